Source: an optimization exercise on an open RTL-to-GDS flow (aim: small area, a short achievable clock period and few clock cycles per item). Production flows keep margins and buffers that such runs may drop.
Where RTL was checked, it was by simulation tests only, not by an equivalence proof against the original.
Runs are listed by start time; runs that overlapped did not see each other's results, and the first one shown may already differ from the original design.
Not every run is shown, and edits may drop behaviour that the tests do not exercise.
No functional check of the RTL was part of runs 1, 7, 12 to 15 and 26.

[config.mk]
export PLATFORM = sky130hd
export DESIGN_NAME = Exponential
export DESIGN_NICKNAME = Exponential
export VERILOG_FILES = /design/flow/design.v
export SDC_FILE = /design/flow/constraint.sdc
export NUM_CORES = 4
export LEC_CHECK = 0
export CAP_MARGIN = 20
export CORE_MARGIN = 2
export CORE_UTILIZATION = 40
export SLEW_MARGIN = 20
[constraint.sdc]
create_clock -name core_clock -period 9.0 [get_ports {clk}]
set_input_delay 1.8000 -clock core_clock [delete_from_list [all_inputs] [get_ports {clk}]]
set_output_delay 1.8000 -clock core_clock [all_outputs]
set_load 0.01 [all_outputs]
[design.v]
module controller(input clk,rst,start,co,
		    output reg done, zx,initx,ldx, zt,initt,ldt, zr,initr,ldr, zc,ldc,enc, s);
	reg [2:0] ps, ns;
	parameter [2:0]
	Idle = 0, Initialization = 1, Begin = 2, Mult1 = 3, Mult2 = 4, Add=5;
	always@(ps,co,start)begin
		ns = Idle;
		case(ps)
			Idle:
				ns = (start)? Initialization : Idle;
			Initialization:
				ns = (start)? Initialization : Begin;
			Begin:
				ns = Mult1;
			Mult1:
				ns = Mult2;
			Mult2:
				ns = Add;
			Add:
				ns = (co)? Idle : Mult1;
		endcase
	end
	always@(ps,co,start)begin
	done = 1'b0; zx = 1'b0; initx = 1'b0; ldx = 1'b0; zt = 1'b0; initt = 1'b0; ldt = 1'b0; 
	zr = 1'b0; initr = 1'b0; ldr = 1'b0;  zc = 1'b0; ldc = 1'b0; enc = 1'b0; s = 1'b0;
		case(ps)
			Idle:begin
				zx = 1'b1;
				zt = 1'b1;
				zc = 1'b1;
				done = 1'b1;
			end
			Initialization: begin
				ldx = 1'b1;
			end
			Begin:begin
				initr = 1'b1;
				initt = 1'b1;
			end
			Mult1:begin
				s = 1'b0;
				ldt = 1'b1;
			end
			Mult2:begin
				s = 1'b1;
				ldt = 1'b1;
			end
			Add:begin
				enc =1'b1;
				ldr = 1'b1;
			end
		endcase
	end
	always@(posedge clk,posedge rst)begin
		if(rst == 1'b1)
			ps <= Idle;
		else
			ps <= ns;
	end
endmodule
`timescale 1 ns/ 100 ps
module register (input clk,rst,zero,init,ld, input [15:0] r_in, output reg [15:0] r_out);
	always@(posedge clk, posedge rst)begin
		if(rst == 1'b1)
			r_out <= 0;
		else
			if(zero == 1'b1)
				r_out <= 0;
			else if (init == 1'b1)
				r_out <= 16'hFFFF;
			else if(ld == 1'b1)
				r_out <= r_in;
	end
 endmodule
`timescale 1 ns/ 100 ps
module register18 (input clk,rst,zero,init,ld, input [17:0] r_in, output reg [17:0] r_out);
	always@(posedge clk, posedge rst)begin
		if(rst == 1'b1)
			r_out <= 0;
		else
			if(zero == 1'b1)
				r_out <= 0;
			else if (init == 1'b1)
				r_out <= 16'hFFFF;
			else if(ld == 1'b1)
				r_out <= r_in;
	end
 endmodule
`timescale 1 ns/ 100 ps
module counter (input clk,rst,zero,ld,enb, input [2:0] in ,output reg [3:0] out, output  co);
	always@(posedge clk, posedge rst)begin
		if(rst == 1'b1)
			out <= 0;
		else
			if(zero == 1'b1)
				out <= 0;
			else if(ld == 1'b1)
				out <= in;
			else if(enb == 1'b1)
				out <= out + 1'b1;
	end
	assign co = (out >= 4'b1000)? 1'b1: 1'b0;
endmodule 
module LUT (input [3:0] adr, output [15:0] data);
reg [15:0] datat;
	always @(adr) begin
		case(adr)
			0: datat = 16'hFFFF;
			1: datat = 16'h8000; 
			2: datat = 16'h5555; 
			3: datat = 16'h4000; 
			4: datat = 16'h3333; 
			5: datat = 16'h2AAA; 
			6: datat = 16'h2492; 
			7: datat = 16'h2000; 
			default: datat = 16'h2000;  
		endcase
	end
assign data = datat;
endmodule
`timescale 1 ns/ 100 ps
module mux2to1(input [15:0] a,b, input s, output [15:0] y);
	assign y = (~s)? a:b;
endmodule 
`timescale 1 ns/ 100 ps
module multiplier(input [15:0] a,b, output [15:0] c);
wire [31:0]temp;
	assign temp = a*b;
	assign c = temp[31:16];
endmodule
module adder(input [17:0] a,b, output [17:0] s);
assign s = a+b;
endmodule
module datapath(input clk,rst, zx,initx,ldx, zt,initt,ldt, zr,initr,ldr, zc,ldc,enc, s,
		 input [15:0] x, output co,output [17:0]result);
	wire [15:0] xptwo;
	wire [2:0] c_in = 0;
	wire [15:0] data,m_out,temp_in,ymux;
	wire [15:0] xptwor,temp_out, xr;
	wire [17:0] res_in;
	wire [3:0] adr;
	register regx(clk,rst,zx,initx,ldx,x,xr);
	counter count(clk,rst,zc,ldc,enc,c_in,adr,co);
	LUT lut(adr,data);
	mux2to1 mux(xr,data,s,m_out);
	multiplier mult(m_out,temp_out,temp_in);
	register rtemp(clk,rst,zt,initt,ldt,temp_in,temp_out);
	adder add(result,{2'b00,temp_out},res_in);
	register18 rres(clk,rst,zr,initr,ldr,res_in,result);
endmodule
module Exponential(input clk,rst,start, input [15:0] x, 
		   output done, output[1:0] intpart, output [15:0]fracpart);
	wire co,zx,initx,ldx,zt,initt,ldt,zr,initr,ldr,zc,ldc,enc,s;
	controller control(clk,rst,start,co,done, zx,initx,ldx, 
			  zt,initt,ldt, zr,initr,ldr, zc,ldc,enc, s);
	datapath dP(clk,rst, zx,initx,ldx, zt,initt,ldt,
		    zr,initr,ldr, zc,ldc,enc, s,x,co,{intpart,fracpart});
endmodule
[run.sh]
#!/bin/bash
# synth_recipe.tcl (not shown) runs the flow's synth.tcl, then flattens the netlist and writes it again
# the make line also repeats each setting of config.mk as NAME=value (left out here)
make -C /OpenROAD-flow-scripts/flow DESIGN_CONFIG=/design/flow/config.mk WORK_HOME=/design/flow/orfs CLKGATE_MAP_FILE= SYNTH_SCRIPT=/design/flow/synth_recipe.tcl finish
==> results.sh, run 1 <==
export IMPL_status="finished clean"
export IMPL_grt_remaining_overflow=0
export IMPL_synth_area_um2=11500
export IMPL_cts_sinks=57
export IMPL_fin_crit_ns=8.35
export IMPL_synthFlopType="dfrtp_1"
export IMPL_ant_nets=0
export IMPL_h_tree_depth=3
export IMPL_required_ns=9.18
export IMPL_rsz0062_at_grt="no"
export IMPL_avgViaCountPerCell=5.23
export IMPL_die_area_um2=30200
export IMPL_seq_area_frac_synth_pct=12.4
export IMPL_r2r_start="control.ps[1]$_DFF_PP0_"
export IMPL_drc=0
export IMPL_initial_utilization_pct=40.4
export IMPL_synth_edf_count=0
export IMPL_cts_reportedPaths_clkPinSlew_ns=0.06
export IMPL_core_area_um2=28500
export IMPL_die_y_um=174
export IMPL_dr_total_vias=8936
export IMPL_slew_violations=0
export IMPL_fin_setup_tns_ns=0
export IMPL_cts_hold_buffers_added=0
export IMPL_endpoint_kind="register"
export IMPL_place_hpwl_um=22300
export IMPL_relSlewSlack_pct=38.4
export IMPL_final_cell_mix="inv_1, nand2_1, fa_1, ha_1, and2_1"
export IMPL_cp_top_family="adder cells"
export IMPL_final_layout_size_suffix_gt1_share_pct=4.23
export IMPL_root_buffer="clkbuf_16"
export IMPL_cp_start_kind="register"
export IMPL_finalCritPeriodShare_pct=92.8
export IMPL_crit_path_frequent_cell="fa_1"
export IMPL_post_cts_resized=0
export IMPL_max_freq_ghz=0.120
export IMPL_hold_viol_final=0
export IMPL_fin_skew_ns=0.00686
export IMPL_crit_start="control.ps[1]$_DFF_PP0_"
export IMPL_gp_congestion=0.837
export IMPL_firstDrtPassIters=5
export IMPL_synth_cells=1312
export IMPL_hold_class="reg2reg"
export IMPL_wirelength_um=29500
export IMPL_die_w_um=174
export IMPL_first_global_vias=9340
export IMPL_grt_pass1_wl_um=49200
export IMPL_worstMarginPinSlew_ns=0.914
export IMPL_postSynthAreaPerCell_um2=8.80
export IMPL_final_common_cell="inv_1"
export IMPL_ys_warn_count=5
export IMPL_cts_buffer_depth=2
export IMPL_crit_path_max_incr_delay_ns=0.78
export IMPL_track_usage_pct=20.5
export IMPL_crit_buf_inv=3
export IMPL_critPathArrivalTime_ns=8.53
export IMPL_wl_per_cell_um=17.2
export IMPL_synth_nets=1647
export IMPL_io_pins=38
export IMPL_ys_types=59
export IMPL_rows=62
export IMPL_finalSetupViolCount=0
export IMPL_tritoncts="done"
export IMPL_ys_ff_latch=57
export IMPL_cts_buffers=9
export IMPL_drt_iter0_drc=504
export IMPL_syn2layout_area_growth_pct=9.52
export IMPL_drv_cap=0
export IMPL_final_net_count=1654
export IMPL_grt_max_degree=58
export IMPL_io_buffers=37
export IMPL_cp_max_fo=23
export IMPL_postCtsSetupBuffers=0
export IMPL_crit_type="reg2reg"
export IMPL_crit_path_top_delay_cell="or3b_1"
export IMPL_worst_hold_startpoint="dP.rres.r_out[17]$_DFFE_PP0P_"
export IMPL_antenna_found_initial=0
export IMPL_clock_latency_ns=0.33
export IMPL_crit_chain="or3b_1 > nor3_1 > a21o_1 > nand2_1 > fa_1 > fa_1 > inv_1 > fa_1 > fa_1 > fa_1 > inv_1 > fa_1 > inv_1 > ha_1 > a2111oi_0 > o21a_1 > o211ai_1 > o22ai_1 > or3_4 > a21boi_2 > or3_1 > a21oi_1 > a211oi_2"
export IMPL_synth_async_reset_ratio_pct=100
layout make-up:
cell class,count,area [um^2]
diodes,1,2.50
clock buffers,9,225
clock inverters,7,101
inverters,242,908
multi-input cells,958,9030
fillers,2914,15900
flip-flops and latches,57,1430
well taps,384,480
repair buffers,51,475
routing by layer:
layer	part of all wire (%)	global-route usage [%]	vias to the layer above	wire length, um
met3	5.1	2.56	25	1520
met4	1.1	3.89	0	326
li1	-	-	4158	-
met5	0	0	-	0
met2	50	35.6	247	14600
met1	44	27.8	4506	13000
per-stage QoR:
step	hold WS (ns)	worst slack [ns]	instances	area [um^2]	util (%)
after CTS	0.480	0.788	1707	12600	44.3
after global placement	0.465	1.08	1691	12300	43.1
after global routing	0.494	0.145	1708	12600	44.3
after floorplan	0.466	1.76	1312	11500	-
after detailed placement	0.463	0.803	1691	12300	43.1
final	0.483	0.650	1709	12600	44.3
state kept, by name, summed over array words and instances, names as in the netlist:
name,count
dP.rres.r_out,18
dP.regx.r_out,16
dP.rtemp.r_out,16
dP.count.out,4
control.ps,3
worst register-to-register path: stages (launching register included):
cell	delay, ns
dfrtp_1	0.55
or3b_1	0.78
nor3_1	0.36
a21o_1	0.58
nand2_1	0.18
fa_1	0.55
fa_1	0.52
inv_1	0.06
fa_1	0.56
fa_1	0.43
fa_1	0.49
inv_1	0.05
fa_1	0.48
inv_1	0.05
ha_1	0.33
a2111oi_0	0.55
o21a_1	0.22
o211ai_1	0.16
o22ai_1	0.42
or3_4	0.25
a21boi_2	0.06
or3_1	0.34
a21oi_1	0.19
a211oi_2	0.06
path summary, 6_finish.rpt:
kind	to	slack, ns	cells after the start
max reg2reg	dP.rtemp.r_out[13]$_DFFE_PP0P_	0.65	23
min in group asynchronous	dP.rres.r_out[2]$_DFFE_PP0P_	2.01	3
min	dP.rres.r_out[17]$_DFFE_PP0P_	0.48	1
max	dP.rtemp.r_out[13]$_DFFE_PP0P_	0.65	23
max in group asynchronous	dP.rtemp.r_out[11]$_DFFE_PP0P_	6.49	3
min reg2reg	dP.rres.r_out[17]$_DFFE_PP0P_	0.48	1
cell families after synthesis:
logic type	share of synthesized area, %
buf+inv	9.73
compound gates	11.2
xor+xnor	1.82
simple gates	17.7
flops	12.4
fa+ha+maj	46.9
mux	0.358
cell usage after synthesis, drive strengths merged (7+ instances only):
cell type,instances,area (um^2)
a211oi,11,103
o21ai,37,189
xnor2,14,123
nor2,36,135
nand2,201,757
xor2,10,87.6
clkbuf,50,188
and2,115,719
inv,242,908
nand3,12,60.1
nand4,7,43.8
dfrtp,57,1430
nor3,15,75.1
a22o,16,140
ha,122,1530
or3,9,66.3
o211ai,11,82.6
fa,194,3880
o21a,11,82.6
a21o,13,97.6
a21oi,58,302
Power of run 1 is left out: the tool's default activity adds up to more than one toggle a clock period on the data nets, which glitch-free logic cannot reach.
==> inputs of run 2 (changes only) <==
==> design.v (replaced) <==
module Exponential(input clk, rst, start, input [15:0] x,
                   output done, output [1:0] intpart, output [15:0] fracpart);
  reg        busy;
  reg [3:0]  step;
  reg [15:0] a;       
  reg [15:0] t;       
  reg [17:0] r;       
  reg        acc;     
  wire [31:0] p = a * t;
  reg [15:0] q;
  always @(*) begin
    case (step)
      4'd0:    q = p[31:17];
      4'd3:    q = p[31:18];
      4'd10:   q = p[31:19];
      default: q = p[31:16];
    endcase
  end
  wire q_term = (step == 4'd0) | (step == 4'd2) | (step == 4'd3) | (step == 4'd5) |
                (step == 4'd7) | (step == 4'd9) | (step == 4'd10);
  wire last   = (step == 4'd10) | (q == 16'd0);
  reg [15:0] a_next;
  always @(*) begin
    case (step)
      4'd1:    a_next = 16'h5555;
      4'd4:    a_next = 16'h3333;
      4'd6:    a_next = 16'h2AAA;
      4'd8:    a_next = 16'h2492;
      default: a_next = x;
    endcase
  end
  wire [17:0] sum = r + (acc ? {2'b00, t} : 18'd0);
  assign {intpart, fracpart} = sum;
  assign done = ~busy;
  wire [15:0] t0 = (x > 16'd2) ? x - 16'd2 : 16'd0;
  always @(posedge clk or posedge rst) begin
    if (rst)
      busy <= 1'b0;
    else if (start & ~busy)
      busy <= 1'b1;
    else if (last)
      busy <= 1'b0;
  end
  always @(posedge clk) begin
    if (start & ~busy) begin
      step <= 4'd0;
      a    <= x;
      t    <= t0;
      r    <= 18'h0FFFF;
      acc  <= 1'b1;
    end else begin
      step <= step + 4'd1;
      a    <= a_next;
      if (busy) begin
        t   <= q;
        r   <= sum;
        acc <= q_term;
      end
    end
  end
endmodule
==> run 2 against run 1 <==
  * Largest cell class unchanged
  * Highest routed layer unchanged
  * Die area increased by 3.7%
  * Critical path type unchanged
  * Non-clock buffer count decreased by 2
  * Final area increased by 1.7%
  * Core utilization decreased by 0.78 points
  * Final cell count increased by 4.9%
  * Clock skew increased by 0.0095 ns
==> results.sh, run 2 <==
export IMPL_status="finished clean"
export IMPL_cp_start_kind="register"
export IMPL_ys_warn_count=1
export IMPL_use_met3_pct=2.66
export IMPL_postCtsSetupBuffers=0
export IMPL_grt_busiest_layer="met2"
export IMPL_synth_edf_count=16
export IMPL_gr_usage_met2_pct=37.6
export IMPL_regMostFlops="r"
export IMPL_hold_class="reg2reg"
export IMPL_cp_max_fo=16
export IMPL_yosysTopAreaCell="fa_1"
export IMPL_cts_reportedPaths_clkPinSlew_ns=0.08
export IMPL_grt_remaining_overflow=0
export IMPL_tritoncts="done"
export IMPL_io_buffers=37
export IMPL_post_dp_cell_area_um2=12700
export IMPL_holdWs_ns=0.478
export IMPL_ys_types=70
export IMPL_cts_buffers=5
export IMPL_dp_slack_ns=1.17
export IMPL_die_w_um=177
export IMPL_clock_latency_ns=0.31
export IMPL_first_global_vias=10100
export IMPL_ant_nets=0
export IMPL_die_y_um=177
export IMPL_avgViaCountPerCell=5.44
export IMPL_crit_start="a[11]$_DFF_P_"
export IMPL_io_pins=38
export IMPL_cts_buffer_depth=2
export IMPL_cts_sinks=56
export IMPL_final_layout_size_suffix_gt1_share_pct=2.57
export IMPL_max_freq_ghz=0.127
export IMPL_reg_top3="r x18, a x16, t x16"
export IMPL_critPathArrivalTime_ns=8.09
export IMPL_synth_area_um2=12000
export IMPL_crit_path_frequent_cell="fa_1"
export IMPL_synth_async_reset_ratio_pct=1.79
export IMPL_hold_viol_final=0
export IMPL_h_tree_depth=2
export IMPL_worstMarginPinSlew_ns=0.851
export IMPL_rsz0062_at_grt="no"
export IMPL_place_hpwl_um=25800
export IMPL_grt_pass1_wl_um=53300
export IMPL_post_cts_resized=0
export IMPL_synth_common_cells="inv_1, nand2_1, fa_1"
export IMPL_wl_per_cell_um=18.2
export IMPL_relSlewSlack_pct=43.2
export IMPL_synth_cells=1402
export IMPL_track_usage_pct=21.8
export IMPL_antenna_cells=0
export IMPL_antenna_found_initial=0
export IMPL_gp_congestion=0.895
export IMPL_finalCritPeriodShare_pct=87.7
export IMPL_yosysMostFrequentCell="inv_1"
export IMPL_fin_crit_ns=7.90
export IMPL_wirelength_um=32600
export IMPL_synthFlopType="dfxtp_1"
export IMPL_fin_skew_ns=0.0164
export IMPL_postSynthAreaPerCell_um2=8.55
export IMPL_drc=0
export IMPL_synth_area_top_cells="fa_1, ha_1, inv_1, and2_1, dfxtp_1"
export IMPL_nFillCells=2936
export IMPL_grtUsageMet1_pct=28.4
export IMPL_design_area_um2=12900
export IMPL_drv_cap=0
export IMPL_fin_setup_tns_ns=0
export IMPL_core_area_um2=29600
export IMPL_synth_nets=1737
export IMPL_syn2layout_area_growth_pct=7.38
export IMPL_die_area_um2=31400
export IMPL_endpoint_kind="register"
export IMPL_final_common_cell="inv_1"
export IMPL_rows=63
export IMPL_slew_violations=0
export IMPL_crit_path_top_delay_cell="dfxtp_1"
export IMPL_firstDrtPassIters=5
export IMPL_crit_path_max_incr_delay_ns=0.85
export IMPL_initial_utilization_pct=40.5
export IMPL_largest_reg_flops=18
export IMPL_dr_total_vias=9754
export IMPL_final_cell_mix="inv_1, nand2_1, fa_1, and2_1, ha_1"
export IMPL_finalSetupViolCount=0
export IMPL_crit_chain="nand2_1 > fa_1 > fa_1 > fa_1 > inv_1 > fa_1 > fa_1 > inv_1 > fa_1 > inv_1 > ha_1 > a211oi_2 > o21bai_2 > o31a_1 > o31ai_1 > a211o_1 > a311oi_1 > o31a_1 > a221o_1 > or4_1 > nor4_1 > a21oi_1"
export IMPL_required_ns=9.19
export IMPL_crit_type="reg2reg"
export IMPL_r2r_start="a[11]$_DFF_P_"
export IMPL_cts_hold_buffers_added=0
export IMPL_worst_hold_startpoint="r[10]$_SDFFE_PP1P_"
export IMPL_setup_ws_ns=1.10
export IMPL_seq_area_frac_synth_pct=10.7
export IMPL_root_buffer="clkbuf_16"
export IMPL_grt_max_degree=31
export IMPL_yosysTopAreaCellShare_pct=32.4
export IMPL_ys_ff_latch=56
export IMPL_drt_iter0_drc=610
export IMPL_final_net_count=1736
-- run 2: cell count changes after synthesis, sizes merged, moves of 10 or more --
cell	delta
dfrtp	-56
dfxtp	+39
and2	+21
inv	+20
edfxtp	+16
a22o	-13
o22a	+13
xnor2	+13
a21oi	-10
-- run 2: final timing paths --
kind	cells after the start	endpoint	slack, ns
max in group asynchronous	2	busy$_DFFE_PP0P_	7.25
min reg2reg	1	r[10]$_SDFFE_PP1P_	0.48
max reg2reg	22	busy$_DFFE_PP0P_	1.10
max	22	busy$_DFFE_PP0P_	1.10
min	1	r[10]$_SDFFE_PP1P_	0.48
min in group asynchronous	2	busy$_DFFE_PP0P_	1.64
-- run 2: critical path, delay by kind of cell, from the launching register on --
family | cells | cell delay (ns)
fa+ha+maj | 7 | 3.49
buf+inv | 3 | 0.15
simple gates | 3 | 0.94
compound gates | 9 | 2.31
flops | 1 | 0.85
-- run 2: cells by family after synthesis --
logic type | count (synthesis) | share of synthesized area [%]
AOI/OAI and AO/OA | 198 | 11.5
xor gates and xnor gates | 41 | 3.00
adders and majority gates | 316 | 45.2
muxes | 6 | 0.512
and+or+nand+nor | 465 | 19.0
buffers and inverters | 320 | 10.0
DFF | 56 | 10.7
-- run 2: layout make-up --
class,count,area [um^2],share of cell area [%]
Multi-Input combinational cell,1026,9490,73.8
Tap cell,390,488,3.79
Inverter,263,987,7.67
Clock inverter,1,8.76,0.0681
Timing Repair Buffer,49,460,3.58
Clock buffer,7,143,1.11
Sequential cell,56,1290,10.0
-- run 2: layer usage --
metal | share of wire, % | wire length [um]
met5 | 0 | 0
met4 | 2.8 | 920
met3 | 4.7 | 1530
met2 | 49 | 16100
met1 | 43 | 14000
-- run 2: metrics by stage --
step | utilization (%) | std cells
global route | 43.5 | 1792
global placement | 43.0 | 1784
detailed placement | 43.0 | 1784
CTS | 43.5 | 1792
floorplan | - | 1402
finish | 43.5 | 1792
Testbench counts for the RTL of run 2, summed over its fixed seeds: cycles 3,466, items 384.
Power of run 2 is left out for the same reason.
==> inputs of run 3 (changes only) <==
--- a/design.v
+++ b/design.v
@@ -2,23 +2,29 @@
                    output done, output [1:0] intpart, output [15:0] fracpart);
   reg        busy;
   reg [3:0]  step;
+  reg        half;    
   reg [15:0] a;       
   reg [15:0] t;       
+  reg [15:0] pp;      
   reg [17:0] r;       
   reg        acc;     
-  wire [31:0] p = a * t;
+  wire [7:0]  dig = half ? t[15:8] : t[7:0];
+  wire [23:0] s   = (half ? {8'd0, pp} : 24'd0) + a * dig;
+  wire        hi  = |t[15:8];
+  wire        fin = half | ~hi;           
+  wire [15:0] prod = half ? s[23:8] : {8'd0, s[23:16]};
   reg [15:0] q;
   always @(*) begin
     case (step)
-      4'd0:    q = p[31:17];
-      4'd3:    q = p[31:18];
-      4'd10:   q = p[31:19];
-      default: q = p[31:16];
+      4'd0:    q = {1'b0, prod[15:1]};
+      4'd3:    q = {2'b0, prod[15:2]};
+      4'd10:   q = {3'b0, prod[15:3]};
+      default: q = prod;
     endcase
   end
   wire q_term = (step == 4'd0) | (step == 4'd2) | (step == 4'd3) | (step == 4'd5) |
                 (step == 4'd7) | (step == 4'd9) | (step == 4'd10);
-  wire last   = (step == 4'd10) | (q == 16'd0);
+  wire last   = fin & ((step == 4'd10) | (q == 16'd0));
   reg [15:0] a_next;
   always @(*) begin
     case (step)
@@ -44,17 +50,20 @@
   always @(posedge clk) begin
     if (start & ~busy) begin
       step <= 4'd0;
+      half <= 1'b0;
       a    <= x;
       t    <= t0;
       r    <= 18'h0FFFF;
       acc  <= 1'b1;
-    end else begin
-      step <= step + 4'd1;
-      a    <= a_next;
-      if (busy) begin
-        t   <= q;
-        r   <= sum;
-        acc <= q_term;
+    end else if (busy) begin
+      r    <= sum;
+      pp   <= s[23:8];
+      half <= ~fin;
+      acc  <= fin & q_term;
+      if (fin) begin
+        step <= step + 4'd1;
+        a    <= a_next;
+        t    <= q;
       end
     end
   end
==> run 3 against run 2 <==
  * Register-to-register slack improved by 0.67 ns
  * Critical path depth shrank 2
  * Non-clock buffer count down 1
  * Synthesized cell count shrank 21%
  * Wire length decreased by 21%
  * Area after synthesis fell by 21%
==> results.sh, run 3 <==
export IMPL_worstMarginPinSlew_ns=1.03
export IMPL_cts_buffers=9
export IMPL_r2r_start="half$_SDFFE_PP0P_"
export IMPL_cts_reportedPaths_clkPinSlew_ns=0.06
export IMPL_tritoncts="done"
export IMPL_io_buffers=37
export IMPL_clock_latency_ns=0.34
export IMPL_rr_worst_depth=20
export IMPL_place_hpwl_um=20300
export IMPL_yosysTopAreaCell="fa_1"
export IMPL_rows=56
export IMPL_required_ns=9.22
export IMPL_dr_total_vias=7957
export IMPL_endpoint="busy$_DFFE_PP0P_"
export IMPL_r2r_end="busy$_DFFE_PP0P_"
export IMPL_wirelength_um=25700
export IMPL_max_freq_ghz=0.138
export IMPL_ys_types=71
export IMPL_drv_cap=0
export IMPL_cp_start_kind="register"
export IMPL_yosysMostFrequentCell="inv_1"
export IMPL_fin_skew_ns=0.0106
export IMPL_die_w_um=158
export IMPL_final_layout_size_suffix_gt1_share_pct=4.05
export IMPL_final_net_count=1312
export IMPL_cts_buffer_depth=2
export IMPL_crit_path_frequent_cell="fa_1"
export IMPL_hold_viol_final=0
export IMPL_die_area_um2=24900
export IMPL_avgViaCountPerCell=5.46
export IMPL_drc=0
export IMPL_wl_per_cell_um=17.6
export IMPL_crit_path_max_incr_delay_ns=0.96
export IMPL_core_area_um2=23300
export IMPL_track_usage_pct=21.4
export IMPL_synth_cells=1111
export IMPL_synth_common_cells="inv_1, nand2_1, fa_1"
export IMPL_relSlewSlack_pct=30.9
export IMPL_postCtsSetupBuffers=0
export IMPL_antenna_cells=0
export IMPL_slew_violations=0
export IMPL_h_tree_depth=3
export IMPL_first_global_vias=7701
export IMPL_grt_pass1_wl_um=41600
export IMPL_fin_setup_tns_ns=0
export IMPL_crit_path_top_delay_cell="dfxtp_2"
export IMPL_synth_nets=1291
export IMPL_drt_iter0_drc=783
export IMPL_cp_max_fo=48
export IMPL_rsz0062_at_grt="no"
export IMPL_ys_warn_count=1
export IMPL_seq_area_frac_synth_pct=20.6
export IMPL_synthMuxAreaShare_pct=1.31
export IMPL_nFillCells=2307
export IMPL_final_cell_mix="inv_1, nand2_1, fa_1, nor2b_1, nor2_1"
export IMPL_status="finished clean"
export IMPL_die_y_um=158
export IMPL_ys_ff_latch=73
export IMPL_grt_remaining_overflow=0
export IMPL_cts_hold_buffers_added=0
export IMPL_reg2reg_slack_ns=1.78
export IMPL_synth_area_top_cells="fa_1, edfxtp_1, ha_1, nor2b_1, inv_1"
export IMPL_post_cts_resized=0
export IMPL_worst_hold_startpoint="r[2]$_SDFFE_PP1P_"
export IMPL_initial_utilization_pct=40.5
export IMPL_crit_type="reg2reg"
export IMPL_antenna_found_initial=0
export IMPL_final_common_cell="inv_1"
export IMPL_largest_reg_flops=18
export IMPL_synth_top_family_by_area="adder cells"
export IMPL_firstDrtPassIters=8
export IMPL_finalCritPeriodShare_pct=80.3
export IMPL_crit_start="half$_SDFFE_PP0P_"
export IMPL_ant_nets=0
export IMPL_synth_simple_gate_area_share_pct=23.5
export IMPL_postSynthAreaPerCell_um2=8.51
export IMPL_endpoint_kind="register"
export IMPL_fin_crit_ns=7.22
export IMPL_synth_area_um2=9460
export IMPL_cts_sinks=73
export IMPL_synthFlopType="edfxtp_1"
export IMPL_synth_edf_count=48
export IMPL_synth_compound_area_share_pct=14.8
export IMPL_critPathArrivalTime_ns=7.44
export IMPL_regMostFlops="r"
export IMPL_crit_chain="mux2i_1 > buf_4 > nand2b_1 > fa_1 > fa_1 > inv_1 > fa_1 > fa_1 > ha_1 > nand4_1 > o31ai_1 > o21ai_0 > o211ai_1 > xnor2_1 > o2bb2ai_1 > a221o_1 > nor4_1 > nand4_1 > nor4_1 > nor2_1"
export IMPL_hold_class="reg2reg"
export IMPL_yosysTopAreaCellShare_pct=21.2
export IMPL_synthXorXnorAreaFrac_pct=3.15
export IMPL_synthAdderAreaFrac_pct=29.2
export IMPL_gp_congestion=0.931
export IMPL_root_buffer="clkbuf_16"
export IMPL_syn2layout_area_growth_pct=10.3
export IMPL_finalSetupViolCount=0
export IMPL_io_pins=38
export IMPL_grt_max_degree=50
export IMPL_synth_async_reset_ratio_pct=1.37
[run 3: cell types whose count changed after synthesis, moves of 16 or more]
cell      delta
nor2b_1     +81
o21ai_0     +16
nor2_1      +44
inv_1      -118
ha_1        -61
clkbuf_1    -23
fa_1        -94
edfxtp_1    +32
nand2b_1    +17
and2_1     -115
nand2_1     -80
[run 3: worst min-delay path by stage]
stage / end / cells past startpoint / slack [ns]
after floorplan: r[12]$_SDFFE_PP1P_ / 2 / 0.45
after global placement: r[6]$_SDFFE_PP1P_ / 2 / 0.47
after detailed placement: r[2]$_SDFFE_PP1P_ / 2 / 0.47
after CTS: r[2]$_SDFFE_PP1P_ / 2 / 0.49
after global routing: r[3]$_SDFFE_PP1P_ / 2 / 0.51
final: r[2]$_SDFFE_PP1P_ / 2 / 0.48
[run 3: final cells by class]
cell class / count / area (um^2) / share of cell area [%]
Tap cell: 319 / 399 / 3.83
Clock inverter: 3 / 17.5 / 0.168
Multi-Input combinational cell: 854 / 6810 / 65.3
Timing Repair Buffer: 48 / 453 / 4.34
Clock buffer: 13 / 250 / 2.40
Sequential cell: 73 / 1950 / 18.7
Inverter: 146 / 548 / 5.25
[run 3: cell families (layout without fill, tap and decap cells)]
group | after synthesis | count (layout)
muxes | 12 | 12
AOI/OAI and AO/OA | 206 | 206
xor gates and xnor gates | 34 | 34
DFF | 73 | 73
buffers and inverters | 184 | 210
and+or+nand+nor | 441 | 441
adders and majority gates | 161 | 161
[run 3: through the flow]
| stage | worst slack, ns | cell area (um^2) | hold WS, ns | util [%] | std cells |
|---|---|---|---|---|---|
| after floorplan | 2.04 | 9460 | 0.452 | - | 1111 |
| after global placement | 1.86 | 10200 | 0.466 | 43.5 | 1440 |
| after detailed placement | 1.88 | 10200 | 0.474 | 43.5 | 1440 |
| after CTS | 1.85 | 10400 | 0.489 | 44.7 | 1456 |
| after global routing | 1.31 | 10400 | 0.508 | 44.7 | 1456 |
| final | 1.78 | 10400 | 0.484 | 44.7 | 1456 |
[run 3: metal layers]
layer / global-route usage, % / share of wire [%] / vias to the layer above
li1: - / - / 3787
met1: 31.0 / 47 / 3821
met2: 33.8 / 45 / 271
met3: 2.16 / 5.5 / 78
met4: 6.19 / 3.0 / 0
met5: 0 / 0 / -
[run 3: critical path, delay by kind of cell (launching register included)]
family	cells	cell delay [ns]
adder cells (fa/ha/maj)	5	2.36
flip-flops	1	0.96
XOR/XNOR	1	0.35
buffers and inverters	2	0.34
AND/OR/NAND/NOR	6	1.13
AO/OA/AOI/OAI	5	1.67
multiplexers	1	0.27
Testbench counts for the RTL of run 3, summed over its fixed seeds: cycles 5,178, items 384.
Power of run 3 is left out for the same reason.
==> inputs of run 4 (changes only) <==
--- a/design.v
+++ b/design.v
@@ -1,3 +1,474 @@
+module mac16x8(input [15:0] a, input [7:0] b, input [15:0] c,
+  output [23:0] s0, output [23:0] s1);
+  wire w1;
+  wire w2;
+  wire w3;
+  wire w4;
+  wire w5;
+  wire w6;
+  wire w7;
+  wire w8;
+  wire w9;
+  wire w10;
+  wire w11;
+  wire w12;
+  wire w13;
+  wire w14;
+  wire w15;
+  wire w16;
+  wire w17;
+  wire w18;
+  wire w19;
+  wire w20;
+  wire w21;
+  wire w22;
+  wire w23;
+  wire w24;
+  wire w25;
+  wire w26;
+  wire w27;
+  wire w28;
+  wire w29;
+  wire w30;
+  wire w31;
+  wire w32;
+  wire w33;
+  wire w34;
+  wire w35;
+  wire w36;
+  wire w37;
+  wire w38;
+  wire w39;
+  wire w40;
+  wire w41;
+  wire w42;
+  wire w43;
+  wire w44;
+  wire w45;
+  wire w46;
+  wire w47;
+  wire w48;
+  wire w49;
+  wire w50;
+  wire w51;
+  wire w52;
+  wire w53;
+  wire w54;
+  wire w55;
+  wire w56;
+  wire w57;
+  wire w58;
+  wire w59;
+  wire w60;
+  wire w61;
+  wire w62;
+  wire w63;
+  wire w64;
+  wire w65;
+  wire w66;
+  wire w67;
+  wire w68;
+  wire w69;
+  wire w70;
+  wire w71;
+  wire w72;
+  wire w73;
+  wire w74;
+  wire w75;
+  wire w76;
+  wire w77;
+  wire w78;
+  wire w79;
+  wire w80;
+  wire w81;
+  wire w82;
+  wire w83;
+  wire w84;
+  wire w85;
+  wire w86;
+  wire w87;
+  wire w88;
+  wire w89;
+  wire w90;
+  wire w91;
+  wire w92;
+  wire w93;
+  wire w94;
+  wire w95;
+  wire w96;
+  wire w97;
+  wire w98;
+  wire w99;
+  wire w100;
+  wire w101;
+  wire w102;
+  wire w103;
+  wire w104;
+  wire w105;
+  wire w106;
+  wire w107;
+  wire w108;
+  wire w109;
+  wire w110;
+  wire w111;
+  wire w112;
+  wire w113;
+  wire w114;
+  wire w115;
+  wire w116;
+  wire w117;
+  wire w118;
+  wire w119;
+  wire w120;
+  wire w121;
+  wire w122;
+  wire w123;
+  wire w124;
+  wire w125;
+  wire w126;
+  wire w127;
+  wire w128;
+  wire w129;
+  wire w130;
+  wire w131;
+  wire w132;
+  wire w133;
+  wire w134;
+  wire w135;
+  wire w136;
+  wire w137;
+  wire w138;
+  wire w139;
+  wire w140;
+  wire w141;
+  wire w142;
+  wire w143;
+  wire w144;
+  wire w145;
+  wire w146;
+  wire w147;
+  wire w148;
+  wire w149;
+  wire w150;
+  wire w151;
+  wire w152;
+  wire w153;
+  wire w154;
+  wire w155;
+  wire w156;
+  wire w157;
+  wire w158;
+  wire w159;
+  wire w160;
+  wire w161;
+  wire w162;
+  wire w163;
+  wire w164;
+  wire w165;
+  wire w166;
+  wire w167;
+  wire w168;
+  wire w169;
+  wire w170;
+  wire w171;
+  wire w172;
+  wire w173;
+  wire w174;
+  wire w175;
+  wire w176;
+  wire w177;
+  wire w178;
+  wire w179;
+  wire w180;
+  wire w181;
+  wire w182;
+  wire w183;
+  wire w184;
+  wire w185;
+  wire w186;
+  wire w187;
+  wire w188;
+  wire w189;
+  wire w190;
+  wire w191;
+  wire w192;
+  wire w193;
+  wire w194;
+  wire w195;
+  wire w196;
+  wire w197;
+  wire w198;
+  wire w199;
+  wire w200;
+  wire w201;
+  wire w202;
+  wire w203;
+  wire w204;
+  wire w205;
+  wire w206;
+  wire w207;
+  wire w208;
+  wire w209;
+  wire w210;
+  assign w1 = (a[0] & b[5]) ^ (a[1] & b[4]);
+  assign w2 = (a[0] & b[5]) & (a[1] & b[4]);
+  assign w3 = (a[0] & b[6]) ^ (a[1] & b[5]) ^ (a[2] & b[4]);
+  assign w4 = ((a[0] & b[6]) & (a[1] & b[5])) | ((a[0] & b[6]) & (a[2] & b[4])) | ((a[1] & b[5]) & (a[2] & b[4]));
+  assign w5 = (a[3] & b[3]) ^ (a[4] & b[2]);
+  assign w6 = (a[3] & b[3]) & (a[4] & b[2]);
+  assign w7 = (a[0] & b[7]) ^ (a[1] & b[6]) ^ (a[2] & b[5]);
+  assign w8 = ((a[0] & b[7]) & (a[1] & b[6])) | ((a[0] & b[7]) & (a[2] & b[5])) | ((a[1] & b[6]) & (a[2] & b[5]));
+  assign w9 = (a[3] & b[4]) ^ (a[4] & b[3]) ^ (a[5] & b[2]);
+  assign w10 = ((a[3] & b[4]) & (a[4] & b[3])) | ((a[3] & b[4]) & (a[5] & b[2])) | ((a[4] & b[3]) & (a[5] & b[2]));
+  assign w11 = (a[6] & b[1]) ^ (a[7] & b[0]);
+  assign w12 = (a[6] & b[1]) & (a[7] & b[0]);
+  assign w13 = (a[1] & b[7]) ^ (a[2] & b[6]) ^ (a[3] & b[5]);
+  assign w14 = ((a[1] & b[7]) & (a[2] & b[6])) | ((a[1] & b[7]) & (a[3] & b[5])) | ((a[2] & b[6]) & (a[3] & b[5]));
+  assign w15 = (a[4] & b[4]) ^ (a[5] & b[3]) ^ (a[6] & b[2]);
+  assign w16 = ((a[4] & b[4]) & (a[5] & b[3])) | ((a[4] & b[4]) & (a[6] & b[2])) | ((a[5] & b[3]) & (a[6] & b[2]));
+  assign w17 = (a[7] & b[1]) ^ (a[8] & b[0]) ^ c[8];
+  assign w18 = ((a[7] & b[1]) & (a[8] & b[0])) | ((a[7] & b[1]) & c[8]) | ((a[8] & b[0]) & c[8]);
+  assign w19 = (a[2] & b[7]) ^ (a[3] & b[6]) ^ (a[4] & b[5]);
+  assign w20 = ((a[2] & b[7]) & (a[3] & b[6])) | ((a[2] & b[7]) & (a[4] & b[5])) | ((a[3] & b[6]) & (a[4] & b[5]));
+  assign w21 = (a[5] & b[4]) ^ (a[6] & b[3]) ^ (a[7] & b[2]);
+  assign w22 = ((a[5] & b[4]) & (a[6] & b[3])) | ((a[5] & b[4]) & (a[7] & b[2])) | ((a[6] & b[3]) & (a[7] & b[2]));
+  assign w23 = (a[8] & b[1]) ^ (a[9] & b[0]) ^ c[9];
+  assign w24 = ((a[8] & b[1]) & (a[9] & b[0])) | ((a[8] & b[1]) & c[9]) | ((a[9] & b[0]) & c[9]);
+  assign w25 = (a[3] & b[7]) ^ (a[4] & b[6]) ^ (a[5] & b[5]);
+  assign w26 = ((a[3] & b[7]) & (a[4] & b[6])) | ((a[3] & b[7]) & (a[5] & b[5])) | ((a[4] & b[6]) & (a[5] & b[5]));
+  assign w27 = (a[6] & b[4]) ^ (a[7] & b[3]) ^ (a[8] & b[2]);
+  assign w28 = ((a[6] & b[4]) & (a[7] & b[3])) | ((a[6] & b[4]) & (a[8] & b[2])) | ((a[7] & b[3]) & (a[8] & b[2]));
+  assign w29 = (a[9] & b[1]) ^ (a[10] & b[0]) ^ c[10];
+  assign w30 = ((a[9] & b[1]) & (a[10] & b[0])) | ((a[9] & b[1]) & c[10]) | ((a[10] & b[0]) & c[10]);
+  assign w31 = (a[4] & b[7]) ^ (a[5] & b[6]) ^ (a[6] & b[5]);
+  assign w32 = ((a[4] & b[7]) & (a[5] & b[6])) | ((a[4] & b[7]) & (a[6] & b[5])) | ((a[5] & b[6]) & (a[6] & b[5]));
+  assign w33 = (a[7] & b[4]) ^ (a[8] & b[3]) ^ (a[9] & b[2]);
+  assign w34 = ((a[7] & b[4]) & (a[8] & b[3])) | ((a[7] & b[4]) & (a[9] & b[2])) | ((a[8] & b[3]) & (a[9] & b[2]));
+  assign w35 = (a[10] & b[1]) ^ (a[11] & b[0]) ^ c[11];
+  assign w36 = ((a[10] & b[1]) & (a[11] & b[0])) | ((a[10] & b[1]) & c[11]) | ((a[11] & b[0]) & c[11]);
+  assign w37 = (a[5] & b[7]) ^ (a[6] & b[6]) ^ (a[7] & b[5]);
+  assign w38 = ((a[5] & b[7]) & (a[6] & b[6])) | ((a[5] & b[7]) & (a[7] & b[5])) | ((a[6] & b[6]) & (a[7] & b[5]));
+  assign w39 = (a[8] & b[4]) ^ (a[9] & b[3]) ^ (a[10] & b[2]);
+  assign w40 = ((a[8] & b[4]) & (a[9] & b[3])) | ((a[8] & b[4]) & (a[10] & b[2])) | ((a[9] & b[3]) & (a[10] & b[2]));
+  assign w41 = (a[11] & b[1]) ^ (a[12] & b[0]) ^ c[12];
+  assign w42 = ((a[11] & b[1]) & (a[12] & b[0])) | ((a[11] & b[1]) & c[12]) | ((a[12] & b[0]) & c[12]);
+  assign w43 = (a[6] & b[7]) ^ (a[7] & b[6]) ^ (a[8] & b[5]);
+  assign w44 = ((a[6] & b[7]) & (a[7] & b[6])) | ((a[6] & b[7]) & (a[8] & b[5])) | ((a[7] & b[6]) & (a[8] & b[5]));
+  assign w45 = (a[9] & b[4]) ^ (a[10] & b[3]) ^ (a[11] & b[2]);
+  assign w46 = ((a[9] & b[4]) & (a[10] & b[3])) | ((a[9] & b[4]) & (a[11] & b[2])) | ((a[10] & b[3]) & (a[11] & b[2]));
+  assign w47 = (a[12] & b[1]) ^ (a[13] & b[0]) ^ c[13];
+  assign w48 = ((a[12] & b[1]) & (a[13] & b[0])) | ((a[12] & b[1]) & c[13]) | ((a[13] & b[0]) & c[13]);
+  assign w49 = (a[7] & b[7]) ^ (a[8] & b[6]) ^ (a[9] & b[5]);
+  assign w50 = ((a[7] & b[7]) & (a[8] & b[6])) | ((a[7] & b[7]) & (a[9] & b[5])) | ((a[8] & b[6]) & (a[9] & b[5]));
+  assign w51 = (a[10] & b[4]) ^ (a[11] & b[3]) ^ (a[12] & b[2]);
+  assign w52 = ((a[10] & b[4]) & (a[11] & b[3])) | ((a[10] & b[4]) & (a[12] & b[2])) | ((a[11] & b[3]) & (a[12] & b[2]));
+  assign w53 = (a[13] & b[1]) ^ (a[14] & b[0]) ^ c[14];
+  assign w54 = ((a[13] & b[1]) & (a[14] & b[0])) | ((a[13] & b[1]) & c[14]) | ((a[14] & b[0]) & c[14]);
+  assign w55 = (a[8] & b[7]) ^ (a[9] & b[6]) ^ (a[10] & b[5]);
+  assign w56 = ((a[8] & b[7]) & (a[9] & b[6])) | ((a[8] & b[7]) & (a[10] & b[5])) | ((a[9] & b[6]) & (a[10] & b[5]));
+  assign w57 = (a[11] & b[4]) ^ (a[12] & b[3]) ^ (a[13] & b[2]);
+  assign w58 = ((a[11] & b[4]) & (a[12] & b[3])) | ((a[11] & b[4]) & (a[13] & b[2])) | ((a[12] & b[3]) & (a[13] & b[2]));
+  assign w59 = (a[14] & b[1]) ^ (a[15] & b[0]) ^ c[15];
+  assign w60 = ((a[14] & b[1]) & (a[15] & b[0])) | ((a[14] & b[1]) & c[15]) | ((a[15] & b[0]) & c[15]);
+  assign w61 = (a[9] & b[7]) ^ (a[10] & b[6]) ^ (a[11] & b[5]);
+  assign w62 = ((a[9] & b[7]) & (a[10] & b[6])) | ((a[9] & b[7]) & (a[11] & b[5])) | ((a[10] & b[6]) & (a[11] & b[5]));
+  assign w63 = (a[12] & b[4]) ^ (a[13] & b[3]) ^ (a[14] & b[2]);
+  assign w64 = ((a[12] & b[4]) & (a[13] & b[3])) | ((a[12] & b[4]) & (a[14] & b[2])) | ((a[13] & b[3]) & (a[14] & b[2]));
+  assign w65 = (a[10] & b[7]) ^ (a[11] & b[6]) ^ (a[12] & b[5]);
+  assign w66 = ((a[10] & b[7]) & (a[11] & b[6])) | ((a[10] & b[7]) & (a[12] & b[5])) | ((a[11] & b[6]) & (a[12] & b[5]));
+  assign w67 = (a[0] & b[3]) ^ (a[1] & b[2]);
+  assign w68 = (a[0] & b[3]) & (a[1] & b[2]);
+  assign w69 = (a[0] & b[4]) ^ (a[1] & b[3]) ^ (a[2] & b[2]);
+  assign w70 = ((a[0] & b[4]) & (a[1] & b[3])) | ((a[0] & b[4]) & (a[2] & b[2])) | ((a[1] & b[3]) & (a[2] & b[2]));
+  assign w71 = (a[3] & b[1]) ^ (a[4] & b[0]);
+  assign w72 = (a[3] & b[1]) & (a[4] & b[0]);
+  assign w73 = w1 ^ (a[2] & b[3]) ^ (a[3] & b[2]);
+  assign w74 = (w1 & (a[2] & b[3])) | (w1 & (a[3] & b[2])) | ((a[2] & b[3]) & (a[3] & b[2]));
+  assign w75 = (a[4] & b[1]) ^ (a[5] & b[0]) ^ c[5];
+  assign w76 = ((a[4] & b[1]) & (a[5] & b[0])) | ((a[4] & b[1]) & c[5]) | ((a[5] & b[0]) & c[5]);
+  assign w77 = w2 ^ w3 ^ w5;
+  assign w78 = (w2 & w3) | (w2 & w5) | (w3 & w5);
+  assign w79 = (a[5] & b[1]) ^ (a[6] & b[0]) ^ c[6];
+  assign w80 = ((a[5] & b[1]) & (a[6] & b[0])) | ((a[5] & b[1]) & c[6]) | ((a[6] & b[0]) & c[6]);
+  assign w81 = w4 ^ w6 ^ w7;
+  assign w82 = (w4 & w6) | (w4 & w7) | (w6 & w7);
+  assign w83 = w9 ^ w11 ^ c[7];
+  assign w84 = (w9 & w11) | (w9 & c[7]) | (w11 & c[7]);
+  assign w85 = w8 ^ w10 ^ w12;
+  assign w86 = (w8 & w10) | (w8 & w12) | (w10 & w12);
+  assign w87 = w13 ^ w15 ^ w17;
+  assign w88 = (w13 & w15) | (w13 & w17) | (w15 & w17);
+  assign w89 = w14 ^ w16 ^ w18;
+  assign w90 = (w14 & w16) | (w14 & w18) | (w16 & w18);
+  assign w91 = w19 ^ w21 ^ w23;
+  assign w92 = (w19 & w21) | (w19 & w23) | (w21 & w23);
+  assign w93 = w20 ^ w22 ^ w24;
+  assign w94 = (w20 & w22) | (w20 & w24) | (w22 & w24);
+  assign w95 = w25 ^ w27 ^ w29;
+  assign w96 = (w25 & w27) | (w25 & w29) | (w27 & w29);
+  assign w97 = w26 ^ w28 ^ w30;
+  assign w98 = (w26 & w28) | (w26 & w30) | (w28 & w30);
+  assign w99 = w31 ^ w33 ^ w35;
+  assign w100 = (w31 & w33) | (w31 & w35) | (w33 & w35);
+  assign w101 = w32 ^ w34 ^ w36;
+  assign w102 = (w32 & w34) | (w32 & w36) | (w34 & w36);
+  assign w103 = w37 ^ w39 ^ w41;
+  assign w104 = (w37 & w39) | (w37 & w41) | (w39 & w41);
+  assign w105 = w38 ^ w40 ^ w42;
+  assign w106 = (w38 & w40) | (w38 & w42) | (w40 & w42);
+  assign w107 = w43 ^ w45 ^ w47;
+  assign w108 = (w43 & w45) | (w43 & w47) | (w45 & w47);
+  assign w109 = w44 ^ w46 ^ w48;
+  assign w110 = (w44 & w46) | (w44 & w48) | (w46 & w48);
+  assign w111 = w49 ^ w51 ^ w53;
+  assign w112 = (w49 & w51) | (w49 & w53) | (w51 & w53);
+  assign w113 = w50 ^ w52 ^ w54;
+  assign w114 = (w50 & w52) | (w50 & w54) | (w52 & w54);
+  assign w115 = w55 ^ w57 ^ w59;
+  assign w116 = (w55 & w57) | (w55 & w59) | (w57 & w59);
+  assign w117 = w56 ^ w58 ^ w60;
+  assign w118 = (w56 & w58) | (w56 & w60) | (w58 & w60);
+  assign w119 = w61 ^ w63 ^ (a[15] & b[1]);
+  assign w120 = (w61 & w63) | (w61 & (a[15] & b[1])) | (w63 & (a[15] & b[1]));
+  assign w121 = w62 ^ w64 ^ w65;
+  assign w122 = (w62 & w64) | (w62 & w65) | (w64 & w65);
+  assign w123 = (a[13] & b[4]) ^ (a[14] & b[3]) ^ (a[15] & b[2]);
+  assign w124 = ((a[13] & b[4]) & (a[14] & b[3])) | ((a[13] & b[4]) & (a[15] & b[2])) | ((a[14] & b[3]) & (a[15] & b[2]));
+  assign w125 = w66 ^ (a[11] & b[7]) ^ (a[12] & b[6]);
+  assign w126 = (w66 & (a[11] & b[7])) | (w66 & (a[12] & b[6])) | ((a[11] & b[7]) & (a[12] & b[6]));
+  assign w127 = (a[13] & b[5]) ^ (a[14] & b[4]) ^ (a[15] & b[3]);
+  assign w128 = ((a[13] & b[5]) & (a[14] & b[4])) | ((a[13] & b[5]) & (a[15] & b[3])) | ((a[14] & b[4]) & (a[15] & b[3]));
+  assign w129 = (a[12] & b[7]) ^ (a[13] & b[6]) ^ (a[14] & b[5]);
+  assign w130 = ((a[12] & b[7]) & (a[13] & b[6])) | ((a[12] & b[7]) & (a[14] & b[5])) | ((a[13] & b[6]) & (a[14] & b[5]));
+  assign w131 = (a[0] & b[2]) ^ (a[1] & b[1]);
+  assign w132 = (a[0] & b[2]) & (a[1] & b[1]);
+  assign w133 = w67 ^ (a[2] & b[1]) ^ (a[3] & b[0]);
+  assign w134 = (w67 & (a[2] & b[1])) | (w67 & (a[3] & b[0])) | ((a[2] & b[1]) & (a[3] & b[0]));
+  assign w135 = w68 ^ w69 ^ w71;
+  assign w136 = (w68 & w69) | (w68 & w71) | (w69 & w71);
+  assign w137 = w70 ^ w72 ^ w73;
+  assign w138 = (w70 & w72) | (w70 & w73) | (w72 & w73);
+  assign w139 = w74 ^ w76 ^ w77;
+  assign w140 = (w74 & w76) | (w74 & w77) | (w76 & w77);
+  assign w141 = w78 ^ w80 ^ w81;
+  assign w142 = (w78 & w80) | (w78 & w81) | (w80 & w81);
+  assign w143 = w82 ^ w84 ^ w85;
+  assign w144 = (w82 & w84) | (w82 & w85) | (w84 & w85);
+  assign w145 = w86 ^ w88 ^ w89;
+  assign w146 = (w86 & w88) | (w86 & w89) | (w88 & w89);
+  assign w147 = w90 ^ w92 ^ w93;
+  assign w148 = (w90 & w92) | (w90 & w93) | (w92 & w93);
+  assign w149 = w94 ^ w96 ^ w97;
+  assign w150 = (w94 & w96) | (w94 & w97) | (w96 & w97);
+  assign w151 = w98 ^ w100 ^ w101;
+  assign w152 = (w98 & w100) | (w98 & w101) | (w100 & w101);
+  assign w153 = w102 ^ w104 ^ w105;
+  assign w154 = (w102 & w104) | (w102 & w105) | (w104 & w105);
+  assign w155 = w106 ^ w108 ^ w109;
+  assign w156 = (w106 & w108) | (w106 & w109) | (w108 & w109);
+  assign w157 = w110 ^ w112 ^ w113;
+  assign w158 = (w110 & w112) | (w110 & w113) | (w112 & w113);
+  assign w159 = w114 ^ w116 ^ w117;
+  assign w160 = (w114 & w116) | (w114 & w117) | (w116 & w117);
+  assign w161 = w118 ^ w120 ^ w121;
+  assign w162 = (w118 & w120) | (w118 & w121) | (w120 & w121);
+  assign w163 = w122 ^ w124 ^ w125;
+  assign w164 = (w122 & w124) | (w122 & w125) | (w124 & w125);
+  assign w165 = w126 ^ w128 ^ w129;
+  assign w166 = (w126 & w128) | (w126 & w129) | (w128 & w129);
+  assign w167 = w130 ^ (a[13] & b[7]) ^ (a[14] & b[6]);
+  assign w168 = (w130 & (a[13] & b[7])) | (w130 & (a[14] & b[6])) | ((a[13] & b[7]) & (a[14] & b[6]));
+  assign w169 = (a[0] & b[1]) ^ (a[1] & b[0]);
+  assign w170 = (a[0] & b[1]) & (a[1] & b[0]);
+  assign w171 = w131 ^ (a[2] & b[0]) ^ c[2];
+  assign w172 = (w131 & (a[2] & b[0])) | (w131 & c[2]) | ((a[2] & b[0]) & c[2]);
+  assign w173 = w132 ^ w133 ^ c[3];
+  assign w174 = (w132 & w133) | (w132 & c[3]) | (w133 & c[3]);
+  assign w175 = w134 ^ w135 ^ c[4];
+  assign w176 = (w134 & w135) | (w134 & c[4]) | (w135 & c[4]);
+  assign w177 = w136 ^ w137 ^ w75;
+  assign w178 = (w136 & w137) | (w136 & w75) | (w137 & w75);
+  assign w179 = w138 ^ w139 ^ w79;
+  assign w180 = (w138 & w139) | (w138 & w79) | (w139 & w79);
+  assign w181 = w140 ^ w141 ^ w83;
+  assign w182 = (w140 & w141) | (w140 & w83) | (w141 & w83);
+  assign w183 = w142 ^ w143 ^ w87;
+  assign w184 = (w142 & w143) | (w142 & w87) | (w143 & w87);
+  assign w185 = w144 ^ w145 ^ w91;
+  assign w186 = (w144 & w145) | (w144 & w91) | (w145 & w91);
+  assign w187 = w146 ^ w147 ^ w95;
+  assign w188 = (w146 & w147) | (w146 & w95) | (w147 & w95);
+  assign w189 = w148 ^ w149 ^ w99;
+  assign w190 = (w148 & w149) | (w148 & w99) | (w149 & w99);
+  assign w191 = w150 ^ w151 ^ w103;
+  assign w192 = (w150 & w151) | (w150 & w103) | (w151 & w103);
+  assign w193 = w152 ^ w153 ^ w107;
+  assign w194 = (w152 & w153) | (w152 & w107) | (w153 & w107);
+  assign w195 = w154 ^ w155 ^ w111;
+  assign w196 = (w154 & w155) | (w154 & w111) | (w155 & w111);
+  assign w197 = w156 ^ w157 ^ w115;
+  assign w198 = (w156 & w157) | (w156 & w115) | (w157 & w115);
+  assign w199 = w158 ^ w159 ^ w119;
+  assign w200 = (w158 & w159) | (w158 & w119) | (w159 & w119);
+  assign w201 = w160 ^ w161 ^ w123;
+  assign w202 = (w160 & w161) | (w160 & w123) | (w161 & w123);
+  assign w203 = w162 ^ w163 ^ w127;
+  assign w204 = (w162 & w163) | (w162 & w127) | (w163 & w127);
+  assign w205 = w164 ^ w165 ^ (a[15] & b[4]);
+  assign w206 = (w164 & w165) | (w164 & (a[15] & b[4])) | (w165 & (a[15] & b[4]));
+  assign w207 = w166 ^ w167 ^ (a[15] & b[5]);
+  assign w208 = (w166 & w167) | (w166 & (a[15] & b[5])) | (w167 & (a[15] & b[5]));
+  assign w209 = w168 ^ (a[14] & b[7]) ^ (a[15] & b[6]);
+  assign w210 = (w168 & (a[14] & b[7])) | (w168 & (a[15] & b[6])) | ((a[14] & b[7]) & (a[15] & b[6]));
+  assign s0[0] = (a[0] & b[0]);
+  assign s1[0] = c[0];
+  assign s0[1] = w169;
+  assign s1[1] = c[1];
+  assign s0[2] = w170;
+  assign s1[2] = w171;
+  assign s0[3] = w172;
+  assign s1[3] = w173;
+  assign s0[4] = w174;
+  assign s1[4] = w175;
+  assign s0[5] = w176;
+  assign s1[5] = w177;
+  assign s0[6] = w178;
+  assign s1[6] = w179;
+  assign s0[7] = w180;
+  assign s1[7] = w181;
+  assign s0[8] = w182;
+  assign s1[8] = w183;
+  assign s0[9] = w184;
+  assign s1[9] = w185;
+  assign s0[10] = w186;
+  assign s1[10] = w187;
+  assign s0[11] = w188;
+  assign s1[11] = w189;
+  assign s0[12] = w190;
+  assign s1[12] = w191;
+  assign s0[13] = w192;
+  assign s1[13] = w193;
+  assign s0[14] = w194;
+  assign s1[14] = w195;
+  assign s0[15] = w196;
+  assign s1[15] = w197;
+  assign s0[16] = w198;
+  assign s1[16] = w199;
+  assign s0[17] = w200;
+  assign s1[17] = w201;
+  assign s0[18] = w202;
+  assign s1[18] = w203;
+  assign s0[19] = w204;
+  assign s1[19] = w205;
+  assign s0[20] = w206;
+  assign s1[20] = w207;
+  assign s0[21] = w208;
+  assign s1[21] = w209;
+  assign s0[22] = w210;
+  assign s1[22] = (a[15] & b[7]);
+  assign s0[23] = 1'b0;
+  assign s1[23] = 1'b0;
+endmodule
 module Exponential(input clk, rst, start, input [15:0] x,
                    output done, output [1:0] intpart, output [15:0] fracpart);
   reg        busy;
@@ -9,7 +480,9 @@
   reg [17:0] r;       
   reg        acc;     
   wire [7:0]  dig = half ? t[15:8] : t[7:0];
-  wire [23:0] s   = (half ? {8'd0, pp} : 24'd0) + a * dig;
+  wire [23:0] s0, s1;
+  mac16x8 mac(.a(a), .b(dig), .c(half ? pp : 16'd0), .s0(s0), .s1(s1));
+  wire [23:0] s   = s0 + s1;
   wire        hi  = |t[15:8];
   wire        fin = half | ~hi;           
   wire [15:0] prod = half ? s[23:8] : {8'd0, s[23:16]};
==> run 4 against run 3 <==
  * Setup slack better by 0.31 ns
  * Via count is 11% lower
  * Final area shrank 7.1%
==> results.sh, run 4 <==
export IMPL_hold_path_cell_count=1
export IMPL_crit_chain="buf_4 > mux2_2 > and2_1 > fa_1 > inv_1 > fa_1 > inv_1 > fa_1 > fa_1 > ha_1 > a21o_1 > a21oi_1 > o21ai_2 > o311ai_2 > nand3_1 > xnor2_2 > o21ai_0 > a221o_1 > or4_1 > nor4b_2 > a21oi_1"
export IMPL_rows=54
export IMPL_antenna_cells=0
export IMPL_syn2layout_area_growth_pct=10.9
export IMPL_dr_total_vias=7082
export IMPL_yosysTopAreaCell="fa_1"
export IMPL_synth_common_cells="inv_1, nand2_1, fa_1"
export IMPL_cts_sinks=73
export IMPL_clock_latency_ns=0.34
export IMPL_rsz0062_at_grt="no"
export IMPL_regMostFlops="r"
export IMPL_fin_setup_tns_ns=0
export IMPL_drc=0
export IMPL_r2r_start="half$_SDFFE_PP0P_"
export IMPL_gp_congestion=0.949
export IMPL_postSynthAreaPerCell_um2=8.83
export IMPL_finalSetupViolCount=0
export IMPL_firstDrtPassIters=8
export IMPL_synth_area_um2=8740
export IMPL_slew_violations=0
export IMPL_synth_area_top_cells="fa_1, edfxtp_1, ha_1, and2_1, dfxtp_1"
export IMPL_r2r_end="busy$_DFFE_PP0P_"
export IMPL_ys_ff_latch=73
export IMPL_cts_buffers=9
export IMPL_postCtsSetupBuffers=0
export IMPL_h_tree_depth=3
export IMPL_final_cells=1286
export IMPL_synth_edf_count=48
export IMPL_worst_hold_startpoint="r[17]$_SDFFE_PP0P_"
export IMPL_reg2reg_slack_ns=2.08
export IMPL_dp_cells=1269
export IMPL_place_hpwl_um=18300
export IMPL_wirelength_um=23400
export IMPL_synth_cells=989
export IMPL_holdWs_ns=0.488
export IMPL_die_y_um=152
export IMPL_seq_area_frac_synth_pct=22.3
export IMPL_tritoncts="done"
export IMPL_required_ns=9.21
export IMPL_finalCritPeriodShare_pct=76.9
export IMPL_core_area_um2=21600
export IMPL_hold_path_end="r[17]$_SDFFE_PP0P_"
export IMPL_cp_top_family="adder cells"
export IMPL_fin_crit_ns=6.92
export IMPL_io_pins=38
export IMPL_die_w_um=152
export IMPL_fin_skew_ns=0.00902
export IMPL_grt_max_degree=42
export IMPL_yosysTopAreaCellShare_pct=22.7
export IMPL_endpoint_kind="register"
export IMPL_crit_type="reg2reg"
export IMPL_initial_utilization_pct=40.4
export IMPL_final_layout_size_suffix_gt1_share_pct=4.27
export IMPL_io_buffers=37
export IMPL_rr_worst_depth=21
export IMPL_synth_nets=1157
export IMPL_relSlewSlack_pct=43.7
export IMPL_track_usage_pct=21.6
export IMPL_antenna_found_initial=2
export IMPL_max_freq_ghz=0.145
export IMPL_ys_warn_count=1
export IMPL_grt_remaining_overflow=0
export IMPL_synth_async_reset_ratio_pct=1.37
export IMPL_crit_path_top_delay_cell="mux2_2"
export IMPL_crit_buf_inv=3
export IMPL_wl_per_cell_um=18.2
export IMPL_largest_reg_flops=18
export IMPL_cp_start_kind="register"
export IMPL_grt_pass1_wl_um=38500
export IMPL_root_buffer="clkbuf_16"
export IMPL_hold_class="reg2reg"
export IMPL_first_global_vias=6953
export IMPL_cp_max_fo=35
export IMPL_cts_buffer_depth=2
export IMPL_ys_types=69
export IMPL_crit_path_max_incr_delay_ns=0.53
export IMPL_synthFlopType="edfxtp_1"
export IMPL_post_cts_resized=0
export IMPL_hold_viol_final=0
export IMPL_drt_iter0_drc=528
export IMPL_drv_cap=0
export IMPL_final_net_count=1169
export IMPL_status="finished clean"
export IMPL_critPathArrivalTime_ns=7.13
export IMPL_crit_path_frequent_cell="fa_1"
export IMPL_die_area_um2=23000
export IMPL_avgViaCountPerCell=5.51
export IMPL_cts_hold_buffers_added=0
export IMPL_worstMarginPinSlew_ns=0.842
export IMPL_cts_reportedPaths_clkPinSlew_ns=0.06
export IMPL_ant_nets=0
export IMPL_final_cell_mix="inv_1, nand2_1, fa_1, and2_1, nor2_1"
run 4: cell types whose count changed in the layout (fill, tap and decap cells not counted), sizes merged, moves of 7 or more:
cell / delta
nor2b: -80
buf: -7
inv: -19
and2: +74
o211ai: -7
nand3: -17
o21ai: -13
nor2: -9
ha: -11
nand2b: -18
and3: +7
run 4: cell type report:
cell class,count,area (um^2)
Clock buffer,10,229
Fill cell,2151,11900
Multi-Input combinational cell,747,6170
Timing Repair Buffer,41,420
Sequential cell,73,1950
Inverter,129,484
Clock inverter,6,92.6
Tap cell,280,350
run 4: worst register-to-register path, cell delays in order, from the launching register on:
cell      delay (ns)
dfxtp_1         0.44
buf_4           0.38
mux2_2          0.54
and2_1          0.24
fa_1            0.50
inv_1           0.05
fa_1            0.39
inv_1           0.08
fa_1            0.43
fa_1            0.47
ha_1            0.34
a21o_1          0.19
a21oi_1         0.20
o21ai_2         0.15
o311ai_2        0.37
nand3_1         0.21
xnor2_2         0.31
o21ai_0         0.24
a221o_1         0.43
or4_1           0.50
nor4b_2         0.22
a21oi_1         0.10
run 4: routing by layer:
metal	vias to the layer above	GRT usage (%)	wire length, um
met2	200	34.2	10900
met4	0	6.02	547
li1	3328	-	-
met5	-	0	0
met3	36	1.65	1040
met1	3518	32.0	11000
run 4: worst max path at each step:
stage / from / end / slack [ns] / cells after the start
final: half$_SDFFE_PP0P_ / busy$_DFFE_PP0P_ / 2.08 / 21
after global routing: half$_SDFFE_PP0P_ / busy$_DFFE_PP0P_ / 1.75 / 20
after detailed placement: half$_SDFFE_PP0P_ / busy$_DFFE_PP0P_ / 2.16 / 21
after floorplan: half$_SDFFE_PP0P_ / busy$_DFFE_PP0P_ / 2.25 / 23
after global placement: half$_SDFFE_PP0P_ / busy$_DFFE_PP0P_ / 2.13 / 21
after CTS: half$_SDFFE_PP0P_ / busy$_DFFE_PP0P_ / 2.09 / 21
run 4: logic make-up after synthesis:
logic type | count (synthesis) | share of synthesized area (%)
compound gates | 168 | 13.6
xor+xnor | 38 | 3.98
fa+ha+maj | 149 | 29.8
buf+inv | 169 | 7.27
flops | 73 | 22.3
mux | 13 | 1.75
simple gates | 379 | 21.2
run 4: metrics by stage:
stage / cell area, um^2 / util [%] / worst slack, ns
floorplan: 8740 / - / 2.25
global placement: 9340 / 43.2 / 2.13
detailed placement: 9340 / 43.2 / 2.16
CTS: 9660 / 44.7 / 2.09
global route: 9690 / 44.8 / 1.75
finish: 9690 / 44.8 / 2.08
Testbench counts for the RTL of run 4, summed over its fixed seeds: cycles 5,178, items 384.
Power of run 4 is left out for the same reason.
==> inputs of run 5 (changes only) <==
==> design.v (replaced) <==
module mul16x16(input [15:0] a, input [15:0] b, input [0:0] c,
  output [31:0] s0, output [31:0] s1);
  wire w1;
  wire w2;
  wire w3;
  wire w4;
  wire w5;
  wire w6;
  wire w7;
  wire w8;
  wire w9;
  wire w10;
  wire w11;
  wire w12;
  wire w13;
  wire w14;
  wire w15;
  wire w16;
  wire w17;
  wire w18;
  wire w19;
  wire w20;
  wire w21;
  wire w22;
  wire w23;
  wire w24;
  wire w25;
  wire w26;
  wire w27;
  wire w28;
  wire w29;
  wire w30;
  wire w31;
  wire w32;
  wire w33;
  wire w34;
  wire w35;
  wire w36;
  wire w37;
  wire w38;
  wire w39;
  wire w40;
  wire w41;
  wire w42;
  wire w43;
  wire w44;
  wire w45;
  wire w46;
  wire w47;
  wire w48;
  wire w49;
  wire w50;
  wire w51;
  wire w52;
  wire w53;
  wire w54;
  wire w55;
  wire w56;
  wire w57;
  wire w58;
  wire w59;
  wire w60;
  wire w61;
  wire w62;
  wire w63;
  wire w64;
  wire w65;
  wire w66;
  wire w67;
  wire w68;
  wire w69;
  wire w70;
  wire w71;
  wire w72;
  wire w73;
  wire w74;
  wire w75;
  wire w76;
  wire w77;
  wire w78;
  wire w79;
  wire w80;
  wire w81;
  wire w82;
  wire w83;
  wire w84;
  wire w85;
  wire w86;
  wire w87;
  wire w88;
  wire w89;
  wire w90;
  wire w91;
  wire w92;
  wire w93;
  wire w94;
  wire w95;
  wire w96;
  wire w97;
  wire w98;
  wire w99;
  wire w100;
  wire w101;
  wire w102;
  wire w103;
  wire w104;
  wire w105;
  wire w106;
  wire w107;
  wire w108;
  wire w109;
  wire w110;
  wire w111;
  wire w112;
  wire w113;
  wire w114;
  wire w115;
  wire w116;
  wire w117;
  wire w118;
  wire w119;
  wire w120;
  wire w121;
  wire w122;
  wire w123;
  wire w124;
  wire w125;
  wire w126;
  wire w127;
  wire w128;
  wire w129;
  wire w130;
  wire w131;
  wire w132;
  wire w133;
  wire w134;
  wire w135;
  wire w136;
  wire w137;
  wire w138;
  wire w139;
  wire w140;
  wire w141;
  wire w142;
  wire w143;
  wire w144;
  wire w145;
  wire w146;
  wire w147;
  wire w148;
  wire w149;
  wire w150;
  wire w151;
  wire w152;
  wire w153;
  wire w154;
  wire w155;
  wire w156;
  wire w157;
  wire w158;
  wire w159;
  wire w160;
  wire w161;
  wire w162;
  wire w163;
  wire w164;
  wire w165;
  wire w166;
  wire w167;
  wire w168;
  wire w169;
  wire w170;
  wire w171;
  wire w172;
  wire w173;
  wire w174;
  wire w175;
  wire w176;
  wire w177;
  wire w178;
  wire w179;
  wire w180;
  wire w181;
  wire w182;
  wire w183;
  wire w184;
  wire w185;
  wire w186;
  wire w187;
  wire w188;
  wire w189;
  wire w190;
  wire w191;
  wire w192;
  wire w193;
  wire w194;
  wire w195;
  wire w196;
  wire w197;
  wire w198;
  wire w199;
  wire w200;
  wire w201;
  wire w202;
  wire w203;
  wire w204;
  wire w205;
  wire w206;
  wire w207;
  wire w208;
  wire w209;
  wire w210;
  wire w211;
  wire w212;
  wire w213;
  wire w214;
  wire w215;
  wire w216;
  wire w217;
  wire w218;
  wire w219;
  wire w220;
  wire w221;
  wire w222;
  wire w223;
  wire w224;
  wire w225;
  wire w226;
  wire w227;
  wire w228;
  wire w229;
  wire w230;
  wire w231;
  wire w232;
  wire w233;
  wire w234;
  wire w235;
  wire w236;
  wire w237;
  wire w238;
  wire w239;
  wire w240;
  wire w241;
  wire w242;
  wire w243;
  wire w244;
  wire w245;
  wire w246;
  wire w247;
  wire w248;
  wire w249;
  wire w250;
  wire w251;
  wire w252;
  wire w253;
  wire w254;
  wire w255;
  wire w256;
  wire w257;
  wire w258;
  wire w259;
  wire w260;
  wire w261;
  wire w262;
  wire w263;
  wire w264;
  wire w265;
  wire w266;
  wire w267;
  wire w268;
  wire w269;
  wire w270;
  wire w271;
  wire w272;
  wire w273;
  wire w274;
  wire w275;
  wire w276;
  wire w277;
  wire w278;
  wire w279;
  wire w280;
  wire w281;
  wire w282;
  wire w283;
  wire w284;
  wire w285;
  wire w286;
  wire w287;
  wire w288;
  wire w289;
  wire w290;
  wire w291;
  wire w292;
  wire w293;
  wire w294;
  wire w295;
  wire w296;
  wire w297;
  wire w298;
  wire w299;
  wire w300;
  wire w301;
  wire w302;
  wire w303;
  wire w304;
  wire w305;
  wire w306;
  wire w307;
  wire w308;
  wire w309;
  wire w310;
  wire w311;
  wire w312;
  wire w313;
  wire w314;
  wire w315;
  wire w316;
  wire w317;
  wire w318;
  wire w319;
  wire w320;
  wire w321;
  wire w322;
  wire w323;
  wire w324;
  wire w325;
  wire w326;
  wire w327;
  wire w328;
  wire w329;
  wire w330;
  wire w331;
  wire w332;
  wire w333;
  wire w334;
  wire w335;
  wire w336;
  wire w337;
  wire w338;
  wire w339;
  wire w340;
  wire w341;
  wire w342;
  wire w343;
  wire w344;
  wire w345;
  wire w346;
  wire w347;
  wire w348;
  wire w349;
  wire w350;
  wire w351;
  wire w352;
  wire w353;
  wire w354;
  wire w355;
  wire w356;
  wire w357;
  wire w358;
  wire w359;
  wire w360;
  wire w361;
  wire w362;
  wire w363;
  wire w364;
  wire w365;
  wire w366;
  wire w367;
  wire w368;
  wire w369;
  wire w370;
  wire w371;
  wire w372;
  wire w373;
  wire w374;
  wire w375;
  wire w376;
  wire w377;
  wire w378;
  wire w379;
  wire w380;
  wire w381;
  wire w382;
  wire w383;
  wire w384;
  wire w385;
  wire w386;
  wire w387;
  wire w388;
  wire w389;
  wire w390;
  wire w391;
  wire w392;
  wire w393;
  wire w394;
  wire w395;
  wire w396;
  wire w397;
  wire w398;
  wire w399;
  wire w400;
  wire w401;
  wire w402;
  wire w403;
  wire w404;
  wire w405;
  wire w406;
  wire w407;
  wire w408;
  wire w409;
  wire w410;
  wire w411;
  wire w412;
  wire w413;
  wire w414;
  wire w415;
  wire w416;
  wire w417;
  wire w418;
  wire w419;
  wire w420;
  assign w1 = (a[0] & b[13]) ^ (a[1] & b[12]);
  assign w2 = (a[0] & b[13]) & (a[1] & b[12]);
  assign w3 = (a[0] & b[14]) ^ (a[1] & b[13]) ^ (a[2] & b[12]);
  assign w4 = ((a[0] & b[14]) & (a[1] & b[13])) | ((a[0] & b[14]) & (a[2] & b[12])) | ((a[1] & b[13]) & (a[2] & b[12]));
  assign w5 = (a[3] & b[11]) ^ (a[4] & b[10]);
  assign w6 = (a[3] & b[11]) & (a[4] & b[10]);
  assign w7 = (a[0] & b[15]) ^ (a[1] & b[14]) ^ (a[2] & b[13]);
  assign w8 = ((a[0] & b[15]) & (a[1] & b[14])) | ((a[0] & b[15]) & (a[2] & b[13])) | ((a[1] & b[14]) & (a[2] & b[13]));
  assign w9 = (a[3] & b[12]) ^ (a[4] & b[11]) ^ (a[5] & b[10]);
  assign w10 = ((a[3] & b[12]) & (a[4] & b[11])) | ((a[3] & b[12]) & (a[5] & b[10])) | ((a[4] & b[11]) & (a[5] & b[10]));
  assign w11 = (a[6] & b[9]) ^ (a[7] & b[8]);
  assign w12 = (a[6] & b[9]) & (a[7] & b[8]);
  assign w13 = (a[1] & b[15]) ^ (a[2] & b[14]) ^ (a[3] & b[13]);
  assign w14 = ((a[1] & b[15]) & (a[2] & b[14])) | ((a[1] & b[15]) & (a[3] & b[13])) | ((a[2] & b[14]) & (a[3] & b[13]));
  assign w15 = (a[4] & b[12]) ^ (a[5] & b[11]) ^ (a[6] & b[10]);
  assign w16 = ((a[4] & b[12]) & (a[5] & b[11])) | ((a[4] & b[12]) & (a[6] & b[10])) | ((a[5] & b[11]) & (a[6] & b[10]));
  assign w17 = (a[7] & b[9]) ^ (a[8] & b[8]);
  assign w18 = (a[7] & b[9]) & (a[8] & b[8]);
  assign w19 = (a[2] & b[15]) ^ (a[3] & b[14]) ^ (a[4] & b[13]);
  assign w20 = ((a[2] & b[15]) & (a[3] & b[14])) | ((a[2] & b[15]) & (a[4] & b[13])) | ((a[3] & b[14]) & (a[4] & b[13]));
  assign w21 = (a[5] & b[12]) ^ (a[6] & b[11]) ^ (a[7] & b[10]);
  assign w22 = ((a[5] & b[12]) & (a[6] & b[11])) | ((a[5] & b[12]) & (a[7] & b[10])) | ((a[6] & b[11]) & (a[7] & b[10]));
  assign w23 = (a[3] & b[15]) ^ (a[4] & b[14]) ^ (a[5] & b[13]);
  assign w24 = ((a[3] & b[15]) & (a[4] & b[14])) | ((a[3] & b[15]) & (a[5] & b[13])) | ((a[4] & b[14]) & (a[5] & b[13]));
  assign w25 = (a[0] & b[9]) ^ (a[1] & b[8]);
  assign w26 = (a[0] & b[9]) & (a[1] & b[8]);
  assign w27 = (a[0] & b[10]) ^ (a[1] & b[9]) ^ (a[2] & b[8]);
  assign w28 = ((a[0] & b[10]) & (a[1] & b[9])) | ((a[0] & b[10]) & (a[2] & b[8])) | ((a[1] & b[9]) & (a[2] & b[8]));
  assign w29 = (a[3] & b[7]) ^ (a[4] & b[6]);
  assign w30 = (a[3] & b[7]) & (a[4] & b[6]);
  assign w31 = (a[0] & b[11]) ^ (a[1] & b[10]) ^ (a[2] & b[9]);
  assign w32 = ((a[0] & b[11]) & (a[1] & b[10])) | ((a[0] & b[11]) & (a[2] & b[9])) | ((a[1] & b[10]) & (a[2] & b[9]));
  assign w33 = (a[3] & b[8]) ^ (a[4] & b[7]) ^ (a[5] & b[6]);
  assign w34 = ((a[3] & b[8]) & (a[4] & b[7])) | ((a[3] & b[8]) & (a[5] & b[6])) | ((a[4] & b[7]) & (a[5] & b[6]));
  assign w35 = (a[6] & b[5]) ^ (a[7] & b[4]);
  assign w36 = (a[6] & b[5]) & (a[7] & b[4]);
  assign w37 = (a[0] & b[12]) ^ (a[1] & b[11]) ^ (a[2] & b[10]);
  assign w38 = ((a[0] & b[12]) & (a[1] & b[11])) | ((a[0] & b[12]) & (a[2] & b[10])) | ((a[1] & b[11]) & (a[2] & b[10]));
  assign w39 = (a[3] & b[9]) ^ (a[4] & b[8]) ^ (a[5] & b[7]);
  assign w40 = ((a[3] & b[9]) & (a[4] & b[8])) | ((a[3] & b[9]) & (a[5] & b[7])) | ((a[4] & b[8]) & (a[5] & b[7]));
  assign w41 = (a[6] & b[6]) ^ (a[7] & b[5]) ^ (a[8] & b[4]);
  assign w42 = ((a[6] & b[6]) & (a[7] & b[5])) | ((a[6] & b[6]) & (a[8] & b[4])) | ((a[7] & b[5]) & (a[8] & b[4]));
  assign w43 = (a[9] & b[3]) ^ (a[10] & b[2]);
  assign w44 = (a[9] & b[3]) & (a[10] & b[2]);
  assign w45 = w1 ^ (a[2] & b[11]) ^ (a[3] & b[10]);
  assign w46 = (w1 & (a[2] & b[11])) | (w1 & (a[3] & b[10])) | ((a[2] & b[11]) & (a[3] & b[10]));
  assign w47 = (a[4] & b[9]) ^ (a[5] & b[8]) ^ (a[6] & b[7]);
  assign w48 = ((a[4] & b[9]) & (a[5] & b[8])) | ((a[4] & b[9]) & (a[6] & b[7])) | ((a[5] & b[8]) & (a[6] & b[7]));
  assign w49 = (a[7] & b[6]) ^ (a[8] & b[5]) ^ (a[9] & b[4]);
  assign w50 = ((a[7] & b[6]) & (a[8] & b[5])) | ((a[7] & b[6]) & (a[9] & b[4])) | ((a[8] & b[5]) & (a[9] & b[4]));
  assign w51 = (a[10] & b[3]) ^ (a[11] & b[2]) ^ (a[12] & b[1]);
  assign w52 = ((a[10] & b[3]) & (a[11] & b[2])) | ((a[10] & b[3]) & (a[12] & b[1])) | ((a[11] & b[2]) & (a[12] & b[1]));
  assign w53 = w2 ^ w3 ^ w5;
  assign w54 = (w2 & w3) | (w2 & w5) | (w3 & w5);
  assign w55 = (a[5] & b[9]) ^ (a[6] & b[8]) ^ (a[7] & b[7]);
  assign w56 = ((a[5] & b[9]) & (a[6] & b[8])) | ((a[5] & b[9]) & (a[7] & b[7])) | ((a[6] & b[8]) & (a[7] & b[7]));
  assign w57 = (a[8] & b[6]) ^ (a[9] & b[5]) ^ (a[10] & b[4]);
  assign w58 = ((a[8] & b[6]) & (a[9] & b[5])) | ((a[8] & b[6]) & (a[10] & b[4])) | ((a[9] & b[5]) & (a[10] & b[4]));
  assign w59 = (a[11] & b[3]) ^ (a[12] & b[2]) ^ (a[13] & b[1]);
  assign w60 = ((a[11] & b[3]) & (a[12] & b[2])) | ((a[11] & b[3]) & (a[13] & b[1])) | ((a[12] & b[2]) & (a[13] & b[1]));
  assign w61 = w4 ^ w6 ^ w7;
  assign w62 = (w4 & w6) | (w4 & w7) | (w6 & w7);
  assign w63 = w9 ^ w11 ^ (a[8] & b[7]);
  assign w64 = (w9 & w11) | (w9 & (a[8] & b[7])) | (w11 & (a[8] & b[7]));
  assign w65 = (a[9] & b[6]) ^ (a[10] & b[5]) ^ (a[11] & b[4]);
  assign w66 = ((a[9] & b[6]) & (a[10] & b[5])) | ((a[9] & b[6]) & (a[11] & b[4])) | ((a[10] & b[5]) & (a[11] & b[4]));
  assign w67 = (a[12] & b[3]) ^ (a[13] & b[2]) ^ (a[14] & b[1]);
  assign w68 = ((a[12] & b[3]) & (a[13] & b[2])) | ((a[12] & b[3]) & (a[14] & b[1])) | ((a[13] & b[2]) & (a[14] & b[1]));
  assign w69 = w8 ^ w10 ^ w12;
  assign w70 = (w8 & w10) | (w8 & w12) | (w10 & w12);
  assign w71 = w13 ^ w15 ^ w17;
  assign w72 = (w13 & w15) | (w13 & w17) | (w15 & w17);
  assign w73 = (a[9] & b[7]) ^ (a[10] & b[6]) ^ (a[11] & b[5]);
  assign w74 = ((a[9] & b[7]) & (a[10] & b[6])) | ((a[9] & b[7]) & (a[11] & b[5])) | ((a[10] & b[6]) & (a[11] & b[5]));
  assign w75 = (a[12] & b[4]) ^ (a[13] & b[3]) ^ (a[14] & b[2]);
  assign w76 = ((a[12] & b[4]) & (a[13] & b[3])) | ((a[12] & b[4]) & (a[14] & b[2])) | ((a[13] & b[3]) & (a[14] & b[2]));
  assign w77 = w14 ^ w16 ^ w18;
  assign w78 = (w14 & w16) | (w14 & w18) | (w16 & w18);
  assign w79 = w19 ^ w21 ^ (a[8] & b[9]);
  assign w80 = (w19 & w21) | (w19 & (a[8] & b[9])) | (w21 & (a[8] & b[9]));
  assign w81 = (a[9] & b[8]) ^ (a[10] & b[7]) ^ (a[11] & b[6]);
  assign w82 = ((a[9] & b[8]) & (a[10] & b[7])) | ((a[9] & b[8]) & (a[11] & b[6])) | ((a[10] & b[7]) & (a[11] & b[6]));
  assign w83 = (a[12] & b[5]) ^ (a[13] & b[4]) ^ (a[14] & b[3]);
  assign w84 = ((a[12] & b[5]) & (a[13] & b[4])) | ((a[12] & b[5]) & (a[14] & b[3])) | ((a[13] & b[4]) & (a[14] & b[3]));
  assign w85 = w20 ^ w22 ^ w23;
  assign w86 = (w20 & w22) | (w20 & w23) | (w22 & w23);
  assign w87 = (a[6] & b[12]) ^ (a[7] & b[11]) ^ (a[8] & b[10]);
  assign w88 = ((a[6] & b[12]) & (a[7] & b[11])) | ((a[6] & b[12]) & (a[8] & b[10])) | ((a[7] & b[11]) & (a[8] & b[10]));
  assign w89 = (a[9] & b[9]) ^ (a[10] & b[8]) ^ (a[11] & b[7]);
  assign w90 = ((a[9] & b[9]) & (a[10] & b[8])) | ((a[9] & b[9]) & (a[11] & b[7])) | ((a[10] & b[8]) & (a[11] & b[7]));
  assign w91 = (a[12] & b[6]) ^ (a[13] & b[5]) ^ (a[14] & b[4]);
  assign w92 = ((a[12] & b[6]) & (a[13] & b[5])) | ((a[12] & b[6]) & (a[14] & b[4])) | ((a[13] & b[5]) & (a[14] & b[4]));
  assign w93 = w24 ^ (a[4] & b[15]) ^ (a[5] & b[14]);
  assign w94 = (w24 & (a[4] & b[15])) | (w24 & (a[5] & b[14])) | ((a[4] & b[15]) & (a[5] & b[14]));
  assign w95 = (a[6] & b[13]) ^ (a[7] & b[12]) ^ (a[8] & b[11]);
  assign w96 = ((a[6] & b[13]) & (a[7] & b[12])) | ((a[6] & b[13]) & (a[8] & b[11])) | ((a[7] & b[12]) & (a[8] & b[11]));
  assign w97 = (a[9] & b[10]) ^ (a[10] & b[9]) ^ (a[11] & b[8]);
  assign w98 = ((a[9] & b[10]) & (a[10] & b[9])) | ((a[9] & b[10]) & (a[11] & b[8])) | ((a[10] & b[9]) & (a[11] & b[8]));
  assign w99 = (a[12] & b[7]) ^ (a[13] & b[6]) ^ (a[14] & b[5]);
  assign w100 = ((a[12] & b[7]) & (a[13] & b[6])) | ((a[12] & b[7]) & (a[14] & b[5])) | ((a[13] & b[6]) & (a[14] & b[5]));
  assign w101 = (a[5] & b[15]) ^ (a[6] & b[14]) ^ (a[7] & b[13]);
  assign w102 = ((a[5] & b[15]) & (a[6] & b[14])) | ((a[5] & b[15]) & (a[7] & b[13])) | ((a[6] & b[14]) & (a[7] & b[13]));
  assign w103 = (a[8] & b[12]) ^ (a[9] & b[11]) ^ (a[10] & b[10]);
  assign w104 = ((a[8] & b[12]) & (a[9] & b[11])) | ((a[8] & b[12]) & (a[10] & b[10])) | ((a[9] & b[11]) & (a[10] & b[10]));
  assign w105 = (a[11] & b[9]) ^ (a[12] & b[8]) ^ (a[13] & b[7]);
  assign w106 = ((a[11] & b[9]) & (a[12] & b[8])) | ((a[11] & b[9]) & (a[13] & b[7])) | ((a[12] & b[8]) & (a[13] & b[7]));
  assign w107 = (a[6] & b[15]) ^ (a[7] & b[14]) ^ (a[8] & b[13]);
  assign w108 = ((a[6] & b[15]) & (a[7] & b[14])) | ((a[6] & b[15]) & (a[8] & b[13])) | ((a[7] & b[14]) & (a[8] & b[13]));
  assign w109 = (a[9] & b[12]) ^ (a[10] & b[11]) ^ (a[11] & b[10]);
  assign w110 = ((a[9] & b[12]) & (a[10] & b[11])) | ((a[9] & b[12]) & (a[11] & b[10])) | ((a[10] & b[11]) & (a[11] & b[10]));
  assign w111 = (a[7] & b[15]) ^ (a[8] & b[14]) ^ (a[9] & b[13]);
  assign w112 = ((a[7] & b[15]) & (a[8] & b[14])) | ((a[7] & b[15]) & (a[9] & b[13])) | ((a[8] & b[14]) & (a[9] & b[13]));
  assign w113 = (a[0] & b[6]) ^ (a[1] & b[5]);
  assign w114 = (a[0] & b[6]) & (a[1] & b[5]);
  assign w115 = (a[0] & b[7]) ^ (a[1] & b[6]) ^ (a[2] & b[5]);
  assign w116 = ((a[0] & b[7]) & (a[1] & b[6])) | ((a[0] & b[7]) & (a[2] & b[5])) | ((a[1] & b[6]) & (a[2] & b[5]));
  assign w117 = (a[3] & b[4]) ^ (a[4] & b[3]);
  assign w118 = (a[3] & b[4]) & (a[4] & b[3]);
  assign w119 = (a[0] & b[8]) ^ (a[1] & b[7]) ^ (a[2] & b[6]);
  assign w120 = ((a[0] & b[8]) & (a[1] & b[7])) | ((a[0] & b[8]) & (a[2] & b[6])) | ((a[1] & b[7]) & (a[2] & b[6]));
  assign w121 = (a[3] & b[5]) ^ (a[4] & b[4]) ^ (a[5] & b[3]);
  assign w122 = ((a[3] & b[5]) & (a[4] & b[4])) | ((a[3] & b[5]) & (a[5] & b[3])) | ((a[4] & b[4]) & (a[5] & b[3]));
  assign w123 = (a[6] & b[2]) ^ (a[7] & b[1]);
  assign w124 = (a[6] & b[2]) & (a[7] & b[1]);
  assign w125 = w25 ^ (a[2] & b[7]) ^ (a[3] & b[6]);
  assign w126 = (w25 & (a[2] & b[7])) | (w25 & (a[3] & b[6])) | ((a[2] & b[7]) & (a[3] & b[6]));
  assign w127 = (a[4] & b[5]) ^ (a[5] & b[4]) ^ (a[6] & b[3]);
  assign w128 = ((a[4] & b[5]) & (a[5] & b[4])) | ((a[4] & b[5]) & (a[6] & b[3])) | ((a[5] & b[4]) & (a[6] & b[3]));
  assign w129 = (a[7] & b[2]) ^ (a[8] & b[1]) ^ (a[9] & b[0]);
  assign w130 = ((a[7] & b[2]) & (a[8] & b[1])) | ((a[7] & b[2]) & (a[9] & b[0])) | ((a[8] & b[1]) & (a[9] & b[0]));
  assign w131 = w26 ^ w27 ^ w29;
  assign w132 = (w26 & w27) | (w26 & w29) | (w27 & w29);
  assign w133 = (a[5] & b[5]) ^ (a[6] & b[4]) ^ (a[7] & b[3]);
  assign w134 = ((a[5] & b[5]) & (a[6] & b[4])) | ((a[5] & b[5]) & (a[7] & b[3])) | ((a[6] & b[4]) & (a[7] & b[3]));
  assign w135 = (a[8] & b[2]) ^ (a[9] & b[1]) ^ (a[10] & b[0]);
  assign w136 = ((a[8] & b[2]) & (a[9] & b[1])) | ((a[8] & b[2]) & (a[10] & b[0])) | ((a[9] & b[1]) & (a[10] & b[0]));
  assign w137 = w28 ^ w30 ^ w31;
  assign w138 = (w28 & w30) | (w28 & w31) | (w30 & w31);
  assign w139 = w33 ^ w35 ^ (a[8] & b[3]);
  assign w140 = (w33 & w35) | (w33 & (a[8] & b[3])) | (w35 & (a[8] & b[3]));
  assign w141 = (a[9] & b[2]) ^ (a[10] & b[1]) ^ (a[11] & b[0]);
  assign w142 = ((a[9] & b[2]) & (a[10] & b[1])) | ((a[9] & b[2]) & (a[11] & b[0])) | ((a[10] & b[1]) & (a[11] & b[0]));
  assign w143 = w32 ^ w34 ^ w36;
  assign w144 = (w32 & w34) | (w32 & w36) | (w34 & w36);
  assign w145 = w37 ^ w39 ^ w41;
  assign w146 = (w37 & w39) | (w37 & w41) | (w39 & w41);
  assign w147 = w43 ^ (a[11] & b[1]) ^ (a[12] & b[0]);
  assign w148 = (w43 & (a[11] & b[1])) | (w43 & (a[12] & b[0])) | ((a[11] & b[1]) & (a[12] & b[0]));
  assign w149 = w38 ^ w40 ^ w42;
  assign w150 = (w38 & w40) | (w38 & w42) | (w40 & w42);
  assign w151 = w44 ^ w45 ^ w47;
  assign w152 = (w44 & w45) | (w44 & w47) | (w45 & w47);
  assign w153 = w49 ^ w51 ^ (a[13] & b[0]);
  assign w154 = (w49 & w51) | (w49 & (a[13] & b[0])) | (w51 & (a[13] & b[0]));
  assign w155 = w46 ^ w48 ^ w50;
  assign w156 = (w46 & w48) | (w46 & w50) | (w48 & w50);
  assign w157 = w52 ^ w53 ^ w55;
  assign w158 = (w52 & w53) | (w52 & w55) | (w53 & w55);
  assign w159 = w57 ^ w59 ^ (a[14] & b[0]);
  assign w160 = (w57 & w59) | (w57 & (a[14] & b[0])) | (w59 & (a[14] & b[0]));
  assign w161 = w54 ^ w56 ^ w58;
  assign w162 = (w54 & w56) | (w54 & w58) | (w56 & w58);
  assign w163 = w60 ^ w61 ^ w63;
  assign w164 = (w60 & w61) | (w60 & w63) | (w61 & w63);
  assign w165 = w65 ^ w67 ^ (a[15] & b[0]);
  assign w166 = (w65 & w67) | (w65 & (a[15] & b[0])) | (w67 & (a[15] & b[0]));
  assign w167 = w62 ^ w64 ^ w66;
  assign w168 = (w62 & w64) | (w62 & w66) | (w64 & w66);
  assign w169 = w68 ^ w69 ^ w71;
  assign w170 = (w68 & w69) | (w68 & w71) | (w69 & w71);
  assign w171 = w73 ^ w75 ^ (a[15] & b[1]);
  assign w172 = (w73 & w75) | (w73 & (a[15] & b[1])) | (w75 & (a[15] & b[1]));
  assign w173 = w70 ^ w72 ^ w74;
  assign w174 = (w70 & w72) | (w70 & w74) | (w72 & w74);
  assign w175 = w76 ^ w77 ^ w79;
  assign w176 = (w76 & w77) | (w76 & w79) | (w77 & w79);
  assign w177 = w81 ^ w83 ^ (a[15] & b[2]);
  assign w178 = (w81 & w83) | (w81 & (a[15] & b[2])) | (w83 & (a[15] & b[2]));
  assign w179 = w78 ^ w80 ^ w82;
  assign w180 = (w78 & w80) | (w78 & w82) | (w80 & w82);
  assign w181 = w84 ^ w85 ^ w87;
  assign w182 = (w84 & w85) | (w84 & w87) | (w85 & w87);
  assign w183 = w89 ^ w91 ^ (a[15] & b[3]);
  assign w184 = (w89 & w91) | (w89 & (a[15] & b[3])) | (w91 & (a[15] & b[3]));
  assign w185 = w86 ^ w88 ^ w90;
  assign w186 = (w86 & w88) | (w86 & w90) | (w88 & w90);
  assign w187 = w92 ^ w93 ^ w95;
  assign w188 = (w92 & w93) | (w92 & w95) | (w93 & w95);
  assign w189 = w97 ^ w99 ^ (a[15] & b[4]);
  assign w190 = (w97 & w99) | (w97 & (a[15] & b[4])) | (w99 & (a[15] & b[4]));
  assign w191 = w94 ^ w96 ^ w98;
  assign w192 = (w94 & w96) | (w94 & w98) | (w96 & w98);
  assign w193 = w100 ^ w101 ^ w103;
  assign w194 = (w100 & w101) | (w100 & w103) | (w101 & w103);
  assign w195 = w105 ^ (a[14] & b[6]) ^ (a[15] & b[5]);
  assign w196 = (w105 & (a[14] & b[6])) | (w105 & (a[15] & b[5])) | ((a[14] & b[6]) & (a[15] & b[5]));
  assign w197 = w102 ^ w104 ^ w106;
  assign w198 = (w102 & w104) | (w102 & w106) | (w104 & w106);
  assign w199 = w107 ^ w109 ^ (a[12] & b[9]);
  assign w200 = (w107 & w109) | (w107 & (a[12] & b[9])) | (w109 & (a[12] & b[9]));
  assign w201 = (a[13] & b[8]) ^ (a[14] & b[7]) ^ (a[15] & b[6]);
  assign w202 = ((a[13] & b[8]) & (a[14] & b[7])) | ((a[13] & b[8]) & (a[15] & b[6])) | ((a[14] & b[7]) & (a[15] & b[6]));
  assign w203 = w108 ^ w110 ^ w111;
  assign w204 = (w108 & w110) | (w108 & w111) | (w110 & w111);
  assign w205 = (a[10] & b[12]) ^ (a[11] & b[11]) ^ (a[12] & b[10]);
  assign w206 = ((a[10] & b[12]) & (a[11] & b[11])) | ((a[10] & b[12]) & (a[12] & b[10])) | ((a[11] & b[11]) & (a[12] & b[10]));
  assign w207 = (a[13] & b[9]) ^ (a[14] & b[8]) ^ (a[15] & b[7]);
  assign w208 = ((a[13] & b[9]) & (a[14] & b[8])) | ((a[13] & b[9]) & (a[15] & b[7])) | ((a[14] & b[8]) & (a[15] & b[7]));
  assign w209 = w112 ^ (a[8] & b[15]) ^ (a[9] & b[14]);
  assign w210 = (w112 & (a[8] & b[15])) | (w112 & (a[9] & b[14])) | ((a[8] & b[15]) & (a[9] & b[14]));
  assign w211 = (a[10] & b[13]) ^ (a[11] & b[12]) ^ (a[12] & b[11]);
  assign w212 = ((a[10] & b[13]) & (a[11] & b[12])) | ((a[10] & b[13]) & (a[12] & b[11])) | ((a[11] & b[12]) & (a[12] & b[11]));
  assign w213 = (a[13] & b[10]) ^ (a[14] & b[9]) ^ (a[15] & b[8]);
  assign w214 = ((a[13] & b[10]) & (a[14] & b[9])) | ((a[13] & b[10]) & (a[15] & b[8])) | ((a[14] & b[9]) & (a[15] & b[8]));
  assign w215 = (a[9] & b[15]) ^ (a[10] & b[14]) ^ (a[11] & b[13]);
  assign w216 = ((a[9] & b[15]) & (a[10] & b[14])) | ((a[9] & b[15]) & (a[11] & b[13])) | ((a[10] & b[14]) & (a[11] & b[13]));
  assign w217 = (a[12] & b[12]) ^ (a[13] & b[11]) ^ (a[14] & b[10]);
  assign w218 = ((a[12] & b[12]) & (a[13] & b[11])) | ((a[12] & b[12]) & (a[14] & b[10])) | ((a[13] & b[11]) & (a[14] & b[10]));
  assign w219 = (a[10] & b[15]) ^ (a[11] & b[14]) ^ (a[12] & b[13]);
  assign w220 = ((a[10] & b[15]) & (a[11] & b[14])) | ((a[10] & b[15]) & (a[12] & b[13])) | ((a[11] & b[14]) & (a[12] & b[13]));
  assign w221 = (a[0] & b[4]) ^ (a[1] & b[3]);
  assign w222 = (a[0] & b[4]) & (a[1] & b[3]);
  assign w223 = (a[0] & b[5]) ^ (a[1] & b[4]) ^ (a[2] & b[3]);
  assign w224 = ((a[0] & b[5]) & (a[1] & b[4])) | ((a[0] & b[5]) & (a[2] & b[3])) | ((a[1] & b[4]) & (a[2] & b[3]));
  assign w225 = (a[3] & b[2]) ^ (a[4] & b[1]);
  assign w226 = (a[3] & b[2]) & (a[4] & b[1]);
  assign w227 = w113 ^ (a[2] & b[4]) ^ (a[3] & b[3]);
  assign w228 = (w113 & (a[2] & b[4])) | (w113 & (a[3] & b[3])) | ((a[2] & b[4]) & (a[3] & b[3]));
  assign w229 = (a[4] & b[2]) ^ (a[5] & b[1]) ^ (a[6] & b[0]);
  assign w230 = ((a[4] & b[2]) & (a[5] & b[1])) | ((a[4] & b[2]) & (a[6] & b[0])) | ((a[5] & b[1]) & (a[6] & b[0]));
  assign w231 = w114 ^ w115 ^ w117;
  assign w232 = (w114 & w115) | (w114 & w117) | (w115 & w117);
  assign w233 = (a[5] & b[2]) ^ (a[6] & b[1]) ^ (a[7] & b[0]);
  assign w234 = ((a[5] & b[2]) & (a[6] & b[1])) | ((a[5] & b[2]) & (a[7] & b[0])) | ((a[6] & b[1]) & (a[7] & b[0]));
  assign w235 = w116 ^ w118 ^ w119;
  assign w236 = (w116 & w118) | (w116 & w119) | (w118 & w119);
  assign w237 = w121 ^ w123 ^ (a[8] & b[0]);
  assign w238 = (w121 & w123) | (w121 & (a[8] & b[0])) | (w123 & (a[8] & b[0]));
  assign w239 = w120 ^ w122 ^ w124;
  assign w240 = (w120 & w122) | (w120 & w124) | (w122 & w124);
  assign w241 = w125 ^ w127 ^ w129;
  assign w242 = (w125 & w127) | (w125 & w129) | (w127 & w129);
  assign w243 = w126 ^ w128 ^ w130;
  assign w244 = (w126 & w128) | (w126 & w130) | (w128 & w130);
  assign w245 = w131 ^ w133 ^ w135;
  assign w246 = (w131 & w133) | (w131 & w135) | (w133 & w135);
  assign w247 = w132 ^ w134 ^ w136;
  assign w248 = (w132 & w134) | (w132 & w136) | (w134 & w136);
  assign w249 = w137 ^ w139 ^ w141;
  assign w250 = (w137 & w139) | (w137 & w141) | (w139 & w141);
  assign w251 = w138 ^ w140 ^ w142;
  assign w252 = (w138 & w140) | (w138 & w142) | (w140 & w142);
  assign w253 = w143 ^ w145 ^ w147;
  assign w254 = (w143 & w145) | (w143 & w147) | (w145 & w147);
  assign w255 = w144 ^ w146 ^ w148;
  assign w256 = (w144 & w146) | (w144 & w148) | (w146 & w148);
  assign w257 = w149 ^ w151 ^ w153;
  assign w258 = (w149 & w151) | (w149 & w153) | (w151 & w153);
  assign w259 = w150 ^ w152 ^ w154;
  assign w260 = (w150 & w152) | (w150 & w154) | (w152 & w154);
  assign w261 = w155 ^ w157 ^ w159;
  assign w262 = (w155 & w157) | (w155 & w159) | (w157 & w159);
  assign w263 = w156 ^ w158 ^ w160;
  assign w264 = (w156 & w158) | (w156 & w160) | (w158 & w160);
  assign w265 = w161 ^ w163 ^ w165;
  assign w266 = (w161 & w163) | (w161 & w165) | (w163 & w165);
  assign w267 = w162 ^ w164 ^ w166;
  assign w268 = (w162 & w164) | (w162 & w166) | (w164 & w166);
  assign w269 = w167 ^ w169 ^ w171;
  assign w270 = (w167 & w169) | (w167 & w171) | (w169 & w171);
  assign w271 = w168 ^ w170 ^ w172;
  assign w272 = (w168 & w170) | (w168 & w172) | (w170 & w172);
  assign w273 = w173 ^ w175 ^ w177;
  assign w274 = (w173 & w175) | (w173 & w177) | (w175 & w177);
  assign w275 = w174 ^ w176 ^ w178;
  assign w276 = (w174 & w176) | (w174 & w178) | (w176 & w178);
  assign w277 = w179 ^ w181 ^ w183;
  assign w278 = (w179 & w181) | (w179 & w183) | (w181 & w183);
  assign w279 = w180 ^ w182 ^ w184;
  assign w280 = (w180 & w182) | (w180 & w184) | (w182 & w184);
  assign w281 = w185 ^ w187 ^ w189;
  assign w282 = (w185 & w187) | (w185 & w189) | (w187 & w189);
  assign w283 = w186 ^ w188 ^ w190;
  assign w284 = (w186 & w188) | (w186 & w190) | (w188 & w190);
  assign w285 = w191 ^ w193 ^ w195;
  assign w286 = (w191 & w193) | (w191 & w195) | (w193 & w195);
  assign w287 = w192 ^ w194 ^ w196;
  assign w288 = (w192 & w194) | (w192 & w196) | (w194 & w196);
  assign w289 = w197 ^ w199 ^ w201;
  assign w290 = (w197 & w199) | (w197 & w201) | (w199 & w201);
  assign w291 = w198 ^ w200 ^ w202;
  assign w292 = (w198 & w200) | (w198 & w202) | (w200 & w202);
  assign w293 = w203 ^ w205 ^ w207;
  assign w294 = (w203 & w205) | (w203 & w207) | (w205 & w207);
  assign w295 = w204 ^ w206 ^ w208;
  assign w296 = (w204 & w206) | (w204 & w208) | (w206 & w208);
  assign w297 = w209 ^ w211 ^ w213;
  assign w298 = (w209 & w211) | (w209 & w213) | (w211 & w213);
  assign w299 = w210 ^ w212 ^ w214;
  assign w300 = (w210 & w212) | (w210 & w214) | (w212 & w214);
  assign w301 = w215 ^ w217 ^ (a[15] & b[9]);
  assign w302 = (w215 & w217) | (w215 & (a[15] & b[9])) | (w217 & (a[15] & b[9]));
  assign w303 = w216 ^ w218 ^ w219;
  assign w304 = (w216 & w218) | (w216 & w219) | (w218 & w219);
  assign w305 = (a[13] & b[12]) ^ (a[14] & b[11]) ^ (a[15] & b[10]);
  assign w306 = ((a[13] & b[12]) & (a[14] & b[11])) | ((a[13] & b[12]) & (a[15] & b[10])) | ((a[14] & b[11]) & (a[15] & b[10]));
  assign w307 = w220 ^ (a[11] & b[15]) ^ (a[12] & b[14]);
  assign w308 = (w220 & (a[11] & b[15])) | (w220 & (a[12] & b[14])) | ((a[11] & b[15]) & (a[12] & b[14]));
  assign w309 = (a[13] & b[13]) ^ (a[14] & b[12]) ^ (a[15] & b[11]);
  assign w310 = ((a[13] & b[13]) & (a[14] & b[12])) | ((a[13] & b[13]) & (a[15] & b[11])) | ((a[14] & b[12]) & (a[15] & b[11]));
  assign w311 = (a[12] & b[15]) ^ (a[13] & b[14]) ^ (a[14] & b[13]);
  assign w312 = ((a[12] & b[15]) & (a[13] & b[14])) | ((a[12] & b[15]) & (a[14] & b[13])) | ((a[13] & b[14]) & (a[14] & b[13]));
  assign w313 = (a[0] & b[3]) ^ (a[1] & b[2]);
  assign w314 = (a[0] & b[3]) & (a[1] & b[2]);
  assign w315 = w221 ^ (a[2] & b[2]) ^ (a[3] & b[1]);
  assign w316 = (w221 & (a[2] & b[2])) | (w221 & (a[3] & b[1])) | ((a[2] & b[2]) & (a[3] & b[1]));
  assign w317 = w222 ^ w223 ^ w225;
  assign w318 = (w222 & w223) | (w222 & w225) | (w223 & w225);
  assign w319 = w224 ^ w226 ^ w227;
  assign w320 = (w224 & w226) | (w224 & w227) | (w226 & w227);
  assign w321 = w228 ^ w230 ^ w231;
  assign w322 = (w228 & w230) | (w228 & w231) | (w230 & w231);
  assign w323 = w232 ^ w234 ^ w235;
  assign w324 = (w232 & w234) | (w232 & w235) | (w234 & w235);
  assign w325 = w236 ^ w238 ^ w239;
  assign w326 = (w236 & w238) | (w236 & w239) | (w238 & w239);
  assign w327 = w240 ^ w242 ^ w243;
  assign w328 = (w240 & w242) | (w240 & w243) | (w242 & w243);
  assign w329 = w244 ^ w246 ^ w247;
  assign w330 = (w244 & w246) | (w244 & w247) | (w246 & w247);
  assign w331 = w248 ^ w250 ^ w251;
  assign w332 = (w248 & w250) | (w248 & w251) | (w250 & w251);
  assign w333 = w252 ^ w254 ^ w255;
  assign w334 = (w252 & w254) | (w252 & w255) | (w254 & w255);
  assign w335 = w256 ^ w258 ^ w259;
  assign w336 = (w256 & w258) | (w256 & w259) | (w258 & w259);
  assign w337 = w260 ^ w262 ^ w263;
  assign w338 = (w260 & w262) | (w260 & w263) | (w262 & w263);
  assign w339 = w264 ^ w266 ^ w267;
  assign w340 = (w264 & w266) | (w264 & w267) | (w266 & w267);
  assign w341 = w268 ^ w270 ^ w271;
  assign w342 = (w268 & w270) | (w268 & w271) | (w270 & w271);
  assign w343 = w272 ^ w274 ^ w275;
  assign w344 = (w272 & w274) | (w272 & w275) | (w274 & w275);
  assign w345 = w276 ^ w278 ^ w279;
  assign w346 = (w276 & w278) | (w276 & w279) | (w278 & w279);
  assign w347 = w280 ^ w282 ^ w283;
  assign w348 = (w280 & w282) | (w280 & w283) | (w282 & w283);
  assign w349 = w284 ^ w286 ^ w287;
  assign w350 = (w284 & w286) | (w284 & w287) | (w286 & w287);
  assign w351 = w288 ^ w290 ^ w291;
  assign w352 = (w288 & w290) | (w288 & w291) | (w290 & w291);
  assign w353 = w292 ^ w294 ^ w295;
  assign w354 = (w292 & w294) | (w292 & w295) | (w294 & w295);
  assign w355 = w296 ^ w298 ^ w299;
  assign w356 = (w296 & w298) | (w296 & w299) | (w298 & w299);
  assign w357 = w300 ^ w302 ^ w303;
  assign w358 = (w300 & w302) | (w300 & w303) | (w302 & w303);
  assign w359 = w304 ^ w306 ^ w307;
  assign w360 = (w304 & w306) | (w304 & w307) | (w306 & w307);
  assign w361 = w308 ^ w310 ^ w311;
  assign w362 = (w308 & w310) | (w308 & w311) | (w310 & w311);
  assign w363 = w312 ^ (a[13] & b[15]) ^ (a[14] & b[14]);
  assign w364 = (w312 & (a[13] & b[15])) | (w312 & (a[14] & b[14])) | ((a[13] & b[15]) & (a[14] & b[14]));
  assign w365 = (a[0] & b[2]) ^ (a[1] & b[1]);
  assign w366 = (a[0] & b[2]) & (a[1] & b[1]);
  assign w367 = w313 ^ (a[2] & b[1]) ^ (a[3] & b[0]);
  assign w368 = (w313 & (a[2] & b[1])) | (w313 & (a[3] & b[0])) | ((a[2] & b[1]) & (a[3] & b[0]));
  assign w369 = w314 ^ w315 ^ (a[4] & b[0]);
  assign w370 = (w314 & w315) | (w314 & (a[4] & b[0])) | (w315 & (a[4] & b[0]));
  assign w371 = w316 ^ w317 ^ (a[5] & b[0]);
  assign w372 = (w316 & w317) | (w316 & (a[5] & b[0])) | (w317 & (a[5] & b[0]));
  assign w373 = w318 ^ w319 ^ w229;
  assign w374 = (w318 & w319) | (w318 & w229) | (w319 & w229);
  assign w375 = w320 ^ w321 ^ w233;
  assign w376 = (w320 & w321) | (w320 & w233) | (w321 & w233);
  assign w377 = w322 ^ w323 ^ w237;
  assign w378 = (w322 & w323) | (w322 & w237) | (w323 & w237);
  assign w379 = w324 ^ w325 ^ w241;
  assign w380 = (w324 & w325) | (w324 & w241) | (w325 & w241);
  assign w381 = w326 ^ w327 ^ w245;
  assign w382 = (w326 & w327) | (w326 & w245) | (w327 & w245);
  assign w383 = w328 ^ w329 ^ w249;
  assign w384 = (w328 & w329) | (w328 & w249) | (w329 & w249);
  assign w385 = w330 ^ w331 ^ w253;
  assign w386 = (w330 & w331) | (w330 & w253) | (w331 & w253);
  assign w387 = w332 ^ w333 ^ w257;
  assign w388 = (w332 & w333) | (w332 & w257) | (w333 & w257);
  assign w389 = w334 ^ w335 ^ w261;
  assign w390 = (w334 & w335) | (w334 & w261) | (w335 & w261);
  assign w391 = w336 ^ w337 ^ w265;
  assign w392 = (w336 & w337) | (w336 & w265) | (w337 & w265);
  assign w393 = w338 ^ w339 ^ w269;
  assign w394 = (w338 & w339) | (w338 & w269) | (w339 & w269);
  assign w395 = w340 ^ w341 ^ w273;
  assign w396 = (w340 & w341) | (w340 & w273) | (w341 & w273);
  assign w397 = w342 ^ w343 ^ w277;
  assign w398 = (w342 & w343) | (w342 & w277) | (w343 & w277);
  assign w399 = w344 ^ w345 ^ w281;
  assign w400 = (w344 & w345) | (w344 & w281) | (w345 & w281);
  assign w401 = w346 ^ w347 ^ w285;
  assign w402 = (w346 & w347) | (w346 & w285) | (w347 & w285);
  assign w403 = w348 ^ w349 ^ w289;
  assign w404 = (w348 & w349) | (w348 & w289) | (w349 & w289);
  assign w405 = w350 ^ w351 ^ w293;
  assign w406 = (w350 & w351) | (w350 & w293) | (w351 & w293);
  assign w407 = w352 ^ w353 ^ w297;
  assign w408 = (w352 & w353) | (w352 & w297) | (w353 & w297);
  assign w409 = w354 ^ w355 ^ w301;
  assign w410 = (w354 & w355) | (w354 & w301) | (w355 & w301);
  assign w411 = w356 ^ w357 ^ w305;
  assign w412 = (w356 & w357) | (w356 & w305) | (w357 & w305);
  assign w413 = w358 ^ w359 ^ w309;
  assign w414 = (w358 & w359) | (w358 & w309) | (w359 & w309);
  assign w415 = w360 ^ w361 ^ (a[15] & b[12]);
  assign w416 = (w360 & w361) | (w360 & (a[15] & b[12])) | (w361 & (a[15] & b[12]));
  assign w417 = w362 ^ w363 ^ (a[15] & b[13]);
  assign w418 = (w362 & w363) | (w362 & (a[15] & b[13])) | (w363 & (a[15] & b[13]));
  assign w419 = w364 ^ (a[14] & b[15]) ^ (a[15] & b[14]);
  assign w420 = (w364 & (a[14] & b[15])) | (w364 & (a[15] & b[14])) | ((a[14] & b[15]) & (a[15] & b[14]));
  assign s0[0] = (a[0] & b[0]);
  assign s1[0] = c[0];
  assign s0[1] = (a[0] & b[1]);
  assign s1[1] = (a[1] & b[0]);
  assign s0[2] = w365;
  assign s1[2] = (a[2] & b[0]);
  assign s0[3] = w366;
  assign s1[3] = w367;
  assign s0[4] = w368;
  assign s1[4] = w369;
  assign s0[5] = w370;
  assign s1[5] = w371;
  assign s0[6] = w372;
  assign s1[6] = w373;
  assign s0[7] = w374;
  assign s1[7] = w375;
  assign s0[8] = w376;
  assign s1[8] = w377;
  assign s0[9] = w378;
  assign s1[9] = w379;
  assign s0[10] = w380;
  assign s1[10] = w381;
  assign s0[11] = w382;
  assign s1[11] = w383;
  assign s0[12] = w384;
  assign s1[12] = w385;
  assign s0[13] = w386;
  assign s1[13] = w387;
  assign s0[14] = w388;
  assign s1[14] = w389;
  assign s0[15] = w390;
  assign s1[15] = w391;
  assign s0[16] = w392;
  assign s1[16] = w393;
  assign s0[17] = w394;
  assign s1[17] = w395;
  assign s0[18] = w396;
  assign s1[18] = w397;
  assign s0[19] = w398;
  assign s1[19] = w399;
  assign s0[20] = w400;
  assign s1[20] = w401;
  assign s0[21] = w402;
  assign s1[21] = w403;
  assign s0[22] = w404;
  assign s1[22] = w405;
  assign s0[23] = w406;
  assign s1[23] = w407;
  assign s0[24] = w408;
  assign s1[24] = w409;
  assign s0[25] = w410;
  assign s1[25] = w411;
  assign s0[26] = w412;
  assign s1[26] = w413;
  assign s0[27] = w414;
  assign s1[27] = w415;
  assign s0[28] = w416;
  assign s1[28] = w417;
  assign s0[29] = w418;
  assign s1[29] = w419;
  assign s0[30] = w420;
  assign s1[30] = (a[15] & b[15]);
  assign s0[31] = 1'b0;
  assign s1[31] = 1'b0;
endmodule
module Exponential(input clk, rst, start, input [15:0] x,
                   output done, output [1:0] intpart, output [15:0] fracpart);
  reg        busy;
  reg [3:0]  step;
  reg [15:0] a;       
  reg [15:0] t;       
  reg [17:0] r;       
  reg        acc;     
  wire [31:0] p0, p1;
  mul16x16 mul(.a(a), .b(t), .c(1'b0), .s0(p0), .s1(p1));
  wire [31:0] p = p0 + p1;
  reg [15:0] q;
  always @(*) begin
    case (step)
      4'd0:    q = p[31:17];
      4'd3:    q = p[31:18];
      4'd10:   q = p[31:19];
      default: q = p[31:16];
    endcase
  end
  wire q_term = (step == 4'd0) | (step == 4'd2) | (step == 4'd3) | (step == 4'd5) |
                (step == 4'd7) | (step == 4'd9) | (step == 4'd10);
  wire last   = (step == 4'd10) | (q == 16'd0);
  reg [15:0] a_next;
  always @(*) begin
    case (step)
      4'd1:    a_next = 16'h5555;
      4'd4:    a_next = 16'h3333;
      4'd6:    a_next = 16'h2AAA;
      4'd8:    a_next = 16'h2492;
      default: a_next = x;
    endcase
  end
  wire [17:0] sum = r + (acc ? {2'b00, t} : 18'd0);
  assign {intpart, fracpart} = sum;
  assign done = ~busy;
  wire [15:0] t0 = (x > 16'd2) ? x - 16'd2 : 16'd0;
  always @(posedge clk or posedge rst) begin
    if (rst)
      busy <= 1'b0;
    else if (start & ~busy)
      busy <= 1'b1;
    else if (last)
      busy <= 1'b0;
  end
  always @(posedge clk) begin
    if (start & ~busy) begin
      step <= 4'd0;
      a    <= x;
      t    <= t0;
      r    <= 18'h0FFFF;
      acc  <= 1'b1;
    end else begin
      step <= step + 4'd1;
      a    <= a_next;
      if (busy) begin
        t   <= q;
        r   <= sum;
        acc <= q_term;
      end
    end
  end
endmodule
==> run 5 against run 4 <==
  * Flip-flop and latch count fell by 17
  * Critical path depth rose by 1
  * Die area rose by 30%
  * Wire length rose by 34%
  * Register-to-register slack got worse by 0.36 ns
  * First-iteration DRC count fell by 1.3%
  * Worst hold slack got worse by 0.011 ns
  * Maximum frequency fell by 4.9%
  * Via count rose by 31%
  * Clock skew rose by 0.0028 ns
  * Setup slack got worse by 0.36 ns
  * Critical endpoint unchanged
==> results.sh, run 5 <==
export IMPL_status="finished clean"
export IMPL_drc=0
export IMPL_seq_area_frac_synth_pct=11.3
export IMPL_slew_violations=0
export IMPL_finalCritPeriodShare_pct=80.8
export IMPL_crit_type="reg2reg"
export IMPL_cp_max_fo=17
export IMPL_synth_nets=1613
export IMPL_yosysMostFrequentCell="inv_1"
export IMPL_ant_nets=0
export IMPL_syn2layout_area_growth_pct=6.88
export IMPL_critPathArrivalTime_ns=7.43
export IMPL_synth_async_reset_ratio_pct=1.79
export IMPL_postCtsSetupBuffers=0
export IMPL_root_buffer="clkbuf_16"
export IMPL_track_usage_pct=21.6
export IMPL_final_layout_size_suffix_gt1_share_pct=2.56
export IMPL_io_buffers=37
export IMPL_synth_common_cells="inv_1, fa_1, nand2_1"
export IMPL_cts_buffer_depth=2
export IMPL_grt_remaining_overflow=0
export IMPL_endpoint_kind="register"
export IMPL_final_net_count=1607
export IMPL_final_common_cell="inv_1"
export IMPL_synth_area_top_cells="fa_1, and2_1, ha_1, inv_1, dfxtp_1"
export IMPL_synth_area_um2=11400
export IMPL_drv_cap=0
export IMPL_regMostFlops="r"
export IMPL_wl_per_cell_um=18.4
export IMPL_reg_top3="r x18, a x16, t x16"
export IMPL_ys_warn_count=1
export IMPL_fin_crit_ns=7.27
export IMPL_core_area_um2=27900
export IMPL_firstDrtPassIters=5
export IMPL_h_tree_depth=2
export IMPL_grt_pass1_wl_um=51600
export IMPL_die_y_um=173
export IMPL_clock_latency_ns=0.30
export IMPL_place_hpwl_um=24400
export IMPL_cts_reportedPaths_clkPinSlew_ns=0.08
export IMPL_required_ns=9.15
export IMPL_drt_iter0_drc=521
export IMPL_die_area_um2=29900
export IMPL_antenna_found_initial=1
export IMPL_synthMuxAreaShare_pct=0.263
export IMPL_synthFlopType="dfxtp_1"
export IMPL_cts_sinks=56
export IMPL_tritoncts="done"
export IMPL_final_cell_mix="inv_1, fa_1, nand2_1, and2_1, ha_1"
export IMPL_relSlewSlack_pct=34.5
export IMPL_yosysTopAreaCellShare_pct=34.2
export IMPL_synth_edf_count=16
export IMPL_post_cts_resized=0
export IMPL_first_global_vias=9646
export IMPL_cp_start_kind="register"
export IMPL_yosysTopAreaCell="fa_1"
export IMPL_cts_buffers=5
export IMPL_fin_setup_tns_ns=0
export IMPL_initial_utilization_pct=40.9
export IMPL_wirelength_um=31400
export IMPL_synthXorXnorAreaFrac_pct=2.84
export IMPL_ys_ff_latch=56
export IMPL_synth_simple_gate_area_share_pct=22.2
export IMPL_synth_compound_area_share_pct=12.5
export IMPL_dr_total_vias=9286
export IMPL_io_pins=38
export IMPL_largest_reg_flops=18
export IMPL_synth_cells=1333
export IMPL_grt_max_degree=32
export IMPL_gp_congestion=0.923
export IMPL_avgViaCountPerCell=5.44
export IMPL_rows=61
export IMPL_postSynthAreaPerCell_um2=8.57
export IMPL_hold_viol_final=0
export IMPL_ys_types=79
export IMPL_synth_top_family_by_area="adder cells"
export IMPL_synthAdderAreaFrac_pct=41.4
export IMPL_cts_hold_buffers_added=0
export IMPL_die_w_um=173
export IMPL_worstMarginPinSlew_ns=0.983
export IMPL_max_freq_ghz=0.137
export IMPL_rsz0062_at_grt="no"
export IMPL_fin_skew_ns=0.0119
export IMPL_finalSetupViolCount=0
export IMPL_hold_class="reg2reg"
export IMPL_antenna_cells=0
run 5: cell types whose count changed in the layout (fill, tap and decap cells not counted), moves of 16 or more:
cell	previous run	this run
nand2_1	128	177
nor2_1	67	36
ha_1	50	66
fa_1	99	195
inv_1	128	220
edfxtp_1	48	16
and2_1	95	174
run 5: path summary, 6_finish.rpt:
check / cells after the start / from / slack (ns) / end
min in group asynchronous: 2 / rst / 1.65 / busy$_DFFE_PP0P_
setup reg to reg: 22 / t[15]$_DFFE_PP_ / 1.73 / busy$_DFFE_PP0P_
setup / recovery: 22 / t[15]$_DFFE_PP_ / 1.73 / busy$_DFFE_PP0P_
hold reg to reg: 1 / r[2]$_SDFFE_PP1P_ / 0.48 / r[2]$_SDFFE_PP1P_
hold / removal: 1 / r[2]$_SDFFE_PP1P_ / 0.48 / r[2]$_SDFFE_PP1P_
max in group asynchronous: 2 / rst / 7.24 / busy$_DFFE_PP0P_
run 5: cell families (layout without fill, tap and decap cells):
logic type / after synthesis / count (layout)
compound gates: 209 / 209
xor+xnor: 37 / 37
fa+ha+maj: 261 / 261
buf+inv: 277 / 272
flops: 56 / 56
mux: 3 / 3
simple gates: 490 / 490
run 5: layout make-up:
cell class / count / area [um^2]
flip-flops and latches: 56 / 1290
repair buffers: 44 / 423
inverters: 220 / 826
fillers: 2880 / 15700
multi-input cells: 1000 / 9050
well taps: 378 / 473
clock buffers: 8 / 156
run 5: metrics by stage:
step / setup slack [ns] / util (%) / hold WS, ns / instance area (um^2) / cells
after CTS: 1.78 / 43.7 / 0.483 / 12200 / 1706
after global placement: 1.86 / 43.2 / 0.452 / 12100 / 1698
after detailed placement: 1.80 / 43.2 / 0.466 / 12100 / 1698
after global routing: 1.30 / 43.7 / 0.497 / 12200 / 1706
after floorplan: 2.56 / - / 0.443 / 11400 / 1333
final: 1.73 / 43.7 / 0.477 / 12200 / 1706
run 5: metal layers:
layer	share of wire (%)	routed length (um)	global-route usage (%)
met5	0	0	0
met2	48	15200	36.7
met4	2.6	803	6.04
met1	43	13600	28.8
met3	5.6	1740	2.95
run 5: worst max-delay path: stages (launching register included):
cell and delay (ns):
edfxtp_1 0.69, and2_1 0.29, fa_1 0.53, inv_1 0.05, fa_1 0.53, inv_1 0.05, fa_1 0.47, inv_1 0.05
fa_1 0.41, fa_1 0.52, inv_1 0.05, fa_1 0.47, ha_1 0.43, a21oi_1 0.37, o211ai_1 0.15, a211oi_1 0.38
nand2_1 0.11, a211o_1 0.33, a22o_2 0.25, o31ai_1 0.30, o2111ai_1 0.18, nor4_1 0.34, a41oi_1 0.16
Testbench counts for the RTL of run 5, summed over its fixed seeds: cycles 3,466, items 384.
Power of run 5 is left out for the same reason.
==> inputs of run 6 (changes only) <==
--- a/design.v
+++ b/design.v
@@ -916,6 +916,19 @@
   wire [31:0] p0, p1;
   mul16x16 mul(.a(a), .b(t), .c(1'b0), .s0(p0), .s1(p1));
   wire [31:0] p = p0 + p1;
+  wire [16:0] c16 = {1'b0, p0[15:0]} + {1'b0, p1[15:0]};
+  wire [17:0] c17 = {1'b0, p0[16:0]} + {1'b0, p1[16:0]};
+  wire [18:0] c18 = {1'b0, p0[17:0]} + {1'b0, p1[17:0]};
+  wire [19:0] c19 = {1'b0, p0[18:0]} + {1'b0, p1[18:0]};
+  reg zero;
+  always @(*) begin
+    case (step)
+      4'd0:    zero = ~(|p0[31:17]) & ~(|p1[31:17]) & ~c17[17];
+      4'd3:    zero = ~(|p0[31:18]) & ~(|p1[31:18]) & ~c18[18];
+      4'd10:   zero = ~(|p0[31:19]) & ~(|p1[31:19]) & ~c19[19];
+      default: zero = ~(|p0[31:16]) & ~(|p1[31:16]) & ~c16[16];
+    endcase
+  end
   reg [15:0] q;
   always @(*) begin
     case (step)
@@ -927,7 +940,7 @@
   end
   wire q_term = (step == 4'd0) | (step == 4'd2) | (step == 4'd3) | (step == 4'd5) |
                 (step == 4'd7) | (step == 4'd9) | (step == 4'd10);
-  wire last   = (step == 4'd10) | (q == 16'd0);
+  wire last   = (step == 4'd11) | zero;
   reg [15:0] a_next;
   always @(*) begin
     case (step)
@@ -938,33 +951,26 @@
       default: a_next = x;
     endcase
   end
-  wire [17:0] sum = r + (acc ? {2'b00, t} : 18'd0);
-  assign {intpart, fracpart} = sum;
+  assign {intpart, fracpart} = r;
   assign done = ~busy;
+  wire        go = start & ~busy;
   wire [15:0] t0 = (x > 16'd2) ? x - 16'd2 : 16'd0;
   always @(posedge clk or posedge rst) begin
     if (rst)
       busy <= 1'b0;
-    else if (start & ~busy)
+    else if (go)
       busy <= 1'b1;
     else if (last)
       busy <= 1'b0;
   end
   always @(posedge clk) begin
-    if (start & ~busy) begin
-      step <= 4'd0;
-      a    <= x;
-      t    <= t0;
-      r    <= 18'h0FFFF;
-      acc  <= 1'b1;
-    end else begin
-      step <= step + 4'd1;
-      a    <= a_next;
-      if (busy) begin
-        t   <= q;
-        r   <= sum;
-        acc <= q_term;
-      end
-    end
+    step <= go ? 4'd0 : step + 4'd1;
+    a    <= go ? x : a_next;
+    t    <= go ? t0 : q;
+    acc  <= go | q_term;
+    if (go)
+      r <= 18'h0FFFF;
+    else if (busy)
+      r <= r + (acc ? {2'b00, t} : 18'd0);
   end
 endmodule
==> run 6 against run 5 <==
  * Flip-flop and latch count unchanged
  * Core utilization decreased by 0.051 points
  * Register-to-register slack gained 0.68 ns
  * Die area is 4.7% lower
  * Via count fell by 7.6%
  * Maximum frequency up 10%
  * Critical endpoint is now t[13]$_DFF_P_
==> results.sh, run 6 <==
export IMPL_status="finished clean"
export IMPL_cts_hold_buffers_added=0
export IMPL_design_area_um2=11700
export IMPL_regMostFlops="r"
export IMPL_dp_slack_ns=2.39
export IMPL_final_cell_mix="inv_1, fa_1, and2_1, nand2_1, ha_1"
export IMPL_h_tree_depth=2
export IMPL_final_core_util_pct=43.7
export IMPL_clock_latency_ns=0.30
export IMPL_largest_reg_flops=18
export IMPL_post_cts_resized=0
export IMPL_ys_ff_latch=56
export IMPL_ys_types=64
export IMPL_seq_area_frac_synth_pct=10.4
export IMPL_slew_violations=0
export IMPL_yosysMostFrequentCell="inv_1"
export IMPL_crit_path_frequent_cell="fa_1"
export IMPL_hold_viol_final=0
export IMPL_root_buffer="clkbuf_16"
export IMPL_grt_remaining_overflow=0
export IMPL_crit_buf_inv=3
export IMPL_rsz0062_at_grt="no"
export IMPL_syn2layout_area_growth_pct=7.60
export IMPL_crit_type="reg2reg"
export IMPL_wl_per_cell_um=18.3
export IMPL_synth_edf_count=0
export IMPL_finalSetupViolCount=0
export IMPL_yosysTopAreaCellShare_pct=35.9
export IMPL_synth_area_top_cells="fa_1, dfxtp_1, and2_1, ha_1, inv_1"
export IMPL_cts_reportedPaths_clkPinSlew_ns=0.08
export IMPL_place_hpwl_um=23300
export IMPL_fin_crit_ns=6.60
export IMPL_firstDrtPassIters=5
export IMPL_cp_max_fo=17
export IMPL_antenna_found_initial=0
export IMPL_required_ns=9.17
export IMPL_wirelength_um=29700
export IMPL_relSlewSlack_pct=35.6
export IMPL_final_net_count=1563
export IMPL_synth_nets=1560
export IMPL_fin_skew_ns=0.0104
export IMPL_nFillCells=2649
export IMPL_crit_path_top_delay_cell="dfxtp_1"
export IMPL_postCtsSetupBuffers=0
export IMPL_endpoint_kind="register"
export IMPL_rows=60
export IMPL_fin_setup_tns_ns=0
export IMPL_avgViaCountPerCell=5.28
export IMPL_critPathArrivalTime_ns=6.76
export IMPL_cts_sinks=56
export IMPL_die_y_um=169
export IMPL_initial_utilization_pct=40.6
export IMPL_crit_chain="nand2_1 > fa_1 > fa_1 > inv_1 > fa_1 > inv_1 > fa_1 > fa_1 > fa_1 > inv_1 > ha_1 > a21oi_1 > nand2_1 > a221oi_2 > o22ai_2 > o21a_1 > or3_1 > xor2_1 > a222oi_1 > o221ai_1"
export IMPL_drc=0
export IMPL_synth_area_um2=10900
export IMPL_final_common_cell="inv_1"
export IMPL_track_usage_pct=21.8
export IMPL_ant_nets=0
export IMPL_ys_warn_count=1
export IMPL_worstMarginPinSlew_ns=0.965
export IMPL_post_dp_cell_area_um2=11600
export IMPL_cts_buffers=5
export IMPL_core_area_um2=26800
export IMPL_grt_max_degree=37
export IMPL_synth_cells=1280
export IMPL_cp_start_kind="register"
export IMPL_postSynthAreaPerCell_um2=8.50
export IMPL_crit_path_max_incr_delay_ns=0.81
export IMPL_drv_cap=0
export IMPL_synth_async_reset_ratio_pct=1.79
export IMPL_reg_top3="r x18, a x16, t x16"
export IMPL_die_area_um2=28500
export IMPL_yosysTopAreaCell="fa_1"
export IMPL_cp_top_family="adder cells"
export IMPL_hold_class="reg2reg"
export IMPL_synthFlopType="dfxtp_1"
export IMPL_drt_iter0_drc=560
export IMPL_tritoncts="done"
export IMPL_dr_total_vias=8584
export IMPL_gp_congestion=0.873
export IMPL_setup_ws_ns=2.40
export IMPL_synth_common_cells="inv_1, fa_1, and2_1"
export IMPL_max_freq_ghz=0.152
export IMPL_io_buffers=37
export IMPL_die_w_um=169
export IMPL_first_global_vias=8877
export IMPL_final_layout_size_suffix_gt1_share_pct=2.49
export IMPL_finalCritPeriodShare_pct=73.3
export IMPL_io_pins=38
export IMPL_cts_buffer_depth=2
export IMPL_grt_pass1_wl_um=48900
-- run 6: cell count changes after synthesis, sizes merged, moves of 10 or more --
| cell | change |
|---|---|
| nand2 | -20 |
| o22a | -16 |
| edfxtp | -16 |
| o22ai | -11 |
| nor3 | +10 |
| dfxtp | +16 |
| nor2 | +14 |
-- run 6: final timing paths --
| path | start | to | slack [ns] | cells after the start |
|---|---|---|---|---|
| min reg2reg | r[17]$_SDFFE_PP0P_ | r[17]$_SDFFE_PP0P_ | 0.47 | 1 |
| max in group asynchronous | rst | busy$_DFFE_PP0P_ | 7.26 | 2 |
| min | r[17]$_SDFFE_PP0P_ | r[17]$_SDFFE_PP0P_ | 0.47 | 1 |
| max | t[10]$_DFF_P_ | t[13]$_DFF_P_ | 2.40 | 20 |
| min in group asynchronous | rst | busy$_DFFE_PP0P_ | 1.64 | 2 |
| max reg2reg | t[10]$_DFF_P_ | t[13]$_DFF_P_ | 2.40 | 20 |
-- run 6: final cells by class --
class | instances | area [um^2] | share of cell area, %
inverter | 212 | 796 | 6.80
clock buffer | 6 | 129 | 1.10
tap | 341 | 427 | 3.65
clock inverter | 2 | 16.3 | 0.139
multi-input combinational | 960 | 8750 | 74.8
antenna | 1 | 2.50 | 0.0214
timing repair buffer | 48 | 453 | 3.87
sequential | 56 | 1130 | 9.62
-- run 6: kinds of logic after synthesis --
logic type               after synthesis  share of synthesized area (%)
AND/OR/NAND/NOR                      478                           22.3
buffers and inverters                264                           9.16
adder cells (fa/ha/maj)              261                           43.5
AO/OA/AOI/OAI                        175                           10.9
flip-flops                            56                           10.4
XOR/XNOR                              40                           3.22
multiplexers                           6                          0.552
-- run 6: stage by stage --
stage | hold slack [ns] | std cells
2_1_floorplan | 0.445 | 1280
3_3_place_gp | 0.447 | 1617
3_5_place_dp | 0.468 | 1617
4_1_cts | 0.479 | 1625
5_1_grt | 0.516 | 1625
6_report | 0.467 | 1626
-- run 6: metal layers --
metal / GRT usage (%) / share of wire, % / vias up
met4: 6.03 / 2.6 / 0
met2: 37.1 / 48 / 189
li1: - / - / 4039
met1: 30.4 / 45 / 4324
met5: 0 / 0 / -
met3: 1.33 / 3.5 / 32
Testbench counts for the RTL of run 6, summed over its fixed seeds: cycles 3,484, items 384.
Power of run 6 is left out for the same reason.
==> inputs of run 7 (changes only) <==
==> design.v (replaced) <==
module mul16r4(input [15:0] a, input [17:0] a3, input [15:0] b,
  output [31:0] s0, output [31:0] s1);
  wire d0_1 = b[0] & ~b[1];
  wire d0_2 = ~b[0] & b[1];
  wire d0_3 = b[0] & b[1];
  wire [17:0] pp0 = ({18{d0_1}} & {2'b00, a}) | ({18{d0_2}} & {1'b0, a, 1'b0}) | ({18{d0_3}} & a3);
  wire d1_1 = b[2] & ~b[3];
  wire d1_2 = ~b[2] & b[3];
  wire d1_3 = b[2] & b[3];
  wire [17:0] pp1 = ({18{d1_1}} & {2'b00, a}) | ({18{d1_2}} & {1'b0, a, 1'b0}) | ({18{d1_3}} & a3);
  wire d2_1 = b[4] & ~b[5];
  wire d2_2 = ~b[4] & b[5];
  wire d2_3 = b[4] & b[5];
  wire [17:0] pp2 = ({18{d2_1}} & {2'b00, a}) | ({18{d2_2}} & {1'b0, a, 1'b0}) | ({18{d2_3}} & a3);
  wire d3_1 = b[6] & ~b[7];
  wire d3_2 = ~b[6] & b[7];
  wire d3_3 = b[6] & b[7];
  wire [17:0] pp3 = ({18{d3_1}} & {2'b00, a}) | ({18{d3_2}} & {1'b0, a, 1'b0}) | ({18{d3_3}} & a3);
  wire d4_1 = b[8] & ~b[9];
  wire d4_2 = ~b[8] & b[9];
  wire d4_3 = b[8] & b[9];
  wire [17:0] pp4 = ({18{d4_1}} & {2'b00, a}) | ({18{d4_2}} & {1'b0, a, 1'b0}) | ({18{d4_3}} & a3);
  wire d5_1 = b[10] & ~b[11];
  wire d5_2 = ~b[10] & b[11];
  wire d5_3 = b[10] & b[11];
  wire [17:0] pp5 = ({18{d5_1}} & {2'b00, a}) | ({18{d5_2}} & {1'b0, a, 1'b0}) | ({18{d5_3}} & a3);
  wire d6_1 = b[12] & ~b[13];
  wire d6_2 = ~b[12] & b[13];
  wire d6_3 = b[12] & b[13];
  wire [17:0] pp6 = ({18{d6_1}} & {2'b00, a}) | ({18{d6_2}} & {1'b0, a, 1'b0}) | ({18{d6_3}} & a3);
  wire d7_1 = b[14] & ~b[15];
  wire d7_2 = ~b[14] & b[15];
  wire d7_3 = b[14] & b[15];
  wire [17:0] pp7 = ({18{d7_1}} & {2'b00, a}) | ({18{d7_2}} & {1'b0, a, 1'b0}) | ({18{d7_3}} & a3);
  wire w1;
  wire w2;
  wire w3;
  wire w4;
  wire w5;
  wire w6;
  wire w7;
  wire w8;
  wire w9;
  wire w10;
  wire w11;
  wire w12;
  wire w13;
  wire w14;
  wire w15;
  wire w16;
  wire w17;
  wire w18;
  wire w19;
  wire w20;
  wire w21;
  wire w22;
  wire w23;
  wire w24;
  wire w25;
  wire w26;
  wire w27;
  wire w28;
  wire w29;
  wire w30;
  wire w31;
  wire w32;
  wire w33;
  wire w34;
  wire w35;
  wire w36;
  wire w37;
  wire w38;
  wire w39;
  wire w40;
  wire w41;
  wire w42;
  wire w43;
  wire w44;
  wire w45;
  wire w46;
  wire w47;
  wire w48;
  wire w49;
  wire w50;
  wire w51;
  wire w52;
  wire w53;
  wire w54;
  wire w55;
  wire w56;
  wire w57;
  wire w58;
  wire w59;
  wire w60;
  wire w61;
  wire w62;
  wire w63;
  wire w64;
  wire w65;
  wire w66;
  wire w67;
  wire w68;
  wire w69;
  wire w70;
  wire w71;
  wire w72;
  wire w73;
  wire w74;
  wire w75;
  wire w76;
  wire w77;
  wire w78;
  wire w79;
  wire w80;
  wire w81;
  wire w82;
  wire w83;
  wire w84;
  wire w85;
  wire w86;
  wire w87;
  wire w88;
  wire w89;
  wire w90;
  wire w91;
  wire w92;
  wire w93;
  wire w94;
  wire w95;
  wire w96;
  wire w97;
  wire w98;
  wire w99;
  wire w100;
  wire w101;
  wire w102;
  wire w103;
  wire w104;
  wire w105;
  wire w106;
  wire w107;
  wire w108;
  wire w109;
  wire w110;
  wire w111;
  wire w112;
  wire w113;
  wire w114;
  wire w115;
  wire w116;
  wire w117;
  wire w118;
  wire w119;
  wire w120;
  wire w121;
  wire w122;
  wire w123;
  wire w124;
  wire w125;
  wire w126;
  wire w127;
  wire w128;
  wire w129;
  wire w130;
  wire w131;
  wire w132;
  wire w133;
  wire w134;
  wire w135;
  wire w136;
  wire w137;
  wire w138;
  wire w139;
  wire w140;
  wire w141;
  wire w142;
  wire w143;
  wire w144;
  wire w145;
  wire w146;
  wire w147;
  wire w148;
  wire w149;
  wire w150;
  wire w151;
  wire w152;
  wire w153;
  wire w154;
  wire w155;
  wire w156;
  wire w157;
  wire w158;
  wire w159;
  wire w160;
  wire w161;
  wire w162;
  wire w163;
  wire w164;
  wire w165;
  wire w166;
  wire w167;
  wire w168;
  wire w169;
  wire w170;
  wire w171;
  wire w172;
  wire w173;
  wire w174;
  wire w175;
  wire w176;
  wire w177;
  wire w178;
  wire w179;
  wire w180;
  wire w181;
  wire w182;
  wire w183;
  wire w184;
  wire w185;
  wire w186;
  wire w187;
  wire w188;
  wire w189;
  wire w190;
  wire w191;
  wire w192;
  assign w1 = pp0[12] ^ pp1[10];
  assign w2 = pp0[12] & pp1[10];
  assign w3 = pp0[13] ^ pp1[11] ^ pp2[9];
  assign w4 = (pp0[13] & pp1[11]) | (pp0[13] & pp2[9]) | (pp1[11] & pp2[9]);
  assign w5 = pp0[14] ^ pp1[12] ^ pp2[10];
  assign w6 = (pp0[14] & pp1[12]) | (pp0[14] & pp2[10]) | (pp1[12] & pp2[10]);
  assign w7 = pp3[8] ^ pp4[6];
  assign w8 = pp3[8] & pp4[6];
  assign w9 = pp0[15] ^ pp1[13] ^ pp2[11];
  assign w10 = (pp0[15] & pp1[13]) | (pp0[15] & pp2[11]) | (pp1[13] & pp2[11]);
  assign w11 = pp3[9] ^ pp4[7] ^ pp5[5];
  assign w12 = (pp3[9] & pp4[7]) | (pp3[9] & pp5[5]) | (pp4[7] & pp5[5]);
  assign w13 = pp0[16] ^ pp1[14] ^ pp2[12];
  assign w14 = (pp0[16] & pp1[14]) | (pp0[16] & pp2[12]) | (pp1[14] & pp2[12]);
  assign w15 = pp3[10] ^ pp4[8] ^ pp5[6];
  assign w16 = (pp3[10] & pp4[8]) | (pp3[10] & pp5[6]) | (pp4[8] & pp5[6]);
  assign w17 = pp0[17] ^ pp1[15] ^ pp2[13];
  assign w18 = (pp0[17] & pp1[15]) | (pp0[17] & pp2[13]) | (pp1[15] & pp2[13]);
  assign w19 = pp3[11] ^ pp4[9] ^ pp5[7];
  assign w20 = (pp3[11] & pp4[9]) | (pp3[11] & pp5[7]) | (pp4[9] & pp5[7]);
  assign w21 = pp1[16] ^ pp2[14] ^ pp3[12];
  assign w22 = (pp1[16] & pp2[14]) | (pp1[16] & pp3[12]) | (pp2[14] & pp3[12]);
  assign w23 = pp4[10] ^ pp5[8];
  assign w24 = pp4[10] & pp5[8];
  assign w25 = pp1[17] ^ pp2[15] ^ pp3[13];
  assign w26 = (pp1[17] & pp2[15]) | (pp1[17] & pp3[13]) | (pp2[15] & pp3[13]);
  assign w27 = pp4[11] ^ pp5[9];
  assign w28 = pp4[11] & pp5[9];
  assign w29 = pp2[16] ^ pp3[14] ^ pp4[12];
  assign w30 = (pp2[16] & pp3[14]) | (pp2[16] & pp4[12]) | (pp3[14] & pp4[12]);
  assign w31 = pp2[17] ^ pp3[15];
  assign w32 = pp2[17] & pp3[15];
  assign w33 = pp0[8] ^ pp1[6];
  assign w34 = pp0[8] & pp1[6];
  assign w35 = pp0[9] ^ pp1[7] ^ pp2[5];
  assign w36 = (pp0[9] & pp1[7]) | (pp0[9] & pp2[5]) | (pp1[7] & pp2[5]);
  assign w37 = pp0[10] ^ pp1[8] ^ pp2[6];
  assign w38 = (pp0[10] & pp1[8]) | (pp0[10] & pp2[6]) | (pp1[8] & pp2[6]);
  assign w39 = pp3[4] ^ pp4[2];
  assign w40 = pp3[4] & pp4[2];
  assign w41 = pp0[11] ^ pp1[9] ^ pp2[7];
  assign w42 = (pp0[11] & pp1[9]) | (pp0[11] & pp2[7]) | (pp1[9] & pp2[7]);
  assign w43 = pp3[5] ^ pp4[3] ^ pp5[1];
  assign w44 = (pp3[5] & pp4[3]) | (pp3[5] & pp5[1]) | (pp4[3] & pp5[1]);
  assign w45 = w1 ^ pp2[8] ^ pp3[6];
  assign w46 = (w1 & pp2[8]) | (w1 & pp3[6]) | (pp2[8] & pp3[6]);
  assign w47 = pp4[4] ^ pp5[2] ^ pp6[0];
  assign w48 = (pp4[4] & pp5[2]) | (pp4[4] & pp6[0]) | (pp5[2] & pp6[0]);
  assign w49 = w2 ^ w3 ^ pp3[7];
  assign w50 = (w2 & w3) | (w2 & pp3[7]) | (w3 & pp3[7]);
  assign w51 = pp4[5] ^ pp5[3] ^ pp6[1];
  assign w52 = (pp4[5] & pp5[3]) | (pp4[5] & pp6[1]) | (pp5[3] & pp6[1]);
  assign w53 = w4 ^ w5 ^ w7;
  assign w54 = (w4 & w5) | (w4 & w7) | (w5 & w7);
  assign w55 = pp5[4] ^ pp6[2] ^ pp7[0];
  assign w56 = (pp5[4] & pp6[2]) | (pp5[4] & pp7[0]) | (pp6[2] & pp7[0]);
  assign w57 = w6 ^ w8 ^ w9;
  assign w58 = (w6 & w8) | (w6 & w9) | (w8 & w9);
  assign w59 = w11 ^ pp6[3] ^ pp7[1];
  assign w60 = (w11 & pp6[3]) | (w11 & pp7[1]) | (pp6[3] & pp7[1]);
  assign w61 = w10 ^ w12 ^ w13;
  assign w62 = (w10 & w12) | (w10 & w13) | (w12 & w13);
  assign w63 = w15 ^ pp6[4] ^ pp7[2];
  assign w64 = (w15 & pp6[4]) | (w15 & pp7[2]) | (pp6[4] & pp7[2]);
  assign w65 = w14 ^ w16 ^ w17;
  assign w66 = (w14 & w16) | (w14 & w17) | (w16 & w17);
  assign w67 = w19 ^ pp6[5] ^ pp7[3];
  assign w68 = (w19 & pp6[5]) | (w19 & pp7[3]) | (pp6[5] & pp7[3]);
  assign w69 = w18 ^ w20 ^ w21;
  assign w70 = (w18 & w20) | (w18 & w21) | (w20 & w21);
  assign w71 = w23 ^ pp6[6] ^ pp7[4];
  assign w72 = (w23 & pp6[6]) | (w23 & pp7[4]) | (pp6[6] & pp7[4]);
  assign w73 = w22 ^ w24 ^ w25;
  assign w74 = (w22 & w24) | (w22 & w25) | (w24 & w25);
  assign w75 = w27 ^ pp6[7] ^ pp7[5];
  assign w76 = (w27 & pp6[7]) | (w27 & pp7[5]) | (pp6[7] & pp7[5]);
  assign w77 = w26 ^ w28 ^ w29;
  assign w78 = (w26 & w28) | (w26 & w29) | (w28 & w29);
  assign w79 = pp5[10] ^ pp6[8] ^ pp7[6];
  assign w80 = (pp5[10] & pp6[8]) | (pp5[10] & pp7[6]) | (pp6[8] & pp7[6]);
  assign w81 = w30 ^ w31 ^ pp4[13];
  assign w82 = (w30 & w31) | (w30 & pp4[13]) | (w31 & pp4[13]);
  assign w83 = pp5[11] ^ pp6[9] ^ pp7[7];
  assign w84 = (pp5[11] & pp6[9]) | (pp5[11] & pp7[7]) | (pp6[9] & pp7[7]);
  assign w85 = w32 ^ pp3[16] ^ pp4[14];
  assign w86 = (w32 & pp3[16]) | (w32 & pp4[14]) | (pp3[16] & pp4[14]);
  assign w87 = pp5[12] ^ pp6[10] ^ pp7[8];
  assign w88 = (pp5[12] & pp6[10]) | (pp5[12] & pp7[8]) | (pp6[10] & pp7[8]);
  assign w89 = pp3[17] ^ pp4[15] ^ pp5[13];
  assign w90 = (pp3[17] & pp4[15]) | (pp3[17] & pp5[13]) | (pp4[15] & pp5[13]);
  assign w91 = pp6[11] ^ pp7[9];
  assign w92 = pp6[11] & pp7[9];
  assign w93 = pp4[16] ^ pp5[14] ^ pp6[12];
  assign w94 = (pp4[16] & pp5[14]) | (pp4[16] & pp6[12]) | (pp5[14] & pp6[12]);
  assign w95 = pp4[17] ^ pp5[15];
  assign w96 = pp4[17] & pp5[15];
  assign w97 = pp0[6] ^ pp1[4];
  assign w98 = pp0[6] & pp1[4];
  assign w99 = pp0[7] ^ pp1[5] ^ pp2[3];
  assign w100 = (pp0[7] & pp1[5]) | (pp0[7] & pp2[3]) | (pp1[5] & pp2[3]);
  assign w101 = w33 ^ pp2[4] ^ pp3[2];
  assign w102 = (w33 & pp2[4]) | (w33 & pp3[2]) | (pp2[4] & pp3[2]);
  assign w103 = w34 ^ w35 ^ pp3[3];
  assign w104 = (w34 & w35) | (w34 & pp3[3]) | (w35 & pp3[3]);
  assign w105 = w36 ^ w37 ^ w39;
  assign w106 = (w36 & w37) | (w36 & w39) | (w37 & w39);
  assign w107 = w38 ^ w40 ^ w41;
  assign w108 = (w38 & w40) | (w38 & w41) | (w40 & w41);
  assign w109 = w42 ^ w44 ^ w45;
  assign w110 = (w42 & w44) | (w42 & w45) | (w44 & w45);
  assign w111 = w46 ^ w48 ^ w49;
  assign w112 = (w46 & w48) | (w46 & w49) | (w48 & w49);
  assign w113 = w50 ^ w52 ^ w53;
  assign w114 = (w50 & w52) | (w50 & w53) | (w52 & w53);
  assign w115 = w54 ^ w56 ^ w57;
  assign w116 = (w54 & w56) | (w54 & w57) | (w56 & w57);
  assign w117 = w58 ^ w60 ^ w61;
  assign w118 = (w58 & w60) | (w58 & w61) | (w60 & w61);
  assign w119 = w62 ^ w64 ^ w65;
  assign w120 = (w62 & w64) | (w62 & w65) | (w64 & w65);
  assign w121 = w66 ^ w68 ^ w69;
  assign w122 = (w66 & w68) | (w66 & w69) | (w68 & w69);
  assign w123 = w70 ^ w72 ^ w73;
  assign w124 = (w70 & w72) | (w70 & w73) | (w72 & w73);
  assign w125 = w74 ^ w76 ^ w77;
  assign w126 = (w74 & w76) | (w74 & w77) | (w76 & w77);
  assign w127 = w78 ^ w80 ^ w81;
  assign w128 = (w78 & w80) | (w78 & w81) | (w80 & w81);
  assign w129 = w82 ^ w84 ^ w85;
  assign w130 = (w82 & w84) | (w82 & w85) | (w84 & w85);
  assign w131 = w86 ^ w88 ^ w89;
  assign w132 = (w86 & w88) | (w86 & w89) | (w88 & w89);
  assign w133 = w90 ^ w92 ^ w93;
  assign w134 = (w90 & w92) | (w90 & w93) | (w92 & w93);
  assign w135 = w94 ^ w95 ^ pp6[13];
  assign w136 = (w94 & w95) | (w94 & pp6[13]) | (w95 & pp6[13]);
  assign w137 = w96 ^ pp5[16] ^ pp6[14];
  assign w138 = (w96 & pp5[16]) | (w96 & pp6[14]) | (pp5[16] & pp6[14]);
  assign w139 = pp5[17] ^ pp6[15];
  assign w140 = pp5[17] & pp6[15];
  assign w141 = pp0[4] ^ pp1[2];
  assign w142 = pp0[4] & pp1[2];
  assign w143 = pp0[5] ^ pp1[3] ^ pp2[1];
  assign w144 = (pp0[5] & pp1[3]) | (pp0[5] & pp2[1]) | (pp1[3] & pp2[1]);
  assign w145 = w97 ^ pp2[2] ^ pp3[0];
  assign w146 = (w97 & pp2[2]) | (w97 & pp3[0]) | (pp2[2] & pp3[0]);
  assign w147 = w98 ^ w99 ^ pp3[1];
  assign w148 = (w98 & w99) | (w98 & pp3[1]) | (w99 & pp3[1]);
  assign w149 = w100 ^ w101 ^ pp4[0];
  assign w150 = (w100 & w101) | (w100 & pp4[0]) | (w101 & pp4[0]);
  assign w151 = w102 ^ w103 ^ pp4[1];
  assign w152 = (w102 & w103) | (w102 & pp4[1]) | (w103 & pp4[1]);
  assign w153 = w104 ^ w105 ^ pp5[0];
  assign w154 = (w104 & w105) | (w104 & pp5[0]) | (w105 & pp5[0]);
  assign w155 = w106 ^ w107 ^ w43;
  assign w156 = (w106 & w107) | (w106 & w43) | (w107 & w43);
  assign w157 = w108 ^ w109 ^ w47;
  assign w158 = (w108 & w109) | (w108 & w47) | (w109 & w47);
  assign w159 = w110 ^ w111 ^ w51;
  assign w160 = (w110 & w111) | (w110 & w51) | (w111 & w51);
  assign w161 = w112 ^ w113 ^ w55;
  assign w162 = (w112 & w113) | (w112 & w55) | (w113 & w55);
  assign w163 = w114 ^ w115 ^ w59;
  assign w164 = (w114 & w115) | (w114 & w59) | (w115 & w59);
  assign w165 = w116 ^ w117 ^ w63;
  assign w166 = (w116 & w117) | (w116 & w63) | (w117 & w63);
  assign w167 = w118 ^ w119 ^ w67;
  assign w168 = (w118 & w119) | (w118 & w67) | (w119 & w67);
  assign w169 = w120 ^ w121 ^ w71;
  assign w170 = (w120 & w121) | (w120 & w71) | (w121 & w71);
  assign w171 = w122 ^ w123 ^ w75;
  assign w172 = (w122 & w123) | (w122 & w75) | (w123 & w75);
  assign w173 = w124 ^ w125 ^ w79;
  assign w174 = (w124 & w125) | (w124 & w79) | (w125 & w79);
  assign w175 = w126 ^ w127 ^ w83;
  assign w176 = (w126 & w127) | (w126 & w83) | (w127 & w83);
  assign w177 = w128 ^ w129 ^ w87;
  assign w178 = (w128 & w129) | (w128 & w87) | (w129 & w87);
  assign w179 = w130 ^ w131 ^ w91;
  assign w180 = (w130 & w131) | (w130 & w91) | (w131 & w91);
  assign w181 = w132 ^ w133 ^ pp7[10];
  assign w182 = (w132 & w133) | (w132 & pp7[10]) | (w133 & pp7[10]);
  assign w183 = w134 ^ w135 ^ pp7[11];
  assign w184 = (w134 & w135) | (w134 & pp7[11]) | (w135 & pp7[11]);
  assign w185 = w136 ^ w137 ^ pp7[12];
  assign w186 = (w136 & w137) | (w136 & pp7[12]) | (w137 & pp7[12]);
  assign w187 = w138 ^ w139 ^ pp7[13];
  assign w188 = (w138 & w139) | (w138 & pp7[13]) | (w139 & pp7[13]);
  assign w189 = w140 ^ pp6[16] ^ pp7[14];
  assign w190 = (w140 & pp6[16]) | (w140 & pp7[14]) | (pp6[16] & pp7[14]);
  assign w191 = pp6[17] ^ pp7[15];
  assign w192 = pp6[17] & pp7[15];
  assign s0[0] = pp0[0];
  assign s1[0] = 1'b0;
  assign s0[1] = pp0[1];
  assign s1[1] = 1'b0;
  assign s0[2] = pp0[2];
  assign s1[2] = pp1[0];
  assign s0[3] = pp0[3];
  assign s1[3] = pp1[1];
  assign s0[4] = w141;
  assign s1[4] = pp2[0];
  assign s0[5] = w142;
  assign s1[5] = w143;
  assign s0[6] = w144;
  assign s1[6] = w145;
  assign s0[7] = w146;
  assign s1[7] = w147;
  assign s0[8] = w148;
  assign s1[8] = w149;
  assign s0[9] = w150;
  assign s1[9] = w151;
  assign s0[10] = w152;
  assign s1[10] = w153;
  assign s0[11] = w154;
  assign s1[11] = w155;
  assign s0[12] = w156;
  assign s1[12] = w157;
  assign s0[13] = w158;
  assign s1[13] = w159;
  assign s0[14] = w160;
  assign s1[14] = w161;
  assign s0[15] = w162;
  assign s1[15] = w163;
  assign s0[16] = w164;
  assign s1[16] = w165;
  assign s0[17] = w166;
  assign s1[17] = w167;
  assign s0[18] = w168;
  assign s1[18] = w169;
  assign s0[19] = w170;
  assign s1[19] = w171;
  assign s0[20] = w172;
  assign s1[20] = w173;
  assign s0[21] = w174;
  assign s1[21] = w175;
  assign s0[22] = w176;
  assign s1[22] = w177;
  assign s0[23] = w178;
  assign s1[23] = w179;
  assign s0[24] = w180;
  assign s1[24] = w181;
  assign s0[25] = w182;
  assign s1[25] = w183;
  assign s0[26] = w184;
  assign s1[26] = w185;
  assign s0[27] = w186;
  assign s1[27] = w187;
  assign s0[28] = w188;
  assign s1[28] = w189;
  assign s0[29] = w190;
  assign s1[29] = w191;
  assign s0[30] = w192;
  assign s1[30] = pp7[16];
  assign s0[31] = pp7[17];
  assign s1[31] = 1'b0;
endmodule
module Exponential(input clk, rst, start, input [15:0] x,
                   output done, output [1:0] intpart, output [15:0] fracpart);
  reg        busy;
  reg [3:0]  step;
  reg [15:0] a;       
  reg [17:0] a3;      
  reg [15:0] t;       
  reg [17:0] r;       
  reg        acc;     
  wire [31:0] p0, p1;
  mul16r4 mul(.a(a), .a3(a3), .b(t), .s0(p0), .s1(p1));
  wire [31:0] p = p0 + p1;
  wire [16:0] c16 = {1'b0, p0[15:0]} + {1'b0, p1[15:0]};
  wire [17:0] c17 = {1'b0, p0[16:0]} + {1'b0, p1[16:0]};
  wire [18:0] c18 = {1'b0, p0[17:0]} + {1'b0, p1[17:0]};
  wire [19:0] c19 = {1'b0, p0[18:0]} + {1'b0, p1[18:0]};
  reg zero;
  always @(*) begin
    case (step)
      4'd0:    zero = ~(|p0[31:17]) & ~(|p1[31:17]) & ~c17[17];
      4'd3:    zero = ~(|p0[31:18]) & ~(|p1[31:18]) & ~c18[18];
      4'd10:   zero = ~(|p0[31:19]) & ~(|p1[31:19]) & ~c19[19];
      default: zero = ~(|p0[31:16]) & ~(|p1[31:16]) & ~c16[16];
    endcase
  end
  reg [15:0] q;
  always @(*) begin
    case (step)
      4'd0:    q = p[31:17];
      4'd3:    q = p[31:18];
      4'd10:   q = p[31:19];
      default: q = p[31:16];
    endcase
  end
  wire q_term = (step == 4'd0) | (step == 4'd2) | (step == 4'd3) | (step == 4'd5) |
                (step == 4'd7) | (step == 4'd9) | (step == 4'd10);
  wire last   = (step == 4'd11) | zero;
  wire [17:0] x3 = {2'b00, x} + {1'b0, x, 1'b0};
  reg [15:0] a_next;
  reg [17:0] a3_next;
  always @(*) begin
    case (step)
      4'd1:    begin a_next = 16'h5555; a3_next = 18'h0FFFF; end
      4'd4:    begin a_next = 16'h3333; a3_next = 18'h09999; end
      4'd6:    begin a_next = 16'h2AAA; a3_next = 18'h07FFE; end
      4'd8:    begin a_next = 16'h2492; a3_next = 18'h06DB6; end
      default: begin a_next = x;        a3_next = x3;        end
    endcase
  end
  assign {intpart, fracpart} = r;
  assign done = ~busy;
  wire        go = start & ~busy;
  wire [15:0] t0 = (x > 16'd2) ? x - 16'd2 : 16'd0;
  always @(posedge clk or posedge rst) begin
    if (rst)
      busy <= 1'b0;
    else if (go)
      busy <= 1'b1;
    else if (last)
      busy <= 1'b0;
  end
  always @(posedge clk) begin
    step <= go ? 4'd0 : step + 4'd1;
    a    <= go ? x : a_next;
    a3   <= go ? x3 : a3_next;
    t    <= go ? t0 : q;
    acc  <= go | q_term;
    if (go)
      r <= 18'h0FFFF;
    else if (busy)
      r <= r + (acc ? {2'b00, t} : 18'd0);
  end
endmodule
==> run 7 against run 6 <==
  * Core utilization rose by 0.47 points
  * Critical path depth did not move
  * Final area rose by 3.9%
  * Wire length rose by 19%
  * Global-route usage rose by 2.8 points
  * Register-to-register slack got worse by 0.14 ns
  * Clock skew fell by 0.0015 ns
  * Sequential share of layout area rose by 2.4 points
  * Worst hold slack got worse by 0.0069 ns
  * Non-clock buffer count rose by 15
  * Synthesized cell count rose by 0.55%
  * Maximum frequency fell by 2.1%
==> results.sh, run 7 <==
export IMPL_status="finished clean"
export IMPL_cts_buffers=9
export IMPL_synth_compound_area_share_pct=22.8
export IMPL_synth_simple_gate_area_share_pct=13.0
export IMPL_io_buffers=37
export IMPL_endpoint="t[10]$_DFF_P_"
export IMPL_antenna_found_initial=1
export IMPL_cts_sinks=73
export IMPL_nFillCells=2714
export IMPL_core_area_um2=27600
export IMPL_yosysTopAreaCell="fa_1"
export IMPL_r2r_start="t[3]$_DFF_P_"
export IMPL_hold_class="reg2reg"
export IMPL_final_net_count=1479
export IMPL_critPathArrivalTime_ns=6.95
export IMPL_place_hpwl_um=26800
export IMPL_relSlewSlack_pct=37.8
export IMPL_syn2layout_area_growth_pct=9.44
export IMPL_root_buffer="clkbuf_16"
export IMPL_synth_async_reset_ratio_pct=1.37
export IMPL_dr_total_vias=9858
export IMPL_fin_setup_tns_ns=0
export IMPL_synthMuxAreaShare_pct=13.2
export IMPL_synth_cells=1287
export IMPL_final_layout_size_suffix_gt1_share_pct=14.3
export IMPL_max_freq_ghz=0.148
export IMPL_finalSetupViolCount=0
export IMPL_io_pins=38
export IMPL_firstDrtPassIters=7
export IMPL_postCtsSetupBuffers=0
export IMPL_synthAdderAreaFrac_pct=26.0
export IMPL_ys_types=75
export IMPL_tritoncts="done"
export IMPL_grt_pass1_wl_um=55500
export IMPL_track_usage_pct=24.7
export IMPL_ys_warn_count=1
export IMPL_clock_latency_ns=0.35
export IMPL_synthXorXnorAreaFrac_pct=4.10
export IMPL_drv_cap=0
export IMPL_die_w_um=171
export IMPL_rr_worst_depth=20
export IMPL_final_common_cell="inv_1"
export IMPL_die_area_um2=29100
export IMPL_post_cts_resized=0
export IMPL_drt_iter0_drc=812
export IMPL_postSynthAreaPerCell_um2=8.63
export IMPL_h_tree_depth=3
export IMPL_cp_start_kind="register"
export IMPL_grt_remaining_overflow=0
export IMPL_cts_buffer_depth=2
export IMPL_first_global_vias=9830
export IMPL_required_ns=9.21
export IMPL_grt_max_degree=37
export IMPL_wl_per_cell_um=21.3
export IMPL_fin_skew_ns=0.00890
export IMPL_cts_hold_buffers_added=0
export IMPL_reg2reg_slack_ns=2.26
export IMPL_rsz0062_at_grt="no"
export IMPL_final_cell_mix="inv_1, mux2_2, ha_1, fa_1, a22o_1"
export IMPL_synth_nets=1486
export IMPL_die_y_um=171
export IMPL_yosysMostFrequentCell="inv_1"
export IMPL_fin_crit_ns=6.74
export IMPL_r2r_end="t[10]$_DFF_P_"
export IMPL_worstMarginPinSlew_ns=0.931
export IMPL_ys_ff_latch=73
export IMPL_gp_congestion=0.941
export IMPL_synth_common_cells="inv_1, mux2_2, ha_1"
export IMPL_finalCritPeriodShare_pct=74.9
export IMPL_initial_utilization_pct=40.3
export IMPL_synthFlopType="dfxtp_1"
export IMPL_cp_max_fo=19
export IMPL_crit_type="reg2reg"
export IMPL_cts_reportedPaths_clkPinSlew_ns=0.07
export IMPL_synth_top_family_by_area="adder cells"
export IMPL_slew_violations=0
export IMPL_seq_area_frac_synth_pct=13.2
export IMPL_avgViaCountPerCell=5.93
export IMPL_reg_top3="a3 x18, r x18, t x16"
export IMPL_drc=0
export IMPL_antenna_cells=0
export IMPL_wirelength_um=35400
export IMPL_synth_edf_count=0
export IMPL_synth_area_um2=11100
export IMPL_crit_start="t[3]$_DFF_P_"
export IMPL_hold_viol_final=0
export IMPL_synth_area_top_cells="fa_1, dfxtp_1, mux2_2, ha_1, a22o_1"
export IMPL_endpoint_kind="register"
export IMPL_yosysTopAreaCellShare_pct=15.3
export IMPL_ant_nets=0
export IMPL_rows=61
run 7: changes by cell type in the layout (fill, tap and decap cells not counted), sizes merged, moves of 17 or more:
cell,before,now
a22o,1,82
a22oi,2,38
and2,173,24
dfxtp,55,72
fa,195,85
ha,66,95
inv,211,146
mux2,0,123
nand2,159,66
run 7: kinds of logic (layout without fill, tap and decap cells):
family | Yosys count | after routing
AND/OR/NAND/NOR | 281 | 281
AO/OA/AOI/OAI | 346 | 346
adder cells (fa/ha/maj) | 180 | 180
buffers and inverters | 224 | 222
flip-flops | 73 | 73
XOR/XNOR | 52 | 52
multiplexers | 131 | 131
run 7: cell type report:
cell class / count / area, um^2 / share of cell area (%)
Sequential cell: 73 / 1470 / 12.1
Clock inverter: 7 / 87.6 / 0.720
Timing Repair Buffer: 63 / 573 / 4.71
Inverter: 143 / 537 / 4.41
Multi-Input combinational cell: 990 / 8800 / 72.4
Clock buffer: 9 / 225 / 1.85
Tap cell: 378 / 473 / 3.89
run 7: per-stage QoR:
| step | hold slack, ns | worst slack [ns] | cell area, um^2 | utilization [%] | instances |
|---|---|---|---|---|---|
| 3_3_place_gp | 0.450 | 2.33 | 11800 | 42.9 | 1646 |
| 2_1_floorplan | 0.445 | 2.68 | 11100 | - | 1287 |
| 4_1_cts | 0.466 | 2.28 | 12100 | 44.1 | 1662 |
| 5_1_grt | 0.502 | 1.99 | 12200 | 44.1 | 1663 |
| 3_5_place_dp | 0.455 | 2.34 | 11800 | 42.9 | 1646 |
| 6_report | 0.460 | 2.26 | 12200 | 44.1 | 1663 |
run 7: worst min-delay path by stage:
stage | startpoint | endpoint | slack (ns) | depth (start not counted)
after floorplan | step[0]$_SDFF_PP0_ | step[0]$_SDFF_PP0_ | 0.44 | 1
after global placement | r[17]$_SDFFE_PP0P_ | r[17]$_SDFFE_PP0P_ | 0.45 | 1
after detailed placement | r[17]$_SDFFE_PP0P_ | r[17]$_SDFFE_PP0P_ | 0.46 | 1
after CTS | r[17]$_SDFFE_PP0P_ | r[17]$_SDFFE_PP0P_ | 0.47 | 1
after global routing | r[17]$_SDFFE_PP0P_ | r[17]$_SDFFE_PP0P_ | 0.50 | 2
final | r[17]$_SDFFE_PP0P_ | r[17]$_SDFFE_PP0P_ | 0.46 | 1
run 7: per-layer routing:
layer  vias to the layer above  global-route usage (%)  part of all wire [%]
li1                       4596                       -                     -
met1                      4723                    33.7                    44
met2                       465                    38.7                    44
met3                        74                    4.88                   8.6
met4                         0                    8.84                   3.1
met5                         -                       0                     0
run 7: critical path, cell delays in order, from the launching register on:
cell and delay [ns]:
dfxtp_1 0.93, mux2_2 0.41, a22o_1 0.19, fa_1 0.51, inv_1 0.06, fa_1 0.52, inv_1 0.05, fa_1 0.47
inv_1 0.05, fa_1 0.50, inv_1 0.04, ha_1 0.37, nand3_2 0.15, or4_4 0.57, nor4_4 0.30, nor4_4 0.13
o31ai_4 0.42, a31oi_2 0.17, xnor2_1 0.21, a222oi_1 0.37, o221ai_1 0.17
Power of run 7 is left out for the same reason.
==> inputs of run 8 (changes only) <==
==> design.v: back to that of run 6 <==
--- a/config.mk
+++ b/config.mk
@@ -8,4 +8,5 @@
 export CAP_MARGIN = 20
 export CORE_MARGIN = 2
 export CORE_UTILIZATION = 40
+export SETUP_SLACK_MARGIN = 4
 export SLEW_MARGIN = 20
==> run 8 against run 7 <==
  * Final area is 4.8% higher
  * Setup slack better by 0.80 ns
  * Worst hold slack better by 0.018 ns
  * Critical path type unchanged
==> results.sh, run 8 <==
export IMPL_drv_cap=0
export IMPL_die_area_um2=28500
export IMPL_drt_iter0_drc=540
export IMPL_initial_utilization_pct=40.6
export IMPL_synth_common_cells="inv_1, fa_1, and2_1"
export IMPL_cp_start_kind="register"
export IMPL_synth_edf_count=0
export IMPL_crit_type="reg2reg"
export IMPL_endpoint_kind="register"
export IMPL_rsz0062_at_grt="yes"
export IMPL_multi_input_area_um2=9260
export IMPL_h_tree_depth=2
export IMPL_ys_warn_count=1
export IMPL_die_w_um=169
export IMPL_regMostFlops="r"
export IMPL_postSynthAreaPerCell_um2=8.50
export IMPL_synth_compound_area_share_pct=10.9
export IMPL_holdWs_ns=0.478
export IMPL_required_ns=9.22
export IMPL_synthFlopType="dfxtp_1"
export IMPL_fin_crit_ns=5.94
export IMPL_hold_viol_final=0
export IMPL_nFillCells=2576
export IMPL_status="finished clean"
export IMPL_final_common_cell="inv_1"
export IMPL_cts_hold_buffers_added=0
export IMPL_relSlewSlack_pct=38.1
export IMPL_dr_total_vias=9020
export IMPL_first_global_vias=9366
export IMPL_hold_class="reg2reg"
export IMPL_antenna_cells=0
export IMPL_rows=60
export IMPL_setup_ws_ns=3.06
export IMPL_cts_buffer_depth=2
export IMPL_reg_top3="r x18, a x16, t x16"
export IMPL_synth_top_family_by_area="adder cells"
export IMPL_track_usage_pct=22.7
export IMPL_die_y_um=169
export IMPL_largest_reg_flops=18
export IMPL_ys_ff_latch=56
export IMPL_final_net_count=1617
export IMPL_cts_buffers=5
export IMPL_wirelength_um=31500
export IMPL_yosysTopAreaCell="fa_1"
export IMPL_seq_area_frac_synth_pct=10.4
export IMPL_firstDrtPassIters=5
export IMPL_register_area_um2=1200
export IMPL_dp_slack_ns=2.55
export IMPL_avgViaCountPerCell=5.37
export IMPL_max_freq_ghz=0.168
export IMPL_synth_area_top_cells="fa_1, dfxtp_1, and2_1, ha_1, inv_1"
export IMPL_yosysMostFrequentCell="inv_1"
export IMPL_wl_per_cell_um=18.8
export IMPL_slew_violations=0
export IMPL_synth_simple_gate_area_share_pct=22.3
export IMPL_finalCritPeriodShare_pct=66.0
export IMPL_antenna_found_initial=2
export IMPL_fin_setup_tns_ns=0
export IMPL_tritoncts="done"
export IMPL_final_layout_size_suffix_gt1_share_pct=14.9
export IMPL_ant_nets=0
export IMPL_synth_area_um2=10900
export IMPL_cp_max_fo=6
export IMPL_clock_latency_ns=0.30
export IMPL_gp_congestion=0.838
export IMPL_io_buffers=37
export IMPL_io_pins=38
export IMPL_cts_sinks=56
export IMPL_grt_pass1_wl_um=50600
export IMPL_yosysTopAreaCellShare_pct=35.9
export IMPL_synthXorXnorAreaFrac_pct=3.22
export IMPL_critPathArrivalTime_ns=6.16
export IMPL_synthAdderAreaFrac_pct=43.5
export IMPL_worstMarginPinSlew_ns=0.927
export IMPL_drc=0
export IMPL_synth_async_reset_ratio_pct=1.79
export IMPL_ys_types=64
export IMPL_synthMuxAreaShare_pct=0.552
export IMPL_synth_cells=1280
export IMPL_cts_reportedPaths_clkPinSlew_ns=0.08
export IMPL_final_cell_mix="inv_1, fa_1, and2_1, nand2_1, buf_4"
export IMPL_grt_max_degree=37
export IMPL_place_hpwl_um=22600
export IMPL_synth_nets=1560
export IMPL_grt_remaining_overflow=0
export IMPL_fin_skew_ns=0.0104
export IMPL_syn2layout_area_growth_pct=17.2
export IMPL_root_buffer="clkbuf_16"
export IMPL_core_area_um2=26800
export IMPL_finalSetupViolCount=0
==> run 8: path summary, 6_finish.rpt <==
kind	from	slack (ns)	depth (start not counted)	end
max	t[15]$_DFF_P_	3.06	23	t[11]$_DFF_P_
min	r[17]$_SDFFE_PP0P_	0.48	1	r[17]$_SDFFE_PP0P_
max reg2reg	t[15]$_DFF_P_	3.06	23	t[11]$_DFF_P_
min reg2reg	r[17]$_SDFFE_PP0P_	0.48	1	r[17]$_SDFFE_PP0P_
max in group asynchronous	rst	7.26	2	busy$_DFFE_PP0P_
min in group asynchronous	rst	1.64	2	busy$_DFFE_PP0P_
==> run 8: cell type report <==
cell class | count | share of cell area (%)
clock buffer | 5 | 0.982
clock inverter | 3 | 0.334
inverter | 212 | 6.24
multi-input combinational | 960 | 72.7
sequential | 56 | 9.39
tap | 341 | 3.35
timing repair buffer | 102 | 7.04
==> run 8: per-stage QoR <==
stage,cell area [um^2],utilization [%],std cells
global route,12700,47.6,1679
global placement,11700,43.6,1614
floorplan,11100,-,1280
finish,12700,47.6,1679
CTS,12500,46.5,1671
detailed placement,11700,43.6,1614
==> run 8: critical path, stage by stage (launching register included) <==
cell,delay [ns]
dfxtp_4,0.39
and2_4,0.16
fa_2,0.56
inv_2,0.04
fa_1,0.52
inv_1,0.05
fa_2,0.53
inv_2,0.04
fa_2,0.36
fa_2,0.54
fa_1,0.42
inv_2,0.10
ha_4,0.21
nand4_1,0.11
inv_2,0.07
a221oi_4,0.38
o22ai_4,0.17
o21a_1,0.21
buf_4,0.13
buf_4,0.12
a211oi_2,0.28
a22o_1,0.21
a21oi_1,0.04
o221ai_1,0.19
==> run 8: timing repair <==
action	4_1_cts	5_1_grt
resized for setup	79	43
setup endpoints to repair	17	17
setup buffers	49	8
pin swaps	48	26
endpoints found under the hold margin	0	0
==> run 8: cell families after synthesis <==
kind of cell,Yosys count
AO/OA/AOI/OAI,175
buffers and inverters,264
multiplexers,6
XOR/XNOR,40
flip-flops,56
AND/OR/NAND/NOR,478
adder cells (fa/ha/maj),261
==> run 8: routing by layer <==
metal  share of wire, %  GRT usage [%]  vias up
met2                 48           37.4      277
met1                 43           31.6     4509
met5                  0              0        -
met4                3.1           7.12        0
met3                5.8           2.38       70
li1                   -              -     4164
Testbench counts for the RTL of run 8, summed over its fixed seeds: cycles 3,484, items 384.
Power of run 8 is left out for the same reason.
==> inputs of run 9 (changes only) <==
--- a/config.mk
+++ b/config.mk
@@ -8,5 +8,5 @@
 export CAP_MARGIN = 20
 export CORE_MARGIN = 2
 export CORE_UTILIZATION = 40
-export SETUP_SLACK_MARGIN = 4
+export SETUP_SLACK_MARGIN = 3
 export SLEW_MARGIN = 20
==> run 9 against run 8 <==
  * Still clean on timing, DRC and antenna
  * Largest cell class unchanged
  * Sequential share of layout area increased by 0.37 points
  * Critical path depth is 5 lower
  * Maximum frequency is essentially flat
==> results.sh, run 9 <==
export IMPL_antenna_cells=0
export IMPL_finalSetupViolCount=0
export IMPL_synth_area_top_cells="fa_1, dfxtp_1, and2_1, ha_1, inv_1"
export IMPL_die_y_um=169
export IMPL_ys_ff_latch=56
export IMPL_grt_pass1_wl_um=49600
export IMPL_final_net_count=1598
export IMPL_synthMuxAreaShare_pct=0.552
export IMPL_wl_per_cell_um=18.4
export IMPL_synthAdderAreaFrac_pct=43.5
export IMPL_r2r_start="t[14]$_DFF_P_"
export IMPL_place_hpwl_um=23300
export IMPL_synth_common_cells="inv_1, fa_1, and2_1"
export IMPL_cts_buffer_depth=2
export IMPL_firstDrtPassIters=5
export IMPL_relSlewSlack_pct=37.3
export IMPL_antenna_found_initial=0
export IMPL_avgViaCountPerCell=5.29
export IMPL_synth_async_reset_ratio_pct=1.79
export IMPL_grt_max_degree=37
export IMPL_cp_max_fo=6
export IMPL_drt_iter0_drc=573
export IMPL_largest_reg_flops=18
export IMPL_cts_hold_buffers_added=0
export IMPL_worstMarginPinSlew_ns=0.940
export IMPL_root_buffer="clkbuf_16"
export IMPL_die_area_um2=28500
export IMPL_reg2reg_slack_ns=3.06
export IMPL_regMostFlops="r"
export IMPL_r2r_end="t[1]$_DFF_P_"
export IMPL_fin_setup_tns_ns=0
export IMPL_rr_worst_depth=18
export IMPL_endpoint_kind="register"
export IMPL_yosysTopAreaCell="fa_1"
export IMPL_rsz0062_at_grt="yes"
export IMPL_seq_area_frac_synth_pct=10.4
export IMPL_tritoncts="done"
export IMPL_drc=0
export IMPL_first_global_vias=9055
export IMPL_ys_types=64
export IMPL_cts_reportedPaths_clkPinSlew_ns=0.08
export IMPL_clock_latency_ns=0.30
export IMPL_required_ns=9.15
export IMPL_hold_path_cell_count=1
export IMPL_rows=60
export IMPL_cts_buffers=5
export IMPL_wirelength_um=30600
export IMPL_crit_type="reg2reg"
export IMPL_ys_warn_count=1
export IMPL_grt_remaining_overflow=0
export IMPL_final_common_cell="inv_1"
export IMPL_synth_compound_area_share_pct=10.9
export IMPL_final_layout_size_suffix_gt1_share_pct=9.78
export IMPL_hold_viol_final=0
export IMPL_max_freq_ghz=0.168
export IMPL_yosysMostFrequentCell="inv_1"
export IMPL_hold_path_end="r[17]$_SDFFE_PP0P_"
export IMPL_hold_class="reg2reg"
export IMPL_gp_congestion=0.873
export IMPL_core_area_um2=26800
export IMPL_ant_nets=0
export IMPL_cts_sinks=56
export IMPL_synth_edf_count=0
export IMPL_slew_violations=0
export IMPL_synth_simple_gate_area_share_pct=22.3
export IMPL_synth_area_um2=10900
export IMPL_synthFlopType="dfxtp_1"
export IMPL_synth_cells=1280
export IMPL_critPathArrivalTime_ns=6.10
export IMPL_final_cell_mix="inv_1, fa_1, and2_1, nand2_1, ha_1"
export IMPL_h_tree_depth=2
export IMPL_cp_start_kind="register"
export IMPL_synth_nets=1560
export IMPL_reg_top3="r x18, a x16, t x16"
export IMPL_track_usage_pct=22.3
export IMPL_die_w_um=169
export IMPL_finalCritPeriodShare_pct=66.0
export IMPL_io_buffers=37
export IMPL_drv_cap=0
export IMPL_postSynthAreaPerCell_um2=8.50
export IMPL_status="finished clean"
export IMPL_synth_top_family_by_area="adder cells"
export IMPL_syn2layout_area_growth_pct=12.8
export IMPL_synthXorXnorAreaFrac_pct=3.22
export IMPL_fin_crit_ns=5.94
export IMPL_dr_total_vias=8783
export IMPL_io_pins=38
export IMPL_fin_skew_ns=0.0125
export IMPL_yosysTopAreaCellShare_pct=35.9
export IMPL_initial_utilization_pct=40.6
export IMPL_worst_hold_startpoint="r[17]$_SDFFE_PP0P_"
## run 9: changes by cell type in the layout (fill, tap and decap cells not counted), moves of 5 or more
cell     previous run  this run
buf_4              57        44
buf_6               7         1
fa_1              175       187
fa_2               20         8
inv_1             194       202
inv_2              17         9
nand2_1           153       158
o21ai_0            34        39
xnor2_1            18        23
## run 9: layer usage
layer | GRT usage [%] | vias to the layer above | share of wire (%)
li1 | - | 4115 | -
met1 | 30.7 | 4395 | 45
met2 | 37.5 | 224 | 48
met3 | 1.54 | 49 | 3.8
met4 | 7.01 | 0 | 3.2
met5 | 0 | - | 0
## run 9: worst max path at each step
| stage | startpoint | end | slack, ns | cells past startpoint |
|---|---|---|---|---|
| after global placement | t[12]$_DFF_P_ | t[13]$_DFF_P_ | 2.57 | 20 |
| after CTS | a[0]$_DFF_P_ | t[13]$_DFF_P_ | 3.00 | 19 |
| final | t[14]$_DFF_P_ | t[1]$_DFF_P_ | 3.06 | 18 |
| after global routing | t[12]$_DFF_P_ | t[13]$_DFF_P_ | 2.82 | 21 |
| after floorplan | t[12]$_DFF_P_ | t[13]$_DFF_P_ | 3.03 | 21 |
| after detailed placement | t[10]$_DFF_P_ | t[13]$_DFF_P_ | 2.39 | 20 |
## run 9: logic make-up after synthesis
| group | after synthesis |
|---|---|
| compound gates | 175 |
| fa+ha+maj | 261 |
| simple gates | 478 |
| buf+inv | 264 |
| mux | 6 |
| flops | 56 |
| xor+xnor | 40 |
## run 9: per-stage QoR
stage	cells	hold slack [ns]	util (%)	cell area [um^2]	worst slack (ns)
finish	1660	0.467	45.8	12300	3.06
global route	1660	0.516	45.8	12300	2.82
CTS	1644	0.479	44.8	12000	3.00
detailed placement	1617	0.468	43.1	11600	2.39
global placement	1617	0.447	43.1	11600	2.57
floorplan	1280	0.445	-	10900	3.03
## run 9: final cells by class
type,count,area (um^2)
fillers,2610,14500
multi-input cells,960,8970
flip-flops and latches,56,1200
inverters,212,796
repair buffers,83,727
well taps,341,427
clock buffers,6,129
clock inverters,2,16.3
## run 9: repair_timing
item / CTS / global route
gates resized for setup: 52 / 36
endpoints found under the setup margin: 17 / 17
pin swaps: 16 / 38
buffers inserted: 19 / 16
hold endpoints to repair: 0 / 0
## run 9: worst max-delay path, cell delays in order, from the launching register on
cell and delay (ns):
dfxtp_4 0.38, and2_1 0.16, fa_1 0.53, inv_1 0.05
fa_2 0.58, fa_1 0.46, fa_2 0.38, fa_2 0.54
inv_1 0.05, fa_1 0.50, ha_4 0.30, and4_1 0.20
nand3_1 0.14, o31ai_1 0.48, a21oi_1 0.20, xor2_1 0.36
o221ai_1 0.19, a21oi_1 0.18, o22ai_1 0.10
Power of run 9 is left out for the same reason.
==> inputs of run 10 (changes only) <==
--- a/config.mk
+++ b/config.mk
@@ -7,6 +7,6 @@
 export LEC_CHECK = 0
 export CAP_MARGIN = 20
 export CORE_MARGIN = 2
-export CORE_UTILIZATION = 40
+export CORE_UTILIZATION = 60
 export SETUP_SLACK_MARGIN = 3
 export SLEW_MARGIN = 20
==> run 10 against run 9 <==
  * Critical endpoint is now t[13]$_DFF_P_
  * Largest cell class unchanged
  * Register-to-register slack better by 0.07 ns
  * Critical path depth up 1
  * Clock skew down 0.0072 ns
  * Sequential share of layout area up 0.17 points
  * Worst hold slack better by 0.0061 ns
  * Global-route usage up 10 points
  * Final area down 1.8%
  * Wire length down 1.6%
  * Synthesized cell count unchanged
==> results.sh, run 10 <==
export IMPL_status="finished clean"
export IMPL_cts_reportedPaths_clkPinSlew_ns=0.08
export IMPL_relSlewSlack_pct=42.2
export IMPL_cp_max_fo=5
export IMPL_worstMarginPinSlew_ns=0.866
export IMPL_postSynthAreaPerCell_um2=8.50
export IMPL_antenna_cells=0
export IMPL_synthXorXnorAreaFrac_pct=3.22
export IMPL_grt_max_degree=37
export IMPL_yosysTopAreaCell="fa_1"
export IMPL_rsz0062_at_grt="yes"
export IMPL_finalSetupViolCount=0
export IMPL_clock_latency_ns=0.31
export IMPL_synth_nets=1560
export IMPL_cts_buffers=5
export IMPL_synth_simple_gate_area_share_pct=22.3
export IMPL_cts_sinks=56
export IMPL_drc=0
export IMPL_antenna_found_initial=1
export IMPL_hold_viol_final=0
export IMPL_ys_ff_latch=56
export IMPL_grt_pass1_wl_um=49500
export IMPL_fin_crit_ns=5.87
export IMPL_wl_per_cell_um=19.5
export IMPL_fin_skew_ns=0.00529
export IMPL_register_area_um2=1190
export IMPL_dr_total_vias=9022
export IMPL_slew_violations=0
export IMPL_synth_common_cells="inv_1, fa_1, and2_1"
export IMPL_multi_input_area_um2=8960
export IMPL_critPathArrivalTime_ns=6.04
export IMPL_holdWs_ns=0.473
export IMPL_synth_edf_count=0
export IMPL_h_tree_depth=2
export IMPL_max_freq_ghz=0.170
export IMPL_nFillCells=1545
export IMPL_die_w_um=139
export IMPL_drt_iter0_drc=786
export IMPL_ys_types=64
export IMPL_dp_slack_ns=2.40
export IMPL_gp_congestion=0.923
export IMPL_track_usage_pct=32.3
export IMPL_ys_warn_count=1
export IMPL_synthAdderAreaFrac_pct=43.5
export IMPL_hold_class="reg2reg"
export IMPL_first_global_vias=9331
export IMPL_synth_async_reset_ratio_pct=1.79
export IMPL_cts_buffer_depth=2
export IMPL_wirelength_um=30100
export IMPL_rows=49
export IMPL_firstDrtPassIters=6
export IMPL_setup_ws_ns=3.13
export IMPL_synth_top_family_by_area="adder cells"
export IMPL_ant_nets=0
export IMPL_initial_utilization_pct=60.7
export IMPL_place_hpwl_um=22100
export IMPL_tritoncts="done"
export IMPL_crit_type="reg2reg"
export IMPL_avgViaCountPerCell=5.86
export IMPL_io_pins=38
export IMPL_die_y_um=139
export IMPL_synth_area_top_cells="fa_1, dfxtp_1, and2_1, ha_1, inv_1"
export IMPL_yosysTopAreaCellShare_pct=35.9
export IMPL_grt_remaining_overflow=0
export IMPL_fin_setup_tns_ns=0
export IMPL_reg_top3="r x18, a x16, t x16"
export IMPL_root_buffer="clkbuf_16"
export IMPL_yosysMostFrequentCell="inv_1"
export IMPL_synth_area_um2=10900
export IMPL_largest_reg_flops=18
export IMPL_synthFlopType="dfxtp_1"
export IMPL_regMostFlops="r"
export IMPL_endpoint_kind="register"
export IMPL_synth_cells=1280
export IMPL_finalCritPeriodShare_pct=65.2
export IMPL_cp_start_kind="register"
export IMPL_final_layout_size_suffix_gt1_share_pct=8.70
export IMPL_syn2layout_area_growth_pct=10.7
export IMPL_required_ns=9.17
export IMPL_seq_area_frac_synth_pct=10.4
export IMPL_io_buffers=37
export IMPL_synth_compound_area_share_pct=10.9
export IMPL_final_net_count=1590
export IMPL_drv_cap=0
export IMPL_core_area_um2=17900
export IMPL_synthMuxAreaShare_pct=0.552
export IMPL_final_cell_mix="inv_1, fa_1, and2_1, nand2_1, ha_1"
export IMPL_final_common_cell="inv_1"
export IMPL_die_area_um2=19200
run 10: timing repair:
item                                    4_1_cts  5_1_grt
hold buffers                                  0        0
endpoints found under the hold margin         0        0
setup buffers                                19        9
endpoints found under the setup margin       17       15
resized for setup                            44       32
pin swaps                                     6       29
run 10: area by class of cell:
type	count	area share [%]
clock inverter	3	0.208
sequential	56	9.93
multi-input combinational	960	74.4
tap	229	2.38
timing repair buffer	75	5.45
inverter	212	6.61
clock buffer	5	1.04
run 10: final timing paths:
path,from,endpoint,slack (ns),depth (start not counted)
max,a[0]$_DFF_P_,t[13]$_DFF_P_,3.13,19
min,r[17]$_SDFFE_PP0P_,r[17]$_SDFFE_PP0P_,0.47,1
max reg2reg,a[0]$_DFF_P_,t[13]$_DFF_P_,3.13,19
min reg2reg,r[17]$_SDFFE_PP0P_,r[17]$_SDFFE_PP0P_,0.47,1
max in group asynchronous,rst,busy$_DFFE_PP0P_,7.28,2
min in group asynchronous,rst,busy$_DFFE_PP0P_,1.62,2
run 10: per-layer routing:
| metal | wire [um] | global-route usage [%] | vias up |
|---|---|---|---|
| met1 | 12700 | 45.1 | 4527 |
| met5 | 0 | 0 | - |
| met2 | 14600 | 54.9 | 330 |
| li1 | - | - | 4101 |
| met3 | 1950 | 3.52 | 64 |
| met4 | 931 | 7.87 | 0 |
run 10: stage by stage:
step	cell area (um^2)	instances	utilization [%]
after floorplan	10900	1280	-
after global placement	11400	1504	63.7
after detailed placement	11400	1504	63.7
after CTS	11900	1531	66.2
after global routing	12000	1540	67.2
final	12000	1540	67.2
run 10: logic make-up after synthesis:
| group | count (synthesis) |
|---|---|
| AND/OR/NAND/NOR | 478 |
| buffers and inverters | 264 |
| AO/OA/AOI/OAI | 175 |
| flip-flops | 56 |
| adder cells (fa/ha/maj) | 261 |
| multiplexers | 6 |
| XOR/XNOR | 40 |
run 10: critical path: stages (launching register included):
cell      delay (ns)
dfxtp_4         0.37
and2_1          0.18
fa_1            0.54
inv_1           0.05
fa_1            0.56
fa_2            0.48
fa_2            0.38
fa_2            0.53
inv_1           0.05
fa_1            0.55
ha_4            0.23
nand4_1         0.15
inv_2           0.07
a221oi_4        0.31
o22ai_4         0.15
o21a_1          0.23
or3_4           0.36
xor2_4          0.17
a222oi_1        0.22
o221ai_1        0.16
Power of run 10 is left out for the same reason.
==> inputs of run 11 (changes only) <==
--- a/config.mk
+++ b/config.mk
@@ -7,6 +7,6 @@
 export LEC_CHECK = 0
 export CAP_MARGIN = 20
 export CORE_MARGIN = 2
-export CORE_UTILIZATION = 60
+export CORE_UTILIZATION = 70
 export SETUP_SLACK_MARGIN = 3
 export SLEW_MARGIN = 20
==> run 11 against run 10 <==
  * Critical path type unchanged
  * Flip-flop and latch count unchanged
  * Final cell count down 2.5%
  * Clock skew rose by 0.0050 ns
  * Count of clock-buffer cells in the layout stayed put
  * First-iteration DRC count is 7.1% higher
  * Core utilization grew 12 points
  * Non-clock buffer count grew 1
  * Global-route usage up 4.4 points
  * Area after synthesis unchanged
==> results.sh, run 11 <==
export IMPL_status="finished clean"
export IMPL_tritoncts="done"
export IMPL_final_net_count=1591
export IMPL_fin_setup_tns_ns=0
export IMPL_postSynthAreaPerCell_um2=8.50
export IMPL_synth_nets=1560
export IMPL_rsz0062_at_grt="yes"
export IMPL_initial_utilization_pct=71.5
export IMPL_grtUsageMet1_pct=47.7
export IMPL_yosysMostFrequentCell="inv_1"
export IMPL_grt_busiest_layer="met2"
export IMPL_wl_per_cell_um=19.8
export IMPL_drv_cap=0
export IMPL_slew_violations=0
export IMPL_finalCritPeriodShare_pct=67.4
export IMPL_cts_reportedPaths_clkPinSlew_ns=0.08
export IMPL_yosysTopAreaCellShare_pct=35.9
export IMPL_grt_max_degree=36
export IMPL_reg_top3="r x18, a x16, t x16"
export IMPL_hold_viol_final=0
export IMPL_final_common_cell="inv_1"
export IMPL_synth_edf_count=0
export IMPL_ys_types=64
export IMPL_required_ns=9.15
export IMPL_wirelength_um=29700
export IMPL_drt_iter0_drc=842
export IMPL_root_buffer="clkbuf_16"
export IMPL_place_hpwl_um=21800
export IMPL_clock_latency_ns=0.30
export IMPL_grt_remaining_overflow=0
export IMPL_yosysTopAreaCell="fa_1"
export IMPL_ys_ff_latch=56
export IMPL_io_pins=38
export IMPL_io_buffers=37
export IMPL_synth_common_cells="inv_1, fa_1, and2_1"
export IMPL_fin_crit_ns=6.06
export IMPL_avgViaCountPerCell=6.15
export IMPL_final_cell_mix="inv_1, fa_1, and2_1, nand2_1, ha_1"
export IMPL_synth_async_reset_ratio_pct=1.79
export IMPL_use_met3_pct=6.86
export IMPL_track_usage_pct=36.7
export IMPL_rows=45
export IMPL_synthFlopType="dfxtp_1"
export IMPL_final_layout_size_suffix_gt1_share_pct=9.76
export IMPL_core_area_um2=15200
export IMPL_die_y_um=129
export IMPL_hold_class="reg2reg"
export IMPL_max_freq_ghz=0.165
export IMPL_ys_warn_count=1
export IMPL_cts_buffer_depth=2
export IMPL_seq_area_frac_synth_pct=10.4
export IMPL_first_global_vias=9465
export IMPL_critPathArrivalTime_ns=6.22
export IMPL_cts_hold_buffers_added=0
export IMPL_synth_cells=1280
export IMPL_die_w_um=129
export IMPL_crit_type="reg2reg"
export IMPL_grt_pass1_wl_um=47200
export IMPL_firstDrtPassIters=6
export IMPL_regMostFlops="r"
export IMPL_antenna_found_initial=1
export IMPL_endpoint_kind="register"
export IMPL_gr_usage_met2_pct=61.5
export IMPL_h_tree_depth=2
export IMPL_synth_area_um2=10900
export IMPL_gp_congestion=0.945
export IMPL_cts_buffers=5
export IMPL_drc=0
export IMPL_ant_nets=0
export IMPL_cp_max_fo=6
export IMPL_largest_reg_flops=18
export IMPL_finalSetupViolCount=0
export IMPL_synth_area_top_cells="fa_1, dfxtp_1, and2_1, ha_1, inv_1"
export IMPL_cts_sinks=56
export IMPL_cp_start_kind="register"
export IMPL_syn2layout_area_growth_pct=10.9
export IMPL_relSlewSlack_pct=43.1
export IMPL_dr_total_vias=9224
export IMPL_worstMarginPinSlew_ns=0.852
export IMPL_fin_skew_ns=0.0103
export IMPL_die_area_um2=16500
==> run 11: logic make-up (layout without fill, tap and decap cells) <==
group / after synthesis / in the layout / share of synthesized area [%]
AOI/OAI and AO/OA: 175 / 175 / 10.9
other: 0 / 1 / 0
and+or+nand+nor: 478 / 478 / 22.3
muxes: 6 / 6 / 0.552
DFF: 56 / 56 / 10.4
adders and majority gates: 261 / 261 / 43.5
xor gates and xnor gates: 40 / 40 / 3.22
buffers and inverters: 264 / 296 / 9.16
==> run 11: cell type report <==
class                   instances  area (um^2)
diodes                          1         2.50
clock buffers                   5          125
inverters                     212          796
fillers                      1098         3140
well taps                     188          235
multi-input cells             960         9030
flip-flops and latches         56         1190
clock inverters                 3         26.3
repair buffers                 76          663
==> run 11: layer usage <==
| layer | vias to the layer above | wire length [um] | part of all wire, % |
|---|---|---|---|
| met5 | - | 11 | 0.037 |
| met4 | 2 | 1410 | 4.7 |
| met2 | 443 | 14400 | 48 |
| met3 | 104 | 2350 | 7.9 |
| met1 | 4576 | 11500 | 39 |
| li1 | 4099 | - | - |
==> run 11: worst max-delay path, cell delays in order (launching register included) <==
cell and delay (ns):
dfxtp_4 0.38, buf_4 0.14, and2_1 0.16, ha_4 0.24, fa_1 0.53, inv_1 0.05, fa_2 0.53, inv_1 0.05
fa_2 0.33, fa_1 0.51, inv_1 0.05, fa_1 0.51, inv_1 0.08, ha_4 0.24, a21o_1 0.20, o21bai_4 0.19
a221oi_4 0.35, o22ai_4 0.17, o21a_1 0.25, or3_4 0.34, xor2_2 0.16, a222oi_1 0.24, o221ai_1 0.18
==> run 11: path summary, 6_finish.rpt <==
path | start | to | slack [ns] | cells past startpoint
worst max register to register | t[13]$_DFF_P_ | t[13]$_DFF_P_ | 2.94 | 22
worst min register to register | r[17]$_SDFFE_PP0P_ | r[17]$_SDFFE_PP0P_ | 0.48 | 1
worst min-delay path | r[17]$_SDFFE_PP0P_ | r[17]$_SDFFE_PP0P_ | 0.48 | 1
max in group asynchronous | rst | busy$_DFFE_PP0P_ | 7.25 | 2
worst max-delay path | t[13]$_DFF_P_ | t[13]$_DFF_P_ | 2.94 | 22
min in group asynchronous | rst | busy$_DFFE_PP0P_ | 1.65 | 2
==> run 11: through the flow <==
stage                     std cells  area [um^2]  util (%)  hold WS [ns]  setup WS (ns)
after floorplan                1280        10900         -         0.445           3.03
after global placement         1461        11300      74.6         0.454           2.53
after detailed placement       1461        11300      74.6         0.460           2.41
after CTS                      1493        11800      77.8         0.470           3.00
after global routing           1500        12100      79.3         0.485           2.83
final                          1501        12100      79.4         0.477           2.94
==> run 11: timing repair <==
item / 4_1_cts / 5_1_grt
setup buffers: 24 / 7
pin swaps: 11 / 37
gates resized for setup: 49 / 40
setup endpoints to repair: 17 / 15
Power of run 11 is left out for the same reason.
==> inputs of run 12 (changes only) <==
--- a/design.v
+++ b/design.v
@@ -905,6 +905,134 @@
   assign s0[31] = 1'b0;
   assign s1[31] = 1'b0;
 endmodule
+module cpa32h(input [31:0] a, input [31:0] b, output [15:0] s,
+  output c16, output c17, output c18, output c19);
+  wire [31:0] g = a & b;
+  wire [31:0] p = a ^ b;
+  wire G1 = g[1] | (p[1] & g[0]);
+  wire G2 = g[3] | (p[3] & g[2]);
+  wire P2 = p[3] & p[2];
+  wire G3 = g[5] | (p[5] & g[4]);
+  wire P3 = p[5] & p[4];
+  wire G4 = g[7] | (p[7] & g[6]);
+  wire P4 = p[7] & p[6];
+  wire G5 = g[9] | (p[9] & g[8]);
+  wire P5 = p[9] & p[8];
+  wire G6 = g[11] | (p[11] & g[10]);
+  wire P6 = p[11] & p[10];
+  wire G7 = g[13] | (p[13] & g[12]);
+  wire P7 = p[13] & p[12];
+  wire G8 = g[15] | (p[15] & g[14]);
+  wire P8 = p[15] & p[14];
+  wire G9 = G2 | (P2 & G1);
+  wire G10 = G4 | (P4 & G3);
+  wire P10 = P4 & P3;
+  wire G11 = G6 | (P6 & G5);
+  wire P11 = P6 & P5;
+  wire G12 = G8 | (P8 & G7);
+  wire P12 = P8 & P7;
+  wire G13 = G10 | (P10 & G9);
+  wire G14 = G12 | (P12 & G11);
+  wire P14 = P12 & P11;
+  wire G15 = G14 | (P14 & G13);
+  assign c16 = G15;
+  wire G16 = g[17] | (p[17] & g[16]);
+  wire P16 = p[17] & p[16];
+  wire G17 = g[19] | (p[19] & g[18]);
+  wire P17 = p[19] & p[18];
+  wire G18 = g[21] | (p[21] & g[20]);
+  wire P18 = p[21] & p[20];
+  wire G19 = g[23] | (p[23] & g[22]);
+  wire P19 = p[23] & p[22];
+  wire G20 = g[25] | (p[25] & g[24]);
+  wire P20 = p[25] & p[24];
+  wire G21 = g[27] | (p[27] & g[26]);
+  wire P21 = p[27] & p[26];
+  wire G22 = g[29] | (p[29] & g[28]);
+  wire P22 = p[29] & p[28];
+  wire G23 = g[31] | (p[31] & g[30]);
+  wire P23 = p[31] & p[30];
+  wire G24 = g[18] | (p[18] & G16);
+  wire P24 = p[18] & P16;
+  wire G25 = G17 | (P17 & G16);
+  wire P25 = P17 & P16;
+  wire G26 = g[22] | (p[22] & G18);
+  wire P26 = p[22] & P18;
+  wire G27 = G19 | (P19 & G18);
+  wire P27 = P19 & P18;
+  wire G28 = g[26] | (p[26] & G20);
+  wire P28 = p[26] & P20;
+  wire G29 = G21 | (P21 & G20);
+  wire P29 = P21 & P20;
+  wire G30 = g[30] | (p[30] & G22);
+  wire P30 = p[30] & P22;
+  wire G31 = G23 | (P23 & G22);
+  wire P31 = P23 & P22;
+  wire G32 = g[20] | (p[20] & G25);
+  wire P32 = p[20] & P25;
+  wire G33 = G18 | (P18 & G25);
+  wire P33 = P18 & P25;
+  wire G34 = G26 | (P26 & G25);
+  wire P34 = P26 & P25;
+  wire G35 = G27 | (P27 & G25);
+  wire P35 = P27 & P25;
+  wire G36 = g[28] | (p[28] & G29);
+  wire P36 = p[28] & P29;
+  wire G37 = G22 | (P22 & G29);
+  wire P37 = P22 & P29;
+  wire G38 = G30 | (P30 & G29);
+  wire P38 = P30 & P29;
+  wire G39 = G31 | (P31 & G29);
+  wire P39 = P31 & P29;
+  wire G40 = g[24] | (p[24] & G35);
+  wire P40 = p[24] & P35;
+  wire G41 = G20 | (P20 & G35);
+  wire P41 = P20 & P35;
+  wire G42 = G28 | (P28 & G35);
+  wire P42 = P28 & P35;
+  wire G43 = G29 | (P29 & G35);
+  wire P43 = P29 & P35;
+  wire G44 = G36 | (P36 & G35);
+  wire P44 = P36 & P35;
+  wire G45 = G37 | (P37 & G35);
+  wire P45 = P37 & P35;
+  wire G46 = G38 | (P38 & G35);
+  wire P46 = P38 & P35;
+  wire G47 = G39 | (P39 & G35);
+  wire P47 = P39 & P35;
+  assign c17 = g[16] | (p[16] & c16);
+  assign c18 = G16 | (P16 & c16);
+  assign c19 = G24 | (P24 & c16);
+  wire c20 = G25 | (P25 & c16);
+  wire c21 = G32 | (P32 & c16);
+  wire c22 = G33 | (P33 & c16);
+  wire c23 = G34 | (P34 & c16);
+  wire c24 = G35 | (P35 & c16);
+  wire c25 = G40 | (P40 & c16);
+  wire c26 = G41 | (P41 & c16);
+  wire c27 = G42 | (P42 & c16);
+  wire c28 = G43 | (P43 & c16);
+  wire c29 = G44 | (P44 & c16);
+  wire c30 = G45 | (P45 & c16);
+  wire c31 = G46 | (P46 & c16);
+  wire c32 = G47 | (P47 & c16);
+  assign s[0] = p[16] ^ c16;
+  assign s[1] = p[17] ^ c17;
+  assign s[2] = p[18] ^ c18;
+  assign s[3] = p[19] ^ c19;
+  assign s[4] = p[20] ^ c20;
+  assign s[5] = p[21] ^ c21;
+  assign s[6] = p[22] ^ c22;
+  assign s[7] = p[23] ^ c23;
+  assign s[8] = p[24] ^ c24;
+  assign s[9] = p[25] ^ c25;
+  assign s[10] = p[26] ^ c26;
+  assign s[11] = p[27] ^ c27;
+  assign s[12] = p[28] ^ c28;
+  assign s[13] = p[29] ^ c29;
+  assign s[14] = p[30] ^ c30;
+  assign s[15] = p[31] ^ c31;
+endmodule
 module Exponential(input clk, rst, start, input [15:0] x,
                    output done, output [1:0] intpart, output [15:0] fracpart);
   reg        busy;
@@ -915,27 +1043,25 @@
   reg        acc;     
   wire [31:0] p0, p1;
   mul16x16 mul(.a(a), .b(t), .c(1'b0), .s0(p0), .s1(p1));
-  wire [31:0] p = p0 + p1;
-  wire [16:0] c16 = {1'b0, p0[15:0]} + {1'b0, p1[15:0]};
-  wire [17:0] c17 = {1'b0, p0[16:0]} + {1'b0, p1[16:0]};
-  wire [18:0] c18 = {1'b0, p0[17:0]} + {1'b0, p1[17:0]};
-  wire [19:0] c19 = {1'b0, p0[18:0]} + {1'b0, p1[18:0]};
+  wire [15:0] p;
+  wire        c16, c17, c18, c19;
+  cpa32h cpa(.a(p0), .b(p1), .s(p), .c16(c16), .c17(c17), .c18(c18), .c19(c19));
   reg zero;
   always @(*) begin
     case (step)
-      4'd0:    zero = ~(|p0[31:17]) & ~(|p1[31:17]) & ~c17[17];
-      4'd3:    zero = ~(|p0[31:18]) & ~(|p1[31:18]) & ~c18[18];
-      4'd10:   zero = ~(|p0[31:19]) & ~(|p1[31:19]) & ~c19[19];
-      default: zero = ~(|p0[31:16]) & ~(|p1[31:16]) & ~c16[16];
+      4'd0:    zero = ~(|p0[31:17]) & ~(|p1[31:17]) & ~c17;
+      4'd3:    zero = ~(|p0[31:18]) & ~(|p1[31:18]) & ~c18;
+      4'd10:   zero = ~(|p0[31:19]) & ~(|p1[31:19]) & ~c19;
+      default: zero = ~(|p0[31:16]) & ~(|p1[31:16]) & ~c16;
     endcase
   end
   reg [15:0] q;
   always @(*) begin
     case (step)
-      4'd0:    q = p[31:17];
-      4'd3:    q = p[31:18];
-      4'd10:   q = p[31:19];
-      default: q = p[31:16];
+      4'd0:    q = {1'b0, p[15:1]};
+      4'd3:    q = {2'b0, p[15:2]};
+      4'd10:   q = {3'b0, p[15:3]};
+      default: q = p;
     endcase
   end
   wire q_term = (step == 4'd0) | (step == 4'd2) | (step == 4'd3) | (step == 4'd5) |
@@ -954,7 +1080,19 @@
   assign {intpart, fracpart} = r;
   assign done = ~busy;
   wire        go = start & ~busy;
-  wire [15:0] t0 = (x > 16'd2) ? x - 16'd2 : 16'd0;
+  reg [15:0] t0;
+  reg        bw;
+  integer    i;
+  always @(*) begin
+    bw = 1'b1;
+    t0[0] = x[0];
+    for (i = 1; i < 16; i = i + 1) begin
+      t0[i] = x[i] ^ bw;
+      bw = bw & ~x[i];
+    end
+    if (bw)
+      t0 = 16'd0;
+  end
   always @(posedge clk or posedge rst) begin
     if (rst)
       busy <= 1'b0;
--- a/config.mk
+++ b/config.mk
@@ -7,6 +7,6 @@
 export LEC_CHECK = 0
 export CAP_MARGIN = 20
 export CORE_MARGIN = 2
-export CORE_UTILIZATION = 70
+export CORE_UTILIZATION = 60
 export SETUP_SLACK_MARGIN = 3
 export SLEW_MARGIN = 20
==> run 12 against run 11 <==
  * Final cell count up 1.3%
  * Core utilization down 10 points
  * Register-to-register slack better by 0.11 ns
  * Global-route usage down 4.2 points
  * Wire length down 2.7%
  * Synthesized cell count down 2.7%
  * Sequential share of layout area up 0.067 points
  * Final area down 0.26%
  * Count of clock-buffer cells in the layout up 1
  * Die area up 14%
  * Setup slack better by 0.11 ns
  * First-iteration DRC count down 36%
  * Critical endpoint is now t[10]$_DFF_P_
==> results.sh, run 12 <==
export IMPL_status="finished clean"
export IMPL_track_usage_pct=32.5
export IMPL_endpoint_kind="register"
export IMPL_fin_skew_ns=0.00756
export IMPL_yosysTopAreaCellShare_pct=36.7
export IMPL_synth_cells=1245
export IMPL_seq_area_frac_synth_pct=10.5
export IMPL_crit_type="reg2reg"
export IMPL_cts_buffers=5
export IMPL_io_buffers=37
export IMPL_die_w_um=138
export IMPL_synth_edf_count=0
export IMPL_r2r_start="t[15]$_DFF_P_"
export IMPL_finalCritPeriodShare_pct=66.2
export IMPL_crit_chain="nand2_4 > fa_1 > inv_2 > fa_1 > fa_2 > inv_2 > fa_2 > fa_1 > fa_1 > inv_2 > ha_4 > a21o_1 > o21bai_4 > a211oi_2 > buf_4 > a211o_4 > a211o_1 > a21boi_2 > nor2b_2 > a222oi_1 > o221ai_1"
export IMPL_crit_path_max_incr_delay_ns=0.57
export IMPL_dr_total_vias=8688
export IMPL_worst_hold_startpoint="r[17]$_SDFFE_PP0P_"
export IMPL_relSlewSlack_pct=51.3
export IMPL_root_buffer="clkbuf_16"
export IMPL_grt_pass1_wl_um=46300
export IMPL_clock_latency_ns=0.30
export IMPL_core_area_um2=17400
export IMPL_cts_buffer_depth=2
export IMPL_wl_per_cell_um=19.0
export IMPL_die_area_um2=18900
export IMPL_drv_cap=0
export IMPL_grt_max_degree=38
export IMPL_drc=0
export IMPL_nFillCells=1445
export IMPL_yosysTopAreaCell="fa_1"
export IMPL_finalSetupViolCount=0
export IMPL_crit_start="t[15]$_DFF_P_"
export IMPL_rsz0062_at_grt="yes"
export IMPL_place_hpwl_um=20700
export IMPL_rows=48
export IMPL_fin_setup_tns_ns=0
export IMPL_syn2layout_area_growth_pct=12.5
export IMPL_crit_path_frequent_cell="fa_1"
export IMPL_postSynthAreaPerCell_um2=8.59
export IMPL_largest_reg_flops=18
export IMPL_hold_viol_final=0
export IMPL_register_area_um2=1190
export IMPL_fin_crit_ns=5.96
export IMPL_tritoncts="done"
export IMPL_antenna_found_initial=0
export IMPL_avgViaCountPerCell=5.72
export IMPL_ant_nets=0
export IMPL_required_ns=9.16
export IMPL_synth_nets=1537
export IMPL_final_net_count=1585
export IMPL_crit_path_top_delay_cell="fa_1"
export IMPL_firstDrtPassIters=6
export IMPL_slew_violations=0
export IMPL_grt_remaining_overflow=0
export IMPL_multi_input_area_um2=8720
export IMPL_reg_top3="r x18, a x16, t x16"
export IMPL_holdWs_ns=0.477
export IMPL_die_y_um=138
export IMPL_synth_area_um2=10700
export IMPL_yosysMostFrequentCell="inv_1"
export IMPL_gp_congestion=0.913
export IMPL_critPathArrivalTime_ns=6.12
export IMPL_max_freq_ghz=0.168
export IMPL_final_layout_size_suffix_gt1_share_pct=11.2
export IMPL_h_tree_depth=2
export IMPL_worstMarginPinSlew_ns=0.728
export IMPL_first_global_vias=8832
export IMPL_io_pins=38
export IMPL_final_common_cell="inv_1"
export IMPL_synth_common_cells="inv_1, fa_1, and2_1"
export IMPL_synth_area_top_cells="fa_1, dfxtp_1, and2_1, ha_1, inv_1"
export IMPL_cp_start_kind="register"
export IMPL_synthFlopType="dfxtp_1"
export IMPL_cts_reportedPaths_clkPinSlew_ns=0.07
export IMPL_regMostFlops="r"
export IMPL_initial_utilization_pct=61.6
export IMPL_wirelength_um=28900
export IMPL_synth_async_reset_ratio_pct=1.79
export IMPL_final_cell_mix="inv_1, fa_1, and2_1, nand2_1, ha_1"
export IMPL_cts_sinks=56
export IMPL_hold_class="reg2reg"
export IMPL_cp_max_fo=6
export IMPL_drt_iter0_drc=538
export IMPL_ys_types=67
export IMPL_ys_warn_count=1
export IMPL_ys_ff_latch=56
[run 12: cell types whose count changed after synthesis, moves of 7 or more]
cell / change
inv_1: +37
o211ai_1: -7
ha_1: +11
o21ai_0: -12
nor2_1: -27
nand4_1: -7
nand2_1: -10
xnor2_1: -13
[run 12: cell families after synthesis]
| group | Yosys count | share of synthesized area [%] |
|---|---|---|
| AND/OR/NAND/NOR | 421 | 20.3 |
| XOR/XNOR | 25 | 2.05 |
| flip-flops | 56 | 10.5 |
| adder cells (fa/ha/maj) | 273 | 45.7 |
| buffers and inverters | 297 | 10.4 |
| AO/OA/AOI/OAI | 170 | 10.7 |
| multiplexers | 3 | 0.281 |
[run 12: per-layer routing]
metal	routed length [um]	GRT usage, %
met5	0	0
met4	943	10.9
met3	1770	5.63
met2	14500	55.3
met1	11700	42.1
[run 12: repair_timing]
action	in CTS	in global routing
pin swaps	2	46
gates resized for setup	35	66
buffers inserted	27	17
hold buffers	0	0
setup endpoints to repair	17	17
[run 12: worst max-delay path, delay by kind of cell (launching register included)]
| family | cells | cell delay (ns) |
|---|---|---|
| fa+ha+maj | 7 | 3.23 |
| compound gates | 8 | 1.71 |
| flops | 1 | 0.43 |
| buf+inv | 4 | 0.31 |
| simple gates | 2 | 0.13 |
[run 12: final timing paths]
path	endpoint	cells after the start	slack [ns]
worst max-delay path	t[10]$_DFF_P_	21	3.04
worst min-delay path	r[17]$_SDFFE_PP0P_	1	0.48
worst min register to register	r[17]$_SDFFE_PP0P_	1	0.48
min in group asynchronous	busy$_DFFE_PP0P_	2	1.63
worst max register to register	t[10]$_DFF_P_	21	3.04
max in group asynchronous	busy$_DFFE_PP0P_	2	7.27
[run 12: layout make-up]
cell class | count | area share, %
clock buffers | 6 | 1.07
repair buffers | 91 | 6.39
multi-input cells | 892 | 72.4
diodes | 1 | 0.0208
clock inverters | 2 | 0.114
well taps | 225 | 2.34
inverters | 247 | 7.70
flip-flops and latches | 56 | 9.93
[run 12: through the flow]
stage                     instances  utilization, %  setup slack, ns  cell area (um^2)
after floorplan                1245               -             3.02             10700
after global placement         1467            64.7             2.37             11200
after detailed placement       1467            64.7             2.38             11200
after CTS                      1502            67.1             2.99             11600
after global routing           1519            69.3             2.88             12000
final                          1520            69.3             3.04             12000
Power of run 12 is left out for the same reason.
==> inputs of run 13 (changes only) <==
==> design.v (replaced) <==
module mulb(input [7:0] one, input [7:0] two, input [7:0] neg, input one8,
  input [15:0] b, output [31:0] s0, output [31:0] s1);
  wire [17:0] bx = {1'b0, b, 1'b0};    
  wire [16:0] m0;
  assign m0[0] = ((one[0] & bx[1]) | (two[0] & bx[0])) ^ neg[0];
  assign m0[1] = ((one[0] & bx[2]) | (two[0] & bx[1])) ^ neg[0];
  assign m0[2] = ((one[0] & bx[3]) | (two[0] & bx[2])) ^ neg[0];
  assign m0[3] = ((one[0] & bx[4]) | (two[0] & bx[3])) ^ neg[0];
  assign m0[4] = ((one[0] & bx[5]) | (two[0] & bx[4])) ^ neg[0];
  assign m0[5] = ((one[0] & bx[6]) | (two[0] & bx[5])) ^ neg[0];
  assign m0[6] = ((one[0] & bx[7]) | (two[0] & bx[6])) ^ neg[0];
  assign m0[7] = ((one[0] & bx[8]) | (two[0] & bx[7])) ^ neg[0];
  assign m0[8] = ((one[0] & bx[9]) | (two[0] & bx[8])) ^ neg[0];
  assign m0[9] = ((one[0] & bx[10]) | (two[0] & bx[9])) ^ neg[0];
  assign m0[10] = ((one[0] & bx[11]) | (two[0] & bx[10])) ^ neg[0];
  assign m0[11] = ((one[0] & bx[12]) | (two[0] & bx[11])) ^ neg[0];
  assign m0[12] = ((one[0] & bx[13]) | (two[0] & bx[12])) ^ neg[0];
  assign m0[13] = ((one[0] & bx[14]) | (two[0] & bx[13])) ^ neg[0];
  assign m0[14] = ((one[0] & bx[15]) | (two[0] & bx[14])) ^ neg[0];
  assign m0[15] = ((one[0] & bx[16]) | (two[0] & bx[15])) ^ neg[0];
  assign m0[16] = ((one[0] & bx[17]) | (two[0] & bx[16])) ^ neg[0];
  wire [16:0] m1;
  assign m1[0] = ((one[1] & bx[1]) | (two[1] & bx[0])) ^ neg[1];
  assign m1[1] = ((one[1] & bx[2]) | (two[1] & bx[1])) ^ neg[1];
  assign m1[2] = ((one[1] & bx[3]) | (two[1] & bx[2])) ^ neg[1];
  assign m1[3] = ((one[1] & bx[4]) | (two[1] & bx[3])) ^ neg[1];
  assign m1[4] = ((one[1] & bx[5]) | (two[1] & bx[4])) ^ neg[1];
  assign m1[5] = ((one[1] & bx[6]) | (two[1] & bx[5])) ^ neg[1];
  assign m1[6] = ((one[1] & bx[7]) | (two[1] & bx[6])) ^ neg[1];
  assign m1[7] = ((one[1] & bx[8]) | (two[1] & bx[7])) ^ neg[1];
  assign m1[8] = ((one[1] & bx[9]) | (two[1] & bx[8])) ^ neg[1];
  assign m1[9] = ((one[1] & bx[10]) | (two[1] & bx[9])) ^ neg[1];
  assign m1[10] = ((one[1] & bx[11]) | (two[1] & bx[10])) ^ neg[1];
  assign m1[11] = ((one[1] & bx[12]) | (two[1] & bx[11])) ^ neg[1];
  assign m1[12] = ((one[1] & bx[13]) | (two[1] & bx[12])) ^ neg[1];
  assign m1[13] = ((one[1] & bx[14]) | (two[1] & bx[13])) ^ neg[1];
  assign m1[14] = ((one[1] & bx[15]) | (two[1] & bx[14])) ^ neg[1];
  assign m1[15] = ((one[1] & bx[16]) | (two[1] & bx[15])) ^ neg[1];
  assign m1[16] = ((one[1] & bx[17]) | (two[1] & bx[16])) ^ neg[1];
  wire [16:0] m2;
  assign m2[0] = ((one[2] & bx[1]) | (two[2] & bx[0])) ^ neg[2];
  assign m2[1] = ((one[2] & bx[2]) | (two[2] & bx[1])) ^ neg[2];
  assign m2[2] = ((one[2] & bx[3]) | (two[2] & bx[2])) ^ neg[2];
  assign m2[3] = ((one[2] & bx[4]) | (two[2] & bx[3])) ^ neg[2];
  assign m2[4] = ((one[2] & bx[5]) | (two[2] & bx[4])) ^ neg[2];
  assign m2[5] = ((one[2] & bx[6]) | (two[2] & bx[5])) ^ neg[2];
  assign m2[6] = ((one[2] & bx[7]) | (two[2] & bx[6])) ^ neg[2];
  assign m2[7] = ((one[2] & bx[8]) | (two[2] & bx[7])) ^ neg[2];
  assign m2[8] = ((one[2] & bx[9]) | (two[2] & bx[8])) ^ neg[2];
  assign m2[9] = ((one[2] & bx[10]) | (two[2] & bx[9])) ^ neg[2];
  assign m2[10] = ((one[2] & bx[11]) | (two[2] & bx[10])) ^ neg[2];
  assign m2[11] = ((one[2] & bx[12]) | (two[2] & bx[11])) ^ neg[2];
  assign m2[12] = ((one[2] & bx[13]) | (two[2] & bx[12])) ^ neg[2];
  assign m2[13] = ((one[2] & bx[14]) | (two[2] & bx[13])) ^ neg[2];
  assign m2[14] = ((one[2] & bx[15]) | (two[2] & bx[14])) ^ neg[2];
  assign m2[15] = ((one[2] & bx[16]) | (two[2] & bx[15])) ^ neg[2];
  assign m2[16] = ((one[2] & bx[17]) | (two[2] & bx[16])) ^ neg[2];
  wire [16:0] m3;
  assign m3[0] = ((one[3] & bx[1]) | (two[3] & bx[0])) ^ neg[3];
  assign m3[1] = ((one[3] & bx[2]) | (two[3] & bx[1])) ^ neg[3];
  assign m3[2] = ((one[3] & bx[3]) | (two[3] & bx[2])) ^ neg[3];
  assign m3[3] = ((one[3] & bx[4]) | (two[3] & bx[3])) ^ neg[3];
  assign m3[4] = ((one[3] & bx[5]) | (two[3] & bx[4])) ^ neg[3];
  assign m3[5] = ((one[3] & bx[6]) | (two[3] & bx[5])) ^ neg[3];
  assign m3[6] = ((one[3] & bx[7]) | (two[3] & bx[6])) ^ neg[3];
  assign m3[7] = ((one[3] & bx[8]) | (two[3] & bx[7])) ^ neg[3];
  assign m3[8] = ((one[3] & bx[9]) | (two[3] & bx[8])) ^ neg[3];
  assign m3[9] = ((one[3] & bx[10]) | (two[3] & bx[9])) ^ neg[3];
  assign m3[10] = ((one[3] & bx[11]) | (two[3] & bx[10])) ^ neg[3];
  assign m3[11] = ((one[3] & bx[12]) | (two[3] & bx[11])) ^ neg[3];
  assign m3[12] = ((one[3] & bx[13]) | (two[3] & bx[12])) ^ neg[3];
  assign m3[13] = ((one[3] & bx[14]) | (two[3] & bx[13])) ^ neg[3];
  assign m3[14] = ((one[3] & bx[15]) | (two[3] & bx[14])) ^ neg[3];
  assign m3[15] = ((one[3] & bx[16]) | (two[3] & bx[15])) ^ neg[3];
  assign m3[16] = ((one[3] & bx[17]) | (two[3] & bx[16])) ^ neg[3];
  wire [16:0] m4;
  assign m4[0] = ((one[4] & bx[1]) | (two[4] & bx[0])) ^ neg[4];
  assign m4[1] = ((one[4] & bx[2]) | (two[4] & bx[1])) ^ neg[4];
  assign m4[2] = ((one[4] & bx[3]) | (two[4] & bx[2])) ^ neg[4];
  assign m4[3] = ((one[4] & bx[4]) | (two[4] & bx[3])) ^ neg[4];
  assign m4[4] = ((one[4] & bx[5]) | (two[4] & bx[4])) ^ neg[4];
  assign m4[5] = ((one[4] & bx[6]) | (two[4] & bx[5])) ^ neg[4];
  assign m4[6] = ((one[4] & bx[7]) | (two[4] & bx[6])) ^ neg[4];
  assign m4[7] = ((one[4] & bx[8]) | (two[4] & bx[7])) ^ neg[4];
  assign m4[8] = ((one[4] & bx[9]) | (two[4] & bx[8])) ^ neg[4];
  assign m4[9] = ((one[4] & bx[10]) | (two[4] & bx[9])) ^ neg[4];
  assign m4[10] = ((one[4] & bx[11]) | (two[4] & bx[10])) ^ neg[4];
  assign m4[11] = ((one[4] & bx[12]) | (two[4] & bx[11])) ^ neg[4];
  assign m4[12] = ((one[4] & bx[13]) | (two[4] & bx[12])) ^ neg[4];
  assign m4[13] = ((one[4] & bx[14]) | (two[4] & bx[13])) ^ neg[4];
  assign m4[14] = ((one[4] & bx[15]) | (two[4] & bx[14])) ^ neg[4];
  assign m4[15] = ((one[4] & bx[16]) | (two[4] & bx[15])) ^ neg[4];
  assign m4[16] = ((one[4] & bx[17]) | (two[4] & bx[16])) ^ neg[4];
  wire [16:0] m5;
  assign m5[0] = ((one[5] & bx[1]) | (two[5] & bx[0])) ^ neg[5];
  assign m5[1] = ((one[5] & bx[2]) | (two[5] & bx[1])) ^ neg[5];
  assign m5[2] = ((one[5] & bx[3]) | (two[5] & bx[2])) ^ neg[5];
  assign m5[3] = ((one[5] & bx[4]) | (two[5] & bx[3])) ^ neg[5];
  assign m5[4] = ((one[5] & bx[5]) | (two[5] & bx[4])) ^ neg[5];
  assign m5[5] = ((one[5] & bx[6]) | (two[5] & bx[5])) ^ neg[5];
  assign m5[6] = ((one[5] & bx[7]) | (two[5] & bx[6])) ^ neg[5];
  assign m5[7] = ((one[5] & bx[8]) | (two[5] & bx[7])) ^ neg[5];
  assign m5[8] = ((one[5] & bx[9]) | (two[5] & bx[8])) ^ neg[5];
  assign m5[9] = ((one[5] & bx[10]) | (two[5] & bx[9])) ^ neg[5];
  assign m5[10] = ((one[5] & bx[11]) | (two[5] & bx[10])) ^ neg[5];
  assign m5[11] = ((one[5] & bx[12]) | (two[5] & bx[11])) ^ neg[5];
  assign m5[12] = ((one[5] & bx[13]) | (two[5] & bx[12])) ^ neg[5];
  assign m5[13] = ((one[5] & bx[14]) | (two[5] & bx[13])) ^ neg[5];
  assign m5[14] = ((one[5] & bx[15]) | (two[5] & bx[14])) ^ neg[5];
  assign m5[15] = ((one[5] & bx[16]) | (two[5] & bx[15])) ^ neg[5];
  assign m5[16] = ((one[5] & bx[17]) | (two[5] & bx[16])) ^ neg[5];
  wire [16:0] m6;
  assign m6[0] = ((one[6] & bx[1]) | (two[6] & bx[0])) ^ neg[6];
  assign m6[1] = ((one[6] & bx[2]) | (two[6] & bx[1])) ^ neg[6];
  assign m6[2] = ((one[6] & bx[3]) | (two[6] & bx[2])) ^ neg[6];
  assign m6[3] = ((one[6] & bx[4]) | (two[6] & bx[3])) ^ neg[6];
  assign m6[4] = ((one[6] & bx[5]) | (two[6] & bx[4])) ^ neg[6];
  assign m6[5] = ((one[6] & bx[6]) | (two[6] & bx[5])) ^ neg[6];
  assign m6[6] = ((one[6] & bx[7]) | (two[6] & bx[6])) ^ neg[6];
  assign m6[7] = ((one[6] & bx[8]) | (two[6] & bx[7])) ^ neg[6];
  assign m6[8] = ((one[6] & bx[9]) | (two[6] & bx[8])) ^ neg[6];
  assign m6[9] = ((one[6] & bx[10]) | (two[6] & bx[9])) ^ neg[6];
  assign m6[10] = ((one[6] & bx[11]) | (two[6] & bx[10])) ^ neg[6];
  assign m6[11] = ((one[6] & bx[12]) | (two[6] & bx[11])) ^ neg[6];
  assign m6[12] = ((one[6] & bx[13]) | (two[6] & bx[12])) ^ neg[6];
  assign m6[13] = ((one[6] & bx[14]) | (two[6] & bx[13])) ^ neg[6];
  assign m6[14] = ((one[6] & bx[15]) | (two[6] & bx[14])) ^ neg[6];
  assign m6[15] = ((one[6] & bx[16]) | (two[6] & bx[15])) ^ neg[6];
  assign m6[16] = ((one[6] & bx[17]) | (two[6] & bx[16])) ^ neg[6];
  wire [16:0] m7;
  assign m7[0] = ((one[7] & bx[1]) | (two[7] & bx[0])) ^ neg[7];
  assign m7[1] = ((one[7] & bx[2]) | (two[7] & bx[1])) ^ neg[7];
  assign m7[2] = ((one[7] & bx[3]) | (two[7] & bx[2])) ^ neg[7];
  assign m7[3] = ((one[7] & bx[4]) | (two[7] & bx[3])) ^ neg[7];
  assign m7[4] = ((one[7] & bx[5]) | (two[7] & bx[4])) ^ neg[7];
  assign m7[5] = ((one[7] & bx[6]) | (two[7] & bx[5])) ^ neg[7];
  assign m7[6] = ((one[7] & bx[7]) | (two[7] & bx[6])) ^ neg[7];
  assign m7[7] = ((one[7] & bx[8]) | (two[7] & bx[7])) ^ neg[7];
  assign m7[8] = ((one[7] & bx[9]) | (two[7] & bx[8])) ^ neg[7];
  assign m7[9] = ((one[7] & bx[10]) | (two[7] & bx[9])) ^ neg[7];
  assign m7[10] = ((one[7] & bx[11]) | (two[7] & bx[10])) ^ neg[7];
  assign m7[11] = ((one[7] & bx[12]) | (two[7] & bx[11])) ^ neg[7];
  assign m7[12] = ((one[7] & bx[13]) | (two[7] & bx[12])) ^ neg[7];
  assign m7[13] = ((one[7] & bx[14]) | (two[7] & bx[13])) ^ neg[7];
  assign m7[14] = ((one[7] & bx[15]) | (two[7] & bx[14])) ^ neg[7];
  assign m7[15] = ((one[7] & bx[16]) | (two[7] & bx[15])) ^ neg[7];
  assign m7[16] = ((one[7] & bx[17]) | (two[7] & bx[16])) ^ neg[7];
  wire w1;
  wire w2;
  wire w3;
  wire w4;
  wire w5;
  wire w6;
  wire w7;
  wire w8;
  wire w9;
  wire w10;
  wire w11;
  wire w12;
  wire w13;
  wire w14;
  wire w15;
  wire w16;
  wire w17;
  wire w18;
  wire w19;
  wire w20;
  wire w21;
  wire w22;
  wire w23;
  wire w24;
  wire w25;
  wire w26;
  wire w27;
  wire w28;
  wire w29;
  wire w30;
  wire w31;
  wire w32;
  wire w33;
  wire w34;
  wire w35;
  wire w36;
  wire w37;
  wire w38;
  wire w39;
  wire w40;
  wire w41;
  wire w42;
  wire w43;
  wire w44;
  wire w45;
  wire w46;
  wire w47;
  wire w48;
  wire w49;
  wire w50;
  wire w51;
  wire w52;
  wire w53;
  wire w54;
  wire w55;
  wire w56;
  wire w57;
  wire w58;
  wire w59;
  wire w60;
  wire w61;
  wire w62;
  wire w63;
  wire w64;
  wire w65;
  wire w66;
  wire w67;
  wire w68;
  wire w69;
  wire w70;
  wire w71;
  wire w72;
  wire w73;
  wire w74;
  wire w75;
  wire w76;
  wire w77;
  wire w78;
  wire w79;
  wire w80;
  wire w81;
  wire w82;
  wire w83;
  wire w84;
  wire w85;
  wire w86;
  wire w87;
  wire w88;
  wire w89;
  wire w90;
  wire w91;
  wire w92;
  wire w93;
  wire w94;
  wire w95;
  wire w96;
  wire w97;
  wire w98;
  wire w99;
  wire w100;
  wire w101;
  wire w102;
  wire w103;
  wire w104;
  wire w105;
  wire w106;
  wire w107;
  wire w108;
  wire w109;
  wire w110;
  wire w111;
  wire w112;
  wire w113;
  wire w114;
  wire w115;
  wire w116;
  wire w117;
  wire w118;
  wire w119;
  wire w120;
  wire w121;
  wire w122;
  wire w123;
  wire w124;
  wire w125;
  wire w126;
  wire w127;
  wire w128;
  wire w129;
  wire w130;
  wire w131;
  wire w132;
  wire w133;
  wire w134;
  wire w135;
  wire w136;
  wire w137;
  wire w138;
  wire w139;
  wire w140;
  wire w141;
  wire w142;
  wire w143;
  wire w144;
  wire w145;
  wire w146;
  wire w147;
  wire w148;
  wire w149;
  wire w150;
  wire w151;
  wire w152;
  wire w153;
  wire w154;
  wire w155;
  wire w156;
  wire w157;
  wire w158;
  wire w159;
  wire w160;
  wire w161;
  wire w162;
  wire w163;
  wire w164;
  wire w165;
  wire w166;
  wire w167;
  wire w168;
  wire w169;
  wire w170;
  wire w171;
  wire w172;
  wire w173;
  wire w174;
  wire w175;
  wire w176;
  wire w177;
  wire w178;
  wire w179;
  wire w180;
  wire w181;
  wire w182;
  wire w183;
  wire w184;
  wire w185;
  wire w186;
  wire w187;
  wire w188;
  wire w189;
  wire w190;
  wire w191;
  wire w192;
  wire w193;
  wire w194;
  wire w195;
  wire w196;
  wire w197;
  wire w198;
  wire w199;
  wire w200;
  wire w201;
  wire w202;
  wire w203;
  wire w204;
  wire w205;
  wire w206;
  wire w207;
  wire w208;
  wire w209;
  wire w210;
  wire w211;
  wire w212;
  wire w213;
  wire w214;
  wire w215;
  wire w216;
  wire w217;
  wire w218;
  wire w219;
  wire w220;
  wire w221;
  wire w222;
  wire w223;
  wire w224;
  wire w225;
  wire w226;
  wire w227;
  wire w228;
  wire w229;
  wire w230;
  wire w231;
  wire w232;
  wire w233;
  wire w234;
  wire w235;
  wire w236;
  wire w237;
  wire w238;
  wire w239;
  wire w240;
  wire w241;
  wire w242;
  wire w243;
  wire w244;
  wire w245;
  wire w246;
  wire w247;
  wire w248;
  wire w249;
  wire w250;
  wire w251;
  wire w252;
  wire w253;
  wire w254;
  wire w255;
  wire w256;
  wire w257;
  wire w258;
  wire w259;
  wire w260;
  wire w261;
  wire w262;
  wire w263;
  wire w264;
  assign w1 = m0[10] ^ m1[8];
  assign w2 = m0[10] & m1[8];
  assign w3 = m0[11] ^ m1[9];
  assign w4 = m0[11] & m1[9];
  assign w5 = m0[12] ^ m1[10] ^ m2[8];
  assign w6 = (m0[12] & m1[10]) | (m0[12] & m2[8]) | (m1[10] & m2[8]);
  assign w7 = m3[6] ^ m4[4];
  assign w8 = m3[6] & m4[4];
  assign w9 = m0[13] ^ m1[11] ^ m2[9];
  assign w10 = (m0[13] & m1[11]) | (m0[13] & m2[9]) | (m1[11] & m2[9]);
  assign w11 = m3[7] ^ m4[5];
  assign w12 = m3[7] & m4[5];
  assign w13 = m0[14] ^ m1[12] ^ m2[10];
  assign w14 = (m0[14] & m1[12]) | (m0[14] & m2[10]) | (m1[12] & m2[10]);
  assign w15 = m3[8] ^ m4[6] ^ m5[4];
  assign w16 = (m3[8] & m4[6]) | (m3[8] & m5[4]) | (m4[6] & m5[4]);
  assign w17 = m6[2] ^ m7[0];
  assign w18 = m6[2] & m7[0];
  assign w19 = m0[15] ^ m1[13] ^ m2[11];
  assign w20 = (m0[15] & m1[13]) | (m0[15] & m2[11]) | (m1[13] & m2[11]);
  assign w21 = m3[9] ^ m4[7] ^ m5[5];
  assign w22 = (m3[9] & m4[7]) | (m3[9] & m5[5]) | (m4[7] & m5[5]);
  assign w23 = m6[3] ^ m7[1];
  assign w24 = m6[3] & m7[1];
  assign w25 = m0[16] ^ m1[14] ^ m2[12];
  assign w26 = (m0[16] & m1[14]) | (m0[16] & m2[12]) | (m1[14] & m2[12]);
  assign w27 = m3[10] ^ m4[8] ^ m5[6];
  assign w28 = (m3[10] & m4[8]) | (m3[10] & m5[6]) | (m4[8] & m5[6]);
  assign w29 = m6[4] ^ m7[2] ^ (one8 & b[0]);
  assign w30 = (m6[4] & m7[2]) | (m6[4] & (one8 & b[0])) | (m7[2] & (one8 & b[0]));
  assign w31 = m1[15] ^ m2[13] ^ m3[11];
  assign w32 = (m1[15] & m2[13]) | (m1[15] & m3[11]) | (m2[13] & m3[11]);
  assign w33 = m4[9] ^ m5[7] ^ m6[5];
  assign w34 = (m4[9] & m5[7]) | (m4[9] & m6[5]) | (m5[7] & m6[5]);
  assign w35 = m7[3] ^ (one8 & b[1]) ^ neg[0];
  assign w36 = (m7[3] & (one8 & b[1])) | (m7[3] & neg[0]) | ((one8 & b[1]) & neg[0]);
  assign w37 = m1[16] ^ m2[14] ^ m3[12];
  assign w38 = (m1[16] & m2[14]) | (m1[16] & m3[12]) | (m2[14] & m3[12]);
  assign w39 = m4[10] ^ m5[8] ^ m6[6];
  assign w40 = (m4[10] & m5[8]) | (m4[10] & m6[6]) | (m5[8] & m6[6]);
  assign w41 = m7[4] ^ (one8 & b[2]) ^ neg[0];
  assign w42 = (m7[4] & (one8 & b[2])) | (m7[4] & neg[0]) | ((one8 & b[2]) & neg[0]);
  assign w43 = ~neg[1] ^ m2[15] ^ m3[13];
  assign w44 = (~neg[1] & m2[15]) | (~neg[1] & m3[13]) | (m2[15] & m3[13]);
  assign w45 = m4[11] ^ m5[9] ^ m6[7];
  assign w46 = (m4[11] & m5[9]) | (m4[11] & m6[7]) | (m5[9] & m6[7]);
  assign w47 = m7[5] ^ (one8 & b[3]) ^ ~neg[0];
  assign w48 = (m7[5] & (one8 & b[3])) | (m7[5] & ~neg[0]) | ((one8 & b[3]) & ~neg[0]);
  assign w49 = m2[16] ^ m3[14] ^ m4[12];
  assign w50 = (m2[16] & m3[14]) | (m2[16] & m4[12]) | (m3[14] & m4[12]);
  assign w51 = m5[10] ^ m6[8] ^ m7[6];
  assign w52 = (m5[10] & m6[8]) | (m5[10] & m7[6]) | (m6[8] & m7[6]);
  assign w53 = (one8 & b[4]) ^ 1'b1;
  assign w54 = (one8 & b[4]) & 1'b1;
  assign w55 = ~neg[2] ^ m3[15] ^ m4[13];
  assign w56 = (~neg[2] & m3[15]) | (~neg[2] & m4[13]) | (m3[15] & m4[13]);
  assign w57 = m5[11] ^ m6[9] ^ m7[7];
  assign w58 = (m5[11] & m6[9]) | (m5[11] & m7[7]) | (m6[9] & m7[7]);
  assign w59 = m3[16] ^ m4[14] ^ m5[12];
  assign w60 = (m3[16] & m4[14]) | (m3[16] & m5[12]) | (m4[14] & m5[12]);
  assign w61 = m6[10] ^ m7[8];
  assign w62 = m6[10] & m7[8];
  assign w63 = ~neg[3] ^ m4[15] ^ m5[13];
  assign w64 = (~neg[3] & m4[15]) | (~neg[3] & m5[13]) | (m4[15] & m5[13]);
  assign w65 = m4[16] ^ m5[14];
  assign w66 = m4[16] & m5[14];
  assign w67 = m0[6] ^ m1[4];
  assign w68 = m0[6] & m1[4];
  assign w69 = m0[7] ^ m1[5];
  assign w70 = m0[7] & m1[5];
  assign w71 = m0[8] ^ m1[6] ^ m2[4];
  assign w72 = (m0[8] & m1[6]) | (m0[8] & m2[4]) | (m1[6] & m2[4]);
  assign w73 = m3[2] ^ m4[0];
  assign w74 = m3[2] & m4[0];
  assign w75 = m0[9] ^ m1[7] ^ m2[5];
  assign w76 = (m0[9] & m1[7]) | (m0[9] & m2[5]) | (m1[7] & m2[5]);
  assign w77 = m3[3] ^ m4[1];
  assign w78 = m3[3] & m4[1];
  assign w79 = w1 ^ m2[6] ^ m3[4];
  assign w80 = (w1 & m2[6]) | (w1 & m3[4]) | (m2[6] & m3[4]);
  assign w81 = m4[2] ^ m5[0] ^ neg[5];
  assign w82 = (m4[2] & m5[0]) | (m4[2] & neg[5]) | (m5[0] & neg[5]);
  assign w83 = w2 ^ w3 ^ m2[7];
  assign w84 = (w2 & w3) | (w2 & m2[7]) | (w3 & m2[7]);
  assign w85 = m3[5] ^ m4[3] ^ m5[1];
  assign w86 = (m3[5] & m4[3]) | (m3[5] & m5[1]) | (m4[3] & m5[1]);
  assign w87 = w4 ^ w5 ^ w7;
  assign w88 = (w4 & w5) | (w4 & w7) | (w5 & w7);
  assign w89 = m5[2] ^ m6[0] ^ neg[6];
  assign w90 = (m5[2] & m6[0]) | (m5[2] & neg[6]) | (m6[0] & neg[6]);
  assign w91 = w6 ^ w8 ^ w9;
  assign w92 = (w6 & w8) | (w6 & w9) | (w8 & w9);
  assign w93 = w11 ^ m5[3] ^ m6[1];
  assign w94 = (w11 & m5[3]) | (w11 & m6[1]) | (m5[3] & m6[1]);
  assign w95 = w10 ^ w12 ^ w13;
  assign w96 = (w10 & w12) | (w10 & w13) | (w12 & w13);
  assign w97 = w15 ^ w17 ^ neg[7];
  assign w98 = (w15 & w17) | (w15 & neg[7]) | (w17 & neg[7]);
  assign w99 = w14 ^ w16 ^ w18;
  assign w100 = (w14 & w16) | (w14 & w18) | (w16 & w18);
  assign w101 = w19 ^ w21 ^ w23;
  assign w102 = (w19 & w21) | (w19 & w23) | (w21 & w23);
  assign w103 = w20 ^ w22 ^ w24;
  assign w104 = (w20 & w22) | (w20 & w24) | (w22 & w24);
  assign w105 = w25 ^ w27 ^ w29;
  assign w106 = (w25 & w27) | (w25 & w29) | (w27 & w29);
  assign w107 = w26 ^ w28 ^ w30;
  assign w108 = (w26 & w28) | (w26 & w30) | (w28 & w30);
  assign w109 = w31 ^ w33 ^ w35;
  assign w110 = (w31 & w33) | (w31 & w35) | (w33 & w35);
  assign w111 = w32 ^ w34 ^ w36;
  assign w112 = (w32 & w34) | (w32 & w36) | (w34 & w36);
  assign w113 = w37 ^ w39 ^ w41;
  assign w114 = (w37 & w39) | (w37 & w41) | (w39 & w41);
  assign w115 = w38 ^ w40 ^ w42;
  assign w116 = (w38 & w40) | (w38 & w42) | (w40 & w42);
  assign w117 = w43 ^ w45 ^ w47;
  assign w118 = (w43 & w45) | (w43 & w47) | (w45 & w47);
  assign w119 = w44 ^ w46 ^ w48;
  assign w120 = (w44 & w46) | (w44 & w48) | (w46 & w48);
  assign w121 = w49 ^ w51 ^ w53;
  assign w122 = (w49 & w51) | (w49 & w53) | (w51 & w53);
  assign w123 = w50 ^ w52 ^ w54;
  assign w124 = (w50 & w52) | (w50 & w54) | (w52 & w54);
  assign w125 = w55 ^ w57 ^ (one8 & b[5]);
  assign w126 = (w55 & w57) | (w55 & (one8 & b[5])) | (w57 & (one8 & b[5]));
  assign w127 = w56 ^ w58 ^ w59;
  assign w128 = (w56 & w58) | (w56 & w59) | (w58 & w59);
  assign w129 = w61 ^ (one8 & b[6]) ^ 1'b1;
  assign w130 = (w61 & (one8 & b[6])) | (w61 & 1'b1) | ((one8 & b[6]) & 1'b1);
  assign w131 = w60 ^ w62 ^ w63;
  assign w132 = (w60 & w62) | (w60 & w63) | (w62 & w63);
  assign w133 = m6[11] ^ m7[9] ^ (one8 & b[7]);
  assign w134 = (m6[11] & m7[9]) | (m6[11] & (one8 & b[7])) | (m7[9] & (one8 & b[7]));
  assign w135 = w64 ^ w65 ^ m6[12];
  assign w136 = (w64 & w65) | (w64 & m6[12]) | (w65 & m6[12]);
  assign w137 = m7[10] ^ (one8 & b[8]) ^ 1'b1;
  assign w138 = (m7[10] & (one8 & b[8])) | (m7[10] & 1'b1) | ((one8 & b[8]) & 1'b1);
  assign w139 = w66 ^ ~neg[4] ^ m5[15];
  assign w140 = (w66 & ~neg[4]) | (w66 & m5[15]) | (~neg[4] & m5[15]);
  assign w141 = m6[13] ^ m7[11] ^ (one8 & b[9]);
  assign w142 = (m6[13] & m7[11]) | (m6[13] & (one8 & b[9])) | (m7[11] & (one8 & b[9]));
  assign w143 = m5[16] ^ m6[14] ^ m7[12];
  assign w144 = (m5[16] & m6[14]) | (m5[16] & m7[12]) | (m6[14] & m7[12]);
  assign w145 = (one8 & b[10]) ^ 1'b1;
  assign w146 = (one8 & b[10]) & 1'b1;
  assign w147 = ~neg[5] ^ m6[15] ^ m7[13];
  assign w148 = (~neg[5] & m6[15]) | (~neg[5] & m7[13]) | (m6[15] & m7[13]);
  assign w149 = m6[16] ^ m7[14];
  assign w150 = m6[16] & m7[14];
  assign w151 = m0[4] ^ m1[2];
  assign w152 = m0[4] & m1[2];
  assign w153 = m0[5] ^ m1[3];
  assign w154 = m0[5] & m1[3];
  assign w155 = w67 ^ m2[2] ^ m3[0];
  assign w156 = (w67 & m2[2]) | (w67 & m3[0]) | (m2[2] & m3[0]);
  assign w157 = w68 ^ w69 ^ m2[3];
  assign w158 = (w68 & w69) | (w68 & m2[3]) | (w69 & m2[3]);
  assign w159 = w70 ^ w71 ^ w73;
  assign w160 = (w70 & w71) | (w70 & w73) | (w71 & w73);
  assign w161 = w72 ^ w74 ^ w75;
  assign w162 = (w72 & w74) | (w72 & w75) | (w74 & w75);
  assign w163 = w76 ^ w78 ^ w79;
  assign w164 = (w76 & w78) | (w76 & w79) | (w78 & w79);
  assign w165 = w80 ^ w82 ^ w83;
  assign w166 = (w80 & w82) | (w80 & w83) | (w82 & w83);
  assign w167 = w84 ^ w86 ^ w87;
  assign w168 = (w84 & w86) | (w84 & w87) | (w86 & w87);
  assign w169 = w88 ^ w90 ^ w91;
  assign w170 = (w88 & w90) | (w88 & w91) | (w90 & w91);
  assign w171 = w92 ^ w94 ^ w95;
  assign w172 = (w92 & w94) | (w92 & w95) | (w94 & w95);
  assign w173 = w96 ^ w98 ^ w99;
  assign w174 = (w96 & w98) | (w96 & w99) | (w98 & w99);
  assign w175 = w100 ^ w102 ^ w103;
  assign w176 = (w100 & w102) | (w100 & w103) | (w102 & w103);
  assign w177 = w104 ^ w106 ^ w107;
  assign w178 = (w104 & w106) | (w104 & w107) | (w106 & w107);
  assign w179 = w108 ^ w110 ^ w111;
  assign w180 = (w108 & w110) | (w108 & w111) | (w110 & w111);
  assign w181 = w112 ^ w114 ^ w115;
  assign w182 = (w112 & w114) | (w112 & w115) | (w114 & w115);
  assign w183 = w116 ^ w118 ^ w119;
  assign w184 = (w116 & w118) | (w116 & w119) | (w118 & w119);
  assign w185 = w120 ^ w122 ^ w123;
  assign w186 = (w120 & w122) | (w120 & w123) | (w122 & w123);
  assign w187 = w124 ^ w126 ^ w127;
  assign w188 = (w124 & w126) | (w124 & w127) | (w126 & w127);
  assign w189 = w128 ^ w130 ^ w131;
  assign w190 = (w128 & w130) | (w128 & w131) | (w130 & w131);
  assign w191 = w132 ^ w134 ^ w135;
  assign w192 = (w132 & w134) | (w132 & w135) | (w134 & w135);
  assign w193 = w136 ^ w138 ^ w139;
  assign w194 = (w136 & w138) | (w136 & w139) | (w138 & w139);
  assign w195 = w140 ^ w142 ^ w143;
  assign w196 = (w140 & w142) | (w140 & w143) | (w142 & w143);
  assign w197 = w144 ^ w146 ^ w147;
  assign w198 = (w144 & w146) | (w144 & w147) | (w146 & w147);
  assign w199 = w148 ^ w149 ^ (one8 & b[12]);
  assign w200 = (w148 & w149) | (w148 & (one8 & b[12])) | (w149 & (one8 & b[12]));
  assign w201 = w150 ^ ~neg[6] ^ m7[15];
  assign w202 = (w150 & ~neg[6]) | (w150 & m7[15]) | (~neg[6] & m7[15]);
  assign w203 = m7[16] ^ (one8 & b[14]);
  assign w204 = m7[16] & (one8 & b[14]);
  assign w205 = m0[2] ^ m1[0];
  assign w206 = m0[2] & m1[0];
  assign w207 = m0[3] ^ m1[1];
  assign w208 = m0[3] & m1[1];
  assign w209 = w151 ^ m2[0] ^ neg[2];
  assign w210 = (w151 & m2[0]) | (w151 & neg[2]) | (m2[0] & neg[2]);
  assign w211 = w152 ^ w153 ^ m2[1];
  assign w212 = (w152 & w153) | (w152 & m2[1]) | (w153 & m2[1]);
  assign w213 = w154 ^ w155 ^ neg[3];
  assign w214 = (w154 & w155) | (w154 & neg[3]) | (w155 & neg[3]);
  assign w215 = w156 ^ w157 ^ m3[1];
  assign w216 = (w156 & w157) | (w156 & m3[1]) | (w157 & m3[1]);
  assign w217 = w158 ^ w159 ^ neg[4];
  assign w218 = (w158 & w159) | (w158 & neg[4]) | (w159 & neg[4]);
  assign w219 = w160 ^ w161 ^ w77;
  assign w220 = (w160 & w161) | (w160 & w77) | (w161 & w77);
  assign w221 = w162 ^ w163 ^ w81;
  assign w222 = (w162 & w163) | (w162 & w81) | (w163 & w81);
  assign w223 = w164 ^ w165 ^ w85;
  assign w224 = (w164 & w165) | (w164 & w85) | (w165 & w85);
  assign w225 = w166 ^ w167 ^ w89;
  assign w226 = (w166 & w167) | (w166 & w89) | (w167 & w89);
  assign w227 = w168 ^ w169 ^ w93;
  assign w228 = (w168 & w169) | (w168 & w93) | (w169 & w93);
  assign w229 = w170 ^ w171 ^ w97;
  assign w230 = (w170 & w171) | (w170 & w97) | (w171 & w97);
  assign w231 = w172 ^ w173 ^ w101;
  assign w232 = (w172 & w173) | (w172 & w101) | (w173 & w101);
  assign w233 = w174 ^ w175 ^ w105;
  assign w234 = (w174 & w175) | (w174 & w105) | (w175 & w105);
  assign w235 = w176 ^ w177 ^ w109;
  assign w236 = (w176 & w177) | (w176 & w109) | (w177 & w109);
  assign w237 = w178 ^ w179 ^ w113;
  assign w238 = (w178 & w179) | (w178 & w113) | (w179 & w113);
  assign w239 = w180 ^ w181 ^ w117;
  assign w240 = (w180 & w181) | (w180 & w117) | (w181 & w117);
  assign w241 = w182 ^ w183 ^ w121;
  assign w242 = (w182 & w183) | (w182 & w121) | (w183 & w121);
  assign w243 = w184 ^ w185 ^ w125;
  assign w244 = (w184 & w185) | (w184 & w125) | (w185 & w125);
  assign w245 = w186 ^ w187 ^ w129;
  assign w246 = (w186 & w187) | (w186 & w129) | (w187 & w129);
  assign w247 = w188 ^ w189 ^ w133;
  assign w248 = (w188 & w189) | (w188 & w133) | (w189 & w133);
  assign w249 = w190 ^ w191 ^ w137;
  assign w250 = (w190 & w191) | (w190 & w137) | (w191 & w137);
  assign w251 = w192 ^ w193 ^ w141;
  assign w252 = (w192 & w193) | (w192 & w141) | (w193 & w141);
  assign w253 = w194 ^ w195 ^ w145;
  assign w254 = (w194 & w195) | (w194 & w145) | (w195 & w145);
  assign w255 = w196 ^ w197 ^ (one8 & b[11]);
  assign w256 = (w196 & w197) | (w196 & (one8 & b[11])) | (w197 & (one8 & b[11]));
  assign w257 = w198 ^ w199 ^ 1'b1;
  assign w258 = (w198 & w199) | (w198 & 1'b1) | (w199 & 1'b1);
  assign w259 = w200 ^ w201 ^ (one8 & b[13]);
  assign w260 = (w200 & w201) | (w200 & (one8 & b[13])) | (w201 & (one8 & b[13]));
  assign w261 = w202 ^ w203 ^ 1'b1;
  assign w262 = (w202 & w203) | (w202 & 1'b1) | (w203 & 1'b1);
  assign w263 = w204 ^ ~neg[7] ^ (one8 & b[15]);
  assign w264 = (w204 & ~neg[7]) | (w204 & (one8 & b[15])) | (~neg[7] & (one8 & b[15]));
  assign s0[0] = m0[0];
  assign s1[0] = neg[0];
  assign s0[1] = m0[1];
  assign s1[1] = 1'b0;
  assign s0[2] = w205;
  assign s1[2] = neg[1];
  assign s0[3] = w206;
  assign s1[3] = w207;
  assign s0[4] = w208;
  assign s1[4] = w209;
  assign s0[5] = w210;
  assign s1[5] = w211;
  assign s0[6] = w212;
  assign s1[6] = w213;
  assign s0[7] = w214;
  assign s1[7] = w215;
  assign s0[8] = w216;
  assign s1[8] = w217;
  assign s0[9] = w218;
  assign s1[9] = w219;
  assign s0[10] = w220;
  assign s1[10] = w221;
  assign s0[11] = w222;
  assign s1[11] = w223;
  assign s0[12] = w224;
  assign s1[12] = w225;
  assign s0[13] = w226;
  assign s1[13] = w227;
  assign s0[14] = w228;
  assign s1[14] = w229;
  assign s0[15] = w230;
  assign s1[15] = w231;
  assign s0[16] = w232;
  assign s1[16] = w233;
  assign s0[17] = w234;
  assign s1[17] = w235;
  assign s0[18] = w236;
  assign s1[18] = w237;
  assign s0[19] = w238;
  assign s1[19] = w239;
  assign s0[20] = w240;
  assign s1[20] = w241;
  assign s0[21] = w242;
  assign s1[21] = w243;
  assign s0[22] = w244;
  assign s1[22] = w245;
  assign s0[23] = w246;
  assign s1[23] = w247;
  assign s0[24] = w248;
  assign s1[24] = w249;
  assign s0[25] = w250;
  assign s1[25] = w251;
  assign s0[26] = w252;
  assign s1[26] = w253;
  assign s0[27] = w254;
  assign s1[27] = w255;
  assign s0[28] = w256;
  assign s1[28] = w257;
  assign s0[29] = w258;
  assign s1[29] = w259;
  assign s0[30] = w260;
  assign s1[30] = w261;
  assign s0[31] = w262;
  assign s1[31] = w263;
endmodule
module cpa32h(input [31:0] a, input [31:0] b, output [15:0] s,
  output c16, output c17, output c18, output c19);
  wire [31:0] g = a & b;
  wire [31:0] p = a ^ b;
  wire G1 = g[1] | (p[1] & g[0]);
  wire G2 = g[3] | (p[3] & g[2]);
  wire P2 = p[3] & p[2];
  wire G3 = g[5] | (p[5] & g[4]);
  wire P3 = p[5] & p[4];
  wire G4 = g[7] | (p[7] & g[6]);
  wire P4 = p[7] & p[6];
  wire G5 = g[9] | (p[9] & g[8]);
  wire P5 = p[9] & p[8];
  wire G6 = g[11] | (p[11] & g[10]);
  wire P6 = p[11] & p[10];
  wire G7 = g[13] | (p[13] & g[12]);
  wire P7 = p[13] & p[12];
  wire G8 = g[15] | (p[15] & g[14]);
  wire P8 = p[15] & p[14];
  wire G9 = G2 | (P2 & G1);
  wire G10 = G4 | (P4 & G3);
  wire P10 = P4 & P3;
  wire G11 = G6 | (P6 & G5);
  wire P11 = P6 & P5;
  wire G12 = G8 | (P8 & G7);
  wire P12 = P8 & P7;
  wire G13 = G10 | (P10 & G9);
  wire G14 = G12 | (P12 & G11);
  wire P14 = P12 & P11;
  wire G15 = G14 | (P14 & G13);
  assign c16 = G15;
  wire G16 = g[17] | (p[17] & g[16]);
  wire P16 = p[17] & p[16];
  wire G17 = g[19] | (p[19] & g[18]);
  wire P17 = p[19] & p[18];
  wire G18 = g[21] | (p[21] & g[20]);
  wire P18 = p[21] & p[20];
  wire G19 = g[23] | (p[23] & g[22]);
  wire P19 = p[23] & p[22];
  wire G20 = g[25] | (p[25] & g[24]);
  wire P20 = p[25] & p[24];
  wire G21 = g[27] | (p[27] & g[26]);
  wire P21 = p[27] & p[26];
  wire G22 = g[29] | (p[29] & g[28]);
  wire P22 = p[29] & p[28];
  wire G23 = g[31] | (p[31] & g[30]);
  wire P23 = p[31] & p[30];
  wire G24 = g[18] | (p[18] & G16);
  wire P24 = p[18] & P16;
  wire G25 = G17 | (P17 & G16);
  wire P25 = P17 & P16;
  wire G26 = g[22] | (p[22] & G18);
  wire P26 = p[22] & P18;
  wire G27 = G19 | (P19 & G18);
  wire P27 = P19 & P18;
  wire G28 = g[26] | (p[26] & G20);
  wire P28 = p[26] & P20;
  wire G29 = G21 | (P21 & G20);
  wire P29 = P21 & P20;
  wire G30 = g[30] | (p[30] & G22);
  wire P30 = p[30] & P22;
  wire G31 = G23 | (P23 & G22);
  wire P31 = P23 & P22;
  wire G32 = g[20] | (p[20] & G25);
  wire P32 = p[20] & P25;
  wire G33 = G18 | (P18 & G25);
  wire P33 = P18 & P25;
  wire G34 = G26 | (P26 & G25);
  wire P34 = P26 & P25;
  wire G35 = G27 | (P27 & G25);
  wire P35 = P27 & P25;
  wire G36 = g[28] | (p[28] & G29);
  wire P36 = p[28] & P29;
  wire G37 = G22 | (P22 & G29);
  wire P37 = P22 & P29;
  wire G38 = G30 | (P30 & G29);
  wire P38 = P30 & P29;
  wire G39 = G31 | (P31 & G29);
  wire P39 = P31 & P29;
  wire G40 = g[24] | (p[24] & G35);
  wire P40 = p[24] & P35;
  wire G41 = G20 | (P20 & G35);
  wire P41 = P20 & P35;
  wire G42 = G28 | (P28 & G35);
  wire P42 = P28 & P35;
  wire G43 = G29 | (P29 & G35);
  wire P43 = P29 & P35;
  wire G44 = G36 | (P36 & G35);
  wire P44 = P36 & P35;
  wire G45 = G37 | (P37 & G35);
  wire P45 = P37 & P35;
  wire G46 = G38 | (P38 & G35);
  wire P46 = P38 & P35;
  wire G47 = G39 | (P39 & G35);
  wire P47 = P39 & P35;
  assign c17 = g[16] | (p[16] & c16);
  assign c18 = G16 | (P16 & c16);
  assign c19 = G24 | (P24 & c16);
  wire c20 = G25 | (P25 & c16);
  wire c21 = G32 | (P32 & c16);
  wire c22 = G33 | (P33 & c16);
  wire c23 = G34 | (P34 & c16);
  wire c24 = G35 | (P35 & c16);
  wire c25 = G40 | (P40 & c16);
  wire c26 = G41 | (P41 & c16);
  wire c27 = G42 | (P42 & c16);
  wire c28 = G43 | (P43 & c16);
  wire c29 = G44 | (P44 & c16);
  wire c30 = G45 | (P45 & c16);
  wire c31 = G46 | (P46 & c16);
  wire c32 = G47 | (P47 & c16);
  assign s[0] = p[16] ^ c16;
  assign s[1] = p[17] ^ c17;
  assign s[2] = p[18] ^ c18;
  assign s[3] = p[19] ^ c19;
  assign s[4] = p[20] ^ c20;
  assign s[5] = p[21] ^ c21;
  assign s[6] = p[22] ^ c22;
  assign s[7] = p[23] ^ c23;
  assign s[8] = p[24] ^ c24;
  assign s[9] = p[25] ^ c25;
  assign s[10] = p[26] ^ c26;
  assign s[11] = p[27] ^ c27;
  assign s[12] = p[28] ^ c28;
  assign s[13] = p[29] ^ c29;
  assign s[14] = p[30] ^ c30;
  assign s[15] = p[31] ^ c31;
endmodule
module Exponential(input clk, rst, start, input [15:0] x,
                   output done, output [1:0] intpart, output [15:0] fracpart);
  reg        busy;
  reg [3:0]  step;
  reg [7:0]  one, two, neg;    
  reg        one8;             
  reg [15:0] t;       
  reg [17:0] r;       
  reg        acc;     
  wire [31:0] p0, p1;
  mulb mul(.one(one), .two(two), .neg(neg), .one8(one8), .b(t), .s0(p0), .s1(p1));
  wire [15:0] p;
  wire        c16, c17, c18, c19;
  cpa32h cpa(.a(p0), .b(p1), .s(p), .c16(c16), .c17(c17), .c18(c18), .c19(c19));
  wire [31:0] hs = p0 ^ p1;
  wire [31:0] ho = p0 | p1;
  wire [31:17] ez = ~(hs[31:17] ^ ho[30:16]);
  wire        ez_hi = &ez[31:20];
  reg zero;
  always @(*) begin
    case (step)
      4'd0:    zero = ez_hi & (&ez[19:18]) & ~(hs[17] ^ c17);
      4'd3:    zero = ez_hi & ez[19] & ~(hs[18] ^ c18);
      4'd10:   zero = ez_hi & ~(hs[19] ^ c19);
      default: zero = ez_hi & (&ez[19:17]) & ~(hs[16] ^ c16);
    endcase
  end
  reg [15:0] q;
  always @(*) begin
    case (step)
      4'd0:    q = {1'b0, p[15:1]};
      4'd3:    q = {2'b0, p[15:2]};
      4'd10:   q = {3'b0, p[15:3]};
      default: q = p;
    endcase
  end
  wire q_term = (step == 4'd0) | (step == 4'd2) | (step == 4'd3) | (step == 4'd5) |
                (step == 4'd7) | (step == 4'd9) | (step == 4'd10);
  wire last   = (step == 4'd11) | zero;
  reg [15:0] y_next;
  always @(*) begin
    case (step)
      4'd1:    y_next = 16'h5555;
      4'd4:    y_next = 16'h3333;
      4'd6:    y_next = 16'h2AAA;
      4'd8:    y_next = 16'h2492;
      default: y_next = x;
    endcase
  end
  wire [15:0] y = (start & ~busy) ? x : y_next;
  wire [16:0] ym = {y, 1'b0};    
  reg  [7:0]  one_n, two_n, neg_n;
  integer j;
  always @(*) begin
    for (j = 0; j < 8; j = j + 1) begin
      one_n[j] = ym[2*j+1] ^ ym[2*j];
      two_n[j] = (ym[2*j+2] & ~ym[2*j+1] & ~ym[2*j]) | (~ym[2*j+2] & ym[2*j+1] & ym[2*j]);
      neg_n[j] = ym[2*j+2];
    end
  end
  assign {intpart, fracpart} = r;
  assign done = ~busy;
  wire go = start & ~busy;
  reg [15:0] t0;
  reg        bw;
  integer    i;
  always @(*) begin
    bw = 1'b1;
    t0[0] = x[0];
    for (i = 1; i < 16; i = i + 1) begin
      t0[i] = x[i] ^ bw;
      bw = bw & ~x[i];
    end
    if (bw)
      t0 = 16'd0;
  end
  always @(posedge clk or posedge rst) begin
    if (rst)
      busy <= 1'b0;
    else if (go)
      busy <= 1'b1;
    else if (last)
      busy <= 1'b0;
  end
  always @(posedge clk) begin
    step <= go ? 4'd0 : step + 4'd1;
    one  <= one_n;
    two  <= two_n;
    neg  <= neg_n;
    one8 <= y[15];
    t    <= go ? t0 : q;
    acc  <= go | q_term;
    if (go)
      r <= 18'h0FFFF;
    else if (busy)
      r <= r + (acc ? {2'b00, t} : 18'd0);
  end
endmodule
==> run 13 against run 12 <==
  * Maximum frequency rose by 2.8%
  * Sequential share of layout area grew 1.5 points
  * Global-route usage is 0.11 points higher
  * Critical endpoint unchanged
  * Critical path type unchanged
  * Still clean on timing, DRC and antenna
  * Area after synthesis is 1.4% lower
==> results.sh, run 13 <==
export IMPL_status="finished clean"
export IMPL_synthFlopType="dfxtp_1"
export IMPL_die_area_um2=18700
export IMPL_crit_path_frequent_cell="fa_1"
export IMPL_drc=0
export IMPL_wirelength_um=29100
export IMPL_relSlewSlack_pct=40.2
export IMPL_cp_start_kind="register"
export IMPL_synth_compound_area_share_pct=19.1
export IMPL_antenna_found_initial=1
export IMPL_fin_skew_ns=0.0101
export IMPL_dr_total_vias=8928
export IMPL_final_layout_size_suffix_gt1_share_pct=6.64
export IMPL_worstMarginPinSlew_ns=0.896
export IMPL_crit_type="reg2reg"
export IMPL_synthXorXnorAreaFrac_pct=15.5
export IMPL_final_cell_mix="inv_1, xnor2_1, a22oi_1, fa_1, ha_1"
export IMPL_ys_ff_latch=64
export IMPL_hold_class="reg2reg"
export IMPL_root_buffer="clkbuf_16"
export IMPL_yosysTopAreaCell="fa_1"
export IMPL_clock_latency_ns=0.34
export IMPL_gp_congestion=0.901
export IMPL_seq_area_frac_synth_pct=12.2
export IMPL_regMostFlops="r"
export IMPL_crit_chain="buf_4 > inv_2 > xnor2_1 > fa_1 > inv_1 > fa_1 > inv_1 > fa_1 > inv_1 > fa_1 > ha_1 > nand2_1 > o21ai_1 > nor4_4 > buf_4 > nor4b_2 > o31ai_4 > a21oi_2 > nor2_1 > xor2_1 > o221ai_1 > o22a_1"
export IMPL_synth_common_cells="inv_1, xnor2_1, a22oi_1"
export IMPL_die_w_um=137
export IMPL_finalSetupViolCount=0
export IMPL_rsz0062_at_grt="yes"
export IMPL_crit_path_top_delay_cell="fa_1"
export IMPL_drv_cap=0
export IMPL_syn2layout_area_growth_pct=8.28
export IMPL_ant_nets=0
export IMPL_cts_buffers=9
export IMPL_drt_iter0_drc=650
export IMPL_grt_max_degree=39
export IMPL_crit_path_max_incr_delay_ns=0.55
export IMPL_track_usage_pct=32.6
export IMPL_synth_async_reset_ratio_pct=1.56
export IMPL_firstDrtPassIters=5
export IMPL_cp_max_fo=11
export IMPL_yosysMostFrequentCell="inv_1"
export IMPL_endpoint_kind="register"
export IMPL_synth_area_um2=10600
export IMPL_max_freq_ghz=0.173
export IMPL_dr_max_layer_used="met4"
export IMPL_grt_remaining_overflow=0
export IMPL_yosysTopAreaCellShare_pct=19.7
export IMPL_cts_sinks=64
export IMPL_tritoncts="done"
export IMPL_ys_types=68
export IMPL_final_cells=1476
export IMPL_met1_length_um=12400
export IMPL_fin_setup_tns_ns=0
export IMPL_wl_per_cell_um=19.7
export IMPL_slew_violations=0
export IMPL_synthMuxAreaShare_pct=1.06
export IMPL_ys_warn_count=1
export IMPL_synth_simple_gate_area_share_pct=10.6
export IMPL_register_area_um2=1310
export IMPL_final_common_cell="inv_1"
export IMPL_final_net_count=1465
export IMPL_avgViaCountPerCell=6.05
export IMPL_synth_nets=1484
export IMPL_multi_input_area_um2=8200
export IMPL_wl_met3_um=2120
export IMPL_synthAdderAreaFrac_pct=31.2
export IMPL_synth_edf_count=0
export IMPL_die_y_um=137
export IMPL_postSynthAreaPerCell_um2=8.35
export IMPL_critPathArrivalTime_ns=6.03
export IMPL_cts_hold_buffers_added=0
export IMPL_cts_reportedPaths_clkPinSlew_ns=0.06
export IMPL_core_area_um2=17200
export IMPL_synth_cells=1264
export IMPL_finalCritPeriodShare_pct=64.4
export IMPL_crit_buf_inv=6
export IMPL_reg_top3="r x18, t x16"
export IMPL_first_global_vias=8839
export IMPL_io_buffers=37
export IMPL_synth_area_top_cells="fa_1, xnor2_1, dfxtp_1, ha_1, a22oi_1"
export IMPL_hold_viol_final=0
export IMPL_initial_utilization_pct=61.2
export IMPL_place_hpwl_um=21600
export IMPL_grt_pass1_wl_um=46600
export IMPL_required_ns=9.24
export IMPL_h_tree_depth=3
export IMPL_cts_buffer_depth=2
export IMPL_synth_top_family_by_area="adder cells"
export IMPL_io_pins=38
export IMPL_cp_top_family="adder cells"
export IMPL_largest_reg_flops=18
export IMPL_nFillCells=1537
export IMPL_rows=48
export IMPL_route_met2_wl_um=13600
export IMPL_fin_crit_ns=5.79
export IMPL_dp_cells=1458
run 13: changes by cell type in the layout (fill, tap and decap cells not counted), moves of 27 or more:
cell     change
a22oi_1    +119
and2_1     -143
fa_1        -80
ha_1        +27
inv_1       -52
nand2_1     -78
xnor2_1    +135
run 13: per-layer routing:
layer / vias up / track usage, %
met4: 0 / 12.8
met3: 88 / 7.07
met1: 4339 / 42.6
li1: 4167 / -
met2: 334 / 52.7
met5: - / 0
run 13: cell type report:
class | instances | area share (%)
Multi-Input combinational cell | 911 | 71.8
Sequential cell | 64 | 11.5
Inverter | 191 | 6.28
Timing Repair Buffer | 68 | 5.31
Tap cell | 225 | 2.46
Clock buffer | 9 | 1.97
Clock inverter | 7 | 0.690
Antenna cell | 1 | 0.0219
run 13: logic make-up after synthesis:
| logic type | Yosys count |
|---|---|
| buffers and inverters | 289 |
| AOI/OAI and AO/OA | 287 |
| xor gates and xnor gates | 186 |
| muxes | 11 |
| and+or+nand+nor | 226 |
| adders and majority gates | 201 |
| DFF | 64 |
run 13: timing repair:
action | 4_1_cts | 5_1_grt
gates resized for setup | 12 | 11
pin swaps | 0 | 1
endpoints found under the setup margin | 17 | 16
buffers inserted | 0 | 1
run 13: per-stage QoR:
| stage | area, um^2 | utilization [%] | setup WS (ns) | hold slack, ns |
|---|---|---|---|---|
| after global placement | 11100 | 64.2 | 2.78 | 0.467 |
| final | 11400 | 66.3 | 3.21 | 0.482 |
| after floorplan | 10600 | - | 3.28 | 0.445 |
| after detailed placement | 11100 | 64.2 | 2.62 | 0.471 |
| after CTS | 11400 | 66.1 | 3.00 | 0.485 |
| after global routing | 11400 | 66.3 | 2.97 | 0.500 |
run 13: worst paths after layout:
path / to / startpoint / slack (ns) / depth (start not counted)
max: t[10]$_DFF_P_ / neg[3]$_DFF_P_ / 3.21 / 22
min: step[0]$_SDFF_PP0_ / step[0]$_SDFF_PP0_ / 0.48 / 1
max reg2reg: t[10]$_DFF_P_ / neg[3]$_DFF_P_ / 3.21 / 22
min reg2reg: step[0]$_SDFF_PP0_ / step[0]$_SDFF_PP0_ / 0.48 / 1
max in group asynchronous: busy$_DFFE_PP0P_ / rst / 7.26 / 2
min in group asynchronous: busy$_DFFE_PP0P_ / rst / 1.63 / 2
Power of run 13 is left out for the same reason.
==> inputs of run 14 (changes only) <==
--- a/config.mk
+++ b/config.mk
@@ -8,5 +8,5 @@
 export CAP_MARGIN = 20
 export CORE_MARGIN = 2
 export CORE_UTILIZATION = 60
-export SETUP_SLACK_MARGIN = 3
+export SETUP_SLACK_MARGIN = 3.5
 export SLEW_MARGIN = 20
==> run 14 against run 13 <==
  * Core utilization up 5.2 points
  * Count of clock-buffer cells in the layout is the same
  * Synthesized cell count did not move
  * Global-route usage shrank 0.090 points
  * Critical path depth fell by 2
  * Sequential share of layout area down 0.44 points
  * Critical path type unchanged
  * Highest routed layer unchanged
==> results.sh, run 14 <==
export IMPL_clock_latency_ns=0.34
export IMPL_die_y_um=137
export IMPL_status="finished clean"
export IMPL_drc=0
export IMPL_place_hpwl_um=21500
export IMPL_crit_chain="a22oi_2 > xnor2_2 > fa_1 > fa_1 > inv_1 > fa_1 > inv_1 > fa_1 > ha_1 > nand2_2 > o21ai_4 > nor4_4 > buf_6 > nor4b_4 > o31ai_4 > a21oi_2 > mux2i_1 > and3_1 > o221ai_1 > o22a_1"
export IMPL_avgViaCountPerCell=6.05
export IMPL_firstDrtPassIters=6
export IMPL_synth_top_family_by_area="adder cells"
export IMPL_dp_cells=1458
export IMPL_synth_area_um2=10600
export IMPL_wirelength_um=30900
export IMPL_dr_total_vias=9239
export IMPL_reg2reg_slack_ns=3.63
export IMPL_crit_path_frequent_cell="fa_1"
export IMPL_crit_type="reg2reg"
export IMPL_synth_compound_area_share_pct=19.1
export IMPL_grt_max_degree=39
export IMPL_finalSetupViolCount=0
export IMPL_synth_cells=1264
export IMPL_synth_async_reset_ratio_pct=1.56
export IMPL_synthFlopType="dfxtp_1"
export IMPL_drv_cap=0
export IMPL_final_layout_size_suffix_gt1_share_pct=14.7
export IMPL_ant_nets=0
export IMPL_synth_common_cells="inv_1, xnor2_1, a22oi_1"
export IMPL_rows=48
export IMPL_postSynthAreaPerCell_um2=8.35
export IMPL_worst_hold_startpoint="step[0]$_SDFF_PP0_"
export IMPL_ys_warn_count=1
export IMPL_initial_utilization_pct=61.2
export IMPL_synthXorXnorAreaFrac_pct=15.5
export IMPL_fin_setup_tns_ns=0
export IMPL_grt_pass1_wl_um=46500
export IMPL_worstMarginPinSlew_ns=0.764
export IMPL_final_net_count=1515
export IMPL_h_tree_depth=3
export IMPL_io_buffers=37
export IMPL_required_ns=9.23
export IMPL_finalCritPeriodShare_pct=59.7
export IMPL_final_common_cell="inv_1"
export IMPL_root_buffer="clkbuf_16"
export IMPL_tritoncts="done"
export IMPL_gp_congestion=0.903
export IMPL_multi_input_area_um2=8550
export IMPL_critPathArrivalTime_ns=5.60
export IMPL_hold_viol_final=0
export IMPL_fin_skew_ns=0.0113
export IMPL_die_area_um2=18700
export IMPL_drt_iter0_drc=851
export IMPL_final_cell_mix="inv_1, xnor2_1, a22oi_1, fa_1, ha_1"
export IMPL_cp_max_fo=6
export IMPL_first_global_vias=8700
export IMPL_cts_reportedPaths_clkPinSlew_ns=0.06
export IMPL_regMostFlops="r"
export IMPL_synth_edf_count=0
export IMPL_core_area_um2=17200
export IMPL_r2r_end="t[9]$_DFF_P_"
export IMPL_rr_worst_depth=20
export IMPL_synthAdderAreaFrac_pct=31.2
export IMPL_fin_crit_ns=5.37
export IMPL_cp_start_kind="register"
export IMPL_synth_area_top_cells="fa_1, xnor2_1, dfxtp_1, ha_1, a22oi_1"
export IMPL_crit_buf_inv=3
export IMPL_cts_hold_buffers_added=0
export IMPL_cp_top_family="adder cells"
export IMPL_wl_per_cell_um=20.2
export IMPL_crit_path_top_delay_cell="fa_1"
export IMPL_cts_sinks=64
export IMPL_synthMuxAreaShare_pct=1.06
export IMPL_rsz0062_at_grt="yes"
export IMPL_ys_types=68
export IMPL_ys_ff_latch=64
export IMPL_r2r_start="t[13]$_DFF_P_"
export IMPL_yosysMostFrequentCell="inv_1"
export IMPL_yosysTopAreaCell="fa_1"
export IMPL_crit_start="t[13]$_DFF_P_"
export IMPL_cts_buffer_depth=2
export IMPL_io_pins=38
export IMPL_seq_area_frac_synth_pct=12.2
export IMPL_track_usage_pct=32.5
export IMPL_register_area_um2=1360
export IMPL_hold_path_end="step[0]$_SDFF_PP0_"
export IMPL_slew_violations=0
export IMPL_relSlewSlack_pct=47.7
export IMPL_cts_buffers=9
export IMPL_hold_path_cell_count=1
export IMPL_yosysTopAreaCellShare_pct=19.7
export IMPL_synth_nets=1484
export IMPL_max_freq_ghz=0.186
export IMPL_synth_simple_gate_area_share_pct=10.6
export IMPL_endpoint_kind="register"
export IMPL_final_cells=1526
export IMPL_antenna_found_initial=1
export IMPL_grt_remaining_overflow=0
export IMPL_crit_path_max_incr_delay_ns=0.51
export IMPL_reg_top3="r x18, t x16"
export IMPL_hold_class="reg2reg"
export IMPL_largest_reg_flops=18
export IMPL_syn2layout_area_growth_pct=16.8
export IMPL_die_w_um=137
export IMPL_nFillCells=1388
run 14: cell count changes in the layout (fill, tap and decap cells not counted), sizes merged:
cell / before / now
buf: 31 / 80
clkbuf: 9 / 10
clkdlybuf4s50: 37 / 36
dlymetal6s2s: 0 / 1
run 14: how the worst max path moves through the flow:
| stage | to | slack, ns | cells past startpoint |
|---|---|---|---|
| global placement | t[8]$_DFF_P_ | 2.76 | 18 |
| floorplan | t[8]$_DFF_P_ | 3.53 | 20 |
| detailed placement | t[8]$_DFF_P_ | 2.66 | 18 |
| global route | t[10]$_DFF_P_ | 3.40 | 19 |
| CTS | t[12]$_DFF_P_ | 3.49 | 22 |
| finish | t[9]$_DFF_P_ | 3.63 | 20 |
run 14: worst register-to-register path: stages (launching register included):
cell and delay, ns:
dfxtp_2 0.48, a22oi_2 0.14, xnor2_2 0.22, fa_1 0.48, fa_1 0.51, inv_1 0.06, fa_1 0.49, inv_1 0.06
fa_1 0.46, ha_1 0.33, nand2_2 0.08, o21ai_4 0.23, nor4_4 0.07, buf_6 0.15, nor4b_4 0.38, o31ai_4 0.13
a21oi_2 0.18, mux2i_1 0.24, and3_1 0.25, o221ai_1 0.14, o22a_1 0.18
run 14: repair_timing:
action                     CTS  global route
setup buffers                2            48
gates cloned                 0             1
pin swaps                    3            29
hold endpoints to repair     0             0
resized for setup           38            98
setup endpoints to repair   17            17
run 14: metrics by stage:
step	utilization [%]	hold WS (ns)	setup slack [ns]	area, um^2
after global routing	71.5	0.517	3.40	12300
after detailed placement	64.2	0.468	2.66	11100
after floorplan	-	0.445	3.53	10600
final	71.5	0.474	3.63	12300
after global placement	64.2	0.462	2.76	11100
after CTS	66.7	0.482	3.49	11500
run 14: cell families after synthesis:
family	after synthesis
AND/OR/NAND/NOR	226
XOR/XNOR	186
adder cells (fa/ha/maj)	201
buffers and inverters	289
flip-flops	64
multiplexers	11
AO/OA/AOI/OAI	287
run 14: final cells by class:
class                           count  share of cell area, %
Antenna cell                        1                 0.0203
Clock buffer                        9                   1.83
Clock inverter                      7                  0.640
Inverter                          191                   5.86
Multi-Input combinational cell    911                   69.4
Sequential cell                    64                   11.0
Tap cell                          225                   2.28
Timing Repair Buffer              118                   8.95
run 14: layer usage:
layer	routed length [um]	GRT usage, %	up-vias
li1	-	-	4255
met1	12800	41.9	4508
met2	14900	52.7	399
met3	2510	9.44	77
met4	738	10.3	0
met5	0	0	-
Power of run 14 is left out for the same reason.
==> inputs of run 15 (changes only) <==
--- a/config.mk
+++ b/config.mk
@@ -8,5 +8,5 @@
 export CAP_MARGIN = 20
 export CORE_MARGIN = 2
 export CORE_UTILIZATION = 60
-export SETUP_SLACK_MARGIN = 3.5
+export SETUP_SLACK_MARGIN = 4.5
 export SLEW_MARGIN = 20
==> run 15 against run 14 <==
  * Sequential share of layout area decreased by 0.22 points
  * Non-clock buffer count is 4 higher
  * Final area increased by 3.1%
  * Register-to-register slack improved by 0.02 ns
  * Die area did not move
  * Clock skew shrank 0.00090 ns
  * Critical endpoint unchanged
==> results.sh, run 15 <==
export IMPL_hold_path_end="step[0]$_SDFF_PP0_"
export IMPL_cp_max_fo=4
export IMPL_cts_hold_buffers_added=0
export IMPL_wl_per_cell_um=20.6
export IMPL_crit_path_top_delay_cell="fa_1"
export IMPL_multi_input_area_um2=8820
export IMPL_firstDrtPassIters=8
export IMPL_h_tree_depth=3
export IMPL_synth_simple_gate_area_share_pct=10.6
export IMPL_drv_cap=0
export IMPL_critPathArrivalTime_ns=5.56
export IMPL_yosysTopAreaCell="fa_1"
export IMPL_rsz0062_at_grt="yes"
export IMPL_final_net_count=1519
export IMPL_wirelength_um=31600
export IMPL_rr_worst_depth=22
export IMPL_initial_utilization_pct=61.2
export IMPL_synth_async_reset_ratio_pct=1.56
export IMPL_rows=48
export IMPL_synth_cells=1264
export IMPL_synth_top_family_by_area="adder cells"
export IMPL_ys_ff_latch=64
export IMPL_crit_chain="buf_12 > a22oi_2 > xnor2_2 > fa_2 > fa_1 > inv_1 > fa_1 > fa_1 > inv_2 > ha_4 > a21oi_4 > o21ai_4 > buf_6 > a21oi_4 > nor4b_4 > o31ai_4 > buf_4 > a21oi_4 > mux2i_2 > and3_4 > o221ai_1 > o22a_1"
export IMPL_r2r_start="t[12]$_DFF_P_"
export IMPL_synth_nets=1484
export IMPL_crit_type="reg2reg"
export IMPL_cts_reportedPaths_clkPinSlew_ns=0.06
export IMPL_final_cell_mix="inv_1, xnor2_1, a22oi_1, fa_1, ha_1"
export IMPL_drc=0
export IMPL_io_pins=38
export IMPL_synth_edf_count=0
export IMPL_avgViaCountPerCell=6.11
export IMPL_synthXorXnorAreaFrac_pct=15.5
export IMPL_synthAdderAreaFrac_pct=31.2
export IMPL_track_usage_pct=34.6
export IMPL_r2r_end="t[9]$_DFF_P_"
export IMPL_io_buffers=37
export IMPL_status="finished clean"
export IMPL_fin_skew_ns=0.0104
export IMPL_synth_compound_area_share_pct=19.1
export IMPL_hold_viol_final=0
export IMPL_place_hpwl_um=21300
export IMPL_seq_area_frac_synth_pct=12.2
export IMPL_hold_path_cell_count=1
export IMPL_fin_setup_tns_ns=0
export IMPL_cts_buffers=9
export IMPL_crit_path_max_incr_delay_ns=0.51
export IMPL_reg2reg_slack_ns=3.65
export IMPL_die_area_um2=18700
export IMPL_finalCritPeriodShare_pct=59.4
export IMPL_core_area_um2=17200
export IMPL_antenna_cells=0
export IMPL_clock_latency_ns=0.33
export IMPL_grt_remaining_overflow=0
export IMPL_dr_total_vias=9349
export IMPL_largest_reg_flops=18
export IMPL_synth_common_cells="inv_1, xnor2_1, a22oi_1"
export IMPL_worstMarginPinSlew_ns=0.764
export IMPL_max_freq_ghz=0.187
export IMPL_cts_sinks=64
export IMPL_slew_violations=0
export IMPL_synth_area_um2=10600
export IMPL_cts_buffer_depth=2
export IMPL_first_global_vias=9259
export IMPL_holdWs_ns=0.493
export IMPL_cp_top_family="adder cells"
export IMPL_antenna_found_initial=0
export IMPL_relSlewSlack_pct=47.8
export IMPL_regMostFlops="r"
export IMPL_ys_types=68
export IMPL_crit_buf_inv=5
export IMPL_grt_pass1_wl_um=49400
export IMPL_yosysMostFrequentCell="inv_1"
export IMPL_yosysTopAreaCellShare_pct=19.7
export IMPL_reg_top3="r x18, t x16"
export IMPL_finalSetupViolCount=0
export IMPL_fin_crit_ns=5.35
export IMPL_root_buffer="clkbuf_16"
export IMPL_syn2layout_area_growth_pct=20.4
export IMPL_hold_class="reg2reg"
export IMPL_synthFlopType="dfxtp_1"
export IMPL_die_y_um=137
export IMPL_gp_congestion=0.897
export IMPL_ant_nets=0
export IMPL_grt_max_degree=39
export IMPL_postSynthAreaPerCell_um2=8.35
export IMPL_tritoncts="done"
export IMPL_ys_warn_count=1
export IMPL_register_area_um2=1380
export IMPL_synth_area_top_cells="fa_1, xnor2_1, dfxtp_1, ha_1, a22oi_1"
export IMPL_synthMuxAreaShare_pct=1.06
export IMPL_endpoint_kind="register"
export IMPL_required_ns=9.22
export IMPL_worst_hold_startpoint="step[0]$_SDFF_PP0_"
export IMPL_cp_start_kind="register"
export IMPL_drt_iter0_drc=835
export IMPL_final_layout_size_suffix_gt1_share_pct=18.8
export IMPL_nFillCells=1326
export IMPL_final_common_cell="inv_1"
export IMPL_die_w_um=137
==> run 15: changes by cell type in the layout (fill, tap and decap cells not counted), moves of 5 or more <==
cell | previous run | this run
dfxtp_1 | 42 | 36
inv_1 | 188 | 182
inv_2 | 1 | 7
ha_4 | 2 | 7
ha_1 | 92 | 87
fa_1 | 100 | 92
xnor2_1 | 140 | 135
fa_2 | 4 | 12
buf_12 | 5 | 12
==> run 15: metal layers <==
metal	GRT usage, %	vias up	routed length, um
li1	-	4278	-
met1	44.5	4545	12500
met2	57.8	439	15400
met3	7.22	87	2630
met4	12.0	0	1070
met5	0	-	0
==> run 15: final cells by class <==
class	count	share of cell area, %
Tap cell	225	2.22
Sequential cell	64	10.8
Clock inverter	6	0.532
Timing Repair Buffer	122	9.44
Clock buffer	10	1.88
Inverter	191	5.68
Multi-Input combinational cell	911	69.4
==> run 15: logic make-up (layout without fill, tap and decap cells) <==
| group | Yosys count | count (layout) |
|---|---|---|
| AOI/OAI and AO/OA | 287 | 287 |
| buffers and inverters | 289 | 329 |
| and+or+nand+nor | 226 | 226 |
| DFF | 64 | 64 |
| xor gates and xnor gates | 186 | 186 |
| adders and majority gates | 201 | 201 |
| muxes | 11 | 11 |
==> run 15: metrics by stage <==
| step | utilization [%] | instances | setup WS, ns | instance area [um^2] |
|---|---|---|---|---|
| after floorplan | - | 1264 | 3.98 | 10800 |
| after global placement | 64.3 | 1453 | 3.02 | 11100 |
| after detailed placement | 64.3 | 1453 | 2.90 | 11100 |
| after CTS | 72.4 | 1521 | 3.72 | 12500 |
| after global routing | 73.7 | 1529 | 3.50 | 12700 |
| final | 73.7 | 1529 | 3.65 | 12700 |
==> run 15: worst max-delay path by stage <==
stage | startpoint | endpoint | cells after the start
2_1_floorplan | one[2]$_DFF_P_ | t[13]$_DFF_P_ | 21
3_3_place_gp | x[1] | t[11]$_DFF_P_ | 21
3_5_place_dp | x[1] | t[11]$_DFF_P_ | 21
4_1_cts | t[11]$_DFF_P_ | t[9]$_DFF_P_ | 21
5_1_grt | two[0]$_DFF_P_ | t[9]$_DFF_P_ | 20
6_report | t[12]$_DFF_P_ | t[9]$_DFF_P_ | 22
==> run 15: repair_timing <==
item / 4_1_cts / 5_1_grt
endpoints found under the setup margin: 19 / 18
setup buffers: 52 / 8
gates resized for setup: 165 / 38
pin swaps: 46 / 28
Power of run 15 is left out for the same reason.
==> inputs of run 16 (changes only) <==
--- a/design.v
+++ b/design.v
@@ -1,3 +1,26 @@
+module radd(input [17:0] r, input [15:0] t, output [17:0] s);
+  wire [8:0] cl;
+  wire [10:0] c0, c1;
+  wire [9:0] s0, s1;
+  wire [9:0] th = {2'b00, t[15:8]};
+  assign cl[0] = 1'b0;
+  genvar i;
+  generate
+    for (i = 0; i < 8; i = i + 1) begin : lo
+      assign s[i]    = r[i] ^ t[i] ^ cl[i];
+      assign cl[i+1] = (r[i] & t[i]) | (r[i] & cl[i]) | (t[i] & cl[i]);
+    end
+    assign c0[0] = 1'b0;
+    assign c1[0] = 1'b1;
+    for (i = 0; i < 10; i = i + 1) begin : hi
+      assign s0[i]   = r[8+i] ^ th[i] ^ c0[i];
+      assign c0[i+1] = (r[8+i] & th[i]) | (r[8+i] & c0[i]) | (th[i] & c0[i]);
+      assign s1[i]   = r[8+i] ^ th[i] ^ c1[i];
+      assign c1[i+1] = (r[8+i] & th[i]) | (r[8+i] & c1[i]) | (th[i] & c1[i]);
+    end
+  endgenerate
+  assign s[17:8] = cl[8] ? s1 : s0;
+endmodule
 module mulb(input [7:0] one, input [7:0] two, input [7:0] neg, input one8,
   input [15:0] b, output [31:0] s0, output [31:0] s1);
   wire [17:0] bx = {1'b0, b, 1'b0};    
@@ -927,6 +950,8 @@
     end
   end
   assign {intpart, fracpart} = r;
+  wire [17:0] rsum;
+  radd ra(.r(r), .t(acc ? t : 16'd0), .s(rsum));
   assign done = ~busy;
   wire go = start & ~busy;
   reg [15:0] t0;
@@ -961,6 +986,6 @@
     if (go)
       r <= 18'h0FFFF;
     else if (busy)
-      r <= r + (acc ? {2'b00, t} : 18'd0);
+      r <= rsum;
   end
 endmodule
--- a/config.mk
+++ b/config.mk
@@ -8,5 +8,5 @@
 export CAP_MARGIN = 20
 export CORE_MARGIN = 2
 export CORE_UTILIZATION = 60
-export SETUP_SLACK_MARGIN = 4.5
+export SETUP_SLACK_MARGIN = 3
 export SLEW_MARGIN = 20
==> run 16 against run 15 <==
  * Still clean on timing, DRC and antenna
  * Via count fell by 2.7%
  * Critical path depth fell by 6
  * Non-clock buffer count fell by 66
  * Worst hold slack worse by 0.0039 ns
  * Maximum frequency decreased by 6.9%
  * Final area fell by 9.6%
  * Global-route usage down 0.73 points
  * Core utilization decreased by 7.6 points
  * Register-to-register slack lost 0.40 ns
  * Count of clock-buffer cells in the layout fell by 1
  * First-iteration DRC count fell by 3.4%
  * Final cell count fell by 2.9%
  * Critical endpoint is now t[3]$_DFF_P_
  * Largest cell class unchanged
  * Highest routed layer unchanged
==> results.sh, run 16 <==
export IMPL_status="finished clean"
export IMPL_synth_nets=1514
export IMPL_die_y_um=138
export IMPL_final_net_count=1476
export IMPL_synth_edf_count=0
export IMPL_synth_area_um2=10700
export IMPL_firstDrtPassIters=6
export IMPL_nFillCells=1494
export IMPL_synth_async_reset_ratio_pct=1.56
export IMPL_seq_area_frac_synth_pct=12.0
export IMPL_initial_utilization_pct=61.6
export IMPL_cts_sinks=64
export IMPL_yosysTopAreaCellShare_pct=20.6
export IMPL_synthFlopType="dfxtp_1"
export IMPL_die_w_um=138
export IMPL_grt_remaining_overflow=0
export IMPL_design_area_um2=11500
export IMPL_max_freq_ghz=0.174
export IMPL_antenna_found_initial=0
export IMPL_clock_latency_ns=0.34
export IMPL_synth_cells=1293
export IMPL_first_global_vias=8971
export IMPL_relSlewSlack_pct=40.2
export IMPL_postSynthAreaPerCell_um2=8.27
export IMPL_slew_violations=0
export IMPL_fin_skew_ns=0.0117
export IMPL_register_area_um2=1320
export IMPL_syn2layout_area_growth_pct=7.33
export IMPL_cts_buffers=9
export IMPL_largest_reg_flops=18
export IMPL_ant_nets=0
export IMPL_drv_cap=0
export IMPL_ys_ff_latch=64
export IMPL_cp_max_fo=18
export IMPL_dr_total_vias=9095
export IMPL_cts_buffer_depth=2
export IMPL_rsz0062_at_grt="no"
export IMPL_rows=48
export IMPL_finalSetupViolCount=0
export IMPL_drc=0
export IMPL_post_dp_cell_area_um2=11100
export IMPL_place_hpwl_um=22400
export IMPL_io_pins=38
export IMPL_yosysTopAreaCell="fa_1"
export IMPL_avgViaCountPerCell=6.12
export IMPL_final_cell_mix="inv_1, xnor2_1, a22oi_1, fa_1, ha_1"
export IMPL_gp_congestion=0.945
export IMPL_fin_crit_ns=5.75
export IMPL_cp_start_kind="register"
export IMPL_fin_setup_tns_ns=0
export IMPL_regMostFlops="r"
export IMPL_final_layout_size_suffix_gt1_share_pct=7.46
export IMPL_multi_input_area_um2=8340
export IMPL_track_usage_pct=33.9
export IMPL_h_tree_depth=3
export IMPL_grt_max_degree=36
export IMPL_finalCritPeriodShare_pct=63.9
export IMPL_die_area_um2=18900
export IMPL_worstMarginPinSlew_ns=0.898
export IMPL_grt_pass1_wl_um=48400
export IMPL_yosysMostFrequentCell="inv_1"
export IMPL_synth_area_top_cells="fa_1, dfxtp_1, ha_1, xnor2_1, a22oi_1"
export IMPL_required_ns=9.21
export IMPL_synth_common_cells="inv_1, xnor2_1, a22oi_1"
export IMPL_endpoint_kind="register"
export IMPL_root_buffer="clkbuf_16"
export IMPL_hold_class="reg2reg"
export IMPL_critPathArrivalTime_ns=5.96
export IMPL_wirelength_um=30800
export IMPL_io_buffers=37
export IMPL_drt_iter0_drc=807
export IMPL_cts_hold_buffers_added=0
export IMPL_tritoncts="done"
export IMPL_ys_types=71
export IMPL_core_area_um2=17400
export IMPL_antenna_cells=0
export IMPL_ys_warn_count=1
export IMPL_wl_per_cell_um=20.7
export IMPL_reg_top3="r x18, t x16"
export IMPL_hold_viol_final=0
export IMPL_cts_reportedPaths_clkPinSlew_ns=0.06
export IMPL_final_common_cell="inv_1"
export IMPL_crit_type="reg2reg"
## run 16: cell types whose count changed after synthesis, moves of 6 or more
cell and change:
clkbuf_1 +8, fa_1 +6, nand2_1 +9, nor2_1 +18, o22ai_1 -7, xnor2_1 -24, xor2_1 +11
## run 16: layer usage
metal | global-route usage, % | wire [um]
met2 | 55.8 | 14800
met5 | 0 | 0
met1 | 44.9 | 12400
met4 | 11.7 | 1010
met3 | 5.89 | 2580
## run 16: layout make-up
type | instances | share of cell area [%]
Inverter | 185 | 6.05
Timing Repair Buffer | 56 | 4.47
Multi-Input combinational cell | 939 | 72.6
Clock buffer | 9 | 1.96
Sequential cell | 64 | 11.5
Clock inverter | 7 | 0.894
Tap cell | 225 | 2.45
## run 16: cell families (layout without fill, tap and decap cells)
group           Yosys count  count (layout)  synth area share (%)
compound gates          287             287                  19.0
xor+xnor                172             172                  14.1
fa+ha+maj               202             202                  31.3
buf+inv                 290             257                  10.2
flops                    64              64                  12.0
mux                      12              12                  1.13
simple gates            266             266                  12.2
## run 16: path summary, 6_finish.rpt
path / start / to / slack, ns / cells past startpoint
max: t[12]$_DFF_P_ / t[3]$_DFF_P_ / 3.25 / 16
min: step[0]$_SDFF_PP0_ / step[0]$_SDFF_PP0_ / 0.49 / 1
max reg2reg: t[12]$_DFF_P_ / t[3]$_DFF_P_ / 3.25 / 16
min reg2reg: step[0]$_SDFF_PP0_ / step[0]$_SDFF_PP0_ / 0.49 / 1
max in group asynchronous: rst / busy$_DFFE_PP0P_ / 7.21 / 2
min in group asynchronous: rst / busy$_DFFE_PP0P_ / 1.69 / 2
## run 16: critical path, cell delays in order, from the launching register on
cell	delay, ns
dfxtp_2	0.67
a22oi_1	0.19
xnor2_1	0.18
fa_1	0.57
inv_1	0.07
fa_1	0.46
fa_1	0.52
inv_1	0.05
fa_1	0.43
ha_1	0.45
a21o_1	0.27
or4_4	0.56
a311oi_2	0.24
xor2_1	0.40
a2bb2o_4	0.24
a211oi_1	0.20
o22ai_1	0.11
## run 16: through the flow
step | setup slack, ns | utilization, % | std cells | hold slack [ns]
after floorplan | 3.24 | - | 1293 | 0.445
after global placement | 2.84 | 63.9 | 1469 | 0.461
after detailed placement | 2.76 | 63.9 | 1469 | 0.472
after CTS | 3.00 | 65.9 | 1485 | 0.486
after global routing | 3.00 | 66.1 | 1485 | 0.498
final | 3.25 | 66.1 | 1485 | 0.489
## run 16: repair_timing
action | 4_1_cts | 5_1_grt
gates cloned | 0 | 0
buffers inserted | 0 | 0
gates resized for setup | 9 | 26
hold endpoints to repair | 0 | 0
endpoints found under the setup margin | 17 | 19
Testbench counts for the RTL of run 16, summed over its fixed seeds: cycles 3,484, items 384.
Power of run 16 is left out for the same reason.
==> inputs of run 17 (changes only) <==
==> design.v (replaced) <==
module radd(input [17:0] r, input [15:0] t, output reg [17:0] s);
  reg [9:0] th, s0, s1;
  reg       c, c0, c1;
  integer   i;
  always @(*) begin
    c = 1'b0;
    for (i = 0; i < 8; i = i + 1) begin
      s[i] = r[i] ^ t[i] ^ c;
      c    = (r[i] & t[i]) | (r[i] & c) | (t[i] & c);
    end
    th = {2'b00, t[15:8]};
    c0 = 1'b0;
    c1 = 1'b1;
    for (i = 0; i < 10; i = i + 1) begin
      s0[i] = r[8+i] ^ th[i] ^ c0;
      c0    = (r[8+i] & th[i]) | (r[8+i] & c0) | (th[i] & c0);
      s1[i] = r[8+i] ^ th[i] ^ c1;
      c1    = (r[8+i] & th[i]) | (r[8+i] & c1) | (th[i] & c1);
    end
    s[17:8] = c ? s1 : s0;
  end
endmodule
module mulb(input [7:0] one, input [7:0] two, input [7:0] neg, input one8,
  input [15:0] b, output reg [31:0] s0, output reg [31:0] s1);
  wire [17:0] bx = {1'b0, b, 1'b0};    
  reg m0_0, m0_1, m0_2, m0_3, m0_4, m0_5, m0_6, m0_7, m0_8, m0_9, m0_10, m0_11, m0_12, m0_13, m0_14, m0_15;
  reg m0_16, m1_0, m1_1, m1_2, m1_3, m1_4, m1_5, m1_6, m1_7, m1_8, m1_9, m1_10, m1_11, m1_12, m1_13, m1_14;
  reg m1_15, m1_16, m2_0, m2_1, m2_2, m2_3, m2_4, m2_5, m2_6, m2_7, m2_8, m2_9, m2_10, m2_11, m2_12, m2_13;
  reg m2_14, m2_15, m2_16, m3_0, m3_1, m3_2, m3_3, m3_4, m3_5, m3_6, m3_7, m3_8, m3_9, m3_10, m3_11, m3_12;
  reg m3_13, m3_14, m3_15, m3_16, m4_0, m4_1, m4_2, m4_3, m4_4, m4_5, m4_6, m4_7, m4_8, m4_9, m4_10, m4_11;
  reg m4_12, m4_13, m4_14, m4_15, m4_16, m5_0, m5_1, m5_2, m5_3, m5_4, m5_5, m5_6, m5_7, m5_8, m5_9, m5_10;
  reg m5_11, m5_12, m5_13, m5_14, m5_15, m5_16, m6_0, m6_1, m6_2, m6_3, m6_4, m6_5, m6_6, m6_7, m6_8, m6_9;
  reg m6_10, m6_11, m6_12, m6_13, m6_14, m6_15, m6_16, m7_0, m7_1, m7_2, m7_3, m7_4, m7_5, m7_6, m7_7, m7_8;
  reg m7_9, m7_10, m7_11, m7_12, m7_13, m7_14, m7_15, m7_16, w1, w2, w3, w4, w5, w6, w7, w8;
  reg w9, w10, w11, w12, w13, w14, w15, w16, w17, w18, w19, w20, w21, w22, w23, w24;
  reg w25, w26, w27, w28, w29, w30, w31, w32, w33, w34, w35, w36, w37, w38, w39, w40;
  reg w41, w42, w43, w44, w45, w46, w47, w48, w49, w50, w51, w52, w53, w54, w55, w56;
  reg w57, w58, w59, w60, w61, w62, w63, w64, w65, w66, w67, w68, w69, w70, w71, w72;
  reg w73, w74, w75, w76, w77, w78, w79, w80, w81, w82, w83, w84, w85, w86, w87, w88;
  reg w89, w90, w91, w92, w93, w94, w95, w96, w97, w98, w99, w100, w101, w102, w103, w104;
  reg w105, w106, w107, w108, w109, w110, w111, w112, w113, w114, w115, w116, w117, w118, w119, w120;
  reg w121, w122, w123, w124, w125, w126, w127, w128, w129, w130, w131, w132, w133, w134, w135, w136;
  reg w137, w138, w139, w140, w141, w142, w143, w144, w145, w146, w147, w148, w149, w150, w151, w152;
  reg w153, w154, w155, w156, w157, w158, w159, w160, w161, w162, w163, w164, w165, w166, w167, w168;
  reg w169, w170, w171, w172, w173, w174, w175, w176, w177, w178, w179, w180, w181, w182, w183, w184;
  reg w185, w186, w187, w188, w189, w190, w191, w192, w193, w194, w195, w196, w197, w198, w199, w200;
  reg w201, w202, w203, w204, w205, w206, w207, w208, w209, w210, w211, w212, w213, w214, w215, w216;
  reg w217, w218, w219, w220, w221, w222, w223, w224, w225, w226, w227, w228, w229, w230, w231, w232;
  reg w233, w234, w235, w236, w237, w238, w239, w240, w241, w242, w243, w244, w245, w246, w247, w248;
  reg w249, w250, w251, w252, w253, w254, w255, w256, w257, w258, w259, w260, w261, w262, w263, w264;
  always @(*) begin
    m0_0 = ((one[0] & bx[1]) | (two[0] & bx[0])) ^ neg[0];
    m0_1 = ((one[0] & bx[2]) | (two[0] & bx[1])) ^ neg[0];
    m0_2 = ((one[0] & bx[3]) | (two[0] & bx[2])) ^ neg[0];
    m0_3 = ((one[0] & bx[4]) | (two[0] & bx[3])) ^ neg[0];
    m0_4 = ((one[0] & bx[5]) | (two[0] & bx[4])) ^ neg[0];
    m0_5 = ((one[0] & bx[6]) | (two[0] & bx[5])) ^ neg[0];
    m0_6 = ((one[0] & bx[7]) | (two[0] & bx[6])) ^ neg[0];
    m0_7 = ((one[0] & bx[8]) | (two[0] & bx[7])) ^ neg[0];
    m0_8 = ((one[0] & bx[9]) | (two[0] & bx[8])) ^ neg[0];
    m0_9 = ((one[0] & bx[10]) | (two[0] & bx[9])) ^ neg[0];
    m0_10 = ((one[0] & bx[11]) | (two[0] & bx[10])) ^ neg[0];
    m0_11 = ((one[0] & bx[12]) | (two[0] & bx[11])) ^ neg[0];
    m0_12 = ((one[0] & bx[13]) | (two[0] & bx[12])) ^ neg[0];
    m0_13 = ((one[0] & bx[14]) | (two[0] & bx[13])) ^ neg[0];
    m0_14 = ((one[0] & bx[15]) | (two[0] & bx[14])) ^ neg[0];
    m0_15 = ((one[0] & bx[16]) | (two[0] & bx[15])) ^ neg[0];
    m0_16 = ((one[0] & bx[17]) | (two[0] & bx[16])) ^ neg[0];
    m1_0 = ((one[1] & bx[1]) | (two[1] & bx[0])) ^ neg[1];
    m1_1 = ((one[1] & bx[2]) | (two[1] & bx[1])) ^ neg[1];
    m1_2 = ((one[1] & bx[3]) | (two[1] & bx[2])) ^ neg[1];
    m1_3 = ((one[1] & bx[4]) | (two[1] & bx[3])) ^ neg[1];
    m1_4 = ((one[1] & bx[5]) | (two[1] & bx[4])) ^ neg[1];
    m1_5 = ((one[1] & bx[6]) | (two[1] & bx[5])) ^ neg[1];
    m1_6 = ((one[1] & bx[7]) | (two[1] & bx[6])) ^ neg[1];
    m1_7 = ((one[1] & bx[8]) | (two[1] & bx[7])) ^ neg[1];
    m1_8 = ((one[1] & bx[9]) | (two[1] & bx[8])) ^ neg[1];
    m1_9 = ((one[1] & bx[10]) | (two[1] & bx[9])) ^ neg[1];
    m1_10 = ((one[1] & bx[11]) | (two[1] & bx[10])) ^ neg[1];
    m1_11 = ((one[1] & bx[12]) | (two[1] & bx[11])) ^ neg[1];
    m1_12 = ((one[1] & bx[13]) | (two[1] & bx[12])) ^ neg[1];
    m1_13 = ((one[1] & bx[14]) | (two[1] & bx[13])) ^ neg[1];
    m1_14 = ((one[1] & bx[15]) | (two[1] & bx[14])) ^ neg[1];
    m1_15 = ((one[1] & bx[16]) | (two[1] & bx[15])) ^ neg[1];
    m1_16 = ((one[1] & bx[17]) | (two[1] & bx[16])) ^ neg[1];
    m2_0 = ((one[2] & bx[1]) | (two[2] & bx[0])) ^ neg[2];
    m2_1 = ((one[2] & bx[2]) | (two[2] & bx[1])) ^ neg[2];
    m2_2 = ((one[2] & bx[3]) | (two[2] & bx[2])) ^ neg[2];
    m2_3 = ((one[2] & bx[4]) | (two[2] & bx[3])) ^ neg[2];
    m2_4 = ((one[2] & bx[5]) | (two[2] & bx[4])) ^ neg[2];
    m2_5 = ((one[2] & bx[6]) | (two[2] & bx[5])) ^ neg[2];
    m2_6 = ((one[2] & bx[7]) | (two[2] & bx[6])) ^ neg[2];
    m2_7 = ((one[2] & bx[8]) | (two[2] & bx[7])) ^ neg[2];
    m2_8 = ((one[2] & bx[9]) | (two[2] & bx[8])) ^ neg[2];
    m2_9 = ((one[2] & bx[10]) | (two[2] & bx[9])) ^ neg[2];
    m2_10 = ((one[2] & bx[11]) | (two[2] & bx[10])) ^ neg[2];
    m2_11 = ((one[2] & bx[12]) | (two[2] & bx[11])) ^ neg[2];
    m2_12 = ((one[2] & bx[13]) | (two[2] & bx[12])) ^ neg[2];
    m2_13 = ((one[2] & bx[14]) | (two[2] & bx[13])) ^ neg[2];
    m2_14 = ((one[2] & bx[15]) | (two[2] & bx[14])) ^ neg[2];
    m2_15 = ((one[2] & bx[16]) | (two[2] & bx[15])) ^ neg[2];
    m2_16 = ((one[2] & bx[17]) | (two[2] & bx[16])) ^ neg[2];
    m3_0 = ((one[3] & bx[1]) | (two[3] & bx[0])) ^ neg[3];
    m3_1 = ((one[3] & bx[2]) | (two[3] & bx[1])) ^ neg[3];
    m3_2 = ((one[3] & bx[3]) | (two[3] & bx[2])) ^ neg[3];
    m3_3 = ((one[3] & bx[4]) | (two[3] & bx[3])) ^ neg[3];
    m3_4 = ((one[3] & bx[5]) | (two[3] & bx[4])) ^ neg[3];
    m3_5 = ((one[3] & bx[6]) | (two[3] & bx[5])) ^ neg[3];
    m3_6 = ((one[3] & bx[7]) | (two[3] & bx[6])) ^ neg[3];
    m3_7 = ((one[3] & bx[8]) | (two[3] & bx[7])) ^ neg[3];
    m3_8 = ((one[3] & bx[9]) | (two[3] & bx[8])) ^ neg[3];
    m3_9 = ((one[3] & bx[10]) | (two[3] & bx[9])) ^ neg[3];
    m3_10 = ((one[3] & bx[11]) | (two[3] & bx[10])) ^ neg[3];
    m3_11 = ((one[3] & bx[12]) | (two[3] & bx[11])) ^ neg[3];
    m3_12 = ((one[3] & bx[13]) | (two[3] & bx[12])) ^ neg[3];
    m3_13 = ((one[3] & bx[14]) | (two[3] & bx[13])) ^ neg[3];
    m3_14 = ((one[3] & bx[15]) | (two[3] & bx[14])) ^ neg[3];
    m3_15 = ((one[3] & bx[16]) | (two[3] & bx[15])) ^ neg[3];
    m3_16 = ((one[3] & bx[17]) | (two[3] & bx[16])) ^ neg[3];
    m4_0 = ((one[4] & bx[1]) | (two[4] & bx[0])) ^ neg[4];
    m4_1 = ((one[4] & bx[2]) | (two[4] & bx[1])) ^ neg[4];
    m4_2 = ((one[4] & bx[3]) | (two[4] & bx[2])) ^ neg[4];
    m4_3 = ((one[4] & bx[4]) | (two[4] & bx[3])) ^ neg[4];
    m4_4 = ((one[4] & bx[5]) | (two[4] & bx[4])) ^ neg[4];
    m4_5 = ((one[4] & bx[6]) | (two[4] & bx[5])) ^ neg[4];
    m4_6 = ((one[4] & bx[7]) | (two[4] & bx[6])) ^ neg[4];
    m4_7 = ((one[4] & bx[8]) | (two[4] & bx[7])) ^ neg[4];
    m4_8 = ((one[4] & bx[9]) | (two[4] & bx[8])) ^ neg[4];
    m4_9 = ((one[4] & bx[10]) | (two[4] & bx[9])) ^ neg[4];
    m4_10 = ((one[4] & bx[11]) | (two[4] & bx[10])) ^ neg[4];
    m4_11 = ((one[4] & bx[12]) | (two[4] & bx[11])) ^ neg[4];
    m4_12 = ((one[4] & bx[13]) | (two[4] & bx[12])) ^ neg[4];
    m4_13 = ((one[4] & bx[14]) | (two[4] & bx[13])) ^ neg[4];
    m4_14 = ((one[4] & bx[15]) | (two[4] & bx[14])) ^ neg[4];
    m4_15 = ((one[4] & bx[16]) | (two[4] & bx[15])) ^ neg[4];
    m4_16 = ((one[4] & bx[17]) | (two[4] & bx[16])) ^ neg[4];
    m5_0 = ((one[5] & bx[1]) | (two[5] & bx[0])) ^ neg[5];
    m5_1 = ((one[5] & bx[2]) | (two[5] & bx[1])) ^ neg[5];
    m5_2 = ((one[5] & bx[3]) | (two[5] & bx[2])) ^ neg[5];
    m5_3 = ((one[5] & bx[4]) | (two[5] & bx[3])) ^ neg[5];
    m5_4 = ((one[5] & bx[5]) | (two[5] & bx[4])) ^ neg[5];
    m5_5 = ((one[5] & bx[6]) | (two[5] & bx[5])) ^ neg[5];
    m5_6 = ((one[5] & bx[7]) | (two[5] & bx[6])) ^ neg[5];
    m5_7 = ((one[5] & bx[8]) | (two[5] & bx[7])) ^ neg[5];
    m5_8 = ((one[5] & bx[9]) | (two[5] & bx[8])) ^ neg[5];
    m5_9 = ((one[5] & bx[10]) | (two[5] & bx[9])) ^ neg[5];
    m5_10 = ((one[5] & bx[11]) | (two[5] & bx[10])) ^ neg[5];
    m5_11 = ((one[5] & bx[12]) | (two[5] & bx[11])) ^ neg[5];
    m5_12 = ((one[5] & bx[13]) | (two[5] & bx[12])) ^ neg[5];
    m5_13 = ((one[5] & bx[14]) | (two[5] & bx[13])) ^ neg[5];
    m5_14 = ((one[5] & bx[15]) | (two[5] & bx[14])) ^ neg[5];
    m5_15 = ((one[5] & bx[16]) | (two[5] & bx[15])) ^ neg[5];
    m5_16 = ((one[5] & bx[17]) | (two[5] & bx[16])) ^ neg[5];
    m6_0 = ((one[6] & bx[1]) | (two[6] & bx[0])) ^ neg[6];
    m6_1 = ((one[6] & bx[2]) | (two[6] & bx[1])) ^ neg[6];
    m6_2 = ((one[6] & bx[3]) | (two[6] & bx[2])) ^ neg[6];
    m6_3 = ((one[6] & bx[4]) | (two[6] & bx[3])) ^ neg[6];
    m6_4 = ((one[6] & bx[5]) | (two[6] & bx[4])) ^ neg[6];
    m6_5 = ((one[6] & bx[6]) | (two[6] & bx[5])) ^ neg[6];
    m6_6 = ((one[6] & bx[7]) | (two[6] & bx[6])) ^ neg[6];
    m6_7 = ((one[6] & bx[8]) | (two[6] & bx[7])) ^ neg[6];
    m6_8 = ((one[6] & bx[9]) | (two[6] & bx[8])) ^ neg[6];
    m6_9 = ((one[6] & bx[10]) | (two[6] & bx[9])) ^ neg[6];
    m6_10 = ((one[6] & bx[11]) | (two[6] & bx[10])) ^ neg[6];
    m6_11 = ((one[6] & bx[12]) | (two[6] & bx[11])) ^ neg[6];
    m6_12 = ((one[6] & bx[13]) | (two[6] & bx[12])) ^ neg[6];
    m6_13 = ((one[6] & bx[14]) | (two[6] & bx[13])) ^ neg[6];
    m6_14 = ((one[6] & bx[15]) | (two[6] & bx[14])) ^ neg[6];
    m6_15 = ((one[6] & bx[16]) | (two[6] & bx[15])) ^ neg[6];
    m6_16 = ((one[6] & bx[17]) | (two[6] & bx[16])) ^ neg[6];
    m7_0 = ((one[7] & bx[1]) | (two[7] & bx[0])) ^ neg[7];
    m7_1 = ((one[7] & bx[2]) | (two[7] & bx[1])) ^ neg[7];
    m7_2 = ((one[7] & bx[3]) | (two[7] & bx[2])) ^ neg[7];
    m7_3 = ((one[7] & bx[4]) | (two[7] & bx[3])) ^ neg[7];
    m7_4 = ((one[7] & bx[5]) | (two[7] & bx[4])) ^ neg[7];
    m7_5 = ((one[7] & bx[6]) | (two[7] & bx[5])) ^ neg[7];
    m7_6 = ((one[7] & bx[7]) | (two[7] & bx[6])) ^ neg[7];
    m7_7 = ((one[7] & bx[8]) | (two[7] & bx[7])) ^ neg[7];
    m7_8 = ((one[7] & bx[9]) | (two[7] & bx[8])) ^ neg[7];
    m7_9 = ((one[7] & bx[10]) | (two[7] & bx[9])) ^ neg[7];
    m7_10 = ((one[7] & bx[11]) | (two[7] & bx[10])) ^ neg[7];
    m7_11 = ((one[7] & bx[12]) | (two[7] & bx[11])) ^ neg[7];
    m7_12 = ((one[7] & bx[13]) | (two[7] & bx[12])) ^ neg[7];
    m7_13 = ((one[7] & bx[14]) | (two[7] & bx[13])) ^ neg[7];
    m7_14 = ((one[7] & bx[15]) | (two[7] & bx[14])) ^ neg[7];
    m7_15 = ((one[7] & bx[16]) | (two[7] & bx[15])) ^ neg[7];
    m7_16 = ((one[7] & bx[17]) | (two[7] & bx[16])) ^ neg[7];
    w1 = m0_10 ^ m1_8;
    w2 = m0_10 & m1_8;
    w3 = m0_11 ^ m1_9;
    w4 = m0_11 & m1_9;
    w5 = m0_12 ^ m1_10 ^ m2_8;
    w6 = (m0_12 & m1_10) | (m0_12 & m2_8) | (m1_10 & m2_8);
    w7 = m3_6 ^ m4_4;
    w8 = m3_6 & m4_4;
    w9 = m0_13 ^ m1_11 ^ m2_9;
    w10 = (m0_13 & m1_11) | (m0_13 & m2_9) | (m1_11 & m2_9);
    w11 = m3_7 ^ m4_5;
    w12 = m3_7 & m4_5;
    w13 = m0_14 ^ m1_12 ^ m2_10;
    w14 = (m0_14 & m1_12) | (m0_14 & m2_10) | (m1_12 & m2_10);
    w15 = m3_8 ^ m4_6 ^ m5_4;
    w16 = (m3_8 & m4_6) | (m3_8 & m5_4) | (m4_6 & m5_4);
    w17 = m6_2 ^ m7_0;
    w18 = m6_2 & m7_0;
    w19 = m0_15 ^ m1_13 ^ m2_11;
    w20 = (m0_15 & m1_13) | (m0_15 & m2_11) | (m1_13 & m2_11);
    w21 = m3_9 ^ m4_7 ^ m5_5;
    w22 = (m3_9 & m4_7) | (m3_9 & m5_5) | (m4_7 & m5_5);
    w23 = m6_3 ^ m7_1;
    w24 = m6_3 & m7_1;
    w25 = m0_16 ^ m1_14 ^ m2_12;
    w26 = (m0_16 & m1_14) | (m0_16 & m2_12) | (m1_14 & m2_12);
    w27 = m3_10 ^ m4_8 ^ m5_6;
    w28 = (m3_10 & m4_8) | (m3_10 & m5_6) | (m4_8 & m5_6);
    w29 = m6_4 ^ m7_2 ^ (one8 & b[0]);
    w30 = (m6_4 & m7_2) | (m6_4 & (one8 & b[0])) | (m7_2 & (one8 & b[0]));
    w31 = m1_15 ^ m2_13 ^ m3_11;
    w32 = (m1_15 & m2_13) | (m1_15 & m3_11) | (m2_13 & m3_11);
    w33 = m4_9 ^ m5_7 ^ m6_5;
    w34 = (m4_9 & m5_7) | (m4_9 & m6_5) | (m5_7 & m6_5);
    w35 = m7_3 ^ (one8 & b[1]) ^ neg[0];
    w36 = (m7_3 & (one8 & b[1])) | (m7_3 & neg[0]) | ((one8 & b[1]) & neg[0]);
    w37 = m1_16 ^ m2_14 ^ m3_12;
    w38 = (m1_16 & m2_14) | (m1_16 & m3_12) | (m2_14 & m3_12);
    w39 = m4_10 ^ m5_8 ^ m6_6;
    w40 = (m4_10 & m5_8) | (m4_10 & m6_6) | (m5_8 & m6_6);
    w41 = m7_4 ^ (one8 & b[2]) ^ neg[0];
    w42 = (m7_4 & (one8 & b[2])) | (m7_4 & neg[0]) | ((one8 & b[2]) & neg[0]);
    w43 = ~neg[1] ^ m2_15 ^ m3_13;
    w44 = (~neg[1] & m2_15) | (~neg[1] & m3_13) | (m2_15 & m3_13);
    w45 = m4_11 ^ m5_9 ^ m6_7;
    w46 = (m4_11 & m5_9) | (m4_11 & m6_7) | (m5_9 & m6_7);
    w47 = m7_5 ^ (one8 & b[3]) ^ ~neg[0];
    w48 = (m7_5 & (one8 & b[3])) | (m7_5 & ~neg[0]) | ((one8 & b[3]) & ~neg[0]);
    w49 = m2_16 ^ m3_14 ^ m4_12;
    w50 = (m2_16 & m3_14) | (m2_16 & m4_12) | (m3_14 & m4_12);
    w51 = m5_10 ^ m6_8 ^ m7_6;
    w52 = (m5_10 & m6_8) | (m5_10 & m7_6) | (m6_8 & m7_6);
    w53 = (one8 & b[4]) ^ 1'b1;
    w54 = (one8 & b[4]) & 1'b1;
    w55 = ~neg[2] ^ m3_15 ^ m4_13;
    w56 = (~neg[2] & m3_15) | (~neg[2] & m4_13) | (m3_15 & m4_13);
    w57 = m5_11 ^ m6_9 ^ m7_7;
    w58 = (m5_11 & m6_9) | (m5_11 & m7_7) | (m6_9 & m7_7);
    w59 = m3_16 ^ m4_14 ^ m5_12;
    w60 = (m3_16 & m4_14) | (m3_16 & m5_12) | (m4_14 & m5_12);
    w61 = m6_10 ^ m7_8;
    w62 = m6_10 & m7_8;
    w63 = ~neg[3] ^ m4_15 ^ m5_13;
    w64 = (~neg[3] & m4_15) | (~neg[3] & m5_13) | (m4_15 & m5_13);
    w65 = m4_16 ^ m5_14;
    w66 = m4_16 & m5_14;
    w67 = m0_6 ^ m1_4;
    w68 = m0_6 & m1_4;
    w69 = m0_7 ^ m1_5;
    w70 = m0_7 & m1_5;
    w71 = m0_8 ^ m1_6 ^ m2_4;
    w72 = (m0_8 & m1_6) | (m0_8 & m2_4) | (m1_6 & m2_4);
    w73 = m3_2 ^ m4_0;
    w74 = m3_2 & m4_0;
    w75 = m0_9 ^ m1_7 ^ m2_5;
    w76 = (m0_9 & m1_7) | (m0_9 & m2_5) | (m1_7 & m2_5);
    w77 = m3_3 ^ m4_1;
    w78 = m3_3 & m4_1;
    w79 = w1 ^ m2_6 ^ m3_4;
    w80 = (w1 & m2_6) | (w1 & m3_4) | (m2_6 & m3_4);
    w81 = m4_2 ^ m5_0 ^ neg[5];
    w82 = (m4_2 & m5_0) | (m4_2 & neg[5]) | (m5_0 & neg[5]);
    w83 = w2 ^ w3 ^ m2_7;
    w84 = (w2 & w3) | (w2 & m2_7) | (w3 & m2_7);
    w85 = m3_5 ^ m4_3 ^ m5_1;
    w86 = (m3_5 & m4_3) | (m3_5 & m5_1) | (m4_3 & m5_1);
    w87 = w4 ^ w5 ^ w7;
    w88 = (w4 & w5) | (w4 & w7) | (w5 & w7);
    w89 = m5_2 ^ m6_0 ^ neg[6];
    w90 = (m5_2 & m6_0) | (m5_2 & neg[6]) | (m6_0 & neg[6]);
    w91 = w6 ^ w8 ^ w9;
    w92 = (w6 & w8) | (w6 & w9) | (w8 & w9);
    w93 = w11 ^ m5_3 ^ m6_1;
    w94 = (w11 & m5_3) | (w11 & m6_1) | (m5_3 & m6_1);
    w95 = w10 ^ w12 ^ w13;
    w96 = (w10 & w12) | (w10 & w13) | (w12 & w13);
    w97 = w15 ^ w17 ^ neg[7];
    w98 = (w15 & w17) | (w15 & neg[7]) | (w17 & neg[7]);
    w99 = w14 ^ w16 ^ w18;
    w100 = (w14 & w16) | (w14 & w18) | (w16 & w18);
    w101 = w19 ^ w21 ^ w23;
    w102 = (w19 & w21) | (w19 & w23) | (w21 & w23);
    w103 = w20 ^ w22 ^ w24;
    w104 = (w20 & w22) | (w20 & w24) | (w22 & w24);
    w105 = w25 ^ w27 ^ w29;
    w106 = (w25 & w27) | (w25 & w29) | (w27 & w29);
    w107 = w26 ^ w28 ^ w30;
    w108 = (w26 & w28) | (w26 & w30) | (w28 & w30);
    w109 = w31 ^ w33 ^ w35;
    w110 = (w31 & w33) | (w31 & w35) | (w33 & w35);
    w111 = w32 ^ w34 ^ w36;
    w112 = (w32 & w34) | (w32 & w36) | (w34 & w36);
    w113 = w37 ^ w39 ^ w41;
    w114 = (w37 & w39) | (w37 & w41) | (w39 & w41);
    w115 = w38 ^ w40 ^ w42;
    w116 = (w38 & w40) | (w38 & w42) | (w40 & w42);
    w117 = w43 ^ w45 ^ w47;
    w118 = (w43 & w45) | (w43 & w47) | (w45 & w47);
    w119 = w44 ^ w46 ^ w48;
    w120 = (w44 & w46) | (w44 & w48) | (w46 & w48);
    w121 = w49 ^ w51 ^ w53;
    w122 = (w49 & w51) | (w49 & w53) | (w51 & w53);
    w123 = w50 ^ w52 ^ w54;
    w124 = (w50 & w52) | (w50 & w54) | (w52 & w54);
    w125 = w55 ^ w57 ^ (one8 & b[5]);
    w126 = (w55 & w57) | (w55 & (one8 & b[5])) | (w57 & (one8 & b[5]));
    w127 = w56 ^ w58 ^ w59;
    w128 = (w56 & w58) | (w56 & w59) | (w58 & w59);
    w129 = w61 ^ (one8 & b[6]) ^ 1'b1;
    w130 = (w61 & (one8 & b[6])) | (w61 & 1'b1) | ((one8 & b[6]) & 1'b1);
    w131 = w60 ^ w62 ^ w63;
    w132 = (w60 & w62) | (w60 & w63) | (w62 & w63);
    w133 = m6_11 ^ m7_9 ^ (one8 & b[7]);
    w134 = (m6_11 & m7_9) | (m6_11 & (one8 & b[7])) | (m7_9 & (one8 & b[7]));
    w135 = w64 ^ w65 ^ m6_12;
    w136 = (w64 & w65) | (w64 & m6_12) | (w65 & m6_12);
    w137 = m7_10 ^ (one8 & b[8]) ^ 1'b1;
    w138 = (m7_10 & (one8 & b[8])) | (m7_10 & 1'b1) | ((one8 & b[8]) & 1'b1);
    w139 = w66 ^ ~neg[4] ^ m5_15;
    w140 = (w66 & ~neg[4]) | (w66 & m5_15) | (~neg[4] & m5_15);
    w141 = m6_13 ^ m7_11 ^ (one8 & b[9]);
    w142 = (m6_13 & m7_11) | (m6_13 & (one8 & b[9])) | (m7_11 & (one8 & b[9]));
    w143 = m5_16 ^ m6_14 ^ m7_12;
    w144 = (m5_16 & m6_14) | (m5_16 & m7_12) | (m6_14 & m7_12);
    w145 = (one8 & b[10]) ^ 1'b1;
    w146 = (one8 & b[10]) & 1'b1;
    w147 = ~neg[5] ^ m6_15 ^ m7_13;
    w148 = (~neg[5] & m6_15) | (~neg[5] & m7_13) | (m6_15 & m7_13);
    w149 = m6_16 ^ m7_14;
    w150 = m6_16 & m7_14;
    w151 = m0_4 ^ m1_2;
    w152 = m0_4 & m1_2;
    w153 = m0_5 ^ m1_3;
    w154 = m0_5 & m1_3;
    w155 = w67 ^ m2_2 ^ m3_0;
    w156 = (w67 & m2_2) | (w67 & m3_0) | (m2_2 & m3_0);
    w157 = w68 ^ w69 ^ m2_3;
    w158 = (w68 & w69) | (w68 & m2_3) | (w69 & m2_3);
    w159 = w70 ^ w71 ^ w73;
    w160 = (w70 & w71) | (w70 & w73) | (w71 & w73);
    w161 = w72 ^ w74 ^ w75;
    w162 = (w72 & w74) | (w72 & w75) | (w74 & w75);
    w163 = w76 ^ w78 ^ w79;
    w164 = (w76 & w78) | (w76 & w79) | (w78 & w79);
    w165 = w80 ^ w82 ^ w83;
    w166 = (w80 & w82) | (w80 & w83) | (w82 & w83);
    w167 = w84 ^ w86 ^ w87;
    w168 = (w84 & w86) | (w84 & w87) | (w86 & w87);
    w169 = w88 ^ w90 ^ w91;
    w170 = (w88 & w90) | (w88 & w91) | (w90 & w91);
    w171 = w92 ^ w94 ^ w95;
    w172 = (w92 & w94) | (w92 & w95) | (w94 & w95);
    w173 = w96 ^ w98 ^ w99;
    w174 = (w96 & w98) | (w96 & w99) | (w98 & w99);
    w175 = w100 ^ w102 ^ w103;
    w176 = (w100 & w102) | (w100 & w103) | (w102 & w103);
    w177 = w104 ^ w106 ^ w107;
    w178 = (w104 & w106) | (w104 & w107) | (w106 & w107);
    w179 = w108 ^ w110 ^ w111;
    w180 = (w108 & w110) | (w108 & w111) | (w110 & w111);
    w181 = w112 ^ w114 ^ w115;
    w182 = (w112 & w114) | (w112 & w115) | (w114 & w115);
    w183 = w116 ^ w118 ^ w119;
    w184 = (w116 & w118) | (w116 & w119) | (w118 & w119);
    w185 = w120 ^ w122 ^ w123;
    w186 = (w120 & w122) | (w120 & w123) | (w122 & w123);
    w187 = w124 ^ w126 ^ w127;
    w188 = (w124 & w126) | (w124 & w127) | (w126 & w127);
    w189 = w128 ^ w130 ^ w131;
    w190 = (w128 & w130) | (w128 & w131) | (w130 & w131);
    w191 = w132 ^ w134 ^ w135;
    w192 = (w132 & w134) | (w132 & w135) | (w134 & w135);
    w193 = w136 ^ w138 ^ w139;
    w194 = (w136 & w138) | (w136 & w139) | (w138 & w139);
    w195 = w140 ^ w142 ^ w143;
    w196 = (w140 & w142) | (w140 & w143) | (w142 & w143);
    w197 = w144 ^ w146 ^ w147;
    w198 = (w144 & w146) | (w144 & w147) | (w146 & w147);
    w199 = w148 ^ w149 ^ (one8 & b[12]);
    w200 = (w148 & w149) | (w148 & (one8 & b[12])) | (w149 & (one8 & b[12]));
    w201 = w150 ^ ~neg[6] ^ m7_15;
    w202 = (w150 & ~neg[6]) | (w150 & m7_15) | (~neg[6] & m7_15);
    w203 = m7_16 ^ (one8 & b[14]);
    w204 = m7_16 & (one8 & b[14]);
    w205 = m0_2 ^ m1_0;
    w206 = m0_2 & m1_0;
    w207 = m0_3 ^ m1_1;
    w208 = m0_3 & m1_1;
    w209 = w151 ^ m2_0 ^ neg[2];
    w210 = (w151 & m2_0) | (w151 & neg[2]) | (m2_0 & neg[2]);
    w211 = w152 ^ w153 ^ m2_1;
    w212 = (w152 & w153) | (w152 & m2_1) | (w153 & m2_1);
    w213 = w154 ^ w155 ^ neg[3];
    w214 = (w154 & w155) | (w154 & neg[3]) | (w155 & neg[3]);
    w215 = w156 ^ w157 ^ m3_1;
    w216 = (w156 & w157) | (w156 & m3_1) | (w157 & m3_1);
    w217 = w158 ^ w159 ^ neg[4];
    w218 = (w158 & w159) | (w158 & neg[4]) | (w159 & neg[4]);
    w219 = w160 ^ w161 ^ w77;
    w220 = (w160 & w161) | (w160 & w77) | (w161 & w77);
    w221 = w162 ^ w163 ^ w81;
    w222 = (w162 & w163) | (w162 & w81) | (w163 & w81);
    w223 = w164 ^ w165 ^ w85;
    w224 = (w164 & w165) | (w164 & w85) | (w165 & w85);
    w225 = w166 ^ w167 ^ w89;
    w226 = (w166 & w167) | (w166 & w89) | (w167 & w89);
    w227 = w168 ^ w169 ^ w93;
    w228 = (w168 & w169) | (w168 & w93) | (w169 & w93);
    w229 = w170 ^ w171 ^ w97;
    w230 = (w170 & w171) | (w170 & w97) | (w171 & w97);
    w231 = w172 ^ w173 ^ w101;
    w232 = (w172 & w173) | (w172 & w101) | (w173 & w101);
    w233 = w174 ^ w175 ^ w105;
    w234 = (w174 & w175) | (w174 & w105) | (w175 & w105);
    w235 = w176 ^ w177 ^ w109;
    w236 = (w176 & w177) | (w176 & w109) | (w177 & w109);
    w237 = w178 ^ w179 ^ w113;
    w238 = (w178 & w179) | (w178 & w113) | (w179 & w113);
    w239 = w180 ^ w181 ^ w117;
    w240 = (w180 & w181) | (w180 & w117) | (w181 & w117);
    w241 = w182 ^ w183 ^ w121;
    w242 = (w182 & w183) | (w182 & w121) | (w183 & w121);
    w243 = w184 ^ w185 ^ w125;
    w244 = (w184 & w185) | (w184 & w125) | (w185 & w125);
    w245 = w186 ^ w187 ^ w129;
    w246 = (w186 & w187) | (w186 & w129) | (w187 & w129);
    w247 = w188 ^ w189 ^ w133;
    w248 = (w188 & w189) | (w188 & w133) | (w189 & w133);
    w249 = w190 ^ w191 ^ w137;
    w250 = (w190 & w191) | (w190 & w137) | (w191 & w137);
    w251 = w192 ^ w193 ^ w141;
    w252 = (w192 & w193) | (w192 & w141) | (w193 & w141);
    w253 = w194 ^ w195 ^ w145;
    w254 = (w194 & w195) | (w194 & w145) | (w195 & w145);
    w255 = w196 ^ w197 ^ (one8 & b[11]);
    w256 = (w196 & w197) | (w196 & (one8 & b[11])) | (w197 & (one8 & b[11]));
    w257 = w198 ^ w199 ^ 1'b1;
    w258 = (w198 & w199) | (w198 & 1'b1) | (w199 & 1'b1);
    w259 = w200 ^ w201 ^ (one8 & b[13]);
    w260 = (w200 & w201) | (w200 & (one8 & b[13])) | (w201 & (one8 & b[13]));
    w261 = w202 ^ w203 ^ 1'b1;
    w262 = (w202 & w203) | (w202 & 1'b1) | (w203 & 1'b1);
    w263 = w204 ^ ~neg[7] ^ (one8 & b[15]);
    w264 = (w204 & ~neg[7]) | (w204 & (one8 & b[15])) | (~neg[7] & (one8 & b[15]));
    s0[0] = m0_0;
    s1[0] = neg[0];
    s0[1] = m0_1;
    s1[1] = 1'b0;
    s0[2] = w205;
    s1[2] = neg[1];
    s0[3] = w206;
    s1[3] = w207;
    s0[4] = w208;
    s1[4] = w209;
    s0[5] = w210;
    s1[5] = w211;
    s0[6] = w212;
    s1[6] = w213;
    s0[7] = w214;
    s1[7] = w215;
    s0[8] = w216;
    s1[8] = w217;
    s0[9] = w218;
    s1[9] = w219;
    s0[10] = w220;
    s1[10] = w221;
    s0[11] = w222;
    s1[11] = w223;
    s0[12] = w224;
    s1[12] = w225;
    s0[13] = w226;
    s1[13] = w227;
    s0[14] = w228;
    s1[14] = w229;
    s0[15] = w230;
    s1[15] = w231;
    s0[16] = w232;
    s1[16] = w233;
    s0[17] = w234;
    s1[17] = w235;
    s0[18] = w236;
    s1[18] = w237;
    s0[19] = w238;
    s1[19] = w239;
    s0[20] = w240;
    s1[20] = w241;
    s0[21] = w242;
    s1[21] = w243;
    s0[22] = w244;
    s1[22] = w245;
    s0[23] = w246;
    s1[23] = w247;
    s0[24] = w248;
    s1[24] = w249;
    s0[25] = w250;
    s1[25] = w251;
    s0[26] = w252;
    s1[26] = w253;
    s0[27] = w254;
    s1[27] = w255;
    s0[28] = w256;
    s1[28] = w257;
    s0[29] = w258;
    s1[29] = w259;
    s0[30] = w260;
    s1[30] = w261;
    s0[31] = w262;
    s1[31] = w263;
  end
endmodule
module cpa32h(input [31:0] a, input [31:0] b, output reg [15:0] s,
  output reg c16, output reg c17, output reg c18, output reg c19);
  reg g0, p0, g1, p1, g2, p2, g3, p3, g4, p4, g5, p5, g6, p6, g7, p7;
  reg g8, p8, g9, p9, g10, p10, g11, p11, g12, p12, g13, p13, g14, p14, g15, p15;
  reg g16, p16, g17, p17, g18, p18, g19, p19, g20, p20, g21, p21, g22, p22, g23, p23;
  reg g24, p24, g25, p25, g26, p26, g27, p27, g28, p28, g29, p29, g30, p30, g31, p31;
  reg G1, G2, P2, G3, P3, G4, P4, G5, P5, G6, P6, G7, P7, G8, P8, G9;
  reg G10, P10, G11, P11, G12, P12, G13, G14, P14, G15, G16, P16, G17, P17, G18, P18;
  reg G19, P19, G20, P20, G21, P21, G22, P22, G23, P23, G24, P24, G25, P25, G26, P26;
  reg G27, P27, G28, P28, G29, P29, G30, P30, G31, P31, G32, P32, G33, P33, G34, P34;
  reg G35, P35, G36, P36, G37, P37, G38, P38, G39, P39, G40, P40, G41, P41, G42, P42;
  reg G43, P43, G44, P44, G45, P45, G46, P46, G47, P47, c20, c21, c22, c23, c24, c25;
  reg c26, c27, c28, c29, c30, c31, c32;
  always @(*) begin
    g0 = a[0] & b[0];
    p0 = a[0] ^ b[0];
    g1 = a[1] & b[1];
    p1 = a[1] ^ b[1];
    g2 = a[2] & b[2];
    p2 = a[2] ^ b[2];
    g3 = a[3] & b[3];
    p3 = a[3] ^ b[3];
    g4 = a[4] & b[4];
    p4 = a[4] ^ b[4];
    g5 = a[5] & b[5];
    p5 = a[5] ^ b[5];
    g6 = a[6] & b[6];
    p6 = a[6] ^ b[6];
    g7 = a[7] & b[7];
    p7 = a[7] ^ b[7];
    g8 = a[8] & b[8];
    p8 = a[8] ^ b[8];
    g9 = a[9] & b[9];
    p9 = a[9] ^ b[9];
    g10 = a[10] & b[10];
    p10 = a[10] ^ b[10];
    g11 = a[11] & b[11];
    p11 = a[11] ^ b[11];
    g12 = a[12] & b[12];
    p12 = a[12] ^ b[12];
    g13 = a[13] & b[13];
    p13 = a[13] ^ b[13];
    g14 = a[14] & b[14];
    p14 = a[14] ^ b[14];
    g15 = a[15] & b[15];
    p15 = a[15] ^ b[15];
    g16 = a[16] & b[16];
    p16 = a[16] ^ b[16];
    g17 = a[17] & b[17];
    p17 = a[17] ^ b[17];
    g18 = a[18] & b[18];
    p18 = a[18] ^ b[18];
    g19 = a[19] & b[19];
    p19 = a[19] ^ b[19];
    g20 = a[20] & b[20];
    p20 = a[20] ^ b[20];
    g21 = a[21] & b[21];
    p21 = a[21] ^ b[21];
    g22 = a[22] & b[22];
    p22 = a[22] ^ b[22];
    g23 = a[23] & b[23];
    p23 = a[23] ^ b[23];
    g24 = a[24] & b[24];
    p24 = a[24] ^ b[24];
    g25 = a[25] & b[25];
    p25 = a[25] ^ b[25];
    g26 = a[26] & b[26];
    p26 = a[26] ^ b[26];
    g27 = a[27] & b[27];
    p27 = a[27] ^ b[27];
    g28 = a[28] & b[28];
    p28 = a[28] ^ b[28];
    g29 = a[29] & b[29];
    p29 = a[29] ^ b[29];
    g30 = a[30] & b[30];
    p30 = a[30] ^ b[30];
    g31 = a[31] & b[31];
    p31 = a[31] ^ b[31];
    G1 = g1 | (p1 & g0);
    G2 = g3 | (p3 & g2);
    P2 = p3 & p2;
    G3 = g5 | (p5 & g4);
    P3 = p5 & p4;
    G4 = g7 | (p7 & g6);
    P4 = p7 & p6;
    G5 = g9 | (p9 & g8);
    P5 = p9 & p8;
    G6 = g11 | (p11 & g10);
    P6 = p11 & p10;
    G7 = g13 | (p13 & g12);
    P7 = p13 & p12;
    G8 = g15 | (p15 & g14);
    P8 = p15 & p14;
    G9 = G2 | (P2 & G1);
    G10 = G4 | (P4 & G3);
    P10 = P4 & P3;
    G11 = G6 | (P6 & G5);
    P11 = P6 & P5;
    G12 = G8 | (P8 & G7);
    P12 = P8 & P7;
    G13 = G10 | (P10 & G9);
    G14 = G12 | (P12 & G11);
    P14 = P12 & P11;
    G15 = G14 | (P14 & G13);
    c16 = G15;
    G16 = g17 | (p17 & g16);
    P16 = p17 & p16;
    G17 = g19 | (p19 & g18);
    P17 = p19 & p18;
    G18 = g21 | (p21 & g20);
    P18 = p21 & p20;
    G19 = g23 | (p23 & g22);
    P19 = p23 & p22;
    G20 = g25 | (p25 & g24);
    P20 = p25 & p24;
    G21 = g27 | (p27 & g26);
    P21 = p27 & p26;
    G22 = g29 | (p29 & g28);
    P22 = p29 & p28;
    G23 = g31 | (p31 & g30);
    P23 = p31 & p30;
    G24 = g18 | (p18 & G16);
    P24 = p18 & P16;
    G25 = G17 | (P17 & G16);
    P25 = P17 & P16;
    G26 = g22 | (p22 & G18);
    P26 = p22 & P18;
    G27 = G19 | (P19 & G18);
    P27 = P19 & P18;
    G28 = g26 | (p26 & G20);
    P28 = p26 & P20;
    G29 = G21 | (P21 & G20);
    P29 = P21 & P20;
    G30 = g30 | (p30 & G22);
    P30 = p30 & P22;
    G31 = G23 | (P23 & G22);
    P31 = P23 & P22;
    G32 = g20 | (p20 & G25);
    P32 = p20 & P25;
    G33 = G18 | (P18 & G25);
    P33 = P18 & P25;
    G34 = G26 | (P26 & G25);
    P34 = P26 & P25;
    G35 = G27 | (P27 & G25);
    P35 = P27 & P25;
    G36 = g28 | (p28 & G29);
    P36 = p28 & P29;
    G37 = G22 | (P22 & G29);
    P37 = P22 & P29;
    G38 = G30 | (P30 & G29);
    P38 = P30 & P29;
    G39 = G31 | (P31 & G29);
    P39 = P31 & P29;
    G40 = g24 | (p24 & G35);
    P40 = p24 & P35;
    G41 = G20 | (P20 & G35);
    P41 = P20 & P35;
    G42 = G28 | (P28 & G35);
    P42 = P28 & P35;
    G43 = G29 | (P29 & G35);
    P43 = P29 & P35;
    G44 = G36 | (P36 & G35);
    P44 = P36 & P35;
    G45 = G37 | (P37 & G35);
    P45 = P37 & P35;
    G46 = G38 | (P38 & G35);
    P46 = P38 & P35;
    G47 = G39 | (P39 & G35);
    P47 = P39 & P35;
    c17 = g16 | (p16 & c16);
    c18 = G16 | (P16 & c16);
    c19 = G24 | (P24 & c16);
    c20 = G25 | (P25 & c16);
    c21 = G32 | (P32 & c16);
    c22 = G33 | (P33 & c16);
    c23 = G34 | (P34 & c16);
    c24 = G35 | (P35 & c16);
    c25 = G40 | (P40 & c16);
    c26 = G41 | (P41 & c16);
    c27 = G42 | (P42 & c16);
    c28 = G43 | (P43 & c16);
    c29 = G44 | (P44 & c16);
    c30 = G45 | (P45 & c16);
    c31 = G46 | (P46 & c16);
    c32 = G47 | (P47 & c16);
    s[0] = p16 ^ c16;
    s[1] = p17 ^ c17;
    s[2] = p18 ^ c18;
    s[3] = p19 ^ c19;
    s[4] = p20 ^ c20;
    s[5] = p21 ^ c21;
    s[6] = p22 ^ c22;
    s[7] = p23 ^ c23;
    s[8] = p24 ^ c24;
    s[9] = p25 ^ c25;
    s[10] = p26 ^ c26;
    s[11] = p27 ^ c27;
    s[12] = p28 ^ c28;
    s[13] = p29 ^ c29;
    s[14] = p30 ^ c30;
    s[15] = p31 ^ c31;
  end
endmodule
module Exponential(input clk, rst, start, input [15:0] x,
                   output done, output [1:0] intpart, output [15:0] fracpart);
  reg        busy;
  reg [3:0]  step;
  reg [7:0]  one, two, neg;    
  reg        one8;             
  reg [15:0] t;       
  reg [17:0] r;       
  reg        acc;     
  wire [31:0] p0, p1;
  mulb mul(.one(one), .two(two), .neg(neg), .one8(one8), .b(t), .s0(p0), .s1(p1));
  wire [15:0] p;
  wire        c16, c17, c18, c19;
  cpa32h cpa(.a(p0), .b(p1), .s(p), .c16(c16), .c17(c17), .c18(c18), .c19(c19));
  reg [15:0] q;
  always @(*) begin
    case (step)
      4'd0:    q = {1'b0, p[15:1]};
      4'd3:    q = {2'b0, p[15:2]};
      4'd10:   q = {3'b0, p[15:3]};
      default: q = p;
    endcase
  end
  wire q_term = (step == 4'd0) | (step == 4'd2) | (step == 4'd3) | (step == 4'd5) |
                (step == 4'd7) | (step == 4'd9) | (step == 4'd10);
  wire tz     = (t == 16'd0);    
  wire go     = start & done;
  reg [15:0] y_next;
  always @(*) begin
    case (step)
      4'd1:    y_next = 16'h5555;
      4'd4:    y_next = 16'h3333;
      4'd6:    y_next = 16'h2AAA;
      4'd8:    y_next = 16'h2492;
      default: y_next = x;
    endcase
  end
  wire [15:0] y = go ? x : y_next;
  wire [16:0] ym = {y, 1'b0};    
  wire [7:0]  one_n, two_n, neg_n;
  genvar j;
  generate
    for (j = 0; j < 8; j = j + 1) begin : enc
      assign one_n[j] = ym[2*j+1] ^ ym[2*j];
      assign two_n[j] = (ym[2*j+2] & ~ym[2*j+1] & ~ym[2*j]) | (~ym[2*j+2] & ym[2*j+1] & ym[2*j]);
      assign neg_n[j] = ym[2*j+2];
    end
  endgenerate
  assign {intpart, fracpart} = r;
  wire [17:0] rsum;
  radd ra(.r(r), .t(acc ? t : 16'd0), .s(rsum));
  assign done = ~busy | tz;
  wire [15:0] bw;       
  wire [15:0] xd;       
  assign bw[1] = 1'b1;
  assign xd[0] = x[0];
  generate
    for (j = 1; j < 16; j = j + 1) begin : dec
      assign xd[j] = x[j] ^ bw[j];
      if (j < 15) begin : b
        assign bw[j+1] = bw[j] & ~x[j];
      end
    end
  endgenerate
  assign bw[0] = 1'b0;
  wire [15:0] t0 = (bw[15] & ~x[15]) ? 16'd0 : xd;
  always @(posedge clk or posedge rst) begin
    if (rst)
      busy <= 1'b0;
    else if (go)
      busy <= 1'b1;
    else if (tz | (step == 4'd11))
      busy <= 1'b0;
  end
  always @(posedge clk) begin
    step <= go ? 4'd0 : step + 4'd1;
    one  <= one_n;
    two  <= two_n;
    neg  <= neg_n;
    one8 <= y[15];
    t    <= go ? t0 : q;
    acc  <= go | q_term;
    if (go)
      r <= 18'h0FFFF;
    else if (busy)
      r <= rsum;
  end
endmodule
==> run 17 against run 16 <==
  * Area after synthesis fell by 4.1%
  * Critical path type unchanged
  * Sequential share of layout area up 0.52 points
  * Critical path depth increased by 1
  * Core utilization is 0.11 points lower
  * Clock skew shrank 0.0019 ns
  * Wire length shrank 6.9%
  * Maximum frequency shrank 0.19%
==> results.sh, run 17 <==
export IMPL_status="finished clean"
export IMPL_register_area_um2=1320
export IMPL_die_w_um=135
export IMPL_final_cell_mix="inv_1, a22oi_1, xnor2_1, fa_1, ha_1"
export IMPL_dr_total_vias=8575
export IMPL_cts_hold_buffers_added=0
export IMPL_antenna_found_initial=0
export IMPL_gp_congestion=0.906
export IMPL_dr_max_layer_used="met4"
export IMPL_hold_viol_final=0
export IMPL_synth_cells=1189
export IMPL_ant_nets=0
export IMPL_cts_buffers=9
export IMPL_postCtsSetupBuffers=0
export IMPL_final_layout_size_suffix_gt1_share_pct=9.07
export IMPL_track_usage_pct=32.9
export IMPL_hold_path_cell_count=1
export IMPL_clock_latency_ns=0.33
export IMPL_max_freq_ghz=0.174
export IMPL_h_tree_depth=3
export IMPL_drv_cap=0
export IMPL_postSynthAreaPerCell_um2=8.63
export IMPL_largest_reg_flops=18
export IMPL_rr_worst_depth=17
export IMPL_final_common_cell="inv_1"
export IMPL_yosysTopAreaCellShare_pct=21.5
export IMPL_drt_iter0_drc=745
export IMPL_initial_utilization_pct=61.6
export IMPL_crit_buf_inv=1
export IMPL_worstMarginPinSlew_ns=0.820
export IMPL_crit_chain="a22oi_1 > xor2_1 > fa_1 > fa_1 > fa_1 > fa_1 > inv_1 > ha_1 > nand4_1 > nor2_1 > or3_4 > o311a_4 > o21ai_2 > mux2i_2 > nand2_1 > a222oi_1 > o221ai_1"
export IMPL_fin_skew_ns=0.00977
export IMPL_crit_path_frequent_cell="fa_1"
export IMPL_ys_ff_latch=64
export IMPL_cts_buffer_depth=2
export IMPL_grt_remaining_overflow=0
export IMPL_regMostFlops="r"
export IMPL_synthFlopType="dfxtp_1"
export IMPL_relSlewSlack_pct=45.2
export IMPL_synth_area_um2=10300
export IMPL_critPathArrivalTime_ns=5.95
export IMPL_ys_types=74
export IMPL_rsz0062_at_grt="no"
export IMPL_crit_type="reg2reg"
export IMPL_cts_sinks=64
export IMPL_seq_area_frac_synth_pct=12.5
export IMPL_finalCritPeriodShare_pct=64.0
export IMPL_place_hpwl_um=20600
export IMPL_required_ns=9.19
export IMPL_drc=0
export IMPL_synth_area_top_cells="fa_1, dfxtp_1, xnor2_1, ha_1, a22oi_1"
export IMPL_route_met2_wl_um=13300
export IMPL_hold_path_end="step[0]$_SDFF_PP0_"
export IMPL_nFillCells=1448
export IMPL_met1_length_um=12200
export IMPL_firstDrtPassIters=6
export IMPL_synth_edf_count=0
export IMPL_grt_max_degree=37
export IMPL_synth_nets=1395
export IMPL_yosysMostFrequentCell="inv_1"
export IMPL_reg2reg_slack_ns=3.24
export IMPL_crit_path_max_incr_delay_ns=0.70
export IMPL_die_area_um2=18200
export IMPL_io_buffers=37
export IMPL_synth_async_reset_ratio_pct=1.56
export IMPL_fin_crit_ns=5.76
export IMPL_multi_input_area_um2=7940
export IMPL_endpoint_kind="register"
export IMPL_wl_per_cell_um=20.6
export IMPL_synth_common_cells="inv_1, a22oi_1, xnor2_1"
export IMPL_syn2layout_area_growth_pct=7.11
export IMPL_ys_warn_count=4
export IMPL_reg_top3="r x18, t x16"
export IMPL_avgViaCountPerCell=6.17
export IMPL_core_area_um2=16600
export IMPL_cp_start_kind="register"
export IMPL_wl_met3_um=2100
export IMPL_r2r_end="t[7]$_DFF_P_"
export IMPL_die_y_um=135
export IMPL_crit_path_top_delay_cell="dfxtp_2"
export IMPL_slew_violations=0
export IMPL_io_pins=38
export IMPL_finalSetupViolCount=0
export IMPL_r2r_start="t[9]$_DFF_P_"
export IMPL_final_net_count=1370
export IMPL_cts_reportedPaths_clkPinSlew_ns=0.06
export IMPL_holdWs_ns=0.493
export IMPL_root_buffer="clkbuf_16"
export IMPL_cp_max_fo=20
export IMPL_first_global_vias=8595
export IMPL_fin_setup_tns_ns=0
export IMPL_hold_class="reg2reg"
export IMPL_yosysTopAreaCell="fa_1"
export IMPL_cp_top_family="adder cells"
export IMPL_rows=47
export IMPL_worst_hold_startpoint="step[0]$_SDFF_PP0_"
export IMPL_tritoncts="done"
export IMPL_grt_pass1_wl_um=46400
export IMPL_wirelength_um=28600
export IMPL_antenna_cells=0
==> run 17: cell count changes after synthesis, sizes merged, moves of 6 or more <==
cell / previous run / this run
ha: 92 / 77
o211ai: 0 / 6
buf: 17 / 25
nand4: 9 / 3
nor2: 62 / 51
inv: 185 / 155
a211oi: 9 / 3
nor3: 22 / 13
clkbuf: 88 / 68
a21oi: 49 / 39
==> run 17: cell families after synthesis <==
logic type | count (synthesis) | share of synthesized area [%]
xor+xnor | 163 | 14.0
fa+ha+maj | 187 | 30.9
compound gates | 268 | 19.0
buf+inv | 250 | 10.4
mux | 19 | 1.89
simple gates | 238 | 11.4
flops | 64 | 12.5
==> run 17: area by class of cell <==
cell class / count / area share, %
inverters: 156 / 5.36
well taps: 220 / 2.50
flip-flops and latches: 64 / 12.0
clock buffers: 10 / 2.17
clock inverters: 6 / 0.831
multi-input cells: 875 / 72.3
repair buffers: 58 / 4.80
==> run 17: worst max-delay path by stage <==
stage	slack, ns	end	from	cells after the start
after floorplan	3.32	t[7]$_DFF_P_	neg[1]$_DFF_P_	19
after global placement	2.88	t[4]$_DFF_P_	neg[0]$_DFF_P_	17
after detailed placement	2.81	t[7]$_DFF_P_	neg[0]$_DFF_P_	17
after CTS	3.00	t[7]$_DFF_P_	t[8]$_DFF_P_	19
after global routing	3.00	t[4]$_DFF_P_	neg[3]$_DFF_P_	20
final	3.24	t[7]$_DFF_P_	t[9]$_DFF_P_	17
==> run 17: layer usage <==
layer / track usage, % / vias up
met2: 53.8 / 359
met5: 0 / -
met4: 12.7 / 0
li1: - / 3929
met3: 5.22 / 72
met1: 44.1 / 4215
==> run 17: through the flow <==
| step | worst slack (ns) | utilization (%) | area, um^2 | std cells |
|---|---|---|---|---|
| after global routing | 3.00 | 66.0 | 11000 | 1389 |
| after detailed placement | 2.81 | 63.6 | 10600 | 1373 |
| after floorplan | 3.32 | - | 10300 | 1189 |
| after global placement | 2.88 | 63.6 | 10600 | 1373 |
| after CTS | 3.00 | 65.6 | 10900 | 1389 |
| final | 3.24 | 66.0 | 11000 | 1389 |
==> run 17: timing repair <==
item,in CTS,in global routing
cloned,0,0
resized for setup,2,34
setup endpoints to repair,13,18
Testbench counts for the RTL of run 17, summed over its fixed seeds: cycles 3,484, items 384.
Power of run 17 is left out for the same reason.
==> inputs of run 18 (changes only) <==
--- a/config.mk
+++ b/config.mk
@@ -8,5 +8,7 @@
 export CAP_MARGIN = 20
 export CORE_MARGIN = 2
 export CORE_UTILIZATION = 60
+export CTS_BUF_LIST = sky130_fd_sc_hd__clkbuf_2 sky130_fd_sc_hd__clkbuf_4
+export CTS_CLUSTER_SIZE = 60
 export SETUP_SLACK_MARGIN = 3
 export SLEW_MARGIN = 20
==> run 18 against run 17 <==
  * Still clean on timing, DRC and antenna
  * Clock skew is 0.0095 ns higher
  * Core utilization fell by 1.0 points
  * Area after synthesis is the same
  * Via count is 0.24% lower
  * First-iteration DRC count fell by 0.27%
  * Count of clock-buffer cells in the layout fell by 1
  * Global-route usage decreased by 0.19 points
  * Non-clock buffer count unchanged
  * Die area unchanged
  * Final area shrank 1.6%
  * Critical endpoint unchanged
==> results.sh, run 18 <==
export IMPL_status="finished clean"
export IMPL_clock_latency_ns=0.42
export IMPL_grt_busiest_layer="met2"
export IMPL_crit_path_top_delay_cell="fa_1"
export IMPL_h_tree_depth=3
export IMPL_finalCritPeriodShare_pct=64.1
export IMPL_wl_per_cell_um=20.4
export IMPL_synthFlopType="dfxtp_1"
export IMPL_cts_buffers=9
export IMPL_first_global_vias=8555
export IMPL_worstMarginPinSlew_ns=0.832
export IMPL_antenna_cells=0
export IMPL_synth_edf_count=0
export IMPL_max_freq_ghz=0.173
export IMPL_finalSetupViolCount=0
export IMPL_io_pins=38
export IMPL_reg_top3="r x18, t x16"
export IMPL_fin_setup_tns_ns=0
export IMPL_ant_nets=0
export IMPL_drt_iter0_drc=743
export IMPL_tritoncts="done"
export IMPL_largest_reg_flops=18
export IMPL_final_net_count=1370
export IMPL_regMostFlops="r"
export IMPL_drc=0
export IMPL_rows=47
export IMPL_crit_type="reg2reg"
export IMPL_grt_max_degree=37
export IMPL_wirelength_um=28400
export IMPL_rr_worst_depth=18
export IMPL_hold_class="reg2reg"
export IMPL_required_ns=9.29
export IMPL_antenna_found_initial=0
export IMPL_die_y_um=135
export IMPL_place_hpwl_um=20600
export IMPL_synth_cells=1189
export IMPL_die_area_um2=18200
export IMPL_grtUsageMet1_pct=43.9
export IMPL_final_cell_mix="inv_1, a22oi_1, xnor2_1, fa_1, ha_1"
export IMPL_ys_ff_latch=64
export IMPL_avgViaCountPerCell=6.16
export IMPL_core_area_um2=16600
export IMPL_crit_path_frequent_cell="fa_1"
export IMPL_synth_nets=1395
export IMPL_synth_area_um2=10300
export IMPL_cp_start_kind="register"
export IMPL_grt_pass1_wl_um=46100
export IMPL_fin_crit_ns=5.77
export IMPL_slew_violations=0
export IMPL_dr_total_vias=8554
export IMPL_root_buffer="clkbuf_4"
export IMPL_seq_area_frac_synth_pct=12.5
export IMPL_hold_viol_final=0
export IMPL_syn2layout_area_growth_pct=5.43
export IMPL_yosysTopAreaCellShare_pct=21.5
export IMPL_yosysTopAreaCell="fa_1"
export IMPL_firstDrtPassIters=6
export IMPL_endpoint_kind="register"
export IMPL_synth_common_cells="inv_1, a22oi_1, xnor2_1"
export IMPL_relSlewSlack_pct=44.5
export IMPL_final_layout_size_suffix_gt1_share_pct=8.81
export IMPL_use_met3_pct=5.11
export IMPL_track_usage_pct=32.8
export IMPL_gr_usage_met2_pct=53.2
export IMPL_drv_cap=0
export IMPL_ys_types=74
export IMPL_grt_remaining_overflow=0
export IMPL_yosysMostFrequentCell="inv_1"
export IMPL_postSynthAreaPerCell_um2=8.63
export IMPL_die_w_um=135
export IMPL_fin_skew_ns=0.0192
export IMPL_crit_path_max_incr_delay_ns=0.57
export IMPL_final_common_cell="inv_1"
export IMPL_cts_reportedPaths_clkPinSlew_ns=0.12
export IMPL_gp_congestion=0.906
export IMPL_initial_utilization_pct=61.6
export IMPL_critPathArrivalTime_ns=6.06
export IMPL_postCtsSetupBuffers=0
export IMPL_io_buffers=37
export IMPL_cts_sinks=64
export IMPL_cp_max_fo=17
export IMPL_rsz0062_at_grt="yes"
export IMPL_hold_path_cell_count=1
export IMPL_ys_warn_count=4
export IMPL_synth_async_reset_ratio_pct=1.56
export IMPL_nFillCells=1469
export IMPL_synth_area_top_cells="fa_1, dfxtp_1, xnor2_1, ha_1, a22oi_1"
export IMPL_crit_chain="buf_4 > a22oi_1 > xnor2_1 > fa_1 > fa_1 > fa_1 > fa_1 > inv_1 > ha_1 > nand4_1 > nor2_1 > or3_4 > o311a_4 > o21ai_2 > mux2i_2 > nand2_1 > a222oi_1 > o221ai_1"
export IMPL_cts_buffer_depth=2
==> run 18: cell type report <==
class / count / area (um^2) / share of cell area, %
Inverter: 156 / 586 / 5.41
Multi-Input combinational cell: 875 / 7940 / 73.4
Clock buffer: 9 / 67.6 / 0.625
Tap cell: 220 / 275 / 2.54
Timing Repair Buffer: 58 / 528 / 4.88
Sequential cell: 64 / 1320 / 12.2
Clock inverter: 7 / 95.1 / 0.879
==> run 18: through the flow <==
stage / worst slack, ns / utilization, % / hold slack [ns] / area (um^2) / std cells
after global routing: 2.98 / 65.0 / 0.554 / 10800 / 1389
after detailed placement: 2.81 / 63.6 / 0.476 / 10600 / 1373
after floorplan: 3.32 / - / 0.445 / 10300 / 1189
after global placement: 2.88 / 63.6 / 0.468 / 10600 / 1373
final: 3.23 / 65.0 / 0.498 / 10800 / 1389
after CTS: 3.03 / 64.6 / 0.504 / 10800 / 1389
==> run 18: repair_timing <==
item	CTS	global route
hold endpoints to repair	0	0
setup endpoints to repair	13	18
hold buffers	0	0
resized for setup	3	31
pin swaps	0	0
==> run 18: worst max-delay path, delay by kind of cell (launching register included) <==
kind,cells,cell delay (ns)
simple gates,4,0.76
xor+xnor,1,0.20
mux,1,0.30
flops,1,0.43
compound gates,5,1.32
fa+ha+maj,5,2.27
buf+inv,2,0.35
==> run 18: cells by family (layout without fill, tap and decap cells) <==
| family | after synthesis | count (layout) | synth area share, % |
|---|---|---|---|
| xor gates and xnor gates | 163 | 163 | 14.0 |
| muxes | 19 | 19 | 1.89 |
| DFF | 64 | 64 | 12.5 |
| buffers and inverters | 250 | 230 | 10.4 |
| adders and majority gates | 187 | 187 | 30.9 |
| AOI/OAI and AO/OA | 268 | 268 | 19.0 |
| and+or+nand+nor | 238 | 238 | 11.4 |
==> run 18: metal layers <==
layer	vias up	share of wire, %
li1	3928	-
met1	4161	42
met2	385	46
met3	80	7.8
met4	0	3.9
met5	-	0
==> run 18: worst paths after layout <==
path                                    start            endpoint  slack (ns)
setup / recovery                t[11]$_DFF_P_        t[7]$_DFF_P_        3.23
hold / removal             step[0]$_SDFF_PP0_  step[0]$_SDFF_PP0_        0.50
setup reg to reg                t[11]$_DFF_P_        t[7]$_DFF_P_        3.23
hold reg to reg            step[0]$_SDFF_PP0_  step[0]$_SDFF_PP0_        0.50
max in group asynchronous                 rst    busy$_DFFE_PP0P_        7.39
min in group asynchronous                 rst    busy$_DFFE_PP0P_        1.51
Power of run 18 is left out for the same reason.
==> inputs of run 19 (changes only) <==
--- a/config.mk
+++ b/config.mk
@@ -8,7 +8,7 @@
 export CAP_MARGIN = 20
 export CORE_MARGIN = 2
 export CORE_UTILIZATION = 60
-export CTS_BUF_LIST = sky130_fd_sc_hd__clkbuf_2 sky130_fd_sc_hd__clkbuf_4
-export CTS_CLUSTER_SIZE = 60
-export SETUP_SLACK_MARGIN = 3
+export CTS_BUF_LIST = sky130_fd_sc_hd__clkbuf_4 sky130_fd_sc_hd__clkbuf_8
+export CTS_CLUSTER_SIZE = 40
+export SETUP_SLACK_MARGIN = 3.5
 export SLEW_MARGIN = 20
==> run 19 against run 18 <==
  * Die area is the same
  * Count of clock-buffer cells in the layout grew 2
  * Flip-flop and latch count is the same
  * Critical path type unchanged
  * Area after synthesis is the same
  * Via count grew 5.1%
  * Register-to-register slack gained 0.38 ns
  * Sequential share of layout area shrank 0.27 points
  * Synthesized cell count is the same
  * Highest routed layer unchanged
  * Non-clock buffer count grew 57
  * Setup slack gained 0.38 ns
==> results.sh, run 19 <==
export IMPL_wirelength_um=30400
export IMPL_synth_nets=1395
export IMPL_postSynthAreaPerCell_um2=8.63
export IMPL_finalSetupViolCount=0
export IMPL_clock_latency_ns=0.35
export IMPL_synth_area_um2=10300
export IMPL_die_area_um2=18200
export IMPL_io_buffers=37
export IMPL_synth_async_reset_ratio_pct=1.56
export IMPL_tritoncts="done"
export IMPL_status="finished clean"
export IMPL_hold_class="reg2reg"
export IMPL_post_dp_cell_area_um2=10600
export IMPL_drt_iter0_drc=791
export IMPL_die_y_um=135
export IMPL_avgViaCountPerCell=6.22
export IMPL_regMostFlops="r"
export IMPL_ant_nets=0
export IMPL_slew_violations=0
export IMPL_reg_top3="r x18, t x16"
export IMPL_io_pins=38
export IMPL_final_net_count=1427
export IMPL_r2r_start="t[14]$_DFF_P_"
export IMPL_wl_per_cell_um=21.0
export IMPL_cts_buffers=9
export IMPL_synth_edf_count=0
export IMPL_gp_congestion=0.930
export IMPL_hold_path_cell_count=1
export IMPL_firstDrtPassIters=5
export IMPL_final_common_cell="inv_1"
export IMPL_worstMarginPinSlew_ns=0.868
export IMPL_yosysTopAreaCellShare_pct=21.5
export IMPL_cp_top_family="adder cells"
export IMPL_track_usage_pct=33.6
export IMPL_crit_path_max_incr_delay_ns=0.50
export IMPL_syn2layout_area_growth_pct=15.2
export IMPL_crit_type="reg2reg"
export IMPL_dr_total_vias=8993
export IMPL_r2r_end="t[8]$_DFF_P_"
export IMPL_cp_start_kind="register"
export IMPL_largest_reg_flops=18
export IMPL_ys_types=74
export IMPL_synth_area_top_cells="fa_1, dfxtp_1, xnor2_1, ha_1, a22oi_1"
export IMPL_place_hpwl_um=20700
export IMPL_max_freq_ghz=0.186
export IMPL_antenna_found_initial=0
export IMPL_synth_common_cells="inv_1, a22oi_1, xnor2_1"
export IMPL_antenna_cells=0
export IMPL_rsz0062_at_grt="yes"
export IMPL_fin_crit_ns=5.38
export IMPL_final_cell_mix="inv_1, xnor2_1, a22oi_1, fa_1, nand2_1"
export IMPL_critPathArrivalTime_ns=5.57
export IMPL_holdWs_ns=0.488
export IMPL_cts_buffer_depth=2
export IMPL_fin_skew_ns=0.00953
export IMPL_grt_pass1_wl_um=47200
export IMPL_rr_worst_depth=18
export IMPL_cts_reportedPaths_clkPinSlew_ns=0.08
export IMPL_crit_path_frequent_cell="fa_1"
export IMPL_worst_hold_startpoint="step[0]$_SDFF_PP0_"
export IMPL_crit_chain="a22oi_2 > xnor2_2 > fa_1 > fa_1 > inv_1 > fa_1 > inv_2 > fa_1 > ha_1 > nand4_1 > nor2_1 > or3_4 > o311a_4 > o21ba_4 > nor2_4 > xnor2_4 > a222oi_1 > o221ai_1"
export IMPL_hold_viol_final=0
export IMPL_yosysMostFrequentCell="inv_1"
export IMPL_first_global_vias=8757
export IMPL_cp_max_fo=6
export IMPL_h_tree_depth=3
export IMPL_finalCritPeriodShare_pct=59.8
export IMPL_required_ns=9.19
export IMPL_synth_cells=1189
export IMPL_root_buffer="clkbuf_8"
export IMPL_cts_sinks=64
export IMPL_design_area_um2=11800
export IMPL_seq_area_frac_synth_pct=12.5
export IMPL_relSlewSlack_pct=42.1
export IMPL_rows=47
export IMPL_die_w_um=135
export IMPL_grt_remaining_overflow=0
export IMPL_final_layout_size_suffix_gt1_share_pct=17.5
export IMPL_fin_setup_tns_ns=0
export IMPL_drc=0
export IMPL_initial_utilization_pct=61.6
export IMPL_crit_buf_inv=2
export IMPL_synthFlopType="dfxtp_1"
export IMPL_hold_path_end="step[0]$_SDFF_PP0_"
export IMPL_yosysTopAreaCell="fa_1"
export IMPL_reg2reg_slack_ns=3.62
export IMPL_core_area_um2=16600
export IMPL_drv_cap=0
export IMPL_crit_path_top_delay_cell="fa_1"
export IMPL_ys_ff_latch=64
export IMPL_grt_max_degree=37
export IMPL_endpoint_kind="register"
export IMPL_nFillCells=1338
export IMPL_ys_warn_count=4
==> run 19: cell counts after synthesis <==
Identical to the previous run, type by type.
==> run 19: worst reg2reg max path: stages (launching register included) <==
cell and delay (ns):
dfxtp_4 0.41, a22oi_2 0.23, xnor2_2 0.10, fa_1 0.50, fa_1 0.50, inv_1 0.05, fa_1 0.49, inv_2 0.04
fa_1 0.46, ha_1 0.30, nand4_1 0.16, nor2_1 0.07, or3_4 0.44, o311a_4 0.37, o21ba_4 0.27, nor2_4 0.16
xnor2_4 0.11, a222oi_1 0.41, o221ai_1 0.17
==> run 19: cell type report <==
cell class	instances	area, um^2	share of cell area (%)
clock buffers	11	145	1.23
clock inverters	5	56.3	0.476
inverters	156	592	5.01
multi-input cells	875	8190	69.3
flip-flops and latches	64	1410	12.0
well taps	220	275	2.33
repair buffers	115	1150	9.74
==> run 19: worst max path at each step <==
stage,to,slack [ns],depth (start not counted),from
6_report,t[8]$_DFF_P_,3.62,18,t[14]$_DFF_P_
4_1_cts,t[7]$_DFF_P_,3.51,20,neg[3]$_DFF_P_
2_1_floorplan,t[7]$_DFF_P_,3.48,20,t[14]$_DFF_P_
3_5_place_dp,t[4]$_DFF_P_,2.74,17,neg[0]$_DFF_P_
3_3_place_gp,t[4]$_DFF_P_,2.86,17,neg[0]$_DFF_P_
5_1_grt,t[8]$_DFF_P_,3.42,18,t[10]$_DFF_P_
==> run 19: timing repair <==
| item | CTS | global route |
|---|---|---|
| pin swaps | 4 | 23 |
| setup buffers | 11 | 51 |
| setup endpoints to repair | 19 | 19 |
| endpoints found under the hold margin | 0 | 0 |
| cloned | 0 | 1 |
| hold buffers | 0 | 0 |
| gates resized for setup | 73 | 82 |
==> run 19: per-layer routing <==
| metal | share of wire, % | wire length [um] | vias to the layer above | GRT usage [%] |
|---|---|---|---|---|
| met5 | 0 | 0 | - | 0 |
| met1 | 41 | 12500 | 4417 | 44.4 |
| li1 | - | - | 4045 | - |
| met2 | 47 | 14100 | 454 | 54.0 |
| met3 | 9.0 | 2730 | 77 | 7.51 |
| met4 | 3.5 | 1050 | 0 | 12.6 |
==> run 19: through the flow <==
| stage | setup WS (ns) | cells | utilization, % |
|---|---|---|---|
| final | 3.62 | 1446 | 71.0 |
| after global placement | 2.86 | 1367 | 63.4 |
| after global routing | 3.42 | 1446 | 71.0 |
| after detailed placement | 2.74 | 1367 | 63.4 |
| after floorplan | 3.48 | 1189 | - |
| after CTS | 3.51 | 1394 | 66.2 |
==> run 19: logic make-up after synthesis <==
| kind of cell | share of synthesized area (%) |
|---|---|
| adder cells (fa/ha/maj) | 30.9 |
| XOR/XNOR | 14.0 |
| flip-flops | 12.5 |
| multiplexers | 1.89 |
| AND/OR/NAND/NOR | 11.4 |
| buffers and inverters | 10.4 |
| AO/OA/AOI/OAI | 19.0 |
Power of run 19 is left out for the same reason.
==> inputs of run 20 (changes only) <==
--- a/config.mk
+++ b/config.mk
@@ -10,5 +10,5 @@
 export CORE_UTILIZATION = 60
 export CTS_BUF_LIST = sky130_fd_sc_hd__clkbuf_4 sky130_fd_sc_hd__clkbuf_8
 export CTS_CLUSTER_SIZE = 40
-export SETUP_SLACK_MARGIN = 3.5
+export SETUP_SLACK_MARGIN = 2.5
 export SLEW_MARGIN = 20
==> run 20 against run 19 <==
  * Area after synthesis stayed put
  * Register-to-register slack worse by 0.77 ns
  * Still clean
  * Final area is 8.5% lower
  * Wire length is 6.0% lower
  * Critical endpoint is now t[4]$_DFF_P_
  * Synthesized cell count stayed put
  * Global-route usage is 0.76 points lower
  * Non-clock buffer count is 57 lower
  * Sequential share of layout area is 0.057 points lower
==> results.sh, run 20 <==
export IMPL_status="finished clean"
export IMPL_yosysTopAreaCell="fa_1"
export IMPL_synth_simple_gate_area_share_pct=11.4
export IMPL_antenna_found_initial=0
export IMPL_reg_top3="r x18, t x16"
export IMPL_nFillCells=1471
export IMPL_drc=0
export IMPL_critPathArrivalTime_ns=6.39
export IMPL_crit_buf_inv=1
export IMPL_cts_buffers=9
export IMPL_tritoncts="done"
export IMPL_r2r_start="t[9]$_DFF_P_"
export IMPL_synthAdderAreaFrac_pct=30.9
export IMPL_cts_sinks=64
export IMPL_synth_top_family_by_area="adder cells"
export IMPL_finalSetupViolCount=0
export IMPL_synthXorXnorAreaFrac_pct=14.0
export IMPL_avgViaCountPerCell=6.15
export IMPL_rows=47
export IMPL_postCtsSetupBuffers=0
export IMPL_first_global_vias=8583
export IMPL_synth_async_reset_ratio_pct=1.56
export IMPL_hold_viol_final=0
export IMPL_io_buffers=37
export IMPL_wirelength_um=28500
export IMPL_ys_types=74
export IMPL_fin_skew_ns=0.0133
export IMPL_final_net_count=1370
export IMPL_finalCritPeriodShare_pct=68.4
export IMPL_crit_path_max_incr_delay_ns=1.03
export IMPL_ys_ff_latch=64
export IMPL_crit_chain="a22oi_1 > xor2_1 > fa_1 > fa_1 > fa_1 > fa_1 > inv_1 > ha_1 > nand4_1 > nor2_1 > or3_4 > o41ai_4 > o31a_2 > o21bai_1 > xnor2_1 > o221ai_1 > a221o_1"
export IMPL_slew_violations=0
export IMPL_largest_reg_flops=18
export IMPL_synth_nets=1395
export IMPL_regMostFlops="r"
export IMPL_root_buffer="clkbuf_8"
export IMPL_core_area_um2=16600
export IMPL_grt_max_degree=37
export IMPL_die_w_um=135
export IMPL_cts_hold_buffers_added=0
export IMPL_r2r_end="t[4]$_DFF_P_"
export IMPL_firstDrtPassIters=6
export IMPL_yosysTopAreaCellShare_pct=21.5
export IMPL_place_hpwl_um=20600
export IMPL_hold_class="reg2reg"
export IMPL_reg2reg_slack_ns=2.84
export IMPL_endpoint_kind="register"
export IMPL_synth_cells=1189
export IMPL_clock_latency_ns=0.35
export IMPL_grt_remaining_overflow=0
export IMPL_cts_buffer_depth=2
export IMPL_synth_edf_count=0
export IMPL_postSynthAreaPerCell_um2=8.63
export IMPL_synthMuxAreaShare_pct=1.89
export IMPL_grt_pass1_wl_um=46200
export IMPL_crit_path_top_delay_cell="dfxtp_1"
export IMPL_hold_path_cell_count=1
export IMPL_final_common_cell="inv_1"
export IMPL_wl_per_cell_um=20.5
export IMPL_fin_crit_ns=6.16
export IMPL_cp_top_family="adder cells"
export IMPL_final_layout_size_suffix_gt1_share_pct=6.16
export IMPL_final_cell_mix="inv_1, a22oi_1, xnor2_1, fa_1, ha_1"
export IMPL_gp_congestion=0.906
export IMPL_drt_iter0_drc=714
export IMPL_dr_total_vias=8543
export IMPL_rr_worst_depth=17
export IMPL_die_area_um2=18200
export IMPL_worst_hold_startpoint="step[0]$_SDFF_PP0_"
export IMPL_synth_area_top_cells="fa_1, dfxtp_1, xnor2_1, ha_1, a22oi_1"
export IMPL_fin_setup_tns_ns=0
export IMPL_ant_nets=0
export IMPL_initial_utilization_pct=61.6
export IMPL_track_usage_pct=32.8
export IMPL_required_ns=9.24
export IMPL_io_pins=38
export IMPL_yosysMostFrequentCell="inv_1"
export IMPL_synth_area_um2=10300
export IMPL_hold_path_end="step[0]$_SDFF_PP0_"
export IMPL_antenna_cells=0
export IMPL_worstMarginPinSlew_ns=1.15
export IMPL_post_cts_resized=0
export IMPL_relSlewSlack_pct=23.0
export IMPL_crit_type="reg2reg"
export IMPL_syn2layout_area_growth_pct=5.43
export IMPL_crit_path_frequent_cell="fa_1"
export IMPL_cts_reportedPaths_clkPinSlew_ns=0.08
export IMPL_rsz0062_at_grt="no"
export IMPL_cp_max_fo=20
export IMPL_synth_common_cells="inv_1, a22oi_1, xnor2_1"
export IMPL_cp_start_kind="register"
export IMPL_ys_warn_count=4
export IMPL_max_freq_ghz=0.162
export IMPL_h_tree_depth=3
export IMPL_synth_compound_area_share_pct=19.0
export IMPL_drv_cap=0
export IMPL_synthFlopType="dfxtp_1"
export IMPL_die_y_um=135
export IMPL_seq_area_frac_synth_pct=12.5
-- run 20: cell counts after synthesis --
No cell type changed its count.
-- run 20: cell type report --
cell class                      count  area (um^2)  area share [%]
Multi-Input combinational cell    875         7910            73.1
Inverter                          156          586            5.41
Tap cell                          220          275            2.54
Clock inverter                      6         91.3           0.844
Clock buffer                       10          138            1.27
Sequential cell                    64         1290            11.9
Timing Repair Buffer               58          528            4.88
-- run 20: cell families (layout without fill, tap and decap cells) --
family | count (synthesis) | in the layout
flops | 64 | 64
xor+xnor | 163 | 163
mux | 19 | 19
fa+ha+maj | 187 | 187
buf+inv | 250 | 230
simple gates | 238 | 238
compound gates | 268 | 268
-- run 20: worst max-delay path by stage --
stage | startpoint | to | slack [ns] | cells past startpoint
6_report | t[9]$_DFF_P_ | t[4]$_DFF_P_ | 2.84 | 17
5_1_grt | t[9]$_DFF_P_ | t[4]$_DFF_P_ | 2.56 | 17
4_1_cts | neg[0]$_DFF_P_ | t[7]$_DFF_P_ | 2.80 | 17
3_5_place_dp | neg[0]$_DFF_P_ | t[7]$_DFF_P_ | 2.81 | 17
3_3_place_gp | neg[0]$_DFF_P_ | t[4]$_DFF_P_ | 2.88 | 17
2_1_floorplan | neg[1]$_DFF_P_ | t[7]$_DFF_P_ | 3.32 | 19
-- run 20: per-stage QoR --
| step | instances | hold slack [ns] | util (%) | worst slack, ns | cell area (um^2) |
|---|---|---|---|---|---|
| CTS | 1389 | 0.494 | 65.0 | 2.80 | 10800 |
| floorplan | 1189 | 0.445 | - | 3.32 | 10300 |
| detailed placement | 1373 | 0.476 | 63.6 | 2.81 | 10600 |
| finish | 1389 | 0.490 | 65.0 | 2.84 | 10800 |
| global route | 1389 | 0.543 | 65.0 | 2.56 | 10800 |
| global placement | 1373 | 0.468 | 63.6 | 2.88 | 10600 |
-- run 20: routing by layer --
metal / vias up / part of all wire, % / track usage (%)
li1: 3933 / - / -
met1: 4167 / 42 / 43.9
met2: 361 / 46 / 53.6
met3: 82 / 7.6 / 4.99
met4: 0 / 4.1 / 13.1
met5: - / 0 / 0
-- run 20: worst reg2reg max path: cells and delay by family, from the launching register on --
family / cells / cell delay [ns]
fa+ha+maj: 5 / 2.24
compound gates: 6 / 1.53
flops: 1 / 1.03
simple gates: 3 / 0.64
xor+xnor: 2 / 0.55
buf+inv: 1 / 0.04
Power of run 20 is left out for the same reason.
==> inputs of run 21 (changes only) <==
--- a/config.mk
+++ b/config.mk
@@ -10,5 +10,5 @@
 export CORE_UTILIZATION = 60
 export CTS_BUF_LIST = sky130_fd_sc_hd__clkbuf_4 sky130_fd_sc_hd__clkbuf_8
 export CTS_CLUSTER_SIZE = 40
-export SETUP_SLACK_MARGIN = 2.5
+export SETUP_SLACK_MARGIN = 2.75
 export SLEW_MARGIN = 20
==> run 21 against run 20 <==
  * Die area did not move
  * Final area rose by 0.12%
  * Final cell count did not move
  * Critical endpoint is now t[7]$_DFF_P_
==> results.sh, run 21 <==
export IMPL_clock_latency_ns=0.35
export IMPL_critPathArrivalTime_ns=6.10
export IMPL_synth_edf_count=0
export IMPL_synthAdderAreaFrac_pct=30.9
export IMPL_required_ns=9.22
export IMPL_cts_reportedPaths_clkPinSlew_ns=0.08
export IMPL_io_pins=38
export IMPL_die_y_um=135
export IMPL_cp_max_fo=16
export IMPL_syn2layout_area_growth_pct=5.55
export IMPL_ys_types=74
export IMPL_die_area_um2=18200
export IMPL_reg_top3="r x18, t x16"
export IMPL_cts_buffers=9
export IMPL_firstDrtPassIters=5
export IMPL_status="finished clean"
export IMPL_synth_nets=1395
export IMPL_h_tree_depth=3
export IMPL_ant_nets=0
export IMPL_final_common_cell="inv_1"
export IMPL_synth_area_um2=10300
export IMPL_synth_top_family_by_area="adder cells"
export IMPL_tritoncts="done"
export IMPL_postSynthAreaPerCell_um2=8.63
export IMPL_antenna_found_initial=0
export IMPL_track_usage_pct=32.8
export IMPL_finalSetupViolCount=0
export IMPL_initial_utilization_pct=61.6
export IMPL_drv_cap=0
export IMPL_worstMarginPinSlew_ns=0.906
export IMPL_synthFlopType="dfxtp_1"
export IMPL_core_area_um2=16600
export IMPL_synth_compound_area_share_pct=19.0
export IMPL_drc=0
export IMPL_final_cell_mix="inv_1, a22oi_1, xnor2_1, fa_1, ha_1"
export IMPL_io_buffers=37
export IMPL_dr_total_vias=8557
export IMPL_largest_reg_flops=18
export IMPL_cp_start_kind="register"
export IMPL_crit_start="one[2]$_DFF_P_"
export IMPL_synth_common_cells="inv_1, a22oi_1, xnor2_1"
export IMPL_crit_type="reg2reg"
export IMPL_synth_area_top_cells="fa_1, dfxtp_1, xnor2_1, ha_1, a22oi_1"
export IMPL_gp_congestion=0.906
export IMPL_max_freq_ghz=0.170
export IMPL_ys_warn_count=4
export IMPL_postCtsSetupBuffers=0
export IMPL_regMostFlops="r"
export IMPL_cts_hold_buffers_added=0
export IMPL_grt_remaining_overflow=0
export IMPL_relSlewSlack_pct=39.5
export IMPL_rows=47
export IMPL_fin_crit_ns=5.88
export IMPL_synthXorXnorAreaFrac_pct=14.0
export IMPL_yosysTopAreaCell="fa_1"
export IMPL_root_buffer="clkbuf_8"
export IMPL_final_layout_size_suffix_gt1_share_pct=7.01
export IMPL_r2r_start="one[2]$_DFF_P_"
export IMPL_endpoint_kind="register"
export IMPL_place_hpwl_um=20600
export IMPL_drt_iter0_drc=692
export IMPL_synthMuxAreaShare_pct=1.89
export IMPL_slew_violations=0
export IMPL_cts_buffer_depth=2
export IMPL_synth_cells=1189
export IMPL_grt_pass1_wl_um=46200
export IMPL_rsz0062_at_grt="no"
export IMPL_fin_setup_tns_ns=0
export IMPL_avgViaCountPerCell=6.16
export IMPL_hold_viol_final=0
export IMPL_die_w_um=135
export IMPL_antenna_cells=0
export IMPL_cts_sinks=64
export IMPL_yosysTopAreaCellShare_pct=21.5
export IMPL_hold_class="reg2reg"
export IMPL_worst_hold_startpoint="step[0]$_SDFF_PP0_"
export IMPL_ys_ff_latch=64
export IMPL_fin_skew_ns=0.0129
export IMPL_seq_area_frac_synth_pct=12.5
export IMPL_wl_per_cell_um=20.5
export IMPL_yosysMostFrequentCell="inv_1"
export IMPL_synth_simple_gate_area_share_pct=11.4
export IMPL_wirelength_um=28500
export IMPL_grt_max_degree=37
export IMPL_finalCritPeriodShare_pct=65.4
export IMPL_synth_async_reset_ratio_pct=1.56
export IMPL_first_global_vias=8583
export IMPL_final_net_count=1370
==> run 21: cell counts after synthesis <==
Identical to the previous run, type by type.
==> run 21: routing by layer <==
metal | vias up | GRT usage (%) | part of all wire, %
li1 | 3932 | - | -
met2 | 371 | 53.6 | 46
met4 | 0 | 13.1 | 4.4
met1 | 4163 | 43.9 | 41
met5 | - | 0 | 0
met3 | 91 | 4.99 | 7.9
==> run 21: final timing paths <==
| path | slack [ns] | depth (start not counted) | end |
|---|---|---|---|
| hold / removal | 0.49 | 1 | step[0]$_SDFF_PP0_ |
| setup / recovery | 3.12 | 18 | t[7]$_DFF_P_ |
| hold reg to reg | 0.49 | 1 | step[0]$_SDFF_PP0_ |
| max in group asynchronous | 7.32 | 2 | busy$_DFFE_PP0P_ |
| min in group asynchronous | 1.58 | 2 | busy$_DFFE_PP0P_ |
| setup reg to reg | 3.12 | 18 | t[7]$_DFF_P_ |
==> run 21: worst max-delay path, stage by stage, from the launching register on <==
cell and delay (ns):
dfxtp_1 0.82, a22oi_1 0.22, xnor2_1 0.22, fa_1 0.47, fa_1 0.49, inv_1 0.05, fa_1 0.47, inv_1 0.05
fa_1 0.44, ha_1 0.30, nand4_1 0.14, nor2_1 0.07, or3_4 0.42, o311a_4 0.41, o21ai_2 0.22, mux2i_1 0.33
nand2_1 0.13, a222oi_1 0.35, o221ai_1 0.16
==> run 21: per-stage QoR <==
stage | std cells | util, % | hold WS, ns | area (um^2) | setup WS (ns)
2_1_floorplan | 1189 | - | 0.445 | 10300 | 3.32
3_3_place_gp | 1373 | 63.6 | 0.468 | 10600 | 2.88
3_5_place_dp | 1373 | 63.6 | 0.476 | 10600 | 2.81
4_1_cts | 1389 | 65.0 | 0.494 | 10800 | 2.80
5_1_grt | 1389 | 65.1 | 0.543 | 10800 | 2.77
6_report | 1389 | 65.1 | 0.490 | 10800 | 3.12
==> run 21: kinds of logic after synthesis <==
kind of cell	Yosys count
AO/OA/AOI/OAI	268
multiplexers	19
AND/OR/NAND/NOR	238
buffers and inverters	250
XOR/XNOR	163
flip-flops	64
adder cells (fa/ha/maj)	187
==> run 21: what timing repair did <==
action                                  CTS  global route
endpoints found under the setup margin    0            16
endpoints found under the hold margin     0             0
resized for setup                         0            11
==> run 21: layout make-up <==
cell class / instances / area [um^2]
fill: 1466 / 5810
inverter: 156 / 586
clock buffer: 10 / 138
clock inverter: 6 / 91.3
sequential: 64 / 1300
tap: 220 / 275
timing repair buffer: 58 / 528
multi-input combinational: 875 / 7910
Power of run 21 is left out for the same reason.
==> inputs of run 22 (changes only) <==
--- a/config.mk
+++ b/config.mk
@@ -10,5 +10,5 @@
 export CORE_UTILIZATION = 60
 export CTS_BUF_LIST = sky130_fd_sc_hd__clkbuf_4 sky130_fd_sc_hd__clkbuf_8
 export CTS_CLUSTER_SIZE = 40
-export SETUP_SLACK_MARGIN = 2.75
+export SETUP_SLACK_MARGIN = 3
 export SLEW_MARGIN = 20
==> run 22 against run 21 <==
  * Final area is 0.51% higher
  * Worst hold slack gained 0.0033 ns
  * Synthesized cell count is the same
  * Maximum frequency increased by 2.6%
  * Critical endpoint unchanged
  * Largest cell class unchanged
==> results.sh, run 22 <==
export IMPL_status="finished clean"
export IMPL_hold_viol_final=0
export IMPL_syn2layout_area_growth_pct=6.09
export IMPL_finalSetupViolCount=0
export IMPL_crit_start="t[9]$_DFF_P_"
export IMPL_regMostFlops="r"
export IMPL_firstDrtPassIters=5
export IMPL_fin_crit_ns=5.74
export IMPL_place_hpwl_um=20600
export IMPL_track_usage_pct=32.8
export IMPL_ys_types=74
export IMPL_dr_total_vias=8577
export IMPL_antenna_found_initial=0
export IMPL_fin_skew_ns=0.0129
export IMPL_core_area_um2=16600
export IMPL_synth_edf_count=0
export IMPL_gp_congestion=0.906
export IMPL_crit_path_frequent_cell="fa_1"
export IMPL_reg_top3="r x18, t x16"
export IMPL_synth_common_cells="inv_1, a22oi_1, xnor2_1"
export IMPL_register_area_um2=1320
export IMPL_rows=47
export IMPL_avgViaCountPerCell=6.17
export IMPL_endpoint_kind="register"
export IMPL_crit_buf_inv=1
export IMPL_yosysMostFrequentCell="inv_1"
export IMPL_ant_nets=0
export IMPL_clock_latency_ns=0.35
export IMPL_cp_top_family="adder cells"
export IMPL_cts_buffer_depth=2
export IMPL_synth_nets=1395
export IMPL_crit_type="reg2reg"
export IMPL_drc=0
export IMPL_cts_buffers=9
export IMPL_crit_chain="a22oi_1 > xor2_1 > fa_1 > fa_1 > fa_1 > fa_1 > inv_1 > ha_1 > nand4_1 > nor2_1 > or3_4 > o311a_4 > o21ai_2 > mux2i_2 > nand2_1 > a222oi_1 > o221ai_1"
export IMPL_synth_area_um2=10300
export IMPL_worstMarginPinSlew_ns=0.826
export IMPL_cp_max_fo=20
export IMPL_crit_path_max_incr_delay_ns=0.71
export IMPL_synthFlopType="dfxtp_1"
export IMPL_final_cell_mix="inv_1, a22oi_1, xnor2_1, fa_1, ha_1"
export IMPL_fin_setup_tns_ns=0
export IMPL_grt_pass1_wl_um=46100
export IMPL_root_buffer="clkbuf_8"
export IMPL_seq_area_frac_synth_pct=12.5
export IMPL_finalCritPeriodShare_pct=63.7
export IMPL_cts_hold_buffers_added=0
export IMPL_required_ns=9.22
export IMPL_io_pins=38
export IMPL_grt_max_degree=37
export IMPL_grt_remaining_overflow=0
export IMPL_yosysTopAreaCellShare_pct=21.5
export IMPL_cts_reportedPaths_clkPinSlew_ns=0.08
export IMPL_largest_reg_flops=18
export IMPL_die_w_um=135
export IMPL_worst_hold_startpoint="step[0]$_SDFF_PP0_"
export IMPL_nFillCells=1465
export IMPL_multi_input_area_um2=7940
export IMPL_critPathArrivalTime_ns=5.96
export IMPL_wl_per_cell_um=20.5
export IMPL_final_net_count=1370
export IMPL_postSynthAreaPerCell_um2=8.63
export IMPL_crit_path_top_delay_cell="dfxtp_2"
export IMPL_h_tree_depth=3
export IMPL_cp_start_kind="register"
export IMPL_antenna_cells=0
export IMPL_die_y_um=135
export IMPL_cts_sinks=64
export IMPL_initial_utilization_pct=61.6
export IMPL_max_freq_ghz=0.174
export IMPL_hold_class="reg2reg"
export IMPL_slew_violations=0
export IMPL_final_layout_size_suffix_gt1_share_pct=8.98
export IMPL_drv_cap=0
export IMPL_synth_cells=1189
export IMPL_synth_area_top_cells="fa_1, dfxtp_1, xnor2_1, ha_1, a22oi_1"
export IMPL_yosysTopAreaCell="fa_1"
export IMPL_ys_warn_count=4
export IMPL_final_common_cell="inv_1"
export IMPL_tritoncts="done"
export IMPL_synth_async_reset_ratio_pct=1.56
export IMPL_rsz0062_at_grt="no"
export IMPL_ys_ff_latch=64
export IMPL_io_buffers=37
export IMPL_r2r_start="t[9]$_DFF_P_"
export IMPL_first_global_vias=8580
export IMPL_wirelength_um=28500
export IMPL_drt_iter0_drc=777
export IMPL_relSlewSlack_pct=44.9
export IMPL_die_area_um2=18200
[run 22: cell counts after synthesis]
Identical to the previous run, type by type.
[run 22: final timing paths]
kind	slack, ns	depth (start not counted)	end
max in group asynchronous	7.32	2	busy$_DFFE_PP0P_
min in group asynchronous	1.58	2	busy$_DFFE_PP0P_
min reg2reg	0.49	1	step[0]$_SDFF_PP0_
max	3.26	17	t[7]$_DFF_P_
min	0.49	1	step[0]$_SDFF_PP0_
max reg2reg	3.26	17	t[7]$_DFF_P_
[run 22: metal layers]
| metal | wire (um) | global-route usage (%) | vias up |
|---|---|---|---|
| met4 | 1150 | 13.1 | 0 |
| met2 | 13200 | 53.5 | 388 |
| met1 | 11900 | 43.8 | 4174 |
| li1 | - | - | 3927 |
| met5 | 0 | 0 | - |
| met3 | 2240 | 4.99 | 88 |
[run 22: cells by family (layout without fill, tap and decap cells)]
family                   count (synthesis)  in the layout  share of synthesized area (%)
AO/OA/AOI/OAI                          268            268                           19.0
XOR/XNOR                               163            163                           14.0
buffers and inverters                  250            230                           10.4
multiplexers                            19             19                           1.89
AND/OR/NAND/NOR                        238            238                           11.4
adder cells (fa/ha/maj)                187            187                           30.9
flip-flops                              64             64                           12.5
[run 22: metrics by stage]
step / hold WS (ns) / util [%] / setup WS [ns] / instance area, um^2 / cells
after global placement: 0.468 / 63.6 / 2.88 / 10600 / 1373
after global routing: 0.543 / 65.4 / 3.00 / 10900 / 1389
after detailed placement: 0.476 / 63.6 / 2.81 / 10600 / 1373
after floorplan: 0.445 / - / 3.32 / 10300 / 1189
after CTS: 0.494 / 65.0 / 3.00 / 10800 / 1389
final: 0.493 / 65.4 / 3.26 / 10900 / 1389
[run 22: worst reg2reg max path: stages (launching register included)]
cell and delay, ns:
dfxtp_2 0.71, a22oi_1 0.20, xor2_1 0.19, fa_1 0.43, fa_1 0.57, fa_1 0.43
fa_1 0.52, inv_1 0.04, ha_1 0.29, nand4_1 0.15, nor2_1 0.07, or3_4 0.42
o311a_4 0.41, o21ai_2 0.23, mux2i_2 0.30, nand2_1 0.13, a222oi_1 0.35, o221ai_1 0.16
[run 22: layout make-up]
class / count / share of cell area (%)
Sequential cell: 64 / 12.2
Clock buffer: 10 / 1.26
Timing Repair Buffer: 58 / 4.85
Clock inverter: 6 / 0.839
Inverter: 156 / 5.38
Tap cell: 220 / 2.53
Multi-Input combinational cell: 875 / 73.0
[run 22: timing repair]
| action | 4_1_cts | 5_1_grt |
|---|---|---|
| setup endpoints to repair | 13 | 18 |
| cloned | 0 | 0 |
| pin swaps | 0 | 0 |
| resized for setup | 2 | 33 |
| setup buffers | 0 | 0 |
Power of run 22 is left out for the same reason.
==> inputs of run 23 (changes only) <==
--- a/design.v
+++ b/design.v
@@ -744,6 +744,12 @@
   wire q_term = (step == 4'd0) | (step == 4'd2) | (step == 4'd3) | (step == 4'd5) |
                 (step == 4'd7) | (step == 4'd9) | (step == 4'd10);
   wire tz     = (t == 16'd0);    
+  wire small3 = (t[15:3] == 13'd0);
+  wire cz     = ((step == 4'd2) & small3 & (t[2:0] <= 3'd3)) |    
+                ((step == 4'd5) & small3 & (t[2:0] <= 3'd5)) |    
+                ((step == 4'd7) & small3 & (t[2:0] <= 3'd6)) |    
+                ((step == 4'd9) & small3);                        
+  wire fin    = tz | cz;         
   wire go     = start & done;
   reg [15:0] y_next;
   always @(*) begin
@@ -769,7 +775,7 @@
   assign {intpart, fracpart} = r;
   wire [17:0] rsum;
   radd ra(.r(r), .t(acc ? t : 16'd0), .s(rsum));
-  assign done = ~busy | tz;
+  assign done = ~busy | fin;
   wire [15:0] bw;       
   wire [15:0] xd;       
   assign bw[1] = 1'b1;
@@ -789,7 +795,7 @@
       busy <= 1'b0;
     else if (go)
       busy <= 1'b1;
-    else if (tz | (step == 4'd11))
+    else if (fin | (step == 4'd11))
       busy <= 1'b0;
   end
   always @(posedge clk) begin
==> run 23 against run 22 <==
  * Area after synthesis is 3.9% lower
  * Non-clock buffer count increased by 15
  * Register-to-register slack got worse by 0.08 ns
  * Largest cell class unchanged
  * Worst hold slack worse by 0.0015 ns
  * Setup slack worse by 0.076 ns
  * Sequential share of layout area grew 0.23 points
  * Highest routed layer unchanged
  * Clock skew increased by 0.0046 ns
  * Final area down 1.0%
  * Core utilization is 1.9 points higher
  * Final cell count down 2.4%
==> results.sh, run 23 <==
export IMPL_drt_iter0_drc=750
export IMPL_place_hpwl_um=20700
export IMPL_endpoint_kind="register"
export IMPL_cts_reportedPaths_clkPinSlew_ns=0.08
export IMPL_synth_edf_count=0
export IMPL_synthAdderAreaFrac_pct=32.1
export IMPL_rsz0062_at_grt="yes"
export IMPL_status="finished clean"
export IMPL_worstMarginPinSlew_ns=0.872
export IMPL_rows=46
export IMPL_synth_simple_gate_area_share_pct=10.4
export IMPL_gp_congestion=0.911
export IMPL_synth_async_reset_ratio_pct=1.56
export IMPL_io_buffers=37
export IMPL_root_buffer="clkbuf_8"
export IMPL_yosysTopAreaCell="fa_1"
export IMPL_antenna_found_initial=0
export IMPL_seq_area_frac_synth_pct=13.0
export IMPL_relSlewSlack_pct=41.9
export IMPL_nFillCells=1396
export IMPL_synth_nets=1348
export IMPL_slew_violations=0
export IMPL_synth_area_um2=9860
export IMPL_grt_max_degree=36
export IMPL_wirelength_um=28300
export IMPL_synthXorXnorAreaFrac_pct=14.8
export IMPL_syn2layout_area_growth_pct=9.26
export IMPL_final_net_count=1340
export IMPL_cts_hold_buffers_added=0
export IMPL_ys_ff_latch=64
export IMPL_final_cell_mix="inv_1, xnor2_1, a22oi_1, fa_1, ha_1"
export IMPL_yosysMostFrequentCell="inv_1"
export IMPL_final_common_cell="inv_1"
export IMPL_synth_top_family_by_area="adder cells"
export IMPL_fin_crit_ns=5.81
export IMPL_ys_types=62
export IMPL_antenna_cells=0
export IMPL_synth_compound_area_share_pct=18.2
export IMPL_grt_remaining_overflow=0
export IMPL_h_tree_depth=3
export IMPL_cts_buffer_depth=2
export IMPL_postSynthAreaPerCell_um2=8.63
export IMPL_largest_reg_flops=18
export IMPL_hold_viol_final=0
export IMPL_max_freq_ghz=0.172
export IMPL_hold_class="reg2reg"
export IMPL_final_layout_size_suffix_gt1_share_pct=8.69
export IMPL_dr_total_vias=8399
export IMPL_io_pins=38
export IMPL_required_ns=9.28
export IMPL_ys_warn_count=4
export IMPL_cp_start_kind="register"
export IMPL_finalCritPeriodShare_pct=64.6
export IMPL_regMostFlops="r"
export IMPL_wl_per_cell_um=20.9
export IMPL_clock_latency_ns=0.37
export IMPL_reg_top3="r x18, t x16"
export IMPL_die_y_um=132
export IMPL_yosysTopAreaCellShare_pct=22.3
export IMPL_multi_input_area_um2=7720
export IMPL_drc=0
export IMPL_track_usage_pct=32.8
export IMPL_first_global_vias=8314
export IMPL_synth_area_top_cells="fa_1, dfxtp_1, xnor2_1, ha_1, a22oi_1"
export IMPL_synthMuxAreaShare_pct=2.14
export IMPL_avgViaCountPerCell=6.20
export IMPL_fin_setup_tns_ns=0
export IMPL_grt_pass1_wl_um=44700
export IMPL_die_w_um=132
export IMPL_firstDrtPassIters=5
export IMPL_critPathArrivalTime_ns=6.10
export IMPL_finalSetupViolCount=0
export IMPL_tritoncts="done"
export IMPL_crit_type="reg2reg"
export IMPL_die_area_um2=17500
export IMPL_cp_max_fo=10
export IMPL_synth_cells=1142
export IMPL_register_area_um2=1340
export IMPL_synthFlopType="dfxtp_1"
export IMPL_ant_nets=0
export IMPL_cts_sinks=64
export IMPL_initial_utilization_pct=61.6
export IMPL_cts_buffers=9
export IMPL_fin_skew_ns=0.0175
export IMPL_synth_common_cells="inv_1, xnor2_1, a22oi_1"
export IMPL_drv_cap=0
export IMPL_core_area_um2=16000
run 23: cell types whose count changed after synthesis, sizes merged, moves of 5 or more:
cell	before	now
a21o	9	16
a21oi	39	26
buf	25	15
clkbuf	68	77
inv	155	147
nand2	74	67
nand3	21	16
nor3	13	7
o21ai	38	22
o22ai	1	10
run 23: final timing paths:
check,from,end,slack (ns),depth (start not counted)
setup / recovery,neg[2]$_DFF_P_,t[7]$_DFF_P_,3.19,18
min in group asynchronous,rst,busy$_DFFE_PP0P_,1.56,2
max in group asynchronous,rst,busy$_DFFE_PP0P_,7.35,2
hold / removal,step[0]$_SDFF_PP0_,step[0]$_SDFF_PP0_,0.49,1
setup reg to reg,neg[2]$_DFF_P_,t[7]$_DFF_P_,3.19,18
hold reg to reg,step[0]$_SDFF_PP0_,step[0]$_SDFF_PP0_,0.49,1
run 23: area by class of cell:
type | instances | share of cell area [%]
Multi-Input combinational cell | 838 | 71.6
Clock inverter | 5 | 0.743
Sequential cell | 64 | 12.4
Inverter | 148 | 5.21
Clock buffer | 11 | 1.35
Tap cell | 216 | 2.51
Timing Repair Buffer | 73 | 6.16
run 23: metrics by stage:
stage               util [%]  cells  hold WS, ns  setup WS (ns)  instance area (um^2)
floorplan                  -   1142        0.445           3.04                  9860
global placement        64.8   1334        0.471           2.59                 10400
detailed placement      64.8   1334        0.480           2.47                 10400
CTS                     66.4   1350        0.498           3.02                 10600
global route            67.3   1355        0.505           2.90                 10800
finish                  67.3   1355        0.492           3.19                 10800
run 23: kinds of logic (layout without fill, tap and decap cells):
| logic type | after synthesis | after routing |
|---|---|---|
| AO/OA/AOI/OAI | 249 | 249 |
| XOR/XNOR | 167 | 167 |
| adder cells (fa/ha/maj) | 187 | 187 |
| buffers and inverters | 240 | 237 |
| flip-flops | 64 | 64 |
| multiplexers | 21 | 21 |
| AND/OR/NAND/NOR | 214 | 214 |
run 23: timing repair:
item	4_1_cts	5_1_grt
buffers inserted	0	5
gates resized for setup	16	34
setup endpoints to repair	16	16
pin swaps	0	8
endpoints found under the hold margin	0	0
run 23: critical path: stages, from the launching register on:
cell and delay, ns:
dfxtp_2 0.50, buf_6 0.23, xor2_1 0.24, fa_1 0.47, fa_1 0.52, fa_1 0.45
fa_1 0.51, inv_1 0.04, ha_1 0.29, nand4_1 0.14, nor3_1 0.07, or3_4 0.39
or4_4 0.48, a31o_4 0.27, a21o_1 0.19, a21o_1 0.19, xor2_1 0.36, a222oi_1 0.16
o221ai_1 0.21
run 23: metal layers:
metal | vias up | routed length [um] | track usage [%]
met4 | 0 | 1330 | 14.6
li1 | 3793 | - | -
met2 | 414 | 13500 | 54.0
met5 | - | 0 | 0
met1 | 4095 | 11200 | 42.2
met3 | 97 | 2300 | 5.92
Testbench counts for the RTL of run 23, summed over its fixed seeds: cycles 3,338, items 384.
Power of run 23 is left out for the same reason.
==> inputs of run 24 (changes only) <==
--- a/design.v
+++ b/design.v
@@ -743,13 +743,24 @@
   end
   wire q_term = (step == 4'd0) | (step == 4'd2) | (step == 4'd3) | (step == 4'd5) |
                 (step == 4'd7) | (step == 4'd9) | (step == 4'd10);
-  wire tz     = (t == 16'd0);    
-  wire small3 = (t[15:3] == 13'd0);
-  wire cz     = ((step == 4'd2) & small3 & (t[2:0] <= 3'd3)) |    
-                ((step == 4'd5) & small3 & (t[2:0] <= 3'd5)) |    
-                ((step == 4'd7) & small3 & (t[2:0] <= 3'd6)) |    
-                ((step == 4'd9) & small3);                        
-  wire fin    = tz | cz;         
+  reg [3:0] thr;
+  always @(*) begin
+    case (step)
+      4'd0:    thr = 4'd2;
+      4'd1:    thr = 4'd4;
+      4'd2:    thr = 4'd3;
+      4'd3:    thr = 4'd4;
+      4'd4:    thr = 4'd6;
+      4'd5:    thr = 4'd5;
+      4'd6:    thr = 4'd7;
+      4'd7:    thr = 4'd6;
+      4'd8:    thr = 4'd8;
+      4'd9:    thr = 4'd7;
+      4'd10:   thr = 4'd8;
+      default: thr = 4'd15;
+    endcase
+  end
+  wire fin = (step == 4'd11) | ((t[15:4] == 12'd0) & (t[3:0] <= thr));
   wire go     = start & done;
   reg [15:0] y_next;
   always @(*) begin
@@ -772,9 +783,10 @@
       assign neg_n[j] = ym[2*j+2];
     end
   endgenerate
-  assign {intpart, fracpart} = r;
   wire [17:0] rsum;
-  radd ra(.r(r), .t(acc ? t : 16'd0), .s(rsum));
+  radd ra(.r(r), .t((acc & busy) ? t : 16'd0), .s(rsum));
+  wire [3:0] tlo = (acc & busy) ? t[3:0] : 4'd0;
+  assign {intpart, fracpart} = r + {14'd0, tlo};
   assign done = ~busy | fin;
   wire [15:0] bw;       
   wire [15:0] xd;       
@@ -795,7 +807,7 @@
       busy <= 1'b0;
     else if (go)
       busy <= 1'b1;
-    else if (fin | (step == 4'd11))
+    else if (fin)
       busy <= 1'b0;
   end
   always @(posedge clk) begin
@@ -806,9 +818,6 @@
     one8 <= y[15];
     t    <= go ? t0 : q;
     acc  <= go | q_term;
-    if (go)
-      r <= 18'h0FFFF;
-    else if (busy)
-      r <= rsum;
+    r    <= go ? 18'h0FFFF : rsum;
   end
 endmodule
==> run 24 against run 23 <==
  * Final cell count rose by 3.5%
  * First-iteration DRC count shrank 2.7%
  * Final area is 3.0% higher
  * Largest cell class unchanged
  * Highest routed layer unchanged
==> results.sh, run 24 <==
export IMPL_required_ns=9.23
export IMPL_synth_simple_gate_area_share_pct=10.9
export IMPL_cts_hold_buffers_added=0
export IMPL_final_common_cell="inv_1"
export IMPL_worstMarginPinSlew_ns=0.744
export IMPL_nFillCells=1529
export IMPL_fin_crit_ns=5.69
export IMPL_fin_setup_tns_ns=0
export IMPL_cts_sinks=68
export IMPL_drv_cap=0
export IMPL_reg2reg_slack_ns=3.31
export IMPL_rsz0062_at_grt="no"
export IMPL_synthFlopType="dfxtp_1"
export IMPL_yosysMostFrequentCell="inv_1"
export IMPL_largest_reg_flops=18
export IMPL_synth_async_reset_ratio_pct=1.47
export IMPL_cp_max_fo=16
export IMPL_critPathArrivalTime_ns=5.93
export IMPL_regMostFlops="r"
export IMPL_synth_common_cells="inv_1, xnor2_1, a22oi_1"
export IMPL_seq_area_frac_synth_pct=13.1
export IMPL_initial_utilization_pct=60.9
export IMPL_die_w_um=136
export IMPL_synth_compound_area_share_pct=18.4
export IMPL_crit_type="reg2reg"
export IMPL_dp_slack_ns=2.76
export IMPL_grt_remaining_overflow=0
export IMPL_grt_pass1_wl_um=45400
export IMPL_final_cell_mix="inv_1, xnor2_1, a22oi_1, fa_1, ha_1"
export IMPL_yosysTopAreaCellShare_pct=21.1
export IMPL_crit_buf_inv=2
export IMPL_hold_viol_final=0
export IMPL_synthAdderAreaFrac_pct=31.4
export IMPL_synth_top_family_by_area="adder cells"
export IMPL_die_area_um2=18400
export IMPL_fin_skew_ns=0.0171
export IMPL_first_global_vias=8502
export IMPL_synthMuxAreaShare_pct=1.26
export IMPL_final_core_util_pct=64.9
export IMPL_finalSetupViolCount=0
export IMPL_root_buffer="clkbuf_8"
export IMPL_crit_path_max_incr_delay_ns=0.74
export IMPL_synth_edf_count=0
export IMPL_synth_area_top_cells="fa_1, dfxtp_1, xnor2_1, ha_1, a22oi_1"
export IMPL_dr_total_vias=8622
export IMPL_clock_latency_ns=0.36
export IMPL_track_usage_pct=32.1
export IMPL_ys_warn_count=4
export IMPL_slew_violations=0
export IMPL_syn2layout_area_growth_pct=6.49
export IMPL_final_layout_size_suffix_gt1_share_pct=8.24
export IMPL_relSlewSlack_pct=50.3
export IMPL_tritoncts="done"
export IMPL_cts_reportedPaths_clkPinSlew_ns=0.09
export IMPL_synth_cells=1201
export IMPL_wirelength_um=28600
export IMPL_reg_top3="r x18, t x16"
export IMPL_firstDrtPassIters=6
export IMPL_hold_class="reg2reg"
export IMPL_drc=0
export IMPL_yosysTopAreaCell="fa_1"
export IMPL_avgViaCountPerCell=6.15
export IMPL_crit_chain="a22oi_1 > xnor2_1 > fa_1 > fa_1 > inv_1 > fa_1 > inv_1 > fa_1 > ha_1 > nand2_1 > nor4_4 > o31ai_4 > a21boi_4 > nor2_1 > xnor2_1 > a222oi_1 > o21ai_0 > o2bb2ai_1"
export IMPL_register_area_um2=1400
export IMPL_cts_buffers=9
export IMPL_wl_per_cell_um=20.4
export IMPL_endpoint_kind="register"
export IMPL_grt_max_degree=34
export IMPL_drt_iter0_drc=730
export IMPL_crit_path_top_delay_cell="dfxtp_1"
export IMPL_h_tree_depth=3
export IMPL_postSynthAreaPerCell_um2=8.68
export IMPL_place_hpwl_um=20100
export IMPL_max_freq_ghz=0.176
export IMPL_crit_path_frequent_cell="fa_1"
export IMPL_synthXorXnorAreaFrac_pct=15.4
export IMPL_finalCritPeriodShare_pct=63.3
export IMPL_multi_input_area_um2=8120
export IMPL_gp_congestion=0.949
export IMPL_die_y_um=136
export IMPL_synth_nets=1416
export IMPL_ys_types=78
export IMPL_setup_ws_ns=3.31
export IMPL_antenna_cells=0
export IMPL_status="finished clean"
export IMPL_cp_top_family="adder cells"
export IMPL_ant_nets=0
export IMPL_final_net_count=1387
export IMPL_cts_buffer_depth=2
export IMPL_core_area_um2=17100
export IMPL_ys_ff_latch=68
export IMPL_io_buffers=37
export IMPL_antenna_found_initial=0
export IMPL_rows=48
export IMPL_cp_start_kind="register"
export IMPL_io_pins=38
export IMPL_synth_area_um2=10400
## run 24: changes by cell type after synthesis, sizes merged, moves of 8 or more
| cell | change |
|---|---|
| a21o | -8 |
| a21oi | +10 |
| and2 | -15 |
| and3 | +16 |
| buf | +8 |
| ha | +9 |
| inv | +8 |
| mux2i | -8 |
| xnor2 | +18 |
## run 24: cell families after synthesis
logic type,Yosys count
AND/OR/NAND/NOR,229
flip-flops,68
AO/OA/AOI/OAI,257
XOR/XNOR,183
adder cells (fa/ha/maj),196
buffers and inverters,255
multiplexers,13
## run 24: final timing paths
| check | start | to | cells past startpoint |
|---|---|---|---|
| worst max-delay path | one[0]$_DFF_P_ | t[1]$_DFF_P_ | 18 |
| worst min-delay path | step[0]$_SDFF_PP0_ | step[0]$_SDFF_PP0_ | 1 |
| worst max register to register | one[0]$_DFF_P_ | t[1]$_DFF_P_ | 18 |
| worst min register to register | step[0]$_SDFF_PP0_ | step[0]$_SDFF_PP0_ | 1 |
| max in group asynchronous | rst | busy$_DFFE_PP0P_ | 2 |
| min in group asynchronous | rst | busy$_DFFE_PP0P_ | 2 |
## run 24: timing repair
item,in CTS,in global routing
endpoints found under the hold margin,0,0
setup endpoints to repair,16,18
gates cloned,0,0
pin swaps,0,1
buffers inserted,0,4
gates resized for setup,17,20
## run 24: layout make-up
type / instances / area share, %
Clock inverter: 6 / 0.440
Clock buffer: 10 / 1.18
Tap cell: 225 / 2.54
Multi-Input combinational cell: 878 / 73.1
Sequential cell: 68 / 12.6
Timing Repair Buffer: 58 / 4.73
Inverter: 157 / 5.34
## run 24: layer usage
metal	up-vias	track usage [%]	routed length (um)
li1	3963	-	-
met1	4255	41.9	11900
met2	335	53.5	13800
met3	69	5.39	1990
met4	0	11.9	876
met5	-	0	0
## run 24: per-stage QoR
stage	cell area, um^2	hold WS (ns)	cells
global route	11100	0.579	1402
floorplan	10400	0.468	1201
CTS	11000	0.536	1398
detailed placement	10800	0.516	1382
finish	11100	0.529	1402
global placement	10800	0.506	1382
Testbench counts for the RTL of run 24, summed over its fixed seeds: cycles 3,058, items 384.
Power of run 24 is left out for the same reason.
==> inputs of run 25 (changes only) <==
--- a/config.mk
+++ b/config.mk
@@ -7,7 +7,7 @@
 export LEC_CHECK = 0
 export CAP_MARGIN = 20
 export CORE_MARGIN = 2
-export CORE_UTILIZATION = 60
+export CORE_UTILIZATION = 50
 export CTS_BUF_LIST = sky130_fd_sc_hd__clkbuf_4 sky130_fd_sc_hd__clkbuf_8
 export CTS_CLUSTER_SIZE = 40
 export SETUP_SLACK_MARGIN = 3
==> run 25 against run 24 <==
  * Die area grew 19%
  * Still clean
  * Worst hold slack worse by 0.0048 ns
  * Maximum frequency down 1.6%
  * Non-clock buffer count is 5 higher
  * Wire length up 2.5%
==> results.sh, run 25 <==
export IMPL_io_pins=38
export IMPL_r2r_end="r[17]$_SDFF_PP0_"
export IMPL_cp_max_fo=15
export IMPL_holdWs_ns=0.524
export IMPL_fin_skew_ns=0.0200
export IMPL_cts_sinks=68
export IMPL_die_w_um=148
export IMPL_critPathArrivalTime_ns=6.03
export IMPL_io_buffers=37
export IMPL_antenna_cells=0
export IMPL_hold_class="reg2reg"
export IMPL_first_global_vias=8597
export IMPL_ys_ff_latch=68
export IMPL_die_y_um=148
export IMPL_reg2reg_slack_ns=3.21
export IMPL_synth_area_um2=10400
export IMPL_max_freq_ghz=0.173
export IMPL_root_buffer="clkbuf_8"
export IMPL_h_tree_depth=3
export IMPL_yosysTopAreaCell="fa_1"
export IMPL_hold_path_end="step[0]$_SDFF_PP0_"
export IMPL_antenna_found_initial=0
export IMPL_hold_path_cell_count=1
export IMPL_postSynthAreaPerCell_um2=8.68
export IMPL_dr_total_vias=8506
export IMPL_place_hpwl_um=21300
export IMPL_finalCritPeriodShare_pct=64.3
export IMPL_synth_cells=1201
export IMPL_reg_top3="r x18, t x16"
export IMPL_synth_common_cells="inv_1, xnor2_1, a22oi_1"
export IMPL_yosysTopAreaCellShare_pct=21.1
export IMPL_worst_hold_startpoint="step[0]$_SDFF_PP0_"
export IMPL_regMostFlops="r"
export IMPL_tritoncts="done"
export IMPL_worstMarginPinSlew_ns=1.13
export IMPL_final_common_cell="inv_1"
export IMPL_relSlewSlack_pct=24.0
export IMPL_synth_area_top_cells="fa_1, dfxtp_1, xnor2_1, ha_1, a22oi_1"
export IMPL_wl_per_cell_um=20.2
export IMPL_ant_nets=0
export IMPL_rr_worst_depth=20
export IMPL_cp_start_kind="register"
export IMPL_crit_type="reg2reg"
export IMPL_final_layout_size_suffix_gt1_share_pct=8.29
export IMPL_status="finished clean"
export IMPL_avgViaCountPerCell=5.86
export IMPL_gp_congestion=0.862
export IMPL_largest_reg_flops=18
export IMPL_initial_utilization_pct=51.2
export IMPL_ys_types=78
export IMPL_drv_cap=0
export IMPL_cts_reportedPaths_clkPinSlew_ns=0.08
export IMPL_drt_iter0_drc=736
export IMPL_synth_async_reset_ratio_pct=1.47
export IMPL_final_core_util_pct=55.4
export IMPL_grt_pass1_wl_um=47400
export IMPL_cts_buffer_depth=2
export IMPL_wirelength_um=29300
export IMPL_core_area_um2=20400
export IMPL_track_usage_pct=27.6
export IMPL_yosysMostFrequentCell="inv_1"
export IMPL_endpoint_kind="register"
export IMPL_syn2layout_area_growth_pct=8.23
export IMPL_finalSetupViolCount=0
export IMPL_hold_viol_final=0
export IMPL_rsz0062_at_grt="yes"
export IMPL_seq_area_frac_synth_pct=13.1
export IMPL_rows=52
export IMPL_synth_edf_count=0
export IMPL_required_ns=9.24
export IMPL_slew_violations=0
export IMPL_clock_latency_ns=0.37
export IMPL_final_cell_mix="inv_1, xnor2_1, a22oi_1, fa_1, ha_1"
export IMPL_r2r_start="busy$_DFFE_PP0P_"
export IMPL_grt_max_degree=37
export IMPL_fin_crit_ns=5.79
export IMPL_ys_warn_count=4
export IMPL_fin_setup_tns_ns=0
export IMPL_die_area_um2=22000
export IMPL_final_cells=1452
export IMPL_synth_nets=1416
export IMPL_synthFlopType="dfxtp_1"
export IMPL_firstDrtPassIters=7
export IMPL_drc=0
export IMPL_cts_buffers=9
export IMPL_dp_cells=1432
export IMPL_grt_remaining_overflow=0
export IMPL_final_net_count=1392
## run 25: cell counts after synthesis
Identical to the previous run, type by type.
## run 25: worst max path at each step
stage	from	slack (ns)	cells after the start	endpoint
floorplan	neg[7]$_DFF_P_	3.30	21	t[13]$_DFF_P_
global placement	neg[0]$_DFF_P_	2.56	16	t[3]$_DFF_P_
detailed placement	neg[0]$_DFF_P_	2.61	17	t[7]$_DFF_P_
CTS	busy$_DFFE_PP0P_	3.01	20	r[17]$_SDFF_PP0_
global route	busy$_DFFE_PP0P_	2.93	20	r[17]$_SDFF_PP0_
finish	busy$_DFFE_PP0P_	3.21	20	r[17]$_SDFF_PP0_
## run 25: what timing repair did
item                                    4_1_cts  5_1_grt
hold buffers                                  0        0
endpoints found under the setup margin       16       18
setup buffers                                 0        4
pin swaps                                     0        1
cloned                                        0        0
hold endpoints to repair                      0        0
resized for setup                            10       23
## run 25: routing by layer
metal	wire length, um	global-route usage [%]
met1	12600	37.3
met2	14000	46.1
met3	1920	4.48
met4	750	7.76
met5	0	0
## run 25: kinds of logic (layout without fill, tap and decap cells)
kind of cell / count (synthesis) / count (layout) / synth area share (%)
compound gates: 257 / 257 / 18.4
xor+xnor: 183 / 183 / 15.4
fa+ha+maj: 196 / 196 / 31.4
buf+inv: 255 / 236 / 9.40
flops: 68 / 68 / 13.1
mux: 13 / 13 / 1.26
simple gates: 229 / 229 / 10.9
## run 25: layout make-up
cell class	instances	area [um^2]
repair buffers	63	566
well taps	270	338
multi-input cells	878	8110
flip-flops and latches	68	1400
inverters	157	597
fillers	1881	9080
clock inverters	7	146
clock buffers	9	124
## run 25: worst max-delay path: stages, from the launching register on
cell and delay (ns):
dfrtp_2 0.51, and3_1 0.19, ha_1 0.20, fa_1 0.44, fa_1 0.41, fa_1 0.39, fa_1 0.39, fa_1 0.39
fa_1 0.39, fa_1 0.42, or2_2 0.31, a31oi_2 0.18, o21bai_1 0.14, a21oi_1 0.22, o21bai_1 0.17, a21oi_2 0.22
o21bai_1 0.12, a21o_1 0.17, ha_1 0.19, xnor2_1 0.17, nor2_1 0.05
## run 25: stage by stage
step | setup WS (ns) | instance area (um^2)
after floorplan | 3.30 | 10400
after global placement | 2.56 | 10900
after detailed placement | 2.61 | 10900
after CTS | 3.01 | 11200
after global routing | 2.93 | 11300
final | 3.21 | 11300
Power of run 25 is left out for the same reason.
==> inputs of run 26 (changes only) <==
--- a/design.v
+++ b/design.v
@@ -743,24 +743,26 @@
   end
   wire q_term = (step == 4'd0) | (step == 4'd2) | (step == 4'd3) | (step == 4'd5) |
                 (step == 4'd7) | (step == 4'd9) | (step == 4'd10);
-  reg [3:0] thr;
+  wire x15 = ~one8;                        
+  wire x13 = ~one8 & ~one[7] & ~two[7];    
+  reg [6:0] thr;
   always @(*) begin
     case (step)
-      4'd0:    thr = 4'd2;
-      4'd1:    thr = 4'd4;
-      4'd2:    thr = 4'd3;
-      4'd3:    thr = 4'd4;
-      4'd4:    thr = 4'd6;
-      4'd5:    thr = 4'd5;
-      4'd6:    thr = 4'd7;
-      4'd7:    thr = 4'd6;
-      4'd8:    thr = 4'd8;
-      4'd9:    thr = 4'd7;
-      4'd10:   thr = 4'd8;
-      default: thr = 4'd15;
+      4'd0:    thr = x13 ? 7'd16 : x15 ? 7'd4  : 7'd2;
+      4'd1:    thr = x13 ? 7'd32 : x15 ? 7'd8  : 7'd4;
+      4'd2:    thr = 7'd3;
+      4'd3:    thr = x13 ? 7'd32 : x15 ? 7'd8  : 7'd4;
+      4'd4:    thr = x13 ? 7'd48 : x15 ? 7'd12 : 7'd6;
+      4'd5:    thr = 7'd5;
+      4'd6:    thr = x13 ? 7'd56 : x15 ? 7'd14 : 7'd7;
+      4'd7:    thr = 7'd6;
+      4'd8:    thr = x13 ? 7'd64 : x15 ? 7'd16 : 7'd8;
+      4'd9:    thr = 7'd7;
+      4'd10:   thr = x13 ? 7'd64 : x15 ? 7'd16 : 7'd8;
+      default: thr = 7'd127;
     endcase
   end
-  wire fin = (step == 4'd11) | ((t[15:4] == 12'd0) & (t[3:0] <= thr));
+  wire fin = (step == 4'd11) | ((t[15:7] == 9'd0) & (t[6:0] <= thr));
   wire go     = start & done;
   reg [15:0] y_next;
   always @(*) begin
@@ -785,8 +787,8 @@
   endgenerate
   wire [17:0] rsum;
   radd ra(.r(r), .t((acc & busy) ? t : 16'd0), .s(rsum));
-  wire [3:0] tlo = (acc & busy) ? t[3:0] : 4'd0;
-  assign {intpart, fracpart} = r + {14'd0, tlo};
+  wire [6:0] tlo = (acc & busy) ? t[6:0] : 7'd0;
+  assign {intpart, fracpart} = r + {11'd0, tlo};
   assign done = ~busy | fin;
   wire [15:0] bw;       
   wire [15:0] xd;       
--- a/config.mk
+++ b/config.mk
@@ -7,8 +7,8 @@
 export LEC_CHECK = 0
 export CAP_MARGIN = 20
 export CORE_MARGIN = 2
-export CORE_UTILIZATION = 50
+export CORE_UTILIZATION = 60
 export CTS_BUF_LIST = sky130_fd_sc_hd__clkbuf_4 sky130_fd_sc_hd__clkbuf_8
 export CTS_CLUSTER_SIZE = 40
-export SETUP_SLACK_MARGIN = 3
+export SETUP_SLACK_MARGIN = 3.25
 export SLEW_MARGIN = 20
==> run 26 against run 25 <==
  * Register-to-register slack improved by 0.27 ns
  * Sequential share of layout area fell by 0.76 points
  * Highest routed layer unchanged
  * Critical path depth stayed put
  * Count of clock-buffer cells in the layout stayed put
  * Still clean on timing, DRC and antenna
==> results.sh, run 26 <==
export IMPL_status="finished clean"
export IMPL_first_global_vias=9002
export IMPL_final_common_cell="xnor2_1"
export IMPL_synth_common_cells="xnor2_1, inv_1, a22oi_1"
export IMPL_fin_setup_tns_ns=0
export IMPL_ant_nets=0
export IMPL_crit_start="t[8]$_DFF_P_"
export IMPL_relSlewSlack_pct=44.1
export IMPL_tritoncts="done"
export IMPL_fin_crit_ns=5.52
export IMPL_largest_reg_flops=18
export IMPL_cts_buffer_depth=2
export IMPL_die_area_um2=19000
export IMPL_multi_input_area_um2=8570
export IMPL_final_core_util_pct=66.7
export IMPL_nFillCells=1452
export IMPL_place_hpwl_um=22500
export IMPL_synth_cells=1292
export IMPL_antenna_found_initial=0
export IMPL_grt_max_degree=37
export IMPL_slew_violations=0
export IMPL_ys_warn_count=4
export IMPL_root_buffer="clkbuf_8"
export IMPL_final_cell_mix="xnor2_1, inv_1, a22oi_1, fa_1, ha_1"
export IMPL_final_layout_size_suffix_gt1_share_pct=9.06
export IMPL_worstMarginPinSlew_ns=0.832
export IMPL_seq_area_frac_synth_pct=11.9
export IMPL_endpoint_kind="register"
export IMPL_yosysTopAreaCellShare_pct=20.4
export IMPL_grt_remaining_overflow=0
export IMPL_yosysMostFrequentCell="xnor2_1"
export IMPL_regMostFlops="r"
export IMPL_crit_type="reg2reg"
export IMPL_clock_latency_ns=0.36
export IMPL_die_y_um=138
export IMPL_cts_sinks=64
export IMPL_reg2reg_slack_ns=3.48
export IMPL_io_buffers=37
export IMPL_cp_start_kind="register"
export IMPL_yosysTopAreaCell="fa_1"
export IMPL_initial_utilization_pct=61.8
export IMPL_avgViaCountPerCell=6.22
export IMPL_dr_total_vias=9297
export IMPL_required_ns=9.25
export IMPL_drt_iter0_drc=653
export IMPL_synth_area_top_cells="fa_1, xnor2_1, dfxtp_1, ha_1, a22oi_1"
export IMPL_grt_pass1_wl_um=49800
export IMPL_r2r_start="t[8]$_DFF_P_"
export IMPL_synth_nets=1511
export IMPL_firstDrtPassIters=6
export IMPL_rr_worst_depth=20
export IMPL_die_w_um=138
export IMPL_max_freq_ghz=0.181
export IMPL_cts_reportedPaths_clkPinSlew_ns=0.08
export IMPL_rsz0062_at_grt="yes"
export IMPL_h_tree_depth=3
export IMPL_synth_area_um2=10800
export IMPL_reg_top3="r x18, t x16"
export IMPL_finalSetupViolCount=0
export IMPL_ys_types=72
export IMPL_rows=48
export IMPL_syn2layout_area_growth_pct=7.93
export IMPL_synth_async_reset_ratio_pct=1.56
export IMPL_io_pins=38
export IMPL_drv_cap=0
export IMPL_post_dp_cell_area_um2=11200
export IMPL_cts_hold_buffers_added=0
export IMPL_hold_viol_final=0
export IMPL_register_area_um2=1350
export IMPL_antenna_cells=0
export IMPL_design_area_um2=11600
export IMPL_wirelength_um=31600
export IMPL_track_usage_pct=34.5
export IMPL_cp_max_fo=19
export IMPL_final_cells=1494
export IMPL_endpoint="t[4]$_DFF_P_"
export IMPL_cts_buffers=9
export IMPL_postSynthAreaPerCell_um2=8.34
export IMPL_dp_cells=1469
export IMPL_critPathArrivalTime_ns=5.77
export IMPL_r2r_end="t[4]$_DFF_P_"
export IMPL_drc=0
export IMPL_synthFlopType="dfxtp_1"
export IMPL_core_area_um2=17400
export IMPL_synth_edf_count=0
export IMPL_gp_congestion=0.927
export IMPL_finalCritPeriodShare_pct=61.3
export IMPL_final_net_count=1483
export IMPL_wl_per_cell_um=21.2
export IMPL_fin_skew_ns=0.0112
export IMPL_hold_class="reg2reg"
export IMPL_ys_ff_latch=64
[run 26: cell count changes after synthesis, sizes merged, moves of 7 or more]
cell / delta
xnor2: +14
xor2: -16
nor2: +28
o21ai: +18
a21oi: +11
nand2: +12
nand2b: +7
[run 26: stage by stage]
stage / worst slack, ns / hold slack (ns)
final: 3.48 / 0.485
after global routing: 3.21 / 0.526
after CTS: 3.26 / 0.493
after detailed placement: 2.86 / 0.474
after global placement: 2.97 / 0.460
after floorplan: 3.36 / 0.445
[run 26: repair_timing]
item,CTS,global route
pin swaps,0,4
endpoints found under the setup margin,18,19
setup buffers,1,8
gates resized for setup,21,50
[run 26: worst min-delay path by stage]
stage,slack [ns],endpoint,cells past startpoint,from
CTS,0.49,step[0]$_SDFF_PP0_,1,step[0]$_SDFF_PP0_
detailed placement,0.47,step[0]$_SDFF_PP0_,1,step[0]$_SDFF_PP0_
finish,0.48,step[0]$_SDFF_PP0_,1,step[0]$_SDFF_PP0_
floorplan,0.44,step[0]$_SDFF_PP0_,1,step[0]$_SDFF_PP0_
global route,0.53,step[0]$_SDFF_PP0_,1,step[0]$_SDFF_PP0_
global placement,0.46,step[0]$_SDFF_PP0_,1,step[0]$_SDFF_PP0_
[run 26: cell type report]
class | instances | share of cell area (%)
timing repair buffer | 66 | 5.27
clock buffer | 9 | 1.07
inverter | 155 | 5.09
tap | 225 | 2.42
clock inverter | 7 | 0.818
sequential | 64 | 11.6
multi-input combinational | 968 | 73.7
[run 26: cell families after synthesis]
family	share of synthesized area, %
compound gates	19.9
buf+inv	9.19
mux	1.41
fa+ha+maj	30.9
flops	11.9
xor+xnor	14.7
simple gates	11.9
[run 26: critical path, stage by stage (launching register included)]
cell      delay, ns
dfxtp_2        0.63
a22oi_1        0.20
xnor2_1        0.18
fa_1           0.54
inv_1          0.05
fa_1           0.41
inv_1          0.08
fa_1           0.41
inv_1          0.08
fa_1           0.43
ha_1           0.31
nand2_1        0.11
nor4_4         0.30
o31ai_4        0.17
a211oi_4       0.37
buf_4          0.18
nor2_4         0.05
nand3b_2       0.11
o211ai_1       0.15
a221o_1        0.39
o31a_1         0.23
[run 26: layer usage]
metal / up-vias / wire [um] / GRT usage [%]
met5: - / 0 / 0
met2: 414 / 14900 / 57.7
met4: 0 / 748 / 8.45
met3: 73 / 2590 / 7.35
li1: 4274 / - / -
met1: 4536 / 13300 / 45.8
Power of run 26 is left out for the same reason.
==> inputs of run 27 (changes only) <==
--- a/design.v
+++ b/design.v
@@ -743,26 +743,24 @@
   end
   wire q_term = (step == 4'd0) | (step == 4'd2) | (step == 4'd3) | (step == 4'd5) |
                 (step == 4'd7) | (step == 4'd9) | (step == 4'd10);
-  wire x15 = ~one8;                        
-  wire x13 = ~one8 & ~one[7] & ~two[7];    
-  reg [6:0] thr;
+  reg [3:0] thr;
   always @(*) begin
     case (step)
-      4'd0:    thr = x13 ? 7'd16 : x15 ? 7'd4  : 7'd2;
-      4'd1:    thr = x13 ? 7'd32 : x15 ? 7'd8  : 7'd4;
-      4'd2:    thr = 7'd3;
-      4'd3:    thr = x13 ? 7'd32 : x15 ? 7'd8  : 7'd4;
-      4'd4:    thr = x13 ? 7'd48 : x15 ? 7'd12 : 7'd6;
-      4'd5:    thr = 7'd5;
-      4'd6:    thr = x13 ? 7'd56 : x15 ? 7'd14 : 7'd7;
-      4'd7:    thr = 7'd6;
-      4'd8:    thr = x13 ? 7'd64 : x15 ? 7'd16 : 7'd8;
-      4'd9:    thr = 7'd7;
-      4'd10:   thr = x13 ? 7'd64 : x15 ? 7'd16 : 7'd8;
-      default: thr = 7'd127;
+      4'd0:    thr = 4'd2;
+      4'd1:    thr = 4'd4;
+      4'd2:    thr = 4'd3;
+      4'd3:    thr = 4'd4;
+      4'd4:    thr = 4'd6;
+      4'd5:    thr = 4'd5;
+      4'd6:    thr = 4'd7;
+      4'd7:    thr = 4'd6;
+      4'd8:    thr = 4'd8;
+      4'd9:    thr = 4'd7;
+      4'd10:   thr = 4'd8;
+      default: thr = 4'd15;
     endcase
   end
-  wire fin = (step == 4'd11) | ((t[15:7] == 9'd0) & (t[6:0] <= thr));
+  wire fin = (step == 4'd11) | ((t[15:4] == 12'd0) & (t[3:0] <= thr));
   wire go     = start & done;
   reg [15:0] y_next;
   always @(*) begin
@@ -787,8 +785,8 @@
   endgenerate
   wire [17:0] rsum;
   radd ra(.r(r), .t((acc & busy) ? t : 16'd0), .s(rsum));
-  wire [6:0] tlo = (acc & busy) ? t[6:0] : 7'd0;
-  assign {intpart, fracpart} = r + {11'd0, tlo};
+  wire [3:0] tlo = (acc & busy) ? t[3:0] : 4'd0;
+  assign {intpart, fracpart} = r + {14'd0, tlo};
   assign done = ~busy | fin;
   wire [15:0] bw;       
   wire [15:0] xd;       
--- a/config.mk
+++ b/config.mk
@@ -10,5 +10,5 @@
 export CORE_UTILIZATION = 60
 export CTS_BUF_LIST = sky130_fd_sc_hd__clkbuf_4 sky130_fd_sc_hd__clkbuf_8
 export CTS_CLUSTER_SIZE = 40
-export SETUP_SLACK_MARGIN = 3.25
+export SETUP_SLACK_MARGIN = 3.5
 export SLEW_MARGIN = 20
==> run 27 against run 26 <==
  * Still clean
  * Area after synthesis fell by 3.2%
  * Count of clock-buffer cells in the layout did not move
  * Global-route usage fell by 2.9 points
  * Core utilization rose by 1.8 points
  * Sequential share of layout area rose by 0.83 points
  * Maximum frequency rose by 3.2%
  * First-iteration DRC count rose by 15%
  * Final area rose by 0.89%
  * Flip-flop and latch count rose by 4
  * Critical endpoint is now t[2]$_DFF_P_
==> results.sh, run 27 <==
export IMPL_yosysMostFrequentCell="inv_1"
export IMPL_firstDrtPassIters=7
export IMPL_grt_remaining_overflow=0
export IMPL_final_common_cell="inv_1"
export IMPL_final_cell_mix="inv_1, xnor2_1, a22oi_1, fa_1, ha_1"
export IMPL_final_cells=1442
export IMPL_rows=48
export IMPL_critPathArrivalTime_ns=5.57
export IMPL_cp_max_fo=16
export IMPL_cp_start_kind="register"
export IMPL_place_hpwl_um=20600
export IMPL_synth_area_um2=10400
export IMPL_root_buffer="clkbuf_8"
export IMPL_ant_nets=0
export IMPL_hold_viol_final=0
export IMPL_fin_setup_tns_ns=0
export IMPL_io_buffers=37
export IMPL_largest_reg_flops=18
export IMPL_crit_type="reg2reg"
export IMPL_track_usage_pct=31.6
export IMPL_reg_top3="r x18, t x16"
export IMPL_h_tree_depth=3
export IMPL_max_freq_ghz=0.187
export IMPL_fin_skew_ns=0.0153
export IMPL_ys_ff_latch=68
export IMPL_wl_per_cell_um=20.1
export IMPL_final_core_util_pct=68.5
export IMPL_cts_reportedPaths_clkPinSlew_ns=0.08
export IMPL_slew_violations=0
export IMPL_antenna_found_initial=0
export IMPL_rsz0062_at_grt="no"
export IMPL_wirelength_um=28900
export IMPL_relSlewSlack_pct=51.3
export IMPL_die_y_um=136
export IMPL_final_net_count=1427
export IMPL_avgViaCountPerCell=6.05
export IMPL_cts_buffer_depth=2
export IMPL_regMostFlops="r"
export IMPL_grt_pass1_wl_um=44800
export IMPL_finalSetupViolCount=0
export IMPL_ys_types=78
export IMPL_fin_crit_ns=5.34
export IMPL_die_w_um=136
export IMPL_endpoint_kind="register"
export IMPL_ys_warn_count=4
export IMPL_dr_total_vias=8725
export IMPL_io_pins=38
export IMPL_clock_latency_ns=0.36
export IMPL_postSynthAreaPerCell_um2=8.68
export IMPL_dp_cells=1387
export IMPL_drv_cap=0
export IMPL_synth_nets=1416
export IMPL_status="finished clean"
export IMPL_worstMarginPinSlew_ns=0.729
export IMPL_initial_utilization_pct=60.9
export IMPL_first_global_vias=8288
export IMPL_synth_cells=1201
export IMPL_drt_iter0_drc=749
export IMPL_post_dp_cell_area_um2=10900
export IMPL_required_ns=9.23
export IMPL_cts_buffers=9
export IMPL_die_area_um2=18400
export IMPL_synth_async_reset_ratio_pct=1.47
export IMPL_gp_congestion=0.890
export IMPL_drc=0
export IMPL_design_area_um2=11700
export IMPL_synth_common_cells="inv_1, xnor2_1, a22oi_1"
export IMPL_finalCritPeriodShare_pct=59.4
export IMPL_cts_sinks=68
export IMPL_synthFlopType="dfxtp_1"
export IMPL_grt_max_degree=37
export IMPL_yosysTopAreaCell="fa_1"
export IMPL_synth_edf_count=0
export IMPL_tritoncts="done"
export IMPL_seq_area_frac_synth_pct=13.1
export IMPL_final_layout_size_suffix_gt1_share_pct=14.1
export IMPL_hold_class="reg2reg"
export IMPL_antenna_cells=0
export IMPL_synth_area_top_cells="fa_1, dfxtp_1, xnor2_1, ha_1, a22oi_1"
export IMPL_core_area_um2=17100
export IMPL_reg2reg_slack_ns=3.66
export IMPL_syn2layout_area_growth_pct=12.5
export IMPL_yosysTopAreaCellShare_pct=21.1
[run 27: cell count changes after synthesis, moves of 7 or more]
cell	delta
a21oi_1	-10
nand2_1	-12
nand2b_1	-7
nor2_1	-26
o21ai_0	-11
o21ai_1	-9
xnor2_1	-14
xor2_1	+15
[run 27: layout make-up]
class,count,area [um^2]
tap,225,282
multi-input combinational,878,8270
fill,1458,5390
sequential,68,1460
clock buffer,9,124
inverter,157,599
timing repair buffer,98,891
clock inverter,7,98.8
[run 27: kinds of logic after synthesis]
kind of cell	synth area share [%]
AO/OA/AOI/OAI	18.4
XOR/XNOR	15.4
adder cells (fa/ha/maj)	31.4
buffers and inverters	9.40
flip-flops	13.1
multiplexers	1.26
AND/OR/NAND/NOR	10.9
[run 27: metal layers]
layer  GRT usage, %  wire length, um  vias up  share of wire (%)
met3           6.02             2040       73                7.1
met5              0                0        -                  0
met1           43.0            12100     4284                 42
met2           50.5            13700      329                 47
met4           11.2             1150        0                4.0
li1               -                -     4039                  -
[run 27: repair_timing]
| action | 4_1_cts | 5_1_grt |
|---|---|---|
| gates resized for setup | 50 | 67 |
| hold buffers | 0 | 0 |
| setup endpoints to repair | 18 | 24 |
| pin swaps | 1 | 21 |
| buffers inserted | 2 | 37 |
[run 27: worst paths after layout]
path	cells after the start	to	start
max in group asynchronous	2	busy$_DFFE_PP0P_	rst
min	1	step[0]$_SDFF_PP0_	step[0]$_SDFF_PP0_
min in group asynchronous	2	busy$_DFFE_PP0P_	rst
min reg2reg	1	step[0]$_SDFF_PP0_	step[0]$_SDFF_PP0_
max reg2reg	21	t[2]$_DFF_P_	t[11]$_DFF_P_
max	21	t[2]$_DFF_P_	t[11]$_DFF_P_
[run 27: stage by stage]
step,hold slack [ns],setup WS (ns)
2_1_floorplan,0.468,3.55
3_3_place_gp,0.505,2.73
3_5_place_dp,0.506,2.74
4_1_cts,0.525,3.50
5_1_grt,0.561,3.48
6_report,0.525,3.66
[run 27: critical path, cell delays in order (launching register included)]
cell and delay [ns]:
dfxtp_4 0.41, buf_8 0.18, a22oi_2 0.10, xnor2_1 0.17, fa_1 0.60, fa_2 0.46, fa_1 0.48, inv_1 0.05
fa_1 0.52, ha_4 0.29, nand2_2 0.08, nor4_4 0.25, buf_4 0.19, o31ai_4 0.10, a21boi_4 0.25, buf_4 0.16
buf_4 0.10, a211o_1 0.12, xor2_1 0.11, a22o_1 0.25, a211oi_1 0.21, o22ai_1 0.11
Testbench counts for the RTL of run 27, summed over its fixed seeds: cycles 3,058, items 384.
Power of run 27 is left out for the same reason.
==> inputs of run 28 (changes only) <==
--- a/config.mk
+++ b/config.mk
@@ -10,5 +10,5 @@
 export CORE_UTILIZATION = 60
 export CTS_BUF_LIST = sky130_fd_sc_hd__clkbuf_4 sky130_fd_sc_hd__clkbuf_8
 export CTS_CLUSTER_SIZE = 40
-export SETUP_SLACK_MARGIN = 3.5
+export SETUP_SLACK_MARGIN = 3.25
 export SLEW_MARGIN = 20
==> run 28 against run 27 <==
  * Still clean on timing, DRC and antenna
  * Final cell count fell by 2.6%
  * Worst hold slack gained 0.011 ns
  * Count of clock-buffer cells in the layout grew 1
  * Register-to-register slack got worse by 0.14 ns
  * Synthesized cell count stayed put
  * Maximum frequency shrank 2.5%
  * Critical endpoint is now t[10]$_DFF_P_
==> results.sh, run 28 <==
export IMPL_fin_setup_tns_ns=0
export IMPL_reg_top3="r x18, t x16"
export IMPL_met1_length_um=11800
export IMPL_crit_type="reg2reg"
export IMPL_crit_path_top_delay_cell="fa_1"
export IMPL_io_pins=38
export IMPL_tritoncts="done"
export IMPL_crit_buf_inv=5
export IMPL_worstMarginPinSlew_ns=0.738
export IMPL_die_y_um=136
export IMPL_drt_iter0_drc=593
export IMPL_final_layout_size_suffix_gt1_share_pct=9.41
export IMPL_regMostFlops="r"
export IMPL_final_common_cell="inv_1"
export IMPL_die_area_um2=18400
export IMPL_grt_max_degree=34
export IMPL_wirelength_um=28700
export IMPL_grt_pass1_wl_um=45600
export IMPL_fin_crit_ns=5.48
export IMPL_largest_reg_flops=18
export IMPL_synth_common_cells="inv_1, xnor2_1, a22oi_1"
export IMPL_cp_start_kind="register"
export IMPL_postSynthAreaPerCell_um2=8.68
export IMPL_synthFlopType="dfxtp_1"
export IMPL_synth_cells=1201
export IMPL_slew_violations=0
export IMPL_hold_class="reg2reg"
export IMPL_antenna_cells=0
export IMPL_avgViaCountPerCell=6.15
export IMPL_synth_edf_count=0
export IMPL_max_freq_ghz=0.182
export IMPL_dr_total_vias=8640
export IMPL_cts_reportedPaths_clkPinSlew_ns=0.09
export IMPL_cts_hold_buffers_added=0
export IMPL_ant_nets=0
export IMPL_core_area_um2=17100
export IMPL_synth_nets=1416
export IMPL_yosysTopAreaCell="fa_1"
export IMPL_synth_area_um2=10400
export IMPL_wl_met3_um=2020
export IMPL_fin_skew_ns=0.0196
export IMPL_finalCritPeriodShare_pct=60.9
export IMPL_required_ns=9.28
export IMPL_critPathArrivalTime_ns=5.76
export IMPL_gp_congestion=0.949
export IMPL_drc=0
export IMPL_cts_sinks=68
export IMPL_yosysTopAreaCellShare_pct=21.1
export IMPL_crit_path_frequent_cell="fa_1"
export IMPL_hold_path_end="step[0]$_SDFF_PP0_"
export IMPL_rsz0062_at_grt="no"
export IMPL_crit_path_max_incr_delay_ns=0.55
export IMPL_yosysMostFrequentCell="inv_1"
export IMPL_reg2reg_slack_ns=3.52
export IMPL_dr_max_layer_used="met4"
export IMPL_route_met2_wl_um=13900
export IMPL_final_net_count=1390
export IMPL_initial_utilization_pct=60.9
export IMPL_cp_max_fo=11
export IMPL_io_buffers=37
export IMPL_syn2layout_area_growth_pct=7.68
export IMPL_ys_warn_count=4
export IMPL_synth_area_top_cells="fa_1, dfxtp_1, xnor2_1, ha_1, a22oi_1"
export IMPL_crit_chain="buf_6 > inv_2 > xnor2_1 > fa_1 > inv_1 > fa_1 > inv_1 > fa_1 > fa_1 > inv_1 > ha_1 > and4_4 > and3_4 > nand3_1 > o22a_1 > a221oi_4 > xor2_1 > a22o_1 > a21oi_1 > o221ai_2"
export IMPL_worst_hold_startpoint="step[0]$_SDFF_PP0_"
export IMPL_hold_path_cell_count=1
export IMPL_wl_per_cell_um=20.5
export IMPL_hold_viol_final=0
export IMPL_nFillCells=1518
export IMPL_multi_input_area_um2=8160
export IMPL_root_buffer="clkbuf_8"
export IMPL_cp_top_family="adder cells"
export IMPL_clock_latency_ns=0.36
export IMPL_antenna_found_initial=1
export IMPL_seq_area_frac_synth_pct=13.1
export IMPL_cts_buffer_depth=2
export IMPL_cts_buffers=9
export IMPL_firstDrtPassIters=7
export IMPL_relSlewSlack_pct=50.8
export IMPL_ys_types=78
export IMPL_synth_async_reset_ratio_pct=1.47
export IMPL_ys_ff_latch=68
export IMPL_place_hpwl_um=20100
export IMPL_first_global_vias=8508
export IMPL_rr_worst_depth=20
export IMPL_r2r_start="neg[3]$_DFF_P_"
export IMPL_rows=48
export IMPL_grt_remaining_overflow=0
export IMPL_finalSetupViolCount=0
export IMPL_r2r_end="t[10]$_DFF_P_"
export IMPL_register_area_um2=1450
export IMPL_drv_cap=0
export IMPL_die_w_um=136
export IMPL_status="finished clean"
export IMPL_endpoint_kind="register"
export IMPL_final_cell_mix="inv_1, xnor2_1, a22oi_1, fa_1, ha_1"
export IMPL_h_tree_depth=3
export IMPL_track_usage_pct=32.2
[run 28: changes by cell type in the layout (fill, tap and decap cells not counted), moves of 4 or more]
cell	change
fa_2	-5
buf_4	-26
a22oi_1	+4
a22oi_2	-4
dfxtp_4	-4
fa_1	+5
buf_6	-5
[run 28: how the worst max path moves through the flow]
stage,startpoint,to,cells after the start
detailed placement,t[13]$_DFF_P_,t[7]$_DFF_P_,18
CTS,busy$_DFFE_PP0P_,r[17]$_SDFF_PP0_,20
global route,neg[3]$_DFF_P_,t[13]$_DFF_P_,20
global placement,t[13]$_DFF_P_,t[7]$_DFF_P_,18
finish,neg[3]$_DFF_P_,t[10]$_DFF_P_,20
floorplan,neg[7]$_DFF_P_,t[13]$_DFF_P_,21
[run 28: cell families after synthesis]
kind of cell,synth area share [%]
AND/OR/NAND/NOR,10.9
flip-flops,13.1
XOR/XNOR,15.4
adder cells (fa/ha/maj),31.4
buffers and inverters,9.40
AO/OA/AOI/OAI,18.4
multiplexers,1.26
[run 28: per-layer routing]
| metal | GRT usage, % | up-vias |
|---|---|---|
| met4 | 12.1 | 0 |
| li1 | - | 3969 |
| met1 | 42.1 | 4259 |
| met5 | 0 | - |
| met2 | 53.5 | 341 |
| met3 | 5.69 | 71 |
[run 28: worst reg2reg max path: stages (launching register included)]
cell      delay [ns]
dfxtp_1         0.33
buf_6           0.22
inv_2           0.22
xnor2_1         0.21
fa_1            0.56
inv_1           0.06
fa_1            0.41
inv_1           0.10
fa_1            0.44
fa_1            0.51
inv_1           0.04
ha_1            0.35
and4_4          0.27
and3_4          0.22
nand3_1         0.09
o22a_1          0.25
a221oi_4        0.35
xor2_1          0.35
a22o_1          0.20
a21oi_1         0.05
o221ai_2        0.18
[run 28: layout make-up]
class,count,share of cell area [%]
well taps,225,2.51
inverters,157,5.32
clock inverters,6,0.435
flip-flops and latches,68,12.9
multi-input cells,878,72.7
clock buffers,10,1.17
repair buffers,61,4.97
[run 28: what timing repair did]
item,4_1_cts,5_1_grt
setup endpoints to repair,18,18
setup buffers,3,4
gates resized for setup,29,40
cloned,0,0
pin swaps,0,3
[run 28: per-stage QoR]
stage               cells  hold WS [ns]  instance area (um^2)  utilization [%]  worst slack, ns
floorplan            1201         0.468                 10400                -             3.30
global placement     1382         0.506                 10800             63.2             2.84
detailed placement   1382         0.516                 10800             63.2             2.76
CTS                  1401         0.536                 11100             64.7             3.28
global route         1405         0.579                 11200             65.6             3.25
finish               1405         0.536                 11200             65.6             3.52
Power of run 28 is left out for the same reason.
==> inputs of run 29 (changes only) <==
--- a/design.v
+++ b/design.v
@@ -20,7 +20,7 @@
     s[17:8] = c ? s1 : s0;
   end
 endmodule
-module mulb(input [7:0] one, input [7:0] two, input [7:0] neg, input one8,
+module mulb(input [7:0] one, input [7:0] two, input [7:0] neg, input [7:0] negn, input one8,
   input [15:0] b, output reg [31:0] s0, output reg [31:0] s1);
   wire [17:0] bx = {1'b0, b, 1'b0};    
   reg m0_0, m0_1, m0_2, m0_3, m0_4, m0_5, m0_6, m0_7, m0_8, m0_9, m0_10, m0_11, m0_12, m0_13, m0_14, m0_15;
@@ -58,14 +58,14 @@
     m0_6 = ((one[0] & bx[7]) | (two[0] & bx[6])) ^ neg[0];
     m0_7 = ((one[0] & bx[8]) | (two[0] & bx[7])) ^ neg[0];
     m0_8 = ((one[0] & bx[9]) | (two[0] & bx[8])) ^ neg[0];
-    m0_9 = ((one[0] & bx[10]) | (two[0] & bx[9])) ^ neg[0];
-    m0_10 = ((one[0] & bx[11]) | (two[0] & bx[10])) ^ neg[0];
-    m0_11 = ((one[0] & bx[12]) | (two[0] & bx[11])) ^ neg[0];
-    m0_12 = ((one[0] & bx[13]) | (two[0] & bx[12])) ^ neg[0];
-    m0_13 = ((one[0] & bx[14]) | (two[0] & bx[13])) ^ neg[0];
-    m0_14 = ((one[0] & bx[15]) | (two[0] & bx[14])) ^ neg[0];
-    m0_15 = ((one[0] & bx[16]) | (two[0] & bx[15])) ^ neg[0];
-    m0_16 = ((one[0] & bx[17]) | (two[0] & bx[16])) ^ neg[0];
+    m0_9 = ((one[0] & bx[10]) | (two[0] & bx[9])) ^ ~negn[0];
+    m0_10 = ((one[0] & bx[11]) | (two[0] & bx[10])) ^ ~negn[0];
+    m0_11 = ((one[0] & bx[12]) | (two[0] & bx[11])) ^ ~negn[0];
+    m0_12 = ((one[0] & bx[13]) | (two[0] & bx[12])) ^ ~negn[0];
+    m0_13 = ((one[0] & bx[14]) | (two[0] & bx[13])) ^ ~negn[0];
+    m0_14 = ((one[0] & bx[15]) | (two[0] & bx[14])) ^ ~negn[0];
+    m0_15 = ((one[0] & bx[16]) | (two[0] & bx[15])) ^ ~negn[0];
+    m0_16 = ((one[0] & bx[17]) | (two[0] & bx[16])) ^ ~negn[0];
     m1_0 = ((one[1] & bx[1]) | (two[1] & bx[0])) ^ neg[1];
     m1_1 = ((one[1] & bx[2]) | (two[1] & bx[1])) ^ neg[1];
     m1_2 = ((one[1] & bx[3]) | (two[1] & bx[2])) ^ neg[1];
@@ -75,14 +75,14 @@
     m1_6 = ((one[1] & bx[7]) | (two[1] & bx[6])) ^ neg[1];
     m1_7 = ((one[1] & bx[8]) | (two[1] & bx[7])) ^ neg[1];
     m1_8 = ((one[1] & bx[9]) | (two[1] & bx[8])) ^ neg[1];
-    m1_9 = ((one[1] & bx[10]) | (two[1] & bx[9])) ^ neg[1];
-    m1_10 = ((one[1] & bx[11]) | (two[1] & bx[10])) ^ neg[1];
-    m1_11 = ((one[1] & bx[12]) | (two[1] & bx[11])) ^ neg[1];
-    m1_12 = ((one[1] & bx[13]) | (two[1] & bx[12])) ^ neg[1];
-    m1_13 = ((one[1] & bx[14]) | (two[1] & bx[13])) ^ neg[1];
-    m1_14 = ((one[1] & bx[15]) | (two[1] & bx[14])) ^ neg[1];
-    m1_15 = ((one[1] & bx[16]) | (two[1] & bx[15])) ^ neg[1];
-    m1_16 = ((one[1] & bx[17]) | (two[1] & bx[16])) ^ neg[1];
+    m1_9 = ((one[1] & bx[10]) | (two[1] & bx[9])) ^ ~negn[1];
+    m1_10 = ((one[1] & bx[11]) | (two[1] & bx[10])) ^ ~negn[1];
+    m1_11 = ((one[1] & bx[12]) | (two[1] & bx[11])) ^ ~negn[1];
+    m1_12 = ((one[1] & bx[13]) | (two[1] & bx[12])) ^ ~negn[1];
+    m1_13 = ((one[1] & bx[14]) | (two[1] & bx[13])) ^ ~negn[1];
+    m1_14 = ((one[1] & bx[15]) | (two[1] & bx[14])) ^ ~negn[1];
+    m1_15 = ((one[1] & bx[16]) | (two[1] & bx[15])) ^ ~negn[1];
+    m1_16 = ((one[1] & bx[17]) | (two[1] & bx[16])) ^ ~negn[1];
     m2_0 = ((one[2] & bx[1]) | (two[2] & bx[0])) ^ neg[2];
     m2_1 = ((one[2] & bx[2]) | (two[2] & bx[1])) ^ neg[2];
     m2_2 = ((one[2] & bx[3]) | (two[2] & bx[2])) ^ neg[2];
@@ -92,14 +92,14 @@
     m2_6 = ((one[2] & bx[7]) | (two[2] & bx[6])) ^ neg[2];
     m2_7 = ((one[2] & bx[8]) | (two[2] & bx[7])) ^ neg[2];
     m2_8 = ((one[2] & bx[9]) | (two[2] & bx[8])) ^ neg[2];
-    m2_9 = ((one[2] & bx[10]) | (two[2] & bx[9])) ^ neg[2];
-    m2_10 = ((one[2] & bx[11]) | (two[2] & bx[10])) ^ neg[2];
-    m2_11 = ((one[2] & bx[12]) | (two[2] & bx[11])) ^ neg[2];
-    m2_12 = ((one[2] & bx[13]) | (two[2] & bx[12])) ^ neg[2];
-    m2_13 = ((one[2] & bx[14]) | (two[2] & bx[13])) ^ neg[2];
-    m2_14 = ((one[2] & bx[15]) | (two[2] & bx[14])) ^ neg[2];
-    m2_15 = ((one[2] & bx[16]) | (two[2] & bx[15])) ^ neg[2];
-    m2_16 = ((one[2] & bx[17]) | (two[2] & bx[16])) ^ neg[2];
+    m2_9 = ((one[2] & bx[10]) | (two[2] & bx[9])) ^ ~negn[2];
+    m2_10 = ((one[2] & bx[11]) | (two[2] & bx[10])) ^ ~negn[2];
+    m2_11 = ((one[2] & bx[12]) | (two[2] & bx[11])) ^ ~negn[2];
+    m2_12 = ((one[2] & bx[13]) | (two[2] & bx[12])) ^ ~negn[2];
+    m2_13 = ((one[2] & bx[14]) | (two[2] & bx[13])) ^ ~negn[2];
+    m2_14 = ((one[2] & bx[15]) | (two[2] & bx[14])) ^ ~negn[2];
+    m2_15 = ((one[2] & bx[16]) | (two[2] & bx[15])) ^ ~negn[2];
+    m2_16 = ((one[2] & bx[17]) | (two[2] & bx[16])) ^ ~negn[2];
     m3_0 = ((one[3] & bx[1]) | (two[3] & bx[0])) ^ neg[3];
     m3_1 = ((one[3] & bx[2]) | (two[3] & bx[1])) ^ neg[3];
     m3_2 = ((one[3] & bx[3]) | (two[3] & bx[2])) ^ neg[3];
@@ -109,14 +109,14 @@
     m3_6 = ((one[3] & bx[7]) | (two[3] & bx[6])) ^ neg[3];
     m3_7 = ((one[3] & bx[8]) | (two[3] & bx[7])) ^ neg[3];
     m3_8 = ((one[3] & bx[9]) | (two[3] & bx[8])) ^ neg[3];
-    m3_9 = ((one[3] & bx[10]) | (two[3] & bx[9])) ^ neg[3];
-    m3_10 = ((one[3] & bx[11]) | (two[3] & bx[10])) ^ neg[3];
-    m3_11 = ((one[3] & bx[12]) | (two[3] & bx[11])) ^ neg[3];
-    m3_12 = ((one[3] & bx[13]) | (two[3] & bx[12])) ^ neg[3];
-    m3_13 = ((one[3] & bx[14]) | (two[3] & bx[13])) ^ neg[3];
-    m3_14 = ((one[3] & bx[15]) | (two[3] & bx[14])) ^ neg[3];
-    m3_15 = ((one[3] & bx[16]) | (two[3] & bx[15])) ^ neg[3];
-    m3_16 = ((one[3] & bx[17]) | (two[3] & bx[16])) ^ neg[3];
+    m3_9 = ((one[3] & bx[10]) | (two[3] & bx[9])) ^ ~negn[3];
+    m3_10 = ((one[3] & bx[11]) | (two[3] & bx[10])) ^ ~negn[3];
+    m3_11 = ((one[3] & bx[12]) | (two[3] & bx[11])) ^ ~negn[3];
+    m3_12 = ((one[3] & bx[13]) | (two[3] & bx[12])) ^ ~negn[3];
+    m3_13 = ((one[3] & bx[14]) | (two[3] & bx[13])) ^ ~negn[3];
+    m3_14 = ((one[3] & bx[15]) | (two[3] & bx[14])) ^ ~negn[3];
+    m3_15 = ((one[3] & bx[16]) | (two[3] & bx[15])) ^ ~negn[3];
+    m3_16 = ((one[3] & bx[17]) | (two[3] & bx[16])) ^ ~negn[3];
     m4_0 = ((one[4] & bx[1]) | (two[4] & bx[0])) ^ neg[4];
     m4_1 = ((one[4] & bx[2]) | (two[4] & bx[1])) ^ neg[4];
     m4_2 = ((one[4] & bx[3]) | (two[4] & bx[2])) ^ neg[4];
@@ -126,14 +126,14 @@
     m4_6 = ((one[4] & bx[7]) | (two[4] & bx[6])) ^ neg[4];
     m4_7 = ((one[4] & bx[8]) | (two[4] & bx[7])) ^ neg[4];
     m4_8 = ((one[4] & bx[9]) | (two[4] & bx[8])) ^ neg[4];
-    m4_9 = ((one[4] & bx[10]) | (two[4] & bx[9])) ^ neg[4];
-    m4_10 = ((one[4] & bx[11]) | (two[4] & bx[10])) ^ neg[4];
-    m4_11 = ((one[4] & bx[12]) | (two[4] & bx[11])) ^ neg[4];
-    m4_12 = ((one[4] & bx[13]) | (two[4] & bx[12])) ^ neg[4];
-    m4_13 = ((one[4] & bx[14]) | (two[4] & bx[13])) ^ neg[4];
-    m4_14 = ((one[4] & bx[15]) | (two[4] & bx[14])) ^ neg[4];
-    m4_15 = ((one[4] & bx[16]) | (two[4] & bx[15])) ^ neg[4];
-    m4_16 = ((one[4] & bx[17]) | (two[4] & bx[16])) ^ neg[4];
+    m4_9 = ((one[4] & bx[10]) | (two[4] & bx[9])) ^ ~negn[4];
+    m4_10 = ((one[4] & bx[11]) | (two[4] & bx[10])) ^ ~negn[4];
+    m4_11 = ((one[4] & bx[12]) | (two[4] & bx[11])) ^ ~negn[4];
+    m4_12 = ((one[4] & bx[13]) | (two[4] & bx[12])) ^ ~negn[4];
+    m4_13 = ((one[4] & bx[14]) | (two[4] & bx[13])) ^ ~negn[4];
+    m4_14 = ((one[4] & bx[15]) | (two[4] & bx[14])) ^ ~negn[4];
+    m4_15 = ((one[4] & bx[16]) | (two[4] & bx[15])) ^ ~negn[4];
+    m4_16 = ((one[4] & bx[17]) | (two[4] & bx[16])) ^ ~negn[4];
     m5_0 = ((one[5] & bx[1]) | (two[5] & bx[0])) ^ neg[5];
     m5_1 = ((one[5] & bx[2]) | (two[5] & bx[1])) ^ neg[5];
     m5_2 = ((one[5] & bx[3]) | (two[5] & bx[2])) ^ neg[5];
@@ -143,14 +143,14 @@
     m5_6 = ((one[5] & bx[7]) | (two[5] & bx[6])) ^ neg[5];
     m5_7 = ((one[5] & bx[8]) | (two[5] & bx[7])) ^ neg[5];
     m5_8 = ((one[5] & bx[9]) | (two[5] & bx[8])) ^ neg[5];
-    m5_9 = ((one[5] & bx[10]) | (two[5] & bx[9])) ^ neg[5];
-    m5_10 = ((one[5] & bx[11]) | (two[5] & bx[10])) ^ neg[5];
-    m5_11 = ((one[5] & bx[12]) | (two[5] & bx[11])) ^ neg[5];
-    m5_12 = ((one[5] & bx[13]) | (two[5] & bx[12])) ^ neg[5];
-    m5_13 = ((one[5] & bx[14]) | (two[5] & bx[13])) ^ neg[5];
-    m5_14 = ((one[5] & bx[15]) | (two[5] & bx[14])) ^ neg[5];
-    m5_15 = ((one[5] & bx[16]) | (two[5] & bx[15])) ^ neg[5];
-    m5_16 = ((one[5] & bx[17]) | (two[5] & bx[16])) ^ neg[5];
+    m5_9 = ((one[5] & bx[10]) | (two[5] & bx[9])) ^ ~negn[5];
+    m5_10 = ((one[5] & bx[11]) | (two[5] & bx[10])) ^ ~negn[5];
+    m5_11 = ((one[5] & bx[12]) | (two[5] & bx[11])) ^ ~negn[5];
+    m5_12 = ((one[5] & bx[13]) | (two[5] & bx[12])) ^ ~negn[5];
+    m5_13 = ((one[5] & bx[14]) | (two[5] & bx[13])) ^ ~negn[5];
+    m5_14 = ((one[5] & bx[15]) | (two[5] & bx[14])) ^ ~negn[5];
+    m5_15 = ((one[5] & bx[16]) | (two[5] & bx[15])) ^ ~negn[5];
+    m5_16 = ((one[5] & bx[17]) | (two[5] & bx[16])) ^ ~negn[5];
     m6_0 = ((one[6] & bx[1]) | (two[6] & bx[0])) ^ neg[6];
     m6_1 = ((one[6] & bx[2]) | (two[6] & bx[1])) ^ neg[6];
     m6_2 = ((one[6] & bx[3]) | (two[6] & bx[2])) ^ neg[6];
@@ -160,14 +160,14 @@
     m6_6 = ((one[6] & bx[7]) | (two[6] & bx[6])) ^ neg[6];
     m6_7 = ((one[6] & bx[8]) | (two[6] & bx[7])) ^ neg[6];
     m6_8 = ((one[6] & bx[9]) | (two[6] & bx[8])) ^ neg[6];
-    m6_9 = ((one[6] & bx[10]) | (two[6] & bx[9])) ^ neg[6];
-    m6_10 = ((one[6] & bx[11]) | (two[6] & bx[10])) ^ neg[6];
-    m6_11 = ((one[6] & bx[12]) | (two[6] & bx[11])) ^ neg[6];
-    m6_12 = ((one[6] & bx[13]) | (two[6] & bx[12])) ^ neg[6];
-    m6_13 = ((one[6] & bx[14]) | (two[6] & bx[13])) ^ neg[6];
-    m6_14 = ((one[6] & bx[15]) | (two[6] & bx[14])) ^ neg[6];
-    m6_15 = ((one[6] & bx[16]) | (two[6] & bx[15])) ^ neg[6];
-    m6_16 = ((one[6] & bx[17]) | (two[6] & bx[16])) ^ neg[6];
+    m6_9 = ((one[6] & bx[10]) | (two[6] & bx[9])) ^ ~negn[6];
+    m6_10 = ((one[6] & bx[11]) | (two[6] & bx[10])) ^ ~negn[6];
+    m6_11 = ((one[6] & bx[12]) | (two[6] & bx[11])) ^ ~negn[6];
+    m6_12 = ((one[6] & bx[13]) | (two[6] & bx[12])) ^ ~negn[6];
+    m6_13 = ((one[6] & bx[14]) | (two[6] & bx[13])) ^ ~negn[6];
+    m6_14 = ((one[6] & bx[15]) | (two[6] & bx[14])) ^ ~negn[6];
+    m6_15 = ((one[6] & bx[16]) | (two[6] & bx[15])) ^ ~negn[6];
+    m6_16 = ((one[6] & bx[17]) | (two[6] & bx[16])) ^ ~negn[6];
     m7_0 = ((one[7] & bx[1]) | (two[7] & bx[0])) ^ neg[7];
     m7_1 = ((one[7] & bx[2]) | (two[7] & bx[1])) ^ neg[7];
     m7_2 = ((one[7] & bx[3]) | (two[7] & bx[2])) ^ neg[7];
@@ -177,14 +177,14 @@
     m7_6 = ((one[7] & bx[7]) | (two[7] & bx[6])) ^ neg[7];
     m7_7 = ((one[7] & bx[8]) | (two[7] & bx[7])) ^ neg[7];
     m7_8 = ((one[7] & bx[9]) | (two[7] & bx[8])) ^ neg[7];
-    m7_9 = ((one[7] & bx[10]) | (two[7] & bx[9])) ^ neg[7];
-    m7_10 = ((one[7] & bx[11]) | (two[7] & bx[10])) ^ neg[7];
-    m7_11 = ((one[7] & bx[12]) | (two[7] & bx[11])) ^ neg[7];
-    m7_12 = ((one[7] & bx[13]) | (two[7] & bx[12])) ^ neg[7];
-    m7_13 = ((one[7] & bx[14]) | (two[7] & bx[13])) ^ neg[7];
-    m7_14 = ((one[7] & bx[15]) | (two[7] & bx[14])) ^ neg[7];
-    m7_15 = ((one[7] & bx[16]) | (two[7] & bx[15])) ^ neg[7];
-    m7_16 = ((one[7] & bx[17]) | (two[7] & bx[16])) ^ neg[7];
+    m7_9 = ((one[7] & bx[10]) | (two[7] & bx[9])) ^ ~negn[7];
+    m7_10 = ((one[7] & bx[11]) | (two[7] & bx[10])) ^ ~negn[7];
+    m7_11 = ((one[7] & bx[12]) | (two[7] & bx[11])) ^ ~negn[7];
+    m7_12 = ((one[7] & bx[13]) | (two[7] & bx[12])) ^ ~negn[7];
+    m7_13 = ((one[7] & bx[14]) | (two[7] & bx[13])) ^ ~negn[7];
+    m7_14 = ((one[7] & bx[15]) | (two[7] & bx[14])) ^ ~negn[7];
+    m7_15 = ((one[7] & bx[16]) | (two[7] & bx[15])) ^ ~negn[7];
+    m7_16 = ((one[7] & bx[17]) | (two[7] & bx[16])) ^ ~negn[7];
     w1 = m0_10 ^ m1_8;
     w2 = m0_10 & m1_8;
     w3 = m0_11 ^ m1_9;
@@ -227,28 +227,28 @@
     w40 = (m4_10 & m5_8) | (m4_10 & m6_6) | (m5_8 & m6_6);
     w41 = m7_4 ^ (one8 & b[2]) ^ neg[0];
     w42 = (m7_4 & (one8 & b[2])) | (m7_4 & neg[0]) | ((one8 & b[2]) & neg[0]);
-    w43 = ~neg[1] ^ m2_15 ^ m3_13;
-    w44 = (~neg[1] & m2_15) | (~neg[1] & m3_13) | (m2_15 & m3_13);
+    w43 = negn[1] ^ m2_15 ^ m3_13;
+    w44 = (negn[1] & m2_15) | (negn[1] & m3_13) | (m2_15 & m3_13);
     w45 = m4_11 ^ m5_9 ^ m6_7;
     w46 = (m4_11 & m5_9) | (m4_11 & m6_7) | (m5_9 & m6_7);
-    w47 = m7_5 ^ (one8 & b[3]) ^ ~neg[0];
-    w48 = (m7_5 & (one8 & b[3])) | (m7_5 & ~neg[0]) | ((one8 & b[3]) & ~neg[0]);
+    w47 = m7_5 ^ (one8 & b[3]) ^ negn[0];
+    w48 = (m7_5 & (one8 & b[3])) | (m7_5 & negn[0]) | ((one8 & b[3]) & negn[0]);
     w49 = m2_16 ^ m3_14 ^ m4_12;
     w50 = (m2_16 & m3_14) | (m2_16 & m4_12) | (m3_14 & m4_12);
     w51 = m5_10 ^ m6_8 ^ m7_6;
     w52 = (m5_10 & m6_8) | (m5_10 & m7_6) | (m6_8 & m7_6);
     w53 = (one8 & b[4]) ^ 1'b1;
     w54 = (one8 & b[4]) & 1'b1;
-    w55 = ~neg[2] ^ m3_15 ^ m4_13;
-    w56 = (~neg[2] & m3_15) | (~neg[2] & m4_13) | (m3_15 & m4_13);
+    w55 = negn[2] ^ m3_15 ^ m4_13;
+    w56 = (negn[2] & m3_15) | (negn[2] & m4_13) | (m3_15 & m4_13);
     w57 = m5_11 ^ m6_9 ^ m7_7;
     w58 = (m5_11 & m6_9) | (m5_11 & m7_7) | (m6_9 & m7_7);
     w59 = m3_16 ^ m4_14 ^ m5_12;
     w60 = (m3_16 & m4_14) | (m3_16 & m5_12) | (m4_14 & m5_12);
     w61 = m6_10 ^ m7_8;
     w62 = m6_10 & m7_8;
-    w63 = ~neg[3] ^ m4_15 ^ m5_13;
-    w64 = (~neg[3] & m4_15) | (~neg[3] & m5_13) | (m4_15 & m5_13);
+    w63 = negn[3] ^ m4_15 ^ m5_13;
+    w64 = (negn[3] & m4_15) | (negn[3] & m5_13) | (m4_15 & m5_13);
     w65 = m4_16 ^ m5_14;
     w66 = m4_16 & m5_14;
     w67 = m0_6 ^ m1_4;
@@ -323,16 +323,16 @@
     w136 = (w64 & w65) | (w64 & m6_12) | (w65 & m6_12);
     w137 = m7_10 ^ (one8 & b[8]) ^ 1'b1;
     w138 = (m7_10 & (one8 & b[8])) | (m7_10 & 1'b1) | ((one8 & b[8]) & 1'b1);
-    w139 = w66 ^ ~neg[4] ^ m5_15;
-    w140 = (w66 & ~neg[4]) | (w66 & m5_15) | (~neg[4] & m5_15);
+    w139 = w66 ^ negn[4] ^ m5_15;
+    w140 = (w66 & negn[4]) | (w66 & m5_15) | (negn[4] & m5_15);
     w141 = m6_13 ^ m7_11 ^ (one8 & b[9]);
     w142 = (m6_13 & m7_11) | (m6_13 & (one8 & b[9])) | (m7_11 & (one8 & b[9]));
     w143 = m5_16 ^ m6_14 ^ m7_12;
     w144 = (m5_16 & m6_14) | (m5_16 & m7_12) | (m6_14 & m7_12);
     w145 = (one8 & b[10]) ^ 1'b1;
     w146 = (one8 & b[10]) & 1'b1;
-    w147 = ~neg[5] ^ m6_15 ^ m7_13;
-    w148 = (~neg[5] & m6_15) | (~neg[5] & m7_13) | (m6_15 & m7_13);
+    w147 = negn[5] ^ m6_15 ^ m7_13;
+    w148 = (negn[5] & m6_15) | (negn[5] & m7_13) | (m6_15 & m7_13);
     w149 = m6_16 ^ m7_14;
     w150 = m6_16 & m7_14;
     w151 = m0_4 ^ m1_2;
@@ -385,8 +385,8 @@
     w198 = (w144 & w146) | (w144 & w147) | (w146 & w147);
     w199 = w148 ^ w149 ^ (one8 & b[12]);
     w200 = (w148 & w149) | (w148 & (one8 & b[12])) | (w149 & (one8 & b[12]));
-    w201 = w150 ^ ~neg[6] ^ m7_15;
-    w202 = (w150 & ~neg[6]) | (w150 & m7_15) | (~neg[6] & m7_15);
+    w201 = w150 ^ negn[6] ^ m7_15;
+    w202 = (w150 & negn[6]) | (w150 & m7_15) | (negn[6] & m7_15);
     w203 = m7_16 ^ (one8 & b[14]);
     w204 = m7_16 & (one8 & b[14]);
     w205 = m0_2 ^ m1_0;
@@ -447,8 +447,8 @@
     w260 = (w200 & w201) | (w200 & (one8 & b[13])) | (w201 & (one8 & b[13]));
     w261 = w202 ^ w203 ^ 1'b1;
     w262 = (w202 & w203) | (w202 & 1'b1) | (w203 & 1'b1);
-    w263 = w204 ^ ~neg[7] ^ (one8 & b[15]);
-    w264 = (w204 & ~neg[7]) | (w204 & (one8 & b[15])) | (~neg[7] & (one8 & b[15]));
+    w263 = w204 ^ negn[7] ^ (one8 & b[15]);
+    w264 = (w204 & negn[7]) | (w204 & (one8 & b[15])) | (negn[7] & (one8 & b[15]));
     s0[0] = m0_0;
     s1[0] = neg[0];
     s0[1] = m0_1;
@@ -723,12 +723,14 @@
   reg        busy;
   reg [3:0]  step;
   reg [7:0]  one, two, neg;    
+  reg [7:0]  negn;             
   reg        one8;             
   reg [15:0] t;       
   reg [17:0] r;       
   reg        acc;     
   wire [31:0] p0, p1;
-  mulb mul(.one(one), .two(two), .neg(neg), .one8(one8), .b(t), .s0(p0), .s1(p1));
+  mulb mul(.one(one), .two(two), .neg(neg), .negn(negn), .one8(one8), .b(t),
+           .s0(p0), .s1(p1));
   wire [15:0] p;
   wire        c16, c17, c18, c19;
   cpa32h cpa(.a(p0), .b(p1), .s(p), .c16(c16), .c17(c17), .c18(c18), .c19(c19));
@@ -815,6 +817,7 @@
     one  <= one_n;
     two  <= two_n;
     neg  <= neg_n;
+    negn <= ~neg_n;
     one8 <= y[15];
     t    <= go ? t0 : q;
     acc  <= go | q_term;
==> run 29 against run 28 <==
  * Still clean on timing, DRC and antenna
  * Core utilization increased by 0.29 points
  * Count of clock-buffer cells in the layout down 1
  * First-iteration DRC count up 44%
  * Sequential share of layout area is 1.2 points higher
  * Register-to-register slack worse by 0.14 ns
  * Non-clock buffer count is 6 lower
  * Die area is 2.1% higher
  * Global-route usage fell by 0.30 points
  * Critical endpoint is now t[12]$_DFF_P_
==> results.sh, run 29 <==
export IMPL_antenna_cells=0
export IMPL_worstMarginPinSlew_ns=0.854
export IMPL_cts_sinks=76
export IMPL_synth_cells=1229
export IMPL_die_w_um=137
export IMPL_largest_reg_flops=18
export IMPL_critPathArrivalTime_ns=5.87
export IMPL_fin_skew_ns=0.0215
export IMPL_seq_area_frac_synth_pct=14.3
export IMPL_clock_latency_ns=0.37
export IMPL_multi_input_area_um2=8190
export IMPL_drt_iter0_drc=851
export IMPL_dr_total_vias=8718
export IMPL_syn2layout_area_growth_pct=7.32
export IMPL_reg_top3="r x18, t x16"
export IMPL_wirelength_um=29300
export IMPL_avgViaCountPerCell=6.11
export IMPL_final_common_cell="inv_1"
export IMPL_synthFlopType="dfxtp_1"
export IMPL_nFillCells=1523
export IMPL_required_ns=9.25
export IMPL_dr_max_layer_used="met4"
export IMPL_drv_cap=0
export IMPL_hold_viol_final=0
export IMPL_die_area_um2=18800
export IMPL_cts_hold_buffers_added=0
export IMPL_fin_crit_ns=5.62
export IMPL_cts_buffer_depth=2
export IMPL_place_hpwl_um=21700
export IMPL_cp_start_kind="register"
export IMPL_rows=48
export IMPL_io_pins=38
export IMPL_synth_async_reset_ratio_pct=1.32
export IMPL_relSlewSlack_pct=42.6
export IMPL_final_layout_size_suffix_gt1_share_pct=8.57
export IMPL_met1_length_um=13100
export IMPL_die_y_um=137
export IMPL_cts_reportedPaths_clkPinSlew_ns=0.10
export IMPL_yosysMostFrequentCell="inv_1"
export IMPL_drc=0
export IMPL_ys_ff_latch=76
export IMPL_max_freq_ghz=0.178
export IMPL_finalSetupViolCount=0
export IMPL_yosysTopAreaCellShare_pct=20.7
export IMPL_io_buffers=37
export IMPL_synth_nets=1444
export IMPL_fin_setup_tns_ns=0
export IMPL_postSynthAreaPerCell_um2=8.67
export IMPL_route_met2_wl_um=13500
export IMPL_endpoint_kind="register"
export IMPL_grt_remaining_overflow=0
export IMPL_regMostFlops="r"
export IMPL_final_cell_mix="inv_1, a22oi_1, xnor2_1, fa_1, ha_1"
export IMPL_finalCritPeriodShare_pct=62.4
export IMPL_synth_area_um2=10700
export IMPL_wl_met3_um=2120
export IMPL_synth_edf_count=0
export IMPL_track_usage_pct=31.9
export IMPL_final_net_count=1412
export IMPL_cts_buffers=9
export IMPL_grt_max_degree=30
export IMPL_synth_common_cells="inv_1, a22oi_1, xnor2_1"
export IMPL_initial_utilization_pct=61.4
export IMPL_hold_path_cell_count=1
export IMPL_rr_worst_depth=15
export IMPL_grt_pass1_wl_um=46000
export IMPL_hold_class="reg2reg"
export IMPL_firstDrtPassIters=6
export IMPL_rsz0062_at_grt="no"
export IMPL_root_buffer="clkbuf_8"
export IMPL_yosysTopAreaCell="fa_1"
export IMPL_antenna_found_initial=0
export IMPL_status="finished clean"
export IMPL_core_area_um2=17400
export IMPL_register_area_um2=1610
export IMPL_gp_congestion=0.915
export IMPL_h_tree_depth=3
export IMPL_ant_nets=0
export IMPL_ys_types=71
export IMPL_tritoncts="done"
export IMPL_slew_violations=0
export IMPL_ys_warn_count=4
export IMPL_crit_type="reg2reg"
export IMPL_first_global_vias=8390
export IMPL_wl_per_cell_um=20.5
export IMPL_cp_max_fo=9
export IMPL_synth_area_top_cells="fa_1, dfxtp_1, ha_1, xnor2_1, a22oi_1"
[run 29: final timing paths]
check | slack (ns) | from | to
min in group asynchronous | 1.57 | rst | busy$_DFFE_PP0P_
hold reg to reg | 0.51 | step[0]$_SDFF_PP0_ | step[0]$_SDFF_PP0_
hold / removal | 0.51 | step[0]$_SDFF_PP0_ | step[0]$_SDFF_PP0_
setup reg to reg | 3.38 | neg[6]$_DFF_P_ | t[12]$_DFF_P_
max in group asynchronous | 7.32 | rst | busy$_DFFE_PP0P_
setup / recovery | 3.38 | neg[6]$_DFF_P_ | t[12]$_DFF_P_
[run 29: cell families after synthesis]
logic type      after synthesis  synth area share (%)
flops                        76                  14.3
simple gates                231                  10.7
buf+inv                     268                  9.62
fa+ha+maj                   198                  31.0
xor+xnor                    177                  14.6
compound gates              267                  18.7
mux                          12                  1.14
[run 29: final cells by class]
class                   instances  share of cell area, %
multi-input cells             885                   71.6
flip-flops and latches         76                   14.1
inverters                     170                   5.60
repair buffers                 55                   4.60
well taps                     225                   2.46
clock buffers                   9                   1.08
clock inverters                 7                  0.569
[run 29: critical path, stage by stage (launching register included)]
cell and delay, ns:
dfxtp_1 0.80, xor2_1 0.19, fa_1 0.52, fa_1 0.40, fa_1 0.51, inv_1 0.05, fa_1 0.45, ha_1 0.36
a21o_1 0.20, a21o_1 0.17, a21o_1 0.26, or3_1 0.37, o21a_1 0.24, o311a_4 0.42, o221a_1 0.26, a32oi_2 0.29
[run 29: per-stage QoR]
step	std cells	utilization (%)	hold slack, ns	setup WS (ns)	area, um^2
2_1_floorplan	1229	-	0.456	3.41	10700
3_3_place_gp	1403	63.3	0.491	2.81	11000
3_5_place_dp	1403	63.3	0.498	2.80	11000
4_1_cts	1422	64.9	0.521	3.25	11300
5_1_grt	1427	65.9	0.542	3.23	11400
6_report	1427	65.9	0.512	3.38	11400
[run 29: repair_timing]
item	in CTS	in global routing
setup endpoints to repair	18	16
resized for setup	38	29
pin swaps	2	4
hold endpoints to repair	0	0
setup buffers	3	5
[run 29: routing by layer]
metal,up-vias,GRT usage [%]
met5,-,0
met4,0,8.82
li1,4047,-
met2,367,49.8
met3,55,5.37
met1,4249,45.8
Testbench counts for the RTL of run 29, summed over its fixed seeds: cycles 3,058, items 384.
Power of run 29 is left out for the same reason.

-- static timing again, ports no longer ideal --
How much do the figures lean on ideal ports? The routed layouts below were timed once more, with nothing changed but the port constraints.
Step 1 (the two cells are an assumption about what drives the block):
set clk [get_ports {clk}]
set_driving_cell -lib_cell sky130_fd_sc_hd__clkbuf_16 $clk
set_driving_cell -lib_cell sky130_fd_sc_hd__buf_2 [delete_from_list [all_inputs] $clk]
Step 2 also shifts input and output timing later by t, the mid clock arrival at the registers, as if the neighbouring blocks saw the same clock.
Three values: no drivers, after step 1, after step 2; two values: the first two.
run	t (ns)	setup slack, ns	latest minus earliest clock arrival (ns)	worst data-port slew with drivers (ns)	cell pins on the clock port's net
run 1	0.369	0.650 / 0.650 / 0.650	0.007 / 0.007	0.04	1
run 2	0.350	1.105 / 1.105 / 1.105	0.018 / 0.018	0.05	1
run 3	0.371	1.776 / 1.776 / 1.776	0.011 / 0.010	0.03	1
run 4	0.373	2.081 / 2.081 / 2.081	0.012 / 0.012	0.06	1
run 5	0.333	1.726 / 1.726 / 1.726	0.011 / 0.012	0.04	1
run 6	0.338	2.401 / 2.401 / 2.401	0.011 / 0.010	0.04	1
run 7	0.395	2.259 / 2.259 / 2.259	0.010 / 0.010	0.03	1
run 8	0.331	3.061 / 3.061 / 3.061	0.010 / 0.010	0.04	1
run 9	0.337	3.060 / 3.060 / 3.060	0.012 / 0.013	0.05	1
run 10	0.340	3.129 / 3.129 / 3.129	0.005 / 0.006	0.03	1
run 11	0.332	2.935 / 2.935 / 2.935	0.011 / 0.011	0.03	1
run 12	0.338	3.044 / 3.044 / 3.044	0.008 / 0.007	0.04	1
run 13	0.379	3.206 / 3.206 / 2.987	0.011 / 0.010	0.04	1
run 14	0.369	3.631 / 3.631 / 3.365	0.011 / 0.011	0.05	1
run 15	0.363	3.651 / 3.651 / 3.604	0.010 / 0.010	0.04	1
run 16	0.373	3.253 / 3.253 / 3.159	0.012 / 0.012	0.05	1
run 17	0.365	3.242 / 3.242 / 3.242	0.010 / 0.010	0.05	1
run 18	0.440	3.233 / 3.233 / 3.233	0.019 / 0.020	0.05	1
run 19	0.377	3.617 / 3.617 / 3.346	0.009 / 0.009	0.06	1
run 20	0.378	2.845 / 2.845 / 2.845	0.014 / 0.014	0.06	1
run 21	0.376	3.117 / 3.117 / 3.117	0.013 / 0.013	0.06	1
run 22	0.377	3.264 / 3.264 / 3.264	0.013 / 0.013	0.05	1
run 23	0.395	3.188 / 3.188 / 3.188	0.020 / 0.020	0.05	1
run 24	0.387	3.305 / 3.305 / 3.305	0.017 / 0.017	0.04	1
run 25	0.397	3.211 / 3.211 / 3.211	0.020 / 0.020	0.04	1
run 26	0.392	3.483 / 3.483 / 3.284	0.012 / 0.011	0.05	1
run 27	0.388	3.655 / 3.655 / 3.551	0.016 / 0.015	0.04	1
run 28	0.386	3.518 / 3.518 / 3.518	0.020 / 0.020	0.04	1
run 29	0.396	3.382 / 3.382 / 3.140	0.021 / 0.022	0.06	1
After both steps setup and hold are still met in every run listed. For run 19, which loses most, drivers alone change the setup slack by 0.000 ns; drivers and shift together by -0.271 ns.
